What follows belongs to an exercise in optimizing a design on an open flow for small area and a short achievable clock period; a production flow would make more cautious choices.
Function was checked by simulation only, so behaviour that the tests miss may differ from the original.
Runs are listed by start time; runs that overlapped did not see each other's results, and the first one shown may already differ from the original design.
Some runs may be left out. An edit can pass the tests and still lose a function that they never use.

File: design/flow/run.sh
#!/bin/bash
# synth_recipe.tcl (not shown) runs the flow's synth.tcl, then flattens the netlist and writes it again
# the make line also repeats each setting of config.mk as NAME=value (left out here)
make -C /OpenROAD-flow-scripts/flow DESIGN_CONFIG=/design/flow/config.mk WORK_HOME=/design/flow/orfs CLKGATE_MAP_FILE= SYNTH_SCRIPT=/design/flow/synth_recipe.tcl finish
File: design/flow/config.mk
export PLATFORM = sky130hd
export DESIGN_NAME = fma
export DESIGN_NICKNAME = fma
export VERILOG_FILES = /design/flow/design.v
export SDC_FILE = /design/flow/constraint.sdc
export NUM_CORES = 4
export LEC_CHECK = 0
export CAP_MARGIN = 20
export CORE_MARGIN = 2
export CORE_UTILIZATION = 40
export SLEW_MARGIN = 20
File: design/flow/constraint.sdc
create_clock -name core_clock -period 22.0 [get_ports {clk_I}]
set_input_delay 4.4000 -clock core_clock [delete_from_list [all_inputs] [get_ports {clk_I}]]
set_output_delay 4.4000 -clock core_clock [all_outputs]
set_load 0.01 [all_outputs]
File: design/flow/design.v
`timescale 1ns/1ns
module VAR_LZC
#(
   parameter C_WIDTH          = 51,
   parameter C_LEADONE_WIDTH  = 6
)
  (
   input   [C_WIDTH-1:0]                data_I,
   output  reg [C_LEADONE_WIDTH-1:0]    leading_one_O,
   output  reg                          no_one_O
   );
    integer i;
  always @(*)begin
    leading_one_O = 0;
    no_one_O = 1'd1;
    for(i=0; i<C_WIDTH; i=i+1)begin
        if(data_I[i])begin
            leading_one_O = C_WIDTH-1'b1 -i;
            no_one_O = 1'd0;
        end
    end
  end
endmodule
`timescale 1ns/1ns  
module fma #(
    parameter       WORDWIDTH = 32,
    parameter       EXPONENTWIDTH = 8,
    parameter       MANTISSAWIDTH = 23
)(
    input wire                   clk_I,
    input wire                   rst_n_I,
    input wire [WORDWIDTH-1:0]           operand_a_I,
    input wire [WORDWIDTH-1:0]           operand_b_I,
    input wire [WORDWIDTH-1:0]           operand_c_I,
    input wire [2:0]                     rnd_mode,
    input                       gate,   
    output wire [WORDWIDTH-1:0]         result_O,
    output wire                         flag_overflow_O,
    output wire                         flag_underflow_O,
    output wire                         done_valid_O
);
localparam     BIAS = 2**(EXPONENTWIDTH-1)-1;
localparam     PRECISION = MANTISSAWIDTH+1;
localparam     SHIFT_WIDTH = $clog2(3*PRECISION+3);
localparam     EXPWIDTH = (EXPONENTWIDTH+2);
localparam     EXPONENT_MAX = 2**EXPONENTWIDTH-1;
localparam     EXPONENT_MIN = 0;
localparam     RNE = 0;
localparam     RTZ = 1;
localparam     RD  = 2;
localparam     RU  = 3;
localparam     RNM = 4;
reg [WORDWIDTH-1:0]   operand_a_d;
reg [WORDWIDTH-1:0]   operand_b_d;
reg [WORDWIDTH-1:0]   operand_c_d;
reg [2:0]             rnd_mode_d;
reg                   in_valid_d;
always @(posedge clk_I or negedge rst_n_I)begin
  if(~rst_n_I)begin
    operand_a_d <= 32'b0_00000000_00000000000000000000000;
    operand_b_d <= 32'b0_00000000_00000000000000000000000;
    operand_c_d <= 32'b0_00000000_00000000000000000000000;
    rnd_mode_d  <= 3'd0;
  end else if(~gate) begin 
    operand_a_d <= operand_a_I;
    operand_b_d <= operand_b_I;
    operand_c_d <= operand_c_I;
    rnd_mode_d  <= rnd_mode;
  end
end
always@(posedge clk_I or negedge rst_n_I)begin
  if(~rst_n_I)
    in_valid_d <= 1'b0;
  else if(~gate)
    in_valid_d <= 1'b1;
  else
    in_valid_d <= 1'b0;
end
wire                               sign_a;
wire                               sign_b;
wire                               sign_c;
wire         [EXPONENTWIDTH-1:0]   exponent_bias_a;
wire         [EXPONENTWIDTH-1:0]   exponent_bias_b;
wire         [EXPONENTWIDTH-1:0]   exponent_bias_c;
wire         [MANTISSAWIDTH-1:0]   mantissa_a;
wire         [MANTISSAWIDTH-1:0]   mantissa_b;
wire         [MANTISSAWIDTH-1:0]   mantissa_c;
wire                               flag_normal_a;
wire                               flag_normal_b;
wire                               flag_normal_c;
wire                               hidBit_a;
wire                               hidBit_b;  
wire                               hidBit_c;    
wire         [MANTISSAWIDTH:0]     significand_a;
wire         [MANTISSAWIDTH:0]     significand_b;
wire         [MANTISSAWIDTH:0]     significand_c;  
assign sign_a = operand_a_d[WORDWIDTH-1];
assign sign_b = operand_b_d[WORDWIDTH-1];
assign sign_c = operand_c_d[WORDWIDTH-1];
assign exponent_bias_a = operand_a_d[WORDWIDTH-2:MANTISSAWIDTH];
assign exponent_bias_b = operand_b_d[WORDWIDTH-2:MANTISSAWIDTH];
assign exponent_bias_c = operand_c_d[WORDWIDTH-2:MANTISSAWIDTH];
assign mantissa_a = operand_a_d[MANTISSAWIDTH-1:0];
assign mantissa_b = operand_b_d[MANTISSAWIDTH-1:0];
assign mantissa_c = operand_c_d[MANTISSAWIDTH-1:0];
assign flag_normal_a =  ((&exponent_bias_a) == 1'd1)
                        ? 1'd0
                        : (((|exponent_bias_a) == 1'd0)
                          ? 1'd0
                          : 1'd1);
assign flag_normal_b =  ((&exponent_bias_b) == 1'd1)
                        ? 1'd0
                        : (((|exponent_bias_b) == 1'd0)
                          ? 1'd0
                          : 1'd1);
assign flag_normal_c =  ((&exponent_bias_c) == 1'd1)
                        ? 1'd0
                        : (((|exponent_bias_c) == 1'd0)
                          ? 1'd0
                          : 1'd1);
assign hidBit_a = |exponent_bias_a;
assign hidBit_b = |exponent_bias_b;
assign hidBit_c = |exponent_bias_c;
assign significand_a = {hidBit_a,mantissa_a};
assign significand_b = {hidBit_b,mantissa_b};
assign significand_c = {hidBit_c,mantissa_c};
wire   flag_NAN_a;
wire   flag_NAN_b;
wire   flag_NAN_c;
wire   flag_INF_a;
wire   flag_INF_b;
wire   flag_INF_c;
wire   flag_subnormal_a;
wire   flag_subnormal_b;
wire   flag_subnormal_c;
wire   flag_zero_a;
wire   flag_zero_b;
wire   flag_zero_c;
assign flag_NAN_a = exponent_bias_a == {EXPONENTWIDTH{1'd1}}
                    ? ((mantissa_a == {MANTISSAWIDTH{1'd0}})
                        ? 0
                        : 1)
                    : 0;
assign flag_NAN_b = exponent_bias_b == {EXPONENTWIDTH{1'd1}}
                    ? ( mantissa_b == {MANTISSAWIDTH{1'd0}}
                        ? 0
                        : 1)
                    : 0;
assign flag_NAN_c = exponent_bias_c == {EXPONENTWIDTH{1'd1}}
                    ? ( mantissa_c == {MANTISSAWIDTH{1'd0}}
                        ? 0
                        : 1)
                    : 0;
assign flag_INF_a = exponent_bias_a == {EXPONENTWIDTH{1'd1}}
                    ? ( mantissa_a == {MANTISSAWIDTH{1'd0}}
                        ? 1
                        : 0)
                    : 0;
assign flag_INF_b = exponent_bias_b == {EXPONENTWIDTH{1'd1}}
                    ? ( mantissa_b == {MANTISSAWIDTH{1'd0}}
                        ? 1
                        : 0)
                    : 0;
assign flag_INF_c = exponent_bias_c == {EXPONENTWIDTH{1'd1}}
                    ? ( mantissa_c == {MANTISSAWIDTH{1'd0}}
                        ? 1
                        : 0)
                    : 0;
assign flag_subnormal_a = exponent_bias_a == {EXPONENTWIDTH{1'd0}}
                          ? (mantissa_a == {MANTISSAWIDTH{1'd0}}
                            ? 0
                            : 1)
                          : 0;
assign flag_subnormal_b = exponent_bias_b == {EXPONENTWIDTH{1'd0}}
                          ? (mantissa_b == {MANTISSAWIDTH{1'd0}}
                            ? 0
                            : 1)
                          : 0;
assign flag_subnormal_c = exponent_bias_c == {EXPONENTWIDTH{1'd0}}
                          ? (mantissa_c == {MANTISSAWIDTH{1'd0}}
                            ? 0
                            : 1)
                          : 0;
assign flag_zero_a = exponent_bias_a == {EXPONENTWIDTH{1'd0}}
                     ? (mantissa_a == {EXPONENTWIDTH{1'd0}}
                       ? 1
                       : 0)
                     : 0;
assign flag_zero_b = exponent_bias_b == {EXPONENTWIDTH{1'd0}}
                     ? (mantissa_b == {EXPONENTWIDTH{1'd0}}
                       ? 1
                       : 0)
                     : 0;
assign flag_zero_c = exponent_bias_c == {EXPONENTWIDTH{1'd0}}
                     ? (mantissa_c == {EXPONENTWIDTH{1'd0}}
                       ? 1
                       : 0)
                     : 0;
wire signed [EXPWIDTH-1:0]  exponent_addend;
wire signed [EXPWIDTH-1:0]  exponent_product;
wire signed [EXPWIDTH-1:0]  exponent_dif;
wire signed [EXPWIDTH-1:0]  exponent_alignment_result;
wire        [SHIFT_WIDTH-1:0]    shift_width_c;
wire        [3*PRECISION+3:0]    shift_c;            
wire        [PRECISION-1  :0]    shift_c_appendix;   
wire                             sticky_alignment;
assign exponent_addend = $signed({1'd0,exponent_bias_c})  +  $signed({1'd0,flag_subnormal_c});
assign exponent_product = (flag_zero_a || flag_zero_b)
                          ? (2 - $signed(BIAS))
                          : (   $signed({1'd0,exponent_bias_a}) + $signed({1'd0,flag_subnormal_a})
                                     + $signed({1'd0,exponent_bias_b}) + $signed({1'd0,flag_subnormal_b})
                                     - $signed(BIAS));
assign exponent_dif = exponent_addend - exponent_product;
assign exponent_alignment_result = (exponent_dif > 0)
                               ? exponent_addend
                               : exponent_product;
assign shift_width_c = (exponent_dif <= $signed(-2*PRECISION - 1))
                 ? 3*PRECISION + 4
                 : (exponent_dif <= $signed(PRECISION + 2)
                   ? $unsigned($signed(PRECISION) + 3 - exponent_dif)
                   : 0
                   );
assign {shift_c , shift_c_appendix} = (significand_c << (3*PRECISION + 4)) >> shift_width_c;
assign sticky_alignment = (| shift_c_appendix);
wire        [2*PRECISION-1:0]   product_ab;
assign product_ab = significand_a * significand_b;
wire        [3*PRECISION+3:0]   shift_ab;   
assign shift_ab = product_ab << 2;  
wire                     flag_effective_subtraction;
wire                     inject_carry_in;   
wire [3*PRECISION+3:0]   addend_temp_c;
wire [3*PRECISION+3:0]   sum;  
wire [3*PRECISION+4:0]   sum_temp;   
wire signed              flag_sum_positive;
wire                     sign_result;
assign flag_effective_subtraction = sign_a ^ sign_b ^ sign_c;
assign inject_carry_in = flag_effective_subtraction & (~sticky_alignment);
assign addend_temp_c = (flag_effective_subtraction) ? ~shift_c : shift_c;
assign sum_temp = shift_ab + addend_temp_c + inject_carry_in;
assign flag_sum_positive = sum_temp[3*PRECISION+4];
wire [3*PRECISION+4:0]   sum_negtive;
assign sum_negtive = -sum_temp;
assign sum = (flag_effective_subtraction && (~flag_sum_positive)) 
             ? sum_negtive[3*PRECISION+3:0]
             : sum_temp[3*PRECISION+3:0];
wire                    sign_product;
assign sign_product = sign_a ^ sign_b;
assign sign_result = (flag_effective_subtraction && (flag_sum_positive == sign_product) )
                     ? 1'b1
                     : (flag_effective_subtraction 
                        ? 1'b0
                        : sign_product
                       );
reg        [3*PRECISION+3:0]     sum_d;
reg signed [EXPWIDTH-1:0]   exponent_dif_d;
reg                              flag_effective_subtraction_d;
reg signed [EXPWIDTH-1:0]   exponent_product_d;
reg        [SHIFT_WIDTH-1:0]     shift_width_c_d;
reg signed [EXPWIDTH-1:0]   exponent_alignment_result_d;
reg                              sticky_alignment_d;
reg        [2:0]                 rnd_mode_d_d;
reg                              flag_NAN_a_d;
reg                              flag_NAN_b_d;
reg                              flag_NAN_c_d;
reg                              sign_result_d;
reg                              in_valid_d_d;
always @(*)begin
    sum_d = sum;
    exponent_dif_d = exponent_dif;
    flag_effective_subtraction_d = flag_effective_subtraction;
    exponent_product_d = exponent_product;
    shift_width_c_d = shift_width_c;
    exponent_alignment_result_d = exponent_alignment_result;
    sticky_alignment_d = sticky_alignment;
    rnd_mode_d_d = rnd_mode_d;
    flag_NAN_a_d = flag_NAN_a;
    flag_NAN_b_d = flag_NAN_b;
    flag_NAN_c_d = flag_NAN_c;  
    sign_result_d = sign_result;
    in_valid_d_d = in_valid_d;
end
parameter LEADONE_WIDTH = $clog2(2*PRECISION + 3);
wire        [LEADONE_WIDTH-1:0]   leading_zero_count;
wire                              flag_no_one;
wire        [SHIFT_WIDTH-1:0]     shift_width_norm;
wire signed [EXPWIDTH   -1:0]   exponent_norm_result;
wire        [PRECISION    :0]         significand_norm;     
wire        [2*PRECISION+2:0]     sticky_norm;      
wire signed [EXPWIDTH   -1:0]   exponent_norm_norm_result;
wire                              sticky_result;
VAR_LZC #(
  .C_WIDTH                (2*PRECISION + 3),
  .C_LEADONE_WIDTH        (LEADONE_WIDTH)
  ) LZC_U0(
   .data_I                (sum_d[2*PRECISION+2:0]),
   .leading_one_O         (leading_zero_count  ),
   .no_one_O              (flag_no_one         ) 
   );
assign shift_width_norm = ((exponent_dif_d <= 0)||(flag_effective_subtraction_d && (exponent_dif_d <= 2)))
                          ? ( (((exponent_product_d - $signed({1'd0,leading_zero_count}) +1)>= 0 )&&(!flag_no_one))
                              ? PRECISION+2+leading_zero_count
                              : $unsigned($signed(PRECISION)+2+exponent_dif_d)     
                          )
                          : shift_width_c_d;
assign exponent_norm_result = ((exponent_dif_d <= 0)||(flag_effective_subtraction_d && (exponent_dif_d <= 2)))
                              ? ( (((exponent_product_d - $signed({1'd0,leading_zero_count}) +1)>=0 )&&(!flag_no_one))
                                  ? exponent_product_d - $signed({1'd0,leading_zero_count}) +1
                                  : EXPONENT_MIN
                              )
                              : exponent_alignment_result_d;
wire [3*PRECISION+4:0]   sum_norm;    
assign sum_norm = sum_d << shift_width_norm;
assign {significand_norm,sticky_norm} = (sum_norm[3*PRECISION+4] == 1'd1)
                                        ? (sum_norm >> 1)
                                        : ((sum_norm[3*PRECISION+3] == 1'd1)
                                          ? sum_norm
                                          : ((sum_norm[3*PRECISION+2] == 1'd1)
                                            ? sum_norm << 1
                                            : 0
                                            )
                                        );    
assign exponent_norm_norm_result = (sum_norm[3*PRECISION+4] == 1'd1)
                                   ? (exponent_norm_result + 1)
                                   : ((sum_norm[3*PRECISION+3] == 1'd1)
                                    ? exponent_norm_result
                                    : ((sum_norm[3*PRECISION+2] == 1'd1)
                                      ? (exponent_norm_result - 1)
                                       : 0
                                       )
                                   );   
assign sticky_result = (|sticky_norm) | sticky_alignment_d;
wire        [EXPONENTWIDTH-1:0]                 exponent_bias_preround;
wire        [MANTISSAWIDTH-1:0]                 mantissa_preround;
wire        [EXPONENTWIDTH+MANTISSAWIDTH-1:0]   exponent_mantissa_round_i;
wire        [EXPONENTWIDTH+MANTISSAWIDTH-1:0]   exponent_mantissa_round_o;
wire        [1:0]                               round_sticky_bit;
wire                                            sign_round;
wire                                            flag_round_overflow_i;
wire                                            flag_round_underflow_i;
wire                                            flag_round_overflow_o;
wire                                            flag_round_underflow_o;
wire                                            flag_round_zero;
reg                                             round_success;
wire                                            round_odd;
assign flag_round_overflow_i = exponent_norm_norm_result >= EXPONENT_MAX;
assign flag_round_underflow_i= exponent_norm_norm_result == EXPONENT_MIN;
assign exponent_bias_preround =   flag_round_overflow_i
                                ? (EXPONENT_MAX-1)
                                : $unsigned(exponent_norm_norm_result[EXPONENTWIDTH-1:0] );
assign mantissa_preround      =   flag_round_overflow_i
                                ? 0   
                                : significand_norm[PRECISION-1:1];
assign exponent_mantissa_round_i = {exponent_bias_preround,mantissa_preround};
assign round_sticky_bit = flag_round_overflow_i? 2'b11 : {significand_norm[0],sticky_result};
assign round_odd = significand_norm[1];
always @(*)begin :round
  case(rnd_mode_d_d)
    RNE:     round_success = (round_sticky_bit[1] == 1'd0)? 0 : ((round_sticky_bit[0]==1'd0)? round_odd : 1'b1);
    RTZ:     round_success = 1'b0;
    RD:      round_success = (|round_sticky_bit)? sign_result: 1'b0;
    RU:      round_success = (|round_sticky_bit)? (~sign_result): 1'b0;
    RNM:     round_success = round_sticky_bit[1];
    default: round_success = 1'b0;
  endcase  
end
assign exponent_mantissa_round_o = exponent_mantissa_round_i + round_success;
assign flag_round_zero = (exponent_mantissa_round_o == 0) && (round_sticky_bit == 0);
assign sign_round = (flag_round_zero && flag_effective_subtraction_d)
                    ? (rnd_mode_d_d == RD)
                    : sign_result_d;
assign flag_round_overflow_o  = exponent_mantissa_round_o[EXPONENTWIDTH+MANTISSAWIDTH-1:MANTISSAWIDTH] == EXPONENT_MAX;
assign flag_round_underflow_o = exponent_mantissa_round_o[EXPONENTWIDTH+MANTISSAWIDTH-1:MANTISSAWIDTH] == EXPONENT_MIN;
wire                   flag_overflow_result;
wire                   flag_underflow_result;
wire [WORDWIDTH-1:0]   result;
assign flag_overflow_result  = (flag_round_overflow_i | flag_round_overflow_o);
assign flag_underflow_result = flag_round_underflow_o;
assign result = (flag_NAN_a_d | flag_NAN_b_d | flag_NAN_c_d) 
                  ? 0
                  : (   flag_round_underflow_o 
                        ? 0
                        : {sign_round,exponent_mantissa_round_o});
reg                   flag_overflow_result_d;
reg                   flag_underflow_result_d;
reg [WORDWIDTH-1:0]   result_d;
reg                   in_valid_d_d_d;
always@(posedge clk_I or negedge rst_n_I)begin
  if(~rst_n_I)begin
    flag_overflow_result_d <= 0;
    flag_underflow_result_d <= 0;
    result_d <= 0;
    in_valid_d_d_d <= 1'b0;
  end
  else begin
    flag_overflow_result_d <= flag_overflow_result;
    flag_underflow_result_d <= flag_underflow_result;
    result_d <= result;
    in_valid_d_d_d <= in_valid_d_d; 
  end
end
assign result_O = result_d;
assign flag_overflow_O = flag_overflow_result_d;
assign flag_underflow_O = flag_underflow_result_d;
assign done_valid_O = in_valid_d_d_d;
endmodule
==> results of run 1 <==
==> through the flow <==
step | worst slack [ns] | instance area (um^2) | std cells
after floorplan | 0.400 | 46900 | 6042
after global placement | -1.73 | 60500 | 8845
after detailed placement | -1.93 | 60500 | 8845
after CTS | 0.0293 | 61300 | 8884
after global routing | -0.165 | 62600 | 8923
final | 0.795 | 62600 | 8925
==> final timing paths <==
path,start,to,slack (ns)
worst max register to register,operand_a_d[1],result_d[6],0.80
worst min register to register,in_valid_d,in_valid_d_d_d,0.35
worst min-delay path,in_valid_d,in_valid_d_d_d,0.35
max in group asynchronous,rst_n_I,operand_b_d[6],16.35
min in group asynchronous,rst_n_I,flag_underflow_result_d,3.79
worst max-delay path,operand_a_d[1],result_d[6],0.80
==> state kept, by name (all words and copies together), names as in the netlist <==
| register | cells |
|---|---|
| in_valid_d | 1 |
| flag_underflow_result_d | 1 |
| flag_overflow_result_d | 1 |
| result_d | 32 |
| rnd_mode_d | 3 |
| operand_b_d | 32 |
| operand_a_d | 32 |
| operand_c_d | 32 |
| in_valid_d_d_d | 1 |
==> synth_stat cells, types with 19 or more instances <==
cell type / count
a2111oi_0: 19
a211oi_1: 86
a211oi_2: 20
a21o_1: 81
a21oi_1: 279
a221oi_1: 23
a22oi_1: 49
a31oi_1: 57
and2_1: 233
and3_1: 36
buf_1: 33
buf_2: 54
clkbuf_1: 284
dfrtp_1: 135
fa_1: 486
ha_1: 277
inv_1: 600
mux2_2: 137
mux2i_1: 160
nand2_1: 758
nand2b_1: 29
nand3_1: 128
nand4_1: 83
nor2_1: 393
nor2b_1: 20
nor3_1: 157
nor4_1: 71
o211ai_1: 69
o21a_1: 35
o21ai_0: 246
o21bai_1: 21
o221ai_1: 22
o22ai_1: 95
o31ai_1: 34
or2_2: 25
or3_1: 37
or4_1: 19
xnor2_1: 249
xor2_1: 83
==> layer usage <==
metal	GRT usage, %	vias to the layer above	wire length [um]
met1	49.7	26389	95300
met5	0	-	0
met2	60.0	2436	102000
met3	5.69	447	17400
met4	12.3	0	8890
li1	-	23826	-
==> timing repair <==
action,CTS,global route
setup buffers,7,36
resized for setup,31,218
gates cloned,0,3
pin swaps,3,51
endpoints found under the setup margin,34,34
hold buffers,0,0
==> cell type report <==
type | instances | area (um^2)
repair buffers | 1711 | 13600
multi-input cells | 4918 | 40800
inverters | 603 | 2270
clock inverters | 15 | 180
clock buffers | 17 | 425
flip-flops and latches | 135 | 3380
diodes | 2 | 5.00
well taps | 1524 | 1910
fillers | 11176 | 53600
==> kinds of logic after synthesis <==
kind of cell	Yosys count
and+or+nand+nor	2062
adders and majority gates	763
DFF	135
muxes	308
xor gates and xnor gates	332
AOI/OAI and AO/OA	1453
buffers and inverters	989
==> worst reg2reg max path: cells and delay by family (launching register included) <==
family,cells,cell delay (ns)
buffers and inverters,25,3.80
DFF,1,0.42
adders and majority gates,10,2.25
AOI/OAI and AO/OA,41,8.66
xor gates and xnor gates,4,0.66
and+or+nand+nor,26,5.35
==> flow_summary.toml, run 1 <==
[status]
status = "finished clean"

[yosys]
syn_inst = 6042
synth_edf_count = 0
syn_area_um2 = 46900
muxShareOfSynthArea_pct = 7.13
syn_avg_cell_area_um2 = 7.75
yosysWarnings = 2
synth_compound_area_share_pct = 21.9
ys_top_cells_by_area = "fa_1, ha_1, dfrtp_1"
synth-simple-area-share_pct = 21.2
yosysTopAreaCell = "fa_1"
synth_seq_cells = 135
synth_top_family_by_area = "adder cells"
synth_cell_type_count = 124
synthAdderAreaFrac_pct = 28.2
synth_xor_area_share_pct = 6.21
ys.flop_type = "dfrtp_1"
synth_fp_nets = 6907
yosysTopAreaCellShare_pct = 20.8
synth_seq_area_share_pct = 7.21
synthArstFlopShare_pct = 100

[global_routing]
grt_first_pass_wirelength_um = 337000
gr-total-overflow = 0
grt_max_degree = 58
antenna_found_initial = 2
track_usage_pct = 36.8
first_global_vias = 52881

[floorplanning]
placementRows = 125
start_util_pct = 40.3
die_y_um = 346
fp.dieW_um = 346
io_pins = 137
core_um2 = 116000
dieArea_um2 = 120000

[cells_and_area]
final_util_pct = 53.9
final_cell_mix = "buf_4, nand2_1, inv_1"
fin_nets = 8251
syn2layout_area_growth_pct = 33.6
layout_commonest_cell = "buf_4"
drive_gt1_share_pct = 27.8

[critical_path]
critPathMaxFanout = 12
rr_worst_depth = 106
crit_top_cell = "buf_4"
cp_data_arrival_time_ns = 21.62
critPathLaunchType = "register"
path_buf_inv = 25
slowest_delay_ns = 0.67
crit_family = "compound AO/OA/AOI/OAI gates"
cp_slowest_cell = "or4b_2"
crit_path_end_kind = "register"
critPathKind = "reg -> reg"
cp.depth = 106
worstPathRequired_ns = 22.42

[detailed_routing]
first_iter_violations = 5183
vias = 53098
via_per_inst = 5.95
antenna_left = 0
drtPass1Iterations = 6
wl_um = 224000
drc = 0
wl_per_cell_um = 25.1

[placed_design]
dp_hpwl_um = 187000
gp_congestion = 1.02
io_buffers = 136

[sta]
max_freq_mhz = 47.2
hold_ws_ns = 0.353
min_period_over_period_pct = 96.4
post-route-min-period_ns = 21.20
final.setup.tns_ns = 0
slew_headroom_pct = 14.1
finalClockSkew_ns = 0.0208
worst_pin_slew_ns = 1.28
setup_viol = 0
drv_slew = 0
final_hold_viol_count = 0

[clock_tree]
clockRootBuffer = "clkbuf_16"
cts.sinks = 135
htreeDepth = 4
cts_tree = "done"
clock_path_buffers = 2
clk_pin_slew_worst_paths_ns = 0.07
clk_latency_ns = 0.53
numCtsBuffers = 17

[run]
cap_violations = 0

[min_path]
hold_depth = 0
hold_class = "reg -> reg"
Power of run 1 is not shown: default switching activity piles up to over one toggle a cycle in this logic, so the estimate is an artifact.
==> run 2: too many edits to list; what changed since run 1 <==
design/flow/design.v: 405 -> 2734 lines; modules unchanged: 0
  VAR_LZC: edited, 22 -> 16 lines
  VAR_LZC_tree51: new, 128 lines
  fma: edited, 381 -> 168 lines
  mul_cs: new, 1270 lines, shown in part
  add_cmp: new, 656 lines, not shown
  norm_win: new, 306 lines, not shown
  lzc76: new, 188 lines
==> module VAR_LZC as of run 2 <==
module VAR_LZC
#(
   parameter C_WIDTH          = 51,
   parameter C_LEADONE_WIDTH  = 6
)
  (
   input   [C_WIDTH-1:0]                data_I,
   output  [C_LEADONE_WIDTH-1:0]        leading_one_O,
   output                               no_one_O
   );
  wire [5:0] cnt;
  wire       zero;
  VAR_LZC_tree51 u_tree (.x(data_I), .cnt(cnt), .zero(zero));
  assign leading_one_O = zero ? {C_LEADONE_WIDTH{1'b0}} : cnt;
  assign no_one_O      = zero;
endmodule
==> module VAR_LZC_tree51 as of run 2 <==
module VAR_LZC_tree51 (input [50:0] x, output [5:0] cnt, output zero);
  wire z0_0 = ~(x[50] | x[49]);
  wire c0_0 = ~x[50];
  wire z0_1 = ~(x[48] | x[47]);
  wire c0_1 = ~x[48];
  wire z0_2 = ~(x[46] | x[45]);
  wire c0_2 = ~x[46];
  wire z0_3 = ~(x[44] | x[43]);
  wire c0_3 = ~x[44];
  wire z0_4 = ~(x[42] | x[41]);
  wire c0_4 = ~x[42];
  wire z0_5 = ~(x[40] | x[39]);
  wire c0_5 = ~x[40];
  wire z0_6 = ~(x[38] | x[37]);
  wire c0_6 = ~x[38];
  wire z0_7 = ~(x[36] | x[35]);
  wire c0_7 = ~x[36];
  wire z0_8 = ~(x[34] | x[33]);
  wire c0_8 = ~x[34];
  wire z0_9 = ~(x[32] | x[31]);
  wire c0_9 = ~x[32];
  wire z0_10 = ~(x[30] | x[29]);
  wire c0_10 = ~x[30];
  wire z0_11 = ~(x[28] | x[27]);
  wire c0_11 = ~x[28];
  wire z0_12 = ~(x[26] | x[25]);
  wire c0_12 = ~x[26];
  wire z0_13 = ~(x[24] | x[23]);
  wire c0_13 = ~x[24];
  wire z0_14 = ~(x[22] | x[21]);
  wire c0_14 = ~x[22];
  wire z0_15 = ~(x[20] | x[19]);
  wire c0_15 = ~x[20];
  wire z0_16 = ~(x[18] | x[17]);
  wire c0_16 = ~x[18];
  wire z0_17 = ~(x[16] | x[15]);
  wire c0_17 = ~x[16];
  wire z0_18 = ~(x[14] | x[13]);
  wire c0_18 = ~x[14];
  wire z0_19 = ~(x[12] | x[11]);
  wire c0_19 = ~x[12];
  wire z0_20 = ~(x[10] | x[9]);
  wire c0_20 = ~x[10];
  wire z0_21 = ~(x[8] | x[7]);
  wire c0_21 = ~x[8];
  wire z0_22 = ~(x[6] | x[5]);
  wire c0_22 = ~x[6];
  wire z0_23 = ~(x[4] | x[3]);
  wire c0_23 = ~x[4];
  wire z0_24 = ~(x[2] | x[1]);
  wire c0_24 = ~x[2];
  wire z0_25 = ~(x[0] | 1'b0);
  wire c0_25 = ~x[0];
  wire z1_0 = z0_0 & z0_1;
  wire c1_0_0 = z0_0 ? c0_1 : c0_0;
  wire z1_1 = z0_2 & z0_3;
  wire c1_1_0 = z0_2 ? c0_3 : c0_2;
  wire z1_2 = z0_4 & z0_5;
  wire c1_2_0 = z0_4 ? c0_5 : c0_4;
  wire z1_3 = z0_6 & z0_7;
  wire c1_3_0 = z0_6 ? c0_7 : c0_6;
  wire z1_4 = z0_8 & z0_9;
  wire c1_4_0 = z0_8 ? c0_9 : c0_8;
  wire z1_5 = z0_10 & z0_11;
  wire c1_5_0 = z0_10 ? c0_11 : c0_10;
  wire z1_6 = z0_12 & z0_13;
  wire c1_6_0 = z0_12 ? c0_13 : c0_12;
  wire z1_7 = z0_14 & z0_15;
  wire c1_7_0 = z0_14 ? c0_15 : c0_14;
  wire z1_8 = z0_16 & z0_17;
  wire c1_8_0 = z0_16 ? c0_17 : c0_16;
  wire z1_9 = z0_18 & z0_19;
  wire c1_9_0 = z0_18 ? c0_19 : c0_18;
  wire z1_10 = z0_20 & z0_21;
  wire c1_10_0 = z0_20 ? c0_21 : c0_20;
  wire z1_11 = z0_22 & z0_23;
  wire c1_11_0 = z0_22 ? c0_23 : c0_22;
  wire z1_12 = z0_24 & z0_25;
  wire c1_12_0 = z0_24 ? c0_25 : c0_24;
  wire z2_0 = z1_0 & z1_1;
  wire c2_0_0 = z1_0 ? z0_2 : z0_0;
  wire c2_0_1 = z1_0 ? c1_1_0 : c1_0_0;
  wire z2_1 = z1_2 & z1_3;
  wire c2_1_0 = z1_2 ? z0_6 : z0_4;
  wire c2_1_1 = z1_2 ? c1_3_0 : c1_2_0;
  wire z2_2 = z1_4 & z1_5;
  wire c2_2_0 = z1_4 ? z0_10 : z0_8;
  wire c2_2_1 = z1_4 ? c1_5_0 : c1_4_0;
  wire z2_3 = z1_6 & z1_7;
  wire c2_3_0 = z1_6 ? z0_14 : z0_12;
  wire c2_3_1 = z1_6 ? c1_7_0 : c1_6_0;
  wire z2_4 = z1_8 & z1_9;
  wire c2_4_0 = z1_8 ? z0_18 : z0_16;
  wire c2_4_1 = z1_8 ? c1_9_0 : c1_8_0;
  wire z2_5 = z1_10 & z1_11;
  wire c2_5_0 = z1_10 ? z0_22 : z0_20;
  wire c2_5_1 = z1_10 ? c1_11_0 : c1_10_0;
  wire z3_0 = z2_0 & z2_1;
  wire c3_0_0 = z2_0 ? z1_2 : z1_0;
  wire c3_0_1 = z2_0 ? c2_1_0 : c2_0_0;
  wire c3_0_2 = z2_0 ? c2_1_1 : c2_0_1;
  wire z3_1 = z2_2 & z2_3;
  wire c3_1_0 = z2_2 ? z1_6 : z1_4;
  wire c3_1_1 = z2_2 ? c2_3_0 : c2_2_0;
  wire c3_1_2 = z2_2 ? c2_3_1 : c2_2_1;
  wire z3_2 = z2_4 & z2_5;
  wire c3_2_0 = z2_4 ? z1_10 : z1_8;
  wire c3_2_1 = z2_4 ? c2_5_0 : c2_4_0;
  wire c3_2_2 = z2_4 ? c2_5_1 : c2_4_1;
  wire z4_0 = z3_0 & z3_1;
  wire c4_0_0 = z3_0 ? z2_2 : z2_0;
  wire c4_0_1 = z3_0 ? c3_1_0 : c3_0_0;
  wire c4_0_2 = z3_0 ? c3_1_1 : c3_0_1;
  wire c4_0_3 = z3_0 ? c3_1_2 : c3_0_2;
  wire z4_1 = z3_2 & z1_12;
  wire c4_1_0 = z3_2 ? 1'b0 : z2_4;
  wire c4_1_1 = z3_2 ? 1'b0 : c3_2_0;
  wire c4_1_2 = z3_2 ? z0_24 : c3_2_1;
  wire c4_1_3 = z3_2 ? c1_12_0 : c3_2_2;
  wire z5_0 = z4_0 & z4_1;
  wire c5_0_0 = z4_0 ? z3_2 : z3_0;
  wire c5_0_1 = z4_0 ? c4_1_0 : c4_0_0;
  wire c5_0_2 = z4_0 ? c4_1_1 : c4_0_1;
  wire c5_0_3 = z4_0 ? c4_1_2 : c4_0_2;
  wire c5_0_4 = z4_0 ? c4_1_3 : c4_0_3;
  assign cnt = {z4_0, c5_0_0, c5_0_1, c5_0_2, c5_0_3, c5_0_4};
  assign zero = ~|x;
endmodule
==> module fma as of run 2 <==
module fma #(
    parameter       WORDWIDTH = 32,
    parameter       EXPONENTWIDTH = 8,
    parameter       MANTISSAWIDTH = 23
)(
    input wire                   clk_I,
    input wire                   rst_n_I,
    input wire [WORDWIDTH-1:0]   operand_a_I,
    input wire [WORDWIDTH-1:0]   operand_b_I,
    input wire [WORDWIDTH-1:0]   operand_c_I,
    input wire [2:0]             rnd_mode,
    input                        gate,
    output wire [WORDWIDTH-1:0]  result_O,
    output wire                  flag_overflow_O,
    output wire                  flag_underflow_O,
    output wire                  done_valid_O
);
localparam RNE = 3'd0;
localparam RTZ = 3'd1;
localparam RD  = 3'd2;
localparam RU  = 3'd3;
localparam RNM = 3'd4;
wire        sgn_a = operand_a_I[31];
wire        sgn_b = operand_b_I[31];
wire        sgn_c = operand_c_I[31];
wire [7:0]  ea = operand_a_I[30:23];
wire [7:0]  eb = operand_b_I[30:23];
wire [7:0]  ec = operand_c_I[30:23];
wire [22:0] ma = operand_a_I[22:0];
wire [22:0] mb = operand_b_I[22:0];
wire [22:0] mc = operand_c_I[22:0];
wire hid_a = |ea;
wire hid_b = |eb;
wire hid_c = |ec;
wire mnz_a = |ma;
wire mnz_b = |mb;
wire mnz_c = |mc;
wire zero_ab = (~hid_a & ~mnz_a) | (~hid_b & ~mnz_b);
wire nan_any = ((&ea) & mnz_a) | ((&eb) & mnz_b) | ((&ec) & mnz_c);
wire [7:0]  ea1 = {ea[7:1], ea[0] | (~hid_a & mnz_a)};
wire [7:0]  eb1 = {eb[7:1], eb[0] | (~hid_b & mnz_b)};
wire [7:0]  ec1 = {ec[7:1], ec[0] | (~hid_c & mnz_c)};
wire signed [9:0] ep_n   = $signed({2'b0, ea1}) + $signed({2'b0, eb1}) - 10'sd127;
wire signed [9:0] ep     = zero_ab ? -10'sd125 : ep_n;
wire signed [9:0] sw_n   = $signed({2'b0, ea1}) + $signed({2'b0, eb1}) - $signed({2'b0, ec1}) - 10'sd100;
wire signed [9:0] sw_z   = -10'sd98 - $signed({2'b0, ec1});
wire signed [9:0] sw_raw = zero_ab ? sw_z : sw_n;
wire        eff_sub = sgn_a ^ sgn_b ^ sgn_c;
wire        sgn_p   = sgn_a ^ sgn_b;
wire        cond_a  = (sw_raw >= 10'sd27) | (eff_sub & (sw_raw >= 10'sd25));
wire        sh_none = sw_raw < 10'sd1;      
wire        sh_big  = sw_raw >= 10'sd128;   
wire [23:0] sig_a = {hid_a, ma};
wire [23:0] sig_b = {hid_b, mb};
wire [23:0] sig_c = {hid_c, mc};
wire [23:0] lost_mask;
genvar gk;
generate for (gk = 0; gk < 24; gk = gk + 1) begin : g_lost
  assign lost_mask[gk] = sw_raw > $signed(10'd52 + gk);
end endgenerate
wire        st_align = |(sig_c & lost_mask);
wire [24:0]  c_op = eff_sub ? (~{1'b0, sig_c} + 25'd1) : {1'b0, sig_c};
wire [100:0] c_sh = $signed({c_op, 76'b0}) >>> sw_raw[6:0];
wire [77:0]  q_add = sh_none ? {c_op[24], c_op, 52'b0}
                   : sh_big  ? {78{c_op[24]}}
                   : {c_sh[100], c_sh[100:24]};
wire [77:0] pp_s, pp_t;
mul_cs u_mul (.a(sig_a), .b(sig_b), .s(pp_s), .t(pp_t));
wire [9:0]  e_alt  = cond_a ? ep : {2'b0, ec1};
wire [6:0]  sh_alt = cond_a ? (7'd53 - sw_raw[6:0]) : (sh_none ? 7'd0 : sw_raw[6:0]);
wire signed [9:0] ep1 = ep + 10'sd1;
wire        lim_neg = ep1[9];
wire [5:0]  lim     = (ep1 >= 10'sd63) ? 6'd63 : ep1[5:0];
reg [77:0] r1_s, r1_t, r1_q;
reg        r1_st, r1_eff_sub, r1_sgn_p, r1_sgn_c, r1_cond_a, r1_nan, r1_lim_neg;
reg [9:0]  r1_e_alt;
reg [6:0]  r1_sh_alt;
reg [5:0]  r1_lim;
reg [2:0]  r1_rnd;
reg        r1_valid, r1_rst;
always @(posedge clk_I) begin
  r1_s <= pp_s; r1_t <= pp_t; r1_q <= q_add;
  r1_st <= st_align; r1_eff_sub <= eff_sub; r1_sgn_p <= sgn_p; r1_sgn_c <= sgn_c;
  r1_cond_a <= cond_a; r1_nan <= nan_any; r1_e_alt <= e_alt; r1_sh_alt <= sh_alt;
  r1_lim <= lim; r1_lim_neg <= lim_neg;
  r1_rnd <= rnd_mode;
end
always @(posedge clk_I or negedge rst_n_I) begin
  if (~rst_n_I) begin
    r1_valid <= 1'b0;
    r1_rst   <= 1'b1;
  end else begin
    r1_valid <= ~gate;
    r1_rst   <= 1'b0;
  end
end
wire [77:0] csa_u = r1_s ^ r1_t ^ r1_q;
wire [77:0] csa_v = {(r1_s[76:0] & r1_t[76:0]) | (r1_s[76:0] & r1_q[76:0]) | (r1_t[76:0] & r1_q[76:0]), 1'b0};
wire [77:0] x_m1, x_0;
add_cmp u_add (.u(csa_u), .v(csa_v), .s0(x_m1), .s1(x_0));
wire        neg  = r1_eff_sub & x_0[77];
wire [75:0] sum  = neg ? ~x_m1[75:0] : x_0[75:0];
wire        sgn_r = neg ? r1_sgn_c : r1_sgn_p;
wire [5:0]  lzc;
wire        no_one;
VAR_LZC #(.C_WIDTH(51), .C_LEADONE_WIDTH(6)) u_lzc (.data_I(sum[50:0]), .leading_one_O(lzc), .no_one_O(no_one));
wire [75:0] sum_rev;
generate for (gk = 0; gk < 76; gk = gk + 1) begin : g_rev
  assign sum_rev[gk] = sum[75 - gk];
end endgenerate
wire [6:0]  tz;
wire        sum_zero;
lzc76 u_tz (.x(sum_rev), .cnt(tz), .zero(sum_zero));
wire        lz_ok = r1_cond_a & ~no_one & ~r1_lim_neg & (lzc <= r1_lim);
wire [6:0]  sh_n  = lz_ok ? (7'd26 + {1'b0, lzc}) : r1_sh_alt;
wire signed [9:0] e_lz = $signed(r1_e_alt) - $signed({4'b0, lzc});
wire [9:0]  e_n   = r1_cond_a ? (lz_ok ? e_lz + 10'd1 : 10'd0) : r1_e_alt;
wire [26:0] win;
norm_win u_win (.x({1'b0, sum}), .sh(sh_n), .y(win));
wire [7:0]  tzsh = {1'b0, tz} + {1'b0, sh_n};
wire        top2 = win[26];
wire        top1 = ~win[26] & win[25];
wire        top0 = ~win[26] & ~win[25] & win[24];
wire [24:0] sig_n = top2 ? win[26:2] : top1 ? win[25:1] : top0 ? win[24:0] : 25'd0;
wire        st_n  = ~sum_zero & ((top2 & (tzsh <= 8'd51)) | (top1 & (tzsh <= 8'd50)) | (top0 & (tzsh <= 8'd49)));
wire [9:0]  e_nn  = top2 ? e_n + 10'd1 : top1 ? e_n : top0 ? e_n - 10'd1 : 10'd0;
wire        sticky = st_n | r1_st;
wire        ovf_i = $signed(e_nn) >= 10'sd255;
wire [30:0] em_i  = ovf_i ? {8'd254, 23'd0} : {e_nn[7:0], sig_n[23:1]};
wire        rb_i  = ovf_i | sig_n[0];
wire        sb_i  = ovf_i | sticky;
reg [30:0] r2_em;
reg        r2_rb, r2_sb, r2_ovf, r2_sgn, r2_zero, r2_valid;
reg [2:0]  r2_rnd;
always @(posedge clk_I or negedge rst_n_I) begin
  if (~rst_n_I) begin
    r2_em <= {8'd1, 23'd0}; r2_rb <= 1'b0; r2_sb <= 1'b0; r2_ovf <= 1'b0;
    r2_sgn <= 1'b0; r2_zero <= 1'b1; r2_rnd <= 3'd0;
  end else if (r1_rst) begin
    r2_em <= 31'd0; r2_rb <= 1'b0; r2_sb <= 1'b0; r2_ovf <= 1'b0;
    r2_sgn <= 1'b0; r2_zero <= 1'b0; r2_rnd <= 3'd0;
  end else if (r1_valid) begin
    r2_em <= em_i; r2_rb <= rb_i; r2_sb <= sb_i; r2_ovf <= ovf_i;
    r2_sgn <= sgn_r; r2_zero <= r1_nan; r2_rnd <= r1_rnd;
  end
end
always @(posedge clk_I or negedge rst_n_I) begin
  if (~rst_n_I) r2_valid <= 1'b0;
  else          r2_valid <= r1_valid;
end
reg         rs;
always @(*) begin
  case (r2_rnd)
    RNE:     rs = r2_rb & (r2_sb | r2_em[0]);
    RD:      rs = (r2_rb | r2_sb) & r2_sgn;
    RU:      rs = (r2_rb | r2_sb) & ~r2_sgn;
    RNM:     rs = r2_rb;
    default: rs = 1'b0;
  endcase
end
wire [30:0] em_o  = r2_em + {30'b0, rs};
wire        unf_o = ~|em_o[30:23];
wire        ovf_o = &em_o[30:23];
assign result_O         = (r2_zero | unf_o) ? 32'b0 : {r2_sgn, em_o};
assign flag_overflow_O  = r2_ovf | ovf_o;
assign flag_underflow_O = unf_o;
assign done_valid_O     = r2_valid;
endmodule
==> module mul_cs as of run 2, first 8 of 1270 lines <==
module mul_cs (input [23:0] a, input [23:0] b, output [77:0] s, output [77:0] t);
  wire [575:0] pp;
  genvar gi, gj;
  generate for (gi = 0; gi < 24; gi = gi + 1) begin : g_r
    for (gj = 0; gj < 24; gj = gj + 1) begin : g_c
      assign pp[gi * 24 + gj] = a[gi] & b[gj];
    end
  end endgenerate
==> module lzc76 as of run 2 <==
module lzc76 (input [75:0] x, output [6:0] cnt, output zero);
  wire z0_0 = ~(x[75] | x[74]);
  wire c0_0 = ~x[75];
  wire z0_1 = ~(x[73] | x[72]);
  wire c0_1 = ~x[73];
  wire z0_2 = ~(x[71] | x[70]);
  wire c0_2 = ~x[71];
  wire z0_3 = ~(x[69] | x[68]);
  wire c0_3 = ~x[69];
  wire z0_4 = ~(x[67] | x[66]);
  wire c0_4 = ~x[67];
  wire z0_5 = ~(x[65] | x[64]);
  wire c0_5 = ~x[65];
  wire z0_6 = ~(x[63] | x[62]);
  wire c0_6 = ~x[63];
  wire z0_7 = ~(x[61] | x[60]);
  wire c0_7 = ~x[61];
  wire z0_8 = ~(x[59] | x[58]);
  wire c0_8 = ~x[59];
  wire z0_9 = ~(x[57] | x[56]);
  wire c0_9 = ~x[57];
  wire z0_10 = ~(x[55] | x[54]);
  wire c0_10 = ~x[55];
  wire z0_11 = ~(x[53] | x[52]);
  wire c0_11 = ~x[53];
  wire z0_12 = ~(x[51] | x[50]);
  wire c0_12 = ~x[51];
  wire z0_13 = ~(x[49] | x[48]);
  wire c0_13 = ~x[49];
  wire z0_14 = ~(x[47] | x[46]);
  wire c0_14 = ~x[47];
  wire z0_15 = ~(x[45] | x[44]);
  wire c0_15 = ~x[45];
  wire z0_16 = ~(x[43] | x[42]);
  wire c0_16 = ~x[43];
  wire z0_17 = ~(x[41] | x[40]);
  wire c0_17 = ~x[41];
  wire z0_18 = ~(x[39] | x[38]);
  wire c0_18 = ~x[39];
  wire z0_19 = ~(x[37] | x[36]);
  wire c0_19 = ~x[37];
  wire z0_20 = ~(x[35] | x[34]);
  wire c0_20 = ~x[35];
  wire z0_21 = ~(x[33] | x[32]);
  wire c0_21 = ~x[33];
  wire z0_22 = ~(x[31] | x[30]);
  wire c0_22 = ~x[31];
  wire z0_23 = ~(x[29] | x[28]);
  wire c0_23 = ~x[29];
  wire z0_24 = ~(x[27] | x[26]);
  wire c0_24 = ~x[27];
  wire z0_25 = ~(x[25] | x[24]);
  wire c0_25 = ~x[25];
  wire z0_26 = ~(x[23] | x[22]);
  wire c0_26 = ~x[23];
  wire z0_27 = ~(x[21] | x[20]);
  wire c0_27 = ~x[21];
  wire z0_28 = ~(x[19] | x[18]);
  wire c0_28 = ~x[19];
  wire z0_29 = ~(x[17] | x[16]);
  wire c0_29 = ~x[17];
  wire z0_30 = ~(x[15] | x[14]);
  wire c0_30 = ~x[15];
  wire z0_31 = ~(x[13] | x[12]);
  wire c0_31 = ~x[13];
  wire z0_32 = ~(x[11] | x[10]);
  wire c0_32 = ~x[11];
  wire z0_33 = ~(x[9] | x[8]);
  wire c0_33 = ~x[9];
  wire z0_34 = ~(x[7] | x[6]);
  wire c0_34 = ~x[7];
  wire z0_35 = ~(x[5] | x[4]);
  wire c0_35 = ~x[5];
  wire z0_36 = ~(x[3] | x[2]);
  wire c0_36 = ~x[3];
  wire z0_37 = ~(x[1] | x[0]);
  wire c0_37 = ~x[1];
  wire z1_0 = z0_0 & z0_1;
  wire c1_0_0 = z0_0 ? c0_1 : c0_0;
  wire z1_1 = z0_2 & z0_3;
  wire c1_1_0 = z0_2 ? c0_3 : c0_2;
  wire z1_2 = z0_4 & z0_5;
  wire c1_2_0 = z0_4 ? c0_5 : c0_4;
  wire z1_3 = z0_6 & z0_7;
  wire c1_3_0 = z0_6 ? c0_7 : c0_6;
  wire z1_4 = z0_8 & z0_9;
  wire c1_4_0 = z0_8 ? c0_9 : c0_8;
  wire z1_5 = z0_10 & z0_11;
  wire c1_5_0 = z0_10 ? c0_11 : c0_10;
  wire z1_6 = z0_12 & z0_13;
  wire c1_6_0 = z0_12 ? c0_13 : c0_12;
  wire z1_7 = z0_14 & z0_15;
  wire c1_7_0 = z0_14 ? c0_15 : c0_14;
  wire z1_8 = z0_16 & z0_17;
  wire c1_8_0 = z0_16 ? c0_17 : c0_16;
  wire z1_9 = z0_18 & z0_19;
  wire c1_9_0 = z0_18 ? c0_19 : c0_18;
  wire z1_10 = z0_20 & z0_21;
  wire c1_10_0 = z0_20 ? c0_21 : c0_20;
  wire z1_11 = z0_22 & z0_23;
  wire c1_11_0 = z0_22 ? c0_23 : c0_22;
  wire z1_12 = z0_24 & z0_25;
  wire c1_12_0 = z0_24 ? c0_25 : c0_24;
  wire z1_13 = z0_26 & z0_27;
  wire c1_13_0 = z0_26 ? c0_27 : c0_26;
  wire z1_14 = z0_28 & z0_29;
  wire c1_14_0 = z0_28 ? c0_29 : c0_28;
  wire z1_15 = z0_30 & z0_31;
  wire c1_15_0 = z0_30 ? c0_31 : c0_30;
  wire z1_16 = z0_32 & z0_33;
  wire c1_16_0 = z0_32 ? c0_33 : c0_32;
  wire z1_17 = z0_34 & z0_35;
  wire c1_17_0 = z0_34 ? c0_35 : c0_34;
  wire z1_18 = z0_36 & z0_37;
  wire c1_18_0 = z0_36 ? c0_37 : c0_36;
  wire z2_0 = z1_0 & z1_1;
  wire c2_0_0 = z1_0 ? z0_2 : z0_0;
  wire c2_0_1 = z1_0 ? c1_1_0 : c1_0_0;
  wire z2_1 = z1_2 & z1_3;
  wire c2_1_0 = z1_2 ? z0_6 : z0_4;
  wire c2_1_1 = z1_2 ? c1_3_0 : c1_2_0;
  wire z2_2 = z1_4 & z1_5;
  wire c2_2_0 = z1_4 ? z0_10 : z0_8;
  wire c2_2_1 = z1_4 ? c1_5_0 : c1_4_0;
  wire z2_3 = z1_6 & z1_7;
  wire c2_3_0 = z1_6 ? z0_14 : z0_12;
  wire c2_3_1 = z1_6 ? c1_7_0 : c1_6_0;
  wire z2_4 = z1_8 & z1_9;
  wire c2_4_0 = z1_8 ? z0_18 : z0_16;
  wire c2_4_1 = z1_8 ? c1_9_0 : c1_8_0;
  wire z2_5 = z1_10 & z1_11;
  wire c2_5_0 = z1_10 ? z0_22 : z0_20;
  wire c2_5_1 = z1_10 ? c1_11_0 : c1_10_0;
  wire z2_6 = z1_12 & z1_13;
  wire c2_6_0 = z1_12 ? z0_26 : z0_24;
  wire c2_6_1 = z1_12 ? c1_13_0 : c1_12_0;
  wire z2_7 = z1_14 & z1_15;
  wire c2_7_0 = z1_14 ? z0_30 : z0_28;
  wire c2_7_1 = z1_14 ? c1_15_0 : c1_14_0;
  wire z2_8 = z1_16 & z1_17;
  wire c2_8_0 = z1_16 ? z0_34 : z0_32;
  wire c2_8_1 = z1_16 ? c1_17_0 : c1_16_0;
  wire z3_0 = z2_0 & z2_1;
  wire c3_0_0 = z2_0 ? z1_2 : z1_0;
  wire c3_0_1 = z2_0 ? c2_1_0 : c2_0_0;
  wire c3_0_2 = z2_0 ? c2_1_1 : c2_0_1;
  wire z3_1 = z2_2 & z2_3;
  wire c3_1_0 = z2_2 ? z1_6 : z1_4;
  wire c3_1_1 = z2_2 ? c2_3_0 : c2_2_0;
  wire c3_1_2 = z2_2 ? c2_3_1 : c2_2_1;
  wire z3_2 = z2_4 & z2_5;
  wire c3_2_0 = z2_4 ? z1_10 : z1_8;
  wire c3_2_1 = z2_4 ? c2_5_0 : c2_4_0;
  wire c3_2_2 = z2_4 ? c2_5_1 : c2_4_1;
  wire z3_3 = z2_6 & z2_7;
  wire c3_3_0 = z2_6 ? z1_14 : z1_12;
  wire c3_3_1 = z2_6 ? c2_7_0 : c2_6_0;
  wire c3_3_2 = z2_6 ? c2_7_1 : c2_6_1;
  wire z3_4 = z2_8 & z1_18;
  wire c3_4_0 = z2_8 ? 1'b0 : z1_16;
  wire c3_4_1 = z2_8 ? z0_36 : c2_8_0;
  wire c3_4_2 = z2_8 ? c1_18_0 : c2_8_1;
  wire z4_0 = z3_0 & z3_1;
  wire c4_0_0 = z3_0 ? z2_2 : z2_0;
  wire c4_0_1 = z3_0 ? c3_1_0 : c3_0_0;
  wire c4_0_2 = z3_0 ? c3_1_1 : c3_0_1;
  wire c4_0_3 = z3_0 ? c3_1_2 : c3_0_2;
  wire z4_1 = z3_2 & z3_3;
  wire c4_1_0 = z3_2 ? z2_6 : z2_4;
  wire c4_1_1 = z3_2 ? c3_3_0 : c3_2_0;
  wire c4_1_2 = z3_2 ? c3_3_1 : c3_2_1;
  wire c4_1_3 = z3_2 ? c3_3_2 : c3_2_2;
  wire z5_0 = z4_0 & z4_1;
  wire c5_0_0 = z4_0 ? z3_2 : z3_0;
  wire c5_0_1 = z4_0 ? c4_1_0 : c4_0_0;
  wire c5_0_2 = z4_0 ? c4_1_1 : c4_0_1;
  wire c5_0_3 = z4_0 ? c4_1_2 : c4_0_2;
  wire c5_0_4 = z4_0 ? c4_1_3 : c4_0_3;
  wire z6_0 = z5_0 & z3_4;
  wire c6_0_0 = z5_0 ? 1'b0 : z4_0;
  wire c6_0_1 = z5_0 ? 1'b0 : c5_0_0;
  wire c6_0_2 = z5_0 ? z2_8 : c5_0_1;
  wire c6_0_3 = z5_0 ? c3_4_0 : c5_0_2;
  wire c6_0_4 = z5_0 ? c3_4_1 : c5_0_3;
  wire c6_0_5 = z5_0 ? c3_4_2 : c5_0_4;
  assign cnt = {z5_0, c6_0_0, c6_0_1, c6_0_2, c6_0_3, c6_0_4, c6_0_5};
  assign zero = ~|x;
endmodule
==> run 2 against run 1 <==
  * Cell area shrank 26%
  * Still clean
  * Maximum frequency up 46%
  * Sequential share of layout area is 5.6 points higher
  * Core utilization shrank 10 points
  * Final cell count down 25%
==> flow_summary.toml, run 2 <==
[status]
status = "finished clean"

[critical_path]
critPathMaxFanout = 38
worstPathRequired_ns = 22.45
slowest_delay_ns = 0.86
critPathLaunchType = "register"
critPathKind = "reg -> reg"
rr_worst_depth = 42
cp_slowest_cell = "nor4b_1"
crit_path_start = "r1_s[33]"
cp_data_arrival_time_ns = 14.94
rr_startpoint = "r1_s[33]"
r2r_end = "r2_em[18]"
crit_path_end_kind = "register"
r2r_slack_ns = 7.50

[clock_tree]
cts_tree = "done"
cts.sinks = 245
cts-resized-gates = 0
cts_hold_buf = 0
clock_path_buffers = 3
numCtsBuffers = 26
htreeDepth = 1
clk_pin_slew_worst_paths_ns = 0.06
post_cts_buffers = 0
clk_latency_ns = 0.58
clockRootBuffer = "clkbuf_16"

[detailed_routing]
vias = 39308
via_per_inst = 5.87
wl_met3_um = 11300
routed.top_layer = "met4"
drc = 0
wl_met1_um = 66300
wl_met2_um = 71800
first_iter_violations = 3694
wl_um = 157000
wl_per_cell_um = 23.4
antenna_left = 0
drtPass1Iterations = 6

[cells_and_area]
seqCellArea_um2 = 5120
drive_gt1_share_pct = 5.41
fillers = 10892
stdcell_area_um2 = 46500
regMostFlops = "r1_q"
syn2layout_area_growth_pct = 8.13
layout_commonest_cell = "inv_1"
fin_nets = 6150
final_cell_mix = "inv_1, fa_1, and2_1"
largest_reg_flops = 77
biggestRegsByFlops = "r1_q (77), r1_t (47), r1_s (46)"
multiInputGateArea_um2 = 34100

[yosys]
synth_edf_count = 0
ys.flop_type = "dfxtp_1"
yosysTopAreaCellShare_pct = 26.5
synth_seq_cells = 245
yosysTopAreaCell = "fa_1"
syn_avg_cell_area_um2 = 8.11
synth_seq_area_share_pct = 11.9
synthTopCellsByCount = "inv_1, fa_1, and2_1, nand2_1, nor2_1"
ys_top_cells_by_area = "fa_1, dfxtp_1, and2_1"
synth_fp_nets = 6187
yosysWarnings = 1
synth_cell_type_count = 120
synthArstFlopShare_pct = 17.1
yosysMostFrequentCell = "inv_1"
syn_area_um2 = 43000
syn_inst = 5304

[global_routing]
grt_max_degree = 68
gr-total-overflow = 0
first_global_vias = 39062
track_usage_pct = 28.0
antenna_found_initial = 4
grt_first_pass_wirelength_um = 240000

[floorplanning]
die_y_um = 332
placementRows = 120
fp.dieW_um = 332
io_pins = 137
dieArea_um2 = 110000
core_um2 = 107000
start_util_pct = 40.2

[min_path]
hold_class = "reg -> reg"
hold_end = "r2_rnd[0]"
hp-start = "r1_rnd[0]"
hold_depth = 2

[sta]
drv_slew = 0
rsz0062_at_grt = "false"
final.setup.tns_ns = 0
final_hold_viol_count = 0
worst_pin_slew_ns = 1.11
slew_headroom_pct = 26.2
finalClockSkew_ns = 0.0269
setup_viol = 0
min_period_over_period_pct = 65.9
max_freq_mhz = 69.0
post-route-min-period_ns = 14.50

[placed_design]
dp_hpwl_um = 123000
io_buffers = 136
gp_congestion = 0.995
dpl-instance-area_um2 = 45600

[run]
cap_violations = 0
[run 2: changes by cell type in the layout (fill, tap and decap cells not counted), moves of 86 or more]
cell     delta
dfrtp_1    -96
a21oi_1    +95
dfxtp_1   +203
and2_1    +271
nand2_1   -332
inv_1      +90
xnor2_1   -164
buf_4    -1444
fa_1       +86
mux2_2    -102
[run 2: final cells by class]
cell class / count / share of cell area, %
clock inverter: 12 / 0.274
timing repair buffer: 227 / 4.38
sequential: 245 / 11.0
multi-input combinational: 4072 / 73.3
antenna: 1 / 0.00538
clock buffer: 36 / 1.61
inverter: 695 / 5.62
tap: 1403 / 3.78
[run 2: how the worst max path moves through the flow]
stage,to,slack [ns],cells past startpoint
finish,r2_em[18],7.50,42
global route,r2_em[15],6.77,42
CTS,r2_em[18],7.81,42
detailed placement,r2_em[15],7.83,42
global placement,r2_em[10],8.05,42
floorplan,r2_em[16],11.29,49
[run 2: kinds of logic after synthesis]
kind of cell,share of synthesized area [%]
AO/OA/AOI/OAI,16.9
adder cells (fa/ha/maj),32.7
multiplexers,4.29
AND/OR/NAND/NOR,22.3
other,0.00872
XOR/XNOR,3.03
buffers and inverters,8.98
flip-flops,11.9
[run 2: per-stage QoR]
stage | cells | utilization [%] | hold WS [ns] | setup slack, ns
finish | 6691 | 43.5 | 0.485 | 7.50
global route | 6690 | 43.5 | 0.507 | 6.77
CTS | 6690 | 43.5 | 0.495 | 7.81
detailed placement | 6642 | 42.7 | 0.472 | 7.83
global placement | 6642 | 42.7 | 0.463 | 8.05
floorplan | 5304 | - | 0.352 | 11.29
[run 2: routing by layer]
metal	track usage, %	up-vias
met5	0	-
met4	11.3	0
met3	3.32	310
met2	45.8	1724
met1	37.7	19558
li1	-	17716
[run 2: critical path, delay by kind of cell (launching register included)]
family,cells,cell delay (ns)
simple gates,14,5.52
fa+ha+maj,4,1.82
compound gates,18,5.59
mux,1,0.21
flops,1,0.32
buf+inv,5,0.87
Power of run 2 is left out for the same reason.
--- run 3: outline of the changes from run 2 ---
design/flow/design.v: 2734 -> 2370 lines; modules unchanged: 5
  fma: edited, 168 -> 264 lines
  mul_cs: edited, 1270 -> 810 lines, shown in part
==> module fma as of run 3 <==
module fma #(
    parameter       WORDWIDTH = 32,
    parameter       EXPONENTWIDTH = 8,
    parameter       MANTISSAWIDTH = 23
)(
    input wire                   clk_I,
    input wire                   rst_n_I,
    input wire [WORDWIDTH-1:0]   operand_a_I,
    input wire [WORDWIDTH-1:0]   operand_b_I,
    input wire [WORDWIDTH-1:0]   operand_c_I,
    input wire [2:0]             rnd_mode,
    input                        gate,
    output wire [WORDWIDTH-1:0]  result_O,
    output wire                  flag_overflow_O,
    output wire                  flag_underflow_O,
    output wire                  done_valid_O
);
localparam RNE = 3'd0;
localparam RTZ = 3'd1;
localparam RD  = 3'd2;
localparam RU  = 3'd3;
localparam RNM = 3'd4;
wire        sgn_a = operand_a_I[31];
wire        sgn_b = operand_b_I[31];
wire        sgn_c = operand_c_I[31];
wire [7:0]  ea = operand_a_I[30:23];
wire [7:0]  eb = operand_b_I[30:23];
wire [7:0]  ec = operand_c_I[30:23];
wire [22:0] ma = operand_a_I[22:0];
wire [22:0] mb = operand_b_I[22:0];
wire [22:0] mc = operand_c_I[22:0];
wire hid_a = |ea;
wire hid_b = |eb;
wire hid_c = |ec;
wire mnz_a = |ma;
wire mnz_b = |mb;
wire mnz_c = |mc;
wire zero_ab = (~hid_a & ~mnz_a) | (~hid_b & ~mnz_b);
wire nan_any = ((&ea) & mnz_a) | ((&eb) & mnz_b) | ((&ec) & mnz_c);
wire [7:0]  ea1 = {ea[7:1], ea[0] | (~hid_a & mnz_a)};
wire [7:0]  eb1 = {eb[7:1], eb[0] | (~hid_b & mnz_b)};
wire [7:0]  ec1 = {ec[7:1], ec[0] | (~hid_c & mnz_c)};
wire signed [9:0] ep_n   = $signed({2'b0, ea1}) + $signed({2'b0, eb1}) - 10'sd127;
wire signed [9:0] ep     = zero_ab ? -10'sd125 : ep_n;
wire signed [9:0] sw_n   = $signed({2'b0, ea1}) + $signed({2'b0, eb1}) - $signed({2'b0, ec1}) - 10'sd100;
wire signed [9:0] sw_z   = -10'sd98 - $signed({2'b0, ec1});
wire signed [9:0] sw_raw = zero_ab ? sw_z : sw_n;
wire [7:0]  ea2 = {ea[7:1], ea[0] | ~hid_a};
wire [7:0]  eb2 = {eb[7:1], eb[0] | ~hid_b};
wire [7:0]  ec2 = {ec[7:1], ec[0] | ~hid_c};
wire signed [9:0] sw_f = $signed({2'b0, ea2}) + $signed({2'b0, eb2}) - $signed({2'b0, ec2}) - 10'sd100;
wire        eff_sub = sgn_a ^ sgn_b ^ sgn_c;
wire        sgn_p   = sgn_a ^ sgn_b;
wire        sh_none = zero_ab | (sw_f < 10'sd1);      
wire        sh_big  = ~zero_ab & (sw_f >= 10'sd128);  
wire [23:0] sig_a = {hid_a, ma};
wire [23:0] sig_b = {hid_b, mb};
wire [23:0] sig_c = {hid_c, mc};
wire [23:0] lost_mask;
genvar gk;
generate for (gk = 0; gk < 24; gk = gk + 1) begin : g_lost
  assign lost_mask[gk] = sw_f > $signed(10'd52 + gk);
end endgenerate
wire        st_align = ~zero_ab & |(sig_c & lost_mask);
wire [24:0]  c_op  = eff_sub ? (~{1'b0, sig_c} + 25'd1) : {1'b0, sig_c};
wire [4:0]   sw_hi = sh_none ? 5'd0 : sw_f[6:2];
wire [1:0]   sw_lo = sh_none ? 2'd0 : sw_f[1:0];
wire [100:0] c_sh  = $signed({c_op, 76'b0}) >>> {sw_hi, 2'b00};
wire [76:0]  q_hi  = c_sh[100:24];
wire [77:0] pp_s, pp_t, pp_u;
mul_cs u_mul (.a(sig_a), .b(sig_b), .s(pp_s), .t(pp_t), .u(pp_u));
reg [77:0] r1_s, r1_t, r1_u;
reg [76:0] r1_q;
reg [1:0]  r1_sw_lo;
reg        r1_big, r1_fill;
reg        r1_st, r1_eff_sub, r1_sgn_p, r1_sgn_c, r1_nan;
reg [9:0]  r1_sw, r1_ep;
reg [7:0]  r1_ec1;
reg [2:0]  r1_rnd;
reg        r1_valid, r1_rst;
always @(posedge clk_I) begin
  r1_s <= pp_s; r1_t <= pp_t; r1_u <= pp_u; r1_q <= q_hi;
  r1_sw_lo <= sw_lo; r1_big <= sh_big; r1_fill <= c_op[24];
  r1_st <= st_align; r1_eff_sub <= eff_sub; r1_sgn_p <= sgn_p; r1_sgn_c <= sgn_c;
  r1_nan <= nan_any; r1_sw <= sw_raw; r1_ep <= ep; r1_ec1 <= ec1;
  r1_rnd <= rnd_mode;
end
always @(posedge clk_I or negedge rst_n_I) begin
  if (~rst_n_I) begin
    r1_valid <= 1'b0;
    r1_rst   <= 1'b1;
  end else begin
    r1_valid <= ~gate;
    r1_rst   <= 1'b0;
  end
end
wire signed [9:0] sw1 = r1_sw;
wire signed [9:0] ep1 = r1_ep;
wire        cond_a  = (sw1 >= 10'sd27) | (r1_eff_sub & (sw1 >= 10'sd25));
wire        sh_none1 = sw1 < 10'sd1;
wire [9:0]  e_alt   = cond_a ? r1_ep : {2'b0, r1_ec1};
wire [6:0]  sh_alt  = cond_a ? (7'd53 - r1_sw[6:0]) : (sh_none1 ? 7'd0 : r1_sw[6:0]);
wire [50:0] lim_mask;
genvar gm;
generate for (gm = 0; gm < 51; gm = gm + 1) begin : g_lim
  assign lim_mask[gm] = ep1 >= $signed(10'd49 - gm);
end endgenerate
wire [76:0] q_sh  = $signed(r1_q) >>> r1_sw_lo;
wire [77:0] q_add = r1_big ? {78{r1_fill}} : {q_sh[76], q_sh};
wire [77:0] c1_u = r1_s ^ r1_t ^ r1_u;
wire [77:0] c1_v = {(r1_s[76:0] & r1_t[76:0]) | (r1_s[76:0] & r1_u[76:0]) | (r1_t[76:0] & r1_u[76:0]), 1'b0};
wire [77:0] csa_u = c1_u ^ c1_v ^ q_add;
wire [77:0] csa_v = {(c1_u[76:0] & c1_v[76:0]) | (c1_u[76:0] & q_add[76:0]) | (c1_v[76:0] & q_add[76:0]), 1'b0};
wire [77:0] x_m1, x_0;
add_cmp u_add (.u(csa_u), .v(csa_v), .s0(x_m1), .s1(x_0));
wire        neg  = r1_eff_sub & x_0[77];
wire [75:0] sum  = neg ? ~x_m1[75:0] : x_0[75:0];
wire        sgn_r = neg ? r1_sgn_c : r1_sgn_p;
wire [5:0]  lzc;
wire        no_one;
VAR_LZC #(.C_WIDTH(51), .C_LEADONE_WIDTH(6)) u_lzc (.data_I(sum[50:0]), .leading_one_O(lzc), .no_one_O(no_one));
wire        lz_ok = cond_a & |(sum[50:0] & lim_mask);
wire [75:0] sum_rev;
generate for (gk = 0; gk < 76; gk = gk + 1) begin : g_rev
  assign sum_rev[gk] = sum[75 - gk];
end endgenerate
wire [6:0]  tz;
wire        sum_zero;
lzc76 u_tz (.x(sum_rev), .cnt(tz), .zero(sum_zero));
reg  [6:0]  lzc26;
always @(*) begin
  case (lzc)
    6'd0: lzc26 = 7'd26;
    6'd1: lzc26 = 7'd27;
    6'd2: lzc26 = 7'd28;
    6'd3: lzc26 = 7'd29;
    6'd4: lzc26 = 7'd30;
    6'd5: lzc26 = 7'd31;
    6'd6: lzc26 = 7'd32;
    6'd7: lzc26 = 7'd33;
    6'd8: lzc26 = 7'd34;
    6'd9: lzc26 = 7'd35;
    6'd10: lzc26 = 7'd36;
    6'd11: lzc26 = 7'd37;
    6'd12: lzc26 = 7'd38;
    6'd13: lzc26 = 7'd39;
    6'd14: lzc26 = 7'd40;
    6'd15: lzc26 = 7'd41;
    6'd16: lzc26 = 7'd42;
    6'd17: lzc26 = 7'd43;
    6'd18: lzc26 = 7'd44;
    6'd19: lzc26 = 7'd45;
    6'd20: lzc26 = 7'd46;
    6'd21: lzc26 = 7'd47;
    6'd22: lzc26 = 7'd48;
    6'd23: lzc26 = 7'd49;
    6'd24: lzc26 = 7'd50;
    6'd25: lzc26 = 7'd51;
    6'd26: lzc26 = 7'd52;
    6'd27: lzc26 = 7'd53;
    6'd28: lzc26 = 7'd54;
    6'd29: lzc26 = 7'd55;
    6'd30: lzc26 = 7'd56;
    6'd31: lzc26 = 7'd57;
    6'd32: lzc26 = 7'd58;
    6'd33: lzc26 = 7'd59;
    6'd34: lzc26 = 7'd60;
    6'd35: lzc26 = 7'd61;
    6'd36: lzc26 = 7'd62;
    6'd37: lzc26 = 7'd63;
    6'd38: lzc26 = 7'd64;
    6'd39: lzc26 = 7'd65;
    6'd40: lzc26 = 7'd66;
    6'd41: lzc26 = 7'd67;
    6'd42: lzc26 = 7'd68;
    6'd43: lzc26 = 7'd69;
    6'd44: lzc26 = 7'd70;
    6'd45: lzc26 = 7'd71;
    6'd46: lzc26 = 7'd72;
    6'd47: lzc26 = 7'd73;
    6'd48: lzc26 = 7'd74;
    6'd49: lzc26 = 7'd75;
    6'd50: lzc26 = 7'd76;
    6'd51: lzc26 = 7'd77;
    6'd52: lzc26 = 7'd78;
    6'd53: lzc26 = 7'd79;
    6'd54: lzc26 = 7'd80;
    6'd55: lzc26 = 7'd81;
    6'd56: lzc26 = 7'd82;
    6'd57: lzc26 = 7'd83;
    6'd58: lzc26 = 7'd84;
    6'd59: lzc26 = 7'd85;
    6'd60: lzc26 = 7'd86;
    6'd61: lzc26 = 7'd87;
    6'd62: lzc26 = 7'd88;
    6'd63: lzc26 = 7'd89;
  endcase
end
wire [6:0]  sh_n  = lz_ok ? lzc26 : sh_alt;
wire [26:0] win;
norm_win u_win (.x({1'b0, sum}), .sh(sh_n), .y(win));
wire [7:0]  tzsh = {1'b0, tz} + {1'b0, sh_n};
wire        top2 = win[26];
wire        top1 = ~win[26] & win[25];
wire        top0 = ~win[26] & ~win[25] & win[24];
wire [24:0] sig_n = top2 ? win[26:2] : top1 ? win[25:1] : top0 ? win[24:0] : 25'd0;
wire        st_n  = ~sum_zero & ((top2 & (tzsh <= 8'd51)) | (top1 & (tzsh <= 8'd50)) | (top0 & (tzsh <= 8'd49)));
wire        sticky = st_n | r1_st;
wire [9:0]  e_b   = cond_a ? 10'd0 : r1_ec1;
wire [9:0]  e_lz  = r1_ep - {4'b0, lzc} + 10'd2;
wire [9:0]  e_p1  = e_b + 10'd1;
wire [9:0]  e_m1  = e_b - 10'd1;
wire        ov_lz = $signed(e_lz) >= 10'sd255;
wire        ov_p1 = $signed(e_p1) >= 10'sd255;
wire        ov_0  = $signed(e_b)  >= 10'sd255;
wire        ov_m1 = $signed(e_m1) >= 10'sd255;
wire [9:0]  e_nn  = lz_ok ? e_lz : top2 ? e_p1 : top1 ? e_b : top0 ? e_m1 : 10'd0;
wire        ovf_i = lz_ok ? ov_lz : top2 ? ov_p1 : top1 ? ov_0 : top0 ? ov_m1 : 1'b0;
wire [30:0] em_i  = ovf_i ? {8'd254, 23'd0} : {e_nn[7:0], sig_n[23:1]};
wire        rb_i  = ovf_i | sig_n[0];
wire        sb_i  = ovf_i | sticky;
reg         rs_i;
always @(*) begin
  case (r1_rnd)
    RNE:     rs_i = rb_i & (sb_i | sig_n[1]);
    RD:      rs_i = (rb_i | sb_i) & sgn_r;
    RU:      rs_i = (rb_i | sb_i) & ~sgn_r;
    RNM:     rs_i = rb_i;
    default: rs_i = 1'b0;
  endcase
end
reg [30:0] r2_em;
reg        r2_rs, r2_ovf, r2_sgn, r2_zero, r2_valid;
always @(posedge clk_I or negedge rst_n_I) begin
  if (~rst_n_I) begin
    r2_em <= {8'd1, 23'd0}; r2_rs <= 1'b0; r2_ovf <= 1'b0;
    r2_sgn <= 1'b0; r2_zero <= 1'b1;
  end else if (r1_rst) begin
    r2_em <= 31'd0; r2_rs <= 1'b0; r2_ovf <= 1'b0;
    r2_sgn <= 1'b0; r2_zero <= 1'b0;
  end else if (r1_valid) begin
    r2_em <= em_i; r2_rs <= rs_i; r2_ovf <= ovf_i;
    r2_sgn <= sgn_r; r2_zero <= r1_nan;
  end
end
always @(posedge clk_I or negedge rst_n_I) begin
  if (~rst_n_I) r2_valid <= 1'b0;
  else          r2_valid <= r1_valid;
end
wire [30:0] ones;
assign ones[0] = 1'b1;
generate for (gk = 1; gk < 31; gk = gk + 1) begin : g_ones
  assign ones[gk] = &r2_em[gk-1:0];
end endgenerate
wire [30:0] em_o  = r2_em ^ (ones & {31{r2_rs}});
wire [7:0]  ex    = r2_em[30:23];
wire        cy_e  = r2_rs & ones[23];
wire        unf_o = cy_e ? (&ex) : ~|ex;
wire        ovf_o = cy_e ? (ex == 8'd254) : (&ex);
assign result_O         = (r2_zero | unf_o) ? 32'b0 : {r2_sgn, em_o};
assign flag_overflow_O  = r2_ovf | ovf_o;
assign flag_underflow_O = unf_o;
assign done_valid_O     = r2_valid;
endmodule
==> module mul_cs, changes in run 3, first 19 of 2019 lines <==
@@ -1,1270 +1,810 @@
-module mul_cs (input [23:0] a, input [23:0] b, output [77:0] s, output [77:0] t);
-  wire [575:0] pp;
-  genvar gi, gj;
-  generate for (gi = 0; gi < 24; gi = gi + 1) begin : g_r
-    for (gj = 0; gj < 24; gj = gj + 1) begin : g_c
-      assign pp[gi * 24 + gj] = a[gi] & b[gj];
-    end
+module mul_cs (input [23:0] a, input [23:0] b, output [77:0] s, output [77:0] t, output [77:0] u);
+  wire [26:0] bx = {2'b00, b, 1'b0};   
+  wire [12:0] one, two, neg;
+  wire [25:0] ax = {1'b0, a, 1'b0};   
+  genvar gi;
+  generate for (gi = 0; gi < 13; gi = gi + 1) begin : g_enc
+    wire b_hi = bx[2*gi+2], b_md = bx[2*gi+1], b_lo = bx[2*gi];
+    assign one[gi] = b_md ^ b_lo;
+    assign two[gi] = (b_hi & ~b_md & ~b_lo) | (~b_hi & b_md & b_lo);
+    assign neg[gi] = b_hi;
   end endgenerate
--- a/design/flow/config.mk
+++ b/design/flow/config.mk
@@ -6,4 +6,5 @@
 export NUM_CORES = 4
 export LEC_CHECK = 0
+export ABC_AREA = 1
 export CAP_MARGIN = 20
 export CORE_MARGIN = 2
==> run 3 against run 2 <==
  * Still clean on timing, DRC and antenna
  * Hold slack got worse by 0.066 ns
  * Maximum frequency rose by 31%
  * Sequential share of layout area rose by 1.6 points
  * Count of clock-buffer cells in the layout rose by 11
  * Synthesized cell count rose by 21%
  * Wire length rose by 11%
  * Global-route usage rose by 2.1 points
  * Core utilization fell by 0.17 points
  * First-iteration DRC count rose by 17%
  * Sequential cell count rose by 47
  * Final cell count rose by 18%
  * Critical endpoint is now r2_em[16]
  * Largest cell class unchanged
  * Highest routed layer is now met5
==> flow_summary.toml, run 3 <==
[status]
status = "finished clean"

[yosys]
yosysTopAreaCellShare_pct = 15.8
yosysWarnings = 1
synth_edf_count = 0
syn_inst = 6416
synth_cell_type_count = 83
ys.flop_type = "dfxtp_1"
synth_seq_cells = 292
synthArstFlopShare_pct = 13.0
syn_avg_cell_area_um2 = 6.93
syn_area_um2 = 44500
yosysTopAreaCell = "fa_1"
ys_top_cells_by_area = "fa_1, dfxtp_1, nand2_1"
synth_fp_nets = 7090
synth_seq_area_share_pct = 13.6
yosysMostFrequentCell = "nand2_1"
synthTopCellsByCount = "nand2_1, inv_1, nor2_1, nand3_1, xor2_1"

[clock_tree]
numCtsBuffers = 37
cts.sinks = 292
clockRootBuffer = "clkbuf_16"
clk_latency_ns = 0.60
cts_hold_buf = 0
cts_tree = "done"
post_cts_buffers = 0
clock_path_buffers = 3
clk_pin_slew_worst_paths_ns = 0.06
htreeDepth = 2
cts-resized-gates = 0

[detailed_routing]
wl_per_cell_um = 22.1
drtPass1Iterations = 7
first_iter_violations = 4339
via_per_inst = 5.54
wl_um = 174000
vias = 43641
antenna_left = 0
drc = 0

[sta]
rsz0062_at_grt = "false"
drv_slew = 0
worst_pin_slew_ns = 1.20
finalClockSkew_ns = 0.0270
max_freq_mhz = 90.2
post-route-min-period_ns = 11.09
min_period_over_period_pct = 50.4
final_hold_viol_count = 0
slew_headroom_pct = 19.0
setup_viol = 0
final.setup.tns_ns = 0

[cells_and_area]
drive_gt1_share_pct = 7.82
largest_reg_flops = 77
syn2layout_area_growth_pct = 7.61
final_cell_mix = "nand2_1, inv_1, nor2_1"
instances_no_fill = 7875
seqCellArea_um2 = 6040
fillers = 11714
regMostFlops = "r1_q"
multiInputGateArea_um2 = 32500
layout_commonest_cell = "nand2_1"
fin_nets = 7029

[critical_path]
worstPathRequired_ns = 22.48
cp_slowest_cell = "a221oi_1"
crit_top_cell = "nand2_1"
cp_data_arrival_time_ns = 11.56
critPathLaunchType = "register"
slowest_delay_ns = 0.91
crit_path_end_kind = "register"
critPathMaxFanout = 108
critPathKind = "reg -> reg"

[floorplanning]
start_util_pct = 40.3
core_um2 = 111000
io_pins = 137
fp.dieW_um = 337
dieArea_um2 = 114000
die_y_um = 337
placementRows = 122

[global_routing]
grt_first_pass_wirelength_um = 261000
gr-total-overflow = 0
grt_max_degree = 109
first_global_vias = 42255
antenna_found_initial = 4
track_usage_pct = 30.1

[run]
cap_violations = 0

[min_path]
hold_class = "reg -> reg"

[placed_design]
gp_congestion = 1.08
io_buffers = 136
numPlacedInstances = 7804
dp_hpwl_um = 140000
[run 3: cells by family (layout without fill, tap and decap cells)]
| kind of cell | Yosys count | count (layout) | synth area share [%] |
|---|---|---|---|
| AND/OR/NAND/NOR | 2472 | 2472 | 25.3 |
| buffers and inverters | 1441 | 1409 | 13.5 |
| AO/OA/AOI/OAI | 1135 | 1135 | 15.5 |
| adder cells (fa/ha/maj) | 572 | 572 | 22.0 |
| XOR/XNOR | 454 | 454 | 8.94 |
| flip-flops | 292 | 292 | 13.6 |
| multiplexers | 49 | 49 | 1.11 |
| other | 1 | 4 | 0.00843 |
[run 3: path summary, 6_finish.rpt]
kind | to | from | cells after the start | slack, ns
worst max-delay path | r2_em[16] | r1_big | 50 | 10.92
worst min-delay path | r2_valid | r1_valid | 0 | 0.42
worst max register to register | r2_em[16] | r1_big | 50 | 10.92
worst min register to register | r2_valid | r1_valid | 0 | 0.42
max in group asynchronous | r2_em[2] | rst_n_I | 1 | 17.50
min in group asynchronous | r2_em[14] | rst_n_I | 1 | 3.93
[run 3: metrics by stage]
step	utilization, %	worst slack, ns	hold WS (ns)	cell area, um^2
final	43.3	10.92	0.419	47900
after global routing	43.3	10.0	0.429	47900
after CTS	43.3	10.94	0.421	47900
after detailed placement	42.2	10.83	0.400	46600
after global placement	42.1	10.70	0.400	46600
after floorplan	-	13.10	0.374	44500
[run 3: worst max-delay path, delay by kind of cell (launching register included)]
family,cells,cell delay (ns)
buffers and inverters,7,2.23
AOI/OAI and AO/OA,7,1.82
adders and majority gates,3,1.09
and+or+nand+nor,33,5.29
DFF,1,0.33
[run 3: layout make-up]
type / instances / share of cell area, %
Multi-Input combinational cell: 4683 / 67.8
Antenna cell: 3 / 0.0157
Sequential cell: 292 / 12.6
Clock buffer: 47 / 2.23
Timing Repair Buffer: 218 / 4.13
Clock inverter: 21 / 0.442
Tap cell: 1488 / 3.89
Inverter: 1123 / 8.83
[run 3: routing by layer]
metal	up-vias	track usage (%)	part of all wire, %
met5	-	0.170	0.015
met4	4	15.3	5.8
met3	422	5.17	8.2
met2	2043	47.7	44
met1	20658	39.4	42
li1	20514	-	-
Power of run 3 is left out for the same reason.
==> run 4: changes to the inputs <==
--- a/design/flow/config.mk
+++ b/design/flow/config.mk
@@ -6,5 +6,4 @@
 export NUM_CORES = 4
 export LEC_CHECK = 0
-export ABC_AREA = 1
 export CAP_MARGIN = 20
 export CORE_MARGIN = 2
==> run 4 against run 3 <==
  * Still clean
  * Register-to-register slack worse by 2.3 ns
  * Global-route usage up 3.1 points
  * Hold slack better by 0.052 ns
  * Core utilization down 0.23 points
  * Worst setup slack worse by 2.3 ns
  * Clock skew up 0.0098 ns
  * Count of clock-buffer cells in the layout down 3
  * Cell area up 9.8%
  * Sequential share of layout area down 1.1 points
  * Largest cell class unchanged
==> flow_summary.toml, run 4 <==
[floorplanning]
dieArea_um2 = 126000
die_y_um = 355
start_util_pct = 40.4
io_pins = 137
fp.dieW_um = 355
core_um2 = 122000
placementRows = 128

[yosys]
syn_area_um2 = 49300
yosysWarnings = 1
ys_top_cells_by_area = "fa_1, dfxtp_1, nand2_1"
syn_inst = 6929
synthTopCellsByCount = "nand2_1, nor2_1, inv_1, a21oi_1, o21ai_0"
synth_seq_cells = 292
synth_edf_count = 0
synthArstFlopShare_pct = 13.0
syn_avg_cell_area_um2 = 7.12
synth_cell_type_count = 123
yosysTopAreaCell = "fa_1"
yosysMostFrequentCell = "nand2_1"
yosysTopAreaCellShare_pct = 14.3
synth_fp_nets = 7603
ys.flop_type = "dfxtp_1"
synth_seq_area_share_pct = 12.2

[critical_path]
crit_top_cell = "buf_4"
cp_data_arrival_time_ns = 13.84
worstPathRequired_ns = 22.48
crit_path_end_kind = "register"
path_buf_inv = 7
critPathLaunchType = "register"
critPathKind = "reg -> reg"
slowest_delay_ns = 0.80
cp_slowest_cell = "or4_1"
crit_family = "simple AND/OR/NAND/NOR gates"
critPathMaxFanout = 56

[placed_design]
dp_hpwl_um = 171000
numPlacedInstances = 8263
gp_congestion = 1.03
io_buffers = 136

[cells_and_area]
fin_nets = 7349
layout_commonest_cell = "nand2_1"
final_cell_mix = "nand2_1, inv_1, nor2_1"
syn2layout_area_growth_pct = 6.62
instances_no_fill = 8329
drive_gt1_share_pct = 6.22
largest_reg_flops = 77
regMostFlops = "r1_q"

[run]
cap_violations = 0

[detailed_routing]
drtPass1Iterations = 7
wl_um = 216000
wl_per_cell_um = 25.9
via_per_inst = 6.23
vias = 51875
first_iter_violations = 5833
antenna_left = 0
drc = 0

[sta]
min_period_over_period_pct = 60.7
drv_slew = 0
worst_pin_slew_ns = 1.31
max_freq_mhz = 74.9
post-route-min-period_ns = 13.35
final_hold_viol_count = 0
slew_headroom_pct = 12.0
final.setup.tns_ns = 0
setup_viol = 0
rsz0062_at_grt = "false"
finalClockSkew_ns = 0.0367

[global_routing]
grt_max_degree = 103
first_global_vias = 48575
track_usage_pct = 33.2
gr-total-overflow = 0
grt_first_pass_wirelength_um = 321000
antenna_found_initial = 2

[min_path]
hold_class = "reg -> reg"

[clock_tree]
clk_pin_slew_worst_paths_ns = 0.06
clk_latency_ns = 0.60
clockRootBuffer = "clkbuf_16"
post_cts_buffers = 0
numCtsBuffers = 35
clock_path_buffers = 3
htreeDepth = 2
cts-resized-gates = 0
cts_tree = "done"
cts.sinks = 292
cts_hold_buf = 0

[status]
status = "finished clean"
## run 4: cell count changes in the layout (fill, tap and decap cells not counted), moves of 84 or more
| cell | change |
|---|---|
| a211oi_1 | +91 |
| a21oi_1 | +377 |
| a221oi_1 | +84 |
| a22oi_1 | +130 |
| inv_1 | -428 |
| mux2i_1 | +113 |
| nand2_1 | -269 |
| nand3_1 | -262 |
| nor2_1 | +106 |
| o21ai_0 | +145 |
| o22ai_1 | -234 |
| xnor2_1 | +94 |
| xor2_1 | -295 |
## run 4: cell families after synthesis
family | after synthesis | share of synthesized area [%]
compound gates | 2096 | 27.7
mux | 216 | 4.52
other cells | 1 | 0.00760
simple gates | 2251 | 20.7
fa+ha+maj | 624 | 20.9
xor+xnor | 253 | 4.49
buf+inv | 1196 | 9.44
flops | 292 | 12.2
## run 4: metrics by stage
stage               utilization [%]  setup slack (ns)  instance area [um^2]  hold WS (ns)
floorplan                         -             11.31                 49300         0.443
global placement               42.1              8.70                 51400         0.463
detailed placement             42.1              8.90                 51400         0.463
CTS                            43.1              8.89                 52600         0.472
global route                   43.1              7.92                 52600         0.518
finish                         43.1              8.65                 52600         0.471
## run 4: final timing paths
check / start / to / slack [ns] / cells past startpoint
worst max-delay path: r1_sw_lo[0] / r2_rs / 8.65 / 39
worst min-delay path: r2_em[23] / r2_em[23] / 0.47 / 2
worst max register to register: r1_sw_lo[0] / r2_rs / 8.65 / 39
worst min register to register: r2_em[23] / r2_em[23] / 0.47 / 2
max in group asynchronous: rst_n_I / r2_em[12] / 17.53 / 1
min in group asynchronous: rst_n_I / r2_valid / 3.92 / 1
## run 4: cell type report
type | count | area [um^2]
fillers | 12696 | 69500
clock inverters | 19 | 168
clock buffers | 44 | 981
multi-input cells | 5441 | 38700
diodes | 3 | 7.51
well taps | 1625 | 2030
inverters | 630 | 2370
repair buffers | 275 | 2270
flip-flops and latches | 292 | 6050
## run 4: worst reg2reg max path: cells and delay by family, from the launching register on
family | cells | cell delay [ns]
AND/OR/NAND/NOR | 11 | 3.96
AO/OA/AOI/OAI | 15 | 3.24
buffers and inverters | 7 | 2.63
flip-flops | 1 | 0.54
multiplexers | 2 | 1.06
adder cells (fa/ha/maj) | 4 | 1.83
## run 4: layer usage
metal,track usage (%),routed length [um],vias up
li1,-,-,23676
met1,42.5,87700,24983
met2,54.5,98500,2675
met3,4.30,16100,539
met4,17.4,13600,2
met5,0,13,-
Power of run 4 is left out for the same reason.
==> run 5: changes to the inputs <==
==> design/flow/flow/run.sh (new file) <==
#!/bin/bash
# Layout: the standard flow, with timing repair aiming for a setup slack
# of MARGIN ns at the design's clock period (the default aims for 0, which
# this design meets without any repair).
set -euo pipefail
MARGIN=$(cat flow/margin.txt)
bash standard.sh SETUP_SLACK_MARGIN="$MARGIN" finish > standard_flow.log 2>&1
==> design/flow/flow/margin.txt (new file) <==
12
==> design/flow/standard.sh (new file) <==
#!/bin/bash
# synth_recipe.tcl (not shown) runs the flow's synth.tcl, then flattens the netlist and writes it again
# the make line also repeats each setting of config.mk as NAME=value (left out here)
make -C /OpenROAD-flow-scripts/flow DESIGN_CONFIG=/design/flow/config.mk WORK_HOME=/design/flow/orfs CLKGATE_MAP_FILE= SYNTH_SCRIPT=/design/flow/synth_recipe.tcl "${@:-finish}"
--- a/design/flow/config.mk
+++ b/design/flow/config.mk
@@ -6,4 +6,5 @@
 export NUM_CORES = 4
 export LEC_CHECK = 0
+export ABC_AREA = 1
 export CAP_MARGIN = 20
 export CORE_MARGIN = 2
removed: design/flow/run.sh
==> run 5 against run 4 <==
  * Synthesized cell count down 7.4%
  * Clock skew down 0.0084 ns
  * Still clean on timing, DRC and antenna
  * Count of clock-buffer cells in the layout up 3
  * Wire length down 18%
  * Highest routed layer unchanged
  * Non-clock buffer count up 9
  * Critical path depth up 13
==> flow_summary.toml, run 5 <==
[detailed_routing]
wl_per_cell_um = 22.2
via_per_inst = 5.54
drc = 0
first_iter_violations = 4282
wl_um = 176000
vias = 44056
drtPass1Iterations = 6
antenna_left = 0

[critical_path]
cp_data_arrival_time_ns = 5.24
critPathLaunchType = "register"
critPathKind = "reg -> out"
critPathMaxFanout = 5
crit_path_end_kind = "primary output"
worstPathRequired_ns = 17.60
cp_slowest_cell = "dfrtp_1"
crit_top_cell = "inv_2"
slowest_delay_ns = 0.39

[clock_tree]
numCtsBuffers = 37
clock_path_buffers = 3
clockRootBuffer = "clkbuf_16"
htreeDepth = 2
clk_latency_ns = 0.60
cts.sinks = 292
clk_pin_slew_worst_paths_ns = 0.06
cts_tree = "done"

[global_routing]
gr-total-overflow = 0
first_global_vias = 42506
grt_first_pass_wirelength_um = 263000
antenna_found_initial = 4
grt_use_met1_pct = 39.7
use_met2_pct = 48.1
grt_max_degree = 71
track_usage_pct = 30.3
gr-max-usage-layer = "met2"
use_met3_pct = 5.07

[sta]
max_freq_mhz = 104
min_period_over_period_pct = 43.8
worst_pin_slew_ns = 1.24
slew_headroom_pct = 16.0
final_hold_viol_count = 0
setup_viol = 0
drv_slew = 0
post-route-min-period_ns = 9.64
hold_ws_ns = 0.418
finalClockSkew_ns = 0.0283
rsz0062_at_grt = "true"
final.setup.tns_ns = 0

[yosys]
yosysWarnings = 1
synth_seq_area_share_pct = 13.6
ys_top_cells_by_area = "fa_1, dfxtp_1, nand2_1"
synth_seq_cells = 292
synth_cell_type_count = 83
syn_area_um2 = 44500
yosysTopAreaCell = "fa_1"
synth_fp_nets = 7090
synthTopCellsByCount = "nand2_1, inv_1, nor2_1, nand3_1, xor2_1"
ys.flop_type = "dfxtp_1"
synth_edf_count = 0
yosysTopAreaCellShare_pct = 15.8
synthArstFlopShare_pct = 13.0
syn_inst = 6416
yosysMostFrequentCell = "nand2_1"
syn_avg_cell_area_um2 = 6.93

[floorplanning]
dieArea_um2 = 114000
fp.dieW_um = 337
die_y_um = 337
start_util_pct = 40.3
placementRows = 122
io_pins = 137
core_um2 = 111000

[placed_design]
dp_hpwl_um = 140000
io_buffers = 136
gp_congestion = 1.08

[cells_and_area]
final_cell_mix = "nand2_1, inv_1, nor2_1"
layout_commonest_cell = "nand2_1"
fin_nets = 7106
largest_reg_flops = 77
regMostFlops = "r1_q"
diodes = 0
syn2layout_area_growth_pct = 9.43
drive_gt1_share_pct = 9.97

[run]
cap_violations = 0

[min_path]
hold_class = "reg -> reg"

[status]
status = "finished clean"
==> run 5: logic make-up after synthesis <==
logic type,after synthesis,share of synthesized area [%]
multiplexers,49,1.11
adder cells (fa/ha/maj),572,22.0
flip-flops,292,13.6
AND/OR/NAND/NOR,2472,25.3
AO/OA/AOI/OAI,1135,15.5
XOR/XNOR,454,8.94
buffers and inverters,1441,13.5
other,1,0.00843
==> run 5: worst paths after layout <==
check	start	to	slack, ns	cells after the start
worst max-delay path	r2_em[0]	result_O[9]	12.36	52
worst max register to register	r1_big	r2_rs	12.50	43
worst min-delay path	r1_valid	r2_valid	0.42	0
min in group asynchronous	rst_n_I	r2_em[14]	3.94	1
max in group asynchronous	rst_n_I	r2_sgn	17.49	1
worst min register to register	r1_valid	r2_valid	0.42	0
==> run 5: area by class of cell <==
type / count / area [um^2]
clock buffer: 47 / 1070
clock inverter: 21 / 211
fill: 11656 / 61800
inverter: 1123 / 4270
multi-input combinational: 4688 / 32700
sequential: 292 / 6040
tap: 1488 / 1860
timing repair buffer: 284 / 2450
timing repair inverter: 6 / 35.0
==> run 5: metal layers <==
| layer | routed length [um] | share of wire, % | vias to the layer above |
|---|---|---|---|
| met5 | 26 | 0.015 | - |
| li1 | - | - | 20664 |
| met4 | 10500 | 5.9 | 4 |
| met3 | 14300 | 8.1 | 455 |
| met1 | 73700 | 42 | 20772 |
| met2 | 78000 | 44 | 2161 |
==> run 5: what timing repair did <==
action	CTS	global route
endpoints found under the hold margin	0	0
endpoints found under the setup margin	142	142
hold buffers	0	0
gates resized for setup	64	116
setup buffers	21	44
cloned	5	7
pin swaps	12	14
==> run 5: stage by stage <==
stage	cell area (um^2)	cells	util, %	setup WS [ns]
final	48700	7949	44.1	12.36
after global routing	48700	7949	44.1	11.83
after CTS	48200	7898	43.6	12.01
after detailed placement	46600	7804	42.2	10.83
after global placement	46600	7803	42.1	10.70
after floorplan	44500	6416	-	13.10
==> run 5: critical path: cells and delay by family (launching register included) <==
kind	cells	cell delay [ns]
compound gates	1	0.16
buf+inv	20	1.34
flops	1	0.39
simple gates	31	2.69
Power of run 5 is left out for the same reason.
==> run 6: changes to the inputs <==
--- a/design/flow/design.v
+++ b/design/flow/design.v
@@ -210,6 +210,6 @@
 wire        st_align = ~zero_ab & |(sig_c & lost_mask);
 wire [24:0]  c_op  = eff_sub ? (~{1'b0, sig_c} + 25'd1) : {1'b0, sig_c};
-wire [4:0]   sw_hi = sh_none ? 5'd0 : sw_f[6:2];
-wire [1:0]   sw_lo = sh_none ? 2'd0 : sw_f[1:0];
+wire [4:0]   sw_hi = sh_none ? 5'd0 : (sw_f[6:2] | {5{sh_big}});
+wire [1:0]   sw_lo = sh_none ? 2'd0 : (sw_f[1:0] | {2{sh_big}});
 wire [100:0] c_sh  = $signed({c_op, 76'b0}) >>> {sw_hi, 2'b00};
 wire [76:0]  q_hi  = c_sh[100:24];
@@ -219,5 +219,4 @@
 reg [76:0] r1_q;
 reg [1:0]  r1_sw_lo;
-reg        r1_big, r1_fill;
 reg        r1_st, r1_eff_sub, r1_sgn_p, r1_sgn_c, r1_nan;
 reg [9:0]  r1_sw, r1_ep;
@@ -227,5 +226,5 @@
 always @(posedge clk_I) begin
   r1_s <= pp_s; r1_t <= pp_t; r1_u <= pp_u; r1_q <= q_hi;
-  r1_sw_lo <= sw_lo; r1_big <= sh_big; r1_fill <= c_op[24];
+  r1_sw_lo <= sw_lo;
   r1_st <= st_align; r1_eff_sub <= eff_sub; r1_sgn_p <= sgn_p; r1_sgn_c <= sgn_c;
   r1_nan <= nan_any; r1_sw <= sw_raw; r1_ep <= ep; r1_ec1 <= ec1;
@@ -253,5 +252,5 @@
 end endgenerate
 wire [76:0] q_sh  = $signed(r1_q) >>> r1_sw_lo;
-wire [77:0] q_add = r1_big ? {78{r1_fill}} : {q_sh[76], q_sh};
+wire [77:0] q_add = {q_sh[76], q_sh};
 wire [77:0] c1_u = r1_s ^ r1_t ^ r1_u;
 wire [77:0] c1_v = {(r1_s[76:0] & r1_t[76:0]) | (r1_s[76:0] & r1_u[76:0]) | (r1_t[76:0] & r1_u[76:0]), 1'b0};
@@ -263,11 +262,15 @@
 wire [75:0] sum  = neg ? ~x_m1[75:0] : x_0[75:0];
 wire        sgn_r = neg ? r1_sgn_c : r1_sgn_p;
-wire [5:0]  lzc;
-wire        no_one;
-VAR_LZC #(.C_WIDTH(51), .C_LEADONE_WIDTH(6)) u_lzc (.data_I(sum[50:0]), .leading_one_O(lzc), .no_one_O(no_one));
-wire        lz_ok = cond_a & |(sum[50:0] & lim_mask);
+wire [5:0]  lzc_p, lzc_n;
+wire        no_one_p, no_one_n;
+VAR_LZC #(.C_WIDTH(51), .C_LEADONE_WIDTH(6)) u_lzc_p (.data_I(x_0[50:0]), .leading_one_O(lzc_p), .no_one_O(no_one_p));
+VAR_LZC #(.C_WIDTH(51), .C_LEADONE_WIDTH(6)) u_lzc_n (.data_I(~x_m1[50:0]), .leading_one_O(lzc_n), .no_one_O(no_one_n));
+wire [5:0]  lzc  = neg ? lzc_n : lzc_p;
+wire        ok_p = |(x_0[50:0] & lim_mask);
+wire        ok_n = |(~x_m1[50:0] & lim_mask);
+wire        lz_ok = cond_a & (neg ? ok_n : ok_p);
 wire [75:0] sum_rev;
 generate for (gk = 0; gk < 76; gk = gk + 1) begin : g_rev
-  assign sum_rev[gk] = sum[75 - gk];
+  assign sum_rev[gk] = x_0[75 - gk];
 end endgenerate
 wire [6:0]  tz;
@@ -377,14 +380,16 @@
 end
 reg [30:0] r2_em;
+reg [2:0]  r2_ab;    
 reg        r2_rs, r2_ovf, r2_sgn, r2_zero, r2_valid;
+wire [2:0] ab_i = {&em_i[22:16], &em_i[15:8], &em_i[7:0]};
 always @(posedge clk_I or negedge rst_n_I) begin
   if (~rst_n_I) begin
-    r2_em <= {8'd1, 23'd0}; r2_rs <= 1'b0; r2_ovf <= 1'b0;
+    r2_em <= {8'd1, 23'd0}; r2_ab <= 3'd0; r2_rs <= 1'b0; r2_ovf <= 1'b0;
     r2_sgn <= 1'b0; r2_zero <= 1'b1;
   end else if (r1_rst) begin
-    r2_em <= 31'd0; r2_rs <= 1'b0; r2_ovf <= 1'b0;
+    r2_em <= 31'd0; r2_ab <= 3'd0; r2_rs <= 1'b0; r2_ovf <= 1'b0;
     r2_sgn <= 1'b0; r2_zero <= 1'b0;
   end else if (r1_valid) begin
-    r2_em <= em_i; r2_rs <= rs_i; r2_ovf <= ovf_i;
+    r2_em <= em_i; r2_ab <= ab_i; r2_rs <= rs_i; r2_ovf <= ovf_i;
     r2_sgn <= sgn_r; r2_zero <= r1_nan;
   end
@@ -395,7 +400,21 @@
 end
 wire [30:0] ones;
-assign ones[0] = 1'b1;
-generate for (gk = 1; gk < 31; gk = gk + 1) begin : g_ones
-  assign ones[gk] = &r2_em[gk-1:0];
+generate for (gk = 0; gk < 31; gk = gk + 1) begin : g_ones
+  if (gk == 0)
+    assign ones[gk] = 1'b1;
+  else if (gk < 8)
+    assign ones[gk] = &r2_em[gk-1:0];
+  else if (gk == 8)
+    assign ones[gk] = r2_ab[0];
+  else if (gk < 16)
+    assign ones[gk] = r2_ab[0] & (&r2_em[gk-1:8]);
+  else if (gk == 16)
+    assign ones[gk] = r2_ab[0] & r2_ab[1];
+  else if (gk < 23)
+    assign ones[gk] = r2_ab[0] & r2_ab[1] & (&r2_em[gk-1:16]);
+  else if (gk == 23)
+    assign ones[gk] = &r2_ab;
+  else
+    assign ones[gk] = (&r2_ab) & (&r2_em[gk-1:23]);
 end endgenerate
 wire [30:0] em_o  = r2_em ^ (ones & {31{r2_rs}});
==> run 6 against run 5 <==
  * Worst setup slack got worse by 0.028 ns
  * Final cell count rose by 5.8%
  * Core utilization rose by 0.73 points
  * Register-to-register slack got worse by 0.17 ns
  * Cell area rose by 1.8%
  * Wire length rose by 9.8%
  * Synthesized cell count rose by 7.4%
  * Via count rose by 7.5%
  * Critical endpoint is now r2_rs
  * Largest cell class unchanged
  * Highest routed layer is now met4
==> flow_summary.toml, run 6 <==
[sta]
rsz0062_at_grt = "true"
slew_headroom_pct = 23.8
worst_pin_slew_ns = 1.14
max_freq_mhz = 103
min_period_over_period_pct = 43.9
drv_slew = 0
setup_viol = 0
post-route-min-period_ns = 9.67
finalClockSkew_ns = 0.0222
final.setup.tns_ns = 0
final_hold_viol_count = 0
setup_slack_ns = 12.33

[cells_and_area]
diodes = 0
drive_gt1_share_pct = 6.12
syn2layout_area_growth_pct = 11.0
fillers = 11649
final_cell_mix = "nand2_1, inv_1, nor2_1"
regMostFlops = "r1_q"
largest_reg_flops = 77
layout_commonest_cell = "nand2_1"
fin_nets = 7573
stdcell_area_um2 = 49600

[clock_tree]
htreeDepth = 2
clk_pin_slew_worst_paths_ns = 0.06
clockRootBuffer = "clkbuf_16"
cts.sinks = 294
clock_path_buffers = 3
cts_tree = "done"
cts_hold_buf = 0
numCtsBuffers = 36
clk_latency_ns = 0.59

[critical_path]
path_buf_inv = 11
worstPathRequired_ns = 22.47
critPathMaxFanout = 47
cp_data_arrival_time_ns = 10.14
critPathLaunchType = "register"
crit_path_end_kind = "register"
crit_family = "simple AND/OR/NAND/NOR gates"
critPathKind = "reg -> reg"
cp_slowest_cell = "inv_1"
slowest_delay_ns = 0.46
crit_top_cell = "nand2_1"

[yosys]
synth_fp_nets = 7567
syn_inst = 6892
ys_top_cells_by_area = "fa_1, nand2_1, dfxtp_1"
yosysWarnings = 1
ys.flop_type = "dfxtp_1"
synth_seq_area_share_pct = 13.7
synth_cell_type_count = 71
yosysTopAreaCellShare_pct = 15.8
syn_avg_cell_area_um2 = 6.48
yosysMostFrequentCell = "nand2_1"
synth_edf_count = 0
syn_area_um2 = 44600
synthArstFlopShare_pct = 13.9
yosysTopAreaCell = "fa_1"
synthTopCellsByCount = "nand2_1, inv_1, nor2_1, o21ai_0, nand3_1"
synth_seq_cells = 294

[detailed_routing]
via_per_inst = 5.63
wl_per_cell_um = 23.0
first_iter_violations = 5552
vias = 47359
antenna_left = 0
drc = 0
wl_um = 194000
drtPass1Iterations = 7

[global_routing]
first_global_vias = 44947
antenna_found_initial = 1
grt_max_degree = 92
track_usage_pct = 33.1
gr-total-overflow = 0
grt_first_pass_wirelength_um = 285000

[placed_design]
io_buffers = 136
dp_hpwl_um = 155000
dpl-instance-area_um2 = 47400
gp_congestion = 1.11
detailedPlace.worstSlack_ns = 9.57

[run]
cap_violations = 0

[status]
status = "finished clean"

[floorplanning]
io_pins = 137
placementRows = 122
start_util_pct = 40.3
dieArea_um2 = 114000
fp.dieW_um = 338
core_um2 = 111000
die_y_um = 338

[min_path]
hold_class = "reg -> reg"
==> run 6: changes by cell type after synthesis, moves of 25 or more <==
cell	before	now
a221oi_1	32	7
inv_1	1051	1209
nand2_1	1166	1581
nand2_2	78	14
nand4_1	43	80
nor2_2	56	27
nor3_1	31	58
o21ai_0	327	483
o21ai_1	43	17
or2_2	8	33
xor2_1	414	357
==> run 6: timing repair <==
item | CTS | global route
buffers inserted | 15 | 10
pin swaps | 2 | 8
hold endpoints to repair | 0 | 0
setup endpoints to repair | 113 | 115
gates resized for setup | 66 | 119
gates cloned | 4 | 5
==> run 6: cell type report <==
class / instances / area, um^2 / share of cell area [%]
clock buffers: 44 / 993 / 2.00
clock inverters: 21 / 223 / 0.449
flip-flops and latches: 294 / 6100 / 12.3
repair buffers: 255 / 2490 / 5.03
well taps: 1488 / 1860 / 3.76
repair inverters: 6 / 35.0 / 0.0707
inverters: 1260 / 4790 / 9.66
multi-input cells: 5045 / 33100 / 66.7
==> run 6: cell families (layout without fill, tap and decap cells) <==
group	Yosys count	after routing	share of synthesized area (%)
multiplexers	39	39	0.877
buffers and inverters	1555	1586	13.3
adder cells (fa/ha/maj)	573	573	22.0
flip-flops	294	294	13.7
AO/OA/AOI/OAI	1198	1198	15.5
XOR/XNOR	390	390	7.65
other	1	1	0.00840
AND/OR/NAND/NOR	2842	2844	27.1
==> run 6: metrics by stage <==
step / hold WS, ns / cells / util [%]
2_1_floorplan: 0.354 / 6892 / -
3_3_place_gp: 0.365 / 8310 / 42.8
3_5_place_dp: 0.364 / 8311 / 42.8
4_1_cts: 0.379 / 8395 / 44.2
5_1_grt: 0.396 / 8413 / 44.8
6_report: 0.385 / 8413 / 44.8
==> run 6: metal layers <==
metal / part of all wire, % / global-route usage, % / wire, um
met5: 0 / 0 / 0
met4: 5.8 / 16.3 / 11300
met3: 8.1 / 4.32 / 15700
met2: 44 / 52.5 / 85800
met1: 42 / 44.4 / 81000
==> run 6: final timing paths <==
check | start | endpoint | slack [ns] | cells past startpoint
max | r1_sw_lo[0] | r2_rs | 12.33 | 49
min | r1_valid | r2_valid | 0.38 | 0
max reg2reg | r1_sw_lo[0] | r2_rs | 12.33 | 49
min reg2reg | r1_valid | r2_valid | 0.38 | 0
max in group asynchronous | rst_n_I | r1_valid | 17.44 | 1
min in group asynchronous | rst_n_I | r2_em[12] | 3.97 | 1
==> run 6: worst reg2reg max path: cells and delay by family, from the launching register on <==
kind            cells  cell delay (ns)
simple gates       25             3.70
xor+xnor            1             0.45
flops               1             0.43
compound gates      8             1.52
buf+inv            11             2.04
fa+ha+maj           4             1.38
Power of run 6 is left out for the same reason.
--- run 7: outline of the changes from run 6 ---
design/flow/design.v: 2389 -> 2468 lines; modules unchanged: 0
  VAR_LZC: edited, 16 -> 137 lines
  fma: edited, 283 -> 91 lines
  fma_s0: new, 886 lines, not shown
  fma_s1: new, 1312 lines, shown in part
  fma_s2: new, 40 lines
  removed: VAR_LZC_tree51, mul_cs, add_cmp, norm_win, lzc76
==> module VAR_LZC as of run 7 <==
module VAR_LZC
#(
   parameter C_WIDTH          = 51,
   parameter C_LEADONE_WIDTH  = 6
)
  (
   input   [C_WIDTH-1:0]                data_I,
   output  [C_LEADONE_WIDTH-1:0]        leading_one_O,
   output                               no_one_O
   );
  wire z0_0 = ~(data_I[50] | data_I[49]);
  wire c0_0 = ~data_I[50];
  wire z0_1 = ~(data_I[48] | data_I[47]);
  wire c0_1 = ~data_I[48];
  wire z0_2 = ~(data_I[46] | data_I[45]);
  wire c0_2 = ~data_I[46];
  wire z0_3 = ~(data_I[44] | data_I[43]);
  wire c0_3 = ~data_I[44];
  wire z0_4 = ~(data_I[42] | data_I[41]);
  wire c0_4 = ~data_I[42];
  wire z0_5 = ~(data_I[40] | data_I[39]);
  wire c0_5 = ~data_I[40];
  wire z0_6 = ~(data_I[38] | data_I[37]);
  wire c0_6 = ~data_I[38];
  wire z0_7 = ~(data_I[36] | data_I[35]);
  wire c0_7 = ~data_I[36];
  wire z0_8 = ~(data_I[34] | data_I[33]);
  wire c0_8 = ~data_I[34];
  wire z0_9 = ~(data_I[32] | data_I[31]);
  wire c0_9 = ~data_I[32];
  wire z0_10 = ~(data_I[30] | data_I[29]);
  wire c0_10 = ~data_I[30];
  wire z0_11 = ~(data_I[28] | data_I[27]);
  wire c0_11 = ~data_I[28];
  wire z0_12 = ~(data_I[26] | data_I[25]);
  wire c0_12 = ~data_I[26];
  wire z0_13 = ~(data_I[24] | data_I[23]);
  wire c0_13 = ~data_I[24];
  wire z0_14 = ~(data_I[22] | data_I[21]);
  wire c0_14 = ~data_I[22];
  wire z0_15 = ~(data_I[20] | data_I[19]);
  wire c0_15 = ~data_I[20];
  wire z0_16 = ~(data_I[18] | data_I[17]);
  wire c0_16 = ~data_I[18];
  wire z0_17 = ~(data_I[16] | data_I[15]);
  wire c0_17 = ~data_I[16];
  wire z0_18 = ~(data_I[14] | data_I[13]);
  wire c0_18 = ~data_I[14];
  wire z0_19 = ~(data_I[12] | data_I[11]);
  wire c0_19 = ~data_I[12];
  wire z0_20 = ~(data_I[10] | data_I[9]);
  wire c0_20 = ~data_I[10];
  wire z0_21 = ~(data_I[8] | data_I[7]);
  wire c0_21 = ~data_I[8];
  wire z0_22 = ~(data_I[6] | data_I[5]);
  wire c0_22 = ~data_I[6];
  wire z0_23 = ~(data_I[4] | data_I[3]);
  wire c0_23 = ~data_I[4];
  wire z0_24 = ~(data_I[2] | data_I[1]);
  wire c0_24 = ~data_I[2];
  wire z0_25 = ~(data_I[0] | 1'b0);
  wire c0_25 = ~data_I[0];
  wire z1_0 = z0_0 & z0_1;
  wire c1_0_0 = z0_0 ? c0_1 : c0_0;
  wire z1_1 = z0_2 & z0_3;
  wire c1_1_0 = z0_2 ? c0_3 : c0_2;
  wire z1_2 = z0_4 & z0_5;
  wire c1_2_0 = z0_4 ? c0_5 : c0_4;
  wire z1_3 = z0_6 & z0_7;
  wire c1_3_0 = z0_6 ? c0_7 : c0_6;
  wire z1_4 = z0_8 & z0_9;
  wire c1_4_0 = z0_8 ? c0_9 : c0_8;
  wire z1_5 = z0_10 & z0_11;
  wire c1_5_0 = z0_10 ? c0_11 : c0_10;
  wire z1_6 = z0_12 & z0_13;
  wire c1_6_0 = z0_12 ? c0_13 : c0_12;
  wire z1_7 = z0_14 & z0_15;
  wire c1_7_0 = z0_14 ? c0_15 : c0_14;
  wire z1_8 = z0_16 & z0_17;
  wire c1_8_0 = z0_16 ? c0_17 : c0_16;
  wire z1_9 = z0_18 & z0_19;
  wire c1_9_0 = z0_18 ? c0_19 : c0_18;
  wire z1_10 = z0_20 & z0_21;
  wire c1_10_0 = z0_20 ? c0_21 : c0_20;
  wire z1_11 = z0_22 & z0_23;
  wire c1_11_0 = z0_22 ? c0_23 : c0_22;
  wire z1_12 = z0_24 & z0_25;
  wire c1_12_0 = z0_24 ? c0_25 : c0_24;
  wire z2_0 = z1_0 & z1_1;
  wire c2_0_0 = z1_0 ? z0_2 : z0_0;
  wire c2_0_1 = z1_0 ? c1_1_0 : c1_0_0;
  wire z2_1 = z1_2 & z1_3;
  wire c2_1_0 = z1_2 ? z0_6 : z0_4;
  wire c2_1_1 = z1_2 ? c1_3_0 : c1_2_0;
  wire z2_2 = z1_4 & z1_5;
  wire c2_2_0 = z1_4 ? z0_10 : z0_8;
  wire c2_2_1 = z1_4 ? c1_5_0 : c1_4_0;
  wire z2_3 = z1_6 & z1_7;
  wire c2_3_0 = z1_6 ? z0_14 : z0_12;
  wire c2_3_1 = z1_6 ? c1_7_0 : c1_6_0;
  wire z2_4 = z1_8 & z1_9;
  wire c2_4_0 = z1_8 ? z0_18 : z0_16;
  wire c2_4_1 = z1_8 ? c1_9_0 : c1_8_0;
  wire z2_5 = z1_10 & z1_11;
  wire c2_5_0 = z1_10 ? z0_22 : z0_20;
  wire c2_5_1 = z1_10 ? c1_11_0 : c1_10_0;
  wire z3_0 = z2_0 & z2_1;
  wire c3_0_0 = z2_0 ? z1_2 : z1_0;
  wire c3_0_1 = z2_0 ? c2_1_0 : c2_0_0;
  wire c3_0_2 = z2_0 ? c2_1_1 : c2_0_1;
  wire z3_1 = z2_2 & z2_3;
  wire c3_1_0 = z2_2 ? z1_6 : z1_4;
  wire c3_1_1 = z2_2 ? c2_3_0 : c2_2_0;
  wire c3_1_2 = z2_2 ? c2_3_1 : c2_2_1;
  wire z3_2 = z2_4 & z2_5;
  wire c3_2_0 = z2_4 ? z1_10 : z1_8;
  wire c3_2_1 = z2_4 ? c2_5_0 : c2_4_0;
  wire c3_2_2 = z2_4 ? c2_5_1 : c2_4_1;
  wire z4_0 = z3_0 & z3_1;
  wire c4_0_0 = z3_0 ? z2_2 : z2_0;
  wire c4_0_1 = z3_0 ? c3_1_0 : c3_0_0;
  wire c4_0_2 = z3_0 ? c3_1_1 : c3_0_1;
  wire c4_0_3 = z3_0 ? c3_1_2 : c3_0_2;
  wire z4_1 = z3_2 & z1_12;
  wire c4_1_0 = z3_2 ? 1'b0 : z2_4;
  wire c4_1_1 = z3_2 ? 1'b0 : c3_2_0;
  wire c4_1_2 = z3_2 ? z0_24 : c3_2_1;
  wire c4_1_3 = z3_2 ? c1_12_0 : c3_2_2;
  wire z5_0 = z4_0 & z4_1;
  wire c5_0_0 = z4_0 ? z3_2 : z3_0;
  wire c5_0_1 = z4_0 ? c4_1_0 : c4_0_0;
  wire c5_0_2 = z4_0 ? c4_1_1 : c4_0_1;
  wire c5_0_3 = z4_0 ? c4_1_2 : c4_0_2;
  wire c5_0_4 = z4_0 ? c4_1_3 : c4_0_3;
  assign leading_one_O = {z4_0, c5_0_0, c5_0_1, c5_0_2, c5_0_3, c5_0_4};
  assign no_one_O = ~|data_I;
endmodule
==> module fma as of run 7 <==
module fma #(
    parameter       WORDWIDTH = 32,
    parameter       EXPONENTWIDTH = 8,
    parameter       MANTISSAWIDTH = 23
)(
    input wire                   clk_I,
    input wire                   rst_n_I,
    input wire [WORDWIDTH-1:0]   operand_a_I,
    input wire [WORDWIDTH-1:0]   operand_b_I,
    input wire [WORDWIDTH-1:0]   operand_c_I,
    input wire [2:0]             rnd_mode,
    input                        gate,
    output wire [WORDWIDTH-1:0]  result_O,
    output wire                  flag_overflow_O,
    output wire                  flag_underflow_O,
    output wire                  done_valid_O
);
wire [45:0] pp_s_nc;
reg  [45:0] r1_s_nc;
wire [45:0] pp_t_nc;
reg  [45:0] r1_t_nc;
wire [45:0] pp_u_nc;
reg  [45:0] r1_u_nc;
wire [76:0] q_hi;
wire [1:0]  sw_lo;
wire        st_align, eff_sub, sgn_p, sgn_c, nan_any;
wire [9:0]  sw_raw, ep;
wire [7:0]  ec1;
fma_s0 u_s0 (
  .operand_a_I(operand_a_I), .operand_b_I(operand_b_I), .operand_c_I(operand_c_I),
  .pp_s_nc(pp_s_nc), .pp_t_nc(pp_t_nc), .pp_u_nc(pp_u_nc),
  .q_hi(q_hi), .sw_lo(sw_lo), .st_align(st_align), .eff_sub(eff_sub),
  .sgn_p(sgn_p), .sgn_c(sgn_c), .nan_any(nan_any), .sw_raw(sw_raw), .ep(ep), .ec1(ec1)
);
reg [76:0] r1_q;
reg [1:0]  r1_sw_lo;
reg        r1_st, r1_eff_sub, r1_sgn_p, r1_sgn_c, r1_nan;
reg [9:0]  r1_sw, r1_ep;
reg [7:0]  r1_ec1;
reg [2:0]  r1_rnd;
reg        r1_valid, r1_rst;
always @(posedge clk_I) begin
  r1_s_nc <= pp_s_nc; r1_t_nc <= pp_t_nc; r1_u_nc <= pp_u_nc; r1_q <= q_hi;
  r1_sw_lo <= sw_lo;
  r1_st <= st_align; r1_eff_sub <= eff_sub; r1_sgn_p <= sgn_p; r1_sgn_c <= sgn_c;
  r1_nan <= nan_any; r1_sw <= sw_raw; r1_ep <= ep; r1_ec1 <= ec1;
  r1_rnd <= rnd_mode;
end
always @(posedge clk_I or negedge rst_n_I) begin
  if (~rst_n_I) begin
    r1_valid <= 1'b0;
    r1_rst   <= 1'b1;
  end else begin
    r1_valid <= ~gate;
    r1_rst   <= 1'b0;
  end
end
wire [30:0] em_i;
wire [2:0]  ab_i;
wire        rs_i, ovf_i, sgn_r;
fma_s1 u_s1 (
  .r1_s_nc(r1_s_nc), .r1_t_nc(r1_t_nc), .r1_u_nc(r1_u_nc), .r1_q(r1_q), .r1_sw_lo(r1_sw_lo),
  .r1_st(r1_st), .r1_eff_sub(r1_eff_sub), .r1_sgn_p(r1_sgn_p), .r1_sgn_c(r1_sgn_c),
  .r1_sw(r1_sw), .r1_ep(r1_ep), .r1_ec1(r1_ec1), .r1_rnd(r1_rnd),
  .em_i(em_i), .ab_i(ab_i), .rs_i(rs_i), .ovf_i(ovf_i), .sgn_r(sgn_r)
);
reg [30:0] r2_em;
reg [2:0]  r2_ab;    
reg        r2_rs, r2_ovf, r2_sgn, r2_zero, r2_valid;
always @(posedge clk_I or negedge rst_n_I) begin
  if (~rst_n_I) begin
    r2_em <= {8'd1, 23'd0}; r2_ab <= 3'd0; r2_rs <= 1'b0; r2_ovf <= 1'b0;
    r2_sgn <= 1'b0; r2_zero <= 1'b1;
  end else if (r1_rst) begin
    r2_em <= 31'd0; r2_ab <= 3'd0; r2_rs <= 1'b0; r2_ovf <= 1'b0;
    r2_sgn <= 1'b0; r2_zero <= 1'b0;
  end else if (r1_valid) begin
    r2_em <= em_i; r2_ab <= ab_i; r2_rs <= rs_i; r2_ovf <= ovf_i;
    r2_sgn <= sgn_r; r2_zero <= r1_nan;
  end
end
always @(posedge clk_I or negedge rst_n_I) begin
  if (~rst_n_I) r2_valid <= 1'b0;
  else          r2_valid <= r1_valid;
end
fma_s2 u_s2 (
  .r2_em(r2_em), .r2_ab(r2_ab), .r2_rs(r2_rs), .r2_ovf(r2_ovf), .r2_sgn(r2_sgn), .r2_zero(r2_zero),
  .result_O(result_O), .flag_overflow_O(flag_overflow_O), .flag_underflow_O(flag_underflow_O)
);
assign done_valid_O = r2_valid;
endmodule
==> module fma_s1 as of run 7, first 27 of 1312 lines <==
module fma_s1 (
    input wire [45:0] r1_s_nc,
    input wire [45:0] r1_t_nc,
    input wire [45:0] r1_u_nc,
    input wire [76:0]  r1_q,
    input wire [1:0]   r1_sw_lo,
    input wire         r1_st,
    input wire         r1_eff_sub,
    input wire         r1_sgn_p,
    input wire         r1_sgn_c,
    input wire [9:0]   r1_sw,
    input wire [9:0]   r1_ep,
    input wire [7:0]   r1_ec1,
    input wire [2:0]   r1_rnd,
    output wire [30:0] em_i,
    output wire [2:0]  ab_i,
    output reg         rs_i,
    output wire        ovf_i,
    output wire        sgn_r
);
localparam RNE = 3'd0;
localparam RTZ = 3'd1;
localparam RD  = 3'd2;
localparam RU  = 3'd3;
localparam RNM = 3'd4;
genvar gk;
wire [77:0] r1_s = {1'b1, 1'b1, 1'b1, 1'b1, 1'b1, 1'b1, 1'b1, 1'b1, 1'b1, 1'b1, 1'b1, 1'b1, 1'b1, 1'b1, 1'b1, 1'b1, 1'b1, 1'b1, 1'b1, 1'b1, 1'b1, 1'b1, 1'b1, 1'b1, 1'b1, 1'b1, 1'b1, 1'b1, r1_s_nc[45], 1'b1, r1_s_nc[44], r1_s_nc[43], r1_s_nc[42], r1_s_nc[41], r1_s_nc[40], r1_s_nc[39], r1_s_nc[38], r1_s_nc[37], r1_s_nc[36], r1_s_nc[35], r1_s_nc[34], r1_s_nc[33], r1_s_nc[32], r1_s_nc[31], r1_s_nc[30], r1_s_nc[29], r1_s_nc[28], r1_s_nc[27], r1_s_nc[26], r1_s_nc[25], r1_s_nc[24], r1_s_nc[23], r1_s_nc[22], r1_s_nc[21], r1_s_nc[20], r1_s_nc[19], r1_s_nc[18], r1_s_nc[17], r1_s_nc[16], r1_s_nc[15], r1_s_nc[14], r1_s_nc[13], r1_s_nc[12], r1_s_nc[11], r1_s_nc[10], r1_s_nc[9], r1_s_nc[8], r1_s_nc[7], r1_s_nc[6], r1_s_nc[5], r1_s_nc[4], r1_s_nc[3], 1'b1, r1_s_nc[2], r1_s_nc[1], r1_s_nc[0], 1'b1, 1'b1};
==> module fma_s2 as of run 7 <==
module fma_s2 (
    input wire [30:0] r2_em,
    input wire [2:0]  r2_ab,
    input wire        r2_rs,
    input wire        r2_ovf,
    input wire        r2_sgn,
    input wire        r2_zero,
    output wire [31:0] result_O,
    output wire        flag_overflow_O,
    output wire        flag_underflow_O
);
wire [30:0] ones;
genvar gk;
generate for (gk = 0; gk < 31; gk = gk + 1) begin : g_ones
  if (gk == 0)
    assign ones[gk] = 1'b1;
  else if (gk < 8)
    assign ones[gk] = &r2_em[gk-1:0];
  else if (gk == 8)
    assign ones[gk] = r2_ab[0];
  else if (gk < 16)
    assign ones[gk] = r2_ab[0] & (&r2_em[gk-1:8]);
  else if (gk == 16)
    assign ones[gk] = r2_ab[0] & r2_ab[1];
  else if (gk < 23)
    assign ones[gk] = r2_ab[0] & r2_ab[1] & (&r2_em[gk-1:16]);
  else if (gk == 23)
    assign ones[gk] = &r2_ab;
  else
    assign ones[gk] = (&r2_ab) & (&r2_em[gk-1:23]);
end endgenerate
wire [30:0] em_o  = r2_em ^ (ones & {31{r2_rs}});
wire [7:0]  ex    = r2_em[30:23];
wire        cy_e  = r2_rs & ones[23];
wire        unf_o = cy_e ? (&ex) : ~|ex;
wire        ovf_o = cy_e ? (ex == 8'd254) : (&ex);
assign result_O         = (r2_zero | unf_o) ? 32'b0 : {r2_sgn, em_o};
assign flag_overflow_O  = r2_ovf | ovf_o;
assign flag_underflow_O = unf_o;
endmodule
==> design/flow/flow/margin.txt (replaced) <==
13
==> run 7 against run 6 <==
  * Cell area rose by 5.8%
  * Synthesized cell count rose by 0.77%
  * Maximum frequency is 10% higher
  * Wire length fell by 0.19%
  * Largest cell class unchanged
  * Hold slack improved by 0.046 ns
  * Highest routed layer unchanged
  * Still clean
==> flow_summary.toml, run 7 <==
[status]
status = "finished clean"

[critical_path]
critPathMaxFanout = 14
crit_top_cell = "nor2_4"
cp_slowest_cell = "clkdlybuf4s50_1"
critPathKind = "in -> reg"
cp_data_arrival_time_ns = 9.32
path_buf_inv = 7
slowest_delay_ns = 0.47
crit_family = "compound AO/OA/AOI/OAI gates"
critPathLaunchType = "input port"
crit_path_end_kind = "register"
worstPathRequired_ns = 22.54

[cells_and_area]
drive_gt1_share_pct = 11.3
fin_nets = 7698
stdcell_area_um2 = 52400
fillers = 11748
instances_no_fill = 8550
regMostFlops = "r1_q"
syn2layout_area_growth_pct = 16.0
final_cell_mix = "nand2_1, inv_1, nand3_1"
largest_reg_flops = 77
diodes = 0
layout_commonest_cell = "nand2_1"

[clock_tree]
clk_pin_slew_worst_paths_ns = 0.06
clk_latency_ns = 0.60
cts.sinks = 294
numCtsBuffers = 37
cts_tree = "done"
clockRootBuffer = "clkbuf_16"
clock_path_buffers = 3
cts_hold_buf = 0
htreeDepth = 2

[detailed_routing]
via_per_inst = 5.61
wl_per_cell_um = 22.6
drc = 0
vias = 47972
antenna_left = 0
drtPass1Iterations = 9
wl_um = 193000
first_iter_violations = 5312

[sta]
min_period_over_period_pct = 39.9
final_hold_viol_count = 0
final.setup.tns_ns = 0
slew_headroom_pct = 22.8
setup_viol = 0
max_freq_mhz = 114
hold_ws_ns = 0.430
finalClockSkew_ns = 0.0281
rsz0062_at_grt = "true"
drv_slew = 0
post-route-min-period_ns = 8.78
worst_pin_slew_ns = 1.16

[yosys]
yosysMostFrequentCell = "nand2_1"
synth_cell_type_count = 69
ys_top_cells_by_area = "fa_1, nand2_1, dfxtp_1"
synth_edf_count = 0
yosysTopAreaCell = "fa_1"
syn_avg_cell_area_um2 = 6.51
syn_inst = 6945
yosysTopAreaCellShare_pct = 15.6
synth_seq_area_share_pct = 13.5
synth_seq_cells = 294
synthArstFlopShare_pct = 13.9
syn_area_um2 = 45200
synthTopCellsByCount = "nand2_1, inv_1, nand3_1, nor2_1, o21ai_0"
ys.flop_type = "dfxtp_1"
synth_fp_nets = 7622
yosysWarnings = 2

[placed_design]
numPlacedInstances = 8355
dp_hpwl_um = 148000
gp_congestion = 1.02
dpl-instance-area_um2 = 47800
io_buffers = 136

[global_routing]
first_global_vias = 44753
grt_max_degree = 92
gr-total-overflow = 0
track_usage_pct = 31.7
antenna_found_initial = 3
grt_first_pass_wirelength_um = 281000

[floorplanning]
fp.dieW_um = 340
core_um2 = 112000
io_pins = 137
placementRows = 123
die_y_um = 340
start_util_pct = 40.2
dieArea_um2 = 116000

[run]
cap_violations = 0

[min_path]
hold_class = "reg -> reg"
-- run 7: path summary, 6_finish.rpt --
check | cells past startpoint | startpoint | endpoint | slack, ns
min in group asynchronous | 1 | rst_n_I | r2_em[10] | 3.93
max in group asynchronous | 1 | rst_n_I | r2_em[29] | 17.49
hold reg to reg | 0 | r1_valid | r2_valid | 0.43
hold / removal | 0 | r1_valid | r2_valid | 0.43
setup reg to reg | 53 | r1_sw_lo[0] | r2_em[30] | 13.29
setup / recovery | 29 | operand_a_I[23] | r1_q[67] | 13.22
-- run 7: cell families (layout without fill, tap and decap cells) --
logic type	count (synthesis)	after routing	synth area share, %
compound gates	1130	1132	14.4
xor+xnor	400	400	7.75
fa+ha+maj	575	575	21.8
buf+inv	1558	1649	13.3
flops	294	294	13.5
mux	33	33	0.731
other cells	1	1	0.00829
simple gates	2954	2966	28.5
-- run 7: per-stage QoR --
stage,setup WS [ns],utilization (%)
final,13.22,46.7
after global routing,12.90,46.7
after CTS,12.98,44.6
after detailed placement,9.93,42.5
after global placement,9.85,42.5
after floorplan,13.00,-
-- run 7: what timing repair did --
item                                   in CTS  in global routing
setup endpoints to repair                 119                118
gates resized for setup                   169                412
endpoints found under the hold margin       0                  0
buffers inserted                           26                 64
pin swaps                                  17                 80
gates cloned                               14                 22
-- run 7: area by class of cell --
class,instances,area [um^2],share of cell area [%]
Tap cell,1500,1880,3.58
Sequential cell,294,6100,11.6
Clock buffer,51,1080,2.06
Clock inverter,17,262,0.499
Inverter,1253,4800,9.15
Timing Repair Buffer,325,3410,6.50
Timing Repair inverter,3,18.8,0.0358
Multi-Input combinational cell,5107,34900,66.5
-- run 7: worst reg2reg max path, delay by kind of cell (launching register included) --
family | cells | cell delay, ns
simple gates | 29 | 3.93
fa+ha+maj | 4 | 1.46
flops | 1 | 0.36
buf+inv | 14 | 1.75
compound gates | 6 | 1.11
-- run 7: routing by layer --
metal / track usage (%) / vias to the layer above / wire, um
li1: - / 22376 / -
met1: 41.9 / 22525 / 79700
met2: 50.3 / 2502 / 84900
met3: 3.87 / 569 / 15200
met4: 17.5 / 0 / 13600
met5: 0 / - / 0
Power of run 7 is left out for the same reason.
==> run 8: changes to the inputs <==
--- a/design/flow/config.mk
+++ b/design/flow/config.mk
@@ -11,2 +11,3 @@
 export CORE_UTILIZATION = 40
 export SLEW_MARGIN = 20
+export SYNTH_HIERARCHICAL = 1
==> run 8 against run 7 <==
  * Non-clock buffer count fell by 11
  * Critical path type unchanged
  * Cell area up 2.8%
  * First-iteration DRC count is 1.6% higher
  * Register-to-register slack better by 0.09 ns
  * Synthesized area rose by 7.3%
  * Via count is 6.0% higher
  * Critical path depth is 15 lower
  * Global-route usage up 2.7 points
  * Still clean on timing, DRC and antenna
  * Count of clock-buffer cells in the layout fell by 2
  * Wire length is 15% higher
==> flow_summary.toml, run 8 <==
[clock_tree]
clock_path_buffers = 3
htreeDepth = 2
cts_tree = "done"
numCtsBuffers = 39
clockRootBuffer = "clkbuf_16"
clk_latency_ns = 0.65
clk_pin_slew_worst_paths_ns = 0.06
cts_hold_buf = 0
cts.sinks = 294

[detailed_routing]
via_per_inst = 5.58
wl_um = 223000
wl_per_cell_um = 24.5
vias = 50830
first_iter_violations = 5398
drtPass1Iterations = 6
drc = 0
antenna_left = 0

[cells_and_area]
syn2layout_area_growth_pct = 11.1
layout_commonest_cell = "nand2_1"
largest_reg_flops = 77
fin_nets = 8137
final_cell_mix = "nand2_1, inv_1, nand3_1"
drive_gt1_share_pct = 10.1
regMostFlops = "r1_q"
fillers = 12756

[yosys]
syn_inst = 7559
yosysWarnings = 8
syn_area_um2 = 48500
syn_avg_cell_area_um2 = 6.42
synth_fp_nets = 8235

[global_routing]
grt_first_pass_wirelength_um = 321000
first_global_vias = 47996
antenna_found_initial = 9
grt_max_degree = 73
track_usage_pct = 34.4
gr-total-overflow = 0

[sta]
drv_slew = 0
final.setup.tns_ns = 0
post-route-min-period_ns = 8.83
max_freq_mhz = 113
min_period_over_period_pct = 40.1
rsz0062_at_grt = "false"
finalClockSkew_ns = 0.0825
final_hold_viol_count = 0
worst_pin_slew_ns = 1.17
setup_viol = 0
slew_headroom_pct = 21.8

[critical_path]
cp_data_arrival_time_ns = 9.30
crit_path_end_kind = "register"
critPathLaunchType = "input port"
worstPathRequired_ns = 22.47
critPathMaxFanout = 23
rr_startpoint = "r1_sw_lo[0]"
r2r_end = "r2_rs"
r2r_slack_ns = 13.38
critPathKind = "in -> reg"
rr_worst_depth = 49

[placed_design]
gp_congestion = 1.08
io_buffers = 136
dp_hpwl_um = 179000

[run]
cap_violations = 0

[floorplanning]
dieArea_um2 = 124000
io_pins = 137
fp.dieW_um = 352
start_util_pct = 40.4
placementRows = 127
core_um2 = 120000
die_y_um = 352

[min_path]
hp-start = "r2_zero"
hold_end = "r2_zero"
hold_class = "reg -> reg"
hold_depth = 2

[status]
status = "finished clean"
[run 8: cell types whose count changed in the layout (fill, tap and decap cells not counted), sizes merged, moves of 14 or more]
cell           change
nor2             +100
o31ai             -16
o22ai             -14
inv               +41
clkdlybuf4s50     +17
nand3            +176
nand2            +348
o21ai            -120
a21oi             -40
mux2i             +19
[run 8: stage by stage]
step	setup slack (ns)	hold WS (ns)	area [um^2]	utilization, %	std cells
final	13.17	0.461	53900	44.9	9105
after global routing	12.93	0.486	53900	44.9	9104
after CTS	12.99	0.464	52200	43.4	9035
after detailed placement	10.44	0.457	49900	41.5	8922
after global placement	10.38	0.452	49800	41.5	8921
after floorplan	13.23	0.391	48500	-	7559
[run 8: area by class of cell]
cell class	instances	area, um^2	share of cell area [%]
Antenna cell	1	2.50	0.00464
Clock buffer	49	1070	1.99
Clock inverter	23	277	0.513
Inverter	1282	4890	9.07
Multi-Input combinational cell	5528	36300	67.4
Sequential cell	294	6100	11.3
Tap cell	1612	2020	3.74
Timing Repair Buffer	314	3170	5.89
Timing Repair inverter	2	12.5	0.0232
[run 8: repair_timing]
item | CTS | global route
buffers inserted | 33 | 54
hold endpoints to repair | 0 | 0
setup endpoints to repair | 118 | 116
pin swaps | 12 | 36
cloned | 8 | 15
resized for setup | 152 | 276
[run 8: critical path: stages]
cell and delay [ns]:
clkdlybuf4s50_1 0.45, buf_4 0.41, nor2_1 0.17, nor2_1 0.36, inv_1 0.56, o22ai_1 0.39, xor2_1 0.11, fa_1 0.52
inv_1 0.04, ha_1 0.29, fa_1 0.52, inv_1 0.06, fa_1 0.48, fa_1 0.52
[run 8: how the worst max path moves through the flow]
stage / startpoint / endpoint / cells past startpoint
2_1_floorplan: operand_b_I[29] / r1_q[42] / 26
3_3_place_gp: operand_c_I[24] / r1_q[65] / 29
3_5_place_dp: operand_c_I[24] / r1_q[65] / 29
4_1_cts: operand_b_I[29] / r1_q[65] / 30
5_1_grt: r1_sw_lo[0] / r2_rs / 59
6_report: operand_b_I[3] / r1_t_nc[22] / 14
[run 8: layer usage]
metal,track usage [%],routed length (um)
met3,6.16,18300
met5,0,53
met2,55.3,99900
met1,43.7,90500
met4,18.5,14500
Power of run 8 is left out for the same reason.
==> run 9: changes to the inputs <==
--- a/design/flow/design.v
+++ b/design/flow/design.v
@@ -155,12 +155,9 @@
     output wire                  done_valid_O
 );
-wire [45:0] pp_s_nc;
-reg  [45:0] r1_s_nc;
-wire [45:0] pp_t_nc;
-reg  [45:0] r1_t_nc;
-wire [45:0] pp_u_nc;
-reg  [45:0] r1_u_nc;
+wire [46:0] pp_s_nc;
+reg  [46:0] r1_s_nc;
+wire [48:0] pp_t_nc;
+reg  [48:0] r1_t_nc;
 wire [76:0] q_hi;
-wire [1:0]  sw_lo;
 wire        st_align, eff_sub, sgn_p, sgn_c, nan_any;
 wire [9:0]  sw_raw, ep;
@@ -168,10 +165,9 @@
 fma_s0 u_s0 (
   .operand_a_I(operand_a_I), .operand_b_I(operand_b_I), .operand_c_I(operand_c_I),
-  .pp_s_nc(pp_s_nc), .pp_t_nc(pp_t_nc), .pp_u_nc(pp_u_nc),
-  .q_hi(q_hi), .sw_lo(sw_lo), .st_align(st_align), .eff_sub(eff_sub),
+  .pp_s_nc(pp_s_nc), .pp_t_nc(pp_t_nc),
+  .q_hi(q_hi), .st_align(st_align), .eff_sub(eff_sub),
   .sgn_p(sgn_p), .sgn_c(sgn_c), .nan_any(nan_any), .sw_raw(sw_raw), .ep(ep), .ec1(ec1)
 );
 reg [76:0] r1_q;
-reg [1:0]  r1_sw_lo;
 reg        r1_st, r1_eff_sub, r1_sgn_p, r1_sgn_c, r1_nan;
 reg [9:0]  r1_sw, r1_ep;
@@ -180,6 +176,5 @@
 reg        r1_valid, r1_rst;
 always @(posedge clk_I) begin
-  r1_s_nc <= pp_s_nc; r1_t_nc <= pp_t_nc; r1_u_nc <= pp_u_nc; r1_q <= q_hi;
-  r1_sw_lo <= sw_lo;
+  r1_s_nc <= pp_s_nc; r1_t_nc <= pp_t_nc; r1_q <= q_hi;
   r1_st <= st_align; r1_eff_sub <= eff_sub; r1_sgn_p <= sgn_p; r1_sgn_c <= sgn_c;
   r1_nan <= nan_any; r1_sw <= sw_raw; r1_ep <= ep; r1_ec1 <= ec1;
@@ -199,5 +194,5 @@
 wire        rs_i, ovf_i, sgn_r;
 fma_s1 u_s1 (
-  .r1_s_nc(r1_s_nc), .r1_t_nc(r1_t_nc), .r1_u_nc(r1_u_nc), .r1_q(r1_q), .r1_sw_lo(r1_sw_lo),
+  .r1_s_nc(r1_s_nc), .r1_t_nc(r1_t_nc), .r1_q(r1_q),
   .r1_st(r1_st), .r1_eff_sub(r1_eff_sub), .r1_sgn_p(r1_sgn_p), .r1_sgn_c(r1_sgn_c),
   .r1_sw(r1_sw), .r1_ep(r1_ep), .r1_ec1(r1_ec1), .r1_rnd(r1_rnd),
@@ -233,9 +228,7 @@
     input wire [31:0] operand_b_I,
     input wire [31:0] operand_c_I,
-    output wire [45:0] pp_s_nc,
-    output wire [45:0] pp_t_nc,
-    output wire [45:0] pp_u_nc,
+    output wire [46:0] pp_s_nc,
+    output wire [48:0] pp_t_nc,
     output wire [76:0] q_hi,
-    output wire [1:0]  sw_lo,
     output wire        st_align,
     output wire        eff_sub,
@@ -298,9 +291,8 @@
 assign st_align = ~zero_ab & |(sig_c & lost_mask);
 wire [24:0]  c_op  = eff_sub ? (~{1'b0, sig_c} + 25'd1) : {1'b0, sig_c};
-wire [4:0]   sw_hi = sh_none ? 5'd0 : (sw_f[6:2] | {5{sh_big}});
-assign sw_lo = sh_none ? 2'd0 : (sw_f[1:0] | {2{sh_big}});
-wire [100:0] c_sh  = $signed({c_op, 76'b0}) >>> {sw_hi, 2'b00};
+wire [6:0]   sw_c  = sh_none ? 7'd0 : (sw_f[6:0] | {7{sh_big}});
+wire [100:0] c_sh  = $signed({c_op, 76'b0}) >>> sw_c;
 assign q_hi = c_sh[100:24];
-wire [77:0] pp_s, pp_t, pp_u;
+wire [77:0] pp_s, pp_t;
   wire [26:0] m_bx = {2'b00, sig_b, 1'b0};
   wire [12:0] m_one, m_two, m_neg;
@@ -326,5 +318,5 @@
   wire [24:0] m_r11 = ((m_ax[24:0] & {25{m_two[11]}}) | ({1'b0, sig_a} & {25{m_one[11]}})) ^ {25{m_neg[11]}};
   wire [23:0] m_r12 = sig_a & {24{m_one[12]}};
-  wire m_n1, m_n2, m_n3, m_n4, m_n5, m_n6, m_n7, m_n8, m_n9, m_n10, m_n11, m_n12, m_n13, m_n14, m_n15, m_n16, m_n17, m_n18, m_n19, m_n20, m_n21, m_n22, m_n23, m_n24, m_n25, m_n26, m_n27, m_n28, m_n29, m_n30, m_n31, m_n32, m_n33, m_n34, m_n35, m_n36, m_n37, m_n38, m_n39, m_n40, m_n41, m_n42, m_n43, m_n44, m_n45, m_n46, m_n47, m_n48, m_n49, m_n50, m_n51, m_n52, m_n53, m_n54, m_n55, m_n56, m_n57, m_n58, m_n59, m_n60, m_n61, m_n62, m_n63, m_n64, m_n65, m_n66, m_n67, m_n68, m_n69, m_n70, m_n71, m_n72, m_n73, m_n74, m_n75, m_n76, m_n77, m_n78, m_n79, m_n80, m_n81, m_n82, m_n83, m_n84, m_n85, m_n86, m_n87, m_n88, m_n89, m_n90, m_n91, m_n92, m_n93, m_n94, m_n95, m_n96, m_n97, m_n98, m_n99, m_n100, m_n101, m_n102, m_n103, m_n104, m_n105, m_n106, m_n107, m_n108, m_n109, m_n110, m_n111, m_n112, m_n113, m_n114, m_n115, m_n116, m_n117, m_n118, m_n119, m_n120, m_n121, m_n122, m_n123, m_n124, m_n125, m_n126, m_n127, m_n128, m_n129, m_n130, m_n131, m_n132, m_n133, m_n134, m_n135, m_n136, m_n137, m_n138, m_n139, m_n140, m_n141, m_n142, m_n143, m_n144, m_n145, m_n146, m_n147, m_n148, m_n149, m_n150, m_n151, m_n152, m_n153, m_n154, m_n155, m_n156, m_n157, m_n158, m_n159, m_n160, m_n161, m_n162, m_n163, m_n164, m_n165, m_n166, m_n167, m_n168, m_n169, m_n170, m_n171, m_n172, m_n173, m_n174, m_n175, m_n176, m_n177, m_n178, m_n179, m_n180, m_n181, m_n182, m_n183, m_n184, m_n185, m_n186, m_n187, m_n188, m_n189, m_n190, m_n191, m_n192, m_n193, m_n194, m_n195, m_n196, m_n197, m_n198, m_n199, m_n200, m_n201, m_n202, m_n203, m_n204, m_n205, m_n206, m_n207, m_n208, m_n209, m_n210, m_n211, m_n212, m_n213, m_n214, m_n215, m_n216, m_n217, m_n218, m_n219, m_n220, m_n221, m_n222, m_n223, m_n224, m_n225, m_n226, m_n227, m_n228, m_n229, m_n230, m_n231, m_n232, m_n233, m_n234, m_n235, m_n236, m_n237, m_n238, m_n239, m_n240, m_n241, m_n242, m_n243, m_n244, m_n245, m_n246, m_n247, m_n248, m_n249, m_n250, m_n251, m_n252, m_n253, m_n254, m_n255, m_n256, m_n257, m_n258, m_n259, m_n260, m_n261, m_n262, m_n263, m_n264, m_n265, m_n266, m_n267, m_n268, m_n269, m_n270, m_n271, m_n272, m_n273, m_n274, m_n275, m_n276, m_n277, m_n278, m_n279, m_n280, m_n281, m_n282, m_n283, m_n284, m_n285, m_n286, m_n287, m_n288, m_n289, m_n290, m_n291, m_n292, m_n293, m_n294, m_n295, m_n296, m_n297, m_n298, m_n299, m_n300, m_n301, m_n302, m_n303, m_n304, m_n305, m_n306, m_n307, m_n308, m_n309, m_n310, m_n311, m_n312, m_n313, m_n314, m_n315, m_n316, m_n317, m_n318, m_n319, m_n320, m_n321, m_n322, m_n323, m_n324, m_n325, m_n326, m_n327, m_n328, m_n329, m_n330, m_n331, m_n332, m_n333, m_n334, m_n335, m_n336, m_n337, m_n338, m_n339, m_n340, m_n341, m_n342, m_n343, m_n344, m_n345, m_n346, m_n347, m_n348, m_n349, m_n350, m_n351, m_n352, m_n353, m_n354, m_n355, m_n356, m_n357, m_n358, m_n359, m_n360, m_n361, m_n362, m_n363, m_n364, m_n365, m_n366, m_n367, m_n368, m_n369, m_n370, m_n371, m_n372, m_n373, m_n374, m_n375, m_n376, m_n377, m_n378, m_n379, m_n380, m_n381, m_n382, m_n383, m_n384, m_n385, m_n386, m_n387, m_n388, m_n389, m_n390, m_n391, m_n392, m_n393, m_n394, m_n395, m_n396, m_n397, m_n398, m_n399, m_n400, m_n401, m_n402, m_n403, m_n404, m_n405, m_n406, m_n407, m_n408, m_n409, m_n410, m_n411, m_n412, m_n413, m_n414, m_n415, m_n416, m_n417, m_n418, m_n419, m_n420, m_n421, m_n422, m_n423, m_n424, m_n425, m_n426, m_n427, m_n428, m_n429, m_n430, m_n431, m_n432, m_n433, m_n434, m_n435, m_n436, m_n437, m_n438, m_n439, m_n440, m_n441, m_n442, m_n443, m_n444, m_n445, m_n446, m_n447, m_n448, m_n449, m_n450, m_n451, m_n452, m_n453, m_n454, m_n455, m_n456, m_n457, m_n458, m_n459, m_n460, m_n461, m_n462, m_n463, m_n464, m_n465, m_n466, m_n467, m_n468, m_n469, m_n470, m_n471, m_n472, m_n473, m_n474, m_n475, m_n476, m_n477, m_n478, m_n479, m_n480, m_n481, m_n482, m_n483, m_n484, m_n485, m_n486, m_n487, m_n488, m_n489, m_n490, m_n491, m_n492, m_n493, m_n494, m_n495, m_n496, m_n497, m_n498, m_n499, m_n500, m_n501, m_n502, m_n503, m_n504, m_n505, m_n506, m_n507, m_n508, m_n509, m_n510, m_n511, m_n512, m_n513, m_n514, m_n515, m_n516, m_n517, m_n518, m_n519, m_n520, m_n521, m_n522, m_n523, m_n524, m_n525, m_n526, m_n527, m_n528, m_n529, m_n530, m_n531, m_n532, m_n533, m_n534, m_n535, m_n536, m_n537, m_n538, m_n539, m_n540, m_n541, m_n542, m_n543, m_n544, m_n545, m_n546, m_n547, m_n548, m_n549, m_n550;
+  wire m_n1, m_n2, m_n3, m_n4, m_n5, m_n6, m_n7, m_n8, m_n9, m_n10, m_n11, m_n12, m_n13, m_n14, m_n15, m_n16, m_n17, m_n18, m_n19, m_n20, m_n21, m_n22, m_n23, m_n24, m_n25, m_n26, m_n27, m_n28, m_n29, m_n30, m_n31, m_n32, m_n33, m_n34, m_n35, m_n36, m_n37, m_n38, m_n39, m_n40, m_n41, m_n42, m_n43, m_n44, m_n45, m_n46, m_n47, m_n48, m_n49, m_n50, m_n51, m_n52, m_n53, m_n54, m_n55, m_n56, m_n57, m_n58, m_n59, m_n60, m_n61, m_n62, m_n63, m_n64, m_n65, m_n66, m_n67, m_n68, m_n69, m_n70, m_n71, m_n72, m_n73, m_n74, m_n75, m_n76, m_n77, m_n78, m_n79, m_n80, m_n81, m_n82, m_n83, m_n84, m_n85, m_n86, m_n87, m_n88, m_n89, m_n90, m_n91, m_n92, m_n93, m_n94, m_n95, m_n96, m_n97, m_n98, m_n99, m_n100, m_n101, m_n102, m_n103, m_n104, m_n105, m_n106, m_n107, m_n108, m_n109, m_n110, m_n111, m_n112, m_n113, m_n114, m_n115, m_n116, m_n117, m_n118, m_n119, m_n120, m_n121, m_n122, m_n123, m_n124, m_n125, m_n126, m_n127, m_n128, m_n129, m_n130, m_n131, m_n132, m_n133, m_n134, m_n135, m_n136, m_n137, m_n138, m_n139, m_n140, m_n141, m_n142, m_n143, m_n144, m_n145, m_n146, m_n147, m_n148, m_n149, m_n150, m_n151, m_n152, m_n153, m_n154, m_n155, m_n156, m_n157, m_n158, m_n159, m_n160, m_n161, m_n162, m_n163, m_n164, m_n165, m_n166, m_n167, m_n168, m_n169, m_n170, m_n171, m_n172, m_n173, m_n174, m_n175, m_n176, m_n177, m_n178, m_n179, m_n180, m_n181, m_n182, m_n183, m_n184, m_n185, m_n186, m_n187, m_n188, m_n189, m_n190, m_n191, m_n192, m_n193, m_n194, m_n195, m_n196, m_n197, m_n198, m_n199, m_n200, m_n201, m_n202, m_n203, m_n204, m_n205, m_n206, m_n207, m_n208, m_n209, m_n210, m_n211, m_n212, m_n213, m_n214, m_n215, m_n216, m_n217, m_n218, m_n219, m_n220, m_n221, m_n222, m_n223, m_n224, m_n225, m_n226, m_n227, m_n228, m_n229, m_n230, m_n231, m_n232, m_n233, m_n234, m_n235, m_n236, m_n237, m_n238, m_n239, m_n240, m_n241, m_n242, m_n243, m_n244, m_n245, m_n246, m_n247, m_n248, m_n249, m_n250, m_n251, m_n252, m_n253, m_n254, m_n255, m_n256, m_n257, m_n258, m_n259, m_n260, m_n261, m_n262, m_n263, m_n264, m_n265, m_n266, m_n267, m_n268, m_n269, m_n270, m_n271, m_n272, m_n273, m_n274, m_n275, m_n276, m_n277, m_n278, m_n279, m_n280, m_n281, m_n282, m_n283, m_n284, m_n285, m_n286, m_n287, m_n288, m_n289, m_n290, m_n291, m_n292, m_n293, m_n294, m_n295, m_n296, m_n297, m_n298, m_n299, m_n300, m_n301, m_n302, m_n303, m_n304, m_n305, m_n306, m_n307, m_n308, m_n309, m_n310, m_n311, m_n312, m_n313, m_n314, m_n315, m_n316, m_n317, m_n318, m_n319, m_n320, m_n321, m_n322, m_n323, m_n324, m_n325, m_n326, m_n327, m_n328, m_n329, m_n330, m_n331, m_n332, m_n333, m_n334, m_n335, m_n336, m_n337, m_n338, m_n339, m_n340, m_n341, m_n342, m_n343, m_n344, m_n345, m_n346, m_n347, m_n348, m_n349, m_n350, m_n351, m_n352, m_n353, m_n354, m_n355, m_n356, m_n357, m_n358, m_n359, m_n360, m_n361, m_n362, m_n363, m_n364, m_n365, m_n366, m_n367, m_n368, m_n369, m_n370, m_n371, m_n372, m_n373, m_n374, m_n375, m_n376, m_n377, m_n378, m_n379, m_n380, m_n381, m_n382, m_n383, m_n384, m_n385, m_n386, m_n387, m_n388, m_n389, m_n390, m_n391, m_n392, m_n393, m_n394, m_n395, m_n396, m_n397, m_n398, m_n399, m_n400, m_n401, m_n402, m_n403, m_n404, m_n405, m_n406, m_n407, m_n408, m_n409, m_n410, m_n411, m_n412, m_n413, m_n414, m_n415, m_n416, m_n417, m_n418, m_n419, m_n420, m_n421, m_n422, m_n423, m_n424, m_n425, m_n426, m_n427, m_n428, m_n429, m_n430, m_n431, m_n432, m_n433, m_n434, m_n435, m_n436, m_n437, m_n438, m_n439, m_n440, m_n441, m_n442, m_n443, m_n444, m_n445, m_n446, m_n447, m_n448, m_n449, m_n450, m_n451, m_n452, m_n453, m_n454, m_n455, m_n456, m_n457, m_n458, m_n459, m_n460, m_n461, m_n462, m_n463, m_n464, m_n465, m_n466, m_n467, m_n468, m_n469, m_n470, m_n471, m_n472, m_n473, m_n474, m_n475, m_n476, m_n477, m_n478, m_n479, m_n480, m_n481, m_n482, m_n483, m_n484, m_n485, m_n486, m_n487, m_n488, m_n489, m_n490, m_n491, m_n492, m_n493, m_n494, m_n495, m_n496, m_n497, m_n498, m_n499, m_n500, m_n501, m_n502, m_n503, m_n504, m_n505, m_n506, m_n507, m_n508, m_n509, m_n510, m_n511, m_n512, m_n513, m_n514, m_n515, m_n516, m_n517, m_n518, m_n519, m_n520, m_n521, m_n522, m_n523, m_n524, m_n525, m_n526, m_n527, m_n528, m_n529, m_n530, m_n531, m_n532, m_n533, m_n534, m_n535, m_n536, m_n537, m_n538, m_n539, m_n540, m_n541, m_n542, m_n543, m_n544, m_n545, m_n546, m_n547, m_n548, m_n549, m_n550, m_n551, m_n552, m_n553, m_n554, m_n555, m_n556, m_n557, m_n558, m_n559, m_n560, m_n561, m_n562, m_n563, m_n564, m_n565, m_n566, m_n567, m_n568, m_n569, m_n570, m_n571, m_n572, m_n573, m_n574, m_n575, m_n576, m_n577, m_n578, m_n579, m_n580, m_n581, m_n582, m_n583, m_n584, m_n585, m_n586, m_n587, m_n588, m_n589, m_n590, m_n591, m_n592, m_n593, m_n594, m_n595, m_n596, m_n597, m_n598, m_n599, m_n600, m_n601, m_n602, m_n603, m_n604, m_n605, m_n606, m_n607, m_n608, m_n609, m_n610, m_n611, m_n612, m_n613, m_n614, m_n615, m_n616, m_n617, m_n618, m_n619, m_n620, m_n621, m_n622, m_n623, m_n624, m_n625, m_n626, m_n627, m_n628, m_n629, m_n630, m_n631, m_n632, m_n633, m_n634, m_n635, m_n636, m_n637, m_n638, m_n639, m_n640, m_n641, m_n642, m_n643, m_n644, m_n645, m_n646;
   assign m_n1 = m_r0[22] ^ m_r1[20];
   assign m_n2 = m_r0[22] & m_r1[20];
@@ -877,248 +869,263 @@
   assign m_n549 = m_r11[24] ^ m_r12[22];
   assign m_n550 = m_r11[24] & m_r12[22];
+  assign m_n551 = m_r0[0] ^ m_neg[0];
+  assign m_n552 = m_r0[0] & m_neg[0];
+  assign m_n553 = m_r0[1] ^ 1'b1;
+  assign m_n554 = m_r0[1] & 1'b1;
+  assign m_n555 = m_neg[1] ^ 1'b1 ^ m_n461;
+  assign m_n556 = (m_neg[1] & 1'b1) | (m_neg[1] & m_n461) | (1'b1 & m_n461);
+  assign m_n557 = 1'b1 ^ m_n463 ^ m_n462;
+  assign m_n558 = (1'b1 & m_n463) | (1'b1 & m_n462) | (m_n463 & m_n462);
+  assign m_n559 = m_n305 ^ m_n465 ^ m_n464;
+  assign m_n560 = (m_n305 & m_n465) | (m_n305 & m_n464) | (m_n465 & m_n464);
+  assign m_n561 = m_n306 ^ m_n467 ^ m_n466;
+  assign m_n562 = (m_n306 & m_n467) | (m_n306 & m_n466) | (m_n467 & m_n466);
+  assign m_n563 = m_n308 ^ m_n469 ^ m_n468;
+  assign m_n564 = (m_n308 & m_n469) | (m_n308 & m_n468) | (m_n469 & m_n468);
+  assign m_n565 = m_n312 ^ m_n471 ^ m_n470;
+  assign m_n566 = (m_n312 & m_n471) | (m_n312 & m_n470) | (m_n471 & m_n470);
+  assign m_n567 = m_n316 ^ m_n473 ^ m_n472;
+  assign m_n568 = (m_n316 & m_n473) | (m_n316 & m_n472) | (m_n473 & m_n472);
+  assign m_n569 = m_n320 ^ m_n475 ^ m_n474;
+  assign m_n570 = (m_n320 & m_n475) | (m_n320 & m_n474) | (m_n475 & m_n474);
+  assign m_n571 = m_n324 ^ m_n477 ^ m_n476;
+  assign m_n572 = (m_n324 & m_n477) | (m_n324 & m_n476) | (m_n477 & m_n476);
+  assign m_n573 = m_n328 ^ m_n479 ^ m_n478;
+  assign m_n574 = (m_n328 & m_n479) | (m_n328 & m_n478) | (m_n479 & m_n478);
+  assign m_n575 = m_n332 ^ m_n481 ^ m_n480;
+  assign m_n576 = (m_n332 & m_n481) | (m_n332 & m_n480) | (m_n481 & m_n480);
+  assign m_n577 = m_n336 ^ m_n483 ^ m_n482;
+  assign m_n578 = (m_n336 & m_n483) | (m_n336 & m_n482) | (m_n483 & m_n482);
+  assign m_n579 = m_n340 ^ m_n485 ^ m_n484;
+  assign m_n580 = (m_n340 & m_n485) | (m_n340 & m_n484) | (m_n485 & m_n484);
+  assign m_n581 = m_n344 ^ m_n487 ^ m_n486;
+  assign m_n582 = (m_n344 & m_n487) | (m_n344 & m_n486) | (m_n487 & m_n486);
+  assign m_n583 = m_n348 ^ m_n489 ^ m_n488;
+  assign m_n584 = (m_n348 & m_n489) | (m_n348 & m_n488) | (m_n489 & m_n488);
+  assign m_n585 = m_n352 ^ m_n491 ^ m_n490;
+  assign m_n586 = (m_n352 & m_n491) | (m_n352 & m_n490) | (m_n491 & m_n490);
+  assign m_n587 = m_n356 ^ m_n493 ^ m_n492;
+  assign m_n588 = (m_n356 & m_n493) | (m_n356 & m_n492) | (m_n493 & m_n492);
+  assign m_n589 = m_n360 ^ m_n495 ^ m_n494;
+  assign m_n590 = (m_n360 & m_n495) | (m_n360 & m_n494) | (m_n495 & m_n494);
+  assign m_n591 = m_n364 ^ m_n497 ^ m_n496;
+  assign m_n592 = (m_n364 & m_n497) | (m_n364 & m_n496) | (m_n497 & m_n496);
+  assign m_n593 = m_n368 ^ m_n499 ^ m_n498;
+  assign m_n594 = (m_n368 & m_n499) | (m_n368 & m_n498) | (m_n499 & m_n498);
+  assign m_n595 = m_n372 ^ m_n501 ^ m_n500;
+  assign m_n596 = (m_n372 & m_n501) | (m_n372 & m_n500) | (m_n501 & m_n500);
+  assign m_n597 = m_n376 ^ m_n503 ^ m_n502;
+  assign m_n598 = (m_n376 & m_n503) | (m_n376 & m_n502) | (m_n503 & m_n502);
+  assign m_n599 = m_n380 ^ m_n505 ^ m_n504;
+  assign m_n600 = (m_n380 & m_n505) | (m_n380 & m_n504) | (m_n505 & m_n504);
+  assign m_n601 = m_n384 ^ m_n507 ^ m_n506;
+  assign m_n602 = (m_n384 & m_n507) | (m_n384 & m_n506) | (m_n507 & m_n506);
+  assign m_n603 = m_n388 ^ m_n509 ^ m_n508;
+  assign m_n604 = (m_n388 & m_n509) | (m_n388 & m_n508) | (m_n509 & m_n508);
+  assign m_n605 = m_n392 ^ m_n511 ^ m_n510;
+  assign m_n606 = (m_n392 & m_n511) | (m_n392 & m_n510) | (m_n511 & m_n510);
+  assign m_n607 = m_n396 ^ m_n513 ^ m_n512;
+  assign m_n608 = (m_n396 & m_n513) | (m_n396 & m_n512) | (m_n513 & m_n512);
+  assign m_n609 = m_n400 ^ m_n515 ^ m_n514;
+  assign m_n610 = (m_n400 & m_n515) | (m_n400 & m_n514) | (m_n515 & m_n514);
+  assign m_n611 = m_n404 ^ m_n517 ^ m_n516;
+  assign m_n612 = (m_n404 & m_n517) | (m_n404 & m_n516) | (m_n517 & m_n516);
+  assign m_n613 = m_n408 ^ m_n519 ^ m_n518;
+  assign m_n614 = (m_n408 & m_n519) | (m_n408 & m_n518) | (m_n519 & m_n518);
+  assign m_n615 = m_n412 ^ m_n521 ^ m_n520;
+  assign m_n616 = (m_n412 & m_n521) | (m_n412 & m_n520) | (m_n521 & m_n520);
+  assign m_n617 = m_n416 ^ m_n523 ^ m_n522;
+  assign m_n618 = (m_n416 & m_n523) | (m_n416 & m_n522) | (m_n523 & m_n522);
+  assign m_n619 = m_n420 ^ m_n525 ^ m_n524;
+  assign m_n620 = (m_n420 & m_n525) | (m_n420 & m_n524) | (m_n525 & m_n524);
+  assign m_n621 = m_n424 ^ m_n527 ^ m_n526;
+  assign m_n622 = (m_n424 & m_n527) | (m_n424 & m_n526) | (m_n527 & m_n526);
+  assign m_n623 = m_n428 ^ m_n529 ^ m_n528;
+  assign m_n624 = (m_n428 & m_n529) | (m_n428 & m_n528) | (m_n529 & m_n528);
+  assign m_n625 = m_n432 ^ m_n531 ^ m_n530;
+  assign m_n626 = (m_n432 & m_n531) | (m_n432 & m_n530) | (m_n531 & m_n530);
+  assign m_n627 = m_n436 ^ m_n533 ^ m_n532;
+  assign m_n628 = (m_n436 & m_n533) | (m_n436 & m_n532) | (m_n533 & m_n532);
+  assign m_n629 = m_n440 ^ m_n535 ^ m_n534;
+  assign m_n630 = (m_n440 & m_n535) | (m_n440 & m_n534) | (m_n535 & m_n534);
+  assign m_n631 = m_n444 ^ m_n537 ^ m_n536;
+  assign m_n632 = (m_n444 & m_n537) | (m_n444 & m_n536) | (m_n537 & m_n536);
+  assign m_n633 = m_n448 ^ m_n539 ^ m_n538;
+  assign m_n634 = (m_n448 & m_n539) | (m_n448 & m_n538) | (m_n539 & m_n538);
+  assign m_n635 = m_n452 ^ m_n541 ^ m_n540;
+  assign m_n636 = (m_n452 & m_n541) | (m_n452 & m_n540) | (m_n541 & m_n540);
+  assign m_n637 = m_n456 ^ m_n543 ^ m_n542;
+  assign m_n638 = (m_n456 & m_n543) | (m_n456 & m_n542) | (m_n543 & m_n542);
+  assign m_n639 = m_n458 ^ m_n545 ^ m_n544;
+  assign m_n640 = (m_n458 & m_n545) | (m_n458 & m_n544) | (m_n545 & m_n544);
+  assign m_n641 = m_n460 ^ m_n547 ^ m_n546;
+  assign m_n642 = (m_n460 & m_n547) | (m_n460 & m_n546) | (m_n547 & m_n546);
+  assign m_n643 = 1'b1 ^ m_n549 ^ m_n548;
+  assign m_n644 = (1'b1 & m_n549) | (1'b1 & m_n548) | (m_n549 & m_n548);
+  assign m_n645 = ~m_neg[11] ^ m_r12[23] ^ m_n550;
+  assign m_n646 = (~m_neg[11] & m_r12[23]) | (~m_neg[11] & m_n550) | (m_r12[23] & m_n550);
   assign pp_s[0] = 1'b1;
   assign pp_t[0] = 1'b0;
-  assign pp_u[0] = 1'b0;
   assign pp_s[1] = 1'b1;
   assign pp_t[1] = 1'b0;
-  assign pp_u[1] = 1'b0;
-  assign pp_s[2] = m_r0[0];
-  assign pp_t[2] = m_neg[0];
-  assign pp_u[2] = 1'b1;
-  assign pp_s[3] = m_r0[1];
-  assign pp_t[3] = 1'b1;
-  assign pp_u[3] = 1'b0;
-  assign pp_s[4] = m_neg[1];
-  assign pp_t[4] = 1'b1;
-  assign pp_u[4] = m_n461;
-  assign pp_s[5] = 1'b1;
-  assign pp_t[5] = m_n463;
-  assign pp_u[5] = m_n462;
-  assign pp_s[6] = m_n305;
-  assign pp_t[6] = m_n465;
-  assign pp_u[6] = m_n464;
-  assign pp_s[7] = m_n306;
-  assign pp_t[7] = m_n467;
-  assign pp_u[7] = m_n466;
-  assign pp_s[8] = m_n308;
-  assign pp_t[8] = m_n469;
-  assign pp_u[8] = m_n468;
-  assign pp_s[9] = m_n312;
-  assign pp_t[9] = m_n471;
-  assign pp_u[9] = m_n470;
-  assign pp_s[10] = m_n316;
-  assign pp_t[10] = m_n473;
-  assign pp_u[10] = m_n472;
-  assign pp_s[11] = m_n320;
-  assign pp_t[11] = m_n475;
-  assign pp_u[11] = m_n474;
-  assign pp_s[12] = m_n324;
-  assign pp_t[12] = m_n477;
-  assign pp_u[12] = m_n476;
-  assign pp_s[13] = m_n328;
-  assign pp_t[13] = m_n479;
-  assign pp_u[13] = m_n478;
-  assign pp_s[14] = m_n332;
-  assign pp_t[14] = m_n481;
-  assign pp_u[14] = m_n480;
-  assign pp_s[15] = m_n336;
-  assign pp_t[15] = m_n483;
-  assign pp_u[15] = m_n482;
-  assign pp_s[16] = m_n340;
-  assign pp_t[16] = m_n485;
-  assign pp_u[16] = m_n484;
-  assign pp_s[17] = m_n344;
-  assign pp_t[17] = m_n487;
-  assign pp_u[17] = m_n486;
-  assign pp_s[18] = m_n348;
-  assign pp_t[18] = m_n489;
-  assign pp_u[18] = m_n488;
-  assign pp_s[19] = m_n352;
-  assign pp_t[19] = m_n491;
-  assign pp_u[19] = m_n490;
-  assign pp_s[20] = m_n356;
-  assign pp_t[20] = m_n493;
-  assign pp_u[20] = m_n492;
-  assign pp_s[21] = m_n360;
-  assign pp_t[21] = m_n495;
-  assign pp_u[21] = m_n494;
-  assign pp_s[22] = m_n364;
-  assign pp_t[22] = m_n497;
-  assign pp_u[22] = m_n496;
-  assign pp_s[23] = m_n368;
-  assign pp_t[23] = m_n499;
-  assign pp_u[23] = m_n498;
-  assign pp_s[24] = m_n372;
-  assign pp_t[24] = m_n501;
-  assign pp_u[24] = m_n500;
-  assign pp_s[25] = m_n376;
-  assign pp_t[25] = m_n503;
-  assign pp_u[25] = m_n502;
-  assign pp_s[26] = m_n380;
-  assign pp_t[26] = m_n505;
-  assign pp_u[26] = m_n504;
-  assign pp_s[27] = m_n384;
-  assign pp_t[27] = m_n507;
-  assign pp_u[27] = m_n506;
-  assign pp_s[28] = m_n388;
-  assign pp_t[28] = m_n509;
-  assign pp_u[28] = m_n508;
-  assign pp_s[29] = m_n392;
-  assign pp_t[29] = m_n511;
-  assign pp_u[29] = m_n510;
-  assign pp_s[30] = m_n396;
-  assign pp_t[30] = m_n513;
-  assign pp_u[30] = m_n512;
-  assign pp_s[31] = m_n400;
-  assign pp_t[31] = m_n515;
-  assign pp_u[31] = m_n514;
-  assign pp_s[32] = m_n404;
-  assign pp_t[32] = m_n517;
-  assign pp_u[32] = m_n516;
-  assign pp_s[33] = m_n408;
-  assign pp_t[33] = m_n519;
-  assign pp_u[33] = m_n518;
-  assign pp_s[34] = m_n412;
-  assign pp_t[34] = m_n521;
-  assign pp_u[34] = m_n520;
-  assign pp_s[35] = m_n416;
-  assign pp_t[35] = m_n523;
-  assign pp_u[35] = m_n522;
-  assign pp_s[36] = m_n420;
-  assign pp_t[36] = m_n525;
-  assign pp_u[36] = m_n524;
-  assign pp_s[37] = m_n424;
-  assign pp_t[37] = m_n527;
-  assign pp_u[37] = m_n526;
-  assign pp_s[38] = m_n428;
-  assign pp_t[38] = m_n529;
-  assign pp_u[38] = m_n528;
-  assign pp_s[39] = m_n432;
-  assign pp_t[39] = m_n531;
-  assign pp_u[39] = m_n530;
-  assign pp_s[40] = m_n436;
-  assign pp_t[40] = m_n533;
-  assign pp_u[40] = m_n532;
-  assign pp_s[41] = m_n440;
-  assign pp_t[41] = m_n535;
-  assign pp_u[41] = m_n534;
-  assign pp_s[42] = m_n444;
-  assign pp_t[42] = m_n537;
-  assign pp_u[42] = m_n536;
-  assign pp_s[43] = m_n448;
-  assign pp_t[43] = m_n539;
-  assign pp_u[43] = m_n538;
-  assign pp_s[44] = m_n452;
-  assign pp_t[44] = m_n541;
-  assign pp_u[44] = m_n540;
-  assign pp_s[45] = m_n456;
-  assign pp_t[45] = m_n543;
-  assign pp_u[45] = m_n542;
-  assign pp_s[46] = m_n458;
-  assign pp_t[46] = m_n545;
-  assign pp_u[46] = m_n544;
-  assign pp_s[47] = m_n460;
-  assign pp_t[47] = m_n547;
-  assign pp_u[47] = m_n546;
-  assign pp_s[48] = 1'b1;
-  assign pp_t[48] = m_n549;
-  assign pp_u[48] = m_n548;
-  assign pp_s[49] = ~m_neg[11];
-  assign pp_t[49] = m_r12[23];
-  assign pp_u[49] = m_n550;
+  assign pp_s[2] = 1'b1;
+  assign pp_t[2] = m_n551;
+  assign pp_s[3] = m_n553;
+  assign pp_t[3] = m_n552;
+  assign pp_s[4] = m_n555;
+  assign pp_t[4] = m_n554;
+  assign pp_s[5] = m_n557;
+  assign pp_t[5] = m_n556;
+  assign pp_s[6] = m_n559;
+  assign pp_t[6] = m_n558;
+  assign pp_s[7] = m_n561;
+  assign pp_t[7] = m_n560;
+  assign pp_s[8] = m_n563;
+  assign pp_t[8] = m_n562;
+  assign pp_s[9] = m_n565;
+  assign pp_t[9] = m_n564;
+  assign pp_s[10] = m_n567;
+  assign pp_t[10] = m_n566;
+  assign pp_s[11] = m_n569;
+  assign pp_t[11] = m_n568;
+  assign pp_s[12] = m_n571;
+  assign pp_t[12] = m_n570;
+  assign pp_s[13] = m_n573;
+  assign pp_t[13] = m_n572;
+  assign pp_s[14] = m_n575;
+  assign pp_t[14] = m_n574;
+  assign pp_s[15] = m_n577;
+  assign pp_t[15] = m_n576;
+  assign pp_s[16] = m_n579;
+  assign pp_t[16] = m_n578;
+  assign pp_s[17] = m_n581;
+  assign pp_t[17] = m_n580;
+  assign pp_s[18] = m_n583;
+  assign pp_t[18] = m_n582;
+  assign pp_s[19] = m_n585;
+  assign pp_t[19] = m_n584;
+  assign pp_s[20] = m_n587;
+  assign pp_t[20] = m_n586;
+  assign pp_s[21] = m_n589;
+  assign pp_t[21] = m_n588;
+  assign pp_s[22] = m_n591;
+  assign pp_t[22] = m_n590;
+  assign pp_s[23] = m_n593;
+  assign pp_t[23] = m_n592;
+  assign pp_s[24] = m_n595;
+  assign pp_t[24] = m_n594;
+  assign pp_s[25] = m_n597;
+  assign pp_t[25] = m_n596;
+  assign pp_s[26] = m_n599;
+  assign pp_t[26] = m_n598;
+  assign pp_s[27] = m_n601;
+  assign pp_t[27] = m_n600;
+  assign pp_s[28] = m_n603;
+  assign pp_t[28] = m_n602;
+  assign pp_s[29] = m_n605;
+  assign pp_t[29] = m_n604;
+  assign pp_s[30] = m_n607;
+  assign pp_t[30] = m_n606;
+  assign pp_s[31] = m_n609;
+  assign pp_t[31] = m_n608;
+  assign pp_s[32] = m_n611;
+  assign pp_t[32] = m_n610;
+  assign pp_s[33] = m_n613;
+  assign pp_t[33] = m_n612;
+  assign pp_s[34] = m_n615;
+  assign pp_t[34] = m_n614;
+  assign pp_s[35] = m_n617;
+  assign pp_t[35] = m_n616;
+  assign pp_s[36] = m_n619;
+  assign pp_t[36] = m_n618;
+  assign pp_s[37] = m_n621;
+  assign pp_t[37] = m_n620;
+  assign pp_s[38] = m_n623;
+  assign pp_t[38] = m_n622;
+  assign pp_s[39] = m_n625;
+  assign pp_t[39] = m_n624;
+  assign pp_s[40] = m_n627;
+  assign pp_t[40] = m_n626;
+  assign pp_s[41] = m_n629;
+  assign pp_t[41] = m_n628;
+  assign pp_s[42] = m_n631;
+  assign pp_t[42] = m_n630;
+  assign pp_s[43] = m_n633;
+  assign pp_t[43] = m_n632;
+  assign pp_s[44] = m_n635;
+  assign pp_t[44] = m_n634;
+  assign pp_s[45] = m_n637;
+  assign pp_t[45] = m_n636;
+  assign pp_s[46] = m_n639;
+  assign pp_t[46] = m_n638;
+  assign pp_s[47] = m_n641;
+  assign pp_t[47] = m_n640;
+  assign pp_s[48] = m_n643;
+  assign pp_t[48] = m_n642;
+  assign pp_s[49] = m_n645;
+  assign pp_t[49] = m_n644;
   assign pp_s[50] = 1'b1;
-  assign pp_t[50] = 1'b0;
-  assign pp_u[50] = 1'b0;
+  assign pp_t[50] = m_n646;
   assign pp_s[51] = 1'b1;
   assign pp_t[51] = 1'b0;
-  assign pp_u[51] = 1'b0;
   assign pp_s[52] = 1'b1;
   assign pp_t[52] = 1'b0;
-  assign pp_u[52] = 1'b0;
   assign pp_s[53] = 1'b1;
   assign pp_t[53] = 1'b0;
-  assign pp_u[53] = 1'b0;
   assign pp_s[54] = 1'b1;
   assign pp_t[54] = 1'b0;
-  assign pp_u[54] = 1'b0;
   assign pp_s[55] = 1'b1;
   assign pp_t[55] = 1'b0;
-  assign pp_u[55] = 1'b0;
   assign pp_s[56] = 1'b1;
   assign pp_t[56] = 1'b0;
-  assign pp_u[56] = 1'b0;
   assign pp_s[57] = 1'b1;
   assign pp_t[57] = 1'b0;
-  assign pp_u[57] = 1'b0;
   assign pp_s[58] = 1'b1;
   assign pp_t[58] = 1'b0;
-  assign pp_u[58] = 1'b0;
   assign pp_s[59] = 1'b1;
   assign pp_t[59] = 1'b0;
-  assign pp_u[59] = 1'b0;
   assign pp_s[60] = 1'b1;
   assign pp_t[60] = 1'b0;
-  assign pp_u[60] = 1'b0;
   assign pp_s[61] = 1'b1;
   assign pp_t[61] = 1'b0;
-  assign pp_u[61] = 1'b0;
   assign pp_s[62] = 1'b1;
   assign pp_t[62] = 1'b0;
-  assign pp_u[62] = 1'b0;
   assign pp_s[63] = 1'b1;
   assign pp_t[63] = 1'b0;
-  assign pp_u[63] = 1'b0;
   assign pp_s[64] = 1'b1;
   assign pp_t[64] = 1'b0;
-  assign pp_u[64] = 1'b0;
   assign pp_s[65] = 1'b1;
   assign pp_t[65] = 1'b0;
-  assign pp_u[65] = 1'b0;
   assign pp_s[66] = 1'b1;
   assign pp_t[66] = 1'b0;
-  assign pp_u[66] = 1'b0;
   assign pp_s[67] = 1'b1;
   assign pp_t[67] = 1'b0;
-  assign pp_u[67] = 1'b0;
   assign pp_s[68] = 1'b1;
   assign pp_t[68] = 1'b0;
-  assign pp_u[68] = 1'b0;
   assign pp_s[69] = 1'b1;
   assign pp_t[69] = 1'b0;
-  assign pp_u[69] = 1'b0;
   assign pp_s[70] = 1'b1;
   assign pp_t[70] = 1'b0;
-  assign pp_u[70] = 1'b0;
   assign pp_s[71] = 1'b1;
   assign pp_t[71] = 1'b0;
-  assign pp_u[71] = 1'b0;
   assign pp_s[72] = 1'b1;
   assign pp_t[72] = 1'b0;
-  assign pp_u[72] = 1'b0;
   assign pp_s[73] = 1'b1;
   assign pp_t[73] = 1'b0;
-  assign pp_u[73] = 1'b0;
   assign pp_s[74] = 1'b1;
   assign pp_t[74] = 1'b0;
-  assign pp_u[74] = 1'b0;
   assign pp_s[75] = 1'b1;
   assign pp_t[75] = 1'b0;
-  assign pp_u[75] = 1'b0;
   assign pp_s[76] = 1'b1;
   assign pp_t[76] = 1'b0;
-  assign pp_u[76] = 1'b0;
   assign pp_s[77] = 1'b1;
   assign pp_t[77] = 1'b0;
-  assign pp_u[77] = 1'b0;
-assign pp_s_nc = {pp_s[49], pp_s[47], pp_s[46], pp_s[45], pp_s[44], pp_s[43], pp_s[42], pp_s[41], pp_s[40], pp_s[39], pp_s[38], pp_s[37], pp_s[36], pp_s[35], pp_s[34], pp_s[33], pp_s[32], pp_s[31], pp_s[30], pp_s[29], pp_s[28], pp_s[27], pp_s[26], pp_s[25], pp_s[24], pp_s[23], pp_s[22], pp_s[21], pp_s[20], pp_s[19], pp_s[18], pp_s[17], pp_s[16], pp_s[15], pp_s[14], pp_s[13], pp_s[12], pp_s[11], pp_s[10], pp_s[9], pp_s[8], pp_s[7], pp_s[6], pp_s[4], pp_s[3], pp_s[2]};
-assign pp_t_nc = {pp_t[49], pp_t[48], pp_t[47], pp_t[46], pp_t[45], pp_t[44], pp_t[43], pp_t[42], pp_t[41], pp_t[40], pp_t[39], pp_t[38], pp_t[37], pp_t[36], pp_t[35], pp_t[34], pp_t[33], pp_t[32], pp_t[31], pp_t[30], pp_t[29], pp_t[28], pp_t[27], pp_t[26], pp_t[25], pp_t[24], pp_t[23], pp_t[22], pp_t[21], pp_t[20], pp_t[19], pp_t[18], pp_t[17], pp_t[16], pp_t[15], pp_t[14], pp_t[13], pp_t[12], pp_t[11], pp_t[10], pp_t[9], pp_t[8], pp_t[7], pp_t[6], pp_t[5], pp_t[2]};
-assign pp_u_nc = {pp_u[49], pp_u[48], pp_u[47], pp_u[46], pp_u[45], pp_u[44], pp_u[43], pp_u[42], pp_u[41], pp_u[40], pp_u[39], pp_u[38], pp_u[37], pp_u[36], pp_u[35], pp_u[34], pp_u[33], pp_u[32], pp_u[31], pp_u[30], pp_u[29], pp_u[28], pp_u[27], pp_u[26], pp_u[25], pp_u[24], pp_u[23], pp_u[22], pp_u[21], pp_u[20], pp_u[19], pp_u[18], pp_u[17], pp_u[16], pp_u[15], pp_u[14], pp_u[13], pp_u[12], pp_u[11], pp_u[10], pp_u[9], pp_u[8], pp_u[7], pp_u[6], pp_u[5], pp_u[4]};
+assign pp_s_nc = {pp_s[49], pp_s[48], pp_s[47], pp_s[46], pp_s[45], pp_s[44], pp_s[43], pp_s[42], pp_s[41], pp_s[40], pp_s[39], pp_s[38], pp_s[37], pp_s[36], pp_s[35], pp_s[34], pp_s[33], pp_s[32], pp_s[31], pp_s[30], pp_s[29], pp_s[28], pp_s[27], pp_s[26], pp_s[25], pp_s[24], pp_s[23], pp_s[22], pp_s[21], pp_s[20], pp_s[19], pp_s[18], pp_s[17], pp_s[16], pp_s[15], pp_s[14], pp_s[13], pp_s[12], pp_s[11], pp_s[10], pp_s[9], pp_s[8], pp_s[7], pp_s[6], pp_s[5], pp_s[4], pp_s[3]};
+assign pp_t_nc = {pp_t[50], pp_t[49], pp_t[48], pp_t[47], pp_t[46], pp_t[45], pp_t[44], pp_t[43], pp_t[42], pp_t[41], pp_t[40], pp_t[39], pp_t[38], pp_t[37], pp_t[36], pp_t[35], pp_t[34], pp_t[33], pp_t[32], pp_t[31], pp_t[30], pp_t[29], pp_t[28], pp_t[27], pp_t[26], pp_t[25], pp_t[24], pp_t[23], pp_t[22], pp_t[21], pp_t[20], pp_t[19], pp_t[18], pp_t[17], pp_t[16], pp_t[15], pp_t[14], pp_t[13], pp_t[12], pp_t[11], pp_t[10], pp_t[9], pp_t[8], pp_t[7], pp_t[6], pp_t[5], pp_t[4], pp_t[3], pp_t[2]};
 endmodule
 module fma_s1 (
-    input wire [45:0] r1_s_nc,
-    input wire [45:0] r1_t_nc,
-    input wire [45:0] r1_u_nc,
+    input wire [46:0] r1_s_nc,
+    input wire [48:0] r1_t_nc,
     input wire [76:0]  r1_q,
-    input wire [1:0]   r1_sw_lo,
     input wire         r1_st,
     input wire         r1_eff_sub,
@@ -1141,7 +1148,6 @@
 localparam RNM = 3'd4;
 genvar gk;
-wire [77:0] r1_s = {1'b1, 1'b1, 1'b1, 1'b1, 1'b1, 1'b1, 1'b1, 1'b1, 1'b1, 1'b1, 1'b1, 1'b1, 1'b1, 1'b1, 1'b1, 1'b1, 1'b1, 1'b1, 1'b1, 1'b1, 1'b1, 1'b1, 1'b1, 1'b1, 1'b1, 1'b1, 1'b1, 1'b1, r1_s_nc[45], 1'b1, r1_s_nc[44], r1_s_nc[43], r1_s_nc[42], r1_s_nc[41], r1_s_nc[40], r1_s_nc[39], r1_s_nc[38], r1_s_nc[37], r1_s_nc[36], r1_s_nc[35], r1_s_nc[34], r1_s_nc[33], r1_s_nc[32], r1_s_nc[31], r1_s_nc[30], r1_s_nc[29], r1_s_nc[28], r1_s_nc[27], r1_s_nc[26], r1_s_nc[25], r1_s_nc[24], r1_s_nc[23], r1_s_nc[22], r1_s_nc[21], r1_s_nc[20], r1_s_nc[19], r1_s_nc[18], r1_s_nc[17], r1_s_nc[16], r1_s_nc[15], r1_s_nc[14], r1_s_nc[13], r1_s_nc[12], r1_s_nc[11], r1_s_nc[10], r1_s_nc[9], r1_s_nc[8], r1_s_nc[7], r1_s_nc[6], r1_s_nc[5], r1_s_nc[4], r1_s_nc[3], 1'b1, r1_s_nc[2], r1_s_nc[1], r1_s_nc[0], 1'b1, 1'b1};
-wire [77:0] r1_t = {1'b0, 1'b0, 1'b0, 1'b0, 1'b0, 1'b0, 1'b0, 1'b0, 1'b0, 1'b0, 1'b0, 1'b0, 1'b0, 1'b0, 1'b0, 1'b0, 1'b0, 1'b0, 1'b0, 1'b0, 1'b0, 1'b0, 1'b0, 1'b0, 1'b0, 1'b0, 1'b0, 1'b0, r1_t_nc[45], r1_t_nc[44], r1_t_nc[43], r1_t_nc[42], r1_t_nc[41], r1_t_nc[40], r1_t_nc[39], r1_t_nc[38], r1_t_nc[37], r1_t_nc[36], r1_t_nc[35], r1_t_nc[34], r1_t_nc[33], r1_t_nc[32], r1_t_nc[31], r1_t_nc[30], r1_t_nc[29], r1_t_nc[28], r1_t_nc[27], r1_t_nc[26], r1_t_nc[25], r1_t_nc[24], r1_t_nc[23], r1_t_nc[22], r1_t_nc[21], r1_t_nc[20], r1_t_nc[19], r1_t_nc[18], r1_t_nc[17], r1_t_nc[16], r1_t_nc[15], r1_t_nc[14], r1_t_nc[13], r1_t_nc[12], r1_t_nc[11], r1_t_nc[10], r1_t_nc[9], r1_t_nc[8], r1_t_nc[7], r1_t_nc[6], r1_t_nc[5], r1_t_nc[4], r1_t_nc[3], r1_t_nc[2], r1_t_nc[1], 1'b1, 1'b1, r1_t_nc[0], 1'b0, 1'b0};
-wire [77:0] r1_u = {1'b0, 1'b0, 1'b0, 1'b0, 1'b0, 1'b0, 1'b0, 1'b0, 1'b0, 1'b0, 1'b0, 1'b0, 1'b0, 1'b0, 1'b0, 1'b0, 1'b0, 1'b0, 1'b0, 1'b0, 1'b0, 1'b0, 1'b0, 1'b0, 1'b0, 1'b0, 1'b0, 1'b0, r1_u_nc[45], r1_u_nc[44], r1_u_nc[43], r1_u_nc[42], r1_u_nc[41], r1_u_nc[40], r1_u_nc[39], r1_u_nc[38], r1_u_nc[37], r1_u_nc[36], r1_u_nc[35], r1_u_nc[34], r1_u_nc[33], r1_u_nc[32], r1_u_nc[31], r1_u_nc[30], r1_u_nc[29], r1_u_nc[28], r1_u_nc[27], r1_u_nc[26], r1_u_nc[25], r1_u_nc[24], r1_u_nc[23], r1_u_nc[22], r1_u_nc[21], r1_u_nc[20], r1_u_nc[19], r1_u_nc[18], r1_u_nc[17], r1_u_nc[16], r1_u_nc[15], r1_u_nc[14], r1_u_nc[13], r1_u_nc[12], r1_u_nc[11], r1_u_nc[10], r1_u_nc[9], r1_u_nc[8], r1_u_nc[7], r1_u_nc[6], r1_u_nc[5], r1_u_nc[4], r1_u_nc[3], r1_u_nc[2], r1_u_nc[1], r1_u_nc[0], 1'b0, 1'b1, 1'b0, 1'b0};
+wire [77:0] r1_s = {1'b1, 1'b1, 1'b1, 1'b1, 1'b1, 1'b1, 1'b1, 1'b1, 1'b1, 1'b1, 1'b1, 1'b1, 1'b1, 1'b1, 1'b1, 1'b1, 1'b1, 1'b1, 1'b1, 1'b1, 1'b1, 1'b1, 1'b1, 1'b1, 1'b1, 1'b1, 1'b1, 1'b1, r1_s_nc[46], r1_s_nc[45], r1_s_nc[44], r1_s_nc[43], r1_s_nc[42], r1_s_nc[41], r1_s_nc[40], r1_s_nc[39], r1_s_nc[38], r1_s_nc[37], r1_s_nc[36], r1_s_nc[35], r1_s_nc[34], r1_s_nc[33], r1_s_nc[32], r1_s_nc[31], r1_s_nc[30], r1_s_nc[29], r1_s_nc[28], r1_s_nc[27], r1_s_nc[26], r1_s_nc[25], r1_s_nc[24], r1_s_nc[23], r1_s_nc[22], r1_s_nc[21], r1_s_nc[20], r1_s_nc[19], r1_s_nc[18], r1_s_nc[17], r1_s_nc[16], r1_s_nc[15], r1_s_nc[14], r1_s_nc[13], r1_s_nc[12], r1_s_nc[11], r1_s_nc[10], r1_s_nc[9], r1_s_nc[8], r1_s_nc[7], r1_s_nc[6], r1_s_nc[5], r1_s_nc[4], r1_s_nc[3], r1_s_nc[2], r1_s_nc[1], r1_s_nc[0], 1'b1, 1'b1, 1'b1};
+wire [77:0] r1_t = {1'b0, 1'b0, 1'b0, 1'b0, 1'b0, 1'b0, 1'b0, 1'b0, 1'b0, 1'b0, 1'b0, 1'b0, 1'b0, 1'b0, 1'b0, 1'b0, 1'b0, 1'b0, 1'b0, 1'b0, 1'b0, 1'b0, 1'b0, 1'b0, 1'b0, 1'b0, 1'b0, r1_t_nc[48], r1_t_nc[47], r1_t_nc[46], r1_t_nc[45], r1_t_nc[44], r1_t_nc[43], r1_t_nc[42], r1_t_nc[41], r1_t_nc[40], r1_t_nc[39], r1_t_nc[38], r1_t_nc[37], r1_t_nc[36], r1_t_nc[35], r1_t_nc[34], r1_t_nc[33], r1_t_nc[32], r1_t_nc[31], r1_t_nc[30], r1_t_nc[29], r1_t_nc[28], r1_t_nc[27], r1_t_nc[26], r1_t_nc[25], r1_t_nc[24], r1_t_nc[23], r1_t_nc[22], r1_t_nc[21], r1_t_nc[20], r1_t_nc[19], r1_t_nc[18], r1_t_nc[17], r1_t_nc[16], r1_t_nc[15], r1_t_nc[14], r1_t_nc[13], r1_t_nc[12], r1_t_nc[11], r1_t_nc[10], r1_t_nc[9], r1_t_nc[8], r1_t_nc[7], r1_t_nc[6], r1_t_nc[5], r1_t_nc[4], r1_t_nc[3], r1_t_nc[2], r1_t_nc[1], r1_t_nc[0], 1'b0, 1'b0};
 wire signed [9:0] sw1 = r1_sw;
 wire signed [9:0] ep1 = r1_ep;
@@ -1155,10 +1161,7 @@
   assign lim_mask[gm] = ep1 >= $signed(10'd49 - gm);
 end endgenerate
-wire [76:0] q_sh  = $signed(r1_q) >>> r1_sw_lo;
-wire [77:0] q_add = {q_sh[76], q_sh};
-wire [77:0] c1_u = r1_s ^ r1_t ^ r1_u;
-wire [77:0] c1_v = {(r1_s[76:0] & r1_t[76:0]) | (r1_s[76:0] & r1_u[76:0]) | (r1_t[76:0] & r1_u[76:0]), 1'b0};
-wire [77:0] csa_u = c1_u ^ c1_v ^ q_add;
-wire [77:0] csa_v = {(c1_u[76:0] & c1_v[76:0]) | (c1_u[76:0] & q_add[76:0]) | (c1_v[76:0] & q_add[76:0]), 1'b0};
+wire [77:0] q_add = {r1_q[76], r1_q};
+wire [77:0] csa_u = r1_s ^ r1_t ^ q_add;
+wire [77:0] csa_v = {(r1_s[76:0] & r1_t[76:0]) | (r1_s[76:0] & q_add[76:0]) | (r1_t[76:0] & q_add[76:0]), 1'b0};
 wire [77:0] x_m1, x_0;
   wire [77:0] a_g = csa_u & csa_v;
--- a/design/flow/config.mk
+++ b/design/flow/config.mk
@@ -11,3 +11,2 @@
 export CORE_UTILIZATION = 40
 export SLEW_MARGIN = 20
-export SYNTH_HIERARCHICAL = 1
==> run 9 against run 8 <==
  * Final cell count down 11%
  * Via count fell by 8.9%
  * Synthesized area shrank 12%
  * Sequential cell count is 44 lower
  * Critical path type unchanged
  * Critical endpoint is now r1_s_nc[27]
==> flow_summary.toml, run 9 <==
[global_routing]
track_usage_pct = 33.9
grt_max_degree = 81
antenna_found_initial = 2
gr-total-overflow = 0
first_global_vias = 43225
grt_first_pass_wirelength_um = 283000

[critical_path]
cp_data_arrival_time_ns = 9.39
cp_slowest_cell = "clkinvlp_2"
critPathLaunchType = "input port"
slowest_delay_ns = 0.98
crit_top_cell = "fa_1"
critPathKind = "in -> reg"
worstPathRequired_ns = 22.45
crit_path_end_kind = "register"
critPathMaxFanout = 12
path_cells = "clkdlybuf4s50_1 > clkinvlp_2 > o22ai_1 > xor2_1 > fa_1 > ha_1 > fa_1 > fa_1 > inv_1 > fa_1"

[cells_and_area]
instances_no_fill = 8097
final_cell_mix = "nand2_1, inv_1, nor2_1"
fillers = 11199
multiInputGateArea_um2 = 33400
fin_nets = 7345
layout_commonest_cell = "nand2_1"
regMostFlops = "r1_q"
largest_reg_flops = 77
seqCellArea_um2 = 5240
syn2layout_area_growth_pct = 12.7
biggestRegsByFlops = "r1_q (77), r1_t_nc (49), r1_s_nc (47)"
drive_gt1_share_pct = 9.16

[sta]
final_hold_viol_count = 0
final.setup.tns_ns = 0
worst_pin_slew_ns = 1.22
slew_headroom_pct = 18.0
post-route-min-period_ns = 8.94
max_freq_mhz = 112
rsz0062_at_grt = "true"
setup_viol = 0
min_period_over_period_pct = 40.7
drv_slew = 0
finalClockSkew_ns = 0.0160

[min_path]
hold_class = "reg -> reg"

[clock_tree]
clock_path_buffers = 3
cts_tree = "done"
htreeDepth = 1
cts_hold_buf = 0
clk_latency_ns = 0.60
clockRootBuffer = "clkbuf_16"
cts.sinks = 250
numCtsBuffers = 30
clk_pin_slew_worst_paths_ns = 0.06

[yosys]
synthArstFlopShare_pct = 16.4
synth_cell_type_count = 72
synthTopCellsByCount = "nand2_1, inv_1, nor2_1, nand3_1, o21ai_0"
ys_top_cells_by_area = "fa_1, nand2_1, dfxtp_1"
syn_area_um2 = 42900
synth_seq_area_share_pct = 12.1
synth_fp_nets = 7292
yosysTopAreaCell = "fa_1"
yosysWarnings = 2
ys.flop_type = "dfxtp_1"
syn_avg_cell_area_um2 = 6.49
yosysTopAreaCellShare_pct = 16.4
synth_edf_count = 0
synth_seq_cells = 250
yosysMostFrequentCell = "nand2_1"
syn_inst = 6617

[placed_design]
numPlacedInstances = 7954
dp_hpwl_um = 153000
io_buffers = 136
gp_congestion = 1.10

[floorplanning]
fp.dieW_um = 332
io_pins = 137
core_um2 = 107000
die_y_um = 332
dieArea_um2 = 110000
placementRows = 120
start_util_pct = 40.2

[detailed_routing]
antenna_left = 0
vias = 46310
drtPass1Iterations = 10
wl_um = 194000
wl_per_cell_um = 24.0
drc = 0
via_per_inst = 5.72
first_iter_violations = 5829

[run]
cap_violations = 0

[status]
status = "finished clean"
## run 9: logic make-up (layout without fill, tap and decap cells)
kind of cell	after synthesis	count (layout)	synth area share, %
compound gates	1076	1080	14.5
xor+xnor	409	409	8.35
fa+ha+maj	573	573	22.9
buf+inv	1373	1438	12.4
flops	250	250	12.1
mux	14	14	0.329
other cells	1	2	0.00874
simple gates	2921	2928	29.5
## run 9: repair_timing
item,4_1_cts,5_1_grt
pin swaps,18,51
buffers inserted,31,35
setup endpoints to repair,155,148
cloned,12,9
gates resized for setup,150,251
## run 9: area by class of cell
type,count,share of cell area [%]
inverter,1094,8.83
antenna,1,0.00518
timing repair inverter,7,0.0957
multi-input combinational,5005,69.1
timing repair buffer,282,5.28
tap,1403,3.63
clock buffer,42,1.90
sequential,250,10.8
clock inverter,13,0.339
## run 9: worst max-delay path: cells and delay by family
kind	cells	cell delay, ns
XOR/XNOR	1	0.20
buffers and inverters	3	1.95
AO/OA/AOI/OAI	1	0.45
adder cells (fa/ha/maj)	5	2.38
## run 9: metal layers
metal | up-vias | track usage, % | share of wire, %
met4 | 0 | 15.9 | 5.9
met5 | - | 0 | 0
met2 | 2428 | 52.7 | 43
met1 | 22050 | 46.5 | 43
li1 | 21369 | - | -
met3 | 463 | 4.74 | 8.2
## run 9: metrics by stage
step | util (%) | worst slack (ns) | area, um^2 | hold WS [ns]
finish | 45.3 | 13.06 | 48400 | 0.390
global route | 45.3 | 12.90 | 48400 | 0.397
global placement | 42.7 | 9.90 | 45600 | 0.376
CTS | 44.4 | 12.99 | 47400 | 0.394
floorplan | - | 13.00 | 43100 | 0.355
detailed placement | 42.7 | 9.80 | 45600 | 0.381
## run 9: path summary, 6_finish.rpt
check                                 from           to  slack [ns]  cells after the start
min reg2reg                       r1_valid     r2_valid        0.39                      0
min                               r1_valid     r2_valid        0.39                      0
max reg2reg                       r1_q[11]        r2_rs       13.38                     50
max                        operand_a_I[20]  r1_s_nc[27]       13.06                     10
min in group asynchronous          rst_n_I    r2_em[14]        3.93                      1
max in group asynchronous          rst_n_I     r2_valid       17.47                      1
Power of run 9 is left out for the same reason.
==> run 10: changes to the inputs <==
--- a/design/flow/config.mk
+++ b/design/flow/config.mk
@@ -9,4 +9,4 @@
 export CAP_MARGIN = 20
 export CORE_MARGIN = 2
-export CORE_UTILIZATION = 40
+export CORE_UTILIZATION = 55
 export SLEW_MARGIN = 20
==> run 10 against run 9 <==
  * Clock skew increased by 0.026 ns
  * Worst setup slack got worse by 0.0012 ns
  * Wire length down 8.1%
  * Register-to-register slack worse by 0.08 ns
  * Die area decreased by 27%
==> flow_summary.toml, run 10 <==
[yosys]
synthArstFlopShare_pct = 16.4
syn_area_um2 = 42900
synth_top_family_by_area = "simple AND/OR/NAND/NOR gates"
synth_cell_type_count = 72
synth_compound_area_share_pct = 14.5
yosysTopAreaCell = "fa_1"
syn_inst = 6617
syn_avg_cell_area_um2 = 6.49
ys_top_cells_by_area = "fa_1, nand2_1, dfxtp_1"
ys.flop_type = "dfxtp_1"
yosysMostFrequentCell = "nand2_1"
synth-simple-area-share_pct = 29.5
synthAdderAreaFrac_pct = 22.9
synth_seq_area_share_pct = 12.1
muxShareOfSynthArea_pct = 0.329
synthTopCellsByCount = "nand2_1, inv_1, nor2_1, nand3_1, o21ai_0"
yosysTopAreaCellShare_pct = 16.4
synth_xor_area_share_pct = 8.35
yosysWarnings = 2
synth_edf_count = 0
synth_seq_cells = 250
synth_fp_nets = 7292

[sta]
final.setup.tns_ns = 0
setup_viol = 0
slew_headroom_pct = 21.9
worst_pin_slew_ns = 1.16
final_hold_viol_count = 0
min_period_over_period_pct = 40.7
finalClockSkew_ns = 0.0417
setup_slack_ns = 13.06
post-route-min-period_ns = 8.94
max_freq_mhz = 112
rsz0062_at_grt = "true"
drv_slew = 0

[global_routing]
first_global_vias = 43064
grt_max_degree = 70
gr-total-overflow = 0
track_usage_pct = 42.6
antenna_found_initial = 1
grt_first_pass_wirelength_um = 264000

[floorplanning]
dieArea_um2 = 80300
die_y_um = 283
io_pins = 137
fp.dieW_um = 283
core_um2 = 77300
placementRows = 102
start_util_pct = 55.5

[cells_and_area]
layout_commonest_cell = "nand2_1"
regMostFlops = "r1_q"
fin_nets = 7366
stdcell_area_um2 = 47900
syn2layout_area_growth_pct = 11.5
drive_gt1_share_pct = 8.91
largest_reg_flops = 77
fillers = 7479
biggestRegsByFlops = "r1_q (77), r1_t_nc (49), r1_s_nc (47)"
final_cell_mix = "nand2_1, inv_1, nor2_1"

[run]
cap_violations = 0

[status]
status = "finished clean"

[min_path]
hold_class = "reg -> reg"

[placed_design]
gp_congestion = 1.17
dpl-instance-area_um2 = 45100
io_buffers = 136
detailedPlace.worstSlack_ns = 9.99
dp_hpwl_um = 140000

[critical_path]
path_buf_inv = 9
critPathMaxFanout = 8
cp_slowest_cell = "fa_2"
critPathKind = "in -> reg"
crit_path_end_kind = "register"
cp_data_arrival_time_ns = 9.42
critPathLaunchType = "input port"
crit_top_cell = "nand2_1"
worstPathRequired_ns = 22.48
crit_family = "simple AND/OR/NAND/NOR gates"
slowest_delay_ns = 0.38

[clock_tree]
htreeDepth = 1
clock_path_buffers = 3
clockRootBuffer = "clkbuf_16"
cts_tree = "done"
numCtsBuffers = 28
clk_latency_ns = 0.60
clk_pin_slew_worst_paths_ns = 0.07
cts.sinks = 250

[detailed_routing]
wl_per_cell_um = 23.0
vias = 46742
drc = 0
wl_um = 178000
via_per_inst = 6.03
antenna_left = 0
drtPass1Iterations = 8
first_iter_violations = 5714
## run 10: repair_timing
item	in CTS	in global routing
hold endpoints to repair	0	0
hold buffers	0	0
setup endpoints to repair	147	148
cloned	13	8
setup buffers	46	50
resized for setup	165	185
pin swaps	22	46
## run 10: path summary, 6_finish.rpt
path	start	slack, ns	depth (start not counted)	end
max	operand_c_I[23]	13.06	38	r1_q[40]
min	r1_valid	0.39	0	r2_valid
max reg2reg	r1_q[11]	13.30	45	r2_rs
min reg2reg	r1_valid	0.39	0	r2_valid
max in group asynchronous	rst_n_I	17.46	1	r2_em[28]
min in group asynchronous	rst_n_I	3.94	1	r2_em[15]
## run 10: metrics by stage
stage	hold WS (ns)	utilization (%)	std cells
final	0.385	61.9	7755
after global routing	0.401	61.9	7753
after CTS	0.385	60.7	7694
after detailed placement	0.372	58.3	7583
after global placement	0.366	58.3	7583
after floorplan	0.355	-	6617
## run 10: cell type report
cell class	count	area [um^2]	area share, %
clock buffers	38	838	1.75
multi-input cells	4999	33200	69.5
repair inverters	13	86.3	0.180
flip-flops and latches	250	5220	10.9
diodes	2	5.00	0.0105
well taps	1040	1300	2.72
repair buffers	305	2790	5.83
inverters	1094	4260	8.90
clock inverters	14	119	0.248
## run 10: routing by layer
metal | wire [um] | part of all wire (%) | vias to the layer above | track usage [%]
li1 | - | - | 21411 | -
met1 | 69200 | 39 | 21741 | 55.5
met2 | 76500 | 43 | 2967 | 66.2
met3 | 18600 | 10 | 621 | 7.49
met4 | 14100 | 7.9 | 2 | 25.6
met5 | 95 | 0.053 | - | 0
## run 10: logic make-up after synthesis
| kind of cell | Yosys count |
|---|---|
| mux | 14 |
| fa+ha+maj | 573 |
| buf+inv | 1373 |
| other cells | 1 |
| compound gates | 1076 |
| flops | 250 |
| simple gates | 2921 |
| xor+xnor | 409 |
Power of run 10 is left out for the same reason.
==> run 11: changes to the inputs <==
==> design/flow/flow/run.sh (replaced) <==
#!/bin/bash
set -euo pipefail
MARGIN=$(cat flow/margin.txt)
bash standard.sh SETUP_SLACK_MARGIN="$MARGIN" \
  BUFFER_PORTS_ARGS="-buffer_cell sky130_fd_sc_hd__buf_2" finish > standard_flow.log 2>&1
--- a/design/flow/config.mk
+++ b/design/flow/config.mk
@@ -9,4 +9,4 @@
 export CAP_MARGIN = 20
 export CORE_MARGIN = 2
-export CORE_UTILIZATION = 55
+export CORE_UTILIZATION = 40
 export SLEW_MARGIN = 20
==> run 11 against run 10 <==
  * Critical endpoint is now r1_s_nc[29]
  * Die area is 37% higher
  * Still clean
  * First-iteration DRC count is 5.7% lower
  * Sequential cell count stayed put
  * Wire length is 8.6% higher
==> flow_summary.toml, run 11 <==
[status]
status = "finished clean"

[cells_and_area]
diodes = 0
regMostFlops = "r1_q"
seqCellArea_um2 = 5240
largest_reg_flops = 77
final_util_pct = 44.6
final_cell_mix = "nand2_1, inv_1, nor2_1"
fin_nets = 7342
syn2layout_area_growth_pct = 11.0
drive_gt1_share_pct = 10.9
fillers = 11235
biggestRegsByFlops = "r1_q (77), r1_t_nc (49), r1_s_nc (47)"
layout_commonest_cell = "nand2_1"
multiInputGateArea_um2 = 33300

[detailed_routing]
drc = 0
antenna_left = 0
drtPass1Iterations = 6
via_per_inst = 5.68
first_iter_violations = 5388
wl_per_cell_um = 23.9
vias = 46008
wl_um = 194000

[critical_path]
crit_top_cell = "fa_1"
cp_data_arrival_time_ns = 9.29
r2r_end = "r2_em[26]"
worstPathRequired_ns = 22.43
rr_startpoint = "r1_q[3]"
critPathMaxFanout = 14
critPathLaunchType = "input port"
critPathKind = "in -> reg"
slowest_delay_ns = 0.65
crit_path_end_kind = "register"
cp_slowest_cell = "nor2_1"
rr_worst_depth = 51
path_cells = "buf_2 > nor2_1 > nor2_1 > clkinvlp_4 > buf_4 > o22ai_1 > xor2_1 > fa_1 > fa_1 > inv_1 > fa_1 > inv_1 > fa_1 > inv_1 > fa_1"
r2r_slack_ns = 13.30

[yosys]
syn_area_um2 = 42900
synth_edf_count = 0
yosysTopAreaCell = "fa_1"
synthTopCellsByCount = "nand2_1, inv_1, nor2_1, nand3_1, o21ai_0"
syn_inst = 6617
synth_fp_nets = 7292
ys.flop_type = "dfxtp_1"
synthArstFlopShare_pct = 16.4
ys_top_cells_by_area = "fa_1, nand2_1, dfxtp_1"
yosysTopAreaCellShare_pct = 16.4
syn_avg_cell_area_um2 = 6.49
synth_seq_area_share_pct = 12.1
synth_seq_cells = 250
yosysWarnings = 2
synth_cell_type_count = 72
yosysMostFrequentCell = "nand2_1"

[floorplanning]
fp.dieW_um = 332
start_util_pct = 40.2
core_um2 = 107000
die_y_um = 332
placementRows = 120
io_pins = 137
dieArea_um2 = 110000

[placed_design]
gp_congestion = 1.07
dp_hpwl_um = 154000
io_buffers = 136

[sta]
min_period_over_period_pct = 40.3
drv_slew = 0
worst_pin_slew_ns = 1.17
finalClockSkew_ns = 0.0276
rsz0062_at_grt = "true"
max_freq_mhz = 113
final_hold_viol_count = 0
post-route-min-period_ns = 8.86
final.setup.tns_ns = 0
slew_headroom_pct = 21.1
setup_viol = 0

[global_routing]
grt_max_degree = 65
antenna_found_initial = 3
first_global_vias = 43385
grt_first_pass_wirelength_um = 283000
gr-total-overflow = 0
track_usage_pct = 34.1

[clock_tree]
clockRootBuffer = "clkbuf_16"
cts.sinks = 250
cts_tree = "done"
clk_latency_ns = 0.61
cts_hold_buf = 0
clock_path_buffers = 3
numCtsBuffers = 30
htreeDepth = 1
clk_pin_slew_worst_paths_ns = 0.06

[min_path]
hold_class = "reg -> reg"
hold_end = "r2_valid"
hp-start = "r1_valid"
hold_depth = 0

[run]
cap_violations = 0
==> run 11: cell counts after synthesis <==
Identical to the previous run, type by type.
==> run 11: through the flow <==
stage          hold slack [ns]  std cells  worst slack, ns  instance area, um^2
5_1_grt                  0.400       8093            12.95                47600
2_1_floorplan            0.355       6617            13.00                43100
4_1_cts                  0.388       8035            13.01                46500
3_3_place_gp             0.369       7949            10.58                44900
3_5_place_dp             0.374       7949            10.52                44900
6_report                 0.383       8093            13.14                47600
==> run 11: repair_timing <==
item / 4_1_cts / 5_1_grt
setup endpoints to repair: 116 / 141
buffers inserted: 19 / 53
pin swaps: 10 / 47
gates cloned: 12 / 5
resized for setup: 105 / 224
==> run 11: worst max-delay path by stage <==
stage                  endpoint  slack, ns            start
global route           r1_q[34]      12.95  operand_c_I[27]
CTS                    r1_q[47]      13.01  operand_a_I[24]
detailed placement     r1_q[50]      10.52  operand_b_I[24]
global placement       r1_q[50]      10.58  operand_b_I[27]
finish              r1_s_nc[29]      13.14  operand_b_I[13]
floorplan              r1_q[51]      13.00  operand_a_I[28]
==> run 11: cell families (layout without fill, tap and decap cells) <==
| kind of cell | Yosys count | count (layout) | synth area share, % |
|---|---|---|---|
| buffers and inverters | 1373 | 1438 | 12.4 |
| multiplexers | 14 | 14 | 0.329 |
| AND/OR/NAND/NOR | 2921 | 2925 | 29.5 |
| AO/OA/AOI/OAI | 1076 | 1080 | 14.5 |
| XOR/XNOR | 409 | 409 | 8.35 |
| adder cells (fa/ha/maj) | 573 | 573 | 22.9 |
| flip-flops | 250 | 250 | 12.1 |
| other | 1 | 1 | 0.00874 |
==> run 11: metal layers <==
| metal | up-vias | part of all wire (%) | track usage, % |
|---|---|---|---|
| li1 | 21343 | - | - |
| met5 | - | 0 | 0 |
| met2 | 2292 | 43 | 53.0 |
| met4 | 0 | 6.6 | 17.9 |
| met3 | 464 | 7.8 | 4.50 |
| met1 | 21909 | 42 | 46.0 |
==> run 11: cell type report <==
class                           count  area share [%]
Clock buffer                       37            1.78
Clock inverter                     18           0.389
Inverter                         1094            8.93
Multi-Input combinational cell   5002            70.0
Sequential cell                   250            11.0
Tap cell                         1403            3.68
Timing Repair Buffer              282            4.12
Timing Repair inverter              7           0.105
==> run 11: critical path: cells and delay by family <==
family	cells	cell delay [ns]
buffers and inverters	6	1.00
xor gates and xnor gates	1	0.24
adders and majority gates	5	2.55
and+or+nand+nor	2	0.87
AOI/OAI and AO/OA	1	0.20
Power of run 11 is left out for the same reason.
==> run 12: changes to the inputs <==
--- a/design/flow/design.v
+++ b/design/flow/design.v
@@ -160,4 +160,5 @@
 reg  [48:0] r1_t_nc;
 wire [76:0] q_hi;
+wire        sw_lo;
 wire        st_align, eff_sub, sgn_p, sgn_c, nan_any;
 wire [9:0]  sw_raw, ep;
@@ -166,8 +167,9 @@
   .operand_a_I(operand_a_I), .operand_b_I(operand_b_I), .operand_c_I(operand_c_I),
   .pp_s_nc(pp_s_nc), .pp_t_nc(pp_t_nc),
-  .q_hi(q_hi), .st_align(st_align), .eff_sub(eff_sub),
+  .q_hi(q_hi), .sw_lo(sw_lo), .st_align(st_align), .eff_sub(eff_sub),
   .sgn_p(sgn_p), .sgn_c(sgn_c), .nan_any(nan_any), .sw_raw(sw_raw), .ep(ep), .ec1(ec1)
 );
 reg [76:0] r1_q;
+reg        r1_sw_lo;
 reg        r1_st, r1_eff_sub, r1_sgn_p, r1_sgn_c, r1_nan;
 reg [9:0]  r1_sw, r1_ep;
@@ -176,5 +178,5 @@
 reg        r1_valid, r1_rst;
 always @(posedge clk_I) begin
-  r1_s_nc <= pp_s_nc; r1_t_nc <= pp_t_nc; r1_q <= q_hi;
+  r1_s_nc <= pp_s_nc; r1_t_nc <= pp_t_nc; r1_q <= q_hi; r1_sw_lo <= sw_lo;
   r1_st <= st_align; r1_eff_sub <= eff_sub; r1_sgn_p <= sgn_p; r1_sgn_c <= sgn_c;
   r1_nan <= nan_any; r1_sw <= sw_raw; r1_ep <= ep; r1_ec1 <= ec1;
@@ -191,25 +193,28 @@
 end
 wire [30:0] em_i;
+wire [1:0]  e_hi;
 wire [2:0]  ab_i;
-wire        rs_i, ovf_i, sgn_r;
+wire        rb_i, st_i, sgn_r;
 fma_s1 u_s1 (
-  .r1_s_nc(r1_s_nc), .r1_t_nc(r1_t_nc), .r1_q(r1_q),
+  .r1_s_nc(r1_s_nc), .r1_t_nc(r1_t_nc), .r1_q(r1_q), .r1_sw_lo(r1_sw_lo),
   .r1_st(r1_st), .r1_eff_sub(r1_eff_sub), .r1_sgn_p(r1_sgn_p), .r1_sgn_c(r1_sgn_c),
-  .r1_sw(r1_sw), .r1_ep(r1_ep), .r1_ec1(r1_ec1), .r1_rnd(r1_rnd),
-  .em_i(em_i), .ab_i(ab_i), .rs_i(rs_i), .ovf_i(ovf_i), .sgn_r(sgn_r)
+  .r1_sw(r1_sw), .r1_ep(r1_ep), .r1_ec1(r1_ec1),
+  .em_i(em_i), .e_hi(e_hi), .ab_i(ab_i), .rb_i(rb_i), .st_i(st_i), .sgn_r(sgn_r)
 );
 reg [30:0] r2_em;
+reg [1:0]  r2_e_hi;
 reg [2:0]  r2_ab;    
-reg        r2_rs, r2_ovf, r2_sgn, r2_zero, r2_valid;
+reg [2:0]  r2_rnd;
+reg        r2_rb, r2_st, r2_sgn, r2_zero, r2_valid;
 always @(posedge clk_I or negedge rst_n_I) begin
   if (~rst_n_I) begin
-    r2_em <= {8'd1, 23'd0}; r2_ab <= 3'd0; r2_rs <= 1'b0; r2_ovf <= 1'b0;
-    r2_sgn <= 1'b0; r2_zero <= 1'b1;
+    r2_em <= {8'd1, 23'd0}; r2_e_hi <= 2'd0; r2_ab <= 3'd0; r2_rb <= 1'b0; r2_st <= 1'b0;
+    r2_rnd <= 3'd0; r2_sgn <= 1'b0; r2_zero <= 1'b1;
   end else if (r1_rst) begin
-    r2_em <= 31'd0; r2_ab <= 3'd0; r2_rs <= 1'b0; r2_ovf <= 1'b0;
-    r2_sgn <= 1'b0; r2_zero <= 1'b0;
+    r2_em <= 31'd0; r2_e_hi <= 2'd0; r2_ab <= 3'd0; r2_rb <= 1'b0; r2_st <= 1'b0;
+    r2_rnd <= 3'd0; r2_sgn <= 1'b0; r2_zero <= 1'b0;
   end else if (r1_valid) begin
-    r2_em <= em_i; r2_ab <= ab_i; r2_rs <= rs_i; r2_ovf <= ovf_i;
-    r2_sgn <= sgn_r; r2_zero <= r1_nan;
+    r2_em <= em_i; r2_e_hi <= e_hi; r2_ab <= ab_i; r2_rb <= rb_i; r2_st <= st_i;
+    r2_rnd <= r1_rnd; r2_sgn <= sgn_r; r2_zero <= r1_nan;
   end
 end
@@ -219,5 +224,6 @@
 end
 fma_s2 u_s2 (
-  .r2_em(r2_em), .r2_ab(r2_ab), .r2_rs(r2_rs), .r2_ovf(r2_ovf), .r2_sgn(r2_sgn), .r2_zero(r2_zero),
+  .r2_em(r2_em), .r2_e_hi(r2_e_hi), .r2_ab(r2_ab), .r2_rb(r2_rb), .r2_st(r2_st), .r2_rnd(r2_rnd),
+  .r2_sgn(r2_sgn), .r2_zero(r2_zero),
   .result_O(result_O), .flag_overflow_O(flag_overflow_O), .flag_underflow_O(flag_underflow_O)
 );
@@ -231,4 +237,5 @@
     output wire [48:0] pp_t_nc,
     output wire [76:0] q_hi,
+    output wire        sw_lo,
     output wire        st_align,
     output wire        eff_sub,
@@ -292,6 +299,7 @@
 wire [24:0]  c_op  = eff_sub ? (~{1'b0, sig_c} + 25'd1) : {1'b0, sig_c};
 wire [6:0]   sw_c  = sh_none ? 7'd0 : (sw_f[6:0] | {7{sh_big}});
-wire [100:0] c_sh  = $signed({c_op, 76'b0}) >>> sw_c;
+wire [100:0] c_sh  = $signed({c_op, 76'b0}) >>> {sw_c[6:1], 1'b0};
 assign q_hi = c_sh[100:24];
+assign sw_lo = sw_c[0];
 wire [77:0] pp_s, pp_t;
   wire [26:0] m_bx = {2'b00, sig_b, 1'b0};
@@ -1128,4 +1136,5 @@
     input wire [48:0] r1_t_nc,
     input wire [76:0]  r1_q,
+    input wire         r1_sw_lo,
     input wire         r1_st,
     input wire         r1_eff_sub,
@@ -1135,16 +1144,11 @@
     input wire [9:0]   r1_ep,
     input wire [7:0]   r1_ec1,
-    input wire [2:0]   r1_rnd,
     output wire [30:0] em_i,
+    output wire [1:0]  e_hi,
     output wire [2:0]  ab_i,
-    output reg         rs_i,
-    output wire        ovf_i,
+    output wire        rb_i,
+    output wire        st_i,
     output wire        sgn_r
 );
-localparam RNE = 3'd0;
-localparam RTZ = 3'd1;
-localparam RD  = 3'd2;
-localparam RU  = 3'd3;
-localparam RNM = 3'd4;
 genvar gk;
 wire [77:0] r1_s = {1'b1, 1'b1, 1'b1, 1'b1, 1'b1, 1'b1, 1'b1, 1'b1, 1'b1, 1'b1, 1'b1, 1'b1, 1'b1, 1'b1, 1'b1, 1'b1, 1'b1, 1'b1, 1'b1, 1'b1, 1'b1, 1'b1, 1'b1, 1'b1, 1'b1, 1'b1, 1'b1, 1'b1, r1_s_nc[46], r1_s_nc[45], r1_s_nc[44], r1_s_nc[43], r1_s_nc[42], r1_s_nc[41], r1_s_nc[40], r1_s_nc[39], r1_s_nc[38], r1_s_nc[37], r1_s_nc[36], r1_s_nc[35], r1_s_nc[34], r1_s_nc[33], r1_s_nc[32], r1_s_nc[31], r1_s_nc[30], r1_s_nc[29], r1_s_nc[28], r1_s_nc[27], r1_s_nc[26], r1_s_nc[25], r1_s_nc[24], r1_s_nc[23], r1_s_nc[22], r1_s_nc[21], r1_s_nc[20], r1_s_nc[19], r1_s_nc[18], r1_s_nc[17], r1_s_nc[16], r1_s_nc[15], r1_s_nc[14], r1_s_nc[13], r1_s_nc[12], r1_s_nc[11], r1_s_nc[10], r1_s_nc[9], r1_s_nc[8], r1_s_nc[7], r1_s_nc[6], r1_s_nc[5], r1_s_nc[4], r1_s_nc[3], r1_s_nc[2], r1_s_nc[1], r1_s_nc[0], 1'b1, 1'b1, 1'b1};
@@ -1161,5 +1165,6 @@
   assign lim_mask[gm] = ep1 >= $signed(10'd49 - gm);
 end endgenerate
-wire [77:0] q_add = {r1_q[76], r1_q};
+wire [76:0] q_sh  = r1_sw_lo ? {r1_q[76], r1_q[76:1]} : r1_q;
+wire [77:0] q_add = {q_sh[76], q_sh};
 wire [77:0] csa_u = r1_s ^ r1_t ^ q_add;
 wire [77:0] csa_v = {(r1_s[76:0] & r1_t[76:0]) | (r1_s[76:0] & q_add[76:0]) | (r1_t[76:0] & q_add[76:0]), 1'b0};
@@ -2410,29 +2415,18 @@
 wire [9:0]  e_p1  = e_b + 10'd1;
 wire [9:0]  e_m1  = e_b - 10'd1;
-wire        ov_lz = $signed(e_lz) >= 10'sd255;
-wire        ov_p1 = $signed(e_p1) >= 10'sd255;
-wire        ov_0  = $signed(e_b)  >= 10'sd255;
-wire        ov_m1 = $signed(e_m1) >= 10'sd255;
 wire [9:0]  e_nn  = lz_ok ? e_lz : top2 ? e_p1 : top1 ? e_b : top0 ? e_m1 : 10'd0;
-assign ovf_i = lz_ok ? ov_lz : top2 ? ov_p1 : top1 ? ov_0 : top0 ? ov_m1 : 1'b0;
-assign em_i  = ovf_i ? {8'd254, 23'd0} : {e_nn[7:0], sig_n[23:1]};
-wire        rb_i  = ovf_i | sig_n[0];
-wire        sb_i  = ovf_i | sticky;
-always @(*) begin
-  case (r1_rnd)
-    RNE:     rs_i = rb_i & (sb_i | sig_n[1]);
-    RD:      rs_i = (rb_i | sb_i) & sgn_r;
-    RU:      rs_i = (rb_i | sb_i) & ~sgn_r;
-    RNM:     rs_i = rb_i;
-    default: rs_i = 1'b0;
-  endcase
-end
-assign ab_i  = {&em_i[22:16], &em_i[15:8], &em_i[7:0]};
+assign e_hi   = e_nn[9:8];
+assign em_i   = {e_nn[7:0], sig_n[23:1]};
+assign rb_i   = sig_n[0];
+assign st_i   = sticky;
+assign ab_i   = {&em_i[22:16], &em_i[15:8], &em_i[7:0]};
 endmodule
 module fma_s2 (
     input wire [30:0] r2_em,
+    input wire [1:0]  r2_e_hi,
     input wire [2:0]  r2_ab,
-    input wire        r2_rs,
-    input wire        r2_ovf,
+    input wire        r2_rb,
+    input wire        r2_st,
+    input wire [2:0]  r2_rnd,
     input wire        r2_sgn,
     input wire        r2_zero,
@@ -2441,4 +2435,24 @@
     output wire        flag_underflow_O
 );
+localparam RNE = 3'd0;
+localparam RTZ = 3'd1;
+localparam RD  = 3'd2;
+localparam RU  = 3'd3;
+localparam RNM = 3'd4;
+wire        ovf_i = ~r2_e_hi[1] & (r2_e_hi[0] | (&r2_em[30:23]));
+wire [30:0] em    = ovf_i ? {8'd254, 23'd0} : r2_em;
+wire [2:0]  ab    = ovf_i ? 3'd0 : r2_ab;
+wire        rb    = ovf_i | r2_rb;
+wire        sb    = ovf_i | r2_st;
+reg         rs;
+always @(*) begin
+  case (r2_rnd)
+    RNE:     rs = rb & (sb | r2_em[0]);
+    RD:      rs = (rb | sb) & r2_sgn;
+    RU:      rs = (rb | sb) & ~r2_sgn;
+    RNM:     rs = rb;
+    default: rs = 1'b0;
+  endcase
+end
 wire [30:0] ones;
 genvar gk;
@@ -2447,25 +2461,25 @@
     assign ones[gk] = 1'b1;
   else if (gk < 8)
-    assign ones[gk] = &r2_em[gk-1:0];
+    assign ones[gk] = &em[gk-1:0];
   else if (gk == 8)
-    assign ones[gk] = r2_ab[0];
+    assign ones[gk] = ab[0];
   else if (gk < 16)
-    assign ones[gk] = r2_ab[0] & (&r2_em[gk-1:8]);
+    assign ones[gk] = ab[0] & (&em[gk-1:8]);
   else if (gk == 16)
-    assign ones[gk] = r2_ab[0] & r2_ab[1];
+    assign ones[gk] = ab[0] & ab[1];
   else if (gk < 23)
-    assign ones[gk] = r2_ab[0] & r2_ab[1] & (&r2_em[gk-1:16]);
+    assign ones[gk] = ab[0] & ab[1] & (&em[gk-1:16]);
   else if (gk == 23)
-    assign ones[gk] = &r2_ab;
+    assign ones[gk] = &ab;
   else
-    assign ones[gk] = (&r2_ab) & (&r2_em[gk-1:23]);
+    assign ones[gk] = (&ab) & (&em[gk-1:23]);
 end endgenerate
-wire [30:0] em_o  = r2_em ^ (ones & {31{r2_rs}});
-wire [7:0]  ex    = r2_em[30:23];
-wire        cy_e  = r2_rs & ones[23];
+wire [30:0] em_o  = em ^ (ones & {31{rs}});
+wire [7:0]  ex    = em[30:23];
+wire        cy_e  = rs & ones[23];
 wire        unf_o = cy_e ? (&ex) : ~|ex;
 wire        ovf_o = cy_e ? (ex == 8'd254) : (&ex);
 assign result_O         = (r2_zero | unf_o) ? 32'b0 : {r2_sgn, em_o};
-assign flag_overflow_O  = r2_ovf | ovf_o;
+assign flag_overflow_O  = ovf_i | ovf_o;
 assign flag_underflow_O = unf_o;
 endmodule
==> run 12 against run 11 <==
  * Via count up 4.3%
  * Clock skew decreased by 0.012 ns
  * Hold slack gained 0.027 ns
  * Worst setup slack worse by 0.047 ns
  * Die area increased by 1.5%
  * Wire length increased by 8.5%
  * Sequential cell count grew 6
  * Register-to-register slack better by 0.04 ns
  * Sequential share of layout area is 0.22 points lower
  * Non-clock buffer count grew 32
  * Synthesized cell count up 2.0%
==> flow_summary.toml, run 12 <==
[status]
status = "finished clean"

[floorplanning]
core_um2 = 108000
fp.dieW_um = 334
dieArea_um2 = 112000
placementRows = 121
start_util_pct = 40.2
io_pins = 137
die_y_um = 334

[cells_and_area]
largest_reg_flops = 77
fin_nets = 7470
biggestRegsByFlops = "r1_q (77), r1_t_nc (49), r1_s_nc (47)"
stdcell_area_um2 = 49700
drive_gt1_share_pct = 13.2
fillers = 11442
syn2layout_area_growth_pct = 14.2
final_cell_mix = "nand2_1, inv_1, nand3_1"
layout_commonest_cell = "nand2_1"
regMostFlops = "r1_q"

[placed_design]
dp_hpwl_um = 165000
gp_congestion = 1.08
dpl-instance-area_um2 = 45400
io_buffers = 136

[clock_tree]
numCtsBuffers = 31
htreeDepth = 1
clock_path_buffers = 3
clockRootBuffer = "clkbuf_16"
cts_tree = "done"
clk_pin_slew_worst_paths_ns = 0.06
clk_latency_ns = 0.62
cts.sinks = 256
cts_hold_buf = 0

[yosys]
yosysWarnings = 3
synth_seq_cells = 256
yosysMostFrequentCell = "nand2_1"
ys_top_cells_by_area = "fa_1, nand2_1, dfxtp_1"
syn_area_um2 = 43600
synthTopCellsByCount = "nand2_1, inv_1, nand3_1, nor2_1, o21ai_0"
yosysTopAreaCell = "fa_1"
synth_seq_area_share_pct = 12.3
yosysTopAreaCellShare_pct = 16.2
synth_fp_nets = 7423
synth_cell_type_count = 70
synthArstFlopShare_pct = 18.0
syn_inst = 6750
synth_edf_count = 0
ys.flop_type = "dfxtp_1"
syn_avg_cell_area_um2 = 6.46

[global_routing]
use_met2_pct = 58.3
gr-total-overflow = 0
track_usage_pct = 35.9
grt_max_degree = 148
antenna_found_initial = 5
grt_use_met1_pct = 46.0
first_global_vias = 44498
use_met3_pct = 4.98
grt_first_pass_wirelength_um = 298000
gr-max-usage-layer = "met2"

[critical_path]
crit_path_end_kind = "register"
critPathLaunchType = "input port"
critPathKind = "in -> reg"
cp_slowest_cell = "fa_2"
rr_startpoint = "r1_sw_lo"
slowest_delay_ns = 0.40
cp_data_arrival_time_ns = 9.45
r2r_slack_ns = 13.34
r2r_end = "r2_st"
rr_worst_depth = 47
critPathMaxFanout = 23
crit_path_start = "operand_a_I[24]"
crit_end = "r1_q[48]"
worstPathRequired_ns = 22.55

[min_path]
hp-start = "r1_valid"
hold_class = "reg -> reg"

[detailed_routing]
wl_per_cell_um = 25.5
via_per_inst = 5.83
drtPass1Iterations = 7
antenna_left = 0
first_iter_violations = 5324
wl_um = 210000
vias = 47999
drc = 0

[sta]
final_hold_viol_count = 0
max_freq_mhz = 112
finalClockSkew_ns = 0.0154
worst_pin_slew_ns = 1.22
final.setup.tns_ns = 0
post-route-min-period_ns = 8.90
min_period_over_period_pct = 40.5
setup_viol = 0
rsz0062_at_grt = "true"
slew_headroom_pct = 17.8
drv_slew = 0

[run]
cap_violations = 0
==> run 12: cell types whose count changed after synthesis, sizes merged, moves of 25 or more <==
cell and delta:
inv -29, nand3 +88, buf +26, a21oi +27, nor2 -25
==> run 12: kinds of logic after synthesis <==
kind of cell / count (synthesis) / share of synthesized area (%)
other: 1 / 0.00861
AO/OA/AOI/OAI: 1130 / 15.0
adder cells (fa/ha/maj): 571 / 22.5
flip-flops: 256 / 12.3
AND/OR/NAND/NOR: 3012 / 29.8
buffers and inverters: 1380 / 12.3
multiplexers: 16 / 0.368
XOR/XNOR: 384 / 7.72
==> run 12: layer usage <==
metal	share of wire, %	routed length (um)	vias up
li1	-	-	21903
met1	39	82800	22801
met2	45	93900	2682
met3	8.7	18300	607
met4	7.2	15200	6
met5	0.022	46	-
==> run 12: worst min path at each step <==
stage / to / slack [ns] / cells after the start
2_1_floorplan: r2_valid / 0.37 / 0
3_3_place_gp: r2_valid / 0.39 / 0
3_5_place_dp: r2_valid / 0.40 / 0
4_1_cts: r2_valid / 0.41 / 0
5_1_grt: r2_valid / 0.42 / 0
6_report: r2_valid / 0.41 / 0
==> run 12: critical path, delay by kind of cell <==
family	cells	cell delay, ns
adders and majority gates	4	1.22
and+or+nand+nor	11	0.90
xor gates and xnor gates	1	0.17
buffers and inverters	12	1.31
AOI/OAI and AO/OA	10	1.44
==> run 12: area by class of cell <==
| cell class | count | area [um^2] | area share, % |
|---|---|---|---|
| Antenna cell | 1 | 2.50 | 0.00503 |
| Clock buffer | 38 | 843 | 1.70 |
| Clock inverter | 20 | 254 | 0.511 |
| Inverter | 1071 | 4140 | 8.32 |
| Multi-Input combinational cell | 5117 | 34600 | 69.6 |
| Sequential cell | 256 | 5360 | 10.8 |
| Tap cell | 1414 | 1770 | 3.56 |
| Timing Repair Buffer | 314 | 2730 | 5.49 |
| Timing Repair inverter | 6 | 46.3 | 0.0931 |
==> run 12: through the flow <==
stage	hold WS (ns)	utilization, %	instances	setup slack [ns]
3_3_place_gp	0.390	41.9	8072	10.66
3_5_place_dp	0.399	41.9	8073	10.67
5_1_grt	0.420	45.9	8236	12.84
4_1_cts	0.413	43.8	8171	12.97
6_report	0.411	45.9	8237	13.10
2_1_floorplan	0.375	-	6750	13.00
==> run 12: what timing repair did <==
| item | CTS | global route |
|---|---|---|
| hold endpoints to repair | 0 | 0 |
| buffers inserted | 31 | 45 |
| cloned | 9 | 19 |
| endpoints found under the setup margin | 115 | 120 |
| gates resized for setup | 195 | 447 |
| pin swaps | 19 | 83 |
Power of run 12 is left out for the same reason.
==> run 13: changes to the inputs <==
==> design/flow/flow/margin.txt (replaced) <==
13.5
==> run 13 against run 12 <==
  * Final cell count grew 1.1%
  * Register-to-register slack better by 0.37 ns
  * Global-route usage shrank 0.56 points
  * Sequential cell count did not move
  * Worst setup slack better by 0.084 ns
  * Synthesized area did not move
  * Wire length down 0.51%
  * Critical path depth stayed put
  * Cell area grew 3.9%
  * Sequential share of layout area shrank 0.40 points
  * Synthesized cell count unchanged
  * Highest routed layer unchanged
==> flow_summary.toml, run 13 <==
[cells_and_area]
instances_no_fill = 8328
fin_nets = 7560
final_cell_mix = "nand2_1, inv_1, nand3_1"
multiInputGateArea_um2 = 35600
largest_reg_flops = 77
stdcell_area_um2 = 51700
drive_gt1_share_pct = 16.8
biggestRegsByFlops = "r1_q (77), r1_t_nc (49), r1_s_nc (47)"
layout_commonest_cell = "nand2_1"
syn2layout_area_growth_pct = 18.6
seqCellArea_um2 = 5360
fillers = 11155
regMostFlops = "r1_q"

[yosys]
synth_seq_area_share_pct = 12.3
yosysWarnings = 3
ys.flop_type = "dfxtp_1"
synth_cell_type_count = 70
synthArstFlopShare_pct = 18.0
synth_edf_count = 0
ys_top_cells_by_area = "fa_1, nand2_1, dfxtp_1"
yosysTopAreaCell = "fa_1"
syn_avg_cell_area_um2 = 6.46
synth_fp_nets = 7423
yosysTopAreaCellShare_pct = 16.2
synth_seq_cells = 256
syn_area_um2 = 43600
synthTopCellsByCount = "nand2_1, inv_1, nand3_1, nor2_1, o21ai_0"
yosysMostFrequentCell = "nand2_1"
syn_inst = 6750

[critical_path]
critPathLaunchType = "input port"
crit_path_end_kind = "register"
slowest_delay_ns = 0.43
critPathMaxFanout = 7
cp_slowest_cell = "fa_2"
critPathKind = "in -> reg"
worstPathRequired_ns = 22.51
cp_data_arrival_time_ns = 9.33

[clock_tree]
clockRootBuffer = "clkbuf_16"
cts_hold_buf = 0
htreeDepth = 1
clock_path_buffers = 3
clk_pin_slew_worst_paths_ns = 0.06
cts_tree = "done"
clk_latency_ns = 0.65
numCtsBuffers = 31
cts.sinks = 256

[sta]
final_hold_viol_count = 0
slew_headroom_pct = 16.3
rsz0062_at_grt = "true"
max_freq_mhz = 113
finalClockSkew_ns = 0.0647
drv_slew = 0
final.setup.tns_ns = 0
worst_pin_slew_ns = 1.24
min_period_over_period_pct = 40.1
post-route-min-period_ns = 8.82
setup_viol = 0

[global_routing]
track_usage_pct = 35.3
grt_max_degree = 148
grt_first_pass_wirelength_um = 295000
antenna_found_initial = 5
first_global_vias = 44544
gr-total-overflow = 0

[placed_design]
io_buffers = 136
dpl-instance-area_um2 = 45500
gp_congestion = 1.06
numPlacedInstances = 8073
dp_hpwl_um = 160000

[detailed_routing]
drtPass1Iterations = 6
first_iter_violations = 5651
wl_um = 209000
wl_per_cell_um = 25.1
via_per_inst = 5.82
drc = 0
vias = 48510
antenna_left = 0

[floorplanning]
start_util_pct = 40.2
core_um2 = 108000
fp.dieW_um = 334
dieArea_um2 = 112000
die_y_um = 334
placementRows = 121
io_pins = 137

[run]
cap_violations = 0

[status]
status = "finished clean"

[min_path]
hold_class = "reg -> reg"
## run 13: metrics by stage
stage	setup WS [ns]	utilization, %	hold slack (ns)
6_report	13.18	47.7	0.409
5_1_grt	13.02	47.7	0.427
4_1_cts	13.37	44.9	0.408
3_5_place_dp	10.99	42.0	0.395
3_3_place_gp	11.09	42.0	0.394
2_1_floorplan	13.32	-	0.375
## run 13: per-layer routing
| metal | GRT usage, % | vias up | wire length, um |
|---|---|---|---|
| li1 | - | 22102 | - |
| met1 | 45.4 | 23101 | 82100 |
| met2 | 57.3 | 2693 | 93200 |
| met3 | 5.75 | 610 | 19400 |
| met4 | 17.5 | 4 | 14400 |
| met5 | 0 | - | 27 |
## run 13: worst max-delay path, delay by kind of cell
kind / cells / cell delay [ns]
buffers and inverters: 11 / 1.22
and+or+nand+nor: 13 / 1.18
adders and majority gates: 4 / 1.18
AOI/OAI and AO/OA: 9 / 1.17
xor gates and xnor gates: 1 / 0.14
## run 13: path summary, 6_finish.rpt
path	start	to	slack, ns	cells after the start
worst max-delay path	operand_c_I[29]	r1_q[44]	13.18	38
worst min-delay path	r1_valid	r2_valid	0.41	0
worst max register to register	r1_sw_lo	r2_st	13.71	49
worst min register to register	r1_valid	r2_valid	0.41	0
max in group asynchronous	rst_n_I	r2_e_hi[0]	17.79	1
min in group asynchronous	rst_n_I	r2_rb	3.75	1
## run 13: logic make-up after synthesis
| group | after synthesis | share of synthesized area [%] |
|---|---|---|
| simple gates | 3012 | 29.8 |
| buf+inv | 1380 | 12.3 |
| compound gates | 1130 | 15.0 |
| fa+ha+maj | 571 | 22.5 |
| xor+xnor | 384 | 7.72 |
| flops | 256 | 12.3 |
| mux | 16 | 0.368 |
| other cells | 1 | 0.00861 |
## run 13: area by class of cell
cell class	instances	area share [%]
diodes	3	0.0145
clock buffers	44	1.80
clock inverters	13	0.262
inverters	1071	8.15
multi-input cells	5121	68.9
flip-flops and latches	256	10.4
well taps	1414	3.42
repair buffers	398	6.94
repair inverters	8	0.145
## run 13: timing repair
item,CTS,global route
gates cloned,16,25
setup buffers,65,87
pin swaps,79,121
endpoints found under the setup margin,148,165
resized for setup,388,428
Power of run 13 is left out for the same reason.
==> run 14: changes to the inputs <==
==> design/flow/design.v: back to that of run 9 <==
==> run 14 against run 13 <==
  * Sequential cell count decreased by 6
  * Non-clock buffer count increased by 17
  * Largest cell class unchanged
  * Final cell count decreased by 1.2%
  * Critical path depth increased by 1
  * Die area decreased by 1.5%
  * Worst setup slack got worse by 0.045 ns
  * Register-to-register slack improved by 0.16 ns
  * The layout now fails its checks (max-capacitance violations, max-slew violations)
  * Hold slack got worse by 0.026 ns
  * Synthesized area decreased by 1.5%
  * Synthesized cell count decreased by 2.0%
==> flow_summary.toml, run 14 <==
[cells_and_area]
syn2layout_area_growth_pct = 18.3
biggestRegsByFlops = "r1_q (77), r1_t_nc (49), r1_s_nc (47)"
layout_commonest_cell = "nand2_1"
drive_gt1_share_pct = 16.5
largest_reg_flops = 77
fin_nets = 7485
fillers = 10860
multiInputGateArea_um2 = 35000
instances_no_fill = 8232
final_cell_mix = "nand2_1, inv_1, nor2_1"
stdcell_area_um2 = 50800
regMostFlops = "r1_q"
seqCellArea_um2 = 5250

[status]
status = "finished with violations"
check.faults = "max-capacitance violations, max-slew violations"

[clock_tree]
clock_path_buffers = 3
clk_pin_slew_worst_paths_ns = 0.06
numCtsBuffers = 29
clk_latency_ns = 0.59
cts_tree = "done"
cts_hold_buf = 0
clockRootBuffer = "clkbuf_16"
cts.sinks = 250
htreeDepth = 1

[critical_path]
r2r_slack_ns = 13.87
cp_data_arrival_time_ns = 9.40
crit_path_end_kind = "register"
slowest_delay_ns = 0.37
critPathMaxFanout = 8
rr_startpoint = "r1_t_nc[32]"
rr_worst_depth = 50
critPathLaunchType = "input port"
cp_slowest_cell = "fa_2"
r2r_end = "r2_rs"
crit_top_cell = "nand2_1"
critPathKind = "in -> reg"
worstPathRequired_ns = 22.53

[sta]
rsz0062_at_grt = "true"
worst_pin_slew_ns = 1.56
max_freq_mhz = 113
drv_slew = 7
slew_headroom_pct = -4.62
final.setup.tns_ns = 0
post-route-min-period_ns = 8.87
final_hold_viol_count = 0
setup_slack_ns = 13.13
setup_viol = 0
min_period_over_period_pct = 40.3
finalClockSkew_ns = 0.0134

[placed_design]
gp_congestion = 1.08
numPlacedInstances = 7945
dpl-instance-area_um2 = 44900
dp_hpwl_um = 150000
detailedPlace.worstSlack_ns = 10.29
io_buffers = 136

[floorplanning]
placementRows = 120
fp.dieW_um = 332
start_util_pct = 40.2
die_y_um = 332
dieArea_um2 = 110000
io_pins = 137
core_um2 = 107000

[yosys]
syn_avg_cell_area_um2 = 6.49
synthArstFlopShare_pct = 16.4
ys_top_cells_by_area = "fa_1, nand2_1, dfxtp_1"
synth_cell_type_count = 72
synth_seq_area_share_pct = 12.1
synth_edf_count = 0
yosysWarnings = 2
synth_seq_cells = 250
yosysMostFrequentCell = "nand2_1"
synth_fp_nets = 7292
syn_area_um2 = 42900
yosysTopAreaCellShare_pct = 16.4
ys.flop_type = "dfxtp_1"
yosysTopAreaCell = "fa_1"
synthTopCellsByCount = "nand2_1, inv_1, nor2_1, nand3_1, o21ai_0"
syn_inst = 6617

[detailed_routing]
drc = 0
via_per_inst = 5.77
wl_um = 197000
vias = 47471
first_iter_violations = 5871
drtPass1Iterations = 7
antenna_left = 0
wl_per_cell_um = 23.9

[global_routing]
antenna_found_initial = 2
track_usage_pct = 33.7
grt_max_degree = 65
gr-total-overflow = 0
grt_first_pass_wirelength_um = 283000
first_global_vias = 44094

[min_path]
hold_class = "reg -> reg"
hold_end = "r2_valid"
hp-start = "r1_valid"
hold_depth = 0

[run]
cap_violations = 1
-- run 14: worst max-delay path, delay by kind of cell --
| kind | cells | cell delay [ns] |
|---|---|---|
| compound gates | 12 | 1.51 |
| buf+inv | 10 | 1.02 |
| simple gates | 13 | 1.35 |
| fa+ha+maj | 4 | 1.11 |
-- run 14: worst max path at each step --
| stage | to | depth (start not counted) | slack (ns) | from |
|---|---|---|---|---|
| after floorplan | r1_q[41] | 35 | 13.01 | operand_a_I[24] |
| after global placement | r1_q[64] | 30 | 10.41 | operand_a_I[24] |
| after detailed placement | r1_q[72] | 30 | 10.29 | operand_a_I[24] |
| after CTS | r1_q[38] | 37 | 13.36 | operand_c_I[23] |
| after global routing | r1_q[49] | 39 | 12.85 | operand_c_I[27] |
| final | r1_q[49] | 39 | 13.13 | operand_c_I[27] |
-- run 14: timing repair --
action,in CTS,in global routing
setup buffers,105,96
hold endpoints to repair,0,0
cloned,22,14
pin swaps,88,144
resized for setup,343,450
endpoints found under the setup margin,149,149
-- run 14: cell type report --
class | count | share of cell area, %
multi-input cells | 5007 | 68.9
flip-flops and latches | 250 | 10.3
inverters | 1094 | 8.47
repair buffers | 415 | 6.84
well taps | 1403 | 3.46
clock buffers | 42 | 1.58
clock inverters | 7 | 0.187
repair inverters | 13 | 0.182
diodes | 1 | 0.00493
-- run 14: cell families after synthesis --
family	count (synthesis)	synth area share, %
AND/OR/NAND/NOR	2921	29.5
XOR/XNOR	409	8.35
other	1	0.00874
buffers and inverters	1373	12.4
multiplexers	14	0.329
adder cells (fa/ha/maj)	573	22.9
AO/OA/AOI/OAI	1076	14.5
flip-flops	250	12.1
-- run 14: layer usage --
metal / vias up / track usage, % / part of all wire, %
li1: 21675 / - / -
met4: 0 / 18.3 / 6.8
met2: 2768 / 51.7 / 43
met1: 22435 / 45.7 / 41
met3: 593 / 5.03 / 9.6
met5: - / 0 / 0
-- run 14: through the flow --
step	util, %	hold WS, ns
2_1_floorplan	-	0.355
4_1_cts	45.0	0.379
5_1_grt	47.6	0.389
3_3_place_gp	42.0	0.361
6_report	47.6	0.383
3_5_place_dp	42.1	0.365
Power of run 14 is left out for the same reason.
==> run 15: changes to the inputs <==
==> design/flow/flow/margin.txt (replaced) <==
13
--- a/design/flow/config.mk
+++ b/design/flow/config.mk
@@ -10,3 +10,4 @@
 export CORE_MARGIN = 2
 export CORE_UTILIZATION = 40
+export CTS_BUF_LIST = sky130_fd_sc_hd__clkbuf_4 sky130_fd_sc_hd__clkbuf_8
 export SLEW_MARGIN = 20
==> run 15 against run 14 <==
  * The run now finishes clean
  * Clock skew is 0.054 ns higher
  * Synthesized cell count stayed put
  * Critical path type unchanged
  * Global-route usage is 0.38 points higher
  * Wire length is 1.1% lower
  * Synthesized area stayed put
  * Die area stayed put
  * Maximum frequency is 0.58% lower
  * Hold slack worse by 0.0034 ns
==> flow_summary.toml, run 15 <==
[status]
status = "finished clean"

[min_path]
hold_class = "reg -> reg"
hold_depth = 0
hp-start = "r1_valid"
hold_end = "r2_valid"

[yosys]
syn_inst = 6617
synthAdderAreaFrac_pct = 22.9
yosysWarnings = 2
yosysTopAreaCellShare_pct = 16.4
yosysMostFrequentCell = "nand2_1"
syn_avg_cell_area_um2 = 6.49
synth_fp_nets = 7292
synthTopCellsByCount = "nand2_1, inv_1, nor2_1, nand3_1, o21ai_0"
synth_seq_area_share_pct = 12.1
yosysTopAreaCell = "fa_1"
syn_area_um2 = 42900
synth_compound_area_share_pct = 14.5
ys_top_cells_by_area = "fa_1, nand2_1, dfxtp_1"
synth_cell_type_count = 72
synthArstFlopShare_pct = 16.4
synth_xor_area_share_pct = 8.35
synth_seq_cells = 250
synth_top_family_by_area = "simple AND/OR/NAND/NOR gates"
muxShareOfSynthArea_pct = 0.329
ys.flop_type = "dfxtp_1"
synth_edf_count = 0
synth-simple-area-share_pct = 29.5

[critical_path]
rr_startpoint = "r1_q[3]"
cp_slowest_cell = "fa_2"
r2r_end = "r2_em[26]"
critPathLaunchType = "input port"
worstPathRequired_ns = 22.60
slowest_delay_ns = 0.37
critPathMaxFanout = 7
r2r_slack_ns = 13.37
cp_data_arrival_time_ns = 9.52
crit_path_end_kind = "register"
critPathKind = "in -> reg"
rr_worst_depth = 50

[cells_and_area]
syn2layout_area_growth_pct = 11.1
final_cell_mix = "nand2_1, inv_1, nor2_1"
regMostFlops = "r1_q"
fin_nets = 7356
layout_commonest_cell = "nand2_1"
drive_gt1_share_pct = 11.0
multiInputGateArea_um2 = 33300
fillers = 11237
final_util_pct = 44.7
seqCellArea_um2 = 5240
largest_reg_flops = 77
biggestRegsByFlops = "r1_q (77), r1_t_nc (49), r1_s_nc (47)"

[sta]
max_freq_mhz = 112
final_hold_viol_count = 0
setup_slack_ns = 13.08
rsz0062_at_grt = "true"
drv_slew = 0
min_period_over_period_pct = 40.5
slew_headroom_pct = 20.1
worst_pin_slew_ns = 1.19
finalClockSkew_ns = 0.0676
post-route-min-period_ns = 8.92
final.setup.tns_ns = 0
setup_viol = 0

[clock_tree]
htreeDepth = 2
numCtsBuffers = 47
clk_latency_ns = 0.70
cts.sinks = 250
clock_path_buffers = 3
clockRootBuffer = "clkbuf_8"
clk_pin_slew_worst_paths_ns = 0.05
cts_tree = "done"
cts_hold_buf = 0

[global_routing]
gr-total-overflow = 0
grt_max_degree = 65
antenna_found_initial = 4
first_global_vias = 43423
track_usage_pct = 34.1
grt_first_pass_wirelength_um = 283000

[floorplanning]
placementRows = 120
die_y_um = 332
io_pins = 137
start_util_pct = 40.2
dieArea_um2 = 110000
core_um2 = 107000
fp.dieW_um = 332

[detailed_routing]
antenna_left = 0
drtPass1Iterations = 6
vias = 45955
wl_per_cell_um = 24.0
wl_um = 195000
first_iter_violations = 5556
via_per_inst = 5.66
drc = 0

[placed_design]
dp_hpwl_um = 154000
detailedPlace.worstSlack_ns = 10.52
gp_congestion = 1.07
io_buffers = 136

[run]
cap_violations = 0
[run 15: cell count changes in the layout (fill, tap and decap cells not counted), moves of 29 or more]
cell       previous run  this run
nand2_2              88        40
clkbuf_16            34         2
o21ai_2              66        31
o21ai_0             246       302
nor2_1              466       501
clkbuf_8              4        58
nand2_1            1493      1556
inv_1               973      1002
buf_4               218       127
[run 15: area by class of cell]
type | instances | area share, %
antenna | 1 | 0.00525
clock buffer | 70 | 1.85
timing repair inverter | 5 | 0.0630
timing repair buffer | 280 | 4.13
multi-input combinational | 5003 | 69.9
tap | 1403 | 3.68
inverter | 1094 | 8.92
sequential | 250 | 11.0
clock inverter | 17 | 0.483
[run 15: per-layer routing]
layer	vias to the layer above	track usage [%]	part of all wire, %
li1	21367	-	-
met1	21805	45.9	42
met2	2334	53.1	43
met3	449	4.47	8.0
met4	0	18.6	6.6
met5	-	0	0
[run 15: what timing repair did]
item                                    in CTS  in global routing
setup buffers                               17                 51
resized for setup                           86                217
gates cloned                                 9                  8
endpoints found under the setup margin     113                116
pin swaps                                   10                 39
[run 15: logic make-up after synthesis]
kind of cell | count (synthesis)
flops | 250
simple gates | 2921
mux | 14
buf+inv | 1373
fa+ha+maj | 573
xor+xnor | 409
other cells | 1
compound gates | 1076
[run 15: worst max-delay path, delay by kind of cell]
| family | cells | cell delay [ns] |
|---|---|---|
| buffers and inverters | 7 | 0.77 |
| muxes | 2 | 0.41 |
| and+or+nand+nor | 13 | 1.26 |
| AOI/OAI and AO/OA | 10 | 1.49 |
| adders and majority gates | 4 | 1.15 |
[run 15: through the flow]
step / cell area, um^2 / hold slack (ns) / instances
floorplan: 43100 / 0.355 / 6617
global placement: 44900 / 0.369 / 7949
detailed placement: 44900 / 0.374 / 7949
CTS: 46500 / 0.386 / 8062
global route: 47700 / 0.398 / 8123
finish: 47700 / 0.379 / 8123
[run 15: worst max path at each step]
stage / from / end / slack, ns / cells past startpoint
after detailed placement: operand_b_I[24] / r1_q[50] / 10.52 / 34
after global routing: operand_c_I[27] / r1_q[54] / 12.73 / 36
after global placement: operand_b_I[27] / r1_q[50] / 10.58 / 34
after CTS: operand_b_I[27] / r1_q[49] / 12.98 / 37
final: operand_c_I[27] / r1_q[54] / 13.08 / 36
after floorplan: operand_a_I[28] / r1_q[51] / 13.00 / 37
Power of run 15 is left out for the same reason.
==> run 16: changes to the inputs <==
--- a/design/flow/design.v
+++ b/design/flow/design.v
@@ -1822,12 +1822,8 @@
 wire [75:0] sum  = neg ? ~x_m1[75:0] : x_0[75:0];
 assign sgn_r = neg ? r1_sgn_c : r1_sgn_p;
-wire [5:0]  lzc_p, lzc_n;
-wire        no_one_p, no_one_n;
-VAR_LZC #(.C_WIDTH(51), .C_LEADONE_WIDTH(6)) u_lzc_p (.data_I(x_0[50:0]), .leading_one_O(lzc_p), .no_one_O(no_one_p));
-VAR_LZC #(.C_WIDTH(51), .C_LEADONE_WIDTH(6)) u_lzc_n (.data_I(~x_m1[50:0]), .leading_one_O(lzc_n), .no_one_O(no_one_n));
-wire [5:0]  lzc  = neg ? lzc_n : lzc_p;
-wire        ok_p = |(x_0[50:0] & lim_mask);
-wire        ok_n = |(~x_m1[50:0] & lim_mask);
-wire        lz_ok = cond_a & (neg ? ok_n : ok_p);
+wire [5:0]  lzc;
+wire        no_one;
+VAR_LZC #(.C_WIDTH(51), .C_LEADONE_WIDTH(6)) u_lzc (.data_I(sum[50:0]), .leading_one_O(lzc), .no_one_O(no_one));
+wire        lz_ok = cond_a & |(sum[50:0] & lim_mask);
 wire [75:0] sum_rev;
 generate for (gk = 0; gk < 76; gk = gk + 1) begin : g_rev
--- a/design/flow/config.mk
+++ b/design/flow/config.mk
@@ -10,4 +10,3 @@
 export CORE_MARGIN = 2
 export CORE_UTILIZATION = 40
-export CTS_BUF_LIST = sky130_fd_sc_hd__clkbuf_4 sky130_fd_sc_hd__clkbuf_8
 export SLEW_MARGIN = 20
==> run 16 against run 15 <==
  * First-iteration DRC count decreased by 9.8%
  * Critical path depth decreased by 3
  * Still clean on timing, DRC and antenna
  * Worst setup slack improved by 0.019 ns
  * Via count decreased by 3.7%
  * Wire length decreased by 8.4%
  * Die area decreased by 1.7%
  * Sequential share of layout area increased by 0.20 points
  * Critical path type unchanged
  * Core utilization about the same
  * Highest routed layer is now met5
  * Cell area decreased by 1.8%
==> flow_summary.toml, run 16 <==
[sta]
final.setup.tns_ns = 0
rsz0062_at_grt = "true"
min_period_over_period_pct = 40.4
setup_viol = 0
drv_slew = 0
slew_headroom_pct = 24.2
finalClockSkew_ns = 0.0280
final_hold_viol_count = 0
max_freq_mhz = 112
worst_pin_slew_ns = 1.14
post-route-min-period_ns = 8.90

[yosys]
synthArstFlopShare_pct = 16.4
ys_top_cells_by_area = "fa_1, nand2_1, dfxtp_1"
yosysMostFrequentCell = "nand2_1"
synth_top_family_by_area = "simple AND/OR/NAND/NOR gates"
syn_area_um2 = 42200
yosysWarnings = 2
syn_avg_cell_area_um2 = 6.68
muxShareOfSynthArea_pct = 0.288
synth_xor_area_share_pct = 9.49
synth_fp_nets = 6984
synthAdderAreaFrac_pct = 23.3
ys.flop_type = "dfxtp_1"
synth_compound_area_share_pct = 14.7
synth_cell_type_count = 77
synth_seq_area_share_pct = 12.4
synth_seq_cells = 250
yosysTopAreaCell = "fa_1"
synth-simple-area-share_pct = 27.3
syn_inst = 6309
synthTopCellsByCount = "nand2_1, inv_1, nand3_1, nor2_1, xor2_1"
synth_edf_count = 0
yosysTopAreaCellShare_pct = 16.7

[detailed_routing]
wl_per_cell_um = 22.9
drc = 0
vias = 44268
via_per_inst = 5.69
drtPass1Iterations = 8
antenna_left = 0
wl_um = 178000
first_iter_violations = 5009

[cells_and_area]
stdcell_area_um2 = 46900
syn2layout_area_growth_pct = 11.1
final_cell_mix = "nand2_1, inv_1, nand3_1"
largest_reg_flops = 77
drive_gt1_share_pct = 11.4
fillers = 11039
layout_commonest_cell = "nand2_1"
biggestRegsByFlops = "r1_q (77), r1_t_nc (49), r1_s_nc (47)"
instances_no_fill = 7780
fin_nets = 7038
regMostFlops = "r1_q"

[floorplanning]
fp.dieW_um = 329
dieArea_um2 = 108000
io_pins = 137
core_um2 = 105000
placementRows = 119
die_y_um = 329
start_util_pct = 40.2

[critical_path]
crit_path_end_kind = "register"
r2r_slack_ns = 13.28
critPathMaxFanout = 7
critPathKind = "in -> reg"
crit_top_cell = "nand2_1"
cp_data_arrival_time_ns = 9.39
critPathLaunchType = "input port"
worstPathRequired_ns = 22.49
slowest_delay_ns = 0.35
rr_startpoint = "r1_q[8]"
crit_path_start = "operand_c_I[26]"
cp_slowest_cell = "fa_2"

[placed_design]
gp_congestion = 1.05
numPlacedInstances = 7608
io_buffers = 136
dp_hpwl_um = 138000
dpl-instance-area_um2 = 43700

[global_routing]
antenna_found_initial = 4
grt_first_pass_wirelength_um = 259000
gr-total-overflow = 0
first_global_vias = 41276
grt_max_degree = 74
track_usage_pct = 31.7

[run]
cap_violations = 0

[clock_tree]
cts.sinks = 250
htreeDepth = 2
clockRootBuffer = "clkbuf_16"
numCtsBuffers = 34
cts_tree = "done"
clk_pin_slew_worst_paths_ns = 0.06
clk_latency_ns = 0.58
clock_path_buffers = 3
cts_hold_buf = 0

[min_path]
hp-start = "r1_valid"
hold_class = "reg -> reg"

[status]
status = "finished clean"
run 16: metrics by stage:
stage | utilization (%) | setup slack, ns | hold WS [ns]
3_3_place_gp | 41.6 | 10.51 | 0.362
3_5_place_dp | 41.6 | 10.34 | 0.360
5_1_grt | 44.6 | 12.78 | 0.397
4_1_cts | 43.2 | 13.00 | 0.373
6_report | 44.6 | 13.10 | 0.371
2_1_floorplan | - | 13.02 | 0.355
run 16: metal layers:
metal	GRT usage (%)	wire length [um]	share of wire, %	vias up
met5	0	23	0.013	-
met4	16.2	10500	5.9	4
met3	4.66	15800	8.8	461
met2	49.6	78400	44	2260
met1	42.4	73700	41	21025
li1	-	-	-	20518
run 16: final timing paths:
| check | endpoint | cells after the start |
|---|---|---|
| worst max-delay path | r1_q[51] | 33 |
| worst min-delay path | r2_valid | 0 |
| worst max register to register | r2_rs | 43 |
| worst min register to register | r2_valid | 0 |
| max in group asynchronous | r1_valid | 1 |
| min in group asynchronous | r2_em[19] | 1 |
run 16: final cells by class:
| class | instances | area, um^2 | area share, % |
|---|---|---|---|
| inverters | 1013 | 3910 | 8.34 |
| well taps | 1391 | 1740 | 3.71 |
| repair inverters | 5 | 36.3 | 0.0774 |
| multi-input cells | 4761 | 32600 | 69.5 |
| clock buffers | 42 | 962 | 2.05 |
| diodes | 1 | 2.50 | 0.00534 |
| flip-flops and latches | 250 | 5240 | 11.2 |
| clock inverters | 19 | 204 | 0.435 |
| repair buffers | 298 | 2190 | 4.68 |
run 16: timing repair:
item | 4_1_cts | 5_1_grt
pin swaps | 10 | 59
setup buffers | 21 | 68
gates cloned | 6 | 15
setup endpoints to repair | 116 | 121
gates resized for setup | 85 | 274
run 16: cell families (layout without fill, tap and decap cells):
group	after synthesis	count (layout)
AND/OR/NAND/NOR	2629	2637
buffers and inverters	1311	1377
AO/OA/AOI/OAI	1077	1082
adder cells (fa/ha/maj)	573	573
XOR/XNOR	456	456
flip-flops	250	250
multiplexers	12	12
other	1	2
run 16: worst max-delay path, delay by kind of cell:
kind / cells / cell delay, ns
AO/OA/AOI/OAI: 8 / 1.25
XOR/XNOR: 1 / 0.16
adder cells (fa/ha/maj): 4 / 1.11
buffers and inverters: 8 / 0.92
multiplexers: 2 / 0.46
AND/OR/NAND/NOR: 10 / 1.08
Power of run 16 is left out for the same reason.
## Run 17: large edit since run 16, in outline
design/flow/design.v: 2467 -> 2471 lines; modules unchanged: 2
  fma: edited, 86 -> 86 lines
  fma_s0: edited, 900 -> 900 lines, shown in part
  fma_s1: edited, 1302 -> 1306 lines
==> module fma, changes in run 17 <==
@@ -16,6 +16,6 @@
     output wire                  done_valid_O
 );
-wire [46:0] pp_s_nc;
-reg  [46:0] r1_s_nc;
+wire [47:0] pp_s_nc;
+reg  [47:0] r1_s_nc;
 wire [48:0] pp_t_nc;
 reg  [48:0] r1_t_nc;
==> module fma_s0 as of run 17, first 48 of 900 lines <==
module fma_s0 (
    input wire [31:0] operand_a_I,
    input wire [31:0] operand_b_I,
    input wire [31:0] operand_c_I,
    output wire [47:0] pp_s_nc,
    output wire [48:0] pp_t_nc,
    output wire [76:0] q_hi,
    output wire        st_align,
    output wire        eff_sub,
    output wire        sgn_p,
    output wire        sgn_c,
    output wire        nan_any,
    output wire [9:0]  sw_raw,
    output wire [9:0]  ep,
    output wire [7:0]  ec1
);
wire        sgn_a = operand_a_I[31];
wire        sgn_b = operand_b_I[31];
assign sgn_c =operand_c_I[31];
wire [7:0]  ea = operand_a_I[30:23];
wire [7:0]  eb = operand_b_I[30:23];
wire [7:0]  ec = operand_c_I[30:23];
wire [22:0] ma = operand_a_I[22:0];
wire [22:0] mb = operand_b_I[22:0];
wire [22:0] mc = operand_c_I[22:0];
wire hid_a = |ea;
wire hid_b = |eb;
wire hid_c = |ec;
wire mnz_a = |ma;
wire mnz_b = |mb;
wire mnz_c = |mc;
wire zero_ab = (~hid_a & ~mnz_a) | (~hid_b & ~mnz_b);
assign nan_any = ((&ea) & mnz_a) | ((&eb) & mnz_b) | ((&ec) & mnz_c);
wire [7:0]  ea1 = {ea[7:1], ea[0] | (~hid_a & mnz_a)};
wire [7:0]  eb1 = {eb[7:1], eb[0] | (~hid_b & mnz_b)};
assign ec1 = {ec[7:1], ec[0] | (~hid_c & mnz_c)};
wire signed [9:0] ep_n   = $signed({2'b0, ea1}) + $signed({2'b0, eb1}) - 10'sd127;
assign ep = zero_ab ? -10'sd125 : ep_n;
wire signed [9:0] sw_n   = $signed({2'b0, ea1}) + $signed({2'b0, eb1}) - $signed({2'b0, ec1}) - 10'sd100;
wire signed [9:0] sw_z   = -10'sd98 - $signed({2'b0, ec1});
assign sw_raw = zero_ab ? sw_z : sw_n;
wire [7:0]  ea2 = {ea[7:1], ea[0] | ~hid_a};
wire [7:0]  eb2 = {eb[7:1], eb[0] | ~hid_b};
wire [7:0]  ec2 = {ec[7:1], ec[0] | ~hid_c};
wire [9:0]  swa  = {2'b0, ea2};
wire [9:0]  swb  = {2'b0, eb2};
wire [9:0]  swc  = ~{2'b0, ec2};
wire [9:0]  swk  = 10'd925;   
==> module fma_s1, changes in run 17 <==
@@ -1,4 +1,4 @@
 module fma_s1 (
-    input wire [46:0] r1_s_nc,
+    input wire [47:0] r1_s_nc,
     input wire [48:0] r1_t_nc,
     input wire [76:0]  r1_q,
@@ -23,5 +23,5 @@
 localparam RNM = 3'd4;
 genvar gk;
-wire [77:0] r1_s = {1'b1, 1'b1, 1'b1, 1'b1, 1'b1, 1'b1, 1'b1, 1'b1, 1'b1, 1'b1, 1'b1, 1'b1, 1'b1, 1'b1, 1'b1, 1'b1, 1'b1, 1'b1, 1'b1, 1'b1, 1'b1, 1'b1, 1'b1, 1'b1, 1'b1, 1'b1, 1'b1, 1'b1, r1_s_nc[46], r1_s_nc[45], r1_s_nc[44], r1_s_nc[43], r1_s_nc[42], r1_s_nc[41], r1_s_nc[40], r1_s_nc[39], r1_s_nc[38], r1_s_nc[37], r1_s_nc[36], r1_s_nc[35], r1_s_nc[34], r1_s_nc[33], r1_s_nc[32], r1_s_nc[31], r1_s_nc[30], r1_s_nc[29], r1_s_nc[28], r1_s_nc[27], r1_s_nc[26], r1_s_nc[25], r1_s_nc[24], r1_s_nc[23], r1_s_nc[22], r1_s_nc[21], r1_s_nc[20], r1_s_nc[19], r1_s_nc[18], r1_s_nc[17], r1_s_nc[16], r1_s_nc[15], r1_s_nc[14], r1_s_nc[13], r1_s_nc[12], r1_s_nc[11], r1_s_nc[10], r1_s_nc[9], r1_s_nc[8], r1_s_nc[7], r1_s_nc[6], r1_s_nc[5], r1_s_nc[4], r1_s_nc[3], r1_s_nc[2], r1_s_nc[1], r1_s_nc[0], 1'b1, 1'b1, 1'b1};
+wire [77:0] r1_s = {1'b1, 1'b1, 1'b1, 1'b1, 1'b1, 1'b1, 1'b1, 1'b1, 1'b1, 1'b1, 1'b1, 1'b1, 1'b1, 1'b1, 1'b1, 1'b1, 1'b1, 1'b1, 1'b1, 1'b1, 1'b1, 1'b1, 1'b1, 1'b1, 1'b1, 1'b1, 1'b1, 1'b1, r1_s_nc[47], r1_s_nc[46], r1_s_nc[45], r1_s_nc[44], r1_s_nc[43], r1_s_nc[42], r1_s_nc[41], r1_s_nc[40], r1_s_nc[39], r1_s_nc[38], r1_s_nc[37], r1_s_nc[36], r1_s_nc[35], r1_s_nc[34], r1_s_nc[33], r1_s_nc[32], r1_s_nc[31], r1_s_nc[30], r1_s_nc[29], r1_s_nc[28], r1_s_nc[27], r1_s_nc[26], r1_s_nc[25], r1_s_nc[24], r1_s_nc[23], r1_s_nc[22], r1_s_nc[21], r1_s_nc[20], r1_s_nc[19], r1_s_nc[18], r1_s_nc[17], r1_s_nc[16], r1_s_nc[15], r1_s_nc[14], r1_s_nc[13], r1_s_nc[12], r1_s_nc[11], r1_s_nc[10], r1_s_nc[9], r1_s_nc[8], r1_s_nc[7], r1_s_nc[6], r1_s_nc[5], r1_s_nc[4], r1_s_nc[3], r1_s_nc[2], r1_s_nc[1], r1_s_nc[0], 1'b1, 1'b1};
 wire [77:0] r1_t = {1'b0, 1'b0, 1'b0, 1'b0, 1'b0, 1'b0, 1'b0, 1'b0, 1'b0, 1'b0, 1'b0, 1'b0, 1'b0, 1'b0, 1'b0, 1'b0, 1'b0, 1'b0, 1'b0, 1'b0, 1'b0, 1'b0, 1'b0, 1'b0, 1'b0, 1'b0, 1'b0, r1_t_nc[48], r1_t_nc[47], r1_t_nc[46], r1_t_nc[45], r1_t_nc[44], r1_t_nc[43], r1_t_nc[42], r1_t_nc[41], r1_t_nc[40], r1_t_nc[39], r1_t_nc[38], r1_t_nc[37], r1_t_nc[36], r1_t_nc[35], r1_t_nc[34], r1_t_nc[33], r1_t_nc[32], r1_t_nc[31], r1_t_nc[30], r1_t_nc[29], r1_t_nc[28], r1_t_nc[27], r1_t_nc[26], r1_t_nc[25], r1_t_nc[24], r1_t_nc[23], r1_t_nc[22], r1_t_nc[21], r1_t_nc[20], r1_t_nc[19], r1_t_nc[18], r1_t_nc[17], r1_t_nc[16], r1_t_nc[15], r1_t_nc[14], r1_t_nc[13], r1_t_nc[12], r1_t_nc[11], r1_t_nc[10], r1_t_nc[9], r1_t_nc[8], r1_t_nc[7], r1_t_nc[6], r1_t_nc[5], r1_t_nc[4], r1_t_nc[3], r1_t_nc[2], r1_t_nc[1], r1_t_nc[0], 1'b0, 1'b0};
 wire signed [9:0] sw1 = r1_sw;
@@ -697,8 +697,12 @@
 wire [75:0] sum  = neg ? ~x_m1[75:0] : x_0[75:0];
 assign sgn_r = neg ? r1_sgn_c : r1_sgn_p;
-wire [5:0]  lzc;
-wire        no_one;
-VAR_LZC #(.C_WIDTH(51), .C_LEADONE_WIDTH(6)) u_lzc (.data_I(sum[50:0]), .leading_one_O(lzc), .no_one_O(no_one));
-wire        lz_ok = cond_a & |(sum[50:0] & lim_mask);
+wire [5:0]  lzc_p, lzc_n;
+wire        no_one_p, no_one_n;
+VAR_LZC #(.C_WIDTH(51), .C_LEADONE_WIDTH(6)) u_lzc_p (.data_I(x_0[50:0]), .leading_one_O(lzc_p), .no_one_O(no_one_p));
+VAR_LZC #(.C_WIDTH(51), .C_LEADONE_WIDTH(6)) u_lzc_n (.data_I(~x_m1[50:0]), .leading_one_O(lzc_n), .no_one_O(no_one_n));
+wire [5:0]  lzc  = neg ? lzc_n : lzc_p;
+wire        ok_p = |(x_0[50:0] & lim_mask);
+wire        ok_n = |(~x_m1[50:0] & lim_mask);
+wire        lz_ok = cond_a & (neg ? ok_n : ok_p);
 wire [75:0] sum_rev;
 generate for (gk = 0; gk < 76; gk = gk + 1) begin : g_rev
==> run 17 against run 16 <==
  * The layout now fails its checks (max-capacitance violations, max-slew violations)
  * Critical path depth rose by 10
  * Global-route usage grew 0.85 points
  * Synthesized cell count grew 5.4%
  * Die area is 2.4% higher
  * Worst setup slack got worse by 0.18 ns
  * Wire length grew 5.3%
  * Cell area rose by 3.3%
  * Register-to-register slack got worse by 0.03 ns
  * Clock skew is 0.015 ns higher
==> flow_summary.toml, run 17 <==
[status]
status = "finished with violations"
check.faults = "max-capacitance violations, max-slew violations"

[min_path]
hold_class = "reg -> reg"

[detailed_routing]
wl_per_cell_um = 23.0
vias = 46147
first_iter_violations = 5165
drc = 0
wl_um = 188000
antenna_left = 0
via_per_inst = 5.66
drtPass1Iterations = 7

[floorplanning]
dieArea_um2 = 111000
core_um2 = 107000
placementRows = 120
fp.dieW_um = 333
io_pins = 137
die_y_um = 333
start_util_pct = 40.4

[yosys]
syn_avg_cell_area_um2 = 6.50
synth_xor_area_share_pct = 8.27
synth_edf_count = 0
synthArstFlopShare_pct = 16.3
yosysMostFrequentCell = "nand2_1"
synth_top_family_by_area = "simple AND/OR/NAND/NOR gates"
synth_seq_area_share_pct = 12.1
syn_inst = 6648
ys.flop_type = "dfxtp_1"
yosysTopAreaCell = "fa_1"
muxShareOfSynthArea_pct = 0.397
synthTopCellsByCount = "nand2_1, inv_1, nand3_1, nor2_1, o21ai_0"
synthAdderAreaFrac_pct = 22.5
synth_cell_type_count = 76
synth_compound_area_share_pct = 14.2
synth-simple-area-share_pct = 29.7
yosysTopAreaCellShare_pct = 16.8
yosysWarnings = 2
synth_fp_nets = 7310
synth_seq_cells = 251
ys_top_cells_by_area = "fa_1, nand2_1, dfxtp_1"
syn_area_um2 = 43200

[sta]
worst_pin_slew_ns = 1.79
setup_viol = 0
max_freq_mhz = 110
finalClockSkew_ns = 0.0425
min_period_over_period_pct = 41.3
slew_headroom_pct = -20.5
final.setup.tns_ns = 0
final_hold_viol_count = 0
post-route-min-period_ns = 9.08
rsz0062_at_grt = "true"
drv_slew = 6

[critical_path]
cp_slowest_cell = "nor4_4"
critPathLaunchType = "input port"
slowest_delay_ns = 0.40
cp_data_arrival_time_ns = 9.53
crit_path_end_kind = "register"
crit_top_cell = "nand2_2"
critPathKind = "in -> reg"
worstPathRequired_ns = 22.45
critPathMaxFanout = 8

[global_routing]
grt_max_degree = 67
grt_first_pass_wirelength_um = 275000
gr-total-overflow = 0
first_global_vias = 43240
antenna_found_initial = 1
track_usage_pct = 32.5

[cells_and_area]
fillers = 11224
stdcell_area_um2 = 48400
multiInputGateArea_um2 = 33600
seqCellArea_um2 = 5240
largest_reg_flops = 77
fin_nets = 7390
final_cell_mix = "nand2_1, inv_1, nand3_1"
layout_commonest_cell = "nand2_1"
syn2layout_area_growth_pct = 12.0
final_util_pct = 45.2
biggestRegsByFlops = "r1_q (77), r1_t_nc (49), r1_s_nc (48)"
regMostFlops = "r1_q"
instances_no_fill = 8154
diodes = 0
drive_gt1_share_pct = 11.7

[clock_tree]
clockRootBuffer = "clkbuf_16"
cts.sinks = 251
htreeDepth = 1
cts_hold_buf = 0
clk_latency_ns = 0.61
numCtsBuffers = 29
clk_pin_slew_worst_paths_ns = 0.06
clock_path_buffers = 3
cts_tree = "done"

[placed_design]
io_buffers = 136
gp_congestion = 1.06
dpl-instance-area_um2 = 45100
dp_hpwl_um = 149000
numPlacedInstances = 7978

[run]
cap_violations = 1
run 17: changes by cell type after synthesis, sizes merged, moves of 14 or more:
| cell | before | now |
|---|---|---|
| nand3 | 539 | 562 |
| nor3 | 63 | 78 |
| a21oi | 207 | 177 |
| nand4 | 63 | 88 |
| xor2 | 402 | 378 |
| ha | 221 | 198 |
| nand2 | 1351 | 1566 |
| xnor2 | 54 | 29 |
| nor2 | 516 | 560 |
| inv | 987 | 1109 |
| o21bai | 23 | 9 |
run 17: cells by family after synthesis:
logic type,Yosys count
and+or+nand+nor,2941
buffers and inverters,1423
adders and majority gates,560
muxes,17
xor gates and xnor gates,407
AOI/OAI and AO/OA,1048
DFF,251
other,1
run 17: through the flow:
| stage | hold slack (ns) | setup WS [ns] |
|---|---|---|
| after floorplan | 0.374 | 12.94 |
| after CTS | 0.398 | 13.00 |
| after detailed placement | 0.385 | 10.87 |
| after global placement | 0.384 | 10.94 |
| final | 0.398 | 12.92 |
| after global routing | 0.440 | 12.64 |
run 17: worst max-delay path: cells and delay by family:
| kind | cells | cell delay (ns) |
|---|---|---|
| adders and majority gates | 3 | 0.81 |
| xor gates and xnor gates | 1 | 0.23 |
| AOI/OAI and AO/OA | 10 | 1.07 |
| buffers and inverters | 11 | 1.06 |
| and+or+nand+nor | 18 | 1.93 |
run 17: metal layers:
| layer | global-route usage, % | wire length (um) | part of all wire, % | vias up |
|---|---|---|---|---|
| met2 | 50.8 | 81500 | 43 | 2314 |
| met5 | 0 | 13 | 0.0069 | - |
| met3 | 3.88 | 15300 | 8.2 | 410 |
| met1 | 43.6 | 78400 | 42 | 21902 |
| li1 | - | - | - | 21519 |
| met4 | 18.1 | 12500 | 6.7 | 2 |
run 17: repair_timing:
item | in CTS | in global routing
buffers inserted | 44 | 57
gates cloned | 8 | 13
setup endpoints to repair | 113 | 115
pin swaps | 25 | 80
resized for setup | 85 | 320
run 17: cell type report:
cell class                      instances  area share (%)
Multi-Input combinational cell       4982            69.4
Sequential cell                       251            10.8
Inverter                             1136            9.04
Timing Repair Buffer                  321            4.96
Tap cell                             1403            3.63
Clock buffer                           44            1.83
Clock inverter                         10           0.225
Timing Repair inverter                  7           0.109
run 17: worst paths after layout:
kind | startpoint | end | slack, ns | cells after the start
min | r1_valid | r2_valid | 0.40 | 0
min in group asynchronous | rst_n_I | r2_em[5] | 3.93 | 1
max in group asynchronous | rst_n_I | r2_em[29] | 17.48 | 1
min reg2reg | r1_valid | r2_valid | 0.40 | 0
max | operand_c_I[30] | r1_q[23] | 12.92 | 43
max reg2reg | r1_q[21] | r2_rs | 13.25 | 44
Power of run 17 is left out for the same reason.
==> run 18: changes to the inputs <==
--- a/design/flow/design.v
+++ b/design/flow/design.v
@@ -1822,12 +1822,8 @@
 wire [75:0] sum  = neg ? ~x_m1[75:0] : x_0[75:0];
 assign sgn_r = neg ? r1_sgn_c : r1_sgn_p;
-wire [5:0]  lzc_p, lzc_n;
-wire        no_one_p, no_one_n;
-VAR_LZC #(.C_WIDTH(51), .C_LEADONE_WIDTH(6)) u_lzc_p (.data_I(x_0[50:0]), .leading_one_O(lzc_p), .no_one_O(no_one_p));
-VAR_LZC #(.C_WIDTH(51), .C_LEADONE_WIDTH(6)) u_lzc_n (.data_I(~x_m1[50:0]), .leading_one_O(lzc_n), .no_one_O(no_one_n));
-wire [5:0]  lzc  = neg ? lzc_n : lzc_p;
-wire        ok_p = |(x_0[50:0] & lim_mask);
-wire        ok_n = |(~x_m1[50:0] & lim_mask);
-wire        lz_ok = cond_a & (neg ? ok_n : ok_p);
+wire [5:0]  lzc;
+wire        no_one;
+VAR_LZC #(.C_WIDTH(51), .C_LEADONE_WIDTH(6)) u_lzc (.data_I(sum[50:0]), .leading_one_O(lzc), .no_one_O(no_one));
+wire        lz_ok = cond_a & |(sum[50:0] & lim_mask);
 wire [75:0] sum_rev;
 generate for (gk = 0; gk < 76; gk = gk + 1) begin : g_rev
==> run 18 against run 17 <==
  * Now clean on timing, DRC and antenna
  * Via count fell by 4.7%
  * Final cell count fell by 4.9%
  * Global-route usage fell by 0.77 points
  * Worst setup slack improved by 0.30 ns
  * Non-clock buffer count fell by 55
  * Critical path depth fell by 7
  * Wire length fell by 6.0%
  * Cell area fell by 3.8%
  * Count of clock-buffer cells in the layout fell by 7
==> flow_summary.toml, run 18 <==
[status]
status = "finished clean"

[sta]
slew_headroom_pct = 16.1
final.setup.tns_ns = 0
finalClockSkew_ns = 0.0343
hold_ws_ns = 0.399
setup_viol = 0
worst_pin_slew_ns = 1.25
rsz0062_at_grt = "true"
drv_slew = 0
min_period_over_period_pct = 39.9
final_hold_viol_count = 0
post-route-min-period_ns = 8.78
max_freq_mhz = 114

[detailed_routing]
wl_met3_um = 15100
antenna_left = 0
drtPass1Iterations = 6
wl_per_cell_um = 22.8
wl_met1_um = 73400
drc = 0
wl_met2_um = 76100
vias = 43962
first_iter_violations = 4545
via_per_inst = 5.67
routed.top_layer = "met5"
wl_um = 177000

[yosys]
syn_avg_cell_area_um2 = 6.67
syn_area_um2 = 42100
yosysTopAreaCell = "fa_1"
syn_inst = 6319
synth_fp_nets = 6981
yosysMostFrequentCell = "nand2_1"
ys.flop_type = "dfxtp_1"
yosysWarnings = 2
synth_seq_area_share_pct = 12.4
synth_seq_cells = 251
synth_cell_type_count = 70
yosysTopAreaCellShare_pct = 17.2
synthArstFlopShare_pct = 16.3
ys_top_cells_by_area = "fa_1, nand2_1, dfxtp_1"
synthTopCellsByCount = "nand2_1, inv_1, nor2_1, nand3_1, xor2_1"
synth_edf_count = 0

[clock_tree]
htreeDepth = 1
clockRootBuffer = "clkbuf_16"
clk_latency_ns = 0.62
clk_pin_slew_worst_paths_ns = 0.06
clock_path_buffers = 3
numCtsBuffers = 30
cts_tree = "done"
cts.sinks = 251
cts_hold_buf = 0

[critical_path]
crit_top_cell = "nand2_1"
critPathKind = "in -> reg"
cp_data_arrival_time_ns = 9.26
crit_family = "buffers and inverters"
crit_path_end_kind = "register"
critPathLaunchType = "input port"
worstPathRequired_ns = 22.48
cp.depth = 36
rr_worst_depth = 50
r2r_slack_ns = 13.35
critPathMaxFanout = 18
path_buf_inv = 12
slowest_delay_ns = 0.37
cp_slowest_cell = "fa_2"
crit_path_start = "operand_a_I[24]"
rr_startpoint = "r1_q[30]"
crit_end = "r1_q[12]"
r2r_end = "r2_ab[0]"

[cells_and_area]
drive_gt1_share_pct = 10.4
layout_commonest_cell = "nand2_1"
regMostFlops = "r1_q"
largest_reg_flops = 77
biggestRegsByFlops = "r1_q (77), r1_t_nc (49), r1_s_nc (48)"
fin_nets = 6999
syn2layout_area_growth_pct = 10.5
final_cell_mix = "nand2_1, inv_1, nand3_1"

[global_routing]
grt_max_degree = 93
grt_first_pass_wirelength_um = 262000
track_usage_pct = 31.8
antenna_found_initial = 4
gr-total-overflow = 0
first_global_vias = 41781

[floorplanning]
io_pins = 137
placementRows = 119
die_y_um = 328
start_util_pct = 40.2
core_um2 = 105000
fp.dieW_um = 328
dieArea_um2 = 108000

[placed_design]
gp_congestion = 1.02
io_buffers = 136
dp_hpwl_um = 138000

[min_path]
hold_class = "reg -> reg"

[run]
cap_violations = 0
==> run 18: changes by cell type after synthesis, sizes merged, moves of 28 or more <==
cell / before / now
a21oi: 177 / 212
inv: 1109 / 1021
nand2: 1566 / 1338
nand3: 562 / 490
nor2: 560 / 526
xor2: 378 / 406
==> run 18: metrics by stage <==
step	setup slack, ns	cells	cell area [um^2]	utilization [%]
after floorplan	13.01	6319	42200	-
after global placement	10.31	7617	43800	41.8
after detailed placement	10.21	7617	43800	41.8
after CTS	13.00	7719	45700	43.6
after global routing	12.95	7753	46500	44.4
final	13.22	7754	46500	44.4
==> run 18: worst register-to-register path: cells and delay by family, from the launching register on <==
kind,cells,cell delay [ns]
buf+inv,11,1.34
xor+xnor,1,0.24
flops,1,0.38
fa+ha+maj,4,1.66
compound gates,4,0.73
simple gates,30,4.25
==> run 18: worst min path at each step <==
stage                to      from  cells past startpoint  slack, ns
2_1_floorplan  r2_valid  r1_valid                      0       0.37
3_3_place_gp   r2_valid  r1_valid                      0       0.40
3_5_place_dp   r2_valid  r1_valid                      0       0.39
4_1_cts        r2_valid  r1_valid                      0       0.41
5_1_grt        r2_valid  r1_valid                      0       0.42
6_report       r2_valid  r1_valid                      0       0.40
==> run 18: logic make-up after synthesis <==
| kind of cell | Yosys count | synth area share (%) |
|---|---|---|
| compound gates | 1099 | 15.0 |
| xor+xnor | 455 | 9.46 |
| fa+ha+maj | 560 | 23.1 |
| buf+inv | 1339 | 12.5 |
| flops | 251 | 12.4 |
| mux | 12 | 0.285 |
| other cells | 1 | 0.00890 |
| simple gates | 2602 | 27.3 |
==> run 18: per-layer routing <==
metal / track usage, % / vias up
li1: - / 20433
met1: 42.3 / 20748
met2: 49.2 / 2269
met3: 4.96 / 510
met4: 17.4 / 2
met5: 0.133 / -
==> run 18: area by class of cell <==
class	count	area (um^2)
antenna	2	5.00
timing repair inverter	9	68.8
inverter	1041	4000
multi-input combinational	4738	32400
clock inverter	19	272
sequential	251	5270
fill	11238	58300
clock buffer	37	881
timing repair buffer	266	1880
tap	1391	1740
==> run 18: what timing repair did <==
action	4_1_cts	5_1_grt
cloned	17	4
setup buffers	29	28
resized for setup	110	223
setup endpoints to repair	117	116
pin swaps	18	43
Power of run 18 is left out for the same reason.
==> run 19: changes to the inputs <==
==> design/flow/flow/run.sh (replaced) <==
#!/bin/bash
# Layout: the standard flow (standard.sh) with these changes:
# - the input and output port buffers are sky130_fd_sc_hd__buf_2 cells.
set -euo pipefail
MARGIN=$(cat flow/margin.txt)
bash standard.sh SETUP_SLACK_MARGIN="$MARGIN" SKIP_GATE_CLONING=1 \
  BUFFER_PORTS_ARGS="-buffer_cell sky130_fd_sc_hd__buf_2" finish > standard_flow.log 2>&1
==> run 19 against run 18 <==
  * Via count is 0.34% lower
  * Non-clock buffer count decreased by 3
  * Die area did not move
  * First-iteration DRC count is 0.84% lower
  * Synthesized cell count did not move
  * Largest cell class unchanged
==> flow_summary.toml, run 19 <==
[clock_tree]
cts_tree = "done"
numCtsBuffers = 30
cts.sinks = 251
clk_pin_slew_worst_paths_ns = 0.06
clock_path_buffers = 3
clk_latency_ns = 0.62
clockRootBuffer = "clkbuf_16"
cts_hold_buf = 0
htreeDepth = 1

[cells_and_area]
final_cell_mix = "nand2_1, inv_1, nand3_1"
regMostFlops = "r1_q"
final_util_pct = 44.1
multiInputGateArea_um2 = 32200
drive_gt1_share_pct = 9.95
largest_reg_flops = 77
biggestRegsByFlops = "r1_q (77), r1_t_nc (49), r1_s_nc (48)"
seqCellArea_um2 = 5270
syn2layout_area_growth_pct = 9.76
fillers = 11253
layout_commonest_cell = "nand2_1"
fin_nets = 6978

[yosys]
yosysTopAreaCellShare_pct = 17.2
synth_edf_count = 0
yosysTopAreaCell = "fa_1"
syn_avg_cell_area_um2 = 6.67
ys.flop_type = "dfxtp_1"
synthTopCellsByCount = "nand2_1, inv_1, nor2_1, nand3_1, xor2_1"
yosysWarnings = 2
synth_cell_type_count = 70
syn_inst = 6319
synth_fp_nets = 6981
synthArstFlopShare_pct = 16.3
syn_area_um2 = 42100
ys_top_cells_by_area = "fa_1, nand2_1, dfxtp_1"
yosysMostFrequentCell = "nand2_1"
synth_seq_area_share_pct = 12.4
synth_seq_cells = 251

[global_routing]
gr-max-usage-layer = "met2"
grt_use_met1_pct = 42.2
grt_max_degree = 92
track_usage_pct = 31.6
first_global_vias = 41572
use_met3_pct = 4.85
antenna_found_initial = 4
use_met2_pct = 48.7
grt_first_pass_wirelength_um = 260000
gr-total-overflow = 0

[detailed_routing]
antenna_left = 0
first_iter_violations = 4507
drc = 0
via_per_inst = 5.67
vias = 43811
drtPass1Iterations = 7
wl_um = 175000
wl_per_cell_um = 22.7

[sta]
hold_ws_ns = 0.399
drv_slew = 0
setup_viol = 0
rsz0062_at_grt = "true"
setup_slack_ns = 13.22
final.setup.tns_ns = 0
post-route-min-period_ns = 8.78
max_freq_mhz = 114
worst_pin_slew_ns = 1.16
final_hold_viol_count = 0
finalClockSkew_ns = 0.0329
min_period_over_period_pct = 39.9
slew_headroom_pct = 21.4

[floorplanning]
dieArea_um2 = 108000
placementRows = 119
io_pins = 137
core_um2 = 105000
start_util_pct = 40.2
fp.dieW_um = 328
die_y_um = 328

[status]
status = "finished clean"

[critical_path]
cp_data_arrival_time_ns = 9.25
crit_top_cell = "nand2_1"
critPathMaxFanout = 7
worstPathRequired_ns = 22.48
critPathLaunchType = "input port"
slowest_delay_ns = 0.35
cp_slowest_cell = "fa_2"
critPathKind = "in -> reg"
crit_path_end_kind = "register"

[min_path]
hold_class = "reg -> reg"

[placed_design]
detailedPlace.worstSlack_ns = 10.21
gp_congestion = 1.02
io_buffers = 136
dp_hpwl_um = 138000

[run]
cap_violations = 0
-- run 19: cell counts after synthesis --
No cell type changed its count.
-- run 19: critical path, delay by kind of cell --
kind | cells | cell delay, ns
AO/OA/AOI/OAI | 10 | 1.49
adder cells (fa/ha/maj) | 3 | 0.73
XOR/XNOR | 1 | 0.27
buffers and inverters | 6 | 0.69
multiplexers | 1 | 0.17
AND/OR/NAND/NOR | 13 | 1.47
-- run 19: worst paths after layout --
check | from | to | slack, ns | cells past startpoint
min reg2reg | r1_valid | r2_valid | 0.40 | 0
min in group asynchronous | rst_n_I | r2_em[4] | 3.96 | 1
min | r1_valid | r2_valid | 0.40 | 0
max reg2reg | r1_q[30] | r2_rs | 13.33 | 49
max in group asynchronous | rst_n_I | r1_valid | 17.42 | 1
max | operand_c_I[25] | r1_q[74] | 13.22 | 34
-- run 19: cell families after synthesis --
group                    count (synthesis)  synth area share [%]
buffers and inverters                 1339                  12.5
AO/OA/AOI/OAI                         1099                  15.0
multiplexers                            12                 0.285
flip-flops                             251                  12.4
adder cells (fa/ha/maj)                560                  23.1
AND/OR/NAND/NOR                       2602                  27.3
other                                    1               0.00890
XOR/XNOR                               455                  9.46
-- run 19: per-layer routing --
metal / vias up / part of all wire, % / wire length (um)
met2: 2177 / 43 / 75800
met1: 20771 / 42 / 73600
li1: 20386 / - / -
met4: 4 / 6.7 / 11700
met3: 473 / 8.2 / 14300
met5: - / 0.013 / 22
-- run 19: area by class of cell --
cell class              count  area share, %
clock inverters            19          0.587
well taps                1391           3.76
diodes                      2         0.0108
repair buffers            263           3.99
flip-flops and latches    251           11.4
multi-input cells        4729           69.7
inverters                1041           8.64
clock buffers              37           1.91
-- run 19: through the flow --
stage	cells	cell area (um^2)
after floorplan	6319	42200
after global placement	7617	43800
after detailed placement	7617	43800
after CTS	7701	45500
after global routing	7732	46200
final	7733	46200
-- run 19: timing repair --
| item | 4_1_cts | 5_1_grt |
|---|---|---|
| buffers inserted | 28 | 29 |
| pin swaps | 12 | 36 |
| endpoints found under the setup margin | 117 | 116 |
| gates resized for setup | 92 | 203 |
Power of run 19 is left out for the same reason.
==> run 20: changes to the inputs <==
--- a/design/flow/design.v
+++ b/design/flow/design.v
@@ -201,10 +201,8 @@
 reg [30:0] r2_em;
 reg [2:0]  r2_ab;    
-reg        r2_rs, r2_ovf, r2_sgn, r2_zero, r2_valid;
-always @(posedge clk_I or negedge rst_n_I) begin
-  if (~rst_n_I) begin
-    r2_em <= {8'd1, 23'd0}; r2_ab <= 3'd0; r2_rs <= 1'b0; r2_ovf <= 1'b0;
-    r2_sgn <= 1'b0; r2_zero <= 1'b1;
-  end else if (r1_rst) begin
+reg        r2_rs, r2_ovf, r2_sgn, r2_zero;
+reg        r2_on, r2_valid;
+always @(posedge clk_I) begin
+  if (r1_rst) begin
     r2_em <= 31'd0; r2_ab <= 3'd0; r2_rs <= 1'b0; r2_ovf <= 1'b0;
     r2_sgn <= 1'b0; r2_zero <= 1'b0;
@@ -215,9 +213,14 @@
 end
 always @(posedge clk_I or negedge rst_n_I) begin
-  if (~rst_n_I) r2_valid <= 1'b0;
-  else          r2_valid <= r1_valid;
+  if (~rst_n_I) begin
+    r2_on    <= 1'b0;
+    r2_valid <= 1'b0;
+  end else begin
+    r2_on    <= 1'b1;
+    r2_valid <= r1_valid;
+  end
 end
 fma_s2 u_s2 (
-  .r2_em(r2_em), .r2_ab(r2_ab), .r2_rs(r2_rs), .r2_ovf(r2_ovf), .r2_sgn(r2_sgn), .r2_zero(r2_zero),
+  .r2_em(r2_em), .r2_ab(r2_ab), .r2_rs(r2_rs), .r2_ovf(r2_ovf), .r2_sgn(r2_sgn), .r2_zero(r2_zero), .r2_on(r2_on),
   .result_O(result_O), .flag_overflow_O(flag_overflow_O), .flag_underflow_O(flag_underflow_O)
 );
@@ -2433,4 +2436,5 @@
     input wire        r2_sgn,
     input wire        r2_zero,
+    input wire        r2_on,
     output wire [31:0] result_O,
     output wire        flag_overflow_O,
@@ -2462,6 +2466,6 @@
 wire        unf_o = cy_e ? (&ex) : ~|ex;
 wire        ovf_o = cy_e ? (ex == 8'd254) : (&ex);
-assign result_O         = (r2_zero | unf_o) ? 32'b0 : {r2_sgn, em_o};
-assign flag_overflow_O  = r2_ovf | ovf_o;
-assign flag_underflow_O = unf_o;
+assign result_O         = (~r2_on | r2_zero | unf_o) ? 32'b0 : {r2_sgn, em_o};
+assign flag_overflow_O  = r2_on & (r2_ovf | ovf_o);
+assign flag_underflow_O = r2_on & unf_o;
 endmodule
==> run 20 against run 19 <==
  * Maximum frequency is 1.3% lower
  * Register-to-register slack worse by 0.06 ns
  * Worst setup slack worse by 0.11 ns
  * Core utilization is 1.1 points higher
  * Via count hardly changed
  * First-iteration DRC count is 1.8% lower
  * Die area is 1.6% lower
  * Sequential share of layout area is 0.44 points lower
  * Wire length is 2.7% higher
==> flow_summary.toml, run 20 <==
[min_path]
hold_class = "reg -> reg"

[yosys]
syn_inst = 6260
syn_avg_cell_area_um2 = 6.62
synth_fp_nets = 6922
yosysMostFrequentCell = "nand2_1"
ys.flop_type = "dfxtp_1"
ys_top_cells_by_area = "fa_1, dfxtp_1, nand2_1"
yosysTopAreaCell = "fa_1"
synthArstFlopShare_pct = 1.59
synth_edf_count = 0
synth_cell_type_count = 68
synthTopCellsByCount = "nand2_1, inv_1, nor2_1, nand3_1, xor2_1"
yosysWarnings = 2
syn_area_um2 = 41400
synth_seq_cells = 252
yosysTopAreaCellShare_pct = 17.5
synth_seq_area_share_pct = 12.2

[detailed_routing]
wl_per_cell_um = 23.4
antenna_left = 0
drtPass1Iterations = 10
drc = 0
vias = 43837
wl_um = 180000
via_per_inst = 5.69
first_iter_violations = 4424

[global_routing]
grt_first_pass_wirelength_um = 266000
track_usage_pct = 32.8
antenna_found_initial = 3
grt_max_degree = 54
gr-total-overflow = 0
first_global_vias = 42280

[critical_path]
crit_top_cell = "nand2_1"
cp_slowest_cell = "fa_2"
crit_path_end_kind = "register"
critPathMaxFanout = 6
critPathLaunchType = "input port"
worstPathRequired_ns = 22.50
critPathKind = "in -> reg"
slowest_delay_ns = 0.36
cp_data_arrival_time_ns = 9.39

[cells_and_area]
layout_commonest_cell = "nand2_1"
final_cell_mix = "nand2_1, inv_1, nor2_1"
final_util_pct = 45.2
drive_gt1_share_pct = 11.7
fin_nets = 6962
biggestRegsByFlops = "r1_q (77), r1_t_nc (49), r1_s_nc (48)"
largest_reg_flops = 77
syn2layout_area_growth_pct = 12.6
regMostFlops = "r1_q"

[clock_tree]
cts_tree = "done"
clock_path_buffers = 3
cts_hold_buf = 0
clk_latency_ns = 0.59
htreeDepth = 2
cts.sinks = 252
clockRootBuffer = "clkbuf_16"
clk_pin_slew_worst_paths_ns = 0.06
numCtsBuffers = 34

[placed_design]
io_buffers = 136
dp_hpwl_um = 141000
gp_congestion = 1.05

[status]
status = "finished clean"

[floorplanning]
core_um2 = 103000
die_y_um = 326
io_pins = 137
start_util_pct = 40.2
dieArea_um2 = 106000
fp.dieW_um = 326
placementRows = 118

[sta]
setup_viol = 0
drv_slew = 0
final_hold_viol_count = 0
worst_pin_slew_ns = 1.21
rsz0062_at_grt = "true"
final.setup.tns_ns = 0
max_freq_mhz = 113
min_period_over_period_pct = 40.4
post-route-min-period_ns = 8.89
slew_headroom_pct = 19.2
finalClockSkew_ns = 0.0335

[run]
cap_violations = 0
==> run 20: changes by cell type after synthesis, moves of 13 or more <==
cell	before	now
a21oi_1	211	239
clkbuf_1	202	182
dfrtp_1	38	3
dfxtp_1	210	248
inv_1	985	1049
nand2_1	1293	1237
nand2_2	31	13
nand3_1	478	422
nand3b_1	34	20
nor2_1	492	546
o221ai_1	7	25
o22ai_1	304	271
xor2_1	406	419
==> run 20: layer usage <==
metal,track usage [%],routed length (um)
met3,5.56,15800
met5,0.665,113
met1,43.8,74800
met2,50.6,78200
met4,17.5,11200
==> run 20: kinds of logic after synthesis <==
group	after synthesis	synth area share [%]
simple gates	2471	25.6
buf+inv	1376	12.9
compound gates	1118	15.6
fa+ha+maj	560	23.5
xor+xnor	462	9.76
flops	252	12.2
mux	19	0.459
other cells	2	0.0181
==> run 20: worst paths after layout <==
kind	from	endpoint	slack, ns	cells after the start
setup reg to reg	r1_q[17]	r2_rs	13.27	50
hold reg to reg	r2_ab[1]	r2_ab[1]	0.47	2
max in group asynchronous	rst_n_I	r1_rst	18.18	1
hold / removal	r2_ab[1]	r2_ab[1]	0.47	2
setup / recovery	operand_c_I[23]	r1_q[3]	13.11	35
min in group asynchronous	rst_n_I	r2_on	3.62	1
==> run 20: critical path, delay by kind of cell <==
kind,cells,cell delay (ns)
adders and majority gates,4,1.14
buffers and inverters,7,0.88
muxes,1,0.25
AOI/OAI and AO/OA,10,1.41
and+or+nand+nor,13,1.27
==> run 20: final cells by class <==
class | count | area (um^2)
Fill cell | 10923 | 56500
Multi-Input combinational cell | 4632 | 32100
Sequential cell | 252 | 5120
Inverter | 1094 | 4260
Timing Repair Buffer | 286 | 2240
Tap cell | 1380 | 1730
Clock buffer | 41 | 927
Clock inverter | 19 | 245
Antenna cell | 1 | 2.50
==> run 20: through the flow <==
stage | worst slack (ns) | hold slack (ns) | instance area, um^2 | instances
2_1_floorplan | 13.01 | 0.352 | 41600 | 6260
3_3_place_gp | 9.79 | 0.458 | 43200 | 7553
3_5_place_dp | 9.64 | 0.463 | 43200 | 7554
4_1_cts | 12.94 | 0.473 | 45100 | 7642
5_1_grt | 12.78 | 0.506 | 46700 | 7705
6_report | 13.11 | 0.472 | 46700 | 7705
==> run 20: what timing repair did <==
action / 4_1_cts / 5_1_grt
pin swaps: 11 / 72
buffers inserted: 28 / 61
gates resized for setup: 175 / 339
setup endpoints to repair: 113 / 118
Power of run 20 is left out for the same reason.
==> run 21: changes to the inputs <==
==> design/flow/flow/run.sh (replaced) <==
#!/bin/bash
set -euo pipefail
MARGIN=$(cat flow/margin.txt)
bash standard.sh SETUP_SLACK_MARGIN="$MARGIN" \
  BUFFER_PORTS_ARGS="-buffer_cell sky130_fd_sc_hd__buf_2" finish > standard_flow.log 2>&1
==> run 21 against run 20 <==
  * Core utilization barely moved
  * Synthesized area is the same
  * Still clean
  * Largest cell class unchanged
  * Synthesized cell count is the same
  * Sequential cell count is the same
  * Register-to-register slack got worse by 0.20 ns
  * Highest routed layer unchanged
  * Wire length is 0.45% higher
==> flow_summary.toml, run 21 <==
[status]
status = "finished clean"

[cells_and_area]
fillers = 10925
biggestRegsByFlops = "r1_q (77), r1_t_nc (49), r1_s_nc (48)"
largest_reg_flops = 77
fin_nets = 6965
layout_commonest_cell = "nand2_1"
drive_gt1_share_pct = 11.7
regMostFlops = "r1_q"
instances_no_fill = 7708
syn2layout_area_growth_pct = 12.5
final_cell_mix = "nand2_1, inv_1, nor2_1"

[sta]
finalClockSkew_ns = 0.0320
final_hold_viol_count = 0
min_period_over_period_pct = 40.6
drv_slew = 0
slew_headroom_pct = 20.9
worst_pin_slew_ns = 1.18
max_freq_mhz = 112
setup_viol = 0
post-route-min-period_ns = 8.93
final.setup.tns_ns = 0
hold_ws_ns = 0.472
setup_slack_ns = 13.08
rsz0062_at_grt = "true"

[detailed_routing]
drc = 0
first_iter_violations = 4459
wl_met2_um = 78200
wl_per_cell_um = 23.5
routed.top_layer = "met5"
wl_met1_um = 75000
antenna_left = 0
wl_met3_um = 15800
wl_um = 181000
vias = 43956
drtPass1Iterations = 6
via_per_inst = 5.70

[critical_path]
worstPathRequired_ns = 22.43
cp_slowest_cell = "or3b_2"
critPathMaxFanout = 5
slowest_delay_ns = 0.52
critPathLaunchType = "register"
cp_data_arrival_time_ns = 9.36
crit_top_cell = "nand2_1"
critPathKind = "reg -> reg"
crit_path_end_kind = "register"

[placed_design]
io_buffers = 136
dp_hpwl_um = 141000
gp_congestion = 1.05
detailedPlace.worstSlack_ns = 9.64
numPlacedInstances = 7554

[clock_tree]
clockRootBuffer = "clkbuf_16"
clock_path_buffers = 3
htreeDepth = 2
cts_hold_buf = 0
cts.sinks = 252
cts_tree = "done"
clk_pin_slew_worst_paths_ns = 0.06
clk_latency_ns = 0.59
numCtsBuffers = 34

[yosys]
synth_fp_nets = 6922
yosysTopAreaCell = "fa_1"
synthArstFlopShare_pct = 1.59
synth_cell_type_count = 68
syn_area_um2 = 41400
yosysWarnings = 2
ys_top_cells_by_area = "fa_1, dfxtp_1, nand2_1"
yosysTopAreaCellShare_pct = 17.5
synth_seq_area_share_pct = 12.2
syn_inst = 6260
ys.flop_type = "dfxtp_1"
synth_seq_cells = 252
yosysMostFrequentCell = "nand2_1"
synthTopCellsByCount = "nand2_1, inv_1, nor2_1, nand3_1, xor2_1"
synth_edf_count = 0
syn_avg_cell_area_um2 = 6.62

[global_routing]
grt_first_pass_wirelength_um = 267000
gr-total-overflow = 0
antenna_found_initial = 2
grt_max_degree = 54
first_global_vias = 42456
track_usage_pct = 32.9

[floorplanning]
die_y_um = 326
placementRows = 118
fp.dieW_um = 326
io_pins = 137
start_util_pct = 40.2
dieArea_um2 = 106000
core_um2 = 103000

[run]
cap_violations = 0

[min_path]
hold_class = "reg -> reg"
## run 21: cell counts after synthesis
Identical to the previous run, type by type.
## run 21: area by class of cell
type	instances	area (um^2)	area share, %
diodes	1	2.50	0.00537
multi-input cells	4643	32200	69.2
repair buffers	268	2040	4.37
flip-flops and latches	252	5110	11.0
inverters	1094	4260	9.13
clock inverters	19	245	0.526
clock buffers	41	927	1.99
repair inverters	10	68.8	0.148
well taps	1380	1730	3.70
## run 21: layer usage
metal,track usage [%],vias up
met3,5.85,520
met2,50.5,2250
met4,18.3,4
li1,-,20198
met1,43.7,20984
met5,0.665,-
## run 21: cells by family after synthesis
group / Yosys count / share of synthesized area (%)
AOI/OAI and AO/OA: 1118 / 15.6
xor gates and xnor gates: 462 / 9.76
adders and majority gates: 560 / 23.5
buffers and inverters: 1376 / 12.9
DFF: 252 / 12.2
muxes: 19 / 0.459
other: 2 / 0.0181
and+or+nand+nor: 2471 / 25.6
## run 21: through the flow
step | util [%] | instance area (um^2)
CTS | 43.9 | 45300
global route | 45.2 | 46600
floorplan | - | 41600
global placement | 41.8 | 43200
detailed placement | 41.8 | 43200
finish | 45.2 | 46600
## run 21: path summary, 6_finish.rpt
| path | cells past startpoint | slack [ns] | to | start |
|---|---|---|---|---|
| worst max-delay path | 46 | 13.08 | r2_rs | r1_q[12] |
| worst min-delay path | 2 | 0.47 | r2_em[16] | r2_em[16] |
| worst max register to register | 46 | 13.08 | r2_rs | r1_q[12] |
| worst min register to register | 2 | 0.47 | r2_em[16] | r2_em[16] |
| max in group asynchronous | 1 | 18.18 | r1_rst | rst_n_I |
| min in group asynchronous | 1 | 3.62 | r2_on | rst_n_I |
## run 21: critical path, delay by kind of cell (launching register included)
| family | cells | cell delay [ns] |
|---|---|---|
| and+or+nand+nor | 25 | 4.63 |
| adders and majority gates | 4 | 1.55 |
| AOI/OAI and AO/OA | 9 | 1.24 |
| buffers and inverters | 7 | 0.78 |
| DFF | 1 | 0.42 |
| xor gates and xnor gates | 1 | 0.15 |
## run 21: what timing repair did
item | 4_1_cts | 5_1_grt
hold endpoints to repair | 0 | 0
buffers inserted | 27 | 38
pin swaps | 17 | 56
gates resized for setup | 202 | 277
gates cloned | 13 | 15
endpoints found under the setup margin | 113 | 118
Power of run 21 is left out for the same reason.
==> run 22: changes to the inputs <==
--- a/design/flow/design.v
+++ b/design/flow/design.v
@@ -201,8 +201,10 @@
 reg [30:0] r2_em;
 reg [2:0]  r2_ab;    
-reg        r2_rs, r2_ovf, r2_sgn, r2_zero;
-reg        r2_on, r2_valid;
-always @(posedge clk_I) begin
-  if (r1_rst) begin
+reg        r2_rs, r2_ovf, r2_sgn, r2_zero, r2_valid;
+always @(posedge clk_I or negedge rst_n_I) begin
+  if (~rst_n_I) begin
+    r2_em <= {8'd1, 23'd0}; r2_ab <= 3'd0; r2_rs <= 1'b0; r2_ovf <= 1'b0;
+    r2_sgn <= 1'b0; r2_zero <= 1'b1;
+  end else if (r1_rst) begin
     r2_em <= 31'd0; r2_ab <= 3'd0; r2_rs <= 1'b0; r2_ovf <= 1'b0;
     r2_sgn <= 1'b0; r2_zero <= 1'b0;
@@ -213,14 +215,9 @@
 end
 always @(posedge clk_I or negedge rst_n_I) begin
-  if (~rst_n_I) begin
-    r2_on    <= 1'b0;
-    r2_valid <= 1'b0;
-  end else begin
-    r2_on    <= 1'b1;
-    r2_valid <= r1_valid;
-  end
+  if (~rst_n_I) r2_valid <= 1'b0;
+  else          r2_valid <= r1_valid;
 end
 fma_s2 u_s2 (
-  .r2_em(r2_em), .r2_ab(r2_ab), .r2_rs(r2_rs), .r2_ovf(r2_ovf), .r2_sgn(r2_sgn), .r2_zero(r2_zero), .r2_on(r2_on),
+  .r2_em(r2_em), .r2_ab(r2_ab), .r2_rs(r2_rs), .r2_ovf(r2_ovf), .r2_sgn(r2_sgn), .r2_zero(r2_zero),
   .result_O(result_O), .flag_overflow_O(flag_overflow_O), .flag_underflow_O(flag_underflow_O)
 );
@@ -2436,5 +2433,4 @@
     input wire        r2_sgn,
     input wire        r2_zero,
-    input wire        r2_on,
     output wire [31:0] result_O,
     output wire        flag_overflow_O,
@@ -2466,6 +2462,6 @@
 wire        unf_o = cy_e ? (&ex) : ~|ex;
 wire        ovf_o = cy_e ? (ex == 8'd254) : (&ex);
-assign result_O         = (~r2_on | r2_zero | unf_o) ? 32'b0 : {r2_sgn, em_o};
-assign flag_overflow_O  = r2_on & (r2_ovf | ovf_o);
-assign flag_underflow_O = r2_on & unf_o;
+assign result_O         = (r2_zero | unf_o) ? 32'b0 : {r2_sgn, em_o};
+assign flag_overflow_O  = r2_ovf | ovf_o;
+assign flag_underflow_O = unf_o;
 endmodule
==> design/flow/flow/run.sh (replaced) <==
#!/bin/bash
# Layout: the standard flow (standard.sh) with these changes:
# - the input and output port buffers are sky130_fd_sc_hd__buf_2 cells.
set -euo pipefail
MARGIN=$(cat flow/margin.txt)
bash standard.sh SETUP_SLACK_MARGIN="$MARGIN" SKIP_GATE_CLONING=1 \
  BUFFER_PORTS_ARGS="-buffer_cell sky130_fd_sc_hd__buf_2" finish > standard_flow.log 2>&1
==> design/flow/flow/margin.txt (replaced) <==
12.75
==> run 22 against run 21 <==
  * Non-clock buffer count decreased by 14
  * Still clean on timing, DRC and antenna
  * Hold slack got worse by 0.072 ns
  * Via count decreased by 0.49%
==> flow_summary.toml, run 22 <==
[status]
status = "finished clean"

[global_routing]
gr-total-overflow = 0
first_global_vias = 41789
grt_max_degree = 78
grt_first_pass_wirelength_um = 260000
antenna_found_initial = 3
track_usage_pct = 31.6

[floorplanning]
io_pins = 137
fp.dieW_um = 328
die_y_um = 328
dieArea_um2 = 108000
placementRows = 119
core_um2 = 105000
start_util_pct = 40.2

[critical_path]
slowest_delay_ns = 0.61
critPathKind = "reg -> reg"
cp.depth = 53
crit_path_end_kind = "register"
path_buf_inv = 9
critPathMaxFanout = 24
worstPathRequired_ns = 22.53
crit_family = "simple AND/OR/NAND/NOR gates"
critPathLaunchType = "register"
crit_top_cell = "nand2_1"
cp_data_arrival_time_ns = 9.55
rr_worst_depth = 53
cp_slowest_cell = "fa_2"

[yosys]
yosysWarnings = 2
ys.flop_type = "dfxtp_1"
synth_seq_area_share_pct = 12.4
yosysTopAreaCell = "fa_1"
synth_fp_nets = 6981
ys_top_cells_by_area = "fa_1, nand2_1, dfxtp_1"
synth_edf_count = 0
synthArstFlopShare_pct = 16.3
syn_area_um2 = 42100
yosysMostFrequentCell = "nand2_1"
syn_avg_cell_area_um2 = 6.67
yosysTopAreaCellShare_pct = 17.2
synthTopCellsByCount = "nand2_1, inv_1, nor2_1, nand3_1, xor2_1"
synth_cell_type_count = 70
syn_inst = 6319
synth_seq_cells = 251

[placed_design]
io_buffers = 136
dp_hpwl_um = 138000
gp_congestion = 1.07
numPlacedInstances = 7621

[detailed_routing]
vias = 43740
drc = 0
antenna_left = 0
via_per_inst = 5.67
drtPass1Iterations = 9
wl_um = 175000
first_iter_violations = 5110
wl_per_cell_um = 22.7

[sta]
rsz0062_at_grt = "true"
post-route-min-period_ns = 9.02
slew_headroom_pct = 19.4
setup_viol = 0
drv_slew = 0
final.setup.tns_ns = 0
min_period_over_period_pct = 41.0
max_freq_mhz = 111
worst_pin_slew_ns = 1.20
final_hold_viol_count = 0
finalClockSkew_ns = 0.0260

[clock_tree]
cts.sinks = 251
clockRootBuffer = "clkbuf_16"
cts_hold_buf = 0
cts_tree = "done"
numCtsBuffers = 28
clock_path_buffers = 3
clk_pin_slew_worst_paths_ns = 0.06
htreeDepth = 1
clk_latency_ns = 0.61

[cells_and_area]
drive_gt1_share_pct = 8.79
instances_no_fill = 7719
biggestRegsByFlops = "r1_q (77), r1_t_nc (49), r1_s_nc (48)"
layout_commonest_cell = "nand2_1"
syn2layout_area_growth_pct = 8.61
largest_reg_flops = 77
fin_nets = 6967
regMostFlops = "r1_q"
final_cell_mix = "nand2_1, inv_1, nor2_1"

[min_path]
hold_class = "reg -> reg"
hold_depth = 0

[run]
cap_violations = 0
-- run 22: repair_timing --
| action | CTS | global route |
|---|---|---|
| pin swaps | 5 | 22 |
| buffers inserted | 12 | 33 |
| setup endpoints to repair | 122 | 113 |
| gates cloned | 0 | 0 |
| gates resized for setup | 65 | 127 |
-- run 22: logic make-up after synthesis --
logic type | Yosys count | share of synthesized area (%)
mux | 12 | 0.285
flops | 251 | 12.4
buf+inv | 1339 | 12.5
other cells | 1 | 0.00890
simple gates | 2602 | 27.3
xor+xnor | 455 | 9.46
compound gates | 1099 | 15.0
fa+ha+maj | 560 | 23.1
-- run 22: cell type report --
cell class | instances | area [um^2]
fill | 11194 | 59100
multi-input combinational | 4729 | 32000
sequential | 251 | 5260
inverter | 1041 | 3990
timing repair buffer | 254 | 1790
tap | 1391 | 1740
clock buffer | 35 | 788
clock inverter | 16 | 201
antenna | 2 | 5.00
-- run 22: metrics by stage --
step                      util (%)  cell area (um^2)  setup WS, ns  hold slack, ns
after global placement        41.8             43800         10.30           0.389
final                         43.6             45700         12.98           0.400
after CTS                     43.1             45100         12.77           0.403
after detailed placement      41.8             43800         10.16           0.386
after floorplan                  -             42100         12.78           0.375
after global routing          43.6             45700         12.69           0.417
-- run 22: final timing paths --
| kind | startpoint | endpoint | slack (ns) |
|---|---|---|---|
| min in group asynchronous | rst_n_I | r2_em[12] | 3.95 |
| max reg2reg | r1_q[30] | r2_rs | 12.98 |
| max in group asynchronous | rst_n_I | r2_valid | 17.47 |
| max | r1_q[30] | r2_rs | 12.98 |
| min | r1_valid | r2_valid | 0.40 |
| min reg2reg | r1_valid | r2_valid | 0.40 |
-- run 22: layer usage --
| metal | global-route usage [%] | part of all wire [%] | vias to the layer above |
|---|---|---|---|
| met2 | 49.0 | 43 | 2223 |
| li1 | - | - | 20354 |
| met1 | 42.3 | 42 | 20673 |
| met3 | 4.72 | 8.7 | 490 |
| met4 | 17.4 | 6.5 | 0 |
| met5 | 0 | 0 | - |
Power of run 22 is left out for the same reason.
==> run 23: changes to the inputs <==
==> design/flow/flow/margin.txt (replaced) <==
13.25
==> run 23 against run 22 <==
  * Die area did not move
  * Hold slack improved by 0.0033 ns
  * Worst setup slack improved by 0.21 ns
  * Critical path depth is 18 lower
  * Sequential cell count stayed put
  * Global-route usage up 0.84 points
  * Largest cell class unchanged
==> flow_summary.toml, run 23 <==
[global_routing]
antenna_found_initial = 3
gr-total-overflow = 0
grt_first_pass_wirelength_um = 266000
track_usage_pct = 32.5
grt_max_degree = 75
first_global_vias = 41880

[cells_and_area]
largest_reg_flops = 77
fillers = 10982
layout_commonest_cell = "nand2_1"
final_util_pct = 45.8
fin_nets = 7055
regMostFlops = "r1_q"
syn2layout_area_growth_pct = 14.0
final_cell_mix = "nand2_1, inv_1, nand3_1"
seqCellArea_um2 = 5290
drive_gt1_share_pct = 14.2
multiInputGateArea_um2 = 33200
biggestRegsByFlops = "r1_q (77), r1_t_nc (49), r1_s_nc (48)"

[detailed_routing]
antenna_left = 0
drc = 0
first_iter_violations = 4845
wl_met1_um = 76400
drtPass1Iterations = 7
wl_um = 183000
wl_per_cell_um = 23.5
wl_met2_um = 78900
via_per_inst = 5.70
vias = 44498
wl_met3_um = 16300
routed.top_layer = "met5"

[critical_path]
rr_worst_depth = 47
worstPathRequired_ns = 22.54
rr_startpoint = "r1_q[0]"
critPathMaxFanout = 7
cp_data_arrival_time_ns = 9.34
r2r_end = "r2_rs"
crit_path_end_kind = "register"
cp_slowest_cell = "fa_2"
crit_top_cell = "o21ai_2"
slowest_delay_ns = 0.39
critPathLaunchType = "input port"
critPathKind = "in -> reg"
r2r_slack_ns = 13.45

[sta]
final.setup.tns_ns = 0
drv_slew = 0
setup_viol = 0
hold_ws_ns = 0.403
max_freq_mhz = 114
min_period_over_period_pct = 40.0
finalClockSkew_ns = 0.0290
post-route-min-period_ns = 8.81
final_hold_viol_count = 0
worst_pin_slew_ns = 1.10
rsz0062_at_grt = "true"
slew_headroom_pct = 26.4

[placed_design]
gp_congestion = 1.03
io_buffers = 136
dp_hpwl_um = 142000

[floorplanning]
start_util_pct = 40.2
fp.dieW_um = 328
io_pins = 137
core_um2 = 105000
dieArea_um2 = 108000
die_y_um = 328
placementRows = 119

[min_path]
hold_class = "reg -> reg"
hold_depth = 0
hp-start = "r1_valid"
hold_end = "r2_valid"

[clock_tree]
cts_tree = "done"
cts.sinks = 251
htreeDepth = 1
clock_path_buffers = 3
clk_pin_slew_worst_paths_ns = 0.06
clk_latency_ns = 0.60
numCtsBuffers = 29
cts_hold_buf = 0
clockRootBuffer = "clkbuf_16"

[yosys]
synth_cell_type_count = 70
synthTopCellsByCount = "nand2_1, inv_1, nor2_1, nand3_1, xor2_1"
yosysTopAreaCell = "fa_1"
synthArstFlopShare_pct = 16.3
ys.flop_type = "dfxtp_1"
syn_inst = 6319
syn_avg_cell_area_um2 = 6.67
synth_fp_nets = 6981
syn_area_um2 = 42100
synth_seq_area_share_pct = 12.4
ys_top_cells_by_area = "fa_1, nand2_1, dfxtp_1"
synth_seq_cells = 251
yosysTopAreaCellShare_pct = 17.2
yosysMostFrequentCell = "nand2_1"
synth_edf_count = 0
yosysWarnings = 2

[status]
status = "finished clean"

[run]
cap_violations = 0
[run 23: routing by layer]
metal / vias to the layer above / track usage (%)
met4: 4 / 17.0
met1: 21199 / 43.7
met2: 2255 / 50.0
met5: - / 0
li1: 20534 / -
met3: 506 / 5.31
[run 23: cell families (layout without fill, tap and decap cells)]
kind of cell / count (synthesis) / in the layout / synth area share (%)
DFF: 251 / 251 / 12.4
buffers and inverters: 1339 / 1435 / 12.5
other: 1 / 2 / 0.00890
AOI/OAI and AO/OA: 1099 / 1099 / 15.0
adders and majority gates: 560 / 560 / 23.1
and+or+nand+nor: 2602 / 2602 / 27.3
muxes: 12 / 12 / 0.285
xor gates and xnor gates: 455 / 455 / 9.46
[run 23: worst max-delay path: cells and delay by family]
family	cells	cell delay [ns]
and+or+nand+nor	10	1.07
AOI/OAI and AO/OA	9	1.28
xor gates and xnor gates	1	0.20
buffers and inverters	10	1.07
muxes	1	0.12
adders and majority gates	4	1.19
[run 23: final cells by class]
type | instances | area share (%)
Multi-Input combinational cell | 4729 | 69.2
Sequential cell | 251 | 11.0
Antenna cell | 1 | 0.00521
Clock buffer | 36 | 1.65
Inverter | 1041 | 8.41
Clock inverter | 17 | 0.349
Tap cell | 1391 | 3.63
Timing Repair Buffer | 341 | 5.71
[run 23: what timing repair did]
| item | CTS | global route |
|---|---|---|
| setup buffers | 34 | 95 |
| endpoints found under the hold margin | 0 | 0 |
| pin swaps | 24 | 123 |
| cloned | 0 | 0 |
| setup endpoints to repair | 118 | 120 |
| gates resized for setup | 148 | 505 |
[run 23: worst max-delay path by stage]
stage,from,end,slack [ns],cells after the start
2_1_floorplan,operand_a_I[26],r1_q[43],13.25,36
3_3_place_gp,operand_b_I[29],r1_q[17],10.89,26
3_5_place_dp,operand_b_I[29],r1_q[12],10.74,26
4_1_cts,operand_c_I[29],r1_q[75],13.21,29
5_1_grt,operand_c_I[25],r1_q[22],12.93,36
6_report,operand_c_I[25],r1_q[54],13.19,35
[run 23: metrics by stage]
stage	std cells	worst slack [ns]	area, um^2
final	7807	13.19	48000
after global routing	7807	12.93	48000
after CTS	7709	13.21	45600
after detailed placement	7622	10.74	43900
after global placement	7622	10.89	43900
after floorplan	6319	13.25	42200
Power of run 23 is left out for the same reason.

-- static timing again, ports no longer ideal --
Ports are ideal in the flow. The routed layouts listed here were re-timed in OpenROAD. Step 1 (the two cells are an assumption about what drives the block):
set clk [get_ports {clk_I}]
set_driving_cell -lib_cell sky130_fd_sc_hd__clkbuf_16 $clk
set_driving_cell -lib_cell sky130_fd_sc_hd__buf_2 [delete_from_list [all_inputs] $clk]
Step 2 moves the port delays by t, midway between the first and last clock arrival at a register: inputs arrive t later, outputs are due t later. That takes back most of the time a late clock gives input paths. a / b / c = ideal / step 1 / step 2; a / b = the first two.
| run | t (ns) | slack for setup (ns) | worst setup path after step 2 | slew at the worst register clock pin (ns) | cell pins on the clock port's net |
|---|---|---|---|---|---|
| run 1 | 0.599 | 0.795 / 0.795 / 0.795 | register to register | 0.09 / 0.09 | 1 |
| run 2 | 0.639 | 7.505 / 7.505 / 7.505 | register to register | 0.07 / 0.07 | 1 |
| run 3 | 0.665 | 10.915 / 10.915 / 10.709 | input to register | 0.07 / 0.07 | 1 |
| run 4 | 0.651 | 8.648 / 8.648 / 8.648 | register to register | 0.06 / 0.06 | 1 |
| run 5 | 0.665 | 12.361 / 12.279 / 11.768 | input to register | 0.07 / 0.07 | 1 |
| run 6 | 0.649 | 12.332 / 12.332 / 11.857 | input to register | 0.07 / 0.07 | 1 |
| run 7 | 0.672 | 13.221 / 13.268 / 12.596 | input to register | 0.07 / 0.07 | 1 |
| run 8 | 0.692 | 13.169 / 13.227 / 12.535 | input to register | 0.09 / 0.09 | 1 |
| run 9 | 0.667 | 13.057 / 13.094 / 12.428 | input to register | 0.07 / 0.07 | 1 |
| run 10 | 0.651 | 13.056 / 13.084 / 12.433 | input to register | 0.07 / 0.07 | 1 |
| run 11 | 0.676 | 13.143 / 13.192 / 12.516 | input to register | 0.07 / 0.07 | 1 |
| run 12 | 0.683 | 13.096 / 13.136 / 12.452 | input to register | 0.07 / 0.07 | 1 |
| run 13 | 0.696 | 13.179 / 13.206 / 12.510 | input to register | 0.10 / 0.10 | 1 |
| run 14 | 0.651 | 13.134 / 13.151 / 12.500 | input to register | 0.07 / 0.07 | 1 |
| run 15 | 0.746 | 13.082 / 13.108 / 12.362 | input to register | 0.08 / 0.08 | 1 |
| run 16 | 0.655 | 13.101 / 13.132 / 12.477 | input to register | 0.07 / 0.07 | 1 |
| run 17 | 0.661 | 12.924 / 12.950 / 12.289 | input to register | 0.07 / 0.07 | 1 |
| run 18 | 0.672 | 13.221 / 13.271 / 12.599 | input to register | 0.07 / 0.07 | 1 |
| run 19 | 0.672 | 13.224 / 13.278 / 12.606 | input to register | 0.07 / 0.07 | 1 |
| run 20 | 0.643 | 13.112 / 13.134 / 12.491 | input to register | 0.07 / 0.07 | 1 |
| run 21 | 0.637 | 13.075 / 13.075 / 12.568 | input to register | 0.07 / 0.07 | 1 |
| run 22 | 0.674 | 12.982 / 12.982 / 12.435 | input to register | 0.07 / 0.07 | 1 |
| run 23 | 0.659 | 13.195 / 13.222 / 12.563 | input to register | 0.07 / 0.07 | 1 |
For run 15, which loses most, drivers alone change the setup slack by +0.026 ns; drivers and shift together by -0.720 ns.
